Background: an optimization exercise with open tools, aiming at small area. Do not read the settings as production practice.
At most, simulation tests tie the RTL to the original design; equivalence was not proved.
The runs stand in the order in which they began. Some may have run side by side, so a run need not build on the results above it, and the first need not be the original design.
Some runs may be left out. An edit can pass the tests and still lose a function that they never use.
Only the layout flow was run in runs 1 and 3 to 5; the RTL was not checked for function there.
Power and IR drop assume default switching activity.

==> design/flow/design.v <==
`timescale 1ns / 1ps
module pcie_us_axi_dma_rd #
(
    parameter AXIS_PCIE_DATA_WIDTH = 256,
    parameter AXIS_PCIE_KEEP_WIDTH = (AXIS_PCIE_DATA_WIDTH/32),
    parameter AXIS_PCIE_RC_USER_WIDTH = AXIS_PCIE_DATA_WIDTH < 512 ? 75 : 161,
    parameter AXIS_PCIE_RQ_USER_WIDTH = AXIS_PCIE_DATA_WIDTH < 512 ? 60 : 137,
    parameter RQ_SEQ_NUM_WIDTH = AXIS_PCIE_RQ_USER_WIDTH == 60 ? 4 : 6,
    parameter RQ_SEQ_NUM_ENABLE = 0,
    parameter AXI_DATA_WIDTH = AXIS_PCIE_DATA_WIDTH,
    parameter AXI_ADDR_WIDTH = 64,
    parameter AXI_STRB_WIDTH = (AXI_DATA_WIDTH/8),
    parameter AXI_ID_WIDTH = 8,
    parameter AXI_MAX_BURST_LEN = 256,
    parameter PCIE_ADDR_WIDTH = 64,
    parameter PCIE_TAG_COUNT = AXIS_PCIE_RQ_USER_WIDTH == 60 ? 64 : 256,
    parameter LEN_WIDTH = 20,
    parameter TAG_WIDTH = 8,
    parameter OP_TABLE_SIZE = (2**AXI_ID_WIDTH < PCIE_TAG_COUNT) ? 2**AXI_ID_WIDTH : PCIE_TAG_COUNT,
    parameter TX_LIMIT = 2**(RQ_SEQ_NUM_WIDTH-1),
    parameter TX_FC_ENABLE = 0
)
(
    input  wire                               clk,
    input  wire                               rst,
    input  wire [AXIS_PCIE_DATA_WIDTH-1:0]    s_axis_rc_tdata,
    input  wire [AXIS_PCIE_KEEP_WIDTH-1:0]    s_axis_rc_tkeep,
    input  wire                               s_axis_rc_tvalid,
    output wire                               s_axis_rc_tready,
    input  wire                               s_axis_rc_tlast,
    input  wire [AXIS_PCIE_RC_USER_WIDTH-1:0] s_axis_rc_tuser,
    output wire [AXIS_PCIE_DATA_WIDTH-1:0]    m_axis_rq_tdata,
    output wire [AXIS_PCIE_KEEP_WIDTH-1:0]    m_axis_rq_tkeep,
    output wire                               m_axis_rq_tvalid,
    input  wire                               m_axis_rq_tready,
    output wire                               m_axis_rq_tlast,
    output wire [AXIS_PCIE_RQ_USER_WIDTH-1:0] m_axis_rq_tuser,
    input  wire [RQ_SEQ_NUM_WIDTH-1:0]        s_axis_rq_seq_num_0,
    input  wire                               s_axis_rq_seq_num_valid_0,
    input  wire [RQ_SEQ_NUM_WIDTH-1:0]        s_axis_rq_seq_num_1,
    input  wire                               s_axis_rq_seq_num_valid_1,
    input  wire [7:0]                         pcie_tx_fc_nph_av,
    input  wire [PCIE_ADDR_WIDTH-1:0]         s_axis_read_desc_pcie_addr,
    input  wire [AXI_ADDR_WIDTH-1:0]          s_axis_read_desc_axi_addr,
    input  wire [LEN_WIDTH-1:0]               s_axis_read_desc_len,
    input  wire [TAG_WIDTH-1:0]               s_axis_read_desc_tag,
    input  wire                               s_axis_read_desc_valid,
    output wire                               s_axis_read_desc_ready,
    output wire [TAG_WIDTH-1:0]               m_axis_read_desc_status_tag,
    output wire                               m_axis_read_desc_status_valid,
    output wire [AXI_ID_WIDTH-1:0]            m_axi_awid,
    output wire [AXI_ADDR_WIDTH-1:0]          m_axi_awaddr,
    output wire [7:0]                         m_axi_awlen,
    output wire [2:0]                         m_axi_awsize,
    output wire [1:0]                         m_axi_awburst,
    output wire                               m_axi_awlock,
    output wire [3:0]                         m_axi_awcache,
    output wire [2:0]                         m_axi_awprot,
    output wire                               m_axi_awvalid,
    input  wire                               m_axi_awready,
    output wire [AXI_DATA_WIDTH-1:0]          m_axi_wdata,
    output wire [AXI_STRB_WIDTH-1:0]          m_axi_wstrb,
    output wire                               m_axi_wlast,
    output wire                               m_axi_wvalid,
    input  wire                               m_axi_wready,
    input  wire [AXI_ID_WIDTH-1:0]            m_axi_bid,
    input  wire [1:0]                         m_axi_bresp,
    input  wire                               m_axi_bvalid,
    output wire                               m_axi_bready,
    input  wire                               enable,
    input  wire                               ext_tag_enable,
    input  wire [15:0]                        requester_id,
    input  wire                               requester_id_enable,
    input  wire [2:0]                         max_read_request_size,
    output wire                               status_error_cor,
    output wire                               status_error_uncor
);
parameter AXI_WORD_WIDTH = AXI_STRB_WIDTH;
parameter AXI_WORD_SIZE = AXI_DATA_WIDTH/AXI_WORD_WIDTH;
parameter AXI_BURST_SIZE = $clog2(AXI_STRB_WIDTH);
parameter AXI_MAX_BURST_SIZE = AXI_MAX_BURST_LEN*AXI_WORD_WIDTH;
parameter AXIS_PCIE_WORD_WIDTH = AXIS_PCIE_KEEP_WIDTH;
parameter AXIS_PCIE_WORD_SIZE = AXIS_PCIE_DATA_WIDTH/AXIS_PCIE_WORD_WIDTH;
parameter OFFSET_WIDTH = $clog2(AXIS_PCIE_DATA_WIDTH/8);
parameter CYCLE_COUNT_WIDTH = 13-AXI_BURST_SIZE;
parameter PCIE_TAG_WIDTH = $clog2(PCIE_TAG_COUNT);
parameter PCIE_TAG_COUNT_1 = 2**PCIE_TAG_WIDTH > 32 ? 32 : 2**PCIE_TAG_WIDTH;
parameter PCIE_TAG_WIDTH_1 = $clog2(PCIE_TAG_COUNT_1);
parameter PCIE_TAG_COUNT_2 = 2**PCIE_TAG_WIDTH > 32 ? 2**PCIE_TAG_WIDTH-32 : 0;
parameter PCIE_TAG_WIDTH_2 = $clog2(PCIE_TAG_COUNT_2);
parameter OP_TAG_WIDTH = $clog2(OP_TABLE_SIZE);
parameter OP_TABLE_READ_COUNT_WIDTH = PCIE_TAG_WIDTH+1;
parameter OP_TABLE_WRITE_COUNT_WIDTH = LEN_WIDTH;
parameter INIT_COUNT_WIDTH = PCIE_TAG_WIDTH > OP_TAG_WIDTH ? PCIE_TAG_WIDTH : OP_TAG_WIDTH;
localparam [3:0]
    REQ_MEM_READ = 4'b0000,
    REQ_MEM_WRITE = 4'b0001,
    REQ_IO_READ = 4'b0010,
    REQ_IO_WRITE = 4'b0011,
    REQ_MEM_FETCH_ADD = 4'b0100,
    REQ_MEM_SWAP = 4'b0101,
    REQ_MEM_CAS = 4'b0110,
    REQ_MEM_READ_LOCKED = 4'b0111,
    REQ_CFG_READ_0 = 4'b1000,
    REQ_CFG_READ_1 = 4'b1001,
    REQ_CFG_WRITE_0 = 4'b1010,
    REQ_CFG_WRITE_1 = 4'b1011,
    REQ_MSG = 4'b1100,
    REQ_MSG_VENDOR = 4'b1101,
    REQ_MSG_ATS = 4'b1110;
localparam [2:0]
    CPL_STATUS_SC  = 3'b000,  
    CPL_STATUS_UR  = 3'b001,  
    CPL_STATUS_CRS = 3'b010,  
    CPL_STATUS_CA  = 3'b100;  
localparam [4:0]
    RC_ERROR_NORMAL_TERMINATION = 4'b0000,
    RC_ERROR_POISONED = 4'b0001,
    RC_ERROR_BAD_STATUS = 4'b0010,
    RC_ERROR_INVALID_LENGTH = 4'b0011,
    RC_ERROR_MISMATCH = 4'b0100,
    RC_ERROR_INVALID_ADDRESS = 4'b0101,
    RC_ERROR_INVALID_TAG = 4'b0110,
    RC_ERROR_TIMEOUT = 4'b1001,
    RC_ERROR_FLR = 4'b1000;
localparam [1:0]
    REQ_STATE_IDLE = 2'd0,
    REQ_STATE_START = 2'd1,
    REQ_STATE_HEADER = 2'd2;
reg [1:0] req_state_reg, req_state_next;
localparam [2:0]
    TLP_STATE_IDLE = 3'd0,
    TLP_STATE_HEADER = 3'd1,
    TLP_STATE_START = 3'd2,
    TLP_STATE_TRANSFER = 3'd3,
    TLP_STATE_DROP_TAG = 3'd4,
    TLP_STATE_WAIT_END = 3'd5;
reg [2:0] tlp_state_reg, tlp_state_next;
reg transfer_in_save;
reg [3:0] first_be;
reg [3:0] last_be;
reg [10:0] dword_count;
reg req_last_tlp;
reg [PCIE_ADDR_WIDTH-1:0] req_pcie_addr;
reg [INIT_COUNT_WIDTH-1:0] init_count_reg;
reg init_done_reg;
reg init_pcie_tag_reg;
reg init_op_tag_reg;
reg [PCIE_ADDR_WIDTH-1:0] req_pcie_addr_reg, req_pcie_addr_next;
reg [AXI_ADDR_WIDTH-1:0] req_axi_addr_reg, req_axi_addr_next;
reg [LEN_WIDTH-1:0] req_op_count_reg, req_op_count_next;
reg [12:0] req_tlp_count_reg, req_tlp_count_next;
reg [OP_TAG_WIDTH-1:0] req_op_tag_reg, req_op_tag_next;
reg [PCIE_TAG_WIDTH-1:0] req_pcie_tag_reg, req_pcie_tag_next;
reg req_pcie_tag_valid_reg, req_pcie_tag_valid_next;
reg [11:0] lower_addr_reg, lower_addr_next;
reg [12:0] byte_count_reg, byte_count_next;
reg [3:0] error_code_reg, error_code_next;
reg [AXI_ADDR_WIDTH-1:0] axi_addr_reg, axi_addr_next;
reg [9:0] op_dword_count_reg, op_dword_count_next;
reg [12:0] op_count_reg, op_count_next;
reg [12:0] tr_count_reg, tr_count_next;
reg [CYCLE_COUNT_WIDTH-1:0] input_cycle_count_reg, input_cycle_count_next;
reg [CYCLE_COUNT_WIDTH-1:0] output_cycle_count_reg, output_cycle_count_next;
reg input_active_reg, input_active_next;
reg bubble_cycle_reg, bubble_cycle_next;
reg first_cycle_reg, first_cycle_next;
reg last_cycle_reg, last_cycle_next;
reg [PCIE_TAG_WIDTH-1:0] pcie_tag_reg, pcie_tag_next;
reg [OP_TAG_WIDTH-1:0] op_tag_reg, op_tag_next;
reg final_cpl_reg, final_cpl_next;
reg finish_tag_reg, finish_tag_next;
reg [OFFSET_WIDTH-1:0] offset_reg, offset_next;
reg [OFFSET_WIDTH-1:0] first_cycle_offset_reg, first_cycle_offset_next;
reg [OFFSET_WIDTH-1:0] last_cycle_offset_reg, last_cycle_offset_next;
reg [127:0] tlp_header_data;
reg [AXIS_PCIE_RQ_USER_WIDTH-1:0] tlp_tuser;
reg [10:0] max_read_request_size_dw_reg;
reg have_credit_reg;
reg [RQ_SEQ_NUM_WIDTH-1:0] active_tx_count_reg;
reg active_tx_count_av_reg;
reg inc_active_tx;
reg s_axis_rc_tready_reg, s_axis_rc_tready_next;
reg s_axis_read_desc_ready_reg, s_axis_read_desc_ready_next;
reg [TAG_WIDTH-1:0] m_axis_read_desc_status_tag_reg, m_axis_read_desc_status_tag_next;
reg m_axis_read_desc_status_valid_reg, m_axis_read_desc_status_valid_next;
reg [AXI_ID_WIDTH-1:0] m_axi_awid_reg, m_axi_awid_next;
reg [AXI_ADDR_WIDTH-1:0] m_axi_awaddr_reg, m_axi_awaddr_next;
reg [7:0] m_axi_awlen_reg, m_axi_awlen_next;
reg m_axi_awvalid_reg, m_axi_awvalid_next;
reg m_axi_bready_reg, m_axi_bready_next;
reg status_error_cor_reg, status_error_cor_next;
reg status_error_uncor_reg, status_error_uncor_next;
reg [AXIS_PCIE_DATA_WIDTH-1:0] save_axis_tdata_reg;
wire [AXI_DATA_WIDTH-1:0] shift_axis_tdata = {s_axis_rc_tdata, save_axis_tdata_reg} >> ((AXI_STRB_WIDTH-offset_reg)*AXI_WORD_SIZE);
reg  [AXIS_PCIE_DATA_WIDTH-1:0]    m_axis_rq_tdata_int;
reg  [AXIS_PCIE_KEEP_WIDTH-1:0]    m_axis_rq_tkeep_int;
reg                                m_axis_rq_tvalid_int;
reg                                m_axis_rq_tready_int_reg;
reg                                m_axis_rq_tlast_int;
reg  [AXIS_PCIE_RQ_USER_WIDTH-1:0] m_axis_rq_tuser_int;
wire                               m_axis_rq_tready_int_early;
reg  [AXI_DATA_WIDTH-1:0]  m_axi_wdata_int;
reg  [AXI_STRB_WIDTH-1:0]  m_axi_wstrb_int;
reg                        m_axi_wvalid_int;
reg                        m_axi_wready_int_reg;
reg                        m_axi_wlast_int;
wire                       m_axi_wready_int_early;
assign s_axis_rc_tready = s_axis_rc_tready_reg;
assign s_axis_read_desc_ready = s_axis_read_desc_ready_reg;
assign m_axis_read_desc_status_tag = m_axis_read_desc_status_tag_reg;
assign m_axis_read_desc_status_valid = m_axis_read_desc_status_valid_reg;
assign m_axi_awid = m_axi_awid_reg;
assign m_axi_awaddr = m_axi_awaddr_reg;
assign m_axi_awlen = m_axi_awlen_reg;
assign m_axi_awsize = $clog2(AXI_STRB_WIDTH);
assign m_axi_awburst = 2'b01;
assign m_axi_awlock = 1'b0;
assign m_axi_awcache = 4'b0011;
assign m_axi_awprot = 3'b010;
assign m_axi_awvalid = m_axi_awvalid_reg;
assign m_axi_bready = m_axi_bready_reg;
assign status_error_cor = status_error_cor_reg;
assign status_error_uncor = status_error_uncor_reg;
reg [PCIE_TAG_WIDTH-1:0] pcie_tag_table_start_ptr_reg, pcie_tag_table_start_ptr_next;
reg [AXI_ADDR_WIDTH-1:0] pcie_tag_table_start_axi_addr_reg, pcie_tag_table_start_axi_addr_next;
reg [OP_TAG_WIDTH-1:0] pcie_tag_table_start_op_tag_reg, pcie_tag_table_start_op_tag_next;
reg pcie_tag_table_start_en_reg, pcie_tag_table_start_en_next;
reg [PCIE_TAG_WIDTH-1:0] pcie_tag_table_finish_ptr;
reg pcie_tag_table_finish_en;
reg [AXI_ADDR_WIDTH-1:0] pcie_tag_table_axi_addr[(2**PCIE_TAG_WIDTH)-1:0];
reg [OP_TAG_WIDTH-1:0] pcie_tag_table_op_tag[(2**PCIE_TAG_WIDTH)-1:0];
reg pcie_tag_table_active_a[(2**PCIE_TAG_WIDTH)-1:0];
reg pcie_tag_table_active_b[(2**PCIE_TAG_WIDTH)-1:0];
reg [PCIE_TAG_WIDTH-1:0] pcie_tag_fifo_wr_tag;
reg [PCIE_TAG_WIDTH_1+1-1:0] pcie_tag_fifo_1_wr_ptr_reg;
reg [PCIE_TAG_WIDTH_1+1-1:0] pcie_tag_fifo_1_rd_ptr_reg, pcie_tag_fifo_1_rd_ptr_next;
reg [PCIE_TAG_WIDTH_1-1:0] pcie_tag_fifo_1_mem [2**PCIE_TAG_WIDTH_1-1:0];
reg pcie_tag_fifo_1_we;
reg [PCIE_TAG_WIDTH_2+1-1:0] pcie_tag_fifo_2_wr_ptr_reg;
reg [PCIE_TAG_WIDTH_2+1-1:0] pcie_tag_fifo_2_rd_ptr_reg, pcie_tag_fifo_2_rd_ptr_next;
reg [PCIE_TAG_WIDTH-1:0] pcie_tag_fifo_2_mem [2**PCIE_TAG_WIDTH_2-1:0];
reg pcie_tag_fifo_2_we;
reg [OP_TAG_WIDTH-1:0] op_table_start_ptr;
reg [TAG_WIDTH-1:0] op_table_start_tag;
reg op_table_start_en;
reg [OP_TAG_WIDTH-1:0] op_table_read_start_ptr;
reg op_table_read_start_commit;
reg op_table_read_start_en;
reg [OP_TAG_WIDTH-1:0] op_table_read_finish_ptr;
reg op_table_read_finish_en;
reg [OP_TAG_WIDTH-1:0] op_table_write_start_ptr;
reg op_table_write_start_commit;
reg op_table_write_start_en;
reg [OP_TAG_WIDTH-1:0] op_table_write_finish_ptr;
reg op_table_write_finish_en;
reg [TAG_WIDTH-1:0] op_table_tag [2**OP_TAG_WIDTH-1:0];
reg op_table_read_init_a [2**OP_TAG_WIDTH-1:0];
reg op_table_read_init_b [2**OP_TAG_WIDTH-1:0];
reg op_table_read_commit [2**OP_TAG_WIDTH-1:0];
reg op_table_read_error [2**OP_TAG_WIDTH-1:0];
reg [OP_TABLE_READ_COUNT_WIDTH-1:0] op_table_read_count_start [2**OP_TAG_WIDTH-1:0];
reg [OP_TABLE_READ_COUNT_WIDTH-1:0] op_table_read_count_finish [2**OP_TAG_WIDTH-1:0];
reg op_table_write_init_a [2**OP_TAG_WIDTH-1:0];
reg op_table_write_init_b [2**OP_TAG_WIDTH-1:0];
reg op_table_write_commit [2**OP_TAG_WIDTH-1:0];
reg [OP_TABLE_WRITE_COUNT_WIDTH-1:0] op_table_write_count_start [2**OP_TAG_WIDTH-1:0];
reg [OP_TABLE_WRITE_COUNT_WIDTH-1:0] op_table_write_count_finish [2**OP_TAG_WIDTH-1:0];
reg [OP_TAG_WIDTH+1-1:0] op_tag_fifo_wr_ptr_reg;
reg [OP_TAG_WIDTH+1-1:0] op_tag_fifo_rd_ptr_reg, op_tag_fifo_rd_ptr_next;
reg [OP_TAG_WIDTH-1:0] op_tag_fifo_mem [2**OP_TAG_WIDTH-1:0];
reg [OP_TAG_WIDTH-1:0] op_tag_fifo_wr_tag;
reg op_tag_fifo_we;
integer i;
always @* begin
    req_state_next = REQ_STATE_IDLE;
    s_axis_read_desc_ready_next = 1'b0;
    req_pcie_addr_next = req_pcie_addr_reg;
    req_axi_addr_next = req_axi_addr_reg;
    req_op_count_next = req_op_count_reg;
    req_tlp_count_next = req_tlp_count_reg;
    req_op_tag_next = req_op_tag_reg;
    req_pcie_tag_next = req_pcie_tag_reg;
    req_pcie_tag_valid_next = req_pcie_tag_valid_reg;
    inc_active_tx = 1'b0;
    op_table_start_ptr = op_tag_fifo_mem[op_tag_fifo_rd_ptr_reg[OP_TAG_WIDTH-1:0]];
    op_table_start_tag = s_axis_read_desc_tag;
    op_table_start_en = 1'b0;
    op_table_read_start_ptr = req_op_tag_reg;
    op_table_read_start_commit = 1'b0;
    op_table_read_start_en = 1'b0;
    op_tag_fifo_rd_ptr_next = op_tag_fifo_rd_ptr_reg;
    if (req_op_count_reg + req_pcie_addr_reg[1:0] <= {max_read_request_size_dw_reg, 2'b00}) begin
        if (((req_pcie_addr_reg & 12'hfff) + (req_op_count_reg & 12'hfff)) >> 12 != 0 || req_op_count_reg >> 12 != 0) begin
            req_tlp_count_next = 13'h1000 - req_pcie_addr_reg[11:0];
            dword_count = 11'h400 - req_pcie_addr_reg[11:2];
            req_last_tlp = (((req_pcie_addr_reg & 12'hfff) + (req_op_count_reg & 12'hfff)) & 12'hfff) == 0;
            req_pcie_addr[PCIE_ADDR_WIDTH-1:12] = req_pcie_addr_reg[PCIE_ADDR_WIDTH-1:12]+1;
            req_pcie_addr[11:0] = 12'd0;
        end else begin
            req_tlp_count_next = req_op_count_reg;
            dword_count = (req_op_count_reg + req_pcie_addr_reg[1:0] + 3) >> 2;
            req_last_tlp = 1'b1;
            req_pcie_addr[PCIE_ADDR_WIDTH-1:12] = req_pcie_addr_reg[PCIE_ADDR_WIDTH-1:12];
            req_pcie_addr[11:0] = req_pcie_addr_reg[11:0] + req_op_count_reg;
        end
    end else begin
        if (((req_pcie_addr_reg & 12'hfff) + {max_read_request_size_dw_reg, 2'b00}) >> 12 != 0) begin
            req_tlp_count_next = 13'h1000 - req_pcie_addr_reg[11:0];
            dword_count = 11'h400 - req_pcie_addr_reg[11:2];
            req_last_tlp = 1'b0;
            req_pcie_addr[PCIE_ADDR_WIDTH-1:12] = req_pcie_addr_reg[PCIE_ADDR_WIDTH-1:12]+1;
            req_pcie_addr[11:0] = 12'd0;
        end else begin
            req_tlp_count_next = {max_read_request_size_dw_reg, 2'b00}-req_pcie_addr_reg[1:0];
            dword_count = max_read_request_size_dw_reg;
            req_last_tlp = 1'b0;
            req_pcie_addr[PCIE_ADDR_WIDTH-1:12] = req_pcie_addr_reg[PCIE_ADDR_WIDTH-1:12];
            req_pcie_addr[11:0] = {req_pcie_addr_reg[11:2] + max_read_request_size_dw_reg, 2'b00};
        end
    end
    pcie_tag_table_start_ptr_next = req_pcie_tag_reg;
    pcie_tag_table_start_axi_addr_next = req_axi_addr_reg + req_tlp_count_next;
    pcie_tag_table_start_op_tag_next = req_op_tag_reg;
    pcie_tag_table_start_en_next = 1'b0;
    first_be = 4'b1111 << req_pcie_addr_reg[1:0];
    last_be = 4'b1111 >> (3 - ((req_pcie_addr_reg[1:0] + req_tlp_count_next[1:0] - 1) & 3));
    tlp_header_data[1:0] = 2'b0;  
    tlp_header_data[63:2] = req_pcie_addr_reg[PCIE_ADDR_WIDTH-1:2];  
    tlp_header_data[74:64] = dword_count;  
    tlp_header_data[78:75] = REQ_MEM_READ;  
    tlp_header_data[79] = 1'b0;  
    tlp_header_data[95:80] = requester_id;
    tlp_header_data[103:96] = req_pcie_tag_reg;
    tlp_header_data[119:104] = 16'd0;  
    tlp_header_data[120] = requester_id_enable;
    tlp_header_data[123:121] = 3'b000;  
    tlp_header_data[126:124] = 3'b000;  
    tlp_header_data[127] = 1'b0;  
    if (AXIS_PCIE_DATA_WIDTH == 512) begin
        tlp_tuser[3:0] = dword_count == 1 ? first_be & last_be : first_be;  
        tlp_tuser[7:4] = 4'd0;  
        tlp_tuser[11:8] = dword_count == 1 ? 4'b0000 : last_be;  
        tlp_tuser[15:12] = 4'd0;  
        tlp_tuser[19:16] = 3'd0;  
        tlp_tuser[21:20] = 2'b01;  
        tlp_tuser[23:22] = 2'd0;  
        tlp_tuser[25:24] = 2'd0;  
        tlp_tuser[27:26] = 2'b01;  
        tlp_tuser[31:28]  = 4'd3;  
        tlp_tuser[35:32] = 4'd0;  
        tlp_tuser[36] = 1'b0;  
        tlp_tuser[38:37] = 2'b00;  
        tlp_tuser[42:39] = 4'b0000;  
        tlp_tuser[44:43] = 2'b00;  
        tlp_tuser[60:45] = 16'd0;  
        tlp_tuser[66:61] = 6'd0;  
        tlp_tuser[72:67] = 6'd0;  
        tlp_tuser[136:73] = 64'd0;  
    end else begin
        tlp_tuser[3:0] = dword_count == 1 ? first_be & last_be : first_be;  
        tlp_tuser[7:4] = dword_count == 1 ? 4'b0000 : last_be;  
        tlp_tuser[10:8] = 3'd0;  
        tlp_tuser[11] = 1'b0;  
        tlp_tuser[12] = 1'b0;  
        tlp_tuser[14:13] = 2'b00;  
        tlp_tuser[15] = 1'b0;  
        tlp_tuser[23:16] = 8'd0;  
        tlp_tuser[27:24] = 4'd0;  
        tlp_tuser[59:28] = 32'd0;  
        if (AXIS_PCIE_RQ_USER_WIDTH == 62) begin
            tlp_tuser[61:60] = 2'd0;  
        end
    end
    if (AXIS_PCIE_DATA_WIDTH == 512) begin
        m_axis_rq_tdata_int = tlp_header_data;
        m_axis_rq_tkeep_int = 16'b0000000000001111;
        m_axis_rq_tlast_int = 1'b1;
    end else if (AXIS_PCIE_DATA_WIDTH == 256) begin
        m_axis_rq_tdata_int = tlp_header_data;
        m_axis_rq_tkeep_int = 8'b00001111;
        m_axis_rq_tlast_int = 1'b1;
    end else if (AXIS_PCIE_DATA_WIDTH == 128) begin
        m_axis_rq_tdata_int = tlp_header_data;
        m_axis_rq_tkeep_int = 4'b1111;
        m_axis_rq_tlast_int = 1'b1;
    end else if (AXIS_PCIE_DATA_WIDTH == 64) begin
        m_axis_rq_tdata_int = tlp_header_data[63:0];
        m_axis_rq_tkeep_int = 2'b11;
        m_axis_rq_tlast_int = 1'b0;
    end
    m_axis_rq_tvalid_int = 1'b0;
    m_axis_rq_tuser_int = tlp_tuser;
    case (req_state_reg)
        REQ_STATE_IDLE: begin
            s_axis_read_desc_ready_next = init_done_reg && enable && (op_tag_fifo_rd_ptr_reg != op_tag_fifo_wr_ptr_reg);
            if (s_axis_read_desc_ready && s_axis_read_desc_valid) begin
                s_axis_read_desc_ready_next = 1'b0;
                req_pcie_addr_next = s_axis_read_desc_pcie_addr;
                req_axi_addr_next = s_axis_read_desc_axi_addr;
                req_op_count_next = s_axis_read_desc_len;
                req_op_tag_next = op_tag_fifo_mem[op_tag_fifo_rd_ptr_reg[OP_TAG_WIDTH-1:0]];
                op_table_start_ptr = op_tag_fifo_mem[op_tag_fifo_rd_ptr_reg[OP_TAG_WIDTH-1:0]];
                op_table_start_tag = s_axis_read_desc_tag;
                op_table_start_en = 1'b1;
                op_tag_fifo_rd_ptr_next = op_tag_fifo_rd_ptr_reg+1;
                req_state_next = REQ_STATE_START;
            end else begin
                req_state_next = REQ_STATE_IDLE;
            end
        end
        REQ_STATE_START: begin
            if (m_axis_rq_tready_int_reg && req_pcie_tag_valid_reg && (!TX_FC_ENABLE || have_credit_reg) && (!RQ_SEQ_NUM_ENABLE || active_tx_count_av_reg)) begin
                m_axis_rq_tvalid_int = 1'b1;
                inc_active_tx = 1'b1;
                if (AXIS_PCIE_DATA_WIDTH > 64) begin
                    req_pcie_addr_next = req_pcie_addr;
                    req_axi_addr_next = req_axi_addr_reg + req_tlp_count_next;
                    req_op_count_next = req_op_count_reg - req_tlp_count_next;
                    pcie_tag_table_start_ptr_next = req_pcie_tag_reg;
                    pcie_tag_table_start_axi_addr_next = req_axi_addr_reg + req_tlp_count_next;
                    pcie_tag_table_start_op_tag_next = req_op_tag_reg;
                    pcie_tag_table_start_en_next = 1'b1;
                    op_table_read_start_ptr = req_op_tag_reg;
                    op_table_read_start_commit = req_last_tlp;
                    op_table_read_start_en = 1'b1;
                    req_pcie_tag_valid_next = 1'b0;
                    if (!req_last_tlp) begin
                        req_state_next = REQ_STATE_START;
                    end else begin
                        s_axis_read_desc_ready_next = init_done_reg && enable && (op_tag_fifo_rd_ptr_reg != op_tag_fifo_wr_ptr_reg);
                        req_state_next = REQ_STATE_IDLE;
                    end
                end else begin
                    req_state_next = REQ_STATE_HEADER;
                end
            end else begin
                req_state_next = REQ_STATE_START;
            end
        end
        REQ_STATE_HEADER: begin
            if (AXIS_PCIE_DATA_WIDTH == 64) begin
                m_axis_rq_tdata_int = tlp_header_data[127:64];
                m_axis_rq_tkeep_int = 2'b11;
                m_axis_rq_tlast_int = 1'b1;
                if (m_axis_rq_tready_int_reg && req_pcie_tag_valid_reg) begin
                    req_pcie_addr_next = req_pcie_addr;
                    req_axi_addr_next = req_axi_addr_reg + req_tlp_count_next;
                    req_op_count_next = req_op_count_reg - req_tlp_count_next;
                    m_axis_rq_tvalid_int = 1'b1;
                    pcie_tag_table_start_ptr_next = req_pcie_tag_reg;
                    pcie_tag_table_start_axi_addr_next = req_axi_addr_reg + req_tlp_count_next;
                    pcie_tag_table_start_op_tag_next = req_op_tag_reg;
                    pcie_tag_table_start_en_next = 1'b1;
                    op_table_read_start_ptr = req_op_tag_reg;
                    op_table_read_start_commit = req_last_tlp;
                    op_table_read_start_en = 1'b1;
                    req_pcie_tag_valid_next = 1'b0;
                    if (!req_last_tlp) begin
                        req_state_next = REQ_STATE_START;
                    end else begin
                        s_axis_read_desc_ready_next = init_done_reg && enable && (op_tag_fifo_rd_ptr_reg != op_tag_fifo_wr_ptr_reg);
                        req_state_next = REQ_STATE_IDLE;
                    end
                end else begin
                    req_state_next = REQ_STATE_HEADER;
                end
            end
        end
    endcase
    pcie_tag_fifo_1_rd_ptr_next = pcie_tag_fifo_1_rd_ptr_reg;
    pcie_tag_fifo_2_rd_ptr_next = pcie_tag_fifo_2_rd_ptr_reg;
    if (!req_pcie_tag_valid_next) begin
        if (pcie_tag_fifo_1_rd_ptr_reg != pcie_tag_fifo_1_wr_ptr_reg) begin
            req_pcie_tag_next = pcie_tag_fifo_1_mem[pcie_tag_fifo_1_rd_ptr_reg[PCIE_TAG_WIDTH_1-1:0]];
            req_pcie_tag_valid_next = 1'b1;
            pcie_tag_fifo_1_rd_ptr_next = pcie_tag_fifo_1_rd_ptr_reg + 1;
        end else if (PCIE_TAG_COUNT > 32 && ext_tag_enable && pcie_tag_fifo_2_rd_ptr_reg != pcie_tag_fifo_2_wr_ptr_reg) begin
            req_pcie_tag_next = pcie_tag_fifo_2_mem[pcie_tag_fifo_2_rd_ptr_reg[PCIE_TAG_WIDTH_2-1:0]];
            req_pcie_tag_valid_next = 1'b1;
            pcie_tag_fifo_2_rd_ptr_next = pcie_tag_fifo_2_rd_ptr_reg + 1;
        end
    end
end
always @* begin
    tlp_state_next = TLP_STATE_IDLE;
    transfer_in_save = 1'b0;
    s_axis_rc_tready_next = 1'b0;
    lower_addr_next = lower_addr_reg;
    byte_count_next = byte_count_reg;
    error_code_next = error_code_reg;
    axi_addr_next = axi_addr_reg;
    op_count_next = op_count_reg;
    tr_count_next = tr_count_reg;
    op_dword_count_next = op_dword_count_reg;
    input_cycle_count_next = input_cycle_count_reg;
    output_cycle_count_next = output_cycle_count_reg;
    input_active_next = input_active_reg;
    bubble_cycle_next = bubble_cycle_reg;
    first_cycle_next = first_cycle_reg;
    last_cycle_next = last_cycle_reg;
    pcie_tag_next = pcie_tag_reg;
    op_tag_next = op_tag_reg;
    final_cpl_next = final_cpl_reg;
    finish_tag_next = 1'b0;
    offset_next = offset_reg;
    first_cycle_offset_next = first_cycle_offset_reg;
    last_cycle_offset_next = last_cycle_offset_reg;
    m_axi_awid_next = m_axi_awid_reg;
    m_axi_awaddr_next = m_axi_awaddr_reg;
    m_axi_awlen_next = m_axi_awlen_reg;
    m_axi_awvalid_next = m_axi_awvalid_reg && !m_axi_awready;
    m_axi_bready_next = 1'b0;
    m_axi_wdata_int = shift_axis_tdata;
    m_axi_wstrb_int = {AXI_STRB_WIDTH{1'b1}};
    m_axi_wvalid_int = 1'b0;
    m_axi_wlast_int = 1'b0;
    status_error_cor_next = 1'b0;
    status_error_uncor_next = 1'b0;
    op_table_read_finish_ptr = op_tag_reg;
    op_table_read_finish_en = 1'b0;
    op_table_write_start_ptr = op_tag_reg;
    op_table_write_start_commit = 1'b0;
    op_table_write_start_en = 1'b0;
    case (tlp_state_reg)
        TLP_STATE_IDLE: begin
            if (AXIS_PCIE_DATA_WIDTH > 64) begin
                s_axis_rc_tready_next = 1'b0;
                if (init_done_reg && s_axis_rc_tvalid) begin
                    lower_addr_next = s_axis_rc_tdata[11:0];  
                    error_code_next = s_axis_rc_tdata[15:12];  
                    byte_count_next = s_axis_rc_tdata[28:16];  
                    op_dword_count_next = s_axis_rc_tdata[42:32];  
                    pcie_tag_next = s_axis_rc_tdata[71:64];  
                    if (byte_count_next > (op_dword_count_next << 2) - lower_addr_next[1:0]) begin
                        op_count_next = (op_dword_count_next << 2) - lower_addr_next[1:0];
                        final_cpl_next = 1'b0;
                    end else begin
                        op_count_next = byte_count_next;
                        final_cpl_next = 1'b1;
                    end
                    axi_addr_next = pcie_tag_table_axi_addr[pcie_tag_next] - byte_count_next;
                    offset_next = axi_addr_next[OFFSET_WIDTH-1:0] - (12+lower_addr_next[1:0]);
                    bubble_cycle_next = axi_addr_next[OFFSET_WIDTH-1:0] < 12+lower_addr_next[1:0];
                    first_cycle_offset_next = axi_addr_next[OFFSET_WIDTH-1:0];
                    first_cycle_next = 1'b1;
                    if (op_count_next <= AXI_MAX_BURST_SIZE-axi_addr_next[OFFSET_WIDTH-1:0] || AXI_MAX_BURST_SIZE >= 4096) begin
                        if ((axi_addr_next ^ (axi_addr_next + op_count_next)) & (1 << 12)) begin
                            tr_count_next = 13'h1000 - axi_addr_next[11:0];
                        end else begin
                            tr_count_next = op_count_next;
                        end
                    end else begin
                        if ((axi_addr_next ^ (axi_addr_next + AXI_MAX_BURST_SIZE)) & (1 << 12)) begin
                            tr_count_next = 13'h1000 - axi_addr_next[11:0];
                        end else begin
                            tr_count_next = AXI_MAX_BURST_SIZE - axi_addr_next[OFFSET_WIDTH-1:0];
                        end
                    end
                    op_tag_next = pcie_tag_table_op_tag[pcie_tag_next];
                    if (pcie_tag_table_active_b[pcie_tag_next] != pcie_tag_table_active_a[pcie_tag_next] && error_code_next == RC_ERROR_NORMAL_TERMINATION) begin
                        s_axis_rc_tready_next = !m_axi_awvalid || m_axi_awready;
                        tlp_state_next = TLP_STATE_START;
                    end else if (error_code_next == RC_ERROR_MISMATCH) begin
                        status_error_uncor_next = 1'b1;
                        s_axis_rc_tready_next = 1'b1;
                        tlp_state_next = TLP_STATE_WAIT_END;
                    end else if (pcie_tag_table_active_b[pcie_tag_next] == pcie_tag_table_active_a[pcie_tag_next] || error_code_next == RC_ERROR_INVALID_TAG) begin
                        status_error_cor_next = 1'b1;
                        s_axis_rc_tready_next = 1'b1;
                        tlp_state_next = TLP_STATE_WAIT_END;
                    end else begin
                        case (error_code_next)
                            RC_ERROR_POISONED: status_error_cor_next = 1'b1;  
                            RC_ERROR_BAD_STATUS: status_error_cor_next = 1'b1;  
                            RC_ERROR_INVALID_LENGTH: status_error_cor_next = 1'b1;  
                            RC_ERROR_MISMATCH: status_error_uncor_next = 1'b1;  
                            RC_ERROR_INVALID_ADDRESS: status_error_cor_next = 1'b1;  
                            RC_ERROR_INVALID_TAG: status_error_cor_next = 1'b1;  
                            RC_ERROR_TIMEOUT: status_error_uncor_next = 1'b1;  
                            RC_ERROR_FLR: status_error_cor_next = 1'b1;  
                            default: status_error_uncor_next = 1'b1;
                        endcase
                        s_axis_rc_tready_next = 1'b1;
                        tlp_state_next = TLP_STATE_DROP_TAG;
                    end
                end else begin
                    s_axis_rc_tready_next = 1'b0;
                    tlp_state_next = TLP_STATE_IDLE;
                end
            end else begin
                s_axis_rc_tready_next = init_done_reg;
                if (s_axis_rc_tready && s_axis_rc_tvalid) begin
                    lower_addr_next = s_axis_rc_tdata[11:0];  
                    error_code_next = s_axis_rc_tdata[15:12];  
                    byte_count_next = s_axis_rc_tdata[28:16];  
                    op_dword_count_next = s_axis_rc_tdata[42:32];  
                    if (byte_count_next > (op_dword_count_next << 2) - lower_addr_next[1:0]) begin
                        op_count_next = (op_dword_count_next << 2) - lower_addr_next[1:0];
                        final_cpl_next = 1'b0;
                    end else begin
                        op_count_next = byte_count_next;
                        final_cpl_next = 1'b1;
                    end
                    if (s_axis_rc_tlast) begin
                        s_axis_rc_tready_next = init_done_reg;
                        tlp_state_next = TLP_STATE_IDLE;
                    end else begin
                        s_axis_rc_tready_next = 1'b0;
                        tlp_state_next = TLP_STATE_HEADER;
                    end
                end else begin
                    s_axis_rc_tready_next = init_done_reg;
                    tlp_state_next = TLP_STATE_IDLE;
                end
            end
        end
        TLP_STATE_HEADER: begin
            s_axis_rc_tready_next = 1'b0;
            if (s_axis_rc_tvalid) begin
                pcie_tag_next = s_axis_rc_tdata[7:0];  
                axi_addr_next = pcie_tag_table_axi_addr[pcie_tag_next] - byte_count_reg;
                offset_next = axi_addr_next[OFFSET_WIDTH-1:0] - (4+lower_addr_reg[1:0]);
                bubble_cycle_next = axi_addr_next[OFFSET_WIDTH-1:0] < 4+lower_addr_reg[1:0];
                first_cycle_offset_next = axi_addr_next[OFFSET_WIDTH-1:0];
                first_cycle_next = 1'b1;
                if (op_count_next <= AXI_MAX_BURST_SIZE-axi_addr_next[OFFSET_WIDTH-1:0] || AXI_MAX_BURST_SIZE >= 4096) begin
                    if ((axi_addr_next ^ (axi_addr_next + op_count_next)) & (1 << 12)) begin
                        tr_count_next = 13'h1000 - axi_addr_next[11:0];
                    end else begin
                        tr_count_next = op_count_next;
                    end
                end else begin
                    if ((axi_addr_next ^ (axi_addr_next + AXI_MAX_BURST_SIZE)) & (1 << 12)) begin
                        tr_count_next = 13'h1000 - axi_addr_next[11:0];
                    end else begin
                        tr_count_next = AXI_MAX_BURST_SIZE - axi_addr_next[OFFSET_WIDTH-1:0];
                    end
                end
                op_tag_next = pcie_tag_table_op_tag[pcie_tag_next];
                if (pcie_tag_table_active_b[pcie_tag_next] != pcie_tag_table_active_a[pcie_tag_next] && error_code_reg == RC_ERROR_NORMAL_TERMINATION) begin
                    s_axis_rc_tready_next = !m_axi_awvalid || m_axi_awready;
                    tlp_state_next = TLP_STATE_START;
                end else if (error_code_next == RC_ERROR_MISMATCH) begin
                    status_error_uncor_next = 1'b1;
                    s_axis_rc_tready_next = 1'b1;
                    tlp_state_next = TLP_STATE_WAIT_END;
                end else if (pcie_tag_table_active_b[pcie_tag_next] == pcie_tag_table_active_a[pcie_tag_next] || error_code_next == RC_ERROR_INVALID_TAG) begin
                    status_error_cor_next = 1'b1;
                    s_axis_rc_tready_next = 1'b1;
                    tlp_state_next = TLP_STATE_WAIT_END;
                end else begin
                    case (error_code_next)
                        RC_ERROR_POISONED: status_error_cor_next = 1'b1;  
                        RC_ERROR_BAD_STATUS: status_error_cor_next = 1'b1;  
                        RC_ERROR_INVALID_LENGTH: status_error_cor_next = 1'b1;  
                        RC_ERROR_MISMATCH: status_error_uncor_next = 1'b1;  
                        RC_ERROR_INVALID_ADDRESS: status_error_cor_next = 1'b1;  
                        RC_ERROR_INVALID_TAG: status_error_cor_next = 1'b1;  
                        RC_ERROR_TIMEOUT: status_error_uncor_next = 1'b1;  
                        RC_ERROR_FLR: status_error_cor_next = 1'b1;  
                        default: status_error_uncor_next = 1'b1;
                    endcase
                    s_axis_rc_tready_next = 1'b1;
                    tlp_state_next = TLP_STATE_DROP_TAG;
                end
            end else begin
                tlp_state_next = TLP_STATE_HEADER;
            end
        end
        TLP_STATE_START: begin
            s_axis_rc_tready_next = !m_axi_awvalid || m_axi_awready;
            if (s_axis_rc_tready && s_axis_rc_tvalid) begin
                transfer_in_save = 1'b1;
                if (AXIS_PCIE_DATA_WIDTH == 64) begin
                    input_cycle_count_next = (tr_count_next + 4+lower_addr_reg[1:0] - 1) >> (AXI_BURST_SIZE);
                end else begin
                    input_cycle_count_next = (tr_count_next + 12+lower_addr_reg[1:0] - 1) >> (AXI_BURST_SIZE);
                end
                output_cycle_count_next = (tr_count_next + axi_addr_reg[OFFSET_WIDTH-1:0] - 1) >> (AXI_BURST_SIZE);
                last_cycle_offset_next = axi_addr_reg[OFFSET_WIDTH-1:0] + tr_count_next;
                last_cycle_next = output_cycle_count_next == 0;
                input_active_next = 1'b1;
                m_axi_awid_next = op_tag_reg;
                m_axi_awaddr_next = axi_addr_reg;
                m_axi_awlen_next = output_cycle_count_next;
                m_axi_awvalid_next = 1'b1;
                axi_addr_next = axi_addr_reg + tr_count_next;
                op_count_next = op_count_reg - tr_count_next;
                if (op_count_next <= AXI_MAX_BURST_SIZE-axi_addr_next[OFFSET_WIDTH-1:0] || AXI_MAX_BURST_SIZE >= 4096) begin
                    if (((axi_addr_next & 12'hfff) + (op_count_next & 12'hfff)) >> 12 != 0 || op_count_next >> 12 != 0) begin
                        tr_count_next = 13'h1000 - axi_addr_next[11:0];
                    end else begin
                        tr_count_next = op_count_next;
                    end
                end else begin
                    if (((axi_addr_next & 12'hfff) + AXI_MAX_BURST_SIZE) >> 12 != 0) begin
                        tr_count_next = 13'h1000 - axi_addr_next[11:0];
                    end else begin
                        tr_count_next = AXI_MAX_BURST_SIZE - axi_addr_next[OFFSET_WIDTH-1:0];
                    end
                end
                op_table_write_start_ptr = op_tag_reg;
                op_table_write_start_commit = op_count_next == 0 && final_cpl_reg && op_table_read_commit[op_table_write_start_ptr] && (op_table_read_count_start[op_table_write_start_ptr] == op_table_read_count_finish[op_table_write_start_ptr]);
                op_table_write_start_en = 1'b1;
                input_active_next = input_cycle_count_next != 0;
                input_cycle_count_next = input_cycle_count_next - 1;
                s_axis_rc_tready_next = m_axi_wready_int_early && input_active_next && bubble_cycle_reg && (!last_cycle_next || op_count_next == 0);
                tlp_state_next = TLP_STATE_TRANSFER;
            end else begin
                tlp_state_next = TLP_STATE_START;
            end
        end
        TLP_STATE_TRANSFER: begin
            s_axis_rc_tready_next = m_axi_wready_int_early && input_active_reg && !(first_cycle_reg && !bubble_cycle_reg) && (!last_cycle_reg || op_count_reg == 0 || !m_axi_awvalid || m_axi_awready);
            if (m_axi_wready_int_reg && ((s_axis_rc_tready && s_axis_rc_tvalid) || !input_active_reg || (first_cycle_reg && !bubble_cycle_reg)) && (!last_cycle_reg || op_count_reg == 0 || !m_axi_awvalid || m_axi_awready)) begin
                transfer_in_save = s_axis_rc_tready && s_axis_rc_tvalid;
                if (first_cycle_reg && !bubble_cycle_reg) begin
                    m_axi_wdata_int = {save_axis_tdata_reg, {AXIS_PCIE_DATA_WIDTH{1'b0}}} >> ((AXI_STRB_WIDTH-offset_reg)*8);
                end else begin
                    m_axi_wdata_int = shift_axis_tdata;
                end
                if (first_cycle_reg) begin
                    m_axi_wstrb_int = {AXI_STRB_WIDTH{1'b1}} << first_cycle_offset_reg;
                end else begin
                    m_axi_wstrb_int = {AXI_STRB_WIDTH{1'b1}};
                end
                if (input_active_reg && !(first_cycle_reg && !bubble_cycle_reg)) begin
                    input_cycle_count_next = input_cycle_count_reg - 1;
                    input_active_next = input_cycle_count_reg != 0;
                end
                output_cycle_count_next = output_cycle_count_reg - 1;
                last_cycle_next = output_cycle_count_next == 0;
                if (last_cycle_reg) begin
                    if (last_cycle_offset_reg != 0 && op_count_reg == 0) begin
                        m_axi_wstrb_int = m_axi_wstrb_int & {AXI_STRB_WIDTH{1'b1}} >> (AXI_STRB_WIDTH-last_cycle_offset_reg);
                    end
                    m_axi_wlast_int = 1'b1;
                end
                m_axi_wvalid_int = 1'b1;
                first_cycle_next = 1'b0;
                if (!last_cycle_reg) begin
                    s_axis_rc_tready_next = m_axi_wready_int_early && input_active_next && (!last_cycle_next || op_count_reg == 0 || !m_axi_awvalid || m_axi_awready);
                    tlp_state_next = TLP_STATE_TRANSFER;
                end else if (op_count_reg != 0) begin
                    bubble_cycle_next = 1'b0;
                    first_cycle_next = 1'b0;
                    input_cycle_count_next = (tr_count_next - offset_reg - 1) >> (AXI_BURST_SIZE);
                    output_cycle_count_next = (tr_count_next + axi_addr_reg[OFFSET_WIDTH-1:0] - 1) >> (AXI_BURST_SIZE);
                    last_cycle_offset_next = axi_addr_reg[OFFSET_WIDTH-1:0] + tr_count_next;
                    last_cycle_next = output_cycle_count_next == 0;
                    input_active_next = tr_count_next > offset_reg;
                    m_axi_awaddr_next = axi_addr_reg;
                    m_axi_awlen_next = output_cycle_count_next;
                    m_axi_awvalid_next = 1'b1;
                    axi_addr_next = axi_addr_reg + tr_count_next;
                    op_count_next = op_count_reg - tr_count_next;
                    if (op_count_next <= AXI_MAX_BURST_SIZE-axi_addr_next[OFFSET_WIDTH-1:0] || AXI_MAX_BURST_SIZE >= 4096) begin
                        if (((axi_addr_next & 12'hfff) + (op_count_next & 12'hfff)) >> 12 != 0 || op_count_next >> 12 != 0) begin
                            tr_count_next = 13'h1000 - axi_addr_next[11:0];
                        end else begin
                            tr_count_next = op_count_next;
                        end
                    end else begin
                        if (((axi_addr_next & 12'hfff) + AXI_MAX_BURST_SIZE) >> 12 != 0) begin
                            tr_count_next = 13'h1000 - axi_addr_next[11:0];
                        end else begin
                            tr_count_next = AXI_MAX_BURST_SIZE - axi_addr_next[OFFSET_WIDTH-1:0];
                        end
                    end
                    op_table_write_start_ptr = op_tag_reg;
                    op_table_write_start_commit = op_count_next == 0 && final_cpl_reg && op_table_read_commit[op_table_write_start_ptr] && (op_table_read_count_start[op_table_write_start_ptr] == op_table_read_count_finish[op_table_write_start_ptr]);
                    op_table_write_start_en = 1'b1;
                    s_axis_rc_tready_next = m_axi_wready_int_early && input_active_next && (!last_cycle_next || op_count_next == 0);
                    tlp_state_next = TLP_STATE_TRANSFER;
                end else begin
                    if (final_cpl_reg) begin
                        finish_tag_next = 1'b1;  
                        op_table_read_finish_ptr = op_tag_reg;
                        op_table_read_finish_en = 1'b1;
                    end
                    if (AXIS_PCIE_DATA_WIDTH > 64) begin
                        s_axis_rc_tready_next = 1'b0;
                    end else begin
                        s_axis_rc_tready_next = init_done_reg;
                    end
                    tlp_state_next = TLP_STATE_IDLE;
                end
            end else begin
                tlp_state_next = TLP_STATE_TRANSFER;
            end
        end
        TLP_STATE_DROP_TAG: begin
            s_axis_rc_tready_next = 1'b1;
            finish_tag_next = 1'b1;
            op_table_read_finish_ptr = op_tag_reg;
            op_table_read_finish_en = 1'b1;
            op_table_write_start_ptr = op_tag_reg;
            op_table_write_start_commit = op_table_read_commit[op_table_write_start_ptr] && (op_table_read_count_start[op_table_write_start_ptr] == op_table_read_count_finish[op_table_write_start_ptr]);
            if (s_axis_rc_tready & s_axis_rc_tvalid) begin
                if (s_axis_rc_tlast) begin
                    if (AXIS_PCIE_DATA_WIDTH > 64) begin
                        s_axis_rc_tready_next = 1'b0;
                    end else begin
                        s_axis_rc_tready_next = init_done_reg;
                    end
                    tlp_state_next = TLP_STATE_IDLE;
                end else begin
                    tlp_state_next = TLP_STATE_WAIT_END;
                end
            end else begin
                tlp_state_next = TLP_STATE_WAIT_END;
            end
        end
        TLP_STATE_WAIT_END: begin
            s_axis_rc_tready_next = 1'b1;
            if (s_axis_rc_tready & s_axis_rc_tvalid) begin
                if (s_axis_rc_tlast) begin
                    if (AXIS_PCIE_DATA_WIDTH > 64) begin
                        s_axis_rc_tready_next = 1'b0;
                    end else begin
                        s_axis_rc_tready_next = init_done_reg;
                    end
                    tlp_state_next = TLP_STATE_IDLE;
                end else begin
                    tlp_state_next = TLP_STATE_WAIT_END;
                end
            end else begin
                tlp_state_next = TLP_STATE_WAIT_END;
            end
        end
    endcase
    pcie_tag_table_finish_ptr = pcie_tag_reg;
    pcie_tag_table_finish_en = 1'b0;
    pcie_tag_fifo_wr_tag = pcie_tag_reg;
    pcie_tag_fifo_1_we = 1'b0;
    pcie_tag_fifo_2_we = 1'b0;
    if (init_pcie_tag_reg) begin
        pcie_tag_fifo_wr_tag = init_count_reg;
        if (pcie_tag_fifo_wr_tag < PCIE_TAG_COUNT_1) begin
            pcie_tag_fifo_1_we = 1'b1;
        end else if (pcie_tag_fifo_wr_tag) begin
            pcie_tag_fifo_2_we = 1'b1;
        end
    end else if (finish_tag_reg) begin
        pcie_tag_table_finish_ptr = pcie_tag_reg;
        pcie_tag_table_finish_en = 1'b1;
        pcie_tag_fifo_wr_tag = pcie_tag_reg;
        if (pcie_tag_fifo_wr_tag < PCIE_TAG_COUNT_1) begin
            pcie_tag_fifo_1_we = 1'b1;
        end else begin
            pcie_tag_fifo_2_we = 1'b1;
        end
    end
    m_axis_read_desc_status_tag_next = op_table_tag[op_table_write_finish_ptr];
    m_axis_read_desc_status_valid_next = 1'b0;
    m_axi_bready_next = 1'b1;
    op_table_write_finish_ptr = m_axi_bid;
    op_table_write_finish_en = 1'b0;
    op_tag_fifo_wr_tag = m_axi_bid;
    op_tag_fifo_we = 1'b0;
    if (init_op_tag_reg) begin
        op_tag_fifo_wr_tag = init_count_reg;
        op_tag_fifo_we = 1'b1;
    end else if (m_axi_bready && m_axi_bvalid) begin
        op_table_write_finish_ptr = m_axi_bid;
        op_table_write_finish_en = 1'b1;
        op_tag_fifo_wr_tag = m_axi_bid;
        m_axis_read_desc_status_tag_next = op_table_tag[op_table_write_finish_ptr];
        if (op_table_write_commit[op_table_write_finish_ptr] && (op_table_write_count_start[op_table_write_finish_ptr] == op_table_write_count_finish[op_table_write_finish_ptr])) begin
            op_tag_fifo_we = 1'b1;
            m_axis_read_desc_status_valid_next = 1'b1;
        end
    end
end
always @(posedge clk) begin
    req_state_reg <= req_state_next;
    tlp_state_reg <= tlp_state_next;
    if (!init_done_reg) begin
        {init_done_reg, init_count_reg} <= init_count_reg + 1;
        init_pcie_tag_reg <= init_count_reg + 1 < 2**PCIE_TAG_WIDTH;
        init_op_tag_reg <= init_count_reg + 1 < 2**OP_TAG_WIDTH;
    end
    status_error_cor_reg <= status_error_cor_next;
    status_error_uncor_reg <= status_error_uncor_next;
    req_pcie_addr_reg <= req_pcie_addr_next;
    req_axi_addr_reg <= req_axi_addr_next;
    req_op_count_reg <= req_op_count_next;
    req_tlp_count_reg <= req_tlp_count_next;
    req_op_tag_reg <= req_op_tag_next;
    req_pcie_tag_reg <= req_pcie_tag_next;
    req_pcie_tag_valid_reg <= req_pcie_tag_valid_next;
    lower_addr_reg <= lower_addr_next;
    byte_count_reg <= byte_count_next;
    error_code_reg <= error_code_next;
    axi_addr_reg <= axi_addr_next;
    op_count_reg <= op_count_next;
    tr_count_reg <= tr_count_next;
    op_dword_count_reg <= op_dword_count_next;
    input_cycle_count_reg <= input_cycle_count_next;
    output_cycle_count_reg <= output_cycle_count_next;
    input_active_reg <= input_active_next;
    bubble_cycle_reg <= bubble_cycle_next;
    first_cycle_reg <= first_cycle_next;
    last_cycle_reg <= last_cycle_next;
    pcie_tag_reg <= pcie_tag_next;
    op_tag_reg <= op_tag_next;
    final_cpl_reg <= final_cpl_next;
    finish_tag_reg <= finish_tag_next;
    offset_reg <= offset_next;
    first_cycle_offset_reg <= first_cycle_offset_next;
    last_cycle_offset_reg <= last_cycle_offset_next;
    s_axis_rc_tready_reg <= s_axis_rc_tready_next;
    s_axis_read_desc_ready_reg <= s_axis_read_desc_ready_next;
    m_axis_read_desc_status_tag_reg <= m_axis_read_desc_status_tag_next;
    m_axis_read_desc_status_valid_reg <= m_axis_read_desc_status_valid_next;
    m_axi_awid_reg <= m_axi_awid_next;
    m_axi_awaddr_reg <= m_axi_awaddr_next;
    m_axi_awlen_reg <= m_axi_awlen_next;
    m_axi_awvalid_reg <= m_axi_awvalid_next;
    m_axi_bready_reg <= m_axi_bready_next;
    max_read_request_size_dw_reg <= 11'd32 << (max_read_request_size > 5 ? 5 : max_read_request_size);
    have_credit_reg <= pcie_tx_fc_nph_av > 4;
    if (inc_active_tx && !s_axis_rq_seq_num_valid_0 && !s_axis_rq_seq_num_valid_1) begin
        active_tx_count_reg <= active_tx_count_reg + 1;
        active_tx_count_av_reg <= active_tx_count_reg < (TX_LIMIT-1);
    end else if ((inc_active_tx && s_axis_rq_seq_num_valid_0 && s_axis_rq_seq_num_valid_1) || (!inc_active_tx && (s_axis_rq_seq_num_valid_0 ^ s_axis_rq_seq_num_valid_1))) begin
        active_tx_count_reg <= active_tx_count_reg - 1;
        active_tx_count_av_reg <= 1'b1;
    end else if (!inc_active_tx && s_axis_rq_seq_num_valid_0 && s_axis_rq_seq_num_valid_1) begin
        active_tx_count_reg <= active_tx_count_reg - 2;
        active_tx_count_av_reg <= 1'b1;
    end else begin
        active_tx_count_av_reg <= active_tx_count_reg < TX_LIMIT;
    end
    if (transfer_in_save) begin
        save_axis_tdata_reg <= s_axis_rc_tdata;
    end
    pcie_tag_table_start_ptr_reg <= pcie_tag_table_start_ptr_next;
    pcie_tag_table_start_axi_addr_reg <= pcie_tag_table_start_axi_addr_next;
    pcie_tag_table_start_op_tag_reg <= pcie_tag_table_start_op_tag_next;
    pcie_tag_table_start_en_reg <= pcie_tag_table_start_en_next;
    if (init_pcie_tag_reg) begin
        pcie_tag_table_active_a[init_count_reg] <= 0;
    end else if (pcie_tag_table_start_en_reg) begin
        pcie_tag_table_axi_addr[pcie_tag_table_start_ptr_reg] <= pcie_tag_table_start_axi_addr_reg;
        pcie_tag_table_op_tag[pcie_tag_table_start_ptr_reg] <= pcie_tag_table_start_op_tag_reg;
        pcie_tag_table_active_a[pcie_tag_table_start_ptr_reg] <= !pcie_tag_table_active_b[pcie_tag_table_start_ptr_reg];
    end
    if (init_pcie_tag_reg) begin
        pcie_tag_table_active_b[init_count_reg] <= 0;
    end else if (pcie_tag_table_finish_en) begin
        pcie_tag_table_active_b[pcie_tag_table_finish_ptr] <= pcie_tag_table_active_a[pcie_tag_table_finish_ptr];
    end
    if (pcie_tag_fifo_1_we) begin
        pcie_tag_fifo_1_mem[pcie_tag_fifo_1_wr_ptr_reg[PCIE_TAG_WIDTH_1-1:0]] <= pcie_tag_fifo_wr_tag;
        pcie_tag_fifo_1_wr_ptr_reg <= pcie_tag_fifo_1_wr_ptr_reg + 1;
    end
    pcie_tag_fifo_1_rd_ptr_reg <= pcie_tag_fifo_1_rd_ptr_next;
    if (pcie_tag_fifo_2_we) begin
        pcie_tag_fifo_2_mem[pcie_tag_fifo_2_wr_ptr_reg[PCIE_TAG_WIDTH_2-1:0]] <= pcie_tag_fifo_wr_tag;
        pcie_tag_fifo_2_wr_ptr_reg <= pcie_tag_fifo_2_wr_ptr_reg + 1;
    end
    pcie_tag_fifo_2_rd_ptr_reg <= pcie_tag_fifo_2_rd_ptr_next;
    if (init_op_tag_reg) begin
        op_table_read_init_a[init_count_reg] <= 1'b0;
        op_table_write_init_a[init_count_reg] <= 1'b0;
    end else if (op_table_start_en) begin
        op_table_tag[op_table_start_ptr] <= op_table_start_tag;
        op_table_read_init_a[op_table_start_ptr] <= !op_table_read_init_b[op_table_start_ptr];
        op_table_write_init_a[op_table_start_ptr] <= !op_table_write_init_b[op_table_start_ptr];
    end
    if (init_op_tag_reg) begin
        op_table_read_init_b[init_count_reg] <= 1'b0;
        op_table_read_count_start[init_count_reg] <= 0;
    end else if (op_table_read_start_en) begin
        op_table_read_init_b[op_table_read_start_ptr] <= op_table_read_init_a[op_table_read_start_ptr];
        op_table_read_commit[op_table_read_start_ptr] <= op_table_read_start_commit;
        if (op_table_read_init_b[op_table_read_start_ptr] != op_table_read_init_a[op_table_read_start_ptr]) begin
            op_table_read_count_start[op_table_read_start_ptr] <= op_table_read_count_finish[op_table_read_start_ptr];
        end else begin
            op_table_read_count_start[op_table_read_start_ptr] <= op_table_read_count_start[op_table_read_start_ptr] + 1;
        end
    end
    if (init_op_tag_reg) begin
        op_table_read_count_finish[init_count_reg] <= 0;
    end else if (op_table_read_finish_en) begin
        op_table_read_count_finish[op_table_read_finish_ptr] <= op_table_read_count_finish[op_table_read_finish_ptr] + 1;
    end
    if (init_op_tag_reg) begin
        op_table_write_init_b[init_count_reg] <= 1'b0;
        op_table_write_count_start[init_count_reg] <= 0;
    end else if (op_table_write_start_en) begin
        op_table_write_init_b[op_table_write_start_ptr] <= op_table_write_init_a[op_table_write_start_ptr];
        op_table_write_commit[op_table_write_start_ptr] <= op_table_write_start_commit;
        if (op_table_write_init_b[op_table_write_start_ptr] != op_table_write_init_a[op_table_write_start_ptr]) begin
            op_table_write_count_start[op_table_write_start_ptr] <= op_table_write_count_finish[op_table_write_start_ptr];
        end else begin
            op_table_write_count_start[op_table_write_start_ptr] <= op_table_write_count_start[op_table_write_start_ptr] + 1;
        end
    end else if (op_table_write_start_commit) begin
        op_table_write_commit[op_table_write_start_ptr] <= op_table_write_start_commit;
    end
    if (init_op_tag_reg) begin
        op_table_write_count_finish[init_count_reg] <= 0;
    end else if (op_table_write_finish_en) begin
        op_table_write_count_finish[op_table_write_finish_ptr] <= op_table_write_count_finish[op_table_write_finish_ptr] + 1;
    end
    if (op_tag_fifo_we) begin
        op_tag_fifo_mem[op_tag_fifo_wr_ptr_reg[OP_TAG_WIDTH-1:0]] <= op_tag_fifo_wr_tag;
        op_tag_fifo_wr_ptr_reg <= op_tag_fifo_wr_ptr_reg + 1;
    end
    op_tag_fifo_rd_ptr_reg <= op_tag_fifo_rd_ptr_next;
    if (rst) begin
        req_state_reg <= REQ_STATE_IDLE;
        tlp_state_reg <= TLP_STATE_IDLE;
        init_count_reg <= 0;
        init_done_reg <= 1'b0;
        init_pcie_tag_reg <= 1'b1;
        init_op_tag_reg <= 1'b1;
        req_pcie_tag_valid_reg <= 1'b0;
        finish_tag_reg <= 1'b0;
        s_axis_rc_tready_reg <= 1'b0;
        s_axis_read_desc_ready_reg <= 1'b0;
        m_axis_read_desc_status_valid_reg <= 1'b0;
        m_axi_awvalid_reg <= 1'b0;
        m_axi_bready_reg <= 1'b0;
        active_tx_count_reg <= {RQ_SEQ_NUM_WIDTH{1'b0}};
        active_tx_count_av_reg <= 1'b1;
        pcie_tag_table_start_en_reg <= 1'b0;
        pcie_tag_fifo_1_wr_ptr_reg <= 0;
        pcie_tag_fifo_1_rd_ptr_reg <= 0;
        pcie_tag_fifo_2_wr_ptr_reg <= 0;
        pcie_tag_fifo_2_rd_ptr_reg <= 0;
        op_tag_fifo_wr_ptr_reg <= 0;
        op_tag_fifo_rd_ptr_reg <= 0;
        status_error_cor_reg <= 1'b0;
        status_error_uncor_reg <= 1'b0;
    end
end
reg [AXIS_PCIE_DATA_WIDTH-1:0]    m_axis_rq_tdata_reg;
reg [AXIS_PCIE_KEEP_WIDTH-1:0]    m_axis_rq_tkeep_reg;
reg                               m_axis_rq_tvalid_reg, m_axis_rq_tvalid_next;
reg                               m_axis_rq_tlast_reg;
reg [AXIS_PCIE_RQ_USER_WIDTH-1:0] m_axis_rq_tuser_reg;
reg [AXIS_PCIE_DATA_WIDTH-1:0]    temp_m_axis_rq_tdata_reg;
reg [AXIS_PCIE_KEEP_WIDTH-1:0]    temp_m_axis_rq_tkeep_reg;
reg                               temp_m_axis_rq_tvalid_reg, temp_m_axis_rq_tvalid_next;
reg                               temp_m_axis_rq_tlast_reg;
reg [AXIS_PCIE_RQ_USER_WIDTH-1:0] temp_m_axis_rq_tuser_reg;
reg store_axis_rq_int_to_output;
reg store_axis_rq_int_to_temp;
reg store_axis_rq_temp_to_output;
assign m_axis_rq_tdata = m_axis_rq_tdata_reg;
assign m_axis_rq_tkeep = m_axis_rq_tkeep_reg;
assign m_axis_rq_tvalid = m_axis_rq_tvalid_reg;
assign m_axis_rq_tlast = m_axis_rq_tlast_reg;
assign m_axis_rq_tuser = m_axis_rq_tuser_reg;
assign m_axis_rq_tready_int_early = m_axis_rq_tready || (!temp_m_axis_rq_tvalid_reg && (!m_axis_rq_tvalid_reg || !m_axis_rq_tvalid_int));
always @* begin
    m_axis_rq_tvalid_next = m_axis_rq_tvalid_reg;
    temp_m_axis_rq_tvalid_next = temp_m_axis_rq_tvalid_reg;
    store_axis_rq_int_to_output = 1'b0;
    store_axis_rq_int_to_temp = 1'b0;
    store_axis_rq_temp_to_output = 1'b0;
    if (m_axis_rq_tready_int_reg) begin
        if (m_axis_rq_tready || !m_axis_rq_tvalid_reg) begin
            m_axis_rq_tvalid_next = m_axis_rq_tvalid_int;
            store_axis_rq_int_to_output = 1'b1;
        end else begin
            temp_m_axis_rq_tvalid_next = m_axis_rq_tvalid_int;
            store_axis_rq_int_to_temp = 1'b1;
        end
    end else if (m_axis_rq_tready) begin
        m_axis_rq_tvalid_next = temp_m_axis_rq_tvalid_reg;
        temp_m_axis_rq_tvalid_next = 1'b0;
        store_axis_rq_temp_to_output = 1'b1;
    end
end
always @(posedge clk) begin
    if (rst) begin
        m_axis_rq_tvalid_reg <= 1'b0;
        m_axis_rq_tready_int_reg <= 1'b0;
        temp_m_axis_rq_tvalid_reg <= 1'b0;
    end else begin
        m_axis_rq_tvalid_reg <= m_axis_rq_tvalid_next;
        m_axis_rq_tready_int_reg <= m_axis_rq_tready_int_early;
        temp_m_axis_rq_tvalid_reg <= temp_m_axis_rq_tvalid_next;
    end
    if (store_axis_rq_int_to_output) begin
        m_axis_rq_tdata_reg <= m_axis_rq_tdata_int;
        m_axis_rq_tkeep_reg <= m_axis_rq_tkeep_int;
        m_axis_rq_tlast_reg <= m_axis_rq_tlast_int;
        m_axis_rq_tuser_reg <= m_axis_rq_tuser_int;
    end else if (store_axis_rq_temp_to_output) begin
        m_axis_rq_tdata_reg <= temp_m_axis_rq_tdata_reg;
        m_axis_rq_tkeep_reg <= temp_m_axis_rq_tkeep_reg;
        m_axis_rq_tlast_reg <= temp_m_axis_rq_tlast_reg;
        m_axis_rq_tuser_reg <= temp_m_axis_rq_tuser_reg;
    end
    if (store_axis_rq_int_to_temp) begin
        temp_m_axis_rq_tdata_reg <= m_axis_rq_tdata_int;
        temp_m_axis_rq_tkeep_reg <= m_axis_rq_tkeep_int;
        temp_m_axis_rq_tlast_reg <= m_axis_rq_tlast_int;
        temp_m_axis_rq_tuser_reg <= m_axis_rq_tuser_int;
    end
end
reg [AXI_DATA_WIDTH-1:0] m_axi_wdata_reg;
reg [AXI_STRB_WIDTH-1:0] m_axi_wstrb_reg;
reg                      m_axi_wvalid_reg, m_axi_wvalid_next;
reg                      m_axi_wlast_reg;
reg [AXI_DATA_WIDTH-1:0] temp_m_axi_wdata_reg;
reg [AXI_STRB_WIDTH-1:0] temp_m_axi_wstrb_reg;
reg                      temp_m_axi_wvalid_reg, temp_m_axi_wvalid_next;
reg                      temp_m_axi_wlast_reg;
reg store_axi_w_int_to_output;
reg store_axi_w_int_to_temp;
reg store_axi_w_temp_to_output;
assign m_axi_wdata = m_axi_wdata_reg;
assign m_axi_wstrb = m_axi_wstrb_reg;
assign m_axi_wvalid = m_axi_wvalid_reg;
assign m_axi_wlast = m_axi_wlast_reg;
assign m_axi_wready_int_early = m_axi_wready || (!temp_m_axi_wvalid_reg && (!m_axi_wvalid_reg || !m_axi_wvalid_int));
always @* begin
    m_axi_wvalid_next = m_axi_wvalid_reg;
    temp_m_axi_wvalid_next = temp_m_axi_wvalid_reg;
    store_axi_w_int_to_output = 1'b0;
    store_axi_w_int_to_temp = 1'b0;
    store_axi_w_temp_to_output = 1'b0;
    if (m_axi_wready_int_reg) begin
        if (m_axi_wready || !m_axi_wvalid_reg) begin
            m_axi_wvalid_next = m_axi_wvalid_int;
            store_axi_w_int_to_output = 1'b1;
        end else begin
            temp_m_axi_wvalid_next = m_axi_wvalid_int;
            store_axi_w_int_to_temp = 1'b1;
        end
    end else if (m_axi_wready) begin
        m_axi_wvalid_next = temp_m_axi_wvalid_reg;
        temp_m_axi_wvalid_next = 1'b0;
        store_axi_w_temp_to_output = 1'b1;
    end
end
always @(posedge clk) begin
    if (rst) begin
        m_axi_wvalid_reg <= 1'b0;
        m_axi_wready_int_reg <= 1'b0;
        temp_m_axi_wvalid_reg <= 1'b0;
    end else begin
        m_axi_wvalid_reg <= m_axi_wvalid_next;
        m_axi_wready_int_reg <= m_axi_wready_int_early;
        temp_m_axi_wvalid_reg <= temp_m_axi_wvalid_next;
    end
    if (store_axi_w_int_to_output) begin
        m_axi_wdata_reg <= m_axi_wdata_int;
        m_axi_wstrb_reg <= m_axi_wstrb_int;
        m_axi_wlast_reg <= m_axi_wlast_int;
    end else if (store_axi_w_temp_to_output) begin
        m_axi_wdata_reg <= temp_m_axi_wdata_reg;
        m_axi_wstrb_reg <= temp_m_axi_wstrb_reg;
        m_axi_wlast_reg <= temp_m_axi_wlast_reg;
    end
    if (store_axi_w_int_to_temp) begin
        temp_m_axi_wdata_reg <= m_axi_wdata_int;
        temp_m_axi_wstrb_reg <= m_axi_wstrb_int;
        temp_m_axi_wlast_reg <= m_axi_wlast_int;
    end
end
endmodule
`timescale 1ns / 1ps
module pcie_us_axi_dma_wr #
(
    parameter AXIS_PCIE_DATA_WIDTH = 256,
    parameter AXIS_PCIE_KEEP_WIDTH = (AXIS_PCIE_DATA_WIDTH/32),
    parameter AXIS_PCIE_RQ_USER_WIDTH = AXIS_PCIE_DATA_WIDTH < 512 ? 60 : 137,
    parameter RQ_SEQ_NUM_WIDTH = AXIS_PCIE_RQ_USER_WIDTH == 60 ? 4 : 6,
    parameter RQ_SEQ_NUM_ENABLE = 0,
    parameter AXI_DATA_WIDTH = AXIS_PCIE_DATA_WIDTH,
    parameter AXI_ADDR_WIDTH = 64,
    parameter AXI_STRB_WIDTH = (AXI_DATA_WIDTH/8),
    parameter AXI_ID_WIDTH = 8,
    parameter AXI_MAX_BURST_LEN = 256,
    parameter PCIE_ADDR_WIDTH = 64,
    parameter LEN_WIDTH = 20,
    parameter TAG_WIDTH = 8,
    parameter OP_TABLE_SIZE = 2**(RQ_SEQ_NUM_WIDTH-1),
    parameter TX_LIMIT = 2**(RQ_SEQ_NUM_WIDTH-1),
    parameter TX_FC_ENABLE = 0
)
(
    input  wire                               clk,
    input  wire                               rst,
    input  wire [AXIS_PCIE_DATA_WIDTH-1:0]    s_axis_rq_tdata,
    input  wire [AXIS_PCIE_KEEP_WIDTH-1:0]    s_axis_rq_tkeep,
    input  wire                               s_axis_rq_tvalid,
    output wire                               s_axis_rq_tready,
    input  wire                               s_axis_rq_tlast,
    input  wire [AXIS_PCIE_RQ_USER_WIDTH-1:0] s_axis_rq_tuser,
    output wire [AXIS_PCIE_DATA_WIDTH-1:0]    m_axis_rq_tdata,
    output wire [AXIS_PCIE_KEEP_WIDTH-1:0]    m_axis_rq_tkeep,
    output wire                               m_axis_rq_tvalid,
    input  wire                               m_axis_rq_tready,
    output wire                               m_axis_rq_tlast,
    output wire [AXIS_PCIE_RQ_USER_WIDTH-1:0] m_axis_rq_tuser,
    input  wire [RQ_SEQ_NUM_WIDTH-1:0]        s_axis_rq_seq_num_0,
    input  wire                               s_axis_rq_seq_num_valid_0,
    input  wire [RQ_SEQ_NUM_WIDTH-1:0]        s_axis_rq_seq_num_1,
    input  wire                               s_axis_rq_seq_num_valid_1,
    output wire [RQ_SEQ_NUM_WIDTH-1:0]        m_axis_rq_seq_num_0,
    output wire                               m_axis_rq_seq_num_valid_0,
    output wire [RQ_SEQ_NUM_WIDTH-1:0]        m_axis_rq_seq_num_1,
    output wire                               m_axis_rq_seq_num_valid_1,
    input  wire [7:0]                         pcie_tx_fc_ph_av,
    input  wire [11:0]                        pcie_tx_fc_pd_av,
    input  wire [PCIE_ADDR_WIDTH-1:0]         s_axis_write_desc_pcie_addr,
    input  wire [AXI_ADDR_WIDTH-1:0]          s_axis_write_desc_axi_addr,
    input  wire [LEN_WIDTH-1:0]               s_axis_write_desc_len,
    input  wire [TAG_WIDTH-1:0]               s_axis_write_desc_tag,
    input  wire                               s_axis_write_desc_valid,
    output wire                               s_axis_write_desc_ready,
    output wire [TAG_WIDTH-1:0]               m_axis_write_desc_status_tag,
    output wire                               m_axis_write_desc_status_valid,
    output wire [AXI_ID_WIDTH-1:0]            m_axi_arid,
    output wire [AXI_ADDR_WIDTH-1:0]          m_axi_araddr,
    output wire [7:0]                         m_axi_arlen,
    output wire [2:0]                         m_axi_arsize,
    output wire [1:0]                         m_axi_arburst,
    output wire                               m_axi_arlock,
    output wire [3:0]                         m_axi_arcache,
    output wire [2:0]                         m_axi_arprot,
    output wire                               m_axi_arvalid,
    input  wire                               m_axi_arready,
    input  wire [AXI_ID_WIDTH-1:0]            m_axi_rid,
    input  wire [AXI_DATA_WIDTH-1:0]          m_axi_rdata,
    input  wire [1:0]                         m_axi_rresp,
    input  wire                               m_axi_rlast,
    input  wire                               m_axi_rvalid,
    output wire                               m_axi_rready,
    input  wire                               enable,
    input  wire [15:0]                        requester_id,
    input  wire                               requester_id_enable,
    input  wire [2:0]                         max_payload_size
);
parameter AXI_WORD_WIDTH = AXI_STRB_WIDTH;
parameter AXI_WORD_SIZE = AXI_DATA_WIDTH/AXI_WORD_WIDTH;
parameter AXI_BURST_SIZE = $clog2(AXI_STRB_WIDTH);
parameter AXI_MAX_BURST_SIZE = AXI_MAX_BURST_LEN*AXI_WORD_WIDTH;
parameter AXIS_PCIE_WORD_WIDTH = AXIS_PCIE_KEEP_WIDTH;
parameter AXIS_PCIE_WORD_SIZE = AXIS_PCIE_DATA_WIDTH/AXIS_PCIE_WORD_WIDTH;
parameter OFFSET_WIDTH = $clog2(AXI_DATA_WIDTH/8);
parameter WORD_LEN_WIDTH = LEN_WIDTH - $clog2(AXIS_PCIE_KEEP_WIDTH);
parameter CYCLE_COUNT_WIDTH = 13-AXI_BURST_SIZE;
parameter SEQ_NUM_MASK = {RQ_SEQ_NUM_WIDTH-1{1'b1}};
parameter SEQ_NUM_FLAG = {1'b1, {RQ_SEQ_NUM_WIDTH-1{1'b0}}};
parameter OP_TAG_WIDTH = $clog2(OP_TABLE_SIZE);
localparam [3:0]
    REQ_MEM_READ = 4'b0000,
    REQ_MEM_WRITE = 4'b0001,
    REQ_IO_READ = 4'b0010,
    REQ_IO_WRITE = 4'b0011,
    REQ_MEM_FETCH_ADD = 4'b0100,
    REQ_MEM_SWAP = 4'b0101,
    REQ_MEM_CAS = 4'b0110,
    REQ_MEM_READ_LOCKED = 4'b0111,
    REQ_CFG_READ_0 = 4'b1000,
    REQ_CFG_READ_1 = 4'b1001,
    REQ_CFG_WRITE_0 = 4'b1010,
    REQ_CFG_WRITE_1 = 4'b1011,
    REQ_MSG = 4'b1100,
    REQ_MSG_VENDOR = 4'b1101,
    REQ_MSG_ATS = 4'b1110;
localparam [2:0]
    CPL_STATUS_SC  = 3'b000,  
    CPL_STATUS_UR  = 3'b001,  
    CPL_STATUS_CRS = 3'b010,  
    CPL_STATUS_CA  = 3'b100;  
localparam [1:0]
    AXI_STATE_IDLE = 2'd0,
    AXI_STATE_START = 2'd1,
    AXI_STATE_REQ = 2'd2;
reg [1:0] axi_state_reg, axi_state_next;
localparam [2:0]
    TLP_STATE_IDLE = 3'd0,
    TLP_STATE_HEADER_1 = 3'd1,
    TLP_STATE_HEADER_2 = 3'd2,
    TLP_STATE_TRANSFER = 3'd3,
    TLP_STATE_PASSTHROUGH = 3'd4;
reg [2:0] tlp_state_reg, tlp_state_next;
reg transfer_in_save;
reg [12:0] tlp_count;
reg [10:0] dword_count;
reg last_tlp;
reg [PCIE_ADDR_WIDTH-1:0] pcie_addr;
reg [12:0] tr_count;
reg last_tr;
reg [AXI_ADDR_WIDTH-1:0] axi_addr;
reg [PCIE_ADDR_WIDTH-1:0] pcie_addr_reg, pcie_addr_next;
reg [AXI_ADDR_WIDTH-1:0] axi_addr_reg, axi_addr_next;
reg [LEN_WIDTH-1:0] op_count_reg, op_count_next;
reg [LEN_WIDTH-1:0] tr_count_reg, tr_count_next;
reg [12:0] tlp_count_reg, tlp_count_next;
reg [PCIE_ADDR_WIDTH-1:0] tlp_addr_reg, tlp_addr_next;
reg [11:0] tlp_len_reg, tlp_len_next;
reg [OFFSET_WIDTH-1:0] offset_reg, offset_next;
reg [9:0] dword_count_reg, dword_count_next;
reg [CYCLE_COUNT_WIDTH-1:0] input_cycle_count_reg, input_cycle_count_next;
reg [CYCLE_COUNT_WIDTH-1:0] output_cycle_count_reg, output_cycle_count_next;
reg input_active_reg, input_active_next;
reg bubble_cycle_reg, bubble_cycle_next;
reg last_cycle_reg, last_cycle_next;
reg [TAG_WIDTH-1:0] tlp_cmd_tag_reg, tlp_cmd_tag_next;
reg tlp_cmd_last_reg, tlp_cmd_last_next;
reg [127:0] tlp_header_data;
reg [AXIS_PCIE_RQ_USER_WIDTH-1:0] tlp_tuser;
reg [10:0] max_payload_size_dw_reg;
reg have_credit_reg;
reg [RQ_SEQ_NUM_WIDTH-1:0] active_tx_count_reg;
reg active_tx_count_av_reg;
reg inc_active_tx;
reg s_axis_rq_tready_reg, s_axis_rq_tready_next;
reg s_axis_write_desc_ready_reg, s_axis_write_desc_ready_next;
reg [TAG_WIDTH-1:0] m_axis_write_desc_status_tag_reg, m_axis_write_desc_status_tag_next;
reg m_axis_write_desc_status_valid_reg, m_axis_write_desc_status_valid_next;
reg [AXI_ADDR_WIDTH-1:0] m_axi_araddr_reg, m_axi_araddr_next;
reg [7:0] m_axi_arlen_reg, m_axi_arlen_next;
reg m_axi_arvalid_reg, m_axi_arvalid_next;
reg m_axi_rready_reg, m_axi_rready_next;
reg [AXI_DATA_WIDTH-1:0] save_axi_rdata_reg;
wire [AXI_DATA_WIDTH-1:0] shift_axi_rdata = {m_axi_rdata, save_axi_rdata_reg} >> ((AXI_STRB_WIDTH-offset_reg)*AXI_WORD_SIZE);
reg  [AXIS_PCIE_DATA_WIDTH-1:0]    m_axis_rq_tdata_int;
reg  [AXIS_PCIE_KEEP_WIDTH-1:0]    m_axis_rq_tkeep_int;
reg                                m_axis_rq_tvalid_int;
reg                                m_axis_rq_tready_int_reg;
reg                                m_axis_rq_tlast_int;
reg  [AXIS_PCIE_RQ_USER_WIDTH-1:0] m_axis_rq_tuser_int;
wire                               m_axis_rq_tready_int_early;
assign s_axis_rq_tready = s_axis_rq_tready_reg;
assign m_axis_rq_seq_num_0 = s_axis_rq_seq_num_0 & SEQ_NUM_MASK;
assign m_axis_rq_seq_num_valid_0 = s_axis_rq_seq_num_valid_0 && (s_axis_rq_seq_num_0 & SEQ_NUM_FLAG);
assign m_axis_rq_seq_num_1 = s_axis_rq_seq_num_1 & SEQ_NUM_MASK;
assign m_axis_rq_seq_num_valid_1 = s_axis_rq_seq_num_valid_1 && (s_axis_rq_seq_num_1 & SEQ_NUM_FLAG);
wire axis_rq_seq_num_valid_0_int = s_axis_rq_seq_num_valid_0 && !(s_axis_rq_seq_num_0 & SEQ_NUM_FLAG);
wire axis_rq_seq_num_valid_1_int = s_axis_rq_seq_num_valid_1 && !(s_axis_rq_seq_num_1 & SEQ_NUM_FLAG);
assign s_axis_write_desc_ready = s_axis_write_desc_ready_reg;
assign m_axis_write_desc_status_tag = m_axis_write_desc_status_tag_reg;
assign m_axis_write_desc_status_valid = m_axis_write_desc_status_valid_reg;
assign m_axi_arid = {AXI_ID_WIDTH{1'b0}};
assign m_axi_araddr = m_axi_araddr_reg;
assign m_axi_arlen = m_axi_arlen_reg;
assign m_axi_arsize = AXI_BURST_SIZE;
assign m_axi_arburst = 2'b01;
assign m_axi_arlock = 1'b0;
assign m_axi_arcache = 4'b0011;
assign m_axi_arprot = 3'b010;
assign m_axi_arvalid = m_axi_arvalid_reg;
assign m_axi_rready = m_axi_rready_reg;
reg [OP_TAG_WIDTH+1-1:0] op_table_start_ptr_reg;
reg [PCIE_ADDR_WIDTH-1:0] op_table_start_pcie_addr;
reg [11:0] op_table_start_len;
reg [9:0] op_table_start_dword_len;
reg [CYCLE_COUNT_WIDTH-1:0] op_table_start_input_cycle_count;
reg [CYCLE_COUNT_WIDTH-1:0] op_table_start_output_cycle_count;
reg [OFFSET_WIDTH-1:0] op_table_start_offset;
reg op_table_start_bubble_cycle;
reg [TAG_WIDTH-1:0] op_table_start_tag;
reg op_table_start_last;
reg op_table_start_en;
reg [OP_TAG_WIDTH+1-1:0] op_table_tx_start_ptr_reg;
reg op_table_tx_start_en;
reg [OP_TAG_WIDTH+1-1:0] op_table_tx_finish_ptr_reg;
reg op_table_tx_finish_en;
reg [OP_TAG_WIDTH+1-1:0] op_table_finish_ptr_reg;
reg op_table_finish_en;
reg [2**OP_TAG_WIDTH-1:0] op_table_active;
reg [2**OP_TAG_WIDTH-1:0] op_table_tx_done;
reg [PCIE_ADDR_WIDTH-1:0] op_table_pcie_addr[2**OP_TAG_WIDTH-1:0];
reg [11:0] op_table_len[2**OP_TAG_WIDTH-1:0];
reg [9:0] op_table_dword_len[2**OP_TAG_WIDTH-1:0];
reg [CYCLE_COUNT_WIDTH-1:0] op_table_input_cycle_count[2**OP_TAG_WIDTH-1:0];
reg [CYCLE_COUNT_WIDTH-1:0] op_table_output_cycle_count[2**OP_TAG_WIDTH-1:0];
reg [OFFSET_WIDTH-1:0] op_table_offset[2**OP_TAG_WIDTH-1:0];
reg op_table_bubble_cycle[2**OP_TAG_WIDTH-1:0];
reg [TAG_WIDTH-1:0] op_table_tag[2**OP_TAG_WIDTH-1:0];
reg op_table_last[2**OP_TAG_WIDTH-1:0];
integer i;
always @* begin
    axi_state_next = AXI_STATE_IDLE;
    s_axis_write_desc_ready_next = 1'b0;
    m_axi_araddr_next = m_axi_araddr_reg;
    m_axi_arlen_next = m_axi_arlen_reg;
    m_axi_arvalid_next = m_axi_arvalid_reg && !m_axi_arready;
    pcie_addr_next = pcie_addr_reg;
    axi_addr_next = axi_addr_reg;
    op_count_next = op_count_reg;
    tr_count_next = tr_count_reg;
    tlp_count_next = tlp_count_reg;
    tlp_cmd_tag_next = tlp_cmd_tag_reg;
    tlp_cmd_last_next = tlp_cmd_last_reg;
    if (op_count_reg <= {max_payload_size_dw_reg, 2'b00}-pcie_addr_reg[1:0]) begin
        if (((pcie_addr_reg & 12'hfff) + (op_count_reg & 12'hfff)) >> 12 != 0 || op_count_reg >> 12 != 0) begin
            tlp_count = 13'h1000 - pcie_addr_reg[11:0];
            dword_count = 11'h400 - pcie_addr_reg[11:2];
            last_tlp = (((pcie_addr_reg & 12'hfff) + (op_count_reg & 12'hfff)) & 12'hfff) == 0;
            pcie_addr[PCIE_ADDR_WIDTH-1:12] = pcie_addr_reg[PCIE_ADDR_WIDTH-1:12]+1;
            pcie_addr[11:0] = 12'd0;
        end else begin
            tlp_count = op_count_reg;
            dword_count = (op_count_reg + pcie_addr_reg[1:0] + 3) >> 2;
            last_tlp = 1'b1;
            pcie_addr[PCIE_ADDR_WIDTH-1:12] = pcie_addr_reg[PCIE_ADDR_WIDTH-1:12];
            pcie_addr[11:0] = pcie_addr_reg[11:0] + op_count_reg;
        end
    end else begin
        if (((pcie_addr_reg & 12'hfff) + {max_payload_size_dw_reg, 2'b00}) >> 12 != 0) begin
            tlp_count = 13'h1000 - pcie_addr_reg[11:0];
            dword_count = 11'h400 - pcie_addr_reg[11:2];
            last_tlp = 1'b0;
            pcie_addr[PCIE_ADDR_WIDTH-1:12] = pcie_addr_reg[PCIE_ADDR_WIDTH-1:12]+1;
            pcie_addr[11:0] = 12'd0;
        end else begin
            tlp_count = {max_payload_size_dw_reg, 2'b00}-pcie_addr_reg[1:0];
            dword_count = max_payload_size_dw_reg;
            last_tlp = 1'b0;
            pcie_addr[PCIE_ADDR_WIDTH-1:12] = pcie_addr_reg[PCIE_ADDR_WIDTH-1:12];
            pcie_addr[11:0] = {pcie_addr_reg[11:2] + max_payload_size_dw_reg, 2'b00};
        end
    end
    if (tlp_count_reg <= AXI_MAX_BURST_SIZE-axi_addr_reg[OFFSET_WIDTH-1:0] || AXI_MAX_BURST_SIZE >= 4096) begin
        if (((axi_addr_reg & 12'hfff) + (tlp_count_reg & 12'hfff)) >> 12 != 0 || tlp_count_reg >> 12 != 0) begin
            tr_count = 13'h1000 - axi_addr_reg[11:0];
            last_tr = (((axi_addr_reg & 12'hfff) + (tlp_count_reg & 12'hfff)) & 12'hfff) == 0;
            axi_addr[AXI_ADDR_WIDTH-1:12] = axi_addr_reg[AXI_ADDR_WIDTH-1:12]+1;
            axi_addr[11:0] = 12'd0;
        end else begin
            tr_count = tlp_count_reg;
            last_tr = 1'b1;
            axi_addr[AXI_ADDR_WIDTH-1:12] = axi_addr_reg[AXI_ADDR_WIDTH-1:12];
            axi_addr[11:0] = axi_addr_reg[11:0] + tlp_count_reg;
        end
    end else begin
        if (((axi_addr_reg & 12'hfff) + AXI_MAX_BURST_SIZE) >> 12 != 0) begin
            tr_count = 13'h1000 - axi_addr_reg[11:0];
            last_tr = 1'b0;
            axi_addr[AXI_ADDR_WIDTH-1:12] = axi_addr_reg[AXI_ADDR_WIDTH-1:12]+1;
            axi_addr[11:0] = 12'd0;
        end else begin
            tr_count = AXI_MAX_BURST_SIZE-axi_addr_reg[1:0];
            last_tr = 1'b0;
            axi_addr[AXI_ADDR_WIDTH-1:12] = axi_addr_reg[AXI_ADDR_WIDTH-1:12];
            axi_addr[11:0] = {axi_addr_reg[11:2], 2'b00} + AXI_MAX_BURST_SIZE;
        end
    end
    op_table_start_pcie_addr = pcie_addr_reg;
    op_table_start_len = tlp_count;
    op_table_start_dword_len = dword_count;
    op_table_start_input_cycle_count = (tlp_count + axi_addr_reg[OFFSET_WIDTH-1:0] - 1) >> AXI_BURST_SIZE;
    if (AXIS_PCIE_DATA_WIDTH >= 256) begin
        op_table_start_output_cycle_count = (tlp_count + 16+pcie_addr_reg[1:0] - 1) >> AXI_BURST_SIZE;
    end else begin
        op_table_start_output_cycle_count = (tlp_count + pcie_addr_reg[1:0] - 1) >> AXI_BURST_SIZE;
    end
    if (AXIS_PCIE_DATA_WIDTH >= 256) begin
        op_table_start_offset = 16+pcie_addr_reg[1:0]-axi_addr_reg[OFFSET_WIDTH-1:0];
        op_table_start_bubble_cycle = axi_addr_reg[OFFSET_WIDTH-1:0] > 16+pcie_addr_reg[1:0];
    end else begin
        op_table_start_offset = pcie_addr_reg[1:0]-axi_addr_reg[OFFSET_WIDTH-1:0];
        op_table_start_bubble_cycle = axi_addr_reg[OFFSET_WIDTH-1:0] > pcie_addr_reg[1:0];
    end
    op_table_start_tag = tlp_cmd_tag_reg;
    op_table_start_last = last_tlp;
    op_table_start_en = 1'b0;
    case (axi_state_reg)
        AXI_STATE_IDLE: begin
            s_axis_write_desc_ready_next = !op_table_active[op_table_start_ptr_reg[OP_TAG_WIDTH-1:0]] && ($unsigned(op_table_start_ptr_reg - op_table_finish_ptr_reg) < 2**OP_TAG_WIDTH) && enable;
            pcie_addr_next = s_axis_write_desc_pcie_addr;
            axi_addr_next = s_axis_write_desc_axi_addr;
            op_count_next = s_axis_write_desc_len;
            if (s_axis_write_desc_ready & s_axis_write_desc_valid) begin
                s_axis_write_desc_ready_next = 1'b0;
                tlp_cmd_tag_next = s_axis_write_desc_tag;
                axi_state_next = AXI_STATE_START;
            end else begin
                axi_state_next = AXI_STATE_IDLE;
            end
        end
        AXI_STATE_START: begin
            tlp_count_next = tlp_count;
            op_table_start_pcie_addr = pcie_addr_reg;
            op_table_start_len = tlp_count;
            op_table_start_dword_len = dword_count;
            op_table_start_input_cycle_count = (tlp_count + axi_addr_reg[OFFSET_WIDTH-1:0] - 1) >> AXI_BURST_SIZE;
            if (AXIS_PCIE_DATA_WIDTH >= 256) begin
                op_table_start_output_cycle_count = (tlp_count + 16+pcie_addr_reg[1:0] - 1) >> AXI_BURST_SIZE;
            end else begin
                op_table_start_output_cycle_count = (tlp_count + pcie_addr_reg[1:0] - 1) >> AXI_BURST_SIZE;
            end
            if (AXIS_PCIE_DATA_WIDTH >= 256) begin
                op_table_start_offset = 16+pcie_addr_reg[1:0]-axi_addr_reg[OFFSET_WIDTH-1:0];
                op_table_start_bubble_cycle = axi_addr_reg[OFFSET_WIDTH-1:0] > 16+pcie_addr_reg[1:0];
            end else begin
                op_table_start_offset = pcie_addr_reg[1:0]-axi_addr_reg[OFFSET_WIDTH-1:0];
                op_table_start_bubble_cycle = axi_addr_reg[OFFSET_WIDTH-1:0] > pcie_addr_reg[1:0];
            end
            op_table_start_tag = tlp_cmd_tag_reg;
            op_table_start_last = last_tlp;
            if (!op_table_active[op_table_start_ptr_reg[OP_TAG_WIDTH-1:0]] && ($unsigned(op_table_start_ptr_reg - op_table_finish_ptr_reg) < 2**OP_TAG_WIDTH)) begin
                pcie_addr_next = pcie_addr;
                op_count_next = op_count_reg - tlp_count_next;
                tlp_cmd_last_next = last_tlp;
                op_table_start_en = 1'b1;
                axi_state_next = AXI_STATE_REQ;
            end else begin
                axi_state_next = AXI_STATE_START;
            end
        end
        AXI_STATE_REQ: begin
            if (!m_axi_arvalid) begin
                tr_count_next = tr_count;
                m_axi_araddr_next = axi_addr_reg;
                m_axi_arlen_next = (tr_count_next + axi_addr_reg[OFFSET_WIDTH-1:0] - 1) >> AXI_BURST_SIZE;
                m_axi_arvalid_next = 1;
                axi_addr_next = axi_addr;
                tlp_count_next = tlp_count_reg - tr_count_next;
                if (!last_tr) begin
                    axi_state_next = AXI_STATE_REQ;
                end else if (!tlp_cmd_last_reg) begin
                    axi_state_next = AXI_STATE_START;
                end else begin
                    s_axis_write_desc_ready_next = !op_table_active[op_table_start_ptr_reg[OP_TAG_WIDTH-1:0]] && ($unsigned(op_table_start_ptr_reg - op_table_finish_ptr_reg) < 2**OP_TAG_WIDTH) && enable;
                    axi_state_next = AXI_STATE_IDLE;
                end
            end else begin
                axi_state_next = AXI_STATE_REQ;
            end
        end
    endcase
end
wire [3:0] first_be = 4'b1111 << tlp_addr_reg[1:0];
wire [3:0] last_be = 4'b1111 >> (3 - ((tlp_addr_reg[1:0] + tlp_len_reg[1:0] - 1) & 3));
always @* begin
    tlp_state_next = TLP_STATE_IDLE;
    transfer_in_save = 1'b0;
    s_axis_rq_tready_next = 1'b0;
    m_axis_write_desc_status_tag_next = m_axis_write_desc_status_tag_reg;
    m_axis_write_desc_status_valid_next = 1'b0;
    m_axi_rready_next = 1'b0;
    tlp_addr_next = tlp_addr_reg;
    tlp_len_next = tlp_len_reg;
    dword_count_next = dword_count_reg;
    offset_next = offset_reg;
    input_cycle_count_next = input_cycle_count_reg;
    output_cycle_count_next = output_cycle_count_reg;
    input_active_next = input_active_reg;
    bubble_cycle_next = bubble_cycle_reg;
    last_cycle_next = last_cycle_reg;
    op_table_tx_start_en = 1'b0;
    op_table_tx_finish_en = 1'b0;
    inc_active_tx = 1'b0;
    tlp_header_data[1:0] = 2'b0;  
    tlp_header_data[63:2] = tlp_addr_reg[PCIE_ADDR_WIDTH-1:2];  
    tlp_header_data[74:64] = dword_count_reg;  
    tlp_header_data[78:75] = REQ_MEM_WRITE;  
    tlp_header_data[79] = 1'b0;  
    tlp_header_data[95:80] = requester_id;
    tlp_header_data[103:96] = 8'd0;  
    tlp_header_data[119:104] = 16'd0;  
    tlp_header_data[120] = requester_id_enable;  
    tlp_header_data[123:121] = 3'b000;  
    tlp_header_data[126:124] = 3'b000;  
    tlp_header_data[127] = 1'b0;  
    if (AXIS_PCIE_DATA_WIDTH == 512) begin
        tlp_tuser[3:0] = dword_count_reg == 1 ? first_be & last_be : first_be;  
        tlp_tuser[7:4] = 4'd0;  
        tlp_tuser[11:8] = dword_count_reg == 1 ? 4'b0000 : last_be;  
        tlp_tuser[15:12] = 4'd0;  
        tlp_tuser[19:16] = 3'd0;  
        tlp_tuser[21:20] = 2'b01;  
        tlp_tuser[23:22] = 2'd0;  
        tlp_tuser[25:24] = 2'd0;  
        tlp_tuser[27:26] = 2'b01;  
        tlp_tuser[31:28]  = 4'd3;  
        tlp_tuser[35:32] = 4'd0;  
        tlp_tuser[36] = 1'b0;  
        tlp_tuser[38:37] = 2'b00;  
        tlp_tuser[42:39] = 4'b0000;  
        tlp_tuser[44:43] = 2'b00;  
        tlp_tuser[60:45] = 16'd0;  
        tlp_tuser[66:61] = op_table_tx_finish_ptr_reg[OP_TAG_WIDTH-1:0] & SEQ_NUM_MASK;  
        tlp_tuser[72:67] = 6'd0;  
        tlp_tuser[136:73] = 64'd0;  
    end else begin
        tlp_tuser[3:0] = dword_count_reg == 1 ? first_be & last_be : first_be;  
        tlp_tuser[7:4] = dword_count_reg == 1 ? 4'b0000 : last_be;  
        tlp_tuser[10:8] = 3'd0;  
        tlp_tuser[11] = 1'b0;  
        tlp_tuser[12] = 1'b0;  
        tlp_tuser[14:13] = 2'b00;  
        tlp_tuser[15] = 1'b0;  
        tlp_tuser[23:16] = 8'd0;  
        tlp_tuser[27:24] = op_table_tx_finish_ptr_reg[OP_TAG_WIDTH-1:0] & SEQ_NUM_MASK;  
        tlp_tuser[59:28] = 32'd0;  
        if (AXIS_PCIE_RQ_USER_WIDTH == 62) begin
            tlp_tuser[61:60] = (op_table_tx_finish_ptr_reg[OP_TAG_WIDTH-1:0] & SEQ_NUM_MASK) >> 4;  
        end
    end
    if (AXIS_PCIE_DATA_WIDTH == 512) begin
        m_axis_rq_tdata_int = tlp_header_data;
        m_axis_rq_tkeep_int = 16'b0000000000001111;
    end else if (AXIS_PCIE_DATA_WIDTH == 256) begin
        m_axis_rq_tdata_int = tlp_header_data;
        m_axis_rq_tkeep_int = 8'b00001111;
    end else if (AXIS_PCIE_DATA_WIDTH == 128) begin
        m_axis_rq_tdata_int = tlp_header_data;
        m_axis_rq_tkeep_int = 4'b1111;
    end else if (AXIS_PCIE_DATA_WIDTH == 64) begin
        m_axis_rq_tdata_int = tlp_header_data[63:0];
        m_axis_rq_tkeep_int = 2'b11;
    end
    m_axis_rq_tvalid_int = 1'b0;
    m_axis_rq_tlast_int = 1'b0;
    m_axis_rq_tuser_int = tlp_tuser;
    case (tlp_state_reg)
        TLP_STATE_IDLE: begin
            s_axis_rq_tready_next = m_axis_rq_tready_int_early;
            m_axis_rq_tdata_int = s_axis_rq_tdata;
            m_axis_rq_tkeep_int = s_axis_rq_tkeep;
            m_axis_rq_tvalid_int = s_axis_rq_tready && s_axis_rq_tvalid;
            m_axis_rq_tlast_int = s_axis_rq_tlast;
            m_axis_rq_tuser_int = s_axis_rq_tuser;
            if (AXIS_PCIE_DATA_WIDTH == 512) begin
                m_axis_rq_tuser_int[61+RQ_SEQ_NUM_WIDTH-1] = 1'b1;
            end else begin
                if (RQ_SEQ_NUM_WIDTH > 4) begin
                    m_axis_rq_tuser_int[60+RQ_SEQ_NUM_WIDTH-4-1] = 1'b1;
                end else begin
                    m_axis_rq_tuser_int[24+RQ_SEQ_NUM_WIDTH-1] = 1'b1;
                end
            end
            m_axi_rready_next = 1'b0;
            tlp_addr_next = op_table_pcie_addr[op_table_tx_start_ptr_reg[OP_TAG_WIDTH-1:0]];
            tlp_len_next = op_table_len[op_table_tx_start_ptr_reg[OP_TAG_WIDTH-1:0]];
            dword_count_next = op_table_dword_len[op_table_tx_start_ptr_reg[OP_TAG_WIDTH-1:0]];
            offset_next = op_table_offset[op_table_tx_start_ptr_reg[OP_TAG_WIDTH-1:0]];
            input_cycle_count_next = op_table_input_cycle_count[op_table_tx_start_ptr_reg[OP_TAG_WIDTH-1:0]];
            output_cycle_count_next = op_table_output_cycle_count[op_table_tx_start_ptr_reg[OP_TAG_WIDTH-1:0]];
            input_active_next = 1'b1;
            bubble_cycle_next = op_table_bubble_cycle[op_table_tx_start_ptr_reg[OP_TAG_WIDTH-1:0]];
            last_cycle_next = op_table_output_cycle_count[op_table_tx_start_ptr_reg[OP_TAG_WIDTH-1:0]] == 0;
            if (s_axis_rq_tready && s_axis_rq_tvalid) begin
                if (s_axis_rq_tlast) begin
                    tlp_state_next = TLP_STATE_IDLE;
                end else begin
                    tlp_state_next = TLP_STATE_PASSTHROUGH;
                end
            end else if (op_table_active[op_table_tx_start_ptr_reg[OP_TAG_WIDTH-1:0]] && op_table_tx_start_ptr_reg != op_table_start_ptr_reg && (!TX_FC_ENABLE || have_credit_reg) && (!RQ_SEQ_NUM_ENABLE || active_tx_count_av_reg)) begin
                s_axis_rq_tready_next = 1'b0;
                op_table_tx_start_en = 1'b1;
                if (AXIS_PCIE_DATA_WIDTH >= 256) begin
                    m_axi_rready_next = m_axis_rq_tready_int_early;
                end else if (AXIS_PCIE_DATA_WIDTH == 128) begin
                    m_axi_rready_next = m_axis_rq_tready_int_early && bubble_cycle_next;
                end else begin
                    m_axi_rready_next = 1'b0;
                end
                tlp_state_next = TLP_STATE_HEADER_1;
            end else begin
                tlp_state_next = TLP_STATE_IDLE;
            end
        end
        TLP_STATE_HEADER_1: begin
            if (AXIS_PCIE_DATA_WIDTH >= 256) begin
                m_axi_rready_next = m_axis_rq_tready_int_early && input_active_reg;
                m_axis_rq_tdata_int[AXIS_PCIE_DATA_WIDTH-1:128] = shift_axi_rdata[AXIS_PCIE_DATA_WIDTH-1:128];
                if (dword_count_reg >= AXIS_PCIE_KEEP_WIDTH-4) begin
                    m_axis_rq_tkeep_int = {AXIS_PCIE_KEEP_WIDTH{1'b1}};
                end else begin
                    m_axis_rq_tkeep_int = {AXIS_PCIE_KEEP_WIDTH{1'b1}} >> (AXIS_PCIE_KEEP_WIDTH-4 - dword_count_reg);
                end
                if (m_axis_rq_tready_int_reg && ((m_axi_rready && m_axi_rvalid) || !input_active_reg)) begin
                    transfer_in_save = m_axi_rready && m_axi_rvalid;
                    if (bubble_cycle_reg) begin
                        if (input_active_reg) begin
                            input_cycle_count_next = input_cycle_count_reg - 1;
                            input_active_next = input_cycle_count_reg != 0;
                        end
                        bubble_cycle_next = 1'b0;
                        m_axi_rready_next = m_axis_rq_tready_int_early && input_active_next;
                        tlp_state_next = TLP_STATE_HEADER_1;
                    end else begin
                        dword_count_next = dword_count_reg - (AXIS_PCIE_KEEP_WIDTH-4);
                        if (input_active_reg) begin
                            input_cycle_count_next = input_cycle_count_reg - 1;
                            input_active_next = input_cycle_count_reg != 0;
                        end
                        output_cycle_count_next = output_cycle_count_reg - 1;
                        last_cycle_next = output_cycle_count_next == 0;
                        m_axis_rq_tvalid_int = 1'b1;
                        inc_active_tx = 1'b1;
                        if (last_cycle_reg) begin
                            m_axis_rq_tlast_int = 1'b1;
                            op_table_tx_finish_en = 1'b1;
                            tlp_addr_next = op_table_pcie_addr[op_table_tx_start_ptr_reg[OP_TAG_WIDTH-1:0]];
                            tlp_len_next = op_table_len[op_table_tx_start_ptr_reg[OP_TAG_WIDTH-1:0]];
                            dword_count_next = op_table_dword_len[op_table_tx_start_ptr_reg[OP_TAG_WIDTH-1:0]];
                            offset_next = op_table_offset[op_table_tx_start_ptr_reg[OP_TAG_WIDTH-1:0]];
                            input_cycle_count_next = op_table_input_cycle_count[op_table_tx_start_ptr_reg[OP_TAG_WIDTH-1:0]];
                            output_cycle_count_next = op_table_output_cycle_count[op_table_tx_start_ptr_reg[OP_TAG_WIDTH-1:0]];
                            input_active_next = 1'b1;
                            bubble_cycle_next = op_table_bubble_cycle[op_table_tx_start_ptr_reg[OP_TAG_WIDTH-1:0]];
                            last_cycle_next = op_table_output_cycle_count[op_table_tx_start_ptr_reg[OP_TAG_WIDTH-1:0]] == 0;
                            if (op_table_active[op_table_tx_start_ptr_reg[OP_TAG_WIDTH-1:0]] && op_table_tx_start_ptr_reg != op_table_start_ptr_reg && !s_axis_rq_tvalid && (!TX_FC_ENABLE || have_credit_reg) && (!RQ_SEQ_NUM_ENABLE || active_tx_count_av_reg)) begin
                                op_table_tx_start_en = 1'b1;
                                if (AXIS_PCIE_DATA_WIDTH >= 256) begin
                                    m_axi_rready_next = m_axis_rq_tready_int_early;
                                end else if (AXIS_PCIE_DATA_WIDTH == 128) begin
                                    m_axi_rready_next = m_axis_rq_tready_int_early && bubble_cycle_next;
                                end else begin
                                    m_axi_rready_next = 1'b0;
                                end
                                tlp_state_next = TLP_STATE_HEADER_1;
                            end else begin
                                s_axis_rq_tready_next = m_axis_rq_tready_int_early;
                                m_axi_rready_next = 0;
                                tlp_state_next = TLP_STATE_IDLE;
                            end
                        end else begin
                            m_axi_rready_next = m_axis_rq_tready_int_early && input_active_next;
                            tlp_state_next = TLP_STATE_TRANSFER;
                        end
                    end
                end else begin
                    tlp_state_next = TLP_STATE_HEADER_1;
                end
            end else begin
                if (m_axis_rq_tready_int_reg) begin
                    m_axis_rq_tvalid_int = 1'b1;
                    inc_active_tx = 1'b1;
                    if (AXIS_PCIE_DATA_WIDTH == 128) begin
                        m_axi_rready_next = m_axis_rq_tready_int_early;
                        if ((m_axi_rready && m_axi_rvalid) && bubble_cycle_reg) begin
                            transfer_in_save = 1'b1;
                            if (input_active_reg) begin
                                input_cycle_count_next = input_cycle_count_reg - 1;
                                input_active_next = input_cycle_count_reg != 0;
                            end
                            bubble_cycle_next = 1'b0;
                            m_axi_rready_next = m_axis_rq_tready_int_early && input_active_next;
                        end
                        tlp_state_next = TLP_STATE_TRANSFER;
                    end else begin
                        m_axi_rready_next = m_axis_rq_tready_int_early && bubble_cycle_reg;
                        tlp_state_next = TLP_STATE_HEADER_2;
                    end
                end else begin
                    tlp_state_next = TLP_STATE_HEADER_1;
                end
            end
        end
        TLP_STATE_HEADER_2: begin
            if (AXIS_PCIE_DATA_WIDTH == 64) begin
                m_axis_rq_tdata_int = tlp_header_data[127:64];
                m_axis_rq_tkeep_int = 2'b11;
                if (m_axis_rq_tready_int_reg) begin
                    m_axis_rq_tvalid_int = 1'b1;
                    m_axi_rready_next = m_axis_rq_tready_int_early;
                    if ((m_axi_rready && m_axi_rvalid) && bubble_cycle_reg) begin
                        transfer_in_save = 1'b1;
                        if (input_active_reg) begin
                            input_cycle_count_next = input_cycle_count_reg - 1;
                            input_active_next = input_cycle_count_reg != 0;
                        end
                        bubble_cycle_next = 1'b0;
                        m_axi_rready_next = m_axis_rq_tready_int_early && input_active_next;
                    end
                    tlp_state_next = TLP_STATE_TRANSFER;
                end else begin
                    tlp_state_next = TLP_STATE_HEADER_2;
                end
            end
        end
        TLP_STATE_TRANSFER: begin
            m_axi_rready_next = m_axis_rq_tready_int_early && input_active_reg;
            m_axis_rq_tdata_int = shift_axi_rdata;
            if (dword_count_reg >= AXIS_PCIE_KEEP_WIDTH) begin
                m_axis_rq_tkeep_int = {AXIS_PCIE_KEEP_WIDTH{1'b1}};
            end else begin
                m_axis_rq_tkeep_int = {AXIS_PCIE_KEEP_WIDTH{1'b1}} >> (AXIS_PCIE_KEEP_WIDTH - dword_count_reg);
            end
            if (m_axis_rq_tready_int_reg && ((m_axi_rready && m_axi_rvalid) || !input_active_reg)) begin
                transfer_in_save = 1'b1;
                if (bubble_cycle_reg) begin
                    if (input_active_reg) begin
                        input_cycle_count_next = input_cycle_count_reg - 1;
                        input_active_next = input_cycle_count_reg != 0;
                    end
                    bubble_cycle_next = 1'b0;
                    m_axi_rready_next = m_axis_rq_tready_int_early && input_active_next;
                    tlp_state_next = TLP_STATE_TRANSFER;
                end else begin
                    dword_count_next = dword_count_reg - AXIS_PCIE_KEEP_WIDTH;
                    if (input_active_reg) begin
                        input_cycle_count_next = input_cycle_count_reg - 1;
                        input_active_next = input_cycle_count_reg != 0;
                    end
                    output_cycle_count_next = output_cycle_count_reg - 1;
                    last_cycle_next = output_cycle_count_next == 0;
                    m_axis_rq_tvalid_int = 1'b1;
                    if (last_cycle_reg) begin
                        m_axis_rq_tlast_int = 1'b1;
                        op_table_tx_finish_en = 1'b1;
                        tlp_addr_next = op_table_pcie_addr[op_table_tx_start_ptr_reg[OP_TAG_WIDTH-1:0]];
                        tlp_len_next = op_table_len[op_table_tx_start_ptr_reg[OP_TAG_WIDTH-1:0]];
                        dword_count_next = op_table_dword_len[op_table_tx_start_ptr_reg[OP_TAG_WIDTH-1:0]];
                        offset_next = op_table_offset[op_table_tx_start_ptr_reg[OP_TAG_WIDTH-1:0]];
                        input_cycle_count_next = op_table_input_cycle_count[op_table_tx_start_ptr_reg[OP_TAG_WIDTH-1:0]];
                        output_cycle_count_next = op_table_output_cycle_count[op_table_tx_start_ptr_reg[OP_TAG_WIDTH-1:0]];
                        input_active_next = 1'b1;
                        bubble_cycle_next = op_table_bubble_cycle[op_table_tx_start_ptr_reg[OP_TAG_WIDTH-1:0]];
                        last_cycle_next = op_table_output_cycle_count[op_table_tx_start_ptr_reg[OP_TAG_WIDTH-1:0]] == 0;
                        if (op_table_active[op_table_tx_start_ptr_reg[OP_TAG_WIDTH-1:0]] && op_table_tx_start_ptr_reg != op_table_start_ptr_reg && !s_axis_rq_tvalid && (!TX_FC_ENABLE || have_credit_reg) && (!RQ_SEQ_NUM_ENABLE || active_tx_count_av_reg)) begin
                            op_table_tx_start_en = 1'b1;
                            if (AXIS_PCIE_DATA_WIDTH >= 256) begin
                                m_axi_rready_next = m_axis_rq_tready_int_early;
                            end else if (AXIS_PCIE_DATA_WIDTH == 128) begin
                                m_axi_rready_next = m_axis_rq_tready_int_early && bubble_cycle_next;
                            end else begin
                                m_axi_rready_next = 1'b0;
                            end
                            tlp_state_next = TLP_STATE_HEADER_1;
                        end else begin
                            s_axis_rq_tready_next = m_axis_rq_tready_int_early;
                            m_axi_rready_next = 0;
                            tlp_state_next = TLP_STATE_IDLE;
                        end
                    end else begin
                        m_axi_rready_next = m_axis_rq_tready_int_early && input_active_next;
                        tlp_state_next = TLP_STATE_TRANSFER;
                    end
                end
            end else begin
                tlp_state_next = TLP_STATE_TRANSFER;
            end
        end
        TLP_STATE_PASSTHROUGH: begin
            s_axis_rq_tready_next = m_axis_rq_tready_int_early;
            m_axis_rq_tdata_int = s_axis_rq_tdata;
            m_axis_rq_tkeep_int = s_axis_rq_tkeep;
            m_axis_rq_tvalid_int = s_axis_rq_tready && s_axis_rq_tvalid;
            m_axis_rq_tlast_int = s_axis_rq_tlast;
            m_axis_rq_tuser_int = s_axis_rq_tuser;
            if (AXIS_PCIE_DATA_WIDTH == 512) begin
                m_axis_rq_tuser_int[61+RQ_SEQ_NUM_WIDTH-1] = 1'b1;
            end else begin
                if (RQ_SEQ_NUM_WIDTH > 4) begin
                    m_axis_rq_tuser_int[60+RQ_SEQ_NUM_WIDTH-4-1] = 1'b1;
                end else begin
                    m_axis_rq_tuser_int[24+RQ_SEQ_NUM_WIDTH-1] = 1'b1;
                end
            end
            if (s_axis_rq_tready && s_axis_rq_tvalid && s_axis_rq_tlast) begin
                tlp_state_next = TLP_STATE_IDLE;
            end else begin
                tlp_state_next = TLP_STATE_PASSTHROUGH;
            end
        end
    endcase
    op_table_finish_en = 1'b0;
    if (op_table_active[op_table_finish_ptr_reg[OP_TAG_WIDTH-1:0]] && (!RQ_SEQ_NUM_ENABLE || op_table_tx_done[op_table_finish_ptr_reg[OP_TAG_WIDTH-1:0]]) && op_table_finish_ptr_reg != op_table_tx_finish_ptr_reg) begin
        op_table_finish_en = 1'b1;
        if (op_table_last[op_table_finish_ptr_reg[OP_TAG_WIDTH-1:0]]) begin
            m_axis_write_desc_status_tag_next = op_table_tag[op_table_finish_ptr_reg[OP_TAG_WIDTH-1:0]];
            m_axis_write_desc_status_valid_next = 1'b1;
        end
    end
end
always @(posedge clk) begin
    axi_state_reg <= axi_state_next;
    tlp_state_reg <= tlp_state_next;
    pcie_addr_reg <= pcie_addr_next;
    axi_addr_reg <= axi_addr_next;
    op_count_reg <= op_count_next;
    tr_count_reg <= tr_count_next;
    tlp_count_reg <= tlp_count_next;
    tlp_addr_reg <= tlp_addr_next;
    tlp_len_reg <= tlp_len_next;
    dword_count_reg <= dword_count_next;
    offset_reg <= offset_next;
    input_cycle_count_reg <= input_cycle_count_next;
    output_cycle_count_reg <= output_cycle_count_next;
    input_active_reg <= input_active_next;
    bubble_cycle_reg <= bubble_cycle_next;
    last_cycle_reg <= last_cycle_next;
    tlp_cmd_tag_reg <= tlp_cmd_tag_next;
    tlp_cmd_last_reg <= tlp_cmd_last_next;
    s_axis_rq_tready_reg <= s_axis_rq_tready_next;
    s_axis_write_desc_ready_reg <= s_axis_write_desc_ready_next;
    m_axis_write_desc_status_tag_reg <= m_axis_write_desc_status_tag_next;
    m_axis_write_desc_status_valid_reg <= m_axis_write_desc_status_valid_next;
    m_axi_araddr_reg <= m_axi_araddr_next;
    m_axi_arlen_reg <= m_axi_arlen_next;
    m_axi_arvalid_reg <= m_axi_arvalid_next;
    m_axi_rready_reg <= m_axi_rready_next;
    max_payload_size_dw_reg <= 11'd32 << (max_payload_size > 5 ? 5 : max_payload_size);
    have_credit_reg <= (pcie_tx_fc_ph_av > 4) && (pcie_tx_fc_pd_av > (max_payload_size_dw_reg >> 1));
    if (active_tx_count_reg < TX_LIMIT && inc_active_tx && !axis_rq_seq_num_valid_0_int && !axis_rq_seq_num_valid_1_int) begin
        active_tx_count_reg <= active_tx_count_reg + 1;
        active_tx_count_av_reg <= active_tx_count_reg < (TX_LIMIT-1);
    end else if (active_tx_count_reg > 0 && ((inc_active_tx && axis_rq_seq_num_valid_0_int && axis_rq_seq_num_valid_1_int) || (!inc_active_tx && (axis_rq_seq_num_valid_0_int ^ axis_rq_seq_num_valid_1_int)))) begin
        active_tx_count_reg <= active_tx_count_reg - 1;
        active_tx_count_av_reg <= 1'b1;
    end else if (active_tx_count_reg > 1 && !inc_active_tx && axis_rq_seq_num_valid_0_int && axis_rq_seq_num_valid_1_int) begin
        active_tx_count_reg <= active_tx_count_reg - 2;
        active_tx_count_av_reg <= 1'b1;
    end else begin
        active_tx_count_av_reg <= active_tx_count_reg < TX_LIMIT;
    end
    if (op_table_start_en) begin
        op_table_start_ptr_reg <= op_table_start_ptr_reg + 1;
        op_table_active[op_table_start_ptr_reg[OP_TAG_WIDTH-1:0]] <= 1'b1;
        op_table_tx_done[op_table_start_ptr_reg[OP_TAG_WIDTH-1:0]] <= 1'b0;
        op_table_pcie_addr[op_table_start_ptr_reg[OP_TAG_WIDTH-1:0]] <= op_table_start_pcie_addr;
        op_table_len[op_table_start_ptr_reg[OP_TAG_WIDTH-1:0]] <= op_table_start_len;
        op_table_dword_len[op_table_start_ptr_reg[OP_TAG_WIDTH-1:0]] <= op_table_start_dword_len;
        op_table_input_cycle_count[op_table_start_ptr_reg[OP_TAG_WIDTH-1:0]] <= op_table_start_input_cycle_count;
        op_table_output_cycle_count[op_table_start_ptr_reg[OP_TAG_WIDTH-1:0]] <= op_table_start_output_cycle_count;
        op_table_offset[op_table_start_ptr_reg[OP_TAG_WIDTH-1:0]] <= op_table_start_offset;
        op_table_bubble_cycle[op_table_start_ptr_reg[OP_TAG_WIDTH-1:0]] <= op_table_start_bubble_cycle;
        op_table_tag[op_table_start_ptr_reg[OP_TAG_WIDTH-1:0]] <= op_table_start_tag;
        op_table_last[op_table_start_ptr_reg[OP_TAG_WIDTH-1:0]] <= op_table_start_last;
    end
    if (op_table_tx_start_en) begin
        op_table_tx_start_ptr_reg <= op_table_tx_start_ptr_reg + 1;
    end
    if (op_table_tx_finish_en) begin
        op_table_tx_finish_ptr_reg <= op_table_tx_finish_ptr_reg + 1;
    end
    if (axis_rq_seq_num_valid_0_int) begin
        op_table_tx_done[s_axis_rq_seq_num_0[OP_TAG_WIDTH-1:0]] <= 1'b1;
    end
    if (axis_rq_seq_num_valid_1_int) begin
        op_table_tx_done[s_axis_rq_seq_num_1[OP_TAG_WIDTH-1:0]] <= 1'b1;
    end
    if (op_table_finish_en) begin
        op_table_finish_ptr_reg <= op_table_finish_ptr_reg + 1;
        op_table_active[op_table_finish_ptr_reg[OP_TAG_WIDTH-1:0]] <= 1'b0;
    end
    if (transfer_in_save) begin
        save_axi_rdata_reg <= m_axi_rdata;
    end
    if (rst) begin
        axi_state_reg <= AXI_STATE_IDLE;
        tlp_state_reg <= TLP_STATE_IDLE;
        s_axis_rq_tready_reg <= 1'b0;
        s_axis_write_desc_ready_reg <= 1'b0;
        m_axis_write_desc_status_valid_reg <= 1'b0;
        m_axi_arvalid_reg <= 1'b0;
        m_axi_rready_reg <= 1'b0;
        active_tx_count_reg <= {RQ_SEQ_NUM_WIDTH{1'b0}};
        active_tx_count_av_reg <= 1'b1;
        op_table_start_ptr_reg <= 0;
        op_table_tx_start_ptr_reg <= 0;
        op_table_tx_finish_ptr_reg <= 0;
        op_table_finish_ptr_reg <= 0;
        op_table_active <= 0;
    end
end
reg [AXIS_PCIE_DATA_WIDTH-1:0]    m_axis_rq_tdata_reg;
reg [AXIS_PCIE_KEEP_WIDTH-1:0]    m_axis_rq_tkeep_reg;
reg                               m_axis_rq_tvalid_reg, m_axis_rq_tvalid_next;
reg                               m_axis_rq_tlast_reg;
reg [AXIS_PCIE_RQ_USER_WIDTH-1:0] m_axis_rq_tuser_reg;
reg [AXIS_PCIE_DATA_WIDTH-1:0]    temp_m_axis_rq_tdata_reg;
reg [AXIS_PCIE_KEEP_WIDTH-1:0]    temp_m_axis_rq_tkeep_reg;
reg                               temp_m_axis_rq_tvalid_reg, temp_m_axis_rq_tvalid_next;
reg                               temp_m_axis_rq_tlast_reg;
reg [AXIS_PCIE_RQ_USER_WIDTH-1:0] temp_m_axis_rq_tuser_reg;
reg store_axis_rq_int_to_output;
reg store_axis_rq_int_to_temp;
reg store_axis_rq_temp_to_output;
assign m_axis_rq_tdata = m_axis_rq_tdata_reg;
assign m_axis_rq_tkeep = m_axis_rq_tkeep_reg;
assign m_axis_rq_tvalid = m_axis_rq_tvalid_reg;
assign m_axis_rq_tlast = m_axis_rq_tlast_reg;
assign m_axis_rq_tuser = m_axis_rq_tuser_reg;
assign m_axis_rq_tready_int_early = m_axis_rq_tready || (!temp_m_axis_rq_tvalid_reg && (!m_axis_rq_tvalid_reg || !m_axis_rq_tvalid_int));
always @* begin
    m_axis_rq_tvalid_next = m_axis_rq_tvalid_reg;
    temp_m_axis_rq_tvalid_next = temp_m_axis_rq_tvalid_reg;
    store_axis_rq_int_to_output = 1'b0;
    store_axis_rq_int_to_temp = 1'b0;
    store_axis_rq_temp_to_output = 1'b0;
    if (m_axis_rq_tready_int_reg) begin
        if (m_axis_rq_tready || !m_axis_rq_tvalid_reg) begin
            m_axis_rq_tvalid_next = m_axis_rq_tvalid_int;
            store_axis_rq_int_to_output = 1'b1;
        end else begin
            temp_m_axis_rq_tvalid_next = m_axis_rq_tvalid_int;
            store_axis_rq_int_to_temp = 1'b1;
        end
    end else if (m_axis_rq_tready) begin
        m_axis_rq_tvalid_next = temp_m_axis_rq_tvalid_reg;
        temp_m_axis_rq_tvalid_next = 1'b0;
        store_axis_rq_temp_to_output = 1'b1;
    end
end
always @(posedge clk) begin
    if (rst) begin
        m_axis_rq_tvalid_reg <= 1'b0;
        m_axis_rq_tready_int_reg <= 1'b0;
        temp_m_axis_rq_tvalid_reg <= 1'b0;
    end else begin
        m_axis_rq_tvalid_reg <= m_axis_rq_tvalid_next;
        m_axis_rq_tready_int_reg <= m_axis_rq_tready_int_early;
        temp_m_axis_rq_tvalid_reg <= temp_m_axis_rq_tvalid_next;
    end
    if (store_axis_rq_int_to_output) begin
        m_axis_rq_tdata_reg <= m_axis_rq_tdata_int;
        m_axis_rq_tkeep_reg <= m_axis_rq_tkeep_int;
        m_axis_rq_tlast_reg <= m_axis_rq_tlast_int;
        m_axis_rq_tuser_reg <= m_axis_rq_tuser_int;
    end else if (store_axis_rq_temp_to_output) begin
        m_axis_rq_tdata_reg <= temp_m_axis_rq_tdata_reg;
        m_axis_rq_tkeep_reg <= temp_m_axis_rq_tkeep_reg;
        m_axis_rq_tlast_reg <= temp_m_axis_rq_tlast_reg;
        m_axis_rq_tuser_reg <= temp_m_axis_rq_tuser_reg;
    end
    if (store_axis_rq_int_to_temp) begin
        temp_m_axis_rq_tdata_reg <= m_axis_rq_tdata_int;
        temp_m_axis_rq_tkeep_reg <= m_axis_rq_tkeep_int;
        temp_m_axis_rq_tlast_reg <= m_axis_rq_tlast_int;
        temp_m_axis_rq_tuser_reg <= m_axis_rq_tuser_int;
    end
end
endmodule
`timescale 1ns / 1ps
module pcie_us_axi_dma #
(
    parameter AXIS_PCIE_DATA_WIDTH = 256,
    parameter AXIS_PCIE_KEEP_WIDTH = (AXIS_PCIE_DATA_WIDTH/32),
    parameter AXIS_PCIE_RC_USER_WIDTH = AXIS_PCIE_DATA_WIDTH < 512 ? 75 : 161,
    parameter AXIS_PCIE_RQ_USER_WIDTH = AXIS_PCIE_DATA_WIDTH < 512 ? 60 : 137,
    parameter RQ_SEQ_NUM_WIDTH = AXIS_PCIE_RQ_USER_WIDTH == 60 ? 4 : 6,
    parameter RQ_SEQ_NUM_ENABLE = 0,
    parameter AXI_DATA_WIDTH = AXIS_PCIE_DATA_WIDTH,
    parameter AXI_ADDR_WIDTH = 64,
    parameter AXI_STRB_WIDTH = (AXI_DATA_WIDTH/8),
    parameter AXI_ID_WIDTH = 8,
    parameter AXI_MAX_BURST_LEN = 256,
    parameter PCIE_ADDR_WIDTH = 64,
    parameter PCIE_TAG_COUNT = AXIS_PCIE_RQ_USER_WIDTH == 60 ? 64 : 256,
    parameter LEN_WIDTH = 20,
    parameter TAG_WIDTH = 8,
    parameter READ_OP_TABLE_SIZE = (2**AXI_ID_WIDTH < PCIE_TAG_COUNT) ? 2**AXI_ID_WIDTH : PCIE_TAG_COUNT,
    parameter READ_TX_LIMIT = 2**(RQ_SEQ_NUM_WIDTH-1),
    parameter READ_TX_FC_ENABLE = 0,
    parameter WRITE_OP_TABLE_SIZE = 2**(RQ_SEQ_NUM_WIDTH-1),
    parameter WRITE_TX_LIMIT = 2**(RQ_SEQ_NUM_WIDTH-1),
    parameter WRITE_TX_FC_ENABLE = 0
)
(
    input  wire                               clk,
    input  wire                               rst,
    input  wire [AXIS_PCIE_DATA_WIDTH-1:0]    s_axis_rc_tdata,
    input  wire [AXIS_PCIE_KEEP_WIDTH-1:0]    s_axis_rc_tkeep,
    input  wire                               s_axis_rc_tvalid,
    output wire                               s_axis_rc_tready,
    input  wire                               s_axis_rc_tlast,
    input  wire [AXIS_PCIE_RC_USER_WIDTH-1:0] s_axis_rc_tuser,
    output wire [AXIS_PCIE_DATA_WIDTH-1:0]    m_axis_rq_tdata,
    output wire [AXIS_PCIE_KEEP_WIDTH-1:0]    m_axis_rq_tkeep,
    output wire                               m_axis_rq_tvalid,
    input  wire                               m_axis_rq_tready,
    output wire                               m_axis_rq_tlast,
    output wire [AXIS_PCIE_RQ_USER_WIDTH-1:0] m_axis_rq_tuser,
    input  wire [RQ_SEQ_NUM_WIDTH-1:0]        s_axis_rq_seq_num_0,
    input  wire                               s_axis_rq_seq_num_valid_0,
    input  wire [RQ_SEQ_NUM_WIDTH-1:0]        s_axis_rq_seq_num_1,
    input  wire                               s_axis_rq_seq_num_valid_1,
    input  wire [7:0]                         pcie_tx_fc_nph_av,
    input  wire [7:0]                         pcie_tx_fc_ph_av,
    input  wire [11:0]                        pcie_tx_fc_pd_av,
    input  wire [PCIE_ADDR_WIDTH-1:0]         s_axis_read_desc_pcie_addr,
    input  wire [AXI_ADDR_WIDTH-1:0]          s_axis_read_desc_axi_addr,
    input  wire [LEN_WIDTH-1:0]               s_axis_read_desc_len,
    input  wire [TAG_WIDTH-1:0]               s_axis_read_desc_tag,
    input  wire                               s_axis_read_desc_valid,
    output wire                               s_axis_read_desc_ready,
    output wire [TAG_WIDTH-1:0]               m_axis_read_desc_status_tag,
    output wire                               m_axis_read_desc_status_valid,
    input  wire [PCIE_ADDR_WIDTH-1:0]         s_axis_write_desc_pcie_addr,
    input  wire [AXI_ADDR_WIDTH-1:0]          s_axis_write_desc_axi_addr,
    input  wire [LEN_WIDTH-1:0]               s_axis_write_desc_len,
    input  wire [TAG_WIDTH-1:0]               s_axis_write_desc_tag,
    input  wire                               s_axis_write_desc_valid,
    output wire                               s_axis_write_desc_ready,
    output wire [TAG_WIDTH-1:0]               m_axis_write_desc_status_tag,
    output wire                               m_axis_write_desc_status_valid,
    output wire [AXI_ID_WIDTH-1:0]            m_axi_awid,
    output wire [AXI_ADDR_WIDTH-1:0]          m_axi_awaddr,
    output wire [7:0]                         m_axi_awlen,
    output wire [2:0]                         m_axi_awsize,
    output wire [1:0]                         m_axi_awburst,
    output wire                               m_axi_awlock,
    output wire [3:0]                         m_axi_awcache,
    output wire [2:0]                         m_axi_awprot,
    output wire                               m_axi_awvalid,
    input  wire                               m_axi_awready,
    output wire [AXI_DATA_WIDTH-1:0]          m_axi_wdata,
    output wire [AXI_STRB_WIDTH-1:0]          m_axi_wstrb,
    output wire                               m_axi_wlast,
    output wire                               m_axi_wvalid,
    input  wire                               m_axi_wready,
    input  wire [AXI_ID_WIDTH-1:0]            m_axi_bid,
    input  wire [1:0]                         m_axi_bresp,
    input  wire                               m_axi_bvalid,
    output wire                               m_axi_bready,
    output wire [AXI_ID_WIDTH-1:0]            m_axi_arid,
    output wire [AXI_ADDR_WIDTH-1:0]          m_axi_araddr,
    output wire [7:0]                         m_axi_arlen,
    output wire [2:0]                         m_axi_arsize,
    output wire [1:0]                         m_axi_arburst,
    output wire                               m_axi_arlock,
    output wire [3:0]                         m_axi_arcache,
    output wire [2:0]                         m_axi_arprot,
    output wire                               m_axi_arvalid,
    input  wire                               m_axi_arready,
    input  wire [AXI_ID_WIDTH-1:0]            m_axi_rid,
    input  wire [AXI_DATA_WIDTH-1:0]          m_axi_rdata,
    input  wire [1:0]                         m_axi_rresp,
    input  wire                               m_axi_rlast,
    input  wire                               m_axi_rvalid,
    output wire                               m_axi_rready,
    input  wire                               read_enable,
    input  wire                               write_enable,
    input  wire                               ext_tag_enable,
    input  wire [15:0]                        requester_id,
    input  wire                               requester_id_enable,
    input  wire [2:0]                         max_read_request_size,
    input  wire [2:0]                         max_payload_size,
    output wire                               status_error_cor,
    output wire                               status_error_uncor
);
wire [AXIS_PCIE_DATA_WIDTH-1:0]    axis_rq_tdata_read;
wire [AXIS_PCIE_KEEP_WIDTH-1:0]    axis_rq_tkeep_read;
wire                               axis_rq_tvalid_read;
wire                               axis_rq_tready_read;
wire                               axis_rq_tlast_read;
wire [AXIS_PCIE_RQ_USER_WIDTH-1:0] axis_rq_tuser_read;
wire [RQ_SEQ_NUM_WIDTH-1:0]        axis_rq_seq_num_read_0;
wire                               axis_rq_seq_num_valid_read_0;
wire [RQ_SEQ_NUM_WIDTH-1:0]        axis_rq_seq_num_read_1;
wire                               axis_rq_seq_num_valid_read_1;
pcie_us_axi_dma_rd #(
    .AXIS_PCIE_DATA_WIDTH(AXIS_PCIE_DATA_WIDTH),
    .AXIS_PCIE_KEEP_WIDTH(AXIS_PCIE_KEEP_WIDTH),
    .AXIS_PCIE_RC_USER_WIDTH(AXIS_PCIE_RC_USER_WIDTH),
    .AXIS_PCIE_RQ_USER_WIDTH(AXIS_PCIE_RQ_USER_WIDTH),
    .RQ_SEQ_NUM_WIDTH(RQ_SEQ_NUM_WIDTH),
    .RQ_SEQ_NUM_ENABLE(RQ_SEQ_NUM_ENABLE),
    .AXI_DATA_WIDTH(AXI_DATA_WIDTH),
    .AXI_ADDR_WIDTH(AXI_ADDR_WIDTH),
    .AXI_STRB_WIDTH(AXI_STRB_WIDTH),
    .AXI_ID_WIDTH(AXI_ID_WIDTH),
    .AXI_MAX_BURST_LEN(AXI_MAX_BURST_LEN),
    .PCIE_ADDR_WIDTH(PCIE_ADDR_WIDTH),
    .PCIE_TAG_COUNT(PCIE_TAG_COUNT),
    .LEN_WIDTH(LEN_WIDTH),
    .TAG_WIDTH(TAG_WIDTH),
    .OP_TABLE_SIZE(READ_OP_TABLE_SIZE),
    .TX_LIMIT(READ_TX_LIMIT),
    .TX_FC_ENABLE(READ_TX_FC_ENABLE)
)
pcie_us_axi_dma_rd_inst (
    .clk(clk),
    .rst(rst),
    .s_axis_rc_tdata(s_axis_rc_tdata),
    .s_axis_rc_tkeep(s_axis_rc_tkeep),
    .s_axis_rc_tvalid(s_axis_rc_tvalid),
    .s_axis_rc_tready(s_axis_rc_tready),
    .s_axis_rc_tlast(s_axis_rc_tlast),
    .s_axis_rc_tuser(s_axis_rc_tuser),
    .m_axis_rq_tdata(axis_rq_tdata_read),
    .m_axis_rq_tkeep(axis_rq_tkeep_read),
    .m_axis_rq_tvalid(axis_rq_tvalid_read),
    .m_axis_rq_tready(axis_rq_tready_read),
    .m_axis_rq_tlast(axis_rq_tlast_read),
    .m_axis_rq_tuser(axis_rq_tuser_read),
    .s_axis_rq_seq_num_0(axis_rq_seq_num_read_0),
    .s_axis_rq_seq_num_valid_0(axis_rq_seq_num_valid_read_0),
    .s_axis_rq_seq_num_1(axis_rq_seq_num_read_1),
    .s_axis_rq_seq_num_valid_1(axis_rq_seq_num_valid_read_1),
    .pcie_tx_fc_nph_av(pcie_tx_fc_nph_av),
    .s_axis_read_desc_pcie_addr(s_axis_read_desc_pcie_addr),
    .s_axis_read_desc_axi_addr(s_axis_read_desc_axi_addr),
    .s_axis_read_desc_len(s_axis_read_desc_len),
    .s_axis_read_desc_tag(s_axis_read_desc_tag),
    .s_axis_read_desc_valid(s_axis_read_desc_valid),
    .s_axis_read_desc_ready(s_axis_read_desc_ready),
    .m_axis_read_desc_status_tag(m_axis_read_desc_status_tag),
    .m_axis_read_desc_status_valid(m_axis_read_desc_status_valid),
    .m_axi_awid(m_axi_awid),
    .m_axi_awaddr(m_axi_awaddr),
    .m_axi_awlen(m_axi_awlen),
    .m_axi_awsize(m_axi_awsize),
    .m_axi_awburst(m_axi_awburst),
    .m_axi_awlock(m_axi_awlock),
    .m_axi_awcache(m_axi_awcache),
    .m_axi_awprot(m_axi_awprot),
    .m_axi_awvalid(m_axi_awvalid),
    .m_axi_awready(m_axi_awready),
    .m_axi_wdata(m_axi_wdata),
    .m_axi_wstrb(m_axi_wstrb),
    .m_axi_wlast(m_axi_wlast),
    .m_axi_wvalid(m_axi_wvalid),
    .m_axi_wready(m_axi_wready),
    .m_axi_bid(m_axi_bid),
    .m_axi_bresp(m_axi_bresp),
    .m_axi_bvalid(m_axi_bvalid),
    .m_axi_bready(m_axi_bready),
    .enable(read_enable),
    .ext_tag_enable(ext_tag_enable),
    .requester_id(requester_id),
    .requester_id_enable(requester_id_enable),
    .max_read_request_size(max_read_request_size),
    .status_error_cor(status_error_cor),
    .status_error_uncor(status_error_uncor)
);
pcie_us_axi_dma_wr #(
    .AXIS_PCIE_DATA_WIDTH(AXIS_PCIE_DATA_WIDTH),
    .AXIS_PCIE_KEEP_WIDTH(AXIS_PCIE_KEEP_WIDTH),
    .AXIS_PCIE_RQ_USER_WIDTH(AXIS_PCIE_RQ_USER_WIDTH),
    .RQ_SEQ_NUM_WIDTH(RQ_SEQ_NUM_WIDTH),
    .RQ_SEQ_NUM_ENABLE(RQ_SEQ_NUM_ENABLE),
    .AXI_DATA_WIDTH(AXI_DATA_WIDTH),
    .AXI_ADDR_WIDTH(AXI_ADDR_WIDTH),
    .AXI_STRB_WIDTH(AXI_STRB_WIDTH),
    .AXI_ID_WIDTH(AXI_ID_WIDTH),
    .AXI_MAX_BURST_LEN(AXI_MAX_BURST_LEN),
    .PCIE_ADDR_WIDTH(PCIE_ADDR_WIDTH),
    .LEN_WIDTH(LEN_WIDTH),
    .TAG_WIDTH(TAG_WIDTH),
    .OP_TABLE_SIZE(WRITE_OP_TABLE_SIZE),
    .TX_LIMIT(WRITE_TX_LIMIT),
    .TX_FC_ENABLE(WRITE_TX_FC_ENABLE)
)
pcie_us_axi_dma_wr_inst (
    .clk(clk),
    .rst(rst),
    .s_axis_rq_tdata(axis_rq_tdata_read),
    .s_axis_rq_tkeep(axis_rq_tkeep_read),
    .s_axis_rq_tvalid(axis_rq_tvalid_read),
    .s_axis_rq_tready(axis_rq_tready_read),
    .s_axis_rq_tlast(axis_rq_tlast_read),
    .s_axis_rq_tuser(axis_rq_tuser_read),
    .m_axis_rq_tdata(m_axis_rq_tdata),
    .m_axis_rq_tkeep(m_axis_rq_tkeep),
    .m_axis_rq_tvalid(m_axis_rq_tvalid),
    .m_axis_rq_tready(m_axis_rq_tready),
    .m_axis_rq_tlast(m_axis_rq_tlast),
    .m_axis_rq_tuser(m_axis_rq_tuser),
    .s_axis_rq_seq_num_0(s_axis_rq_seq_num_0),
    .s_axis_rq_seq_num_valid_0(s_axis_rq_seq_num_valid_0),
    .s_axis_rq_seq_num_1(s_axis_rq_seq_num_1),
    .s_axis_rq_seq_num_valid_1(s_axis_rq_seq_num_valid_1),
    .m_axis_rq_seq_num_0(axis_rq_seq_num_read_0),
    .m_axis_rq_seq_num_valid_0(axis_rq_seq_num_valid_read_0),
    .m_axis_rq_seq_num_1(axis_rq_seq_num_read_1),
    .m_axis_rq_seq_num_valid_1(axis_rq_seq_num_valid_read_1),
    .pcie_tx_fc_ph_av(pcie_tx_fc_ph_av),
    .pcie_tx_fc_pd_av(pcie_tx_fc_pd_av),
    .s_axis_write_desc_pcie_addr(s_axis_write_desc_pcie_addr),
    .s_axis_write_desc_axi_addr(s_axis_write_desc_axi_addr),
    .s_axis_write_desc_len(s_axis_write_desc_len),
    .s_axis_write_desc_tag(s_axis_write_desc_tag),
    .s_axis_write_desc_valid(s_axis_write_desc_valid),
    .s_axis_write_desc_ready(s_axis_write_desc_ready),
    .m_axis_write_desc_status_tag(m_axis_write_desc_status_tag),
    .m_axis_write_desc_status_valid(m_axis_write_desc_status_valid),
    .m_axi_arid(m_axi_arid),
    .m_axi_araddr(m_axi_araddr),
    .m_axi_arlen(m_axi_arlen),
    .m_axi_arsize(m_axi_arsize),
    .m_axi_arburst(m_axi_arburst),
    .m_axi_arlock(m_axi_arlock),
    .m_axi_arcache(m_axi_arcache),
    .m_axi_arprot(m_axi_arprot),
    .m_axi_arvalid(m_axi_arvalid),
    .m_axi_arready(m_axi_arready),
    .m_axi_rid(m_axi_rid),
    .m_axi_rdata(m_axi_rdata),
    .m_axi_rresp(m_axi_rresp),
    .m_axi_rlast(m_axi_rlast),
    .m_axi_rvalid(m_axi_rvalid),
    .m_axi_rready(m_axi_rready),
    .enable(write_enable),
    .requester_id(requester_id),
    .requester_id_enable(requester_id_enable),
    .max_payload_size(max_payload_size)
);
endmodule
`timescale 1ns / 1ps
module pcie_us_axi_dma_x64 (
    input  wire          clk,
    input  wire          rst,
    input  wire [63:0]   s_axis_rc_tdata,
    input  wire [1:0]    s_axis_rc_tkeep,
    input  wire          s_axis_rc_tvalid,
    output wire          s_axis_rc_tready,
    input  wire          s_axis_rc_tlast,
    input  wire [74:0]   s_axis_rc_tuser,
    output wire [63:0]   m_axis_rq_tdata,
    output wire [1:0]    m_axis_rq_tkeep,
    output wire          m_axis_rq_tvalid,
    input  wire          m_axis_rq_tready,
    output wire          m_axis_rq_tlast,
    output wire [59:0]   m_axis_rq_tuser,
    input  wire [63:0]   s_axis_read_desc_pcie_addr,
    input  wire [31:0]   s_axis_read_desc_axi_addr,
    input  wire [15:0]   s_axis_read_desc_len,
    input  wire [7:0]    s_axis_read_desc_tag,
    input  wire          s_axis_read_desc_valid,
    output wire          s_axis_read_desc_ready,
    output wire [7:0]    m_axis_read_desc_status_tag,
    output wire          m_axis_read_desc_status_valid,
    input  wire [63:0]   s_axis_write_desc_pcie_addr,
    input  wire [31:0]   s_axis_write_desc_axi_addr,
    input  wire [15:0]   s_axis_write_desc_len,
    input  wire [7:0]    s_axis_write_desc_tag,
    input  wire          s_axis_write_desc_valid,
    output wire          s_axis_write_desc_ready,
    output wire [7:0]    m_axis_write_desc_status_tag,
    output wire          m_axis_write_desc_status_valid,
    output wire [7:0]    m_axi_awid,
    output wire [31:0]   m_axi_awaddr,
    output wire [7:0]    m_axi_awlen,
    output wire [2:0]    m_axi_awsize,
    output wire [1:0]    m_axi_awburst,
    output wire          m_axi_awlock,
    output wire [3:0]    m_axi_awcache,
    output wire [2:0]    m_axi_awprot,
    output wire          m_axi_awvalid,
    input  wire          m_axi_awready,
    output wire [63:0]   m_axi_wdata,
    output wire [7:0]    m_axi_wstrb,
    output wire          m_axi_wlast,
    output wire          m_axi_wvalid,
    input  wire          m_axi_wready,
    input  wire [7:0]    m_axi_bid,
    input  wire [1:0]    m_axi_bresp,
    input  wire          m_axi_bvalid,
    output wire          m_axi_bready,
    output wire [7:0]    m_axi_arid,
    output wire [31:0]   m_axi_araddr,
    output wire [7:0]    m_axi_arlen,
    output wire [2:0]    m_axi_arsize,
    output wire [1:0]    m_axi_arburst,
    output wire          m_axi_arlock,
    output wire [3:0]    m_axi_arcache,
    output wire [2:0]    m_axi_arprot,
    output wire          m_axi_arvalid,
    input  wire          m_axi_arready,
    input  wire [7:0]    m_axi_rid,
    input  wire [63:0]   m_axi_rdata,
    input  wire [1:0]    m_axi_rresp,
    input  wire          m_axi_rlast,
    input  wire          m_axi_rvalid,
    output wire          m_axi_rready,
    input  wire          read_enable,
    input  wire          write_enable,
    input  wire          ext_tag_enable,
    input  wire [15:0]   requester_id,
    input  wire          requester_id_enable,
    input  wire [2:0]    max_read_request_size,
    input  wire [2:0]    max_payload_size,
    output wire          status_error_cor,
    output wire          status_error_uncor
);
pcie_us_axi_dma #(
    .AXIS_PCIE_DATA_WIDTH(64),
    .AXIS_PCIE_KEEP_WIDTH(2),
    .AXIS_PCIE_RC_USER_WIDTH(75),
    .AXIS_PCIE_RQ_USER_WIDTH(60),
    .RQ_SEQ_NUM_WIDTH(4),
    .RQ_SEQ_NUM_ENABLE(0),
    .AXI_DATA_WIDTH(64),
    .AXI_ADDR_WIDTH(32),
    .AXI_STRB_WIDTH(8),
    .AXI_ID_WIDTH(8),
    .AXI_MAX_BURST_LEN(256),
    .PCIE_ADDR_WIDTH(64),
    .PCIE_TAG_COUNT(64),
    .LEN_WIDTH(16),
    .TAG_WIDTH(8),
    .READ_TX_FC_ENABLE(0),
    .WRITE_TX_FC_ENABLE(0)
)
dma_inst (
    .clk(clk),
    .rst(rst),
    .s_axis_rc_tdata(s_axis_rc_tdata),
    .s_axis_rc_tkeep(s_axis_rc_tkeep),
    .s_axis_rc_tvalid(s_axis_rc_tvalid),
    .s_axis_rc_tready(s_axis_rc_tready),
    .s_axis_rc_tlast(s_axis_rc_tlast),
    .s_axis_rc_tuser(s_axis_rc_tuser),
    .m_axis_rq_tdata(m_axis_rq_tdata),
    .m_axis_rq_tkeep(m_axis_rq_tkeep),
    .m_axis_rq_tvalid(m_axis_rq_tvalid),
    .m_axis_rq_tready(m_axis_rq_tready),
    .m_axis_rq_tlast(m_axis_rq_tlast),
    .m_axis_rq_tuser(m_axis_rq_tuser),
    .s_axis_rq_seq_num_0(4'd0),
    .s_axis_rq_seq_num_valid_0(1'b0),
    .s_axis_rq_seq_num_1(4'd0),
    .s_axis_rq_seq_num_valid_1(1'b0),
    .pcie_tx_fc_nph_av(8'd0),
    .pcie_tx_fc_ph_av(8'd0),
    .pcie_tx_fc_pd_av(12'd0),
    .s_axis_read_desc_pcie_addr(s_axis_read_desc_pcie_addr),
    .s_axis_read_desc_axi_addr(s_axis_read_desc_axi_addr),
    .s_axis_read_desc_len(s_axis_read_desc_len),
    .s_axis_read_desc_tag(s_axis_read_desc_tag),
    .s_axis_read_desc_valid(s_axis_read_desc_valid),
    .s_axis_read_desc_ready(s_axis_read_desc_ready),
    .m_axis_read_desc_status_tag(m_axis_read_desc_status_tag),
    .m_axis_read_desc_status_valid(m_axis_read_desc_status_valid),
    .s_axis_write_desc_pcie_addr(s_axis_write_desc_pcie_addr),
    .s_axis_write_desc_axi_addr(s_axis_write_desc_axi_addr),
    .s_axis_write_desc_len(s_axis_write_desc_len),
    .s_axis_write_desc_tag(s_axis_write_desc_tag),
    .s_axis_write_desc_valid(s_axis_write_desc_valid),
    .s_axis_write_desc_ready(s_axis_write_desc_ready),
    .m_axis_write_desc_status_tag(m_axis_write_desc_status_tag),
    .m_axis_write_desc_status_valid(m_axis_write_desc_status_valid),
    .m_axi_awid(m_axi_awid),
    .m_axi_awaddr(m_axi_awaddr),
    .m_axi_awlen(m_axi_awlen),
    .m_axi_awsize(m_axi_awsize),
    .m_axi_awburst(m_axi_awburst),
    .m_axi_awlock(m_axi_awlock),
    .m_axi_awcache(m_axi_awcache),
    .m_axi_awprot(m_axi_awprot),
    .m_axi_awvalid(m_axi_awvalid),
    .m_axi_awready(m_axi_awready),
    .m_axi_wdata(m_axi_wdata),
    .m_axi_wstrb(m_axi_wstrb),
    .m_axi_wlast(m_axi_wlast),
    .m_axi_wvalid(m_axi_wvalid),
    .m_axi_wready(m_axi_wready),
    .m_axi_bid(m_axi_bid),
    .m_axi_bresp(m_axi_bresp),
    .m_axi_bvalid(m_axi_bvalid),
    .m_axi_bready(m_axi_bready),
    .m_axi_arid(m_axi_arid),
    .m_axi_araddr(m_axi_araddr),
    .m_axi_arlen(m_axi_arlen),
    .m_axi_arsize(m_axi_arsize),
    .m_axi_arburst(m_axi_arburst),
    .m_axi_arlock(m_axi_arlock),
    .m_axi_arcache(m_axi_arcache),
    .m_axi_arprot(m_axi_arprot),
    .m_axi_arvalid(m_axi_arvalid),
    .m_axi_arready(m_axi_arready),
    .m_axi_rid(m_axi_rid),
    .m_axi_rdata(m_axi_rdata),
    .m_axi_rresp(m_axi_rresp),
    .m_axi_rlast(m_axi_rlast),
    .m_axi_rvalid(m_axi_rvalid),
    .m_axi_rready(m_axi_rready),
    .read_enable(read_enable),
    .write_enable(write_enable),
    .ext_tag_enable(ext_tag_enable),
    .requester_id(requester_id),
    .requester_id_enable(requester_id_enable),
    .max_read_request_size(max_read_request_size),
    .max_payload_size(max_payload_size),
    .status_error_cor(status_error_cor),
    .status_error_uncor(status_error_uncor)
);
endmodule
==> design/flow/run.sh <==
#!/bin/bash
# synth_recipe.tcl (not shown) runs the flow's synth.tcl, then flattens the netlist and writes it again
# the make line also repeats each setting of config.mk as NAME=value (left out here)
make -C /OpenROAD-flow-scripts/flow DESIGN_CONFIG=/design/flow/config.mk WORK_HOME=/design/flow/orfs CLKGATE_MAP_FILE= SYNTH_SCRIPT=/design/flow/synth_recipe.tcl finish
==> design/flow/config.mk <==
export PLATFORM = sky130hd
export DESIGN_NAME = pcie_us_axi_dma_x64
export DESIGN_NICKNAME = pcie_us_axi_dma_x64
export VERILOG_FILES = /design/flow/design.v
export SDC_FILE = /design/flow/constraint.sdc
export NUM_CORES = 8
export LEC_CHECK = 0
export CAP_MARGIN = 20
export CORE_MARGIN = 2
export CORE_UTILIZATION = 40
export SLEW_MARGIN = 20
==> design/flow/constraint.sdc <==
create_clock -name core_clock -period 10.0 [get_ports {clk}]
set_input_delay 2.0000 -clock core_clock [delete_from_list [all_inputs] [get_ports {clk}]]
set_output_delay 2.0000 -clock core_clock [all_outputs]
set_load 0.01 [all_outputs]
==> results of run 1 <==
[worst paths after layout]
path                                                                             startpoint  slack [ns]   end
worst max register to register  dma_inst.pcie_us_axi_dma_wr_inst.pcie_addr_reg[1]$_DFFE_PP_        1.41  flop
worst min register to register                                                         flop        0.46  flop
worst min-delay path                                                                   flop        0.46  flop
worst max-delay path            dma_inst.pcie_us_axi_dma_wr_inst.pcie_addr_reg[1]$_DFFE_PP_        1.41  flop
[cells in the final DEF, fill, tap and decap left out, types with 165 or more instances in the layout]
cell	n
edfxtp_1	9163
nand2_1	1205
nor2_1	1530
nor3_1	228
a22oi_1	407
xor2_1	279
buf_4	739
mux2_2	683
clkinv_1	186
mux4_2	2575
xnor2_1	313
clkbuf_1	165
mux2i_1	626
a21oi_1	716
o22ai_1	489
clkdlybuf4s50_1	657
a211oi_1	174
a221oi_1	259
nand3_1	266
clkbuf_16	976
inv_1	324
clkinv_2	216
nor2b_1	184
ha_1	375
o21ai_0	576
[where the power goes]
group	internal [mW]	switching [mW]
clock network	21.2	15.8
registers	44.1	0.616
logic	2.63	4.68
total	67.9	21.1
[cells by family (layout without fill, tap and decap cells)]
group           count (synthesis)  after routing  share of synthesized area
other cells                     2            153                  0.0000181
flops                        9367           9367                      0.673
xor+xnor                      597            597                     0.0126
compound gates               3726           3726                     0.0604
simple gates                 4446           4446                     0.0483
fa+ha+maj                     394            394                     0.0122
mux                          3885           3885                      0.173
buf+inv                      1983           3628                     0.0199
[critical path, stage by stage, from the launching register on]
cell,delay (ns)
edfxtp_1,0.70
inv_1,0.25
ha_1,0.45
nor4_1,0.43
nor2b_1,0.26
nor2b_1,0.23
nand2b_1,0.13
ha_1,0.31
a21o_1,0.18
a21o_1,0.18
a21oi_1,0.23
nand2_1,0.16
o31ai_4,0.23
buf_4,0.32
nand2_1,0.54
a211oi_1,0.41
o22ai_1,0.29
ha_1,0.40
inv_1,0.04
ha_1,0.26
inv_1,0.04
o41ai_1,0.75
a31oi_1,0.26
o21ai_0,0.47
a21oi_1,0.16
xnor2_1,0.60
[layout make-up]
cell class	count	area [um2]
well taps	13724	17200
fillers	87967	561000
repair buffers	1483	13700
diodes	69	173
clock inverters	651	7230
inverters	343	1310
clock buffers	1151	25200
flip-flops and latches	9367	279000
multi-input cells	13132	130000
[metal layers]
| layer | global-route usage | up-vias | share of wire |
|---|---|---|---|
| li1 | - | 101184 | - |
| met1 | 0.327 | 129714 | 0.38 |
| met2 | 0.385 | 14066 | 0.46 |
| met3 | 0.0585 | 2889 | 0.10 |
| met4 | 0.113 | 42 | 0.053 |
| met5 | 0 | - | 0.00028 |
==> impl_metrics.toml, run 1 <==
[placed_design]
placedCellCount = 38038
postPlaceCellArea_um2 = 442000
dp_hpwl_mm = 839
port_buffers = 678
gp_congestion = 0.933
dpl_worst_slack_ns = 0.791

[floorplanning]
die_area_um2 = 1050000
die_h_mm = 1.02
fp.dieW_mm = 1.02
start_util = 0.401
num_io_pins = 855
rows = 374
fp.coreArea_um2 = 1040000

[clocking]
clockBufferDepth = 5
clk_pin_slew_ns = 0.06
cts_made_buffers = 970
clkLatencyLatePin_ns = 1.25
cts_root_buf = "clkbuf_16"
cts_max_level = 6
cts_hold_buf = 0
postCtsSetupBuffers = 0
cts_tree = "built"
cts_resized = 0
clock-sinks = 9367

[timing]
finClkSkew_ns = 0.127
tns_ns = 0
fin_hold_ws_ns = 0.460
report.final.slew_viol_count = 0
period_needed_ns = 8.59
hold_viol = 0
worst_pin_slew_ns = 1.34
max_freq_mhz = 116
relSlewSlack = 0.0943
rsz0062_at_grt = "false"
timing.final.ws_setup_ns = 1.41
finalSetupViolCount = 0
timing.final.crit_share = 0.859

[global_routing]
grt_max_degree = 169
grt.overflow.total = 0
grt_pass1_vias = 243454
antenna_found_initial = 99
grt_pass1_wl_mm = 1850
grt_util_all_layers = 0.246

[logic_synthesis]
synth_area_leaders = "edfxtp_1 66%, mux4_2 14%, mux2_2 1.9%"
synth_common_cells = "9163 x edfxtp_1, 2575 x mux4_2, 1770 x nor2_1"
synth_edf_count = 9163
synth_seq_area_share = 0.673
syn_area_per_cell_um2 = 17.0
yosys_warnings = 2
yosysTopAreaCell = "edfxtp_1"
ys_types = 94
post_synth_inst_count = 24400
synth.most_common_cell = "edfxtp_1"
synthesis.area_um2 = 415000
async_flop_share = 0
synth-seq-cells = 9367
synthFlopType = "edfxtp_1"
synth_top_area_frac = 0.663

[layout]
largest_register_ffs = 2048
top_register = "dma_inst.pcie_us_axi_dma_rd_inst.pcie_tag_table_axi_addr"
reg_top3 = "dma_inst.pcie_us_axi_dma_rd_inst.pcie_tag_table_axi_addr (2048), dma_inst.pcie_us_axi_dma_rd_inst.op_table_write_count_finish (1024), dma_inst.pcie_us_axi_dma_rd_inst.op_table_write_count_start (1024)"
finish.utilization = 0.458
final_cells = 39920
layout-drive-gt1-share = 0.234
syn2layout_area_growth_pct = 14.4
finalInstanceArea_um2 = 474000
nets = 26195

[min_path]
min_path_cells = 1
hold_path_class = "flop to flop"

[setup_path]
crit_arrival_ns = 9.51
start_kind = "flop"
required_ns = 10.92
crit_fanout = 29
critPathKind = "flop to flop"
ff2ff_path_depth = 25
endpoint_kind = "flop"

[outcome]
outcome = "finished clean"

[routing]
vias_per_cell = 6.21
dr.pass1.iters = 10
drtAntennaViolNets = 0
drt_iter0_markers = 32184
wl_mm = 1330
drc = 0
wl_per_cell_um = 33.3
vias = 247895

[power_and_ir_drop]
power_density_nw_per_um2 = 188
leakagePower_nw = 155
p_total_mw = 89.0
irDropWorstVdd_uv = 197

[run]
drv_cap = 0
==> run 2, diff against run 1 <==
--- a/design/flow/design.v
+++ b/design/flow/design.v
@@ -222,16 +222,15 @@
 assign m_axi_bready = m_axi_bready_reg;
 assign status_error_cor = status_error_cor_reg;
 assign status_error_uncor = status_error_uncor_reg;
-reg [PCIE_TAG_WIDTH-1:0] pcie_tag_table_start_ptr_reg, pcie_tag_table_start_ptr_next;
-reg [AXI_ADDR_WIDTH-1:0] pcie_tag_table_start_axi_addr_reg, pcie_tag_table_start_axi_addr_next;
-reg [OP_TAG_WIDTH-1:0] pcie_tag_table_start_op_tag_reg, pcie_tag_table_start_op_tag_next;
-reg pcie_tag_table_start_en_reg, pcie_tag_table_start_en_next;
+reg [PCIE_TAG_WIDTH-1:0] pcie_tag_table_start_ptr;
+reg [AXI_ADDR_WIDTH-1:0] pcie_tag_table_start_axi_addr;
+reg [OP_TAG_WIDTH-1:0] pcie_tag_table_start_op_tag;
+reg pcie_tag_table_start_en;
 reg [PCIE_TAG_WIDTH-1:0] pcie_tag_table_finish_ptr;
 reg pcie_tag_table_finish_en;
 reg [AXI_ADDR_WIDTH-1:0] pcie_tag_table_axi_addr[(2**PCIE_TAG_WIDTH)-1:0];
 reg [OP_TAG_WIDTH-1:0] pcie_tag_table_op_tag[(2**PCIE_TAG_WIDTH)-1:0];
-reg pcie_tag_table_active_a[(2**PCIE_TAG_WIDTH)-1:0];
-reg pcie_tag_table_active_b[(2**PCIE_TAG_WIDTH)-1:0];
+reg [(2**PCIE_TAG_WIDTH)-1:0] pcie_tag_table_active;
 reg [PCIE_TAG_WIDTH-1:0] pcie_tag_fifo_wr_tag;
 reg [PCIE_TAG_WIDTH_1+1-1:0] pcie_tag_fifo_1_wr_ptr_reg;
 reg [PCIE_TAG_WIDTH_1+1-1:0] pcie_tag_fifo_1_rd_ptr_reg, pcie_tag_fifo_1_rd_ptr_next;
@@ -239,33 +238,21 @@
 reg pcie_tag_fifo_1_we;
 reg [PCIE_TAG_WIDTH_2+1-1:0] pcie_tag_fifo_2_wr_ptr_reg;
 reg [PCIE_TAG_WIDTH_2+1-1:0] pcie_tag_fifo_2_rd_ptr_reg, pcie_tag_fifo_2_rd_ptr_next;
-reg [PCIE_TAG_WIDTH-1:0] pcie_tag_fifo_2_mem [2**PCIE_TAG_WIDTH_2-1:0];
+reg [PCIE_TAG_WIDTH_2-1:0] pcie_tag_fifo_2_mem [2**PCIE_TAG_WIDTH_2-1:0];
 reg pcie_tag_fifo_2_we;
 reg [OP_TAG_WIDTH-1:0] op_table_start_ptr;
 reg [TAG_WIDTH-1:0] op_table_start_tag;
 reg op_table_start_en;
-reg [OP_TAG_WIDTH-1:0] op_table_read_start_ptr;
-reg op_table_read_start_commit;
-reg op_table_read_start_en;
-reg [OP_TAG_WIDTH-1:0] op_table_read_finish_ptr;
-reg op_table_read_finish_en;
 reg [OP_TAG_WIDTH-1:0] op_table_write_start_ptr;
 reg op_table_write_start_commit;
 reg op_table_write_start_en;
 reg [OP_TAG_WIDTH-1:0] op_table_write_finish_ptr;
 reg op_table_write_finish_en;
+reg op_read_done;
+parameter WR_COUNT_WIDTH = 11;
 reg [TAG_WIDTH-1:0] op_table_tag [2**OP_TAG_WIDTH-1:0];
-reg op_table_read_init_a [2**OP_TAG_WIDTH-1:0];
-reg op_table_read_init_b [2**OP_TAG_WIDTH-1:0];
-reg op_table_read_commit [2**OP_TAG_WIDTH-1:0];
-reg op_table_read_error [2**OP_TAG_WIDTH-1:0];
-reg [OP_TABLE_READ_COUNT_WIDTH-1:0] op_table_read_count_start [2**OP_TAG_WIDTH-1:0];
-reg [OP_TABLE_READ_COUNT_WIDTH-1:0] op_table_read_count_finish [2**OP_TAG_WIDTH-1:0];
-reg op_table_write_init_a [2**OP_TAG_WIDTH-1:0];
-reg op_table_write_init_b [2**OP_TAG_WIDTH-1:0];
 reg op_table_write_commit [2**OP_TAG_WIDTH-1:0];
-reg [OP_TABLE_WRITE_COUNT_WIDTH-1:0] op_table_write_count_start [2**OP_TAG_WIDTH-1:0];
-reg [OP_TABLE_WRITE_COUNT_WIDTH-1:0] op_table_write_count_finish [2**OP_TAG_WIDTH-1:0];
+reg [WR_COUNT_WIDTH-1:0] op_table_write_count [2**OP_TAG_WIDTH-1:0];
 reg [OP_TAG_WIDTH+1-1:0] op_tag_fifo_wr_ptr_reg;
 reg [OP_TAG_WIDTH+1-1:0] op_tag_fifo_rd_ptr_reg, op_tag_fifo_rd_ptr_next;
 reg [OP_TAG_WIDTH-1:0] op_tag_fifo_mem [2**OP_TAG_WIDTH-1:0];
@@ -286,9 +273,6 @@
     op_table_start_ptr = op_tag_fifo_mem[op_tag_fifo_rd_ptr_reg[OP_TAG_WIDTH-1:0]];
     op_table_start_tag = s_axis_read_desc_tag;
     op_table_start_en = 1'b0;
-    op_table_read_start_ptr = req_op_tag_reg;
-    op_table_read_start_commit = 1'b0;
-    op_table_read_start_en = 1'b0;
     op_tag_fifo_rd_ptr_next = op_tag_fifo_rd_ptr_reg;
     if (req_op_count_reg + req_pcie_addr_reg[1:0] <= {max_read_request_size_dw_reg, 2'b00}) begin
         if (((req_pcie_addr_reg & 12'hfff) + (req_op_count_reg & 12'hfff)) >> 12 != 0 || req_op_count_reg >> 12 != 0) begin
@@ -319,10 +303,10 @@
             req_pcie_addr[11:0] = {req_pcie_addr_reg[11:2] + max_read_request_size_dw_reg, 2'b00};
         end
     end
-    pcie_tag_table_start_ptr_next = req_pcie_tag_reg;
-    pcie_tag_table_start_axi_addr_next = req_axi_addr_reg + req_tlp_count_next;
-    pcie_tag_table_start_op_tag_next = req_op_tag_reg;
-    pcie_tag_table_start_en_next = 1'b0;
+    pcie_tag_table_start_ptr = req_pcie_tag_reg;
+    pcie_tag_table_start_axi_addr = req_axi_addr_reg + req_tlp_count_next;
+    pcie_tag_table_start_op_tag = req_op_tag_reg;
+    pcie_tag_table_start_en = 1'b0;
     first_be = 4'b1111 << req_pcie_addr_reg[1:0];
     last_be = 4'b1111 >> (3 - ((req_pcie_addr_reg[1:0] + req_tlp_count_next[1:0] - 1) & 3));
     tlp_header_data[1:0] = 2'b0;  
@@ -417,13 +401,7 @@
                     req_pcie_addr_next = req_pcie_addr;
                     req_axi_addr_next = req_axi_addr_reg + req_tlp_count_next;
                     req_op_count_next = req_op_count_reg - req_tlp_count_next;
-                    pcie_tag_table_start_ptr_next = req_pcie_tag_reg;
-                    pcie_tag_table_start_axi_addr_next = req_axi_addr_reg + req_tlp_count_next;
-                    pcie_tag_table_start_op_tag_next = req_op_tag_reg;
-                    pcie_tag_table_start_en_next = 1'b1;
-                    op_table_read_start_ptr = req_op_tag_reg;
-                    op_table_read_start_commit = req_last_tlp;
-                    op_table_read_start_en = 1'b1;
+                    pcie_tag_table_start_en = 1'b1;
                     req_pcie_tag_valid_next = 1'b0;
                     if (!req_last_tlp) begin
                         req_state_next = REQ_STATE_START;
@@ -448,13 +426,7 @@
                     req_axi_addr_next = req_axi_addr_reg + req_tlp_count_next;
                     req_op_count_next = req_op_count_reg - req_tlp_count_next;
                     m_axis_rq_tvalid_int = 1'b1;
-                    pcie_tag_table_start_ptr_next = req_pcie_tag_reg;
-                    pcie_tag_table_start_axi_addr_next = req_axi_addr_reg + req_tlp_count_next;
-                    pcie_tag_table_start_op_tag_next = req_op_tag_reg;
-                    pcie_tag_table_start_en_next = 1'b1;
-                    op_table_read_start_ptr = req_op_tag_reg;
-                    op_table_read_start_commit = req_last_tlp;
-                    op_table_read_start_en = 1'b1;
+                    pcie_tag_table_start_en = 1'b1;
                     req_pcie_tag_valid_next = 1'b0;
                     if (!req_last_tlp) begin
                         req_state_next = REQ_STATE_START;
@@ -476,12 +448,21 @@
             req_pcie_tag_valid_next = 1'b1;
             pcie_tag_fifo_1_rd_ptr_next = pcie_tag_fifo_1_rd_ptr_reg + 1;
         end else if (PCIE_TAG_COUNT > 32 && ext_tag_enable && pcie_tag_fifo_2_rd_ptr_reg != pcie_tag_fifo_2_wr_ptr_reg) begin
-            req_pcie_tag_next = pcie_tag_fifo_2_mem[pcie_tag_fifo_2_rd_ptr_reg[PCIE_TAG_WIDTH_2-1:0]];
+            req_pcie_tag_next = {1'b1, pcie_tag_fifo_2_mem[pcie_tag_fifo_2_rd_ptr_reg[PCIE_TAG_WIDTH_2-1:0]]};
             req_pcie_tag_valid_next = 1'b1;
             pcie_tag_fifo_2_rd_ptr_next = pcie_tag_fifo_2_rd_ptr_reg + 1;
         end
     end
 end
+integer j;
+always @* begin
+    op_read_done = !(req_state_reg != REQ_STATE_IDLE && req_op_tag_reg == op_tag_reg);
+    for (j = 0; j < 2**PCIE_TAG_WIDTH; j = j + 1) begin
+        if (pcie_tag_table_active[j] && pcie_tag_table_op_tag[j] == op_tag_reg && j != pcie_tag_reg) begin
+            op_read_done = 1'b0;
+        end
+    end
+end
 always @* begin
     tlp_state_next = TLP_STATE_IDLE;
     transfer_in_save = 1'b0;
@@ -517,8 +498,7 @@
     m_axi_wlast_int = 1'b0;
     status_error_cor_next = 1'b0;
     status_error_uncor_next = 1'b0;
-    op_table_read_finish_ptr = op_tag_reg;
-    op_table_read_finish_en = 1'b0;
+    pcie_tag_table_finish_en = 1'b0;
     op_table_write_start_ptr = op_tag_reg;
     op_table_write_start_commit = 1'b0;
     op_table_write_start_en = 1'b0;
@@ -558,14 +538,14 @@
                         end
                     end
                     op_tag_next = pcie_tag_table_op_tag[pcie_tag_next];
-                    if (pcie_tag_table_active_b[pcie_tag_next] != pcie_tag_table_active_a[pcie_tag_next] && error_code_next == RC_ERROR_NORMAL_TERMINATION) begin
+                    if (pcie_tag_table_active[pcie_tag_next] && error_code_next == RC_ERROR_NORMAL_TERMINATION) begin
                         s_axis_rc_tready_next = !m_axi_awvalid || m_axi_awready;
                         tlp_state_next = TLP_STATE_START;
                     end else if (error_code_next == RC_ERROR_MISMATCH) begin
                         status_error_uncor_next = 1'b1;
                         s_axis_rc_tready_next = 1'b1;
                         tlp_state_next = TLP_STATE_WAIT_END;
-                    end else if (pcie_tag_table_active_b[pcie_tag_next] == pcie_tag_table_active_a[pcie_tag_next] || error_code_next == RC_ERROR_INVALID_TAG) begin
+                    end else if (!pcie_tag_table_active[pcie_tag_next] || error_code_next == RC_ERROR_INVALID_TAG) begin
                         status_error_cor_next = 1'b1;
                         s_axis_rc_tready_next = 1'b1;
                         tlp_state_next = TLP_STATE_WAIT_END;
@@ -638,14 +618,14 @@
                     end
                 end
                 op_tag_next = pcie_tag_table_op_tag[pcie_tag_next];
-                if (pcie_tag_table_active_b[pcie_tag_next] != pcie_tag_table_active_a[pcie_tag_next] && error_code_reg == RC_ERROR_NORMAL_TERMINATION) begin
+                if (pcie_tag_table_active[pcie_tag_next] && error_code_reg == RC_ERROR_NORMAL_TERMINATION) begin
                     s_axis_rc_tready_next = !m_axi_awvalid || m_axi_awready;
                     tlp_state_next = TLP_STATE_START;
                 end else if (error_code_next == RC_ERROR_MISMATCH) begin
                     status_error_uncor_next = 1'b1;
                     s_axis_rc_tready_next = 1'b1;
                     tlp_state_next = TLP_STATE_WAIT_END;
-                end else if (pcie_tag_table_active_b[pcie_tag_next] == pcie_tag_table_active_a[pcie_tag_next] || error_code_next == RC_ERROR_INVALID_TAG) begin
+                end else if (!pcie_tag_table_active[pcie_tag_next] || error_code_next == RC_ERROR_INVALID_TAG) begin
                     status_error_cor_next = 1'b1;
                     s_axis_rc_tready_next = 1'b1;
                     tlp_state_next = TLP_STATE_WAIT_END;
@@ -701,7 +681,7 @@
                     end
                 end
                 op_table_write_start_ptr = op_tag_reg;
-                op_table_write_start_commit = op_count_next == 0 && final_cpl_reg && op_table_read_commit[op_table_write_start_ptr] && (op_table_read_count_start[op_table_write_start_ptr] == op_table_read_count_finish[op_table_write_start_ptr]);
+                op_table_write_start_commit = op_count_next == 0 && final_cpl_reg && op_read_done;
                 op_table_write_start_en = 1'b1;
                 input_active_next = input_cycle_count_next != 0;
                 input_cycle_count_next = input_cycle_count_next - 1;
@@ -769,15 +749,14 @@
                         end
                     end
                     op_table_write_start_ptr = op_tag_reg;
-                    op_table_write_start_commit = op_count_next == 0 && final_cpl_reg && op_table_read_commit[op_table_write_start_ptr] && (op_table_read_count_start[op_table_write_start_ptr] == op_table_read_count_finish[op_table_write_start_ptr]);
+                    op_table_write_start_commit = op_count_next == 0 && final_cpl_reg && op_read_done;
                     op_table_write_start_en = 1'b1;
                     s_axis_rc_tready_next = m_axi_wready_int_early && input_active_next && (!last_cycle_next || op_count_next == 0);
                     tlp_state_next = TLP_STATE_TRANSFER;
                 end else begin
                     if (final_cpl_reg) begin
                         finish_tag_next = 1'b1;  
-                        op_table_read_finish_ptr = op_tag_reg;
-                        op_table_read_finish_en = 1'b1;
+                        pcie_tag_table_finish_en = 1'b1;
                     end
                     if (AXIS_PCIE_DATA_WIDTH > 64) begin
                         s_axis_rc_tready_next = 1'b0;
@@ -793,10 +772,9 @@
         TLP_STATE_DROP_TAG: begin
             s_axis_rc_tready_next = 1'b1;
             finish_tag_next = 1'b1;
-            op_table_read_finish_ptr = op_tag_reg;
-            op_table_read_finish_en = 1'b1;
+            pcie_tag_table_finish_en = 1'b1;
             op_table_write_start_ptr = op_tag_reg;
-            op_table_write_start_commit = op_table_read_commit[op_table_write_start_ptr] && (op_table_read_count_start[op_table_write_start_ptr] == op_table_read_count_finish[op_table_write_start_ptr]);
+            op_table_write_start_commit = op_read_done;
             if (s_axis_rc_tready & s_axis_rc_tvalid) begin
                 if (s_axis_rc_tlast) begin
                     if (AXIS_PCIE_DATA_WIDTH > 64) begin
@@ -831,7 +809,6 @@
         end
     endcase
     pcie_tag_table_finish_ptr = pcie_tag_reg;
-    pcie_tag_table_finish_en = 1'b0;
     pcie_tag_fifo_wr_tag = pcie_tag_reg;
     pcie_tag_fifo_1_we = 1'b0;
     pcie_tag_fifo_2_we = 1'b0;
@@ -843,8 +820,6 @@
             pcie_tag_fifo_2_we = 1'b1;
         end
     end else if (finish_tag_reg) begin
-        pcie_tag_table_finish_ptr = pcie_tag_reg;
-        pcie_tag_table_finish_en = 1'b1;
         pcie_tag_fifo_wr_tag = pcie_tag_reg;
         if (pcie_tag_fifo_wr_tag < PCIE_TAG_COUNT_1) begin
             pcie_tag_fifo_1_we = 1'b1;
@@ -867,7 +842,7 @@
         op_table_write_finish_en = 1'b1;
         op_tag_fifo_wr_tag = m_axi_bid;
         m_axis_read_desc_status_tag_next = op_table_tag[op_table_write_finish_ptr];
-        if (op_table_write_commit[op_table_write_finish_ptr] && (op_table_write_count_start[op_table_write_finish_ptr] == op_table_write_count_finish[op_table_write_finish_ptr])) begin
+        if (op_table_write_commit[op_table_write_finish_ptr] && op_table_write_count[op_table_write_finish_ptr] == 1) begin
             op_tag_fifo_we = 1'b1;
             m_axis_read_desc_status_valid_next = 1'b1;
         end
@@ -936,21 +911,17 @@
     if (transfer_in_save) begin
         save_axis_tdata_reg <= s_axis_rc_tdata;
     end
-    pcie_tag_table_start_ptr_reg <= pcie_tag_table_start_ptr_next;
-    pcie_tag_table_start_axi_addr_reg <= pcie_tag_table_start_axi_addr_next;
-    pcie_tag_table_start_op_tag_reg <= pcie_tag_table_start_op_tag_next;
-    pcie_tag_table_start_en_reg <= pcie_tag_table_start_en_next;
-    if (init_pcie_tag_reg) begin
-        pcie_tag_table_active_a[init_count_reg] <= 0;
-    end else if (pcie_tag_table_start_en_reg) begin
-        pcie_tag_table_axi_addr[pcie_tag_table_start_ptr_reg] <= pcie_tag_table_start_axi_addr_reg;
-        pcie_tag_table_op_tag[pcie_tag_table_start_ptr_reg] <= pcie_tag_table_start_op_tag_reg;
-        pcie_tag_table_active_a[pcie_tag_table_start_ptr_reg] <= !pcie_tag_table_active_b[pcie_tag_table_start_ptr_reg];
-    end
     if (init_pcie_tag_reg) begin
-        pcie_tag_table_active_b[init_count_reg] <= 0;
-    end else if (pcie_tag_table_finish_en) begin
-        pcie_tag_table_active_b[pcie_tag_table_finish_ptr] <= pcie_tag_table_active_a[pcie_tag_table_finish_ptr];
+        pcie_tag_table_active[init_count_reg] <= 1'b0;
+    end else begin
+        if (pcie_tag_table_start_en) begin
+            pcie_tag_table_axi_addr[pcie_tag_table_start_ptr] <= pcie_tag_table_start_axi_addr;
+            pcie_tag_table_op_tag[pcie_tag_table_start_ptr] <= pcie_tag_table_start_op_tag;
+            pcie_tag_table_active[pcie_tag_table_start_ptr] <= 1'b1;
+        end
+        if (pcie_tag_table_finish_en) begin
+            pcie_tag_table_active[pcie_tag_table_finish_ptr] <= 1'b0;
+        end
     end
     if (pcie_tag_fifo_1_we) begin
         pcie_tag_fifo_1_mem[pcie_tag_fifo_1_wr_ptr_reg[PCIE_TAG_WIDTH_1-1:0]] <= pcie_tag_fifo_wr_tag;
@@ -962,49 +933,24 @@
         pcie_tag_fifo_2_wr_ptr_reg <= pcie_tag_fifo_2_wr_ptr_reg + 1;
     end
     pcie_tag_fifo_2_rd_ptr_reg <= pcie_tag_fifo_2_rd_ptr_next;
-    if (init_op_tag_reg) begin
-        op_table_read_init_a[init_count_reg] <= 1'b0;
-        op_table_write_init_a[init_count_reg] <= 1'b0;
-    end else if (op_table_start_en) begin
+    if (op_table_start_en) begin
         op_table_tag[op_table_start_ptr] <= op_table_start_tag;
-        op_table_read_init_a[op_table_start_ptr] <= !op_table_read_init_b[op_table_start_ptr];
-        op_table_write_init_a[op_table_start_ptr] <= !op_table_write_init_b[op_table_start_ptr];
-    end
-    if (init_op_tag_reg) begin
-        op_table_read_init_b[init_count_reg] <= 1'b0;
-        op_table_read_count_start[init_count_reg] <= 0;
-    end else if (op_table_read_start_en) begin
-        op_table_read_init_b[op_table_read_start_ptr] <= op_table_read_init_a[op_table_read_start_ptr];
-        op_table_read_commit[op_table_read_start_ptr] <= op_table_read_start_commit;
-        if (op_table_read_init_b[op_table_read_start_ptr] != op_table_read_init_a[op_table_read_start_ptr]) begin
-            op_table_read_count_start[op_table_read_start_ptr] <= op_table_read_count_finish[op_table_read_start_ptr];
-        end else begin
-            op_table_read_count_start[op_table_read_start_ptr] <= op_table_read_count_start[op_table_read_start_ptr] + 1;
-        end
     end
-    if (init_op_tag_reg) begin
-        op_table_read_count_finish[init_count_reg] <= 0;
-    end else if (op_table_read_finish_en) begin
-        op_table_read_count_finish[op_table_read_finish_ptr] <= op_table_read_count_finish[op_table_read_finish_ptr] + 1;
-    end
-    if (init_op_tag_reg) begin
-        op_table_write_init_b[init_count_reg] <= 1'b0;
-        op_table_write_count_start[init_count_reg] <= 0;
-    end else if (op_table_write_start_en) begin
-        op_table_write_init_b[op_table_write_start_ptr] <= op_table_write_init_a[op_table_write_start_ptr];
+    if (op_table_write_start_en) begin
         op_table_write_commit[op_table_write_start_ptr] <= op_table_write_start_commit;
-        if (op_table_write_init_b[op_table_write_start_ptr] != op_table_write_init_a[op_table_write_start_ptr]) begin
-            op_table_write_count_start[op_table_write_start_ptr] <= op_table_write_count_finish[op_table_write_start_ptr];
-        end else begin
-            op_table_write_count_start[op_table_write_start_ptr] <= op_table_write_count_start[op_table_write_start_ptr] + 1;
-        end
     end else if (op_table_write_start_commit) begin
         op_table_write_commit[op_table_write_start_ptr] <= op_table_write_start_commit;
     end
     if (init_op_tag_reg) begin
-        op_table_write_count_finish[init_count_reg] <= 0;
-    end else if (op_table_write_finish_en) begin
-        op_table_write_count_finish[op_table_write_finish_ptr] <= op_table_write_count_finish[op_table_write_finish_ptr] + 1;
+        op_table_write_count[init_count_reg] <= 0;
+    end else if (op_table_write_start_en && op_table_write_finish_en && op_table_write_start_ptr == op_table_write_finish_ptr) begin
+    end else begin
+        if (op_table_write_start_en) begin
+            op_table_write_count[op_table_write_start_ptr] <= op_table_write_count[op_table_write_start_ptr] + 1;
+        end
+        if (op_table_write_finish_en) begin
+            op_table_write_count[op_table_write_finish_ptr] <= op_table_write_count[op_table_write_finish_ptr] - 1;
+        end
     end
     if (op_tag_fifo_we) begin
         op_tag_fifo_mem[op_tag_fifo_wr_ptr_reg[OP_TAG_WIDTH-1:0]] <= op_tag_fifo_wr_tag;
@@ -1027,7 +973,6 @@
         m_axi_bready_reg <= 1'b0;
         active_tx_count_reg <= {RQ_SEQ_NUM_WIDTH{1'b0}};
         active_tx_count_av_reg <= 1'b1;
-        pcie_tag_table_start_en_reg <= 1'b0;
         pcie_tag_fifo_1_wr_ptr_reg <= 0;
         pcie_tag_fifo_1_rd_ptr_reg <= 0;
         pcie_tag_fifo_2_wr_ptr_reg <= 0;
@@ -1299,12 +1244,9 @@
 reg [LEN_WIDTH-1:0] op_count_reg, op_count_next;
 reg [LEN_WIDTH-1:0] tr_count_reg, tr_count_next;
 reg [12:0] tlp_count_reg, tlp_count_next;
-reg [PCIE_ADDR_WIDTH-1:0] tlp_addr_reg, tlp_addr_next;
-reg [11:0] tlp_len_reg, tlp_len_next;
 reg [OFFSET_WIDTH-1:0] offset_reg, offset_next;
 reg [9:0] dword_count_reg, dword_count_next;
 reg [CYCLE_COUNT_WIDTH-1:0] input_cycle_count_reg, input_cycle_count_next;
-reg [CYCLE_COUNT_WIDTH-1:0] output_cycle_count_reg, output_cycle_count_next;
 reg input_active_reg, input_active_next;
 reg bubble_cycle_reg, bubble_cycle_next;
 reg last_cycle_reg, last_cycle_next;
@@ -1373,13 +1315,22 @@
 reg op_table_finish_en;
 reg [2**OP_TAG_WIDTH-1:0] op_table_active;
 reg [2**OP_TAG_WIDTH-1:0] op_table_tx_done;
+reg [1:0] tlp_addr_reg, tlp_addr_next;
+reg [1:0] tlp_len_reg, tlp_len_next;
 reg [PCIE_ADDR_WIDTH-1:0] op_table_pcie_addr[2**OP_TAG_WIDTH-1:0];
-reg [11:0] op_table_len[2**OP_TAG_WIDTH-1:0];
-reg [9:0] op_table_dword_len[2**OP_TAG_WIDTH-1:0];
-reg [CYCLE_COUNT_WIDTH-1:0] op_table_input_cycle_count[2**OP_TAG_WIDTH-1:0];
-reg [CYCLE_COUNT_WIDTH-1:0] op_table_output_cycle_count[2**OP_TAG_WIDTH-1:0];
-reg [OFFSET_WIDTH-1:0] op_table_offset[2**OP_TAG_WIDTH-1:0];
-reg op_table_bubble_cycle[2**OP_TAG_WIDTH-1:0];
+reg [10:0] op_table_len[2**OP_TAG_WIDTH-1:0];
+reg [OFFSET_WIDTH-1:0] op_table_axi_addr[2**OP_TAG_WIDTH-1:0];
+wire [OP_TAG_WIDTH-1:0] op_table_rd_ptr = tlp_state_reg == TLP_STATE_HEADER_1 ? op_table_tx_start_ptr_reg[OP_TAG_WIDTH-1:0] - 1 : op_table_tx_start_ptr_reg[OP_TAG_WIDTH-1:0];
+wire [PCIE_ADDR_WIDTH-1:0] rd_pcie_addr = op_table_pcie_addr[op_table_rd_ptr];
+wire [10:0] rd_len = op_table_len[op_table_rd_ptr];
+wire [OFFSET_WIDTH-1:0] rd_axi_addr = op_table_axi_addr[op_table_rd_ptr];
+wire [11:0] rd_len_a = rd_len + rd_pcie_addr[1:0];
+wire [9:0] rd_dword_len = (rd_len_a + 3) >> 2;
+wire [11:0] rd_len_x = rd_len + rd_axi_addr - 1;
+wire [CYCLE_COUNT_WIDTH-1:0] rd_input_cycle_count = rd_len_x >> AXI_BURST_SIZE;
+wire rd_last_cycle = rd_len_a <= 8;
+wire [OFFSET_WIDTH-1:0] rd_offset = rd_pcie_addr[1:0] - rd_axi_addr;
+wire rd_bubble_cycle = rd_axi_addr > rd_pcie_addr[1:0];
 reg [TAG_WIDTH-1:0] op_table_tag[2**OP_TAG_WIDTH-1:0];
 reg op_table_last[2**OP_TAG_WIDTH-1:0];
 integer i;
@@ -1535,8 +1486,8 @@
         end
     endcase
 end
-wire [3:0] first_be = 4'b1111 << tlp_addr_reg[1:0];
-wire [3:0] last_be = 4'b1111 >> (3 - ((tlp_addr_reg[1:0] + tlp_len_reg[1:0] - 1) & 3));
+wire [3:0] first_be = 4'b1111 << tlp_addr_reg;
+wire [3:0] last_be = 4'b1111 >> (3 - ((tlp_addr_reg + tlp_len_reg - 1) & 3));
 always @* begin
     tlp_state_next = TLP_STATE_IDLE;
     transfer_in_save = 1'b0;
@@ -1549,7 +1500,6 @@
     dword_count_next = dword_count_reg;
     offset_next = offset_reg;
     input_cycle_count_next = input_cycle_count_reg;
-    output_cycle_count_next = output_cycle_count_reg;
     input_active_next = input_active_reg;
     bubble_cycle_next = bubble_cycle_reg;
     last_cycle_next = last_cycle_reg;
@@ -1557,7 +1507,7 @@
     op_table_tx_finish_en = 1'b0;
     inc_active_tx = 1'b0;
     tlp_header_data[1:0] = 2'b0;  
-    tlp_header_data[63:2] = tlp_addr_reg[PCIE_ADDR_WIDTH-1:2];  
+    tlp_header_data[63:2] = rd_pcie_addr[PCIE_ADDR_WIDTH-1:2];  
     tlp_header_data[74:64] = dword_count_reg;  
     tlp_header_data[78:75] = REQ_MEM_WRITE;  
     tlp_header_data[79] = 1'b0;  
@@ -1637,15 +1587,14 @@
                 end
             end
             m_axi_rready_next = 1'b0;
-            tlp_addr_next = op_table_pcie_addr[op_table_tx_start_ptr_reg[OP_TAG_WIDTH-1:0]];
-            tlp_len_next = op_table_len[op_table_tx_start_ptr_reg[OP_TAG_WIDTH-1:0]];
-            dword_count_next = op_table_dword_len[op_table_tx_start_ptr_reg[OP_TAG_WIDTH-1:0]];
-            offset_next = op_table_offset[op_table_tx_start_ptr_reg[OP_TAG_WIDTH-1:0]];
-            input_cycle_count_next = op_table_input_cycle_count[op_table_tx_start_ptr_reg[OP_TAG_WIDTH-1:0]];
-            output_cycle_count_next = op_table_output_cycle_count[op_table_tx_start_ptr_reg[OP_TAG_WIDTH-1:0]];
+            tlp_addr_next = rd_pcie_addr[1:0];
+            tlp_len_next = rd_len[1:0];
+            dword_count_next = rd_dword_len;
+            offset_next = rd_offset;
+            input_cycle_count_next = rd_input_cycle_count;
             input_active_next = 1'b1;
-            bubble_cycle_next = op_table_bubble_cycle[op_table_tx_start_ptr_reg[OP_TAG_WIDTH-1:0]];
-            last_cycle_next = op_table_output_cycle_count[op_table_tx_start_ptr_reg[OP_TAG_WIDTH-1:0]] == 0;
+            bubble_cycle_next = rd_bubble_cycle;
+            last_cycle_next = rd_last_cycle;
             if (s_axis_rq_tready && s_axis_rq_tvalid) begin
                 if (s_axis_rq_tlast) begin
                     tlp_state_next = TLP_STATE_IDLE;
@@ -1692,22 +1641,20 @@
                             input_cycle_count_next = input_cycle_count_reg - 1;
                             input_active_next = input_cycle_count_reg != 0;
                         end
-                        output_cycle_count_next = output_cycle_count_reg - 1;
-                        last_cycle_next = output_cycle_count_next == 0;
+                        last_cycle_next = dword_count_reg == 3 || dword_count_reg == 4;
                         m_axis_rq_tvalid_int = 1'b1;
                         inc_active_tx = 1'b1;
                         if (last_cycle_reg) begin
                             m_axis_rq_tlast_int = 1'b1;
                             op_table_tx_finish_en = 1'b1;
-                            tlp_addr_next = op_table_pcie_addr[op_table_tx_start_ptr_reg[OP_TAG_WIDTH-1:0]];
-                            tlp_len_next = op_table_len[op_table_tx_start_ptr_reg[OP_TAG_WIDTH-1:0]];
-                            dword_count_next = op_table_dword_len[op_table_tx_start_ptr_reg[OP_TAG_WIDTH-1:0]];
-                            offset_next = op_table_offset[op_table_tx_start_ptr_reg[OP_TAG_WIDTH-1:0]];
-                            input_cycle_count_next = op_table_input_cycle_count[op_table_tx_start_ptr_reg[OP_TAG_WIDTH-1:0]];
-                            output_cycle_count_next = op_table_output_cycle_count[op_table_tx_start_ptr_reg[OP_TAG_WIDTH-1:0]];
+                            tlp_addr_next = rd_pcie_addr[1:0];
+                            tlp_len_next = rd_len[1:0];
+                            dword_count_next = rd_dword_len;
+                            offset_next = rd_offset;
+                            input_cycle_count_next = rd_input_cycle_count;
                             input_active_next = 1'b1;
-                            bubble_cycle_next = op_table_bubble_cycle[op_table_tx_start_ptr_reg[OP_TAG_WIDTH-1:0]];
-                            last_cycle_next = op_table_output_cycle_count[op_table_tx_start_ptr_reg[OP_TAG_WIDTH-1:0]] == 0;
+                            bubble_cycle_next = rd_bubble_cycle;
+                            last_cycle_next = rd_last_cycle;
                             if (op_table_active[op_table_tx_start_ptr_reg[OP_TAG_WIDTH-1:0]] && op_table_tx_start_ptr_reg != op_table_start_ptr_reg && !s_axis_rq_tvalid && (!TX_FC_ENABLE || have_credit_reg) && (!RQ_SEQ_NUM_ENABLE || active_tx_count_av_reg)) begin
                                 op_table_tx_start_en = 1'b1;
                                 if (AXIS_PCIE_DATA_WIDTH >= 256) begin
@@ -1802,21 +1749,19 @@
                         input_cycle_count_next = input_cycle_count_reg - 1;
                         input_active_next = input_cycle_count_reg != 0;
                     end
-                    output_cycle_count_next = output_cycle_count_reg - 1;
-                    last_cycle_next = output_cycle_count_next == 0;
+                    last_cycle_next = dword_count_reg == 3 || dword_count_reg == 4;
                     m_axis_rq_tvalid_int = 1'b1;
                     if (last_cycle_reg) begin
                         m_axis_rq_tlast_int = 1'b1;
                         op_table_tx_finish_en = 1'b1;
-                        tlp_addr_next = op_table_pcie_addr[op_table_tx_start_ptr_reg[OP_TAG_WIDTH-1:0]];
-                        tlp_len_next = op_table_len[op_table_tx_start_ptr_reg[OP_TAG_WIDTH-1:0]];
-                        dword_count_next = op_table_dword_len[op_table_tx_start_ptr_reg[OP_TAG_WIDTH-1:0]];
-                        offset_next = op_table_offset[op_table_tx_start_ptr_reg[OP_TAG_WIDTH-1:0]];
-                        input_cycle_count_next = op_table_input_cycle_count[op_table_tx_start_ptr_reg[OP_TAG_WIDTH-1:0]];
-                        output_cycle_count_next = op_table_output_cycle_count[op_table_tx_start_ptr_reg[OP_TAG_WIDTH-1:0]];
+                        tlp_addr_next = rd_pcie_addr[1:0];
+                        tlp_len_next = rd_len[1:0];
+                        dword_count_next = rd_dword_len;
+                        offset_next = rd_offset;
+                        input_cycle_count_next = rd_input_cycle_count;
                         input_active_next = 1'b1;
-                        bubble_cycle_next = op_table_bubble_cycle[op_table_tx_start_ptr_reg[OP_TAG_WIDTH-1:0]];
-                        last_cycle_next = op_table_output_cycle_count[op_table_tx_start_ptr_reg[OP_TAG_WIDTH-1:0]] == 0;
+                        bubble_cycle_next = rd_bubble_cycle;
+                        last_cycle_next = rd_last_cycle;
                         if (op_table_active[op_table_tx_start_ptr_reg[OP_TAG_WIDTH-1:0]] && op_table_tx_start_ptr_reg != op_table_start_ptr_reg && !s_axis_rq_tvalid && (!TX_FC_ENABLE || have_credit_reg) && (!RQ_SEQ_NUM_ENABLE || active_tx_count_av_reg)) begin
                             op_table_tx_start_en = 1'b1;
                             if (AXIS_PCIE_DATA_WIDTH >= 256) begin
@@ -1886,7 +1831,6 @@
     dword_count_reg <= dword_count_next;
     offset_reg <= offset_next;
     input_cycle_count_reg <= input_cycle_count_next;
-    output_cycle_count_reg <= output_cycle_count_next;
     input_active_reg <= input_active_next;
     bubble_cycle_reg <= bubble_cycle_next;
     last_cycle_reg <= last_cycle_next;
@@ -1920,11 +1864,7 @@
         op_table_tx_done[op_table_start_ptr_reg[OP_TAG_WIDTH-1:0]] <= 1'b0;
         op_table_pcie_addr[op_table_start_ptr_reg[OP_TAG_WIDTH-1:0]] <= op_table_start_pcie_addr;
         op_table_len[op_table_start_ptr_reg[OP_TAG_WIDTH-1:0]] <= op_table_start_len;
-        op_table_dword_len[op_table_start_ptr_reg[OP_TAG_WIDTH-1:0]] <= op_table_start_dword_len;
-        op_table_input_cycle_count[op_table_start_ptr_reg[OP_TAG_WIDTH-1:0]] <= op_table_start_input_cycle_count;
-        op_table_output_cycle_count[op_table_start_ptr_reg[OP_TAG_WIDTH-1:0]] <= op_table_start_output_cycle_count;
-        op_table_offset[op_table_start_ptr_reg[OP_TAG_WIDTH-1:0]] <= op_table_start_offset;
-        op_table_bubble_cycle[op_table_start_ptr_reg[OP_TAG_WIDTH-1:0]] <= op_table_start_bubble_cycle;
+        op_table_axi_addr[op_table_start_ptr_reg[OP_TAG_WIDTH-1:0]] <= axi_addr_reg[OFFSET_WIDTH-1:0];
         op_table_tag[op_table_start_ptr_reg[OP_TAG_WIDTH-1:0]] <= op_table_start_tag;
         op_table_last[op_table_start_ptr_reg[OP_TAG_WIDTH-1:0]] <= op_table_start_last;
     end
==> run 2 against run 1 <==
- worst setup slack improved by 0.34 ns
- utilization rose by 0.10 points
- global-route usage is 2.0 points higher
- clock skew fell by 0.0065 ns
- via count decreased by 22%
- combinational power is 27% lower
- die area shrank 28%
- synthesized cell count decreased by 19%
- register-to-register slack better by 0.34 ns
- count of clock-buffer cells in the layout decreased by 288
- area after synthesis down 28%
- sequential cell count shrank 2964
- largest cell class unchanged
==> impl_metrics.toml, run 2 <==
[layout]
nets = 21362
largest_register_ffs = 2048
mostFrequentLayoutCells = "6195 x edfxtp_1, 1386 x nand2_1, 1371 x mux4_2"
syn2layout_area_growth_pct = 14.5
final_common_cell = "edfxtp_1"
reg_top3 = "dma_inst.pcie_us_axi_dma_rd_inst.pcie_tag_table_axi_addr (2048), dma_inst.pcie_us_axi_dma_rd_inst.op_table_write_count (704)"
layout-drive-gt1-share = 0.180
top_register = "dma_inst.pcie_us_axi_dma_rd_inst.pcie_tag_table_axi_addr"
finalInstanceArea_um2 = 340000
final_cells = 30941

[floorplanning]
start_util = 0.401
die_h_um = 865
fp.coreArea_um2 = 740000
fp.dieW_um = 865
rows = 316
num_io_pins = 855
die_area_um2 = 749000

[min_path]
min_path_cells = 0
hold_path_class = "flop to flop"
min_from = "dma_inst.pcie_us_axi_dma_rd_inst.axi_addr_reg[11]$_DFFE_PP_"

[timing]
rsz0062_at_grt = "false"
timing.final.crit_share = 0.825
relSlewSlack = 0.114
period_needed_ns = 8.25
max_freq_mhz = 121
timing.final.ws_setup_ns = 1.75
report.final.slew_viol_count = 0
worst_pin_slew_ns = 1.33
fin_hold_ws_ns = 0.445
tns_ns = 0
finClkSkew_ns = 0.121
finalSetupViolCount = 0
hold_viol = 0

[logic_synthesis]
synth_seq_area_share = 0.641
yosys_warnings = 2
post_synth_inst_count = 19805
synthesis.area_um2 = 297000
yosysTopAreaCell = "edfxtp_1"
synth_compound_area_frac = 0.0767
synth_top_family_by_area = "multiplexers"
yosys.area_share.simple = 0.0643
synth.most_common_cell = "edfxtp_1"
synth_edf_count = 6195
synthFlopType = "edfxtp_1"
synth-seq-cells = 6403
async_flop_share = 0
synth_top_area_frac = 0.627
synth_area_leaders = "edfxtp_1 63%, mux4_2 10%, mux2i_1 2.6%"
yosys.area_share.adder = 0.0174
ys_types = 103
synth_xor_area_frac = 0.0280
syn_area_per_cell_um2 = 15.0
synth.area.mux_share = 0.148
synth_common_cells = "6195 x edfxtp_1, 1394 x nand2_1, 1371 x mux4_2"

[routing]
vias = 192636
drtAntennaViolNets = 0
dr.pass1.iters = 9
wl_per_cell_um = 33.3
vias_per_cell = 6.23
wl_mm = 1030
drt_iter0_markers = 28105
drc = 0

[global_routing]
grt_pass1_wl_mm = 1430
grt_pass1_vias = 182703
grt.overflow.total = 0
antenna_found_initial = 126
grt_util_all_layers = 0.265
grt_max_degree = 137

[clocking]
postCtsSetupBuffers = 0
clkLatencyLatePin_ns = 1.20
clk_pin_slew_ns = 0.06
clockBufferDepth = 4
cts_root_buf = "clkbuf_16"
clock-sinks = 6403
cts_made_buffers = 683
cts_max_level = 6
cts_resized = 0
cts_hold_buf = 0
cts_tree = "built"

[setup_path]
required_ns = 10.79
cp_slowest_cell = "o211ai_1"
critPathKind = "flop to flop"
crit_fanout = 65
cp_slowest_stage_delay_ns = 0.51
endpoint_kind = "flop"
ff2ff_path_depth = 26
start_kind = "flop"
crit_arrival_ns = 9.04
reg2reg_setup_slack_ns = 1.75

[outcome]
outcome = "finished clean"

[power_and_ir_drop]
power_density_nw_per_um2 = 180
leakagePower_nw = 113
irDropWorstVdd_uv = 188

[placed_design]
postPlaceCellArea_um2 = 317000
port_buffers = 678
dp_hpwl_mm = 665
placedCellCount = 29621
gp_congestion = 0.997
dpl_worst_slack_ns = 0.942

[run]
drv_cap = 0
run 2: cell types whose count changed after synthesis, sizes merged, moves of 175 or more:
| cell | delta |
|---|---|
| o21ai | +234 |
| mux2 | -221 |
| nand2 | +175 |
| mux4 | -1204 |
| clkbuf | -202 |
| edfxtp | -2968 |
| nor2 | -531 |
| xnor2 | +251 |
run 2: per-stage QoR:
step                      total power, mW  utilization
after CTS                            61.3        0.459
after global routing                 62.7        0.459
final                                61.1        0.459
after detailed placement             35.9        0.428
after global placement               35.8        0.428
after floorplan                      33.6            -
run 2: logic make-up after synthesis:
group,Yosys count
AOI/OAI and AO/OA,3568
DFF,6403
buffers and inverters,1723
xor gates and xnor gates,946
and+or+nand+nor,4145
adders and majority gates,404
muxes,2614
other,2
run 2: report_power, final:
| group | total [mW] | internal, mW | switching [mW] |
|---|---|---|---|
| combinational | 5.36 | 1.88 | 3.49 |
| sequential | 30.1 | 29.7 | 0.338 |
| clock | 25.7 | 14.6 | 11.1 |
run 2: layout make-up:
type                            count  area (um2)
Clock inverter                    390        4470
Antenna cell                       61         153
Clock buffer                      863       18000
Fill cell                       64112      400000
Sequential cell                  6403      190000
Timing Repair Buffer             1271       11800
Inverter                          334        1250
Multi-Input combinational cell  11761      101000
Tap cell                         9858       12300
run 2: worst max-delay path by stage:
stage,to,cells after the start
4_1_cts,flop,26
3_5_place_dp,dma_inst.pcie_us_axi_dma_rd_inst.tr_count_reg[3]$_DFFE_PP_,23
6_report,flop,26
5_1_grt,flop,25
3_3_place_gp,dma_inst.pcie_us_axi_dma_rd_inst.tr_count_reg[3]$_DFFE_PP_,23
2_1_floorplan,dma_inst.pcie_us_axi_dma_rd_inst.tr_count_reg[3]$_DFFE_PP_,30
run 2: worst max-delay path: cells and delay by family (launching register included):
| kind | cells | cell delay [ns] |
|---|---|---|
| AOI/OAI and AO/OA | 10 | 3.03 |
| and+or+nand+nor | 8 | 1.78 |
| adders and majority gates | 4 | 1.28 |
| buffers and inverters | 2 | 0.87 |
| DFF | 1 | 0.49 |
| xor gates and xnor gates | 2 | 0.28 |
run 2: metal layers:
| layer | track usage | vias to the layer above | share of wire |
|---|---|---|---|
| li1 | - | 79230 | - |
| met1 | 0.367 | 99133 | 0.39 |
| met2 | 0.399 | 11867 | 0.44 |
| met3 | 0.0619 | 2357 | 0.11 |
| met4 | 0.121 | 49 | 0.055 |
| met5 | 0 | - | 0.00049 |
==> run 3, diff against run 2 <==
--- a/design/flow/design.v
+++ b/design/flow/design.v
@@ -250,6 +250,8 @@
 reg op_table_write_finish_en;
 reg op_read_done;
 parameter WR_COUNT_WIDTH = 11;
+localparam [WR_COUNT_WIDTH-1:0] WR_COUNT_ZERO = 11'b00000000001;
+localparam [WR_COUNT_WIDTH-1:0] WR_COUNT_ONE = 11'b00000000010;
 reg [TAG_WIDTH-1:0] op_table_tag [2**OP_TAG_WIDTH-1:0];
 reg op_table_write_commit [2**OP_TAG_WIDTH-1:0];
 reg [WR_COUNT_WIDTH-1:0] op_table_write_count [2**OP_TAG_WIDTH-1:0];
@@ -259,6 +261,57 @@
 reg [OP_TAG_WIDTH-1:0] op_tag_fifo_wr_tag;
 reg op_tag_fifo_we;
 integer i;
+reg [2**PCIE_TAG_WIDTH-1:0] tag_rd_sel;
+reg [AXI_ADDR_WIDTH-1:0] tag_rd_axi_addr;
+reg [OP_TAG_WIDTH-1:0] tag_rd_op_tag;
+reg tag_rd_active;
+reg [2**OP_TAG_WIDTH-1:0] bid_rd_sel;
+reg [TAG_WIDTH-1:0] bid_rd_tag;
+reg bid_rd_commit;
+reg bid_rd_count_one;
+reg [2**OP_TAG_WIDTH-1:0] op_rd_sel;
+reg [2**OP_TAG_WIDTH-1:0] op_tag_fifo_rd_sel;
+reg [OP_TAG_WIDTH-1:0] op_tag_fifo_rd_data;
+reg [2**PCIE_TAG_WIDTH_1-1:0] pcie_tag_fifo_1_rd_sel;
+reg [PCIE_TAG_WIDTH_1-1:0] pcie_tag_fifo_1_rd_data;
+reg [2**PCIE_TAG_WIDTH_2-1:0] pcie_tag_fifo_2_rd_sel;
+reg [PCIE_TAG_WIDTH_2-1:0] pcie_tag_fifo_2_rd_data;
+integer k;
+integer m;
+always @* begin
+    tag_rd_sel = {{2**PCIE_TAG_WIDTH-1{1'b0}}, 1'b1} << s_axis_rc_tdata[PCIE_TAG_WIDTH-1:0];
+    tag_rd_axi_addr = 0;
+    tag_rd_op_tag = 0;
+    tag_rd_active = 1'b0;
+    for (k = 0; k < 2**PCIE_TAG_WIDTH; k = k + 1) begin
+        tag_rd_axi_addr = tag_rd_axi_addr | (pcie_tag_table_axi_addr[k] & {AXI_ADDR_WIDTH{tag_rd_sel[k]}});
+        tag_rd_op_tag = tag_rd_op_tag | (pcie_tag_table_op_tag[k] & {OP_TAG_WIDTH{tag_rd_sel[k]}});
+        tag_rd_active = tag_rd_active | (pcie_tag_table_active[k] & tag_rd_sel[k]);
+    end
+    bid_rd_sel = {{2**OP_TAG_WIDTH-1{1'b0}}, 1'b1} << m_axi_bid[OP_TAG_WIDTH-1:0];
+    op_rd_sel = {{2**OP_TAG_WIDTH-1{1'b0}}, 1'b1} << op_tag_reg;
+    op_tag_fifo_rd_sel = {{2**OP_TAG_WIDTH-1{1'b0}}, 1'b1} << op_tag_fifo_rd_ptr_reg[OP_TAG_WIDTH-1:0];
+    bid_rd_tag = 0;
+    bid_rd_commit = 1'b0;
+    bid_rd_count_one = 1'b0;
+    op_tag_fifo_rd_data = 0;
+    for (k = 0; k < 2**OP_TAG_WIDTH; k = k + 1) begin
+        bid_rd_tag = bid_rd_tag | (op_table_tag[k] & {TAG_WIDTH{bid_rd_sel[k]}});
+        bid_rd_commit = bid_rd_commit | (op_table_write_commit[k] & bid_rd_sel[k]);
+        bid_rd_count_one = bid_rd_count_one | (op_table_write_count[k] == WR_COUNT_ONE && bid_rd_sel[k]);
+        op_tag_fifo_rd_data = op_tag_fifo_rd_data | (op_tag_fifo_mem[k] & {OP_TAG_WIDTH{op_tag_fifo_rd_sel[k]}});
+    end
+    pcie_tag_fifo_1_rd_sel = {{2**PCIE_TAG_WIDTH_1-1{1'b0}}, 1'b1} << pcie_tag_fifo_1_rd_ptr_reg[PCIE_TAG_WIDTH_1-1:0];
+    pcie_tag_fifo_2_rd_sel = {{2**PCIE_TAG_WIDTH_2-1{1'b0}}, 1'b1} << pcie_tag_fifo_2_rd_ptr_reg[PCIE_TAG_WIDTH_2-1:0];
+    pcie_tag_fifo_1_rd_data = 0;
+    pcie_tag_fifo_2_rd_data = 0;
+    for (k = 0; k < 2**PCIE_TAG_WIDTH_1; k = k + 1) begin
+        pcie_tag_fifo_1_rd_data = pcie_tag_fifo_1_rd_data | (pcie_tag_fifo_1_mem[k] & {PCIE_TAG_WIDTH_1{pcie_tag_fifo_1_rd_sel[k]}});
+    end
+    for (k = 0; k < 2**PCIE_TAG_WIDTH_2; k = k + 1) begin
+        pcie_tag_fifo_2_rd_data = pcie_tag_fifo_2_rd_data | (pcie_tag_fifo_2_mem[k] & {PCIE_TAG_WIDTH_2{pcie_tag_fifo_2_rd_sel[k]}});
+    end
+end
 always @* begin
     req_state_next = REQ_STATE_IDLE;
     s_axis_read_desc_ready_next = 1'b0;
@@ -270,7 +323,7 @@
     req_pcie_tag_next = req_pcie_tag_reg;
     req_pcie_tag_valid_next = req_pcie_tag_valid_reg;
     inc_active_tx = 1'b0;
-    op_table_start_ptr = op_tag_fifo_mem[op_tag_fifo_rd_ptr_reg[OP_TAG_WIDTH-1:0]];
+    op_table_start_ptr = op_tag_fifo_rd_data;
     op_table_start_tag = s_axis_read_desc_tag;
     op_table_start_en = 1'b0;
     op_tag_fifo_rd_ptr_next = op_tag_fifo_rd_ptr_reg;
@@ -383,8 +436,8 @@
                 req_pcie_addr_next = s_axis_read_desc_pcie_addr;
                 req_axi_addr_next = s_axis_read_desc_axi_addr;
                 req_op_count_next = s_axis_read_desc_len;
-                req_op_tag_next = op_tag_fifo_mem[op_tag_fifo_rd_ptr_reg[OP_TAG_WIDTH-1:0]];
-                op_table_start_ptr = op_tag_fifo_mem[op_tag_fifo_rd_ptr_reg[OP_TAG_WIDTH-1:0]];
+                req_op_tag_next = op_tag_fifo_rd_data;
+                op_table_start_ptr = op_tag_fifo_rd_data;
                 op_table_start_tag = s_axis_read_desc_tag;
                 op_table_start_en = 1'b1;
                 op_tag_fifo_rd_ptr_next = op_tag_fifo_rd_ptr_reg+1;
@@ -444,11 +497,11 @@
     pcie_tag_fifo_2_rd_ptr_next = pcie_tag_fifo_2_rd_ptr_reg;
     if (!req_pcie_tag_valid_next) begin
         if (pcie_tag_fifo_1_rd_ptr_reg != pcie_tag_fifo_1_wr_ptr_reg) begin
-            req_pcie_tag_next = pcie_tag_fifo_1_mem[pcie_tag_fifo_1_rd_ptr_reg[PCIE_TAG_WIDTH_1-1:0]];
+            req_pcie_tag_next = pcie_tag_fifo_1_rd_data;
             req_pcie_tag_valid_next = 1'b1;
             pcie_tag_fifo_1_rd_ptr_next = pcie_tag_fifo_1_rd_ptr_reg + 1;
         end else if (PCIE_TAG_COUNT > 32 && ext_tag_enable && pcie_tag_fifo_2_rd_ptr_reg != pcie_tag_fifo_2_wr_ptr_reg) begin
-            req_pcie_tag_next = {1'b1, pcie_tag_fifo_2_mem[pcie_tag_fifo_2_rd_ptr_reg[PCIE_TAG_WIDTH_2-1:0]]};
+            req_pcie_tag_next = {1'b1, pcie_tag_fifo_2_rd_data};
             req_pcie_tag_valid_next = 1'b1;
             pcie_tag_fifo_2_rd_ptr_next = pcie_tag_fifo_2_rd_ptr_reg + 1;
         end
@@ -519,7 +572,7 @@
                         op_count_next = byte_count_next;
                         final_cpl_next = 1'b1;
                     end
-                    axi_addr_next = pcie_tag_table_axi_addr[pcie_tag_next] - byte_count_next;
+                    axi_addr_next = tag_rd_axi_addr - byte_count_next;
                     offset_next = axi_addr_next[OFFSET_WIDTH-1:0] - (12+lower_addr_next[1:0]);
                     bubble_cycle_next = axi_addr_next[OFFSET_WIDTH-1:0] < 12+lower_addr_next[1:0];
                     first_cycle_offset_next = axi_addr_next[OFFSET_WIDTH-1:0];
@@ -537,15 +590,15 @@
                             tr_count_next = AXI_MAX_BURST_SIZE - axi_addr_next[OFFSET_WIDTH-1:0];
                         end
                     end
-                    op_tag_next = pcie_tag_table_op_tag[pcie_tag_next];
-                    if (pcie_tag_table_active[pcie_tag_next] && error_code_next == RC_ERROR_NORMAL_TERMINATION) begin
+                    op_tag_next = tag_rd_op_tag;
+                    if (tag_rd_active && error_code_next == RC_ERROR_NORMAL_TERMINATION) begin
                         s_axis_rc_tready_next = !m_axi_awvalid || m_axi_awready;
                         tlp_state_next = TLP_STATE_START;
                     end else if (error_code_next == RC_ERROR_MISMATCH) begin
                         status_error_uncor_next = 1'b1;
                         s_axis_rc_tready_next = 1'b1;
                         tlp_state_next = TLP_STATE_WAIT_END;
-                    end else if (!pcie_tag_table_active[pcie_tag_next] || error_code_next == RC_ERROR_INVALID_TAG) begin
+                    end else if (!tag_rd_active || error_code_next == RC_ERROR_INVALID_TAG) begin
                         status_error_cor_next = 1'b1;
                         s_axis_rc_tready_next = 1'b1;
                         tlp_state_next = TLP_STATE_WAIT_END;
@@ -599,7 +652,7 @@
             s_axis_rc_tready_next = 1'b0;
             if (s_axis_rc_tvalid) begin
                 pcie_tag_next = s_axis_rc_tdata[7:0];  
-                axi_addr_next = pcie_tag_table_axi_addr[pcie_tag_next] - byte_count_reg;
+                axi_addr_next = tag_rd_axi_addr - byte_count_reg;
                 offset_next = axi_addr_next[OFFSET_WIDTH-1:0] - (4+lower_addr_reg[1:0]);
                 bubble_cycle_next = axi_addr_next[OFFSET_WIDTH-1:0] < 4+lower_addr_reg[1:0];
                 first_cycle_offset_next = axi_addr_next[OFFSET_WIDTH-1:0];
@@ -617,15 +670,15 @@
                         tr_count_next = AXI_MAX_BURST_SIZE - axi_addr_next[OFFSET_WIDTH-1:0];
                     end
                 end
-                op_tag_next = pcie_tag_table_op_tag[pcie_tag_next];
-                if (pcie_tag_table_active[pcie_tag_next] && error_code_reg == RC_ERROR_NORMAL_TERMINATION) begin
+                op_tag_next = tag_rd_op_tag;
+                if (tag_rd_active && error_code_reg == RC_ERROR_NORMAL_TERMINATION) begin
                     s_axis_rc_tready_next = !m_axi_awvalid || m_axi_awready;
                     tlp_state_next = TLP_STATE_START;
                 end else if (error_code_next == RC_ERROR_MISMATCH) begin
                     status_error_uncor_next = 1'b1;
                     s_axis_rc_tready_next = 1'b1;
                     tlp_state_next = TLP_STATE_WAIT_END;
-                end else if (!pcie_tag_table_active[pcie_tag_next] || error_code_next == RC_ERROR_INVALID_TAG) begin
+                end else if (!tag_rd_active || error_code_next == RC_ERROR_INVALID_TAG) begin
                     status_error_cor_next = 1'b1;
                     s_axis_rc_tready_next = 1'b1;
                     tlp_state_next = TLP_STATE_WAIT_END;
@@ -827,7 +880,7 @@
             pcie_tag_fifo_2_we = 1'b1;
         end
     end
-    m_axis_read_desc_status_tag_next = op_table_tag[op_table_write_finish_ptr];
+    m_axis_read_desc_status_tag_next = bid_rd_tag;
     m_axis_read_desc_status_valid_next = 1'b0;
     m_axi_bready_next = 1'b1;
     op_table_write_finish_ptr = m_axi_bid;
@@ -841,8 +894,8 @@
         op_table_write_finish_ptr = m_axi_bid;
         op_table_write_finish_en = 1'b1;
         op_tag_fifo_wr_tag = m_axi_bid;
-        m_axis_read_desc_status_tag_next = op_table_tag[op_table_write_finish_ptr];
-        if (op_table_write_commit[op_table_write_finish_ptr] && op_table_write_count[op_table_write_finish_ptr] == 1) begin
+        m_axis_read_desc_status_tag_next = bid_rd_tag;
+        if (bid_rd_commit && bid_rd_count_one) begin
             op_tag_fifo_we = 1'b1;
             m_axis_read_desc_status_valid_next = 1'b1;
         end
@@ -941,15 +994,15 @@
     end else if (op_table_write_start_commit) begin
         op_table_write_commit[op_table_write_start_ptr] <= op_table_write_start_commit;
     end
-    if (init_op_tag_reg) begin
-        op_table_write_count[init_count_reg] <= 0;
-    end else if (op_table_write_start_en && op_table_write_finish_en && op_table_write_start_ptr == op_table_write_finish_ptr) begin
-    end else begin
-        if (op_table_write_start_en) begin
-            op_table_write_count[op_table_write_start_ptr] <= op_table_write_count[op_table_write_start_ptr] + 1;
-        end
-        if (op_table_write_finish_en) begin
-            op_table_write_count[op_table_write_finish_ptr] <= op_table_write_count[op_table_write_finish_ptr] - 1;
+    for (m = 0; m < 2**OP_TAG_WIDTH; m = m + 1) begin
+        if (init_op_tag_reg) begin
+            if (init_count_reg == m) begin
+                op_table_write_count[m] <= WR_COUNT_ZERO;
+            end
+        end else if (op_table_write_start_en && op_rd_sel[m] && !(op_table_write_finish_en && bid_rd_sel[m])) begin
+            op_table_write_count[m] <= {op_table_write_count[m][WR_COUNT_WIDTH-2:0], op_table_write_count[m][10] ^ op_table_write_count[m][8]};
+        end else if (op_table_write_finish_en && bid_rd_sel[m] && !(op_table_write_start_en && op_rd_sel[m])) begin
+            op_table_write_count[m] <= {op_table_write_count[m][0] ^ op_table_write_count[m][9], op_table_write_count[m][WR_COUNT_WIDTH-1:1]};
         end
     end
     if (op_tag_fifo_we) begin
--- a/design/flow/config.mk
+++ b/design/flow/config.mk
@@ -7,5 +7,7 @@
 export LEC_CHECK = 0
 export CAP_MARGIN = 20
 export CORE_MARGIN = 2
-export CORE_UTILIZATION = 40
+export CORE_UTILIZATION = 60
+export CTS_BUF_LIST = sky130_fd_sc_hd__clkbuf_4 sky130_fd_sc_hd__clkbuf_8 sky130_fd_sc_hd__clkbuf_16
+export PLACE_DENSITY = 0.7
 export SLEW_MARGIN = 20
==> run 3 against run 2 <==
- utilization is 23 points higher
- via count is 8.6% higher
- highest routed layer unchanged
- count of clock-buffer cells in the layout is 85 lower
- die area is 35% lower
- sequential cell count is 16 lower
- synthesized cell count is 11% higher
- critical path type is now primary input to flop
- first-iteration DRC count is 27% higher
- fmax is 14% lower
- worst setup slack worse by 1.4 ns
==> impl_metrics.toml, run 3 <==
[power_and_ir_drop]
leakagePower_nw = 113
irDropWorstVdd_uv = 218
p_total_mw = 60.3
power_density_nw_per_um2 = 184

[clocking]
cts_hold_buf = 0
clkLatencyLatePin_ns = 1.18
cts_tree = "built"
postCtsSetupBuffers = 0
cts_made_buffers = 653
cts_root_buf = "clkbuf_16"
cts_max_level = 6
cts_resized = 0
clockBufferDepth = 4
clk_pin_slew_ns = 0.06
clock-sinks = 6387

[layout]
syn2layout_area_growth_pct = 13.8
final_common_cell = "edfxtp_1"
reg_top3 = "dma_inst.pcie_us_axi_dma_rd_inst.pcie_tag_table_axi_addr (2048), dma_inst.pcie_us_axi_dma_rd_inst.op_table_write_count (704)"
top_register = "dma_inst.pcie_us_axi_dma_rd_inst.pcie_tag_table_axi_addr"
layout-drive-gt1-share = 0.125
largest_register_ffs = 2048
mostFrequentLayoutCells = "6195 x edfxtp_1, 2326 x nand2_1, 1247 x nor2_1"
fill_cells = 33443
finalInstanceArea_um2 = 328000
nets = 23654

[logic_synthesis]
synth_common_cells = "6195 x edfxtp_1, 2335 x nand2_1, 1419 x nor2_1"
async_flop_share = 0
synth-seq-cells = 6387
synthesis.area_um2 = 288000
ys_types = 105
yosysTopAreaCell = "edfxtp_1"
synth_edf_count = 6195
syn_area_per_cell_um2 = 13.2
synth_top_area_frac = 0.646
synth_area_leaders = "edfxtp_1 65%, nand2_1 3.0%, a22oi_1 2.9%"
synth_seq_area_share = 0.659
yosys_warnings = 3
post_synth_inst_count = 21886
synth.most_common_cell = "edfxtp_1"
synthFlopType = "edfxtp_1"

[floorplanning]
rows = 254
num_io_pins = 855
fp.coreArea_um2 = 478000
fp.dieW_um = 697
die_h_um = 697
die_area_um2 = 486000
start_util = 0.602

[timing]
report.final.slew_viol_count = 0
finalSetupViolCount = 0
relSlewSlack = 0.0813
timing.final.crit_share = 0.961
max_freq_mhz = 104
finClkSkew_ns = 0.120
rsz0062_at_grt = "false"
fin_hold_ws_ns = 0.463
worst_pin_slew_ns = 1.37
period_needed_ns = 9.61
hold_viol = 0

[setup_path]
critPathKind = "primary input to flop"
crit_fanout = 18
reg2reg_setup_slack_ns = 0.86
start_kind = "primary input"
crit_arrival_ns = 10.44
required_ns = 10.83
endpoint_kind = "flop"
ff2ff_path_depth = 25

[routing]
drc = 0
dr.pass1.iters = 12
vias = 209130
vias_per_cell = 7.03
drt_iter0_markers = 35560
drtAntennaViolNets = 0
wl_mm = 1060
wl_per_cell_um = 35.7

[outcome]
outcome = "finished clean"

[placed_design]
port_buffers = 678
gp_congestion = 1.04
postPlaceCellArea_um2 = 305000
dp_hpwl_mm = 692

[global_routing]
grt_pass1_wl_mm = 1470
antenna_found_initial = 81
grt_max_degree = 239
grt.overflow.total = 0
grt_pass1_vias = 194003
grt_util_all_layers = 0.425

[run]
drv_cap = 0

[min_path]
min_path_cells = 0
min_from = "dma_inst.pcie_us_axi_dma_rd_inst.axi_addr_reg[27]$_DFFE_PP_"
hold_path_class = "flop to flop"
## run 3: cell count changes after synthesis, sizes merged, moves of 93 or more
cell	previous run	this run
nand4	140	403
nand2	1394	2335
nand3	322	970
a22oi	247	1111
nor4	105	402
o211ai	58	211
buf	578	401
o22ai	377	88
clkbuf	811	904
xor2	379	499
mux2i	781	648
and2	89	215
mux4	1371	205
nor2	1241	1419
## run 3: logic make-up after synthesis
family	count (synthesis)	share of synthesized area
and+or+nand+nor	6777	0.111
DFF	6387	0.659
AOI/OAI and AO/OA	4338	0.101
buffers and inverters	1650	0.0235
muxes	1245	0.0539
xor gates and xnor gates	1065	0.0325
adders and majority gates	422	0.0187
other	2	0.0000261
## run 3: layer usage
metal | part of all wire | global-route usage
met5 | 0.00057 | 0
met4 | 0.079 | 0.260
met3 | 0.15 | 0.136
met2 | 0.42 | 0.615
met1 | 0.35 | 0.563
## run 3: cell type report
cell class              count  area (um2)  area share
flip-flops and latches   6387      190000       0.579
multi-input cells       13931       94000       0.286
clock buffers             778       17400      0.0532
repair buffers           1410       12500      0.0381
well taps                6400        8010      0.0244
clock inverters           432        4780      0.0146
inverters                 345        1300     0.00396
diodes                     56         140    0.000427
## run 3: power breakdown
part | internal, mW | switching [mW] | leakage, nW
logic | 1.54 | 3.29 | 44.8
clock network | 14.7 | 10.8 | 11.0
registers | 29.7 | 0.299 | 57.3
## run 3: through the flow
| stage | worst slack, ns | instances | TNS, ns | util |
|---|---|---|---|---|
| 3_3_place_gp | -0.127 | 28458 | -0.809 | 0.638 |
| 4_1_cts | 0.821 | 29676 | 0 | 0.685 |
| 3_5_place_dp | -0.301 | 28466 | -2.34 | 0.639 |
| 5_1_grt | 0.227 | 29696 | 0 | 0.686 |
| 6_report | 0.391 | 29739 | 0 | 0.686 |
| 2_1_floorplan | -0.971 | 21968 | -169.00 | - |
## run 3: worst max-delay path by stage
stage	start	endpoint	slack [ns]	depth (start not counted)
after global placement	s_axis_rc_tdata[1]	dma_inst.pcie_us_axi_dma_rd_inst.tr_count_reg[0]$_DFFE_PP_	-0.13	28
after global routing	s_axis_rc_tdata[1]	dma_inst.pcie_us_axi_dma_rd_inst.tr_count_reg[1]$_DFFE_PP_	0.23	29
final	s_axis_rc_tdata[1]	dma_inst.pcie_us_axi_dma_rd_inst.tr_count_reg[1]$_DFFE_PP_	0.39	28
after floorplan	flop	flop	-0.97	10
after CTS	s_axis_rc_tdata[1]	dma_inst.pcie_us_axi_dma_rd_inst.tr_count_reg[1]$_DFFE_PP_	0.82	29
after detailed placement	s_axis_rc_tdata[1]	dma_inst.pcie_us_axi_dma_rd_inst.tr_count_reg[1]$_DFFE_PP_	-0.30	29
## run 3: worst max-delay path, stage by stage
cell and delay [ns]:
clkdlybuf4s50_1 0.96, inv_1 0.19, ha_1 0.47, and3_2 0.33, and2_2 0.51, buf_4 0.44, a22oi_1 0.24, nand2_1 0.07
nor4_1 0.60, nand4_1 0.54, buf_4 0.34, ha_1 0.22, or3_1 0.37, o2111a_1 0.28, or4_1 0.47, a21oi_1 0.18
xor2_1 0.24, clkinv_1 0.14, ha_1 0.29, o21ai_0 0.12, nor2_1 0.08, a211oi_1 0.37, xnor2_1 0.11, buf_4 0.20
nor2_1 0.19, buf_4 0.18, mux2i_1 0.18, mux2i_1 0.10
==> run 4, diff against run 3 <==
--- a/design/flow/config.mk
+++ b/design/flow/config.mk
@@ -8,6 +8,6 @@
 export CAP_MARGIN = 20
 export CORE_MARGIN = 2
 export CORE_UTILIZATION = 60
-export CTS_BUF_LIST = sky130_fd_sc_hd__clkbuf_4 sky130_fd_sc_hd__clkbuf_8 sky130_fd_sc_hd__clkbuf_16
+export CTS_BUF_LIST = sky130_fd_sc_hd__clkbuf_4
 export PLACE_DENSITY = 0.7
 export SLEW_MARGIN = 20
==> run 4 against run 3 <==
- worst setup slack gained 0.42 ns
- first-iteration DRC count shrank 0.43%
- still clean on timing, DRC and antenna
- sequential cell count is the same
==> impl_metrics.toml, run 4 <==
[outcome]
outcome = "finished clean"

[clocking]
cts_made_buffers = 1659
cts_tree = "built"
clk_pin_slew_ns = 0.07
clockBufferDepth = 5
postCtsSetupBuffers = 0
cts_hold_buf = 0
clock-sinks = 6387
cts_resized = 0
cts_max_level = 7
clkLatencyLatePin_ns = 1.92
cts_root_buf = "clkbuf_4"

[power_and_ir_drop]
power_frac_clock = 0.386
seqPwrFrac = 0.529
p_total_mw = 56.7
irDropWorstVdd_uv = 161
power_density_nw_per_um2 = 174
p_comb_frac = 0.085
power.switching_mw = 14.4
leakagePower_nw = 114
switching_share = 0.253
p_int_mw = 42.3

[placed_design]
placedCellCount = 28466
dp_hpwl_mm = 692
gp_congestion = 1.04
port_buffers = 678

[layout]
syn2layout_area_growth_pct = 13.0
final_common_cell = "edfxtp_1"
top_register = "dma_inst.pcie_us_axi_dma_rd_inst.pcie_tag_table_axi_addr"
reg_top3 = "dma_inst.pcie_us_axi_dma_rd_inst.pcie_tag_table_axi_addr (2048), dma_inst.pcie_us_axi_dma_rd_inst.op_table_write_count (704)"
layout-drive-gt1-share = 0.172
largest_register_ffs = 2048
nets = 24660
mostFrequentLayoutCells = "6195 x edfxtp_1, 2345 x clkbuf_4, 2326 x nand2_1"
final_cells = 31314

[timing]
worst_pin_slew_ns = 1.38
period_needed_ns = 9.19
max_freq_mhz = 109
hold_viol = 0
tns_ns = 0
finClkSkew_ns = 0.235
finalSetupViolCount = 0
timing.final.crit_share = 0.919
report.final.slew_viol_count = 0
relSlewSlack = 0.0721
rsz0062_at_grt = "false"

[logic_synthesis]
synth_top_area_frac = 0.646
synth.most_common_cell = "edfxtp_1"
yosys_warnings = 3
synth_area_leaders = "edfxtp_1 65%, nand2_1 3.0%, a22oi_1 2.9%"
synth-seq-cells = 6387
ys_types = 105
synthFlopType = "edfxtp_1"
synth_seq_area_share = 0.659
synth_edf_count = 6195
synth_common_cells = "6195 x edfxtp_1, 2335 x nand2_1, 1419 x nor2_1"
post_synth_inst_count = 21886
synthesis.area_um2 = 288000
syn_area_per_cell_um2 = 13.2
yosysTopAreaCell = "edfxtp_1"
async_flop_share = 0

[min_path]
hold_path_class = "flop to flop"

[floorplanning]
fp.dieW_um = 697
die_h_um = 697
rows = 254
fp.coreArea_um2 = 478000
die_area_um2 = 486000
start_util = 0.602
num_io_pins = 855

[global_routing]
grt_max_degree = 239
grt_pass1_vias = 201096
grt.overflow.total = 0
antenna_found_initial = 73
grt_pass1_wl_mm = 1480
grt_util_all_layers = 0.431

[run]
drv_cap = 0

[setup_path]
required_ns = 11.46
crit_arrival_ns = 10.64
start_kind = "flop"
reg2reg_setup_slack_ns = 0.81
endpoint_kind = "flop"
critPathKind = "flop to flop"
crit_fanout = 64

[routing]
drt_iter0_markers = 35408
vias_per_cell = 6.86
dr.pass1.iters = 10
wl_per_cell_um = 34.1
wl_mm = 1070
drtAntennaViolNets = 0
vias = 214784
drc = 0
## run 4: cell counts after synthesis
No cell type changed its count.
## run 4: layout make-up
class / count / area (um2)
flip-flops and latches: 6387 / 190000
fillers: 34647 / 153000
inverters: 345 / 1300
well taps: 6400 / 8010
clock buffers: 2345 / 17600
clock inverters: 431 / 2120
multi-input cells: 13931 / 94000
repair buffers: 1410 / 12500
diodes: 65 / 163
## run 4: cell families after synthesis
family	count (synthesis)	share of synthesized area
adders and majority gates	422	0.0187
muxes	1245	0.0539
AOI/OAI and AO/OA	4338	0.101
DFF	6387	0.659
other	2	0.0000261
and+or+nand+nor	6777	0.111
buffers and inverters	1650	0.0235
xor gates and xnor gates	1065	0.0325
## run 4: per-layer routing
layer,wire (um),track usage,part of all wire
met1,369000,0.560,0.35
met2,454000,0.621,0.43
met3,162000,0.147,0.15
met4,82900,0.277,0.078
met5,286,0,0.00027
## run 4: path summary, 6_finish.rpt
kind / startpoint / to / cells past startpoint
setup / recovery: flop / flop / 25
hold / removal: dma_inst.pcie_us_axi_dma_rd_inst.axi_addr_reg[27]$_DFFE_PP_ / flop / 0
setup reg to reg: flop / flop / 25
hold reg to reg: dma_inst.pcie_us_axi_dma_rd_inst.axi_addr_reg[27]$_DFFE_PP_ / flop / 0
## run 4: through the flow
stage	utilization	cell area [um2]	hold WS, ns	setup WS (ns)
3_5_place_dp	0.639	305000	0.447	-0.301
5_1_grt	0.680	325000	0.451	0.265
2_1_floorplan	-	288000	0.421	-0.971
6_report	0.681	326000	0.456	0.814
3_3_place_gp	0.638	305000	0.443	-0.127
4_1_cts	0.680	325000	0.442	0.912
## run 4: critical path, stage by stage, from the launching register on
cell and delay, ns:
edfxtp_1 0.48, ha_1 0.23, fa_1 0.32, nand2_1 0.08, nor3_1 0.49, nand3_1 0.17, xnor2_1 0.16, ha_1 0.30
nand3_1 0.08, or4_1 0.59, a22o_1 0.54, a21oi_4 0.55, mux2i_1 0.59, inv_1 0.17, fa_2 0.43, a21o_1 0.18
a21oi_1 0.28, nor2b_1 0.08, o21a_1 0.21, o41ai_1 0.63, o21ai_0 0.45, o21a_1 0.37, nand4b_1 0.27, o21ai_0 0.18
nand2_2 0.26, buf_4 0.64
## run 4: power groups by stage
stage                     Combinational [mW]  Clock [mW]  Sequential (mW)
after floorplan                         2.62           0             30.5
after global placement                  4.57           0             30.6
after detailed placement                4.64           0             30.6
after CTS                               4.66        22.0             30.0
after global routing                    5.05        23.3             30.0
final                                   4.81        21.9             30.0
==> run 5, diff against run 4 <==
--- a/design/flow/config.mk
+++ b/design/flow/config.mk
@@ -8,6 +8,6 @@
 export CAP_MARGIN = 20
 export CORE_MARGIN = 2
 export CORE_UTILIZATION = 60
-export CTS_BUF_LIST = sky130_fd_sc_hd__clkbuf_4
+export CTS_BUF_LIST = sky130_fd_sc_hd__clkbuf_8
 export PLACE_DENSITY = 0.7
 export SLEW_MARGIN = 20
==> run 5 against run 4 <==
- still clean
- fmax fell by 1.5%
- hold slack improved by 0.0024 ns
- sequential cell count did not move
- clock power fell by 2%
- sequential share of layout area rose by 0.16 points
- cell area fell by 0.27%
- first-iteration DRC count rose by 0.47%
- largest power group unchanged
- highest routed layer unchanged
==> impl_metrics.toml, run 5 <==
[power_and_ir_drop]
leakagePower_nw = 113
seqPwrFrac = 0.533
irDropWorstVdd_uv = 166
power.switching_mw = 14.2
p_total_mw = 56.3
power_density_nw_per_um2 = 173
p_comb_frac = 0.085
power_frac_clock = 0.382
switching_share = 0.252
p_int_mw = 42.1

[logic_synthesis]
synth_area_leaders = "edfxtp_1 65%, nand2_1 3.0%, a22oi_1 2.9%"
ys_types = 105
synth.most_common_cell = "edfxtp_1"
synthesis.area_um2 = 288000
async_flop_share = 0
synth_top_area_frac = 0.646
syn_area_per_cell_um2 = 13.2
yosysTopAreaCell = "edfxtp_1"
yosys_warnings = 3
synthFlopType = "edfxtp_1"
synth_common_cells = "6195 x edfxtp_1, 2335 x nand2_1, 1419 x nor2_1"
synth_edf_count = 6195
synth_seq_area_share = 0.659
synth-seq-cells = 6387
post_synth_inst_count = 21886

[clocking]
clock-sinks = 6387
clk_pin_slew_ns = 0.06
clockBufferDepth = 5
cts_tree = "built"
cts_max_level = 7
cts_hold_buf = 0
cts_root_buf = "clkbuf_8"
postCtsSetupBuffers = 0
cts_made_buffers = 1114
clkLatencyLatePin_ns = 1.43
cts_resized = 0

[timing]
timing.final.crit_share = 0.932
period_needed_ns = 9.32
finalSetupViolCount = 0
timing.final.ws_setup_ns = 0.675
relSlewSlack = 0.0963
tns_ns = 0
worst_pin_slew_ns = 1.36
fin_hold_ws_ns = 0.458
hold_viol = 0
max_freq_mhz = 107
finClkSkew_ns = 0.125
rsz0062_at_grt = "false"
report.final.slew_viol_count = 0

[floorplanning]
num_io_pins = 855
die_h_um = 697
start_util = 0.602
fp.coreArea_um2 = 478000
die_area_um2 = 486000
rows = 254
fp.dieW_um = 697

[layout]
top_register = "dma_inst.pcie_us_axi_dma_rd_inst.pcie_tag_table_axi_addr"
mostFrequentLayoutCells = "6195 x edfxtp_1, 2326 x nand2_1, 1247 x nor2_1"
nets = 24115
final_common_cell = "edfxtp_1"
syn2layout_area_growth_pct = 12.7
layout-drive-gt1-share = 0.129
reg_top3 = "dma_inst.pcie_us_axi_dma_rd_inst.pcie_tag_table_axi_addr (2048), dma_inst.pcie_us_axi_dma_rd_inst.op_table_write_count (704)"
fill_cells = 34144
largest_register_ffs = 2048

[setup_path]
crit_path_frequent_cell = "buf_4"
cp_top_family = "simple AND/OR/NAND/NOR gates"
critPathKind = "primary input to flop"
start_kind = "primary input"
required_ns = 11.10
cp_num_buf_inv = 8
crit_fanout = 17
cp_slowest_stage_delay_ns = 0.94
endpoint_kind = "flop"
crit_arrival_ns = 10.42
cp_slowest_cell = "clkdlybuf4s50_1"

[routing]
vias = 211034
dr.pass1.iters = 13
drt_iter0_markers = 35575
wl_per_cell_um = 35.1
drtAntennaViolNets = 0
drc = 0
vias_per_cell = 6.95
wl_mm = 1070

[global_routing]
antenna_found_initial = 74
grt_util_all_layers = 0.429
grt_max_degree = 239
grt_pass1_vias = 197148
grt_pass1_wl_mm = 1470
grt.overflow.total = 0

[placed_design]
port_buffers = 678
dp_hpwl_mm = 692
gp_congestion = 1.04
dpl_worst_slack_ns = -0.301

[run]
drv_cap = 0

[min_path]
hold_path_class = "flop to flop"

[outcome]
outcome = "finished clean"
==> run 5: power by group through the flow <==
stage / Clock [mW] / Sequential [mW] / Combinational, mW
6_report: 21.5 / 30.0 / 4.81
5_1_grt: 22.6 / 30.0 / 5.05
4_1_cts: 21.5 / 30.0 / 4.66
3_5_place_dp: 0 / 30.6 / 4.64
3_3_place_gp: 0 / 30.6 / 4.57
2_1_floorplan: 0 / 30.5 / 2.62
==> run 5: layer usage <==
metal  global-route usage  vias to the layer above  wire length (um)
met2                0.614                    17271            450000
met4                0.274                       42             83200
li1                     -                    86731                 -
met5              0.00392                        -               379
met1                0.559                   103093            372000
met3                0.153                     3897            161000
==> run 5: cells by family after synthesis <==
family                   synth area share
AND/OR/NAND/NOR                     0.111
flip-flops                          0.659
AO/OA/AOI/OAI                       0.101
buffers and inverters              0.0235
multiplexers                       0.0539
XOR/XNOR                           0.0325
adder cells (fa/ha/maj)            0.0187
other                           0.0000261
==> run 5: worst register-to-register path, stage by stage, from the launching register on <==
cell	delay, ns
edfxtp_1	0.47
ha_1	0.23
fa_1	0.32
nand2_1	0.08
nor3_1	0.47
nand3_1	0.17
xnor2_1	0.16
ha_1	0.30
nand3_1	0.08
or4_1	0.59
a22o_1	0.54
a21oi_4	0.55
mux2i_1	0.60
inv_1	0.17
fa_2	0.43
a21o_1	0.18
a21oi_1	0.28
nor2b_1	0.09
o21a_1	0.20
o41ai_1	0.63
o21ai_0	0.44
o21a_1	0.37
nand4b_1	0.28
o21ai_0	0.19
nand2_2	0.25
buf_4	0.65
==> run 5: final timing paths <==
path / cells past startpoint / slack, ns / start / endpoint
worst min register to register: 0 / 0.46 / dma_inst.pcie_us_axi_dma_rd_inst.axi_addr_reg[6]$_DFFE_PP_ / flop
worst max register to register: 25 / 0.82 / flop / flop
worst min-delay path: 0 / 0.46 / dma_inst.pcie_us_axi_dma_rd_inst.axi_addr_reg[6]$_DFFE_PP_ / flop
worst max-delay path: 29 / 0.68 / s_axis_rc_tdata[1] / dma_inst.pcie_us_axi_dma_rd_inst.tr_count_reg[2]$_DFFE_PP_
==> run 5: area by class of cell <==
class	instances	area [um2]	area share
Sequential cell	6387	190000	0.585
Multi-Input combinational cell	13931	94000	0.289
Clock buffer	1158	15900	0.0491
Timing Repair Buffer	1410	12500	0.0384
Tap cell	6400	8010	0.0247
Clock inverter	674	2950	0.00908
Inverter	345	1300	0.00400
Antenna cell	59	148	0.000455
==> run 5: stage by stage <==
| step | cell area, um2 | util | cells |
|---|---|---|---|
| 2_1_floorplan | 288000 | - | 21968 |
| 3_3_place_gp | 305000 | 0.638 | 28458 |
| 3_5_place_dp | 305000 | 0.639 | 28466 |
| 4_1_cts | 324000 | 0.678 | 30298 |
| 5_1_grt | 325000 | 0.679 | 30319 |
| 6_report | 325000 | 0.679 | 30364 |
==> run 6, diff against run 5 <==
--- a/design/flow/design.v
+++ b/design/flow/design.v
@@ -232,14 +232,16 @@
 reg [OP_TAG_WIDTH-1:0] pcie_tag_table_op_tag[(2**PCIE_TAG_WIDTH)-1:0];
 reg [(2**PCIE_TAG_WIDTH)-1:0] pcie_tag_table_active;
 reg [PCIE_TAG_WIDTH-1:0] pcie_tag_fifo_wr_tag;
-reg [PCIE_TAG_WIDTH_1+1-1:0] pcie_tag_fifo_1_wr_ptr_reg;
-reg [PCIE_TAG_WIDTH_1+1-1:0] pcie_tag_fifo_1_rd_ptr_reg, pcie_tag_fifo_1_rd_ptr_next;
-reg [PCIE_TAG_WIDTH_1-1:0] pcie_tag_fifo_1_mem [2**PCIE_TAG_WIDTH_1-1:0];
+reg [PCIE_TAG_WIDTH_1-1:0] pcie_tag_fifo_1_head_reg, pcie_tag_fifo_1_tail_reg;
+reg pcie_tag_fifo_1_valid_reg;
 reg pcie_tag_fifo_1_we;
-reg [PCIE_TAG_WIDTH_2+1-1:0] pcie_tag_fifo_2_wr_ptr_reg;
-reg [PCIE_TAG_WIDTH_2+1-1:0] pcie_tag_fifo_2_rd_ptr_reg, pcie_tag_fifo_2_rd_ptr_next;
-reg [PCIE_TAG_WIDTH_2-1:0] pcie_tag_fifo_2_mem [2**PCIE_TAG_WIDTH_2-1:0];
+reg pcie_tag_fifo_1_pop;
+reg [PCIE_TAG_WIDTH_2-1:0] pcie_tag_fifo_2_head_reg, pcie_tag_fifo_2_tail_reg;
+reg pcie_tag_fifo_2_valid_reg;
 reg pcie_tag_fifo_2_we;
+reg pcie_tag_fifo_2_pop;
+reg [PCIE_TAG_WIDTH-1:0] pcie_tag_link_wr_ptr;
+reg pcie_tag_link_we;
 reg [OP_TAG_WIDTH-1:0] op_table_start_ptr;
 reg [TAG_WIDTH-1:0] op_table_start_tag;
 reg op_table_start_en;
@@ -255,11 +257,12 @@
 reg [TAG_WIDTH-1:0] op_table_tag [2**OP_TAG_WIDTH-1:0];
 reg op_table_write_commit [2**OP_TAG_WIDTH-1:0];
 reg [WR_COUNT_WIDTH-1:0] op_table_write_count [2**OP_TAG_WIDTH-1:0];
-reg [OP_TAG_WIDTH+1-1:0] op_tag_fifo_wr_ptr_reg;
-reg [OP_TAG_WIDTH+1-1:0] op_tag_fifo_rd_ptr_reg, op_tag_fifo_rd_ptr_next;
-reg [OP_TAG_WIDTH-1:0] op_tag_fifo_mem [2**OP_TAG_WIDTH-1:0];
+reg [OP_TAG_WIDTH-1:0] op_tag_fifo_head_reg, op_tag_fifo_tail_reg;
+reg op_tag_fifo_valid_reg;
 reg [OP_TAG_WIDTH-1:0] op_tag_fifo_wr_tag;
 reg op_tag_fifo_we;
+reg op_tag_fifo_pop;
+reg op_tag_link_we;
 integer i;
 reg [2**PCIE_TAG_WIDTH-1:0] tag_rd_sel;
 reg [AXI_ADDR_WIDTH-1:0] tag_rd_axi_addr;
@@ -271,11 +274,9 @@
 reg bid_rd_count_one;
 reg [2**OP_TAG_WIDTH-1:0] op_rd_sel;
 reg [2**OP_TAG_WIDTH-1:0] op_tag_fifo_rd_sel;
-reg [OP_TAG_WIDTH-1:0] op_tag_fifo_rd_data;
-reg [2**PCIE_TAG_WIDTH_1-1:0] pcie_tag_fifo_1_rd_sel;
-reg [PCIE_TAG_WIDTH_1-1:0] pcie_tag_fifo_1_rd_data;
-reg [2**PCIE_TAG_WIDTH_2-1:0] pcie_tag_fifo_2_rd_sel;
-reg [PCIE_TAG_WIDTH_2-1:0] pcie_tag_fifo_2_rd_data;
+reg [OP_TAG_WIDTH-1:0] op_tag_fifo_rd_link;
+reg [2**PCIE_TAG_WIDTH-1:0] pcie_tag_fifo_rd_sel;
+reg [PCIE_TAG_WIDTH_1-1:0] pcie_tag_fifo_rd_link;
 integer k;
 integer m;
 always @* begin
@@ -290,26 +291,21 @@
     end
     bid_rd_sel = {{2**OP_TAG_WIDTH-1{1'b0}}, 1'b1} << m_axi_bid[OP_TAG_WIDTH-1:0];
     op_rd_sel = {{2**OP_TAG_WIDTH-1{1'b0}}, 1'b1} << op_tag_reg;
-    op_tag_fifo_rd_sel = {{2**OP_TAG_WIDTH-1{1'b0}}, 1'b1} << op_tag_fifo_rd_ptr_reg[OP_TAG_WIDTH-1:0];
+    op_tag_fifo_rd_sel = {{2**OP_TAG_WIDTH-1{1'b0}}, 1'b1} << op_tag_fifo_head_reg;
     bid_rd_tag = 0;
     bid_rd_commit = 1'b0;
     bid_rd_count_one = 1'b0;
-    op_tag_fifo_rd_data = 0;
+    op_tag_fifo_rd_link = 0;
     for (k = 0; k < 2**OP_TAG_WIDTH; k = k + 1) begin
         bid_rd_tag = bid_rd_tag | (op_table_tag[k] & {TAG_WIDTH{bid_rd_sel[k]}});
         bid_rd_commit = bid_rd_commit | (op_table_write_commit[k] & bid_rd_sel[k]);
         bid_rd_count_one = bid_rd_count_one | (op_table_write_count[k] == WR_COUNT_ONE && bid_rd_sel[k]);
-        op_tag_fifo_rd_data = op_tag_fifo_rd_data | (op_tag_fifo_mem[k] & {OP_TAG_WIDTH{op_tag_fifo_rd_sel[k]}});
+        op_tag_fifo_rd_link = op_tag_fifo_rd_link | (op_table_tag[k][OP_TAG_WIDTH-1:0] & {OP_TAG_WIDTH{op_tag_fifo_rd_sel[k]}});
     end
-    pcie_tag_fifo_1_rd_sel = {{2**PCIE_TAG_WIDTH_1-1{1'b0}}, 1'b1} << pcie_tag_fifo_1_rd_ptr_reg[PCIE_TAG_WIDTH_1-1:0];
-    pcie_tag_fifo_2_rd_sel = {{2**PCIE_TAG_WIDTH_2-1{1'b0}}, 1'b1} << pcie_tag_fifo_2_rd_ptr_reg[PCIE_TAG_WIDTH_2-1:0];
-    pcie_tag_fifo_1_rd_data = 0;
-    pcie_tag_fifo_2_rd_data = 0;
-    for (k = 0; k < 2**PCIE_TAG_WIDTH_1; k = k + 1) begin
-        pcie_tag_fifo_1_rd_data = pcie_tag_fifo_1_rd_data | (pcie_tag_fifo_1_mem[k] & {PCIE_TAG_WIDTH_1{pcie_tag_fifo_1_rd_sel[k]}});
-    end
-    for (k = 0; k < 2**PCIE_TAG_WIDTH_2; k = k + 1) begin
-        pcie_tag_fifo_2_rd_data = pcie_tag_fifo_2_rd_data | (pcie_tag_fifo_2_mem[k] & {PCIE_TAG_WIDTH_2{pcie_tag_fifo_2_rd_sel[k]}});
+    pcie_tag_fifo_rd_sel = {{2**PCIE_TAG_WIDTH-1{1'b0}}, 1'b1} << (pcie_tag_fifo_1_valid_reg ? {1'b0, pcie_tag_fifo_1_head_reg} : {1'b1, pcie_tag_fifo_2_head_reg});
+    pcie_tag_fifo_rd_link = 0;
+    for (k = 0; k < 2**PCIE_TAG_WIDTH; k = k + 1) begin
+        pcie_tag_fifo_rd_link = pcie_tag_fifo_rd_link | (pcie_tag_table_op_tag[k][PCIE_TAG_WIDTH_1-1:0] & {PCIE_TAG_WIDTH_1{pcie_tag_fifo_rd_sel[k]}});
     end
 end
 always @* begin
@@ -323,10 +319,10 @@
     req_pcie_tag_next = req_pcie_tag_reg;
     req_pcie_tag_valid_next = req_pcie_tag_valid_reg;
     inc_active_tx = 1'b0;
-    op_table_start_ptr = op_tag_fifo_rd_data;
+    op_table_start_ptr = op_tag_fifo_head_reg;
     op_table_start_tag = s_axis_read_desc_tag;
     op_table_start_en = 1'b0;
-    op_tag_fifo_rd_ptr_next = op_tag_fifo_rd_ptr_reg;
+    op_tag_fifo_pop = 1'b0;
     if (req_op_count_reg + req_pcie_addr_reg[1:0] <= {max_read_request_size_dw_reg, 2'b00}) begin
         if (((req_pcie_addr_reg & 12'hfff) + (req_op_count_reg & 12'hfff)) >> 12 != 0 || req_op_count_reg >> 12 != 0) begin
             req_tlp_count_next = 13'h1000 - req_pcie_addr_reg[11:0];
@@ -430,17 +426,17 @@
     m_axis_rq_tuser_int = tlp_tuser;
     case (req_state_reg)
         REQ_STATE_IDLE: begin
-            s_axis_read_desc_ready_next = init_done_reg && enable && (op_tag_fifo_rd_ptr_reg != op_tag_fifo_wr_ptr_reg);
+            s_axis_read_desc_ready_next = init_done_reg && enable && op_tag_fifo_valid_reg;
             if (s_axis_read_desc_ready && s_axis_read_desc_valid) begin
                 s_axis_read_desc_ready_next = 1'b0;
                 req_pcie_addr_next = s_axis_read_desc_pcie_addr;
                 req_axi_addr_next = s_axis_read_desc_axi_addr;
                 req_op_count_next = s_axis_read_desc_len;
-                req_op_tag_next = op_tag_fifo_rd_data;
-                op_table_start_ptr = op_tag_fifo_rd_data;
+                req_op_tag_next = op_tag_fifo_head_reg;
+                op_table_start_ptr = op_tag_fifo_head_reg;
                 op_table_start_tag = s_axis_read_desc_tag;
                 op_table_start_en = 1'b1;
-                op_tag_fifo_rd_ptr_next = op_tag_fifo_rd_ptr_reg+1;
+                op_tag_fifo_pop = 1'b1;
                 req_state_next = REQ_STATE_START;
             end else begin
                 req_state_next = REQ_STATE_IDLE;
@@ -459,7 +455,7 @@
                     if (!req_last_tlp) begin
                         req_state_next = REQ_STATE_START;
                     end else begin
-                        s_axis_read_desc_ready_next = init_done_reg && enable && (op_tag_fifo_rd_ptr_reg != op_tag_fifo_wr_ptr_reg);
+                        s_axis_read_desc_ready_next = init_done_reg && enable && op_tag_fifo_valid_reg;
                         req_state_next = REQ_STATE_IDLE;
                     end
                 end else begin
@@ -484,7 +480,7 @@
                     if (!req_last_tlp) begin
                         req_state_next = REQ_STATE_START;
                     end else begin
-                        s_axis_read_desc_ready_next = init_done_reg && enable && (op_tag_fifo_rd_ptr_reg != op_tag_fifo_wr_ptr_reg);
+                        s_axis_read_desc_ready_next = init_done_reg && enable && op_tag_fifo_valid_reg;
                         req_state_next = REQ_STATE_IDLE;
                     end
                 end else begin
@@ -493,17 +489,17 @@
             end
         end
     endcase
-    pcie_tag_fifo_1_rd_ptr_next = pcie_tag_fifo_1_rd_ptr_reg;
-    pcie_tag_fifo_2_rd_ptr_next = pcie_tag_fifo_2_rd_ptr_reg;
+    pcie_tag_fifo_1_pop = 1'b0;
+    pcie_tag_fifo_2_pop = 1'b0;
     if (!req_pcie_tag_valid_next) begin
-        if (pcie_tag_fifo_1_rd_ptr_reg != pcie_tag_fifo_1_wr_ptr_reg) begin
-            req_pcie_tag_next = pcie_tag_fifo_1_rd_data;
+        if (pcie_tag_fifo_1_valid_reg) begin
+            req_pcie_tag_next = {1'b0, pcie_tag_fifo_1_head_reg};
             req_pcie_tag_valid_next = 1'b1;
-            pcie_tag_fifo_1_rd_ptr_next = pcie_tag_fifo_1_rd_ptr_reg + 1;
-        end else if (PCIE_TAG_COUNT > 32 && ext_tag_enable && pcie_tag_fifo_2_rd_ptr_reg != pcie_tag_fifo_2_wr_ptr_reg) begin
-            req_pcie_tag_next = {1'b1, pcie_tag_fifo_2_rd_data};
+            pcie_tag_fifo_1_pop = 1'b1;
+        end else if (PCIE_TAG_COUNT > 32 && ext_tag_enable && pcie_tag_fifo_2_valid_reg) begin
+            req_pcie_tag_next = {1'b1, pcie_tag_fifo_2_head_reg};
             req_pcie_tag_valid_next = 1'b1;
-            pcie_tag_fifo_2_rd_ptr_next = pcie_tag_fifo_2_rd_ptr_reg + 1;
+            pcie_tag_fifo_2_pop = 1'b1;
         end
     end
 end
@@ -976,16 +972,45 @@
             pcie_tag_table_active[pcie_tag_table_finish_ptr] <= 1'b0;
         end
     end
+    pcie_tag_link_we = 1'b0;
+    pcie_tag_link_wr_ptr = {1'b0, pcie_tag_fifo_1_tail_reg};
+    if (pcie_tag_fifo_1_pop) begin
+        if (pcie_tag_fifo_1_head_reg == pcie_tag_fifo_1_tail_reg) begin
+            pcie_tag_fifo_1_valid_reg <= 1'b0;
+        end else begin
+            pcie_tag_fifo_1_head_reg <= pcie_tag_fifo_rd_link;
+        end
+    end
     if (pcie_tag_fifo_1_we) begin
-        pcie_tag_fifo_1_mem[pcie_tag_fifo_1_wr_ptr_reg[PCIE_TAG_WIDTH_1-1:0]] <= pcie_tag_fifo_wr_tag;
-        pcie_tag_fifo_1_wr_ptr_reg <= pcie_tag_fifo_1_wr_ptr_reg + 1;
+        if (!pcie_tag_fifo_1_valid_reg || (pcie_tag_fifo_1_pop && pcie_tag_fifo_1_head_reg == pcie_tag_fifo_1_tail_reg)) begin
+            pcie_tag_fifo_1_head_reg <= pcie_tag_fifo_wr_tag[PCIE_TAG_WIDTH_1-1:0];
+        end else begin
+            pcie_tag_link_we = 1'b1;
+            pcie_tag_link_wr_ptr = {1'b0, pcie_tag_fifo_1_tail_reg};
+        end
+        pcie_tag_fifo_1_tail_reg <= pcie_tag_fifo_wr_tag[PCIE_TAG_WIDTH_1-1:0];
+        pcie_tag_fifo_1_valid_reg <= 1'b1;
+    end
+    if (pcie_tag_fifo_2_pop) begin
+        if (pcie_tag_fifo_2_head_reg == pcie_tag_fifo_2_tail_reg) begin
+            pcie_tag_fifo_2_valid_reg <= 1'b0;
+        end else begin
+            pcie_tag_fifo_2_head_reg <= pcie_tag_fifo_rd_link;
+        end
     end
-    pcie_tag_fifo_1_rd_ptr_reg <= pcie_tag_fifo_1_rd_ptr_next;
     if (pcie_tag_fifo_2_we) begin
-        pcie_tag_fifo_2_mem[pcie_tag_fifo_2_wr_ptr_reg[PCIE_TAG_WIDTH_2-1:0]] <= pcie_tag_fifo_wr_tag;
-        pcie_tag_fifo_2_wr_ptr_reg <= pcie_tag_fifo_2_wr_ptr_reg + 1;
+        if (!pcie_tag_fifo_2_valid_reg || (pcie_tag_fifo_2_pop && pcie_tag_fifo_2_head_reg == pcie_tag_fifo_2_tail_reg)) begin
+            pcie_tag_fifo_2_head_reg <= pcie_tag_fifo_wr_tag[PCIE_TAG_WIDTH_2-1:0];
+        end else begin
+            pcie_tag_link_we = 1'b1;
+            pcie_tag_link_wr_ptr = {1'b1, pcie_tag_fifo_2_tail_reg};
+        end
+        pcie_tag_fifo_2_tail_reg <= pcie_tag_fifo_wr_tag[PCIE_TAG_WIDTH_2-1:0];
+        pcie_tag_fifo_2_valid_reg <= 1'b1;
+    end
+    if (pcie_tag_link_we) begin
+        pcie_tag_table_op_tag[pcie_tag_link_wr_ptr] <= pcie_tag_fifo_wr_tag[PCIE_TAG_WIDTH_1-1:0];
     end
-    pcie_tag_fifo_2_rd_ptr_reg <= pcie_tag_fifo_2_rd_ptr_next;
     if (op_table_start_en) begin
         op_table_tag[op_table_start_ptr] <= op_table_start_tag;
     end
@@ -1005,11 +1030,26 @@
             op_table_write_count[m] <= {op_table_write_count[m][0] ^ op_table_write_count[m][9], op_table_write_count[m][WR_COUNT_WIDTH-1:1]};
         end
     end
+    op_tag_link_we = 1'b0;
+    if (op_tag_fifo_pop) begin
+        if (op_tag_fifo_head_reg == op_tag_fifo_tail_reg) begin
+            op_tag_fifo_valid_reg <= 1'b0;
+        end else begin
+            op_tag_fifo_head_reg <= op_tag_fifo_rd_link;
+        end
+    end
     if (op_tag_fifo_we) begin
-        op_tag_fifo_mem[op_tag_fifo_wr_ptr_reg[OP_TAG_WIDTH-1:0]] <= op_tag_fifo_wr_tag;
-        op_tag_fifo_wr_ptr_reg <= op_tag_fifo_wr_ptr_reg + 1;
+        if (!op_tag_fifo_valid_reg || (op_tag_fifo_pop && op_tag_fifo_head_reg == op_tag_fifo_tail_reg)) begin
+            op_tag_fifo_head_reg <= op_tag_fifo_wr_tag;
+        end else begin
+            op_tag_link_we = 1'b1;
+        end
+        op_tag_fifo_tail_reg <= op_tag_fifo_wr_tag;
+        op_tag_fifo_valid_reg <= 1'b1;
+    end
+    if (op_tag_link_we) begin
+        op_table_tag[op_tag_fifo_tail_reg] <= op_tag_fifo_wr_tag;
     end
-    op_tag_fifo_rd_ptr_reg <= op_tag_fifo_rd_ptr_next;
     if (rst) begin
         req_state_reg <= REQ_STATE_IDLE;
         tlp_state_reg <= TLP_STATE_IDLE;
@@ -1026,12 +1066,9 @@
         m_axi_bready_reg <= 1'b0;
         active_tx_count_reg <= {RQ_SEQ_NUM_WIDTH{1'b0}};
         active_tx_count_av_reg <= 1'b1;
-        pcie_tag_fifo_1_wr_ptr_reg <= 0;
-        pcie_tag_fifo_1_rd_ptr_reg <= 0;
-        pcie_tag_fifo_2_wr_ptr_reg <= 0;
-        pcie_tag_fifo_2_rd_ptr_reg <= 0;
-        op_tag_fifo_wr_ptr_reg <= 0;
-        op_tag_fifo_rd_ptr_reg <= 0;
+        pcie_tag_fifo_1_valid_reg <= 1'b0;
+        pcie_tag_fifo_2_valid_reg <= 1'b0;
+        op_tag_fifo_valid_reg <= 1'b0;
         status_error_cor_reg <= 1'b0;
         status_error_uncor_reg <= 1'b0;
     end
==> run 6 against run 5 <==
- now fails the layout checks on antenna rules
- total power is 5.9% lower
- area after synthesis is 4.1% lower
- highest routed layer unchanged
- first-iteration DRC count is 31% higher
- critical endpoint is now dma_inst.pcie_us_axi_dma_rd_inst.tr_count_reg[10]$_DFFE_PP_
- worst setup slack better by 0.095 ns
- non-clock buffer count is 133 higher
==> impl_metrics.toml, run 6 <==
[outcome]
outcome = "failed layout checks"
violations = "antenna rules"

[power_and_ir_drop]
power_density_nw_per_um2 = 170
leakagePower_nw = 108
irDropWorstVdd_uv = 196
p_total_mw = 53.0

[clocking]
clock-sinks = 5680
cts_hold_buf = 0
clk_pin_slew_ns = 0.06
cts_max_level = 6
postCtsSetupBuffers = 0
clkLatencyLatePin_ns = 1.58
clockBufferDepth = 4
cts_made_buffers = 879
cts_tree = "built"
cts_resized = 0
cts_root_buf = "clkbuf_8"

[routing]
drtAntennaViolNets = 1
drc = 0
dr.pass1.iters = 14
vias = 232938
vias_per_cell = 7.45
wl_mm = 1250
wl_per_cell_um = 40.0
drt_iter0_markers = 46434

[timing]
rsz0062_at_grt = "false"
worst_pin_slew_ns = 1.37
period_needed_ns = 9.23
finalSetupViolCount = 0
report.final.slew_viol_count = 0
max_freq_mhz = 108
finClkSkew_ns = 0.238
timing.final.crit_share = 0.923
tns_ns = 0
hold_viol = 0
relSlewSlack = 0.0850

[setup_path]
crit_path_frequent_cell = "ha_1"
cp_slowest_cell = "nand3_1"
cp-startpoint = "s_axis_rc_tdata[0]"
critPathKind = "primary input to flop"
path_cells = "clkdlybuf4s50_1 > ha_1 > nor3b_2 > and2_2 > buf_4 > a22oi_1 > nand4_1 > nor4_1 > nand3_1 > ha_1 > a2111oi_0 > buf_4 > nand2b_1 > xor2_1 > inv_1 > ha_1 > o21a_1 > o21ai_0 > a21oi_1 > o41ai_1 > a21boi_0 > a22o_1 > o211a_1"
crit_fanout = 12
endpoint_kind = "flop"
cp_slowest_stage_delay_ns = 1.08
required_ns = 11.13
start_kind = "primary input"
crit_arrival_ns = 10.35

[logic_synthesis]
synth.most_common_cell = "edfxtp_1"
syn_area_per_cell_um2 = 11.9
synth-seq-cells = 5680
synthFlopType = "edfxtp_1"
synth_common_cells = "5315 x edfxtp_1, 2810 x nand2_1, 1449 x nor2_1"
ys_types = 111
synth_edf_count = 5315
yosys_warnings = 3
synth_area_leaders = "edfxtp_1 58%, nand2_1 3.8%, mux2i_1 3.3%"
yosysTopAreaCell = "edfxtp_1"
async_flop_share = 0
synthesis.area_um2 = 276000
post_synth_inst_count = 23322
synth_seq_area_share = 0.604
synth_top_area_frac = 0.577

[global_routing]
grt_max_degree = 189
grt_util_all_layers = 0.522
grt.overflow.total = 0
antenna_found_initial = 175
grt_pass1_wl_mm = 1680
grt_pass1_vias = 210183

[placed_design]
dp_hpwl_mm = 833
port_buffers = 678
postPlaceCellArea_um2 = 294000
gp_congestion = 1.18

[layout]
nets = 25104
finalInstanceArea_um2 = 311000
mostFrequentLayoutCells = "5315 x edfxtp_1, 2802 x nand2_1, 1330 x nand3_1"
reg_top3 = "dma_inst.pcie_us_axi_dma_rd_inst.pcie_tag_table_axi_addr (2048), dma_inst.pcie_us_axi_dma_rd_inst.op_table_write_count (704)"
final_common_cell = "edfxtp_1"
largest_register_ffs = 2048
layout-drive-gt1-share = 0.123
top_register = "dma_inst.pcie_us_axi_dma_rd_inst.pcie_tag_table_axi_addr"
syn2layout_area_growth_pct = 12.6

[run]
drv_cap = 0

[floorplanning]
die_h_um = 683
num_io_pins = 855
start_util = 0.602
rows = 249
fp.coreArea_um2 = 459000
die_area_um2 = 466000
fp.dieW_um = 683

[min_path]
hold_path_class = "flop to flop"
min_from = "dma_inst.pcie_us_axi_dma_rd_inst.axi_addr_reg[6]$_DFFE_PP_"
==> run 6: cell types whose count changed after synthesis, sizes merged, moves of 113 or more <==
cell    previous run  this run
o21ai            789      1339
nand3            970      1333
dfxtp            192       365
a22o             170       283
nor4             402       249
xor2             499       334
xnor2            566       714
mux2i            648       922
clkbuf           904      1191
edfxtp          6195      5315
nand2           2335      2813
a21oi            906      1079
a22oi           1111       863
==> run 6: final cells by class <==
type,instances,area (um2)
Clock buffer,925,12700
Tap cell,6149,7690
Clock inverter,694,4080
Sequential cell,5680,167000
Fill cell,32664,148000
Antenna cell,162,405
Timing Repair Buffer,1543,13600
Multi-Input combinational cell,15787,105000
Inverter,315,1190
==> run 6: cell families (layout without fill, tap and decap cells) <==
kind of cell,count (synthesis),after routing,synth area share
AND/OR/NAND/NOR,7653,7653,0.130
flip-flops,5680,5680,0.604
AO/OA/AOI/OAI,5136,5136,0.122
buffers and inverters,1937,3477,0.0285
multiplexers,1472,1472,0.0646
XOR/XNOR,1048,1048,0.0333
adder cells (fa/ha/maj),394,394,0.0183
other,2,246,0.0000272
==> run 6: final timing paths <==
| path | endpoint | slack [ns] | depth (start not counted) |
|---|---|---|---|
| max | dma_inst.pcie_us_axi_dma_rd_inst.tr_count_reg[10]$_DFFE_PP_ | 0.77 | 23 |
| min | flop | 0.46 | 0 |
| max reg2reg | flop | 0.89 | 25 |
| min reg2reg | flop | 0.46 | 0 |
==> run 6: per-layer routing <==
layer	track usage	routed length, um
met1	0.633	404000
met2	0.705	495000
met3	0.262	221000
met4	0.399	129000
met5	0.0195	1600
==> run 6: worst max-delay path: cells and delay by family <==
kind / cells / cell delay [ns]
xor gates and xnor gates: 1 / 0.20
AOI/OAI and AO/OA: 9 / 2.23
and+or+nand+nor: 6 / 3.20
buffers and inverters: 4 / 1.20
adders and majority gates: 3 / 1.46
==> run 6: where the power goes <==
part           leakage (nW)  total, mW  switching [mW]  internal [mW]
Combinational          47.1       6.85            4.61           2.24
Clock                  9.76       19.2            9.86           9.31
Sequential             51.3       27.0           0.560           26.4
==> run 6: metrics by stage <==
stage / utilization / worst slack [ns] / hold slack [ns] / std cells
finish: 0.678 / 0.771 / 0.463 / 31255
global placement: 0.639 / -0.0333 / 0.449 / 29453
detailed placement: 0.639 / -0.0573 / 0.447 / 29457
global route: 0.677 / 0.513 / 0.472 / 31127
CTS: 0.676 / 1.06 / 0.463 / 31076
floorplan: - / 0.722 / 0.406 / 23404
==> run 7, diff against run 6 <==
--- a/design/flow/design.v
+++ b/design/flow/design.v
@@ -192,7 +192,8 @@
 reg status_error_cor_reg, status_error_cor_next;
 reg status_error_uncor_reg, status_error_uncor_next;
 reg [AXIS_PCIE_DATA_WIDTH-1:0] save_axis_tdata_reg;
-wire [AXI_DATA_WIDTH-1:0] shift_axis_tdata = {s_axis_rc_tdata, save_axis_tdata_reg} >> ((AXI_STRB_WIDTH-offset_reg)*AXI_WORD_SIZE);
+wire shift_axis_first = first_cycle_reg && !bubble_cycle_reg;
+wire [AXI_DATA_WIDTH-1:0] shift_axis_tdata = {shift_axis_first ? save_axis_tdata_reg : s_axis_rc_tdata, shift_axis_first ? {AXIS_PCIE_DATA_WIDTH{1'b0}} : save_axis_tdata_reg} >> ((AXI_STRB_WIDTH-offset_reg)*AXI_WORD_SIZE);
 reg  [AXIS_PCIE_DATA_WIDTH-1:0]    m_axis_rq_tdata_int;
 reg  [AXIS_PCIE_KEEP_WIDTH-1:0]    m_axis_rq_tkeep_int;
 reg                                m_axis_rq_tvalid_int;
@@ -242,6 +243,12 @@
 reg pcie_tag_fifo_2_pop;
 reg [PCIE_TAG_WIDTH-1:0] pcie_tag_link_wr_ptr;
 reg pcie_tag_link_we;
+reg [PCIE_TAG_WIDTH-1:0] pcie_tag_link_pend_ptr_reg;
+reg [PCIE_TAG_WIDTH_1-1:0] pcie_tag_link_pend_data_reg;
+reg pcie_tag_link_pend_valid_reg;
+reg [PCIE_TAG_WIDTH-1:0] pcie_tag_op_wr_ptr;
+reg [OP_TAG_WIDTH-1:0] pcie_tag_op_wr_data;
+reg pcie_tag_op_we;
 reg [OP_TAG_WIDTH-1:0] op_table_start_ptr;
 reg [TAG_WIDTH-1:0] op_table_start_tag;
 reg op_table_start_en;
@@ -307,6 +314,9 @@
     for (k = 0; k < 2**PCIE_TAG_WIDTH; k = k + 1) begin
         pcie_tag_fifo_rd_link = pcie_tag_fifo_rd_link | (pcie_tag_table_op_tag[k][PCIE_TAG_WIDTH_1-1:0] & {PCIE_TAG_WIDTH_1{pcie_tag_fifo_rd_sel[k]}});
     end
+    if (pcie_tag_link_pend_valid_reg && pcie_tag_link_pend_ptr_reg == (pcie_tag_fifo_1_valid_reg ? {1'b0, pcie_tag_fifo_1_head_reg} : {1'b1, pcie_tag_fifo_2_head_reg})) begin
+        pcie_tag_fifo_rd_link = pcie_tag_link_pend_data_reg;
+    end
 end
 always @* begin
     req_state_next = REQ_STATE_IDLE;
@@ -573,7 +583,7 @@
                     bubble_cycle_next = axi_addr_next[OFFSET_WIDTH-1:0] < 12+lower_addr_next[1:0];
                     first_cycle_offset_next = axi_addr_next[OFFSET_WIDTH-1:0];
                     first_cycle_next = 1'b1;
-                    if (op_count_next <= AXI_MAX_BURST_SIZE-axi_addr_next[OFFSET_WIDTH-1:0] || AXI_MAX_BURST_SIZE >= 4096) begin
+                    if (1'b1) begin  
                         if ((axi_addr_next ^ (axi_addr_next + op_count_next)) & (1 << 12)) begin
                             tr_count_next = 13'h1000 - axi_addr_next[11:0];
                         end else begin
@@ -653,7 +663,7 @@
                 bubble_cycle_next = axi_addr_next[OFFSET_WIDTH-1:0] < 4+lower_addr_reg[1:0];
                 first_cycle_offset_next = axi_addr_next[OFFSET_WIDTH-1:0];
                 first_cycle_next = 1'b1;
-                if (op_count_next <= AXI_MAX_BURST_SIZE-axi_addr_next[OFFSET_WIDTH-1:0] || AXI_MAX_BURST_SIZE >= 4096) begin
+                if (1'b1) begin  
                     if ((axi_addr_next ^ (axi_addr_next + op_count_next)) & (1 << 12)) begin
                         tr_count_next = 13'h1000 - axi_addr_next[11:0];
                     end else begin
@@ -716,8 +726,8 @@
                 m_axi_awvalid_next = 1'b1;
                 axi_addr_next = axi_addr_reg + tr_count_next;
                 op_count_next = op_count_reg - tr_count_next;
-                if (op_count_next <= AXI_MAX_BURST_SIZE-axi_addr_next[OFFSET_WIDTH-1:0] || AXI_MAX_BURST_SIZE >= 4096) begin
-                    if (((axi_addr_next & 12'hfff) + (op_count_next & 12'hfff)) >> 12 != 0 || op_count_next >> 12 != 0) begin
+                if (1'b1) begin  
+                    if (((axi_addr_next & 12'hfff) + (op_count_next & 12'hfff)) >> 12 != 0) begin
                         tr_count_next = 13'h1000 - axi_addr_next[11:0];
                     end else begin
                         tr_count_next = op_count_next;
@@ -745,7 +755,7 @@
             if (m_axi_wready_int_reg && ((s_axis_rc_tready && s_axis_rc_tvalid) || !input_active_reg || (first_cycle_reg && !bubble_cycle_reg)) && (!last_cycle_reg || op_count_reg == 0 || !m_axi_awvalid || m_axi_awready)) begin
                 transfer_in_save = s_axis_rc_tready && s_axis_rc_tvalid;
                 if (first_cycle_reg && !bubble_cycle_reg) begin
-                    m_axi_wdata_int = {save_axis_tdata_reg, {AXIS_PCIE_DATA_WIDTH{1'b0}}} >> ((AXI_STRB_WIDTH-offset_reg)*8);
+                    m_axi_wdata_int = shift_axis_tdata;
                 end else begin
                     m_axi_wdata_int = shift_axis_tdata;
                 end
@@ -784,8 +794,8 @@
                     m_axi_awvalid_next = 1'b1;
                     axi_addr_next = axi_addr_reg + tr_count_next;
                     op_count_next = op_count_reg - tr_count_next;
-                    if (op_count_next <= AXI_MAX_BURST_SIZE-axi_addr_next[OFFSET_WIDTH-1:0] || AXI_MAX_BURST_SIZE >= 4096) begin
-                        if (((axi_addr_next & 12'hfff) + (op_count_next & 12'hfff)) >> 12 != 0 || op_count_next >> 12 != 0) begin
+                    if (1'b1) begin  
+                        if (((axi_addr_next & 12'hfff) + (op_count_next & 12'hfff)) >> 12 != 0) begin
                             tr_count_next = 13'h1000 - axi_addr_next[11:0];
                         end else begin
                             tr_count_next = op_count_next;
@@ -965,7 +975,6 @@
     end else begin
         if (pcie_tag_table_start_en) begin
             pcie_tag_table_axi_addr[pcie_tag_table_start_ptr] <= pcie_tag_table_start_axi_addr;
-            pcie_tag_table_op_tag[pcie_tag_table_start_ptr] <= pcie_tag_table_start_op_tag;
             pcie_tag_table_active[pcie_tag_table_start_ptr] <= 1'b1;
         end
         if (pcie_tag_table_finish_en) begin
@@ -1008,8 +1017,28 @@
         pcie_tag_fifo_2_tail_reg <= pcie_tag_fifo_wr_tag[PCIE_TAG_WIDTH_2-1:0];
         pcie_tag_fifo_2_valid_reg <= 1'b1;
     end
-    if (pcie_tag_link_we) begin
-        pcie_tag_table_op_tag[pcie_tag_link_wr_ptr] <= pcie_tag_fifo_wr_tag[PCIE_TAG_WIDTH_1-1:0];
+    if (!init_pcie_tag_reg && pcie_tag_table_start_en) begin
+        pcie_tag_op_wr_ptr = pcie_tag_table_start_ptr;
+        pcie_tag_op_wr_data = pcie_tag_table_start_op_tag;
+        pcie_tag_op_we = 1'b1;
+    end else if (pcie_tag_link_pend_valid_reg) begin
+        pcie_tag_op_wr_ptr = pcie_tag_link_pend_ptr_reg;
+        pcie_tag_op_wr_data = pcie_tag_link_pend_data_reg;
+        pcie_tag_op_we = 1'b1;
+    end else begin
+        pcie_tag_op_wr_ptr = pcie_tag_link_wr_ptr;
+        pcie_tag_op_wr_data = pcie_tag_fifo_wr_tag[PCIE_TAG_WIDTH_1-1:0];
+        pcie_tag_op_we = pcie_tag_link_we;
+    end
+    if (pcie_tag_op_we) begin
+        pcie_tag_table_op_tag[pcie_tag_op_wr_ptr] <= pcie_tag_op_wr_data;
+    end
+    if (pcie_tag_link_we && ((!init_pcie_tag_reg && pcie_tag_table_start_en) || pcie_tag_link_pend_valid_reg)) begin
+        pcie_tag_link_pend_valid_reg <= 1'b1;
+        pcie_tag_link_pend_ptr_reg <= pcie_tag_link_wr_ptr;
+        pcie_tag_link_pend_data_reg <= pcie_tag_fifo_wr_tag[PCIE_TAG_WIDTH_1-1:0];
+    end else if (init_pcie_tag_reg || !pcie_tag_table_start_en) begin
+        pcie_tag_link_pend_valid_reg <= 1'b0;
     end
     if (op_table_start_en) begin
         op_table_tag[op_table_start_ptr] <= op_table_start_tag;
@@ -1068,6 +1097,7 @@
         active_tx_count_av_reg <= 1'b1;
         pcie_tag_fifo_1_valid_reg <= 1'b0;
         pcie_tag_fifo_2_valid_reg <= 1'b0;
+        pcie_tag_link_pend_valid_reg <= 1'b0;
         op_tag_fifo_valid_reg <= 1'b0;
         status_error_cor_reg <= 1'b0;
         status_error_uncor_reg <= 1'b0;
@@ -1466,8 +1496,8 @@
             pcie_addr[11:0] = {pcie_addr_reg[11:2] + max_payload_size_dw_reg, 2'b00};
         end
     end
-    if (tlp_count_reg <= AXI_MAX_BURST_SIZE-axi_addr_reg[OFFSET_WIDTH-1:0] || AXI_MAX_BURST_SIZE >= 4096) begin
-        if (((axi_addr_reg & 12'hfff) + (tlp_count_reg & 12'hfff)) >> 12 != 0 || tlp_count_reg >> 12 != 0) begin
+    if (1'b1) begin  
+        if (((axi_addr_reg & 12'hfff) + (tlp_count_reg & 12'hfff)) >> 12 != 0) begin
             tr_count = 13'h1000 - axi_addr_reg[11:0];
             last_tr = (((axi_addr_reg & 12'hfff) + (tlp_count_reg & 12'hfff)) & 12'hfff) == 0;
             axi_addr[AXI_ADDR_WIDTH-1:12] = axi_addr_reg[AXI_ADDR_WIDTH-1:12]+1;
--- a/design/flow/config.mk
+++ b/design/flow/config.mk
@@ -8,6 +8,8 @@
 export CAP_MARGIN = 20
 export CORE_MARGIN = 2
 export CORE_UTILIZATION = 60
-export CTS_BUF_LIST = sky130_fd_sc_hd__clkbuf_8
+export CTS_BUF_LIST = sky130_fd_sc_hd__clkbuf_16
+export CTS_CLUSTER_DIAMETER = 90
+export CTS_CLUSTER_SIZE = 20
 export PLACE_DENSITY = 0.7
 export SLEW_MARGIN = 20
==> run 7 against run 6 <==
- the run now finishes clean
- largest cell class unchanged
- critical endpoint is now dma_inst.pcie_us_axi_dma_rd_inst.tr_count_reg[5]$_DFFE_PP_
- count of clock-buffer cells in the layout shrank 587
- sequential share of layout area is 2.8 points higher
- total power decreased by 9.4%
- highest routed layer unchanged
==> impl_metrics.toml, run 7 <==
[outcome]
outcome = "finished clean"

[logic_synthesis]
synthFlopType = "edfxtp_1"
syn_area_per_cell_um2 = 12.6
synth_common_cells = "5389 x edfxtp_1, 2264 x nand2_1, 1693 x nor2_1"
synth.most_common_cell = "edfxtp_1"
yosysTopAreaCell = "edfxtp_1"
synth_top_area_frac = 0.601
synth_edf_count = 5389
synth_area_leaders = "edfxtp_1 60%, mux2i_1 4.3%, a22oi_1 3.4%"
yosys_warnings = 3
synth_seq_area_share = 0.623
async_flop_share = 0
ys_types = 108
post_synth_inst_count = 21420
synth-seq-cells = 5691
synthesis.area_um2 = 269000

[placed_design]
postPlaceCellArea_um2 = 287000
dp_hpwl_mm = 827
dpl_worst_slack_ns = 0.199
placedCellCount = 27547
port_buffers = 678
gp_congestion = 1.11

[global_routing]
grt_max_degree = 216
antenna_found_initial = 202
grt_pass1_vias = 197701
grt.overflow.total = 0
grt_util_all_layers = 0.529
grt_pass1_wl_mm = 1640

[routing]
wl_mm = 1230
drtAntennaViolNets = 0
vias = 217496
drt_iter0_markers = 43750
vias_per_cell = 7.69
wl_per_cell_um = 43.6
drc = 0
dr.pass1.iters = 15

[layout]
register_area_um2 = 168000
nets = 22811
multi_input_area_um2 = 97700
syn2layout_area_growth_pct = 10.5
mostFrequentLayoutCells = "5389 x edfxtp_1, 2256 x nand2_1, 1548 x nor2_1"
largest_register_ffs = 2048
fill_cells = 30937
reg_top3 = "dma_inst.pcie_us_axi_dma_rd_inst.pcie_tag_table_axi_addr (2048), dma_inst.pcie_us_axi_dma_rd_inst.op_table_write_count (704)"
final_common_cell = "edfxtp_1"
layout-drive-gt1-share = 0.106
final_cells = 28280
finalInstanceArea_um2 = 298000
top_register = "dma_inst.pcie_us_axi_dma_rd_inst.pcie_tag_table_axi_addr"
finish.utilization = 0.664

[power_and_ir_drop]
switching_share = 0.275
seqPwrFrac = 0.559
power_frac_clock = 0.305
power_density_nw_per_um2 = 161
p_int_mw = 34.8
leakagePower_nw = 101
p_total_mw = 48.0
power.switching_mw = 13.2
irDropWorstVdd_uv = 258
p_comb_frac = 0.135

[min_path]
hold_path_class = "flop to flop"
min_path_cells = 0

[floorplanning]
rows = 246
die_area_um2 = 454000
die_h_um = 674
fp.dieW_um = 674
start_util = 0.601
num_io_pins = 855
fp.coreArea_um2 = 448000

[clocking]
clk_pin_slew_ns = 0.08
cts_made_buffers = 336
clock-sinks = 5691
cts_resized = 0
cts_root_buf = "clkbuf_16"
cts_tree = "built"
clkLatencyLatePin_ns = 1.14
cts_max_level = 5
clockBufferDepth = 4
cts_hold_buf = 0
postCtsSetupBuffers = 0

[timing]
worst_pin_slew_ns = 1.46
hold_viol = 0
fin_hold_ws_ns = 0.467
finClkSkew_ns = 0.147
timing.final.crit_share = 0.940
period_needed_ns = 9.40
timing.final.ws_setup_ns = 0.599
relSlewSlack = 0.0294
tns_ns = 0
rsz0062_at_grt = "false"
report.final.slew_viol_count = 0
max_freq_mhz = 106
finalSetupViolCount = 0

[setup_path]
cp_top_family = "simple AND/OR/NAND/NOR gates"
ff2ff_path_depth = 27
start_kind = "primary input"
cp_slowest_cell = "nand4_1"
critical_path_depth = 26
crit_fanout = 22
critPathKind = "primary input to flop"
required_ns = 10.87
crit_arrival_ns = 10.27
cp_num_buf_inv = 6
cp_slowest_stage_delay_ns = 0.81
endpoint_kind = "flop"

[run]
drv_cap = 0
run 7: layer usage:
layer	part of all wire	vias to the layer above	global-route usage	wire, um
met4	0.12	113	0.452	142000
met3	0.17	6986	0.246	205000
li1	-	82656	-	-
met5	0.0016	-	0.0326	2030
met1	0.31	104351	0.625	387000
met2	0.40	23390	0.727	498000
run 7: power by group through the flow:
stage                     registers (mW)  clock network [mW]  logic [mW]
after global placement              27.4                   0        5.97
after detailed placement            27.4                   0        6.07
after floorplan                     27.2                   0        3.55
after CTS                           26.8                14.4        6.12
final                               26.9                14.7        6.50
after global routing                26.9                15.1        6.66
run 7: worst paths after layout:
| path | from | to | slack (ns) |
|---|---|---|---|
| worst min register to register | dma_inst.pcie_us_axi_dma_rd_inst.axi_addr_reg[3]$_DFFE_PP_ | flop | 0.47 |
| worst max register to register | flop | flop | 1.15 |
| worst min-delay path | dma_inst.pcie_us_axi_dma_rd_inst.axi_addr_reg[3]$_DFFE_PP_ | flop | 0.47 |
| worst max-delay path | s_axis_rc_tdata[0] | dma_inst.pcie_us_axi_dma_rd_inst.tr_count_reg[5]$_DFFE_PP_ | 0.60 |
run 7: cell type report:
cell class / instances / share of cell area
Clock buffer: 338 / 0.0284
Tap cell: 5952 / 0.0250
Antenna cell: 217 / 0.00182
Timing Repair Buffer: 1514 / 0.0447
Multi-Input combinational cell: 14111 / 0.328
Clock inverter: 157 / 0.00435
Sequential cell: 5691 / 0.564
Inverter: 300 / 0.00379
run 7: cell families (layout without fill, tap and decap cells):
group           after synthesis  after routing  synth area share
buf+inv                    1700           2309            0.0254
mux                        1754           1754            0.0774
xor+xnor                   1121           1121            0.0365
other cells                   2            301         0.0000279
flops                      5691           5691             0.623
simple gates               6391           6391             0.110
fa+ha+maj                   354            354            0.0169
compound gates             4407           4407             0.110
==> run 8, diff against run 7 <==
--- a/design/flow/design.v
+++ b/design/flow/design.v
@@ -259,8 +259,8 @@
 reg op_table_write_finish_en;
 reg op_read_done;
 parameter WR_COUNT_WIDTH = 11;
-localparam [WR_COUNT_WIDTH-1:0] WR_COUNT_ZERO = 11'b00000000001;
-localparam [WR_COUNT_WIDTH-1:0] WR_COUNT_ONE = 11'b00000000010;
+localparam [WR_COUNT_WIDTH-1:0] WR_COUNT_ZERO = 11'b11111111111;
+localparam [WR_COUNT_WIDTH-1:0] WR_COUNT_ONE = 11'b11111111110;
 reg [TAG_WIDTH-1:0] op_table_tag [2**OP_TAG_WIDTH-1:0];
 reg op_table_write_commit [2**OP_TAG_WIDTH-1:0];
 reg [WR_COUNT_WIDTH-1:0] op_table_write_count [2**OP_TAG_WIDTH-1:0];
@@ -971,7 +971,7 @@
         save_axis_tdata_reg <= s_axis_rc_tdata;
     end
     if (init_pcie_tag_reg) begin
-        pcie_tag_table_active[init_count_reg] <= 1'b0;
+        pcie_tag_table_active <= 0;
     end else begin
         if (pcie_tag_table_start_en) begin
             pcie_tag_table_axi_addr[pcie_tag_table_start_ptr] <= pcie_tag_table_start_axi_addr;
@@ -1050,9 +1050,7 @@
     end
     for (m = 0; m < 2**OP_TAG_WIDTH; m = m + 1) begin
         if (init_op_tag_reg) begin
-            if (init_count_reg == m) begin
-                op_table_write_count[m] <= WR_COUNT_ZERO;
-            end
+            op_table_write_count[m] <= {1'b1, op_table_write_count[m][WR_COUNT_WIDTH-1:1]};
         end else if (op_table_write_start_en && op_rd_sel[m] && !(op_table_write_finish_en && bid_rd_sel[m])) begin
             op_table_write_count[m] <= {op_table_write_count[m][WR_COUNT_WIDTH-2:0], op_table_write_count[m][10] ^ op_table_write_count[m][8]};
         end else if (op_table_write_finish_en && bid_rd_sel[m] && !(op_table_write_start_en && op_rd_sel[m])) begin
==> design/flow/flow/run.sh (new file) <==
#!/bin/bash
# Layout: the standard flow (standard.sh: unchanged synthesis, floorplan, power
# grid, placement, clock tree, routing), with two ORFS settings passed through the
# environment:
#  - BUFFER_PORTS_ARGS: every input and output port still gets its own buffer, but a
#    buf_1 instead of the default cell;
#  - RECOVER_POWER: after global routing, gates on paths with positive slack are
#    downsized (ORFS's recover_power step).
# make's output goes to standard.log in this folder; each tool's full log is under
# orfs/logs/.
set -euo pipefail
export BUFFER_PORTS_ARGS="-buffer_cell sky130_fd_sc_hd__buf_1"
export RECOVER_POWER=100
bash standard.sh > standard.log 2>&1
==> design/flow/standard.sh (new file) <==
#!/bin/bash
# synth_recipe.tcl (not shown) runs the flow's synth.tcl, then flattens the netlist and writes it again
# the make line also repeats each setting of config.mk as NAME=value (left out here)
make -C /OpenROAD-flow-scripts/flow DESIGN_CONFIG=/design/flow/config.mk WORK_HOME=/design/flow/orfs CLKGATE_MAP_FILE= SYNTH_SCRIPT=/design/flow/synth_recipe.tcl "${@:-finish}"
removed: design/flow/run.sh
==> run 8 against run 7 <==
- now fails the layout checks on capacitance limit, slew limit
- sequential share of layout area is 1.3 points higher
- global-route usage shrank 1.0 points
- fmax decreased by 3.3%
- wire length down 2.0%
- combinational power shrank 28%
- utilization fell by 1.3 points
- hold slack worse by 0.010 ns
- count of clock-buffer cells in the layout increased by 1
- critical path depth is 14 lower
- die area is 0.30% lower
- sequential cell count did not move
- total power fell by 4.2%
- largest cell class unchanged
- largest power group unchanged
==> impl_metrics.toml, run 8 <==
[setup_path]
critical_path_depth = 12
crit_arrival_ns = 10.30
critPathKind = "primary input to flop"
path_cells = "clkbuf_1 > nand2_1 > nor2_1 > a32oi_1 > nand4_1 > nor4_1 > a211oi_1 > o211ai_1 > or3b_1 > clkbuf_1 > nor2_1 > or2_0"
cp_slowest_cell = "a211oi_1"
crit_fanout = 17
start_kind = "primary input"
endpoint_kind = "flop"
required_ns = 10.58
reg2reg_setup_slack_ns = 0.44
regToRegStartpoint = "dma_inst.pcie_us_axi_dma_rd_inst.op_tag_reg[4]$_DFFE_PP_"
ff2ff_path_depth = 13
cp_slowest_stage_delay_ns = 1.80
cp-startpoint = "m_axi_bid[0]"
cp_num_buf_inv = 2
cp_top_family = "simple AND/OR/NAND/NOR gates"

[routing]
drc = 0
vias_per_cell = 7.63
drtAntennaViolNets = 0
dr.pass1.iters = 13
wl_mm = 1210
vias = 212020
wl_per_cell_um = 43.5
drt_iter0_markers = 41657

[layout]
nets = 22476
finish.utilization = 0.651
final_common_cell = "edfxtp_1"
fill_cells = 31384
layout-drive-gt1-share = 0.110
syn2layout_area_growth_pct = 7.98
mostFrequentLayoutCells = "5325 x edfxtp_1, 1842 x nand2_1, 1189 x a22oi_1"
multi_input_area_um2 = 96000
register_area_um2 = 167000
top_register = "dma_inst.pcie_us_axi_dma_rd_inst.pcie_tag_table_axi_addr"
largest_register_ffs = 2048
finalInstanceArea_um2 = 290000
reg_top3 = "dma_inst.pcie_us_axi_dma_rd_inst.pcie_tag_table_axi_addr (2048), dma_inst.pcie_us_axi_dma_rd_inst.op_table_write_count (704)"

[timing]
relSlewSlack = -2.72
finalSetupViolCount = 0
worst_pin_slew_ns = 5.58
tns_ns = 0
rsz0062_at_grt = "false"
max_freq_mhz = 103
timing.final.crit_share = 0.972
hold_viol = 0
period_needed_ns = 9.72
finClkSkew_ns = 0.168
report.final.slew_viol_count = 5783

[logic_synthesis]
synth_top_area_frac = 0.595
synth_seq_area_share = 0.623
ys_types = 108
yosysTopAreaCell = "edfxtp_1"
synthFlopType = "edfxtp_1"
syn_area_per_cell_um2 = 12.8
yosys_warnings = 3
synth_common_cells = "5325 x edfxtp_1, 1848 x nand2_1, 1189 x a22oi_1"
synth_area_leaders = "edfxtp_1 60%, mux2_2 4.0%, a22oi_1 3.3%"
synth_edf_count = 5325
synth.most_common_cell = "edfxtp_1"
post_synth_inst_count = 21021
async_flop_share = 0
synthesis.area_um2 = 269000
synth-seq-cells = 5691

[power_and_ir_drop]
leakagePower_nw = 96.1
power.switching_mw = 12.0
top_power_group = "sequential cells"
irDropWorstVdd_uv = 223
p_int_mw = 34.0
pg_clk_mw = 14.7
power_density_nw_per_um2 = 159
pg_seq_mw = 26.6
p_comb_frac = 0.102
power_frac_clock = 0.319
p_comb_mw = 4.67
switching_share = 0.261
seqPwrFrac = 0.579
p_total_mw = 46.0

[floorplanning]
num_io_pins = 855
rows = 245
die_h_um = 673
die_area_um2 = 453000
start_util = 0.603
fp.dieW_um = 673
fp.coreArea_um2 = 445000

[global_routing]
grt_pass1_wl_mm = 1610
grt_pass1_vias = 195431
grt.overflow.total = 0
grt_max_degree = 187
grt_util_all_layers = 0.520
antenna_found_initial = 199

[min_path]
min_path_cells = 0
hold_path_class = "flop to flop"
min_from = "dma_inst.pcie_us_axi_dma_rd_inst.axi_addr_reg[17]$_DFFE_PP_"

[placed_design]
port_buffers = 678
postPlaceCellArea_um2 = 281000
dp_hpwl_mm = 811
gp_congestion = 1.15

[clocking]
postCtsSetupBuffers = 0
cts_made_buffers = 334
cts_hold_buf = 0
cts_tree = "built"
cts_resized = 0
cts_max_level = 5
clkLatencyLatePin_ns = 1.13
clk_pin_slew_ns = 0.08
clockBufferDepth = 4
cts_root_buf = "clkbuf_16"
clock-sinks = 5691

[run]
drv_cap = 163

[outcome]
violations = "capacitance limit, slew limit"
outcome = "failed layout checks"
run 8: cell families (layout without fill, tap and decap cells):
logic type,after synthesis,after routing,share of synthesized area
AND/OR/NAND/NOR,6431,6431,0.117
flip-flops,5691,5691,0.623
AO/OA/AOI/OAI,3795,3795,0.0963
buffers and inverters,1796,2361,0.0272
multiplexers,1785,1785,0.0799
XOR/XNOR,1044,1044,0.0341
adder cells (fa/ha/maj),477,477,0.0227
other,2,281,0.0000280
run 8: cell type report:
| class | count | area share |
|---|---|---|
| sequential | 5691 | 0.577 |
| multi-input combinational | 13616 | 0.331 |
| clock buffer | 339 | 0.0292 |
| tap | 5928 | 0.0256 |
| timing repair buffer | 1403 | 0.0254 |
| inverter | 449 | 0.00582 |
| clock inverter | 170 | 0.00468 |
| antenna | 197 | 0.00170 |
run 8: worst min path at each step:
stage                                                                              end  slack [ns]  cells after the start
after floorplan           dma_inst.pcie_us_axi_dma_rd_inst.req_op_tag_reg[0]$_DFFE_PP_        0.41                      0
after global placement                                                            flop        0.44                      0
after detailed placement                                                          flop        0.44                      0
after CTS                                                                         flop        0.46                      0
run 8: power by group through the flow:
stage / clock, mW / sequential [mW] / combinational (mW)
after floorplan: 0 / 27.0 / 2.52
after global placement: 0 / 27.1 / 4.26
after detailed placement: 0 / 27.1 / 4.34
after CTS: 14.5 / 26.6 / 4.38
run 8: routing by layer:
metal	wire length [um]	vias up	part of all wire	track usage
li1	-	81413	-	-
met1	389000	102048	0.32	0.626
met2	486000	22075	0.40	0.718
met3	199000	6394	0.16	0.229
met4	135000	90	0.11	0.427
met5	937	-	0.00077	0.00840
run 8: stage by stage:
step	setup slack [ns]	hold slack (ns)	instances
after CTS	1.90	0.455	27584
after detailed placement	0.838	0.435	27075
final	0.282	0.456	27793
after global placement	0.800	0.440	27072
after global routing	0.660	0.478	27670
after floorplan	0.591	0.406	21103
==> run 9, diff against run 8 <==
--- a/design/flow/design.v
+++ b/design/flow/design.v
@@ -158,8 +158,8 @@
 reg [3:0] error_code_reg, error_code_next;
 reg [AXI_ADDR_WIDTH-1:0] axi_addr_reg, axi_addr_next;
 reg [9:0] op_dword_count_reg, op_dword_count_next;
-reg [12:0] op_count_reg, op_count_next;
-reg [12:0] tr_count_reg, tr_count_next;
+reg [10:0] op_count_reg, op_count_next;
+reg [10:0] tr_count_reg, tr_count_next;
 reg [CYCLE_COUNT_WIDTH-1:0] input_cycle_count_reg, input_cycle_count_next;
 reg [CYCLE_COUNT_WIDTH-1:0] output_cycle_count_reg, output_cycle_count_next;
 reg input_active_reg, input_active_next;
@@ -175,7 +175,7 @@
 reg [OFFSET_WIDTH-1:0] last_cycle_offset_reg, last_cycle_offset_next;
 reg [127:0] tlp_header_data;
 reg [AXIS_PCIE_RQ_USER_WIDTH-1:0] tlp_tuser;
-reg [10:0] max_read_request_size_dw_reg;
+wire [10:0] max_read_request_size_dw_reg = 11'd32 << (max_read_request_size > 5 ? 5 : max_read_request_size);
 reg have_credit_reg;
 reg [RQ_SEQ_NUM_WIDTH-1:0] active_tx_count_reg;
 reg active_tx_count_av_reg;
@@ -953,7 +953,6 @@
     m_axi_awlen_reg <= m_axi_awlen_next;
     m_axi_awvalid_reg <= m_axi_awvalid_next;
     m_axi_bready_reg <= m_axi_bready_next;
-    max_read_request_size_dw_reg <= 11'd32 << (max_read_request_size > 5 ? 5 : max_read_request_size);
     have_credit_reg <= pcie_tx_fc_nph_av > 4;
     if (inc_active_tx && !s_axis_rq_seq_num_valid_0 && !s_axis_rq_seq_num_valid_1) begin
         active_tx_count_reg <= active_tx_count_reg + 1;
@@ -1372,7 +1371,7 @@
 reg tlp_cmd_last_reg, tlp_cmd_last_next;
 reg [127:0] tlp_header_data;
 reg [AXIS_PCIE_RQ_USER_WIDTH-1:0] tlp_tuser;
-reg [10:0] max_payload_size_dw_reg;
+wire [10:0] max_payload_size_dw_reg = 11'd32 << (max_payload_size > 5 ? 5 : max_payload_size);
 reg have_credit_reg;
 reg [RQ_SEQ_NUM_WIDTH-1:0] active_tx_count_reg;
 reg active_tx_count_av_reg;
@@ -1962,7 +1961,6 @@
     m_axi_arlen_reg <= m_axi_arlen_next;
     m_axi_arvalid_reg <= m_axi_arvalid_next;
     m_axi_rready_reg <= m_axi_rready_next;
-    max_payload_size_dw_reg <= 11'd32 << (max_payload_size > 5 ? 5 : max_payload_size);
     have_credit_reg <= (pcie_tx_fc_ph_av > 4) && (pcie_tx_fc_pd_av > (max_payload_size_dw_reg >> 1));
     if (active_tx_count_reg < TX_LIMIT && inc_active_tx && !axis_rq_seq_num_valid_0_int && !axis_rq_seq_num_valid_1_int) begin
         active_tx_count_reg <= active_tx_count_reg + 1;
==> design/flow/flow/run.sh (replaced) <==
#!/bin/bash
# Layout: the standard flow (standard.sh: unchanged synthesis, floorplan, power
# grid, placement, clock tree, routing), with two ORFS settings passed through the
# environment:
#  - BUFFER_PORTS_ARGS: every input and output port still gets its own buffer, but a
#    buf_1 instead of the default cell;
#  - MAX_REPAIR_ANTENNAS_ITER_DRT: more rounds of antenna repair after detailed
#    routing (10 instead of 5) before giving up.
# make's output goes to standard.log in this folder; each tool's full log is under
# orfs/logs/.
set -euo pipefail
export BUFFER_PORTS_ARGS="-buffer_cell sky130_fd_sc_hd__buf_1"
export MAX_REPAIR_ANTENNAS_ITER_DRT=10
bash standard.sh > standard.log 2>&1
==> run 9 against run 8 <==
- largest power group unchanged
- wire length fell by 4.1%
- clock power about the same
- total power shrank 1.6%
- via count decreased by 3.7%
- first-iteration DRC count down 4.2%
- the layout still fails its checks (capacitance limit, slew limit)
==> impl_metrics.toml, run 9 <==
[power_and_ir_drop]
seqPwrFrac = 0.585
p_comb_frac = 0.094
p_int_mw = 33.7
switching_share = 0.255
power_density_nw_per_um2 = 157
leakagePower_nw = 96.9
irDropWorstVdd_uv = 180
power_frac_clock = 0.321
power.switching_mw = 11.6

[layout]
syn2layout_area_growth_pct = 8.69
nets = 21492
largest_register_ffs = 2048
layout-drive-gt1-share = 0.137
final_common_cell = "edfxtp_1"
top_register = "dma_inst.pcie_us_axi_dma_rd_inst.pcie_tag_table_axi_addr"
fill_cells = 31052
final_cells = 26752
mostFrequentLayoutCells = "5321 x edfxtp_1, 1414 x nand2_1, 1211 x a22oi_1"
register_area_um2 = 167000
reg_top3 = "dma_inst.pcie_us_axi_dma_rd_inst.pcie_tag_table_axi_addr (2048), dma_inst.pcie_us_axi_dma_rd_inst.op_table_write_count (704)"
multi_input_area_um2 = 94700

[floorplanning]
start_util = 0.603
num_io_pins = 855
rows = 244
die_h_um = 670
fp.dieW_um = 670
die_area_um2 = 449000
fp.coreArea_um2 = 441000

[logic_synthesis]
synth_common_cells = "5321 x edfxtp_1, 1421 x nand2_1, 1215 x a22oi_1"
synthFlopType = "edfxtp_1"
post_synth_inst_count = 20000
yosys_warnings = 3
yosysTopAreaCell = "edfxtp_1"
synth-seq-cells = 5675
async_flop_share = 0
synth_area_leaders = "edfxtp_1 60%, mux2_2 4.0%, a22oi_1 3.4%"
syn_area_per_cell_um2 = 13.3
synth.most_common_cell = "edfxtp_1"
synth_edf_count = 5321
ys_types = 97
synth_top_area_frac = 0.601
synthesis.area_um2 = 266000
synth_seq_area_share = 0.627

[routing]
wl_per_cell_um = 43.3
wl_mm = 1160
dr.pass1.iters = 12
drt_iter0_markers = 39900
drc = 0
vias_per_cell = 7.63
drtAntennaViolNets = 0
vias = 204171

[timing]
fin_hold_ws_ns = 0.459
rsz0062_at_grt = "false"
max_freq_mhz = 112
report.final.slew_viol_count = 11
finalSetupViolCount = 0
finClkSkew_ns = 0.174
worst_pin_slew_ns = 1.80
hold_viol = 0
period_needed_ns = 8.96
timing.final.crit_share = 0.896
relSlewSlack = -0.197

[setup_path]
start_kind = "primary input"
cp_slowest_stage_delay_ns = 0.96
critPathKind = "primary input to flop"
cp_slowest_cell = "nor2_4"
cp_num_buf_inv = 4
required_ns = 10.70
crit_arrival_ns = 9.66
path_cells = "buf_1 > buf_4 > ha_1 > nand3_1 > nor2_4 > a22o_1 > a221oi_1 > nand3_1 > nor4_1 > nand2_1 > ha_1 > inv_1 > a21oi_1 > o31ai_1 > a21boi_1 > ha_1 > o21ai_0 > a21oi_1 > o2111ai_1 > a21o_1 > buf_4 > mux2i_1 > mux2i_1"
crit_path_frequent_cell = "ha_1"
crit_fanout = 13
endpoint_kind = "flop"
cp_top_family = "simple AND/OR/NAND/NOR gates"

[clocking]
clock-sinks = 5675
clkLatencyLatePin_ns = 1.14
cts_root_buf = "clkbuf_16"
cts_resized = 0
cts_made_buffers = 336
clk_pin_slew_ns = 0.09
postCtsSetupBuffers = 0
cts_hold_buf = 0
cts_max_level = 5
clockBufferDepth = 4
cts_tree = "built"

[placed_design]
gp_congestion = 1.12
dp_hpwl_mm = 785
placedCellCount = 26077
port_buffers = 678

[global_routing]
grt.overflow.total = 0
grt_max_degree = 97
antenna_found_initial = 138
grt_util_all_layers = 0.503
grt_pass1_wl_mm = 1550
grt_pass1_vias = 187106

[outcome]
violations = "capacitance limit, slew limit"
outcome = "failed layout checks"

[run]
drv_cap = 2

[min_path]
hold_path_class = "flop to flop"
## run 9: cell count changes in the layout (fill, tap and decap cells not counted), sizes merged, moves of 153 or more
cell,delta
a22o,+272
buf,+293
clkbuf,-280
nand2,-428
nand3,-487
nor2,-153
o21ai,-258
xnor2,-209
xor2,+200
## run 9: cells by family (layout without fill, tap and decap cells)
family / Yosys count / in the layout / synth area share
AOI/OAI and AO/OA: 3952 / 3952 / 0.107
DFF: 5675 / 5675 / 0.627
buffers and inverters: 1758 / 2352 / 0.0266
adders and majority gates: 467 / 467 / 0.0224
muxes: 1812 / 1812 / 0.0829
and+or+nand+nor: 5299 / 5299 / 0.0996
xor gates and xnor gates: 1035 / 1035 / 0.0341
other: 2 / 256 / 0.0000282
## run 9: power by group through the flow
stage               Combinational (mW)  Sequential [mW]  Clock (mW)
floorplan                         2.29             26.9           0
global placement                  3.91             27.0           0
detailed placement                3.96             27.0           0
CTS                               3.99             26.5        14.4
global route                      4.34             26.5        15.1
finish                            4.26             26.5        14.6
## run 9: path summary, 6_finish.rpt
path	start	endpoint	slack, ns	cells after the start
min	dma_inst.pcie_us_axi_dma_rd_inst.axi_addr_reg[8]$_DFFE_PP_	flop	0.46	0
max reg2reg	flop	flop	2.11	28
max	s_axis_rc_tdata[0]	dma_inst.pcie_us_axi_dma_rd_inst.tr_count_reg[5]$_DFFE_PP_	1.04	23
min reg2reg	dma_inst.pcie_us_axi_dma_rd_inst.axi_addr_reg[8]$_DFFE_PP_	flop	0.46	0
## run 9: layout make-up
class | instances | share of cell area
diodes | 169 | 0.00146
clock buffers | 339 | 0.0293
clock inverters | 157 | 0.00443
inverters | 440 | 0.00573
multi-input cells | 12652 | 0.328
flip-flops and latches | 5675 | 0.577
well taps | 5904 | 0.0255
repair buffers | 1416 | 0.0287
## run 9: metal layers
layer / vias to the layer above / global-route usage / wire length [um]
met3: 5490 / 0.223 / 189000
li1: 78656 / - / -
met5: - / 0.0104 / 1400
met2: 20368 / 0.698 / 471000
met1: 99569 / 0.618 / 382000
met4: 88 / 0.376 / 115000
## run 9: through the flow
step / area (um2) / setup TNS [ns] / setup WS, ns / util / power (mW)
2_1_floorplan: 266000 / -176.33 / -1.01 / - / 29.2
3_3_place_gp: 279000 / 0 / 0.645 / 0.631 / 30.9
3_5_place_dp: 279000 / 0 / 0.674 / 0.631 / 31.0
4_1_cts: 289000 / 0 / 1.67 / 0.654 / 44.8
5_1_grt: 289000 / 0 / 1.13 / 0.654 / 46.0
6_report: 289000 / 0 / 1.04 / 0.655 / 45.3
==> run 10, diff against run 9 <==
--- a/design/flow/config.mk
+++ b/design/flow/config.mk
@@ -7,9 +7,9 @@
 export LEC_CHECK = 0
 export CAP_MARGIN = 20
 export CORE_MARGIN = 2
-export CORE_UTILIZATION = 60
+export CORE_UTILIZATION = 50
 export CTS_BUF_LIST = sky130_fd_sc_hd__clkbuf_16
 export CTS_CLUSTER_DIAMETER = 90
 export CTS_CLUSTER_SIZE = 20
-export PLACE_DENSITY = 0.7
+export PLACE_DENSITY = 0.6
 export SLEW_MARGIN = 20
==> run 10 against run 9 <==
- the run now finishes clean
- synthesized cell count is the same
- utilization shrank 11 points
- largest cell class unchanged
- area after synthesis is the same
- combinational power is essentially flat
- largest power group unchanged
- fmax shrank 2.3%
- hold slack gained 0.022 ns
- global-route usage shrank 7.2 points
- clock skew shrank 0.033 ns
- critical endpoint is now dma_inst.pcie_us_axi_dma_rd_inst.axi_addr_reg[30]$_DFFE_PP_
==> impl_metrics.toml, run 10 <==
[outcome]
outcome = "finished clean"

[floorplanning]
fp.coreArea_um2 = 530000
rows = 267
fp.dieW_um = 733
start_util = 0.502
die_area_um2 = 538000
num_io_pins = 855
die_h_um = 733

[clocking]
postCtsSetupBuffers = 0
clock-sinks = 5675
cts_tree = "built"
clockBufferDepth = 4
cts_made_buffers = 339
clkLatencyLatePin_ns = 1.15
cts_hold_buf = 0
cts_max_level = 5
clk_pin_slew_ns = 0.08
cts_root_buf = "clkbuf_16"
cts_resized = 0

[logic_synthesis]
async_flop_share = 0
syn_area_per_cell_um2 = 13.3
synth_edf_count = 5321
yosysTopAreaCell = "edfxtp_1"
synth_common_cells = "5321 x edfxtp_1, 1421 x nand2_1, 1215 x a22oi_1"
ys_types = 97
post_synth_inst_count = 20000
synth_seq_area_share = 0.627
synth.most_common_cell = "edfxtp_1"
synth_area_leaders = "edfxtp_1 60%, mux2_2 4.0%, a22oi_1 3.4%"
synth-seq-cells = 5675
synthesis.area_um2 = 266000
synthFlopType = "edfxtp_1"
yosys_warnings = 3
synth_top_area_frac = 0.601

[global_routing]
grt.overflow.total = 0
grt_max_degree = 146
antenna_found_initial = 148
grt_pass1_wl_mm = 1590
grt_pass1_vias = 179668
grt_util_all_layers = 0.431

[timing]
finalSetupViolCount = 0
timing.final.crit_share = 0.917
period_needed_ns = 9.17
hold_viol = 0
finClkSkew_ns = 0.141
tns_ns = 0
fin_hold_ws_ns = 0.481
worst_pin_slew_ns = 1.34
max_freq_mhz = 109
report.final.slew_viol_count = 0
relSlewSlack = 0.106
rsz0062_at_grt = "false"

[layout]
finalInstanceArea_um2 = 291000
reg_top3 = "dma_inst.pcie_us_axi_dma_rd_inst.pcie_tag_table_axi_addr (2048), dma_inst.pcie_us_axi_dma_rd_inst.op_table_write_count (704)"
top_register = "dma_inst.pcie_us_axi_dma_rd_inst.pcie_tag_table_axi_addr"
final_common_cell = "edfxtp_1"
mostFrequentLayoutCells = "5321 x edfxtp_1, 1417 x nand2_1, 1214 x a22oi_1"
nets = 21509
syn2layout_area_growth_pct = 9.33
finish.utilization = 0.549
largest_register_ffs = 2048
layout-drive-gt1-share = 0.137

[min_path]
min_path_cells = 0
min_from = "dma_inst.pcie_us_axi_dma_rd_inst.axi_addr_reg[3]$_DFFE_PP_"
hold_path_class = "flop to flop"

[routing]
wl_per_cell_um = 43.0
vias_per_cell = 7.07
drtAntennaViolNets = 0
drc = 0
wl_mm = 1190
vias = 196563
dr.pass1.iters = 7
drt_iter0_markers = 32797

[power_and_ir_drop]
power_density_nw_per_um2 = 157
p_total_mw = 45.6
leakagePower_nw = 97.2
irDropWorstVdd_uv = 177

[setup_path]
ff2ff_path_depth = 29
crit_arrival_ns = 9.91
endpoint_kind = "flop"
start_kind = "primary input"
critPathKind = "primary input to flop"
cp-startpoint = "s_axis_rc_tdata[0]"
reg2reg_setup_slack_ns = 2.43
crit_fanout = 17
required_ns = 10.74

[placed_design]
gp_congestion = 1.11
dp_hpwl_mm = 811
port_buffers = 678
postPlaceCellArea_um2 = 280000

[run]
drv_cap = 0
-- run 10: cell types whose count changed in the layout (fill, tap and decap cells not counted), moves of 4 or more --
| cell | change |
|---|---|
| diode_2 | -76 |
| inv_1 | +18 |
| buf_12 | +17 |
| nor2_1 | +15 |
| nor2_2 | -14 |
| clkinv_2 | +8 |
| buf_4 | -6 |
| clkbuf_16 | +6 |
| nor4_1 | -6 |
| inv_6 | -5 |
| buf_6 | -4 |
-- run 10: report_power, final --
group / switching (mW) / leakage (nW) / internal, mW / total (mW)
Sequential: 0.345 / 51.2 / 26.2 / 26.5
Combinational: 3.04 / 40.8 / 1.25 / 4.28
Clock: 8.38 / 5.29 / 6.45 / 14.8
Total: 11.8 / 97.2 / 33.8 / 45.6
-- run 10: worst max-delay path, stage by stage --
cell       delay, ns
buf_1           0.28
inv_1           0.24
ha_1            0.53
and3b_1         0.64
and2_2          0.49
buf_4           0.34
a22oi_1         0.25
nand4_1         0.17
nor4_1          0.77
nand3_1         0.89
ha_1            0.67
nor4_1          0.28
a21oi_1         0.10
a31oi_1         0.27
o31ai_1         0.17
a2111oi_2       0.61
nand4_1         0.44
nor4_1          0.45
xnor2_1         0.19
mux2i_1         0.09
-- run 10: layout make-up --
class                           count  area (um2)
Fill cell                       43700      239000
Sequential cell                  5675      167000
Multi-Input combinational cell  12652       94700
Tap cell                         6994        8750
Clock buffer                      345        8630
Timing Repair Buffer             1430        8620
Inverter                          440        1660
Clock inverter                    181        1360
Antenna cell                       93         233
-- run 10: how the worst max path moves through the flow --
stage / to / cells after the start
CTS: dma_inst.pcie_us_axi_dma_rd_inst.axi_addr_reg[30]$_DFFE_PP_ / 20
global route: dma_inst.pcie_us_axi_dma_rd_inst.axi_addr_reg[30]$_DFFE_PP_ / 21
global placement: dma_inst.pcie_us_axi_dma_rd_inst.axi_addr_reg[30]$_DFFE_PP_ / 20
floorplan: flop / 8
finish: dma_inst.pcie_us_axi_dma_rd_inst.axi_addr_reg[30]$_DFFE_PP_ / 20
detailed placement: dma_inst.pcie_us_axi_dma_rd_inst.axi_addr_reg[30]$_DFFE_PP_ / 20
-- run 10: per-stage QoR --
| stage | worst slack, ns | cells |
|---|---|---|
| final | 0.832 | 27810 |
| after global routing | 0.882 | 27734 |
| after global placement | 0.295 | 27173 |
| after CTS | 1.39 | 27702 |
| after detailed placement | 0.360 | 27176 |
| after floorplan | -1.01 | 20085 |
-- run 10: routing by layer --
| metal | up-vias | global-route usage | routed length, um |
|---|---|---|---|
| met1 | 99384 | 0.567 | 441000 |
| met3 | 3418 | 0.145 | 159000 |
| met2 | 15086 | 0.619 | 503000 |
| met5 | - | 0 | 508 |
| met4 | 68 | 0.259 | 90400 |
| li1 | 78607 | - | - |
-- run 10: logic make-up (layout without fill, tap and decap cells) --
family | after synthesis | after routing | share of synthesized area
multiplexers | 1812 | 1812 | 0.0829
other | 2 | 180 | 0.0000282
XOR/XNOR | 1035 | 1035 | 0.0341
buffers and inverters | 1758 | 2396 | 0.0266
AND/OR/NAND/NOR | 5299 | 5299 | 0.0996
adder cells (fa/ha/maj) | 467 | 467 | 0.0224
flip-flops | 5675 | 5675 | 0.627
AO/OA/AOI/OAI | 3952 | 3952 | 0.107
==> run 11, diff against run 10 <==
--- a/design/flow/design.v
+++ b/design/flow/design.v
@@ -286,6 +286,7 @@
 reg [PCIE_TAG_WIDTH_1-1:0] pcie_tag_fifo_rd_link;
 integer k;
 integer m;
+reg wr_count_fwd, wr_count_back;
 always @* begin
     tag_rd_sel = {{2**PCIE_TAG_WIDTH-1{1'b0}}, 1'b1} << s_axis_rc_tdata[PCIE_TAG_WIDTH-1:0];
     tag_rd_axi_addr = 0;
@@ -1048,12 +1049,11 @@
         op_table_write_commit[op_table_write_start_ptr] <= op_table_write_start_commit;
     end
     for (m = 0; m < 2**OP_TAG_WIDTH; m = m + 1) begin
-        if (init_op_tag_reg) begin
-            op_table_write_count[m] <= {1'b1, op_table_write_count[m][WR_COUNT_WIDTH-1:1]};
-        end else if (op_table_write_start_en && op_rd_sel[m] && !(op_table_write_finish_en && bid_rd_sel[m])) begin
-            op_table_write_count[m] <= {op_table_write_count[m][WR_COUNT_WIDTH-2:0], op_table_write_count[m][10] ^ op_table_write_count[m][8]};
-        end else if (op_table_write_finish_en && bid_rd_sel[m] && !(op_table_write_start_en && op_rd_sel[m])) begin
-            op_table_write_count[m] <= {op_table_write_count[m][0] ^ op_table_write_count[m][9], op_table_write_count[m][WR_COUNT_WIDTH-1:1]};
+        wr_count_fwd = !init_op_tag_reg && op_table_write_start_en && op_rd_sel[m] && !(op_table_write_finish_en && bid_rd_sel[m]);
+        wr_count_back = init_op_tag_reg || (op_table_write_finish_en && bid_rd_sel[m] && !(op_table_write_start_en && op_rd_sel[m]));
+        if (wr_count_fwd || wr_count_back) begin
+            op_table_write_count[m] <= ({WR_COUNT_WIDTH{wr_count_fwd}} & {op_table_write_count[m][WR_COUNT_WIDTH-2:0], op_table_write_count[m][10] ^ op_table_write_count[m][8]})
+                | ({WR_COUNT_WIDTH{wr_count_back}} & {init_op_tag_reg || (op_table_write_count[m][0] ^ op_table_write_count[m][9]), op_table_write_count[m][WR_COUNT_WIDTH-1:1]});
         end
     end
     op_tag_link_we = 1'b0;
==> run 11 against run 10 <==
- still clean
- fmax increased by 7.6%
- global-route usage increased by 0.95 points
- total power increased by 3.5%
- non-clock buffer count decreased by 8
- worst setup slack improved by 0.65 ns
- register-to-register slack got worse by 0.95 ns
- clock power about the same
- cell area decreased by 0.70%
- sequential power about the same
- synthesized cell count increased by 1.8%
- area after synthesis decreased by 0.43%
- largest cell class unchanged
==> impl_metrics.toml, run 11 <==
[clocking]
postCtsSetupBuffers = 0
cts_tree = "built"
cts_root_buf = "clkbuf_16"
cts_max_level = 5
clockBufferDepth = 4
clock-sinks = 5675
clk_pin_slew_ns = 0.09
clkLatencyLatePin_ns = 1.12
cts_hold_buf = 0
cts_made_buffers = 336
cts_resized = 0

[setup_path]
crit_arrival_ns = 9.31
cp_slowest_stage_delay_ns = 0.84
cp_slowest_cell = "o41a_1"
start_kind = "flop"
cp_num_buf_inv = 1
cp_top_family = "compound AO/OA/AOI/OAI gates"
critPathKind = "flop to flop"
crit_fanout = 64
required_ns = 10.79
endpoint_kind = "flop"
path_cells = "ha_1 > fa_1 > a21o_1 > a21oi_1 > o21ai_0 > nand4_1 > nand4_1 > nand2_1 > nand2_1 > a21o_1 > ha_4 > fa_2 > a21o_1 > a21oi_1 > nor2b_1 > o21a_1 > o41ai_1 > o21ai_0 > o41a_1 > nand4_1 > xnor2_2 > buf_4"

[global_routing]
grt_util_all_layers = 0.440
grt.overflow.total = 0
grt_max_degree = 135
grt_pass1_wl_mm = 1620
grt_pass1_vias = 183360
antenna_found_initial = 143

[floorplanning]
fp.coreArea_um2 = 528000
die_area_um2 = 536000
die_h_um = 732
fp.dieW_um = 732
start_util = 0.502
num_io_pins = 855
rows = 267

[timing]
worst_pin_slew_ns = 1.38
finClkSkew_ns = 0.112
finalSetupViolCount = 0
tns_ns = 0
period_needed_ns = 8.52
max_freq_mhz = 117
timing.final.crit_share = 0.852
hold_viol = 0
relSlewSlack = 0.0707
rsz0062_at_grt = "false"
report.final.slew_viol_count = 0
fin_hold_ws_ns = 0.485

[logic_synthesis]
yosysTopAreaCell = "edfxtp_1"
yosys.area_share.adder = 0.0164
synthFlopType = "edfxtp_1"
synth_seq_area_share = 0.632
synth-seq-cells = 5675
post_synth_inst_count = 20358
synth.most_common_cell = "edfxtp_1"
yosys_warnings = 3
synth_top_family_by_area = "compound AO/OA/AOI/OAI gates"
ys_types = 101
synthesis.area_um2 = 265000
synth_edf_count = 5385
synth_top_area_frac = 0.610
synth.area.mux_share = 0.0541
yosys.area_share.simple = 0.109
synth_area_leaders = "edfxtp_1 61%, a22o_1 3.7%, a22oi_1 3.6%"
async_flop_share = 0
synth_common_cells = "5385 x edfxtp_1, 1389 x nand2_1, 1283 x a22oi_1"
syn_area_per_cell_um2 = 13.0
synth_xor_area_frac = 0.0324
synth_compound_area_frac = 0.129

[layout]
finish.utilization = 0.547
reg_top3 = "dma_inst.pcie_us_axi_dma_rd_inst.pcie_tag_table_axi_addr (2048), dma_inst.pcie_us_axi_dma_rd_inst.op_table_write_count (704)"
syn2layout_area_growth_pct = 9.03
largest_register_ffs = 2048
top_register = "dma_inst.pcie_us_axi_dma_rd_inst.pcie_tag_table_axi_addr"
final_common_cell = "edfxtp_1"
mostFrequentLayoutCells = "5385 x edfxtp_1, 1381 x nand2_1, 1282 x a22oi_1"
layout-drive-gt1-share = 0.113
nets = 21616

[routing]
vias_per_cell = 7.19
drt_iter0_markers = 32932
wl_mm = 1220
wl_per_cell_um = 43.5
dr.pass1.iters = 9
drtAntennaViolNets = 0
vias = 201424
drc = 0

[placed_design]
port_buffers = 678
dp_hpwl_mm = 834
gp_congestion = 1.12

[outcome]
outcome = "finished clean"

[power_and_ir_drop]
leakagePower_nw = 95.5
power_density_nw_per_um2 = 163
irDropWorstVdd_uv = 199
p_total_mw = 47.2

[run]
drv_cap = 0

[min_path]
hold_path_class = "flop to flop"
==> run 11: per-layer routing <==
layer	vias to the layer above	GRT usage	part of all wire
met5	-	0	0.00043
met4	82	0.319	0.091
met3	3891	0.137	0.13
met2	15763	0.637	0.42
met1	101363	0.561	0.36
li1	80325	-	-
==> run 11: kinds of logic after synthesis <==
kind of cell | Yosys count
xor gates and xnor gates | 979
adders and majority gates | 336
DFF | 5675
AOI/OAI and AO/OA | 4722
and+or+nand+nor | 5743
muxes | 1109
buffers and inverters | 1792
other | 2
==> run 11: worst register-to-register path, cell delays in order, from the launching register on <==
cell,delay (ns)
edfxtp_1,0.57
ha_1,0.32
fa_1,0.48
a21o_1,0.21
a21oi_1,0.28
o21ai_0,0.17
nand4_1,0.15
nand4_1,0.20
nand2_1,0.71
nand2_1,0.65
a21o_1,0.43
ha_4,0.20
fa_2,0.41
a21o_1,0.18
a21oi_1,0.29
nor2b_1,0.08
o21a_1,0.20
o41ai_1,0.39
o21ai_0,0.33
o41a_1,0.84
nand4_1,0.37
xnor2_2,0.14
buf_4,0.57
==> run 11: area by class of cell <==
cell class | instances | area (um2)
Antenna cell | 94 | 235
Inverter | 365 | 1380
Clock inverter | 134 | 1260
Multi-Input combinational cell | 12976 | 92800
Clock buffer | 337 | 8430
Tap cell | 6994 | 8750
Timing Repair Buffer | 1422 | 8460
Fill cell | 43513 | 239000
Sequential cell | 5675 | 168000
==> run 11: final timing paths <==
| kind | slack (ns) | startpoint | to | depth (start not counted) |
|---|---|---|---|---|
| setup / recovery | 1.48 | flop | flop | 22 |
| hold / removal | 0.48 | dma_inst.pcie_us_axi_dma_wr_inst.axi_addr_reg[31]$_DFFE_PP_ | flop | 0 |
| setup reg to reg | 1.48 | flop | flop | 22 |
| hold reg to reg | 0.48 | dma_inst.pcie_us_axi_dma_wr_inst.axi_addr_reg[31]$_DFFE_PP_ | flop | 0 |
==> run 11: where the power goes <==
group	internal (mW)	switching [mW]	leakage, nW	total [mW]
Clock	6.30	8.34	4.97	14.6
Combinational	1.74	4.06	39.9	5.80
Sequential	26.3	0.438	50.6	26.7
==> run 11: through the flow <==
stage | instance area [um2] | setup slack [ns] | cells
final | 289000 | 1.48 | 27997
after global routing | 289000 | 1.08 | 27915
after CTS | 288000 | 1.61 | 27894
after detailed placement | 279000 | 0.712 | 27423
after global placement | 278000 | 0.794 | 27418
after floorplan | 265000 | 0.448 | 20443
==> run 12, diff against run 11 <==
==> design/flow/flow/run.sh (replaced) <==
#!/bin/bash
# Layout: the standard flow (standard.sh: unchanged synthesis, floorplan, power
# grid, placement, clock tree, routing), with two ORFS settings passed through the
# environment:
#  - BUFFER_PORTS_ARGS: every input and output port still gets its own buffer, but a
#    buf_2 instead of the default cell;
#  - MAX_REPAIR_ANTENNAS_ITER_DRT: more rounds of antenna repair after detailed
#    routing (10 instead of 5) before giving up.
# make's output goes to standard.log in this folder; each tool's full log is under
# orfs/logs/.
set -euo pipefail
export BUFFER_PORTS_ARGS="-buffer_cell sky130_fd_sc_hd__buf_2"
export MAX_REPAIR_ANTENNAS_ITER_DRT=10
bash standard.sh > standard.log 2>&1
==> run 12 against run 11 <==
- non-clock buffer count is 22 lower
- cell area is 0.21% higher
- first-iteration DRC count is 2.9% higher
- sequential cell count stayed put
- clock power hardly changed
- largest power group unchanged
- highest routed layer unchanged
==> impl_metrics.toml, run 12 <==
[power_and_ir_drop]
p_comb_frac = 0.124
power.switching_mw = 12.8
power_density_nw_per_um2 = 163
irDropWorstVdd_uv = 175
switching_share = 0.272
power_frac_clock = 0.309
p_int_mw = 34.3
leakagePower_nw = 97.2
seqPwrFrac = 0.567

[logic_synthesis]
synth_area_leaders = "edfxtp_1 61%, a22o_1 3.7%, a22oi_1 3.6%"
synth.most_common_cell = "edfxtp_1"
synthFlopType = "edfxtp_1"
synthesis.area_um2 = 265000
ys_types = 101
syn_area_per_cell_um2 = 13.0
yosysTopAreaCell = "edfxtp_1"
post_synth_inst_count = 20358
synth_common_cells = "5385 x edfxtp_1, 1389 x nand2_1, 1283 x a22oi_1"
synth_top_area_frac = 0.610
async_flop_share = 0
synth_seq_area_share = 0.632
synth_edf_count = 5385
yosys_warnings = 3
synth-seq-cells = 5675

[clocking]
cts_root_buf = "clkbuf_16"
cts_tree = "built"
cts_hold_buf = 0
cts_made_buffers = 334
clkLatencyLatePin_ns = 1.16
cts_max_level = 5
clockBufferDepth = 4
postCtsSetupBuffers = 0
clock-sinks = 5675
clk_pin_slew_ns = 0.09
cts_resized = 0

[layout]
largest_register_ffs = 2048
final_common_cell = "edfxtp_1"
finalInstanceArea_um2 = 289000
reg_top3 = "dma_inst.pcie_us_axi_dma_rd_inst.pcie_tag_table_axi_addr (2048), dma_inst.pcie_us_axi_dma_rd_inst.op_table_write_count (704)"
finish.utilization = 0.548
mostFrequentLayoutCells = "5385 x edfxtp_1, 1378 x nand2_1, 1282 x a22oi_1"
top_register = "dma_inst.pcie_us_axi_dma_rd_inst.pcie_tag_table_axi_addr"
nets = 21592
layout-drive-gt1-share = 0.144
syn2layout_area_growth_pct = 9.26

[timing]
hold_viol = 0
timing.final.ws_setup_ns = 1.27
max_freq_mhz = 115
timing.final.crit_share = 0.873
tns_ns = 0
rsz0062_at_grt = "false"
worst_pin_slew_ns = 1.40
period_needed_ns = 8.73
relSlewSlack = 0.0661
finalSetupViolCount = 0
report.final.slew_viol_count = 0
finClkSkew_ns = 0.135

[min_path]
hold_path_class = "flop to flop"

[routing]
drtAntennaViolNets = 0
vias = 201305
dr.pass1.iters = 9
wl_mm = 1220
drc = 0
vias_per_cell = 7.20
wl_per_cell_um = 43.5
drt_iter0_markers = 33879

[run]
drv_cap = 0

[global_routing]
antenna_found_initial = 171
grt.overflow.total = 0
grt_util_all_layers = 0.440
grt_pass1_wl_mm = 1620
grt_pass1_vias = 182646
grt_max_degree = 174

[setup_path]
cp_slowest_cell = "o41a_1"
cp_slowest_stage_delay_ns = 0.71
endpoint_kind = "flop"
start_kind = "flop"
ff2ff_path_depth = 27
required_ns = 10.79
crit_arrival_ns = 9.51
crit_fanout = 65
reg2reg_setup_slack_ns = 1.27
critPathKind = "flop to flop"
crit_path_frequent_cell = "a21o_1"

[floorplanning]
fp.dieW_um = 732
start_util = 0.502
fp.coreArea_um2 = 528000
die_h_um = 732
die_area_um2 = 536000
rows = 267
num_io_pins = 855

[outcome]
outcome = "finished clean"

[placed_design]
dp_hpwl_mm = 831
port_buffers = 678
dpl_worst_slack_ns = 0.456
postPlaceCellArea_um2 = 279000
gp_congestion = 1.11
-- run 12: worst min path at each step --
stage                                                                            from                                                      endpoint  slack, ns  cells after the start
final                     dma_inst.pcie_us_axi_dma_wr_inst.axi_addr_reg[31]$_DFFE_PP_                                                          flop       0.48                      0
after global routing      dma_inst.pcie_us_axi_dma_wr_inst.axi_addr_reg[31]$_DFFE_PP_                                                          flop       0.49                      0
after CTS                                                                        flop                                                          flop       0.48                      2
after detailed placement  dma_inst.pcie_us_axi_dma_wr_inst.axi_addr_reg[31]$_DFFE_PP_                                                          flop       0.46                      0
after global placement                                                           flop                                                          flop       0.46                      2
after floorplan                                                                  flop  dma_inst.pcie_us_axi_dma_rd_inst.req_op_tag_reg[0]$_DFFE_PP_       0.41                      0
-- run 12: power groups by stage --
| stage | clock (mW) | sequential (mW) | combinational (mW) |
|---|---|---|---|
| final | 14.5 | 26.7 | 5.85 |
| after floorplan | 0 | 27.1 | 3.33 |
| after global routing | 15.3 | 26.8 | 6.08 |
| after global placement | 0 | 27.3 | 5.58 |
| after CTS | 14.5 | 26.7 | 5.64 |
| after detailed placement | 0 | 27.3 | 5.61 |
-- run 12: final cells by class --
class | instances | area (um2)
diodes | 90 | 225
clock buffers | 337 | 8430
clock inverters | 130 | 1140
fillers | 43443 | 239000
inverters | 365 | 1380
multi-input cells | 12976 | 92800
flip-flops and latches | 5675 | 168000
well taps | 6994 | 8750
repair buffers | 1400 | 9160
-- run 12: cells by family after synthesis --
| kind of cell | count (synthesis) | synth area share |
|---|---|---|
| and+or+nand+nor | 5743 | 0.109 |
| other | 2 | 0.0000284 |
| DFF | 5675 | 0.632 |
| buffers and inverters | 1792 | 0.0272 |
| xor gates and xnor gates | 979 | 0.0324 |
| muxes | 1109 | 0.0541 |
| AOI/OAI and AO/OA | 4722 | 0.129 |
| adders and majority gates | 336 | 0.0164 |
-- run 12: routing by layer --
metal / GRT usage / part of all wire / vias to the layer above
met5: 0.00160 / 0.00095 / -
met4: 0.304 / 0.089 / 110
met3: 0.132 / 0.13 / 3746
met2: 0.634 / 0.42 / 16027
met1: 0.573 / 0.36 / 101153
li1: - / - / 80269
-- run 12: critical path, delay by kind of cell, from the launching register on --
kind	cells	cell delay, ns
AND/OR/NAND/NOR	8	2.11
XOR/XNOR	2	0.29
buffers and inverters	3	0.62
AO/OA/AOI/OAI	9	3.17
multiplexers	1	0.35
flip-flops	1	0.63
adder cells (fa/ha/maj)	4	1.23
-- run 12: through the flow --
| step | cells | power, mW | hold WS [ns] |
|---|---|---|---|
| floorplan | 20443 | 30.4 | 0.406 |
| global placement | 27398 | 32.8 | 0.458 |
| detailed placement | 27400 | 32.9 | 0.462 |
| CTS | 27867 | 46.9 | 0.479 |
| global route | 27895 | 48.1 | 0.492 |
| finish | 27967 | 47.1 | 0.483 |
==> run 13, diff against run 12 <==
--- a/design/flow/design.v
+++ b/design/flow/design.v
@@ -727,19 +727,7 @@
                 m_axi_awvalid_next = 1'b1;
                 axi_addr_next = axi_addr_reg + tr_count_next;
                 op_count_next = op_count_reg - tr_count_next;
-                if (1'b1) begin  
-                    if (((axi_addr_next & 12'hfff) + (op_count_next & 12'hfff)) >> 12 != 0) begin
-                        tr_count_next = 13'h1000 - axi_addr_next[11:0];
-                    end else begin
-                        tr_count_next = op_count_next;
-                    end
-                end else begin
-                    if (((axi_addr_next & 12'hfff) + AXI_MAX_BURST_SIZE) >> 12 != 0) begin
-                        tr_count_next = 13'h1000 - axi_addr_next[11:0];
-                    end else begin
-                        tr_count_next = AXI_MAX_BURST_SIZE - axi_addr_next[OFFSET_WIDTH-1:0];
-                    end
-                end
+                tr_count_next = op_count_next;
                 op_table_write_start_ptr = op_tag_reg;
                 op_table_write_start_commit = op_count_next == 0 && final_cpl_reg && op_read_done;
                 op_table_write_start_en = 1'b1;
@@ -795,19 +783,7 @@
                     m_axi_awvalid_next = 1'b1;
                     axi_addr_next = axi_addr_reg + tr_count_next;
                     op_count_next = op_count_reg - tr_count_next;
-                    if (1'b1) begin  
-                        if (((axi_addr_next & 12'hfff) + (op_count_next & 12'hfff)) >> 12 != 0) begin
-                            tr_count_next = 13'h1000 - axi_addr_next[11:0];
-                        end else begin
-                            tr_count_next = op_count_next;
-                        end
-                    end else begin
-                        if (((axi_addr_next & 12'hfff) + AXI_MAX_BURST_SIZE) >> 12 != 0) begin
-                            tr_count_next = 13'h1000 - axi_addr_next[11:0];
-                        end else begin
-                            tr_count_next = AXI_MAX_BURST_SIZE - axi_addr_next[OFFSET_WIDTH-1:0];
-                        end
-                    end
+                    tr_count_next = op_count_next;
                     op_table_write_start_ptr = op_tag_reg;
                     op_table_write_start_commit = op_count_next == 0 && final_cpl_reg && op_read_done;
                     op_table_write_start_en = 1'b1;
==> design/flow/flow/run.sh (replaced) <==
#!/bin/bash
# Layout: the standard flow (standard.sh: unchanged synthesis, floorplan, power
# grid, placement, clock tree, routing), with two ORFS settings passed through the
# environment:
#  - BUFFER_PORTS_ARGS: every input and output port still gets its own buffer, but a
#    buf_1 instead of the default cell;
#  - MAX_REPAIR_ANTENNAS_ITER_DRT: more rounds of antenna repair after detailed
#    routing (10 instead of 5) before giving up.
# make's output goes to standard.log in this folder; each tool's full log is under
# orfs/logs/.
set -euo pipefail
export BUFFER_PORTS_ARGS="-buffer_cell sky130_fd_sc_hd__buf_1"
export MAX_REPAIR_ANTENNAS_ITER_DRT=10
bash standard.sh > standard.log 2>&1
==> run 13 against run 12 <==
- still clean
- register-to-register slack worse by 0.02 ns
- die area down 0.44%
- via count about the same
- global-route usage fell by 0.38 points
- sequential share of layout area increased by 0.13 points
- highest routed layer unchanged
==> impl_metrics.toml, run 13 <==
[outcome]
outcome = "finished clean"

[min_path]
min_from = "dma_inst.pcie_us_axi_dma_rd_inst.axi_addr_reg[25]$_DFFE_PP_"
hold_path_class = "flop to flop"
min_path_cells = 0

[routing]
wl_mm = 1200
vias_per_cell = 7.20
drtAntennaViolNets = 0
vias = 201129
drt_iter0_markers = 34191
wl_per_cell_um = 43.0
drc = 0
dr.pass1.iters = 14

[timing]
rsz0062_at_grt = "false"
hold_viol = 0
fin_hold_ws_ns = 0.459
max_freq_mhz = 114
tns_ns = 0
finalSetupViolCount = 0
worst_pin_slew_ns = 1.45
finClkSkew_ns = 0.0834
report.final.slew_viol_count = 0
timing.final.ws_setup_ns = 1.25
timing.final.crit_share = 0.875
relSlewSlack = 0.0352
period_needed_ns = 8.75

[setup_path]
endpoint_kind = "flop"
crit_fanout = 64
critPathKind = "flop to flop"
crit_arrival_ns = 9.48
start_kind = "flop"
crit_path_frequent_cell = "nand2_1"
cp_slowest_stage_delay_ns = 0.65
cp_slowest_cell = "o41ai_1"
ff2ff_path_depth = 28
required_ns = 10.73
reg2reg_setup_slack_ns = 1.25

[placed_design]
gp_congestion = 1.12
port_buffers = 678
postPlaceCellArea_um2 = 279000
placedCellCount = 27319
dp_hpwl_mm = 817
dpl_worst_slack_ns = 0.366

[logic_synthesis]
synth-seq-cells = 5675
async_flop_share = 0
ys_types = 102
yosys_warnings = 3
synth.most_common_cell = "edfxtp_1"
yosysTopAreaCell = "edfxtp_1"
post_synth_inst_count = 20176
synth_edf_count = 5385
synthFlopType = "edfxtp_1"
synthesis.area_um2 = 264000
synth_area_leaders = "edfxtp_1 61%, a22o_1 3.8%, a22oi_1 3.4%"
syn_area_per_cell_um2 = 13.1
synth_top_area_frac = 0.613
synth_common_cells = "5385 x edfxtp_1, 1292 x nand2_1, 1191 x a22oi_1"
synth_seq_area_share = 0.635

[power_and_ir_drop]
power_density_nw_per_um2 = 164
seqPwrFrac = 0.562
switching_share = 0.274
p_comb_frac = 0.130
power_frac_clock = 0.308
leakagePower_nw = 95.9
power.switching_mw = 13.0
p_total_mw = 47.4
p_int_mw = 34.4
irDropWorstVdd_uv = 197

[layout]
final_cells = 27924
fill_cells = 43857
finish.utilization = 0.550
nets = 21527
reg_top3 = "dma_inst.pcie_us_axi_dma_rd_inst.pcie_tag_table_axi_addr (2048), dma_inst.pcie_us_axi_dma_rd_inst.op_table_write_count (704)"
top_register = "dma_inst.pcie_us_axi_dma_rd_inst.pcie_tag_table_axi_addr"
layout-drive-gt1-share = 0.114
finalInstanceArea_um2 = 289000
final_common_cell = "edfxtp_1"
syn2layout_area_growth_pct = 9.50
multi_input_area_um2 = 92000
largest_register_ffs = 2048
register_area_um2 = 168000
mostFrequentLayoutCells = "5385 x edfxtp_1, 1283 x nand2_1, 1191 x a22oi_1"

[floorplanning]
num_io_pins = 855
die_area_um2 = 533000
die_h_um = 730
fp.dieW_um = 730
start_util = 0.502
rows = 266
fp.coreArea_um2 = 525000

[clocking]
clk_pin_slew_ns = 0.08
clockBufferDepth = 4
clkLatencyLatePin_ns = 1.10
cts_root_buf = "clkbuf_16"
cts_tree = "built"
clock-sinks = 5675
cts_hold_buf = 0
cts_max_level = 5
postCtsSetupBuffers = 0
cts_made_buffers = 333
cts_resized = 0

[global_routing]
grt_pass1_wl_mm = 1590
grt_util_all_layers = 0.437
grt_max_degree = 160
grt_pass1_vias = 181416
antenna_found_initial = 160
grt.overflow.total = 0

[run]
drv_cap = 0
## run 13: cell types whose count changed after synthesis, sizes merged, moves of 35 or more
cell	previous run	this run
a22oi	1283	1191
a221oi	82	159
nand3	1108	1016
nand2	1390	1292
nor4	363	200
nor3	297	450
mux2i	528	567
a21o	99	139
nand4	544	478
a21oi	632	726
nor2	1155	1064
inv	361	396
## run 13: area by class of cell
class,instances,area share
sequential,5675,0.580
multi-input combinational,12779,0.319
timing repair buffer,1510,0.0315
tap,6968,0.0302
clock buffer,337,0.0292
inverter,397,0.00517
clock inverter,160,0.00435
antenna,98,0.000849
## run 13: routing by layer
| metal | track usage | vias up | share of wire |
|---|---|---|---|
| met5 | 0.00899 | - | 0.00092 |
| met1 | 0.577 | 101808 | 0.37 |
| met3 | 0.140 | 3483 | 0.14 |
| li1 | - | 79894 | - |
| met2 | 0.621 | 15866 | 0.42 |
| met4 | 0.281 | 78 | 0.081 |
## run 13: cells by family after synthesis
kind of cell	Yosys count	synth area share
compound gates	4903	0.134
xor+xnor	970	0.0323
fa+ha+maj	327	0.0160
buf+inv	1807	0.0273
flops	5675	0.635
mux	1146	0.0553
other cells	2	0.0000285
simple gates	5346	0.100
## run 13: critical path, delay by kind of cell, from the launching register on
family	cells	cell delay, ns
compound gates	11	3.55
simple gates	9	2.04
fa+ha+maj	3	1.05
buf+inv	4	1.02
flops	1	0.56
xor+xnor	1	0.17
## run 13: worst max-delay path by stage
stage | from | endpoint | depth (start not counted)
6_report | flop | flop | 28
4_1_cts | flop | flop | 27
3_3_place_gp | max_read_request_size[1] | flop | 24
5_1_grt | flop | flop | 28
3_5_place_dp | max_read_request_size[1] | flop | 24
2_1_floorplan | max_payload_size[2] | dma_inst.pcie_us_axi_dma_wr_inst.pcie_addr_reg[12]$_DFFE_PP_ | 14
## run 13: power groups by stage
stage | logic [mW] | clock network, mW | registers (mW)
CTS | 5.94 | 14.6 | 26.6
global route | 6.43 | 15.3 | 26.7
finish | 6.18 | 14.6 | 26.6
detailed placement | 5.91 | 0 | 27.2
floorplan | 3.58 | 0 | 27.0
global placement | 5.89 | 0 | 27.2
==> run 14, diff against run 13 <==
--- a/design/flow/config.mk
+++ b/design/flow/config.mk
@@ -5,11 +5,11 @@
 export SDC_FILE = /design/flow/constraint.sdc
 export NUM_CORES = 8
 export LEC_CHECK = 0
-export CAP_MARGIN = 20
+export CAP_MARGIN = 30
 export CORE_MARGIN = 2
 export CORE_UTILIZATION = 50
 export CTS_BUF_LIST = sky130_fd_sc_hd__clkbuf_16
 export CTS_CLUSTER_DIAMETER = 90
 export CTS_CLUSTER_SIZE = 20
 export PLACE_DENSITY = 0.6
-export SLEW_MARGIN = 20
+export SLEW_MARGIN = 30
==> run 14 against run 13 <==
- largest cell class unchanged
- sequential power is essentially flat
- die area did not move
- critical path depth did not move
- synthesized cell count unchanged
- still clean on timing, DRC and antenna
- combinational power barely moved
- total power hardly changed
- cell area is 0.27% higher
==> impl_metrics.toml, run 14 <==
[timing]
hold_viol = 0
finClkSkew_ns = 0.123
timing.final.ws_setup_ns = 1.42
tns_ns = 0
worst_pin_slew_ns = 1.30
max_freq_mhz = 117
rsz0062_at_grt = "false"
report.final.slew_viol_count = 0
relSlewSlack = 0.124
finalSetupViolCount = 0
period_needed_ns = 8.58
timing.final.crit_share = 0.858

[power_and_ir_drop]
seqPwrFrac = 0.562
power_frac_clock = 0.307
power_density_nw_per_um2 = 164
switching_share = 0.273
power.switching_mw = 12.9
irDropWorstVdd_uv = 179
leakagePower_nw = 96.2
p_int_mw = 34.5
p_comb_frac = 0.131

[placed_design]
postPlaceCellArea_um2 = 279000
dp_hpwl_mm = 818
dpl_worst_slack_ns = 0.442
gp_congestion = 1.12
port_buffers = 678

[setup_path]
cp_slowest_cell = "o41ai_1"
required_ns = 10.79
cp_slowest_stage_delay_ns = 0.61
endpoint_kind = "flop"
crit_arrival_ns = 9.37
start_kind = "flop"
critPathKind = "flop to flop"
crit_fanout = 64
crit_path_frequent_cell = "nand2_1"
reg2reg_setup_slack_ns = 1.42
ff2ff_path_depth = 28

[logic_synthesis]
synth_common_cells = "5385 x edfxtp_1, 1292 x nand2_1, 1191 x a22oi_1"
ys_types = 102
synth-seq-cells = 5675
syn_area_per_cell_um2 = 13.1
yosys_warnings = 3
async_flop_share = 0
synth_top_area_frac = 0.613
yosysTopAreaCell = "edfxtp_1"
synthFlopType = "edfxtp_1"
post_synth_inst_count = 20176
synthesis.area_um2 = 264000
synth_area_leaders = "edfxtp_1 61%, a22o_1 3.8%, a22oi_1 3.4%"
synth.most_common_cell = "edfxtp_1"
synth_seq_area_share = 0.635
synth_edf_count = 5385

[global_routing]
grt_pass1_wl_mm = 1590
grt_util_all_layers = 0.435
antenna_found_initial = 131
grt_max_degree = 160
grt.overflow.total = 0
grt_pass1_vias = 181063

[outcome]
outcome = "finished clean"

[min_path]
hold_path_class = "flop to flop"
min_path_cells = 0
min_from = "dma_inst.pcie_us_axi_dma_rd_inst.axi_addr_reg[25]$_DFFE_PP_"

[layout]
final_common_cell = "edfxtp_1"
finalInstanceArea_um2 = 290000
finish.utilization = 0.551
reg_top3 = "dma_inst.pcie_us_axi_dma_rd_inst.pcie_tag_table_axi_addr (2048), dma_inst.pcie_us_axi_dma_rd_inst.op_table_write_count (704)"
largest_register_ffs = 2048
nets = 21546
top_register = "dma_inst.pcie_us_axi_dma_rd_inst.pcie_tag_table_axi_addr"
layout-drive-gt1-share = 0.117
mostFrequentLayoutCells = "5385 x edfxtp_1, 1279 x nand2_1, 1191 x a22oi_1"
syn2layout_area_growth_pct = 9.80
fill_cells = 43588

[floorplanning]
die_area_um2 = 533000
die_h_um = 730
rows = 266
fp.coreArea_um2 = 525000
start_util = 0.502
num_io_pins = 855
fp.dieW_um = 730

[clocking]
cts_max_level = 5
cts_root_buf = "clkbuf_16"
clkLatencyLatePin_ns = 1.11
clk_pin_slew_ns = 0.09
postCtsSetupBuffers = 0
cts_hold_buf = 0
clockBufferDepth = 4
cts_made_buffers = 332
clock-sinks = 5675
cts_tree = "built"
cts_resized = 0

[routing]
dr.pass1.iters = 9
drtAntennaViolNets = 0
wl_per_cell_um = 42.8
wl_mm = 1200
drt_iter0_markers = 33061
vias_per_cell = 7.16
drc = 0
vias = 199934

[run]
drv_cap = 0
[run 14: cell types whose count changed in the layout (fill, tap and decap cells not counted), moves of 5 or more]
| cell | previous run | this run |
|---|---|---|
| buf_6 | 5 | 31 |
| a21oi_2 | 7 | 16 |
| nand3_1 | 1012 | 1007 |
| nand3_2 | 4 | 9 |
| buf_16 | 2 | 15 |
| nor2_1 | 902 | 895 |
| a21oi_1 | 718 | 709 |
| nor2_2 | 26 | 33 |
| inv_1 | 491 | 485 |
| buf_4 | 802 | 775 |
[run 14: worst max path at each step]
stage	from	to	cells after the start
2_1_floorplan	max_payload_size[2]	dma_inst.pcie_us_axi_dma_wr_inst.pcie_addr_reg[12]$_DFFE_PP_	14
3_3_place_gp	max_read_request_size[1]	flop	24
3_5_place_dp	max_read_request_size[1]	flop	24
4_1_cts	flop	flop	27
5_1_grt	flop	flop	28
6_report	flop	flop	28
[run 14: area by class of cell]
class | count | area (um2) | area share
Tap cell | 6968 | 8720 | 0.0301
Timing Repair Buffer | 1530 | 9650 | 0.0333
Clock inverter | 151 | 1290 | 0.00444
Sequential cell | 5675 | 168000 | 0.579
Inverter | 397 | 1490 | 0.00516
Multi-Input combinational cell | 12779 | 92300 | 0.319
Antenna cell | 100 | 250 | 0.000864
Clock buffer | 335 | 8380 | 0.0290
[run 14: through the flow]
stage | power, mW | hold WS [ns] | instances
4_1_cts | 47.2 | 0.455 | 27826
6_report | 47.4 | 0.457 | 27935
5_1_grt | 48.4 | 0.471 | 27871
3_3_place_gp | 33.0 | 0.439 | 27308
2_1_floorplan | 30.6 | 0.406 | 20261
3_5_place_dp | 33.1 | 0.440 | 27340
[run 14: cell families (layout without fill, tap and decap cells)]
| group | after synthesis | after routing | share of synthesized area |
|---|---|---|---|
| DFF | 5675 | 5675 | 0.635 |
| and+or+nand+nor | 5346 | 5346 | 0.100 |
| other | 2 | 187 | 0.0000285 |
| xor gates and xnor gates | 970 | 970 | 0.0323 |
| adders and majority gates | 327 | 327 | 0.0160 |
| muxes | 1146 | 1146 | 0.0553 |
| buffers and inverters | 1807 | 2413 | 0.0273 |
| AOI/OAI and AO/OA | 4903 | 4903 | 0.134 |
[run 14: worst max-delay path: cells and delay by family, from the launching register on]
| family | cells | cell delay [ns] |
|---|---|---|
| xor+xnor | 1 | 0.16 |
| flops | 1 | 0.56 |
| simple gates | 9 | 1.96 |
| compound gates | 11 | 3.47 |
| fa+ha+maj | 3 | 1.05 |
| buf+inv | 4 | 1.03 |
[run 14: per-layer routing]
metal / routed length (um) / GRT usage / up-vias / part of all wire
met5: 846 / 0.00494 / - / 0.00071
li1: - / - / 79909 / -
met3: 162000 / 0.147 / 3394 / 0.14
met2: 498000 / 0.618 / 15501 / 0.42
met1: 440000 / 0.573 / 101046 / 0.37
met4: 94300 / 0.278 / 84 / 0.079
[run 14: power by group through the flow]
stage	combinational [mW]	sequential, mW	clock [mW]
2_1_floorplan	3.58	27.0	0
3_3_place_gp	5.89	27.2	0
3_5_place_dp	5.94	27.2	0
4_1_cts	5.97	26.6	14.6
5_1_grt	6.46	26.7	15.3
6_report	6.20	26.6	14.6
==> run 15, diff against run 14 <==
==> design/flow/config.mk (replaced) <==
export PLATFORM = sky130hd
export DESIGN_NAME = pcie_us_axi_dma_x64
export DESIGN_NICKNAME = pcie_us_axi_dma_x64
export VERILOG_FILES = /design/flow/design.v
export SDC_FILE = /design/flow/constraint.sdc
export NUM_CORES = 8
export LEC_CHECK = 0
export CAP_MARGIN = 20
export CORE_MARGIN = 2
export CORE_UTILIZATION = 50
export CTS_BUF_LIST = sky130_fd_sc_hd__clkbuf_16
export CTS_CLUSTER_DIAMETER = 100
export CTS_CLUSTER_SIZE = 24
export PLACE_DENSITY = 0.6
export SLEW_MARGIN = 20
==> run 15 against run 14 <==
- still clean
- fmax down 2.7%
- sequential cell count unchanged
- non-clock buffer count fell by 17
- count of clock-buffer cells in the layout is 46 lower
- largest power group unchanged
- highest routed layer unchanged
==> impl_metrics.toml, run 15 <==
[outcome]
outcome = "finished clean"

[clocking]
cts_tree = "built"
cts_resized = 0
cts_root_buf = "clkbuf_16"
clkLatencyLatePin_ns = 1.09
cts_hold_buf = 0
cts_made_buffers = 285
clock-sinks = 5675
cts_max_level = 5
clk_pin_slew_ns = 0.10
clockBufferDepth = 4
postCtsSetupBuffers = 0

[power_and_ir_drop]
leakagePower_nw = 95.2
irDropWorstVdd_uv = 228
p_comb_frac = 0.133
p_total_mw = 46.3
seqPwrFrac = 0.575
switching_share = 0.274
power_density_nw_per_um2 = 161
p_int_mw = 33.6
power.switching_mw = 12.7
power_frac_clock = 0.291

[routing]
wl_per_cell_um = 43.0
drc = 0
wl_mm = 1200
drtAntennaViolNets = 0
vias_per_cell = 7.19
drt_iter0_markers = 34119
dr.pass1.iters = 12
vias = 200347

[layout]
top_register = "dma_inst.pcie_us_axi_dma_rd_inst.pcie_tag_table_axi_addr"
multi_input_area_um2 = 92000
finish.utilization = 0.547
finalInstanceArea_um2 = 287000
syn2layout_area_growth_pct = 8.99
final_common_cell = "edfxtp_1"
mostFrequentLayoutCells = "5385 x edfxtp_1, 1283 x nand2_1, 1191 x a22oi_1"
reg_top3 = "dma_inst.pcie_us_axi_dma_rd_inst.pcie_tag_table_axi_addr (2048), dma_inst.pcie_us_axi_dma_rd_inst.op_table_write_count (704)"
largest_register_ffs = 2048
layout-drive-gt1-share = 0.112
fill_cells = 44016
nets = 21482
final_cells = 27853
register_area_um2 = 168000

[global_routing]
grt_max_degree = 160
grt_pass1_vias = 180949
grt.overflow.total = 0
antenna_found_initial = 155
grt_pass1_wl_mm = 1590
grt_util_all_layers = 0.436

[setup_path]
start_kind = "flop"
crit_fanout = 64
ff2ff_path_depth = 28
cp_slowest_cell = "o41ai_1"
required_ns = 10.74
crit_arrival_ns = 9.55
endpoint_kind = "flop"
cp_slowest_stage_delay_ns = 0.65
reg2reg_setup_slack_ns = 1.18
crit_path_frequent_cell = "nand2_1"
critPathKind = "flop to flop"

[placed_design]
dp_hpwl_mm = 817
dpl_worst_slack_ns = 0.366
port_buffers = 678
placedCellCount = 27319
postPlaceCellArea_um2 = 279000
gp_congestion = 1.12

[logic_synthesis]
synth_seq_area_share = 0.635
yosysTopAreaCell = "edfxtp_1"
synth.most_common_cell = "edfxtp_1"
syn_area_per_cell_um2 = 13.1
synthesis.area_um2 = 264000
synth_edf_count = 5385
yosys_warnings = 3
synth_top_area_frac = 0.613
synth_common_cells = "5385 x edfxtp_1, 1292 x nand2_1, 1191 x a22oi_1"
synthFlopType = "edfxtp_1"
ys_types = 102
post_synth_inst_count = 20176
synth-seq-cells = 5675
synth_area_leaders = "edfxtp_1 61%, a22o_1 3.8%, a22oi_1 3.4%"
async_flop_share = 0

[floorplanning]
fp.dieW_um = 730
fp.coreArea_um2 = 525000
die_h_um = 730
start_util = 0.502
num_io_pins = 855
die_area_um2 = 533000
rows = 266

[timing]
fin_hold_ws_ns = 0.445
max_freq_mhz = 113
timing.final.ws_setup_ns = 1.18
rsz0062_at_grt = "false"
hold_viol = 0
report.final.slew_viol_count = 0
worst_pin_slew_ns = 1.38
finClkSkew_ns = 0.0977
relSlewSlack = 0.0769
finalSetupViolCount = 0
timing.final.crit_share = 0.882
period_needed_ns = 8.82
tns_ns = 0

[min_path]
min_from = "dma_inst.pcie_us_axi_dma_rd_inst.axi_addr_reg[25]$_DFFE_PP_"
hold_path_class = "flop to flop"
min_path_cells = 0

[run]
drv_cap = 0
## run 15: cell types whose count changed in the layout (fill, tap and decap cells not counted), sizes merged
cell / previous run / this run
bufinv: 6 / 2
inv: 513 / 500
clkbuf: 348 / 306
buf: 1517 / 1496
diode: 100 / 95
clkinvlp: 1 / 4
## run 15: cell type report
type,instances,area share
clock buffer,289,0.0252
sequential,5675,0.583
timing repair buffer,1513,0.0318
tap,6968,0.0303
inverter,397,0.00520
antenna,95,0.000827
clock inverter,137,0.00381
multi-input combinational,12779,0.320
## run 15: logic make-up (layout without fill, tap and decap cells)
logic type / after synthesis / count (layout) / share of synthesized area
XOR/XNOR: 970 / 970 / 0.0323
AO/OA/AOI/OAI: 4903 / 4903 / 0.134
buffers and inverters: 1807 / 2336 / 0.0273
other: 2 / 182 / 0.0000285
AND/OR/NAND/NOR: 5346 / 5346 / 0.100
flip-flops: 5675 / 5675 / 0.635
multiplexers: 1146 / 1146 / 0.0553
adder cells (fa/ha/maj): 327 / 327 / 0.0160
## run 15: power groups by stage
stage	Clock, mW	Combinational, mW	Sequential (mW)
2_1_floorplan	0	3.58	27.0
6_report	13.5	6.17	26.6
3_3_place_gp	0	5.89	27.2
3_5_place_dp	0	5.91	27.2
4_1_cts	13.5	5.94	26.6
5_1_grt	14.2	6.43	26.7
## run 15: worst max-delay path: cells and delay by family, from the launching register on
kind / cells / cell delay, ns
simple gates: 9 / 2.04
buf+inv: 4 / 1.03
compound gates: 11 / 3.60
flops: 1 / 0.56
xor+xnor: 1 / 0.17
fa+ha+maj: 3 / 1.05
## run 15: worst max-delay path by stage
| stage | depth (start not counted) | end | start |
|---|---|---|---|
| final | 28 | flop | flop |
| after global routing | 28 | flop | flop |
| after CTS | 27 | flop | flop |
| after detailed placement | 24 | flop | max_read_request_size[1] |
| after global placement | 24 | flop | max_read_request_size[1] |
| after floorplan | 14 | dma_inst.pcie_us_axi_dma_wr_inst.pcie_addr_reg[12]$_DFFE_PP_ | max_payload_size[2] |
## run 15: per-layer routing
| metal | track usage | up-vias | share of wire |
|---|---|---|---|
| li1 | - | 79730 | - |
| met1 | 0.577 | 101539 | 0.37 |
| met2 | 0.620 | 15487 | 0.42 |
| met3 | 0.138 | 3485 | 0.13 |
| met4 | 0.282 | 106 | 0.082 |
| met5 | 0.00692 | - | 0.00097 |
==> run 16, diff against run 15 <==
--- a/design/flow/design.v
+++ b/design/flow/design.v
@@ -286,7 +286,7 @@
 reg [PCIE_TAG_WIDTH_1-1:0] pcie_tag_fifo_rd_link;
 integer k;
 integer m;
-reg wr_count_fwd, wr_count_back;
+reg wr_count_fwd, wr_count_back, wr_count_alloc, wr_count_link;
 always @* begin
     tag_rd_sel = {{2**PCIE_TAG_WIDTH-1{1'b0}}, 1'b1} << s_axis_rc_tdata[PCIE_TAG_WIDTH-1:0];
     tag_rd_axi_addr = 0;
@@ -308,7 +308,7 @@
         bid_rd_tag = bid_rd_tag | (op_table_tag[k] & {TAG_WIDTH{bid_rd_sel[k]}});
         bid_rd_commit = bid_rd_commit | (op_table_write_commit[k] & bid_rd_sel[k]);
         bid_rd_count_one = bid_rd_count_one | (op_table_write_count[k] == WR_COUNT_ONE && bid_rd_sel[k]);
-        op_tag_fifo_rd_link = op_tag_fifo_rd_link | (op_table_tag[k][OP_TAG_WIDTH-1:0] & {OP_TAG_WIDTH{op_tag_fifo_rd_sel[k]}});
+        op_tag_fifo_rd_link = op_tag_fifo_rd_link | (op_table_write_count[k][OP_TAG_WIDTH-1:0] & {OP_TAG_WIDTH{op_tag_fifo_rd_sel[k]}});
     end
     pcie_tag_fifo_rd_sel = {{2**PCIE_TAG_WIDTH-1{1'b0}}, 1'b1} << (pcie_tag_fifo_1_valid_reg ? {1'b0, pcie_tag_fifo_1_head_reg} : {1'b1, pcie_tag_fifo_2_head_reg});
     pcie_tag_fifo_rd_link = 0;
@@ -1024,14 +1024,6 @@
     end else if (op_table_write_start_commit) begin
         op_table_write_commit[op_table_write_start_ptr] <= op_table_write_start_commit;
     end
-    for (m = 0; m < 2**OP_TAG_WIDTH; m = m + 1) begin
-        wr_count_fwd = !init_op_tag_reg && op_table_write_start_en && op_rd_sel[m] && !(op_table_write_finish_en && bid_rd_sel[m]);
-        wr_count_back = init_op_tag_reg || (op_table_write_finish_en && bid_rd_sel[m] && !(op_table_write_start_en && op_rd_sel[m]));
-        if (wr_count_fwd || wr_count_back) begin
-            op_table_write_count[m] <= ({WR_COUNT_WIDTH{wr_count_fwd}} & {op_table_write_count[m][WR_COUNT_WIDTH-2:0], op_table_write_count[m][10] ^ op_table_write_count[m][8]})
-                | ({WR_COUNT_WIDTH{wr_count_back}} & {init_op_tag_reg || (op_table_write_count[m][0] ^ op_table_write_count[m][9]), op_table_write_count[m][WR_COUNT_WIDTH-1:1]});
-        end
-    end
     op_tag_link_we = 1'b0;
     if (op_tag_fifo_pop) begin
         if (op_tag_fifo_head_reg == op_tag_fifo_tail_reg) begin
@@ -1049,8 +1041,17 @@
         op_tag_fifo_tail_reg <= op_tag_fifo_wr_tag;
         op_tag_fifo_valid_reg <= 1'b1;
     end
-    if (op_tag_link_we) begin
-        op_table_tag[op_tag_fifo_tail_reg] <= op_tag_fifo_wr_tag;
+    for (m = 0; m < 2**OP_TAG_WIDTH; m = m + 1) begin
+        wr_count_fwd = op_table_write_start_en && op_rd_sel[m] && !(op_table_write_finish_en && bid_rd_sel[m]);
+        wr_count_back = op_table_write_finish_en && bid_rd_sel[m] && !(op_table_write_start_en && op_rd_sel[m]);
+        wr_count_alloc = op_table_start_en && op_tag_fifo_rd_sel[m];
+        wr_count_link = op_tag_link_we && op_tag_fifo_tail_reg == m;
+        if (wr_count_fwd || wr_count_back || wr_count_alloc || wr_count_link) begin
+            op_table_write_count[m] <= ({WR_COUNT_WIDTH{wr_count_fwd}} & {op_table_write_count[m][WR_COUNT_WIDTH-2:0], op_table_write_count[m][10] ^ op_table_write_count[m][8]})
+                | ({WR_COUNT_WIDTH{wr_count_back}} & {op_table_write_count[m][0] ^ op_table_write_count[m][9], op_table_write_count[m][WR_COUNT_WIDTH-1:1]})
+                | {WR_COUNT_WIDTH{wr_count_alloc}}
+                | ({WR_COUNT_WIDTH{wr_count_link}} & op_tag_fifo_wr_tag);
+        end
     end
     if (rst) begin
         req_state_reg <= REQ_STATE_IDLE;
--- a/design/flow/config.mk
+++ b/design/flow/config.mk
@@ -9,7 +9,7 @@
 export CORE_MARGIN = 2
 export CORE_UTILIZATION = 50
 export CTS_BUF_LIST = sky130_fd_sc_hd__clkbuf_16
-export CTS_CLUSTER_DIAMETER = 100
-export CTS_CLUSTER_SIZE = 24
+export CTS_CLUSTER_DIAMETER = 90
+export CTS_CLUSTER_SIZE = 20
 export PLACE_DENSITY = 0.6
 export SLEW_MARGIN = 20
==> run 16 against run 15 <==
- count of clock-buffer cells in the layout up 46
- still clean on timing, DRC and antenna
- utilization up 0.47 points
- largest cell class unchanged
- critical path depth down 5
- via count down 0.91%
- fmax down 3.9%
- die area down 0.65%
- combinational power down 28%
- worst setup slack worse by 0.36 ns
==> impl_metrics.toml, run 16 <==
[outcome]
outcome = "finished clean"

[placed_design]
postPlaceCellArea_um2 = 277000
dpl_worst_slack_ns = 0.146
dp_hpwl_mm = 864
gp_congestion = 1.05
port_buffers = 678

[clocking]
cts_tree = "built"
clk_pin_slew_ns = 0.08
postCtsSetupBuffers = 0
cts_made_buffers = 334
cts_root_buf = "clkbuf_16"
clkLatencyLatePin_ns = 1.11
cts_max_level = 5
cts_resized = 0
clock-sinks = 5675
clockBufferDepth = 4
cts_hold_buf = 0

[layout]
fill_cells = 43051
final_common_cell = "edfxtp_1"
nets = 21167
top_register = "dma_inst.pcie_us_axi_dma_rd_inst.pcie_tag_table_axi_addr"
syn2layout_area_growth_pct = 9.81
finalInstanceArea_um2 = 288000
mostFrequentLayoutCells = "5513 x edfxtp_1, 1303 x nand2_1, 1180 x a22oi_1"
reg_top3 = "dma_inst.pcie_us_axi_dma_rd_inst.pcie_tag_table_axi_addr (2048), dma_inst.pcie_us_axi_dma_rd_inst.op_table_write_count (704)"
layout-drive-gt1-share = 0.114
largest_register_ffs = 2048

[timing]
timing.final.ws_setup_ns = 0.826
timing.final.crit_share = 0.917
finClkSkew_ns = 0.0843
max_freq_mhz = 109
worst_pin_slew_ns = 1.33
tns_ns = 0
relSlewSlack = 0.108
finalSetupViolCount = 0
report.final.slew_viol_count = 0
hold_viol = 0
rsz0062_at_grt = "false"
period_needed_ns = 9.17

[logic_synthesis]
syn_area_per_cell_um2 = 13.4
ys_types = 100
synth_common_cells = "5513 x edfxtp_1, 1308 x nand2_1, 1180 x a22oi_1"
synthFlopType = "edfxtp_1"
synth_xor_area_frac = 0.0331
yosys.area_share.adder = 0.0222
synthesis.area_um2 = 262000
synth_seq_area_share = 0.644
yosys.area_share.simple = 0.0938
synth_top_area_frac = 0.632
yosysTopAreaCell = "edfxtp_1"
synth_top_family_by_area = "compound AO/OA/AOI/OAI gates"
synth.area.mux_share = 0.0522
synth_compound_area_frac = 0.127
synth_area_leaders = "edfxtp_1 63%, a22oi_1 3.4%, ha_1 2.1%"
synth.most_common_cell = "edfxtp_1"
post_synth_inst_count = 19559
async_flop_share = 0
yosys_warnings = 3
synth_edf_count = 5513
synth-seq-cells = 5675

[global_routing]
grt-busiest-layer = "met2"
met3_usage = 0.131
grt_pass1_wl_mm = 1620
grt_util_all_layers = 0.452
grt_use_met2 = 0.649
antenna_found_initial = 195
grtUsageMet1 = 0.575
grt.overflow.total = 0
grt_pass1_vias = 179950
grt_max_degree = 159

[routing]
wl_mm = 1230
wl_per_cell_um = 44.8
drt_iter0_markers = 34152
dr.pass1.iters = 6
vias_per_cell = 7.22
drc = 0
vias = 198527
drtAntennaViolNets = 0

[floorplanning]
fp.coreArea_um2 = 521000
rows = 265
die_area_um2 = 530000
num_io_pins = 855
fp.dieW_um = 728
die_h_um = 728
start_util = 0.503

[setup_path]
crit_fanout = 5
endpoint_kind = "flop"
required_ns = 10.82
critPathKind = "primary input to flop"
crit_arrival_ns = 10.00
start_kind = "primary input"

[power_and_ir_drop]
irDropWorstVdd_uv = 181
power_density_nw_per_um2 = 159
leakagePower_nw = 94.2

[min_path]
hold_path_class = "flop to flop"

[run]
drv_cap = 0
run 16: final timing paths:
| check | startpoint | endpoint | slack (ns) | cells after the start |
|---|---|---|---|---|
| setup reg to reg | flop | flop | 0.98 | 27 |
| hold / removal | dma_inst.pcie_us_axi_dma_rd_inst.axi_addr_reg[9]$_DFFE_PP_ | flop | 0.48 | 0 |
| setup / recovery | s_axis_rc_tdata[1] | dma_inst.pcie_us_axi_dma_rd_inst.axi_addr_reg[31]$_DFFE_PP_ | 0.83 | 23 |
| hold reg to reg | dma_inst.pcie_us_axi_dma_rd_inst.axi_addr_reg[9]$_DFFE_PP_ | flop | 0.48 | 0 |
run 16: final cells by class:
cell class | instances | area [um2] | share of cell area
inverters | 474 | 1780 | 0.00620
multi-input cells | 12187 | 88900 | 0.309
well taps | 6942 | 8690 | 0.0302
clock buffers | 335 | 8380 | 0.0291
flip-flops and latches | 5675 | 169000 | 0.587
repair buffers | 1536 | 9400 | 0.0327
clock inverters | 144 | 1290 | 0.00450
diodes | 194 | 485 | 0.00169
run 16: critical path: stages:
cell,delay (ns)
buf_1,0.49
inv_1,0.21
ha_2,0.37
nand3b_1,0.39
buf_4,0.24
nor2_4,0.07
a22o_1,0.31
a221oi_1,0.65
nand3_1,0.21
nor2_1,0.39
nand3_1,0.67
ha_1,0.55
nor2b_1,0.13
o21a_1,0.17
o21ai_0,0.33
a211oi_1,0.17
or3_1,0.43
a41oi_1,0.48
nand3_1,0.51
nor4_4,0.55
nand4_1,0.19
xnor2_1,0.17
mux2_2,0.29
run 16: power breakdown:
| part | total [mW] | internal [mW] | switching, mW |
|---|---|---|---|
| combinational | 4.47 | 1.30 | 3.18 |
| sequential | 26.7 | 26.3 | 0.398 |
| clock | 14.7 | 6.32 | 8.34 |
run 16: layer usage:
metal  wire [um]  up-vias
met2      519000    16086
met4      120000       68
li1            -    78395
met3      159000     3919
met1      433000   100059
met5         753        -
run 16: kinds of logic after synthesis:
| family | count (synthesis) |
|---|---|
| AOI/OAI and AO/OA | 4663 |
| xor gates and xnor gates | 991 |
| adders and majority gates | 455 |
| buffers and inverters | 1782 |
| DFF | 5675 |
| muxes | 1025 |
| other | 2 |
| and+or+nand+nor | 4966 |
run 16: metrics by stage:
step	cells	utilization	total power, mW	hold WS (ns)
2_1_floorplan	19644	-	29.4	0.406
3_3_place_gp	26799	0.532	31.5	0.452
3_5_place_dp	26809	0.532	31.5	0.450
4_1_cts	27288	0.551	45.6	0.480
5_1_grt	27377	0.551	46.7	0.488
6_report	27487	0.552	45.8	0.481
==> run 17, diff against run 16 <==
--- a/design/flow/config.mk
+++ b/design/flow/config.mk
@@ -9,7 +9,7 @@
 export CORE_MARGIN = 2
 export CORE_UTILIZATION = 50
 export CTS_BUF_LIST = sky130_fd_sc_hd__clkbuf_16
-export CTS_CLUSTER_DIAMETER = 90
-export CTS_CLUSTER_SIZE = 20
+export CTS_CLUSTER_DIAMETER = 100
+export CTS_CLUSTER_SIZE = 24
 export PLACE_DENSITY = 0.6
 export SLEW_MARGIN = 20
==> run 17 against run 16 <==
- die area is the same
- combinational power is essentially flat
- hold slack got worse by 0.0079 ns
- utilization down 0.22 points
- total power decreased by 2.0%
- largest power group unchanged
==> impl_metrics.toml, run 17 <==
[outcome]
outcome = "finished clean"

[logic_synthesis]
yosys.area_share.simple = 0.0938
synth_top_area_frac = 0.632
synth_area_leaders = "edfxtp_1 63%, a22oi_1 3.4%, ha_1 2.1%"
ys_types = 100
synth.area.mux_share = 0.0522
async_flop_share = 0
syn_area_per_cell_um2 = 13.4
synth-seq-cells = 5675
yosysTopAreaCell = "edfxtp_1"
yosys.area_share.adder = 0.0222
synth_xor_area_frac = 0.0331
synth_compound_area_frac = 0.127
post_synth_inst_count = 19559
yosys_warnings = 3
synth_seq_area_share = 0.644
synth_edf_count = 5513
synth_common_cells = "5513 x edfxtp_1, 1308 x nand2_1, 1180 x a22oi_1"
synthFlopType = "edfxtp_1"
synth.most_common_cell = "edfxtp_1"
synthesis.area_um2 = 262000
synth_top_family_by_area = "compound AO/OA/AOI/OAI gates"

[floorplanning]
fp.dieW_um = 728
start_util = 0.503
num_io_pins = 855
die_area_um2 = 530000
die_h_um = 728
rows = 265
fp.coreArea_um2 = 521000

[layout]
multi_input_area_um2 = 88900
mostFrequentLayoutCells = "5513 x edfxtp_1, 1303 x nand2_1, 1180 x a22oi_1"
register_area_um2 = 169000
final_common_cell = "edfxtp_1"
syn2layout_area_growth_pct = 9.37
layout-drive-gt1-share = 0.113
reg_top3 = "dma_inst.pcie_us_axi_dma_rd_inst.pcie_tag_table_axi_addr (2048), dma_inst.pcie_us_axi_dma_rd_inst.op_table_write_count (704)"
nets = 21121
top_register = "dma_inst.pcie_us_axi_dma_rd_inst.pcie_tag_table_axi_addr"
largest_register_ffs = 2048
fill_cells = 43139

[run]
drv_cap = 0

[timing]
timing.final.crit_share = 0.935
rsz0062_at_grt = "false"
hold_viol = 0
max_freq_mhz = 107
relSlewSlack = 0.0659
report.final.slew_viol_count = 0
period_needed_ns = 9.35
finalSetupViolCount = 0
fin_hold_ws_ns = 0.473
worst_pin_slew_ns = 1.40
finClkSkew_ns = 0.0845
tns_ns = 0

[clocking]
cts_hold_buf = 0
clk_pin_slew_ns = 0.10
cts_made_buffers = 289
clkLatencyLatePin_ns = 1.07
clockBufferDepth = 4
cts_max_level = 5
cts_root_buf = "clkbuf_16"
cts_tree = "built"
clock-sinks = 5675
postCtsSetupBuffers = 0
cts_resized = 0

[routing]
wl_per_cell_um = 44.9
dr.pass1.iters = 9
wl_mm = 1230
drc = 0
vias_per_cell = 7.22
drtAntennaViolNets = 0
vias = 197891
drt_iter0_markers = 34401

[setup_path]
cp_num_buf_inv = 3
start_kind = "primary input"
crit_path_frequent_cell = "nand3_1"
path_cells = "buf_1 > inv_1 > ha_2 > nand3b_1 > buf_4 > nor2_4 > a22o_1 > a221oi_1 > nand3_1 > nor2_1 > nand3_1 > ha_1 > nor2b_1 > o21a_1 > o21ai_0 > a211oi_1 > or3_1 > a41oi_1 > nand3_1 > nor4_4 > nand4_1 > xnor2_1 > mux2_2"
cp_slowest_stage_delay_ns = 0.69
cp_slowest_cell = "nand3_1"
critPathKind = "primary input to flop"
crit_arrival_ns = 10.16
cp_top_family = "simple AND/OR/NAND/NOR gates"
endpoint_kind = "flop"
critical_path_depth = 23
ff2ff_path_depth = 27
reg2reg_setup_slack_ns = 0.98
crit_fanout = 5
required_ns = 10.81

[power_and_ir_drop]
seqPwrFrac = 0.595
power_density_nw_per_um2 = 157
p_comb_frac = 0.100
switching_share = 0.262
irDropWorstVdd_uv = 181
power_frac_clock = 0.306
power.switching_mw = 11.8
leakagePower_nw = 93.5
p_int_mw = 33.2

[global_routing]
grt_max_degree = 159
grt_util_all_layers = 0.451
grt.overflow.total = 0
antenna_found_initial = 194
grt_pass1_vias = 179618
grt_pass1_wl_mm = 1620

[placed_design]
port_buffers = 678
gp_congestion = 1.05
dp_hpwl_mm = 864

[min_path]
min_path_cells = 0
hold_path_class = "flop to flop"
## run 17: area by class of cell
type,count,share of cell area
Inverter,474,0.00622
Antenna cell,174,0.00152
Tap cell,6942,0.0303
Clock buffer,295,0.0258
Sequential cell,5675,0.589
Multi-Input combinational cell,12187,0.310
Timing Repair Buffer,1535,0.0328
Clock inverter,115,0.00408
## run 17: per-stage QoR
| stage | std cells | total power, mW | worst slack [ns] | area [um2] | util |
|---|---|---|---|---|---|
| 4_1_cts | 27219 | 44.7 | 1.15 | 286000 | 0.549 |
| 3_5_place_dp | 26809 | 31.5 | 0.146 | 277000 | 0.532 |
| 6_report | 27397 | 44.9 | 0.651 | 287000 | 0.550 |
| 5_1_grt | 27305 | 45.8 | 0.579 | 286000 | 0.549 |
| 2_1_floorplan | 19644 | 29.4 | 0.183 | 262000 | - |
| 3_3_place_gp | 26799 | 31.5 | 0.184 | 277000 | 0.532 |
## run 17: cell families (layout without fill, tap and decap cells)
kind of cell,count (synthesis),after routing
other cells,2,261
flops,5675,5675
buf+inv,1782,2419
fa+ha+maj,455,455
xor+xnor,991,991
compound gates,4663,4663
simple gates,4966,4966
mux,1025,1025
## run 17: power by group through the flow
stage / combinational, mW / clock (mW) / sequential [mW]
4_1_cts: 4.31 / 13.7 / 26.7
3_3_place_gp: 4.25 / 0 / 27.2
5_1_grt: 4.64 / 14.4 / 26.7
6_report: 4.47 / 13.7 / 26.7
2_1_floorplan: 2.36 / 0 / 27.1
3_5_place_dp: 4.29 / 0 / 27.2
## run 17: per-layer routing
layer	GRT usage	share of wire
met4	0.346	0.095
met5	0.00943	0.00069
met2	0.650	0.42
met3	0.135	0.13
met1	0.572	0.35
## run 17: worst paths after layout
check                                                                                   end                                                  startpoint
worst min register to register                                                         flop  dma_inst.pcie_us_axi_dma_rd_inst.axi_addr_reg[8]$_DFFE_PP_
worst min-delay path                                                                   flop  dma_inst.pcie_us_axi_dma_rd_inst.axi_addr_reg[8]$_DFFE_PP_
worst max-delay path            dma_inst.pcie_us_axi_dma_rd_inst.axi_addr_reg[31]$_DFFE_PP_                                          s_axis_rc_tdata[1]
worst max register to register                                                         flop                                                        flop

[re-timing with driven ports]
Ports are ideal in the flow. The routed layouts listed here were re-timed in OpenROAD.
Step 1: set_driving_cell puts a clkbuf_16 on clk and a buf_2 on each other input, an assumption about the parent block.
Step 2 adds t to the input delays and takes it off the output delays; t is the mean of the earliest and latest rising clock arrival at the registers after step 1. Input paths then give back, and output paths get back, about the clock's delay inside the block.
a / b / c = no drivers / after step 1 / after step 2; a / b = the first two.
| run | shift t [ns] | setup slack, ns | clock arrival spread, ns | slew at the worst register clock pin (ns) | pins driven straight from the clock port |
|---|---|---|---|---|---|
| run 1 | 1.325 | 1.408 / 1.408 / 0.822 | 0.165 / 0.166 | 0.07 / 0.07 | 1 |
| run 2 | 1.300 | 1.749 / 1.749 / 0.784 | 0.136 / 0.135 | 0.07 / 0.07 | 1 |
| run 3 | 1.248 | 0.391 / 0.496 / -0.752 | 0.126 / 0.126 | 0.07 / 0.07 | 1 |
| run 4 | 1.938 | 0.814 / 0.814 / -0.926 | 0.237 / 0.237 | 0.08 / 0.08 | 1 |
| run 5 | 1.506 | 0.675 / 0.784 / -0.722 | 0.126 / 0.127 | 0.08 / 0.08 | 1 |
| run 6 | 1.591 | 0.771 / 0.879 / -0.712 | 0.249 / 0.249 | 0.08 / 0.08 | 1 |
| run 7 | 1.212 | 0.599 / 0.580 / -0.632 | 0.149 / 0.150 | 0.10 / 0.10 | 1 |
| run 8 | 1.191 | 0.282 / 0.365 / -0.826 | 0.168 / 0.168 | 0.10 / 0.10 | 1 |
| run 9 | 1.196 | 1.040 / 1.155 / -0.041 | 0.189 / 0.189 | 0.10 / 0.10 | 1 |
| run 10 | 1.224 | 0.832 / 0.957 / -0.266 | 0.163 / 0.163 | 0.10 / 0.10 | 1 |
| run 11 | 1.212 | 1.481 / 1.481 / 0.271 | 0.117 / 0.117 | 0.10 / 0.10 | 1 |
| run 12 | 1.239 | 1.274 / 1.274 / 0.165 | 0.138 / 0.138 | 0.10 / 0.10 | 1 |
| run 13 | 1.203 | 1.253 / 1.253 / 0.265 | 0.094 / 0.094 | 0.10 / 0.10 | 1 |
| run 14 | 1.196 | 1.419 / 1.419 / 0.457 | 0.134 / 0.135 | 0.10 / 0.10 | 1 |
| run 15 | 1.179 | 1.185 / 1.185 / 0.250 | 0.106 / 0.106 | 0.11 / 0.11 | 1 |
| run 16 | 1.205 | 0.826 / 0.940 / -0.265 | 0.103 / 0.104 | 0.10 / 0.10 | 1 |
| run 17 | 1.181 | 0.651 / 0.764 / -0.417 | 0.108 / 0.108 | 0.11 / 0.11 | 1 |
The setup slack of run 4, which loses most, moves by 0.000 ns with the drivers and by -1.740 ns with both steps.
